Context: an optimization exercise on an open-source flow, tuned for small area and a short achievable clock period. The choices shown serve that exercise and are no tape-out recipe.
Where RTL was checked, it was by simulation tests only, not by an equivalence proof against the original.
The runs stand in the order in which they began. Some may have run side by side, so a run need not build on the results above it, and the first need not be the original design.
Not every run is shown, and edits may drop behaviour that the tests do not exercise.
For runs 17, 21 and 34, only the layout was checked, not whether the RTL still works.
No driver is modelled on the clock port, so clocking that relies on it looks cheaper here than on a real chip.
Power and IR drop assume default switching activity.

<file path="flow/constraint.sdc">
create_clock -name core_clock -period 5.0 [get_ports {clk}]
set_input_delay 1.0000 -clock core_clock [delete_from_list [all_inputs] [get_ports {clk}]]
set_output_delay 1.0000 -clock core_clock [all_outputs]
set_load 0.01 [all_outputs]
</file>
<file path="flow/run.sh">
#!/bin/bash
# synth_recipe.tcl (not shown) runs the flow's synth.tcl, then flattens the netlist and writes it again
# the make line also repeats each setting of config.mk as NAME=value (left out here)
make -C /OpenROAD-flow-scripts/flow DESIGN_CONFIG=/design/flow/config.mk WORK_HOME=/design/flow/orfs CLKGATE_MAP_FILE= SYNTH_SCRIPT=/design/flow/synth_recipe.tcl finish
</file>
<file path="flow/design.v">
module RLE(in,load,clk,out);
	input [15:0] in;
	input load,clk;
	output reg [15:0] out;
        wire [15:0] mxout;
	wire [15:0] dffout;
	reg [15:0] dffin;
	reg [15:0] mxin;
	  MuxRLE #(16) Mux(mxin,in,load,mxout);
	  vDFF #(16) DFF(clk,dffin,dffout);
	  always @(*) begin
	   dffin = mxout;
	   mxin = dffout;
	   out = dffout;
	  end
endmodule
module Dec(a, b);
 parameter n=2 ;
 parameter m=4 ;
 input [n-1:0] a ;
 output [m-1:0] b ;
 wire [m-1:0] b = 1<<a ;
endmodule
module MuxRLE(in0,in1,load,out);
  	parameter k=1;
	input [k-1:0] in0,in1;
	input load;
	output reg[k-1:0] out;
	always @(*) begin
		case(load)
		 1'b0: out = in0;
		 1'b1: out = in1;
		 default: out = {k{1'bx}};
		endcase
	end
endmodule
module vDFF(clk, in, out) ;
	parameter n=1;
	input clk;
	input [n-1:0] in;
	output [n-1:0] out;
	reg [n-1:0] out;
	always @(posedge clk)
		out <= in;
endmodule
module ANDs(in,write,out);
 input [7:0] in;
 input write;
 output [7:0] out;
 assign out[0] = in[0] & write;
 assign out[1] = in[1] & write;
 assign out[2] = in[2] & write;
 assign out[3] = in[3] & write;
 assign out[4] = in[4] & write;
 assign out[5] = in[5] & write;
 assign out[6] = in[6] & write;
 assign out[7] = in[7] & write;
endmodule
module MuxMain(in0,in1,in2,in3,in4,in5,in6,in7,load,out);
  	parameter k=1;
	input [k-1:0] in0,in1,in2,in3,in4,in5,in6,in7;
	input [7:0] load;
	output reg[k-1:0] out;
	always @(*) begin
		case(load)
		 8'b00000001: out = in0;
		 8'b00000010: out = in1;
		 8'b00000100: out = in2;
		 8'b00001000: out = in3;
		 8'b00010000: out = in4;
		 8'b00100000: out = in5;
		 8'b01000000: out = in6;
		 8'b10000000: out = in7;
		 default: out = {k{1'bx}};
		endcase
	end
endmodule
module regfile(writenum,write,data_in,clk,readnum,data_out);
 input [15:0] data_in;
 input [2:0] writenum, readnum;
 input clk, write;
 output [15:0] data_out;
 wire [15:0] RLE_out0, RLE_out1, RLE_out2, RLE_out3, RLE_out4, RLE_out5, RLE_out6, RLE_out7;
 wire [7:0] dec_out0, dec_out1, AND_out;
 Dec #(3,8) dec0(writenum,dec_out0); 
 Dec #(3,8) dec1(readnum,dec_out1);
 ANDs ands(dec_out0,write,AND_out);
 RLE R0(data_in, AND_out[0], clk, RLE_out0);
 RLE R1(data_in, AND_out[1], clk, RLE_out1);
 RLE R2(data_in, AND_out[2], clk, RLE_out2);
 RLE R3(data_in, AND_out[3], clk, RLE_out3);
 RLE R4(data_in, AND_out[4], clk, RLE_out4);
 RLE R5(data_in, AND_out[5], clk, RLE_out5);
 RLE R6(data_in, AND_out[6], clk, RLE_out6);
 RLE R7(data_in, AND_out[7], clk, RLE_out7);
 MuxMain #(16) BIGMux(RLE_out0, RLE_out1, RLE_out2, RLE_out3, RLE_out4, RLE_out5, RLE_out6, RLE_out7, dec_out1, data_out);
endmodule
module pipelinereg(in,load,clk,out);
	input [15:0] in;
	input load,clk;
	output reg [15:0] out;
	wire [15:0] mxout,dffout;
	reg [15:0] dffin,mxin;
	MuxPLR #(16) Mux(mxin,in,load,mxout);
	vDFF2 #(16) DFF(clk,dffin,dffout);
	always@(*)begin
		dffin = mxout;
		mxin = dffout;
		out = dffout;
	end
endmodule
module vDFF2(clk, in, out) ;
	parameter n=1;
	input clk;
	input [n-1:0] in;
	output [n-1:0] out;
	reg [n-1:0] out;
	always @(posedge clk)
		out <= in;
endmodule
module MuxPLR(in0,in1,load,out);
  	parameter k=1;
	input [k-1:0] in0,in1;
	input load;
	output reg[k-1:0] out;
	always @(*) begin
		case(load)
		 1'b0: out = in0;
		 1'b1: out = in1;
		 default: out = {k{1'bx}};
		endcase
	end
endmodule
module pipelinereg_status(in,load,clk,out);
	input in;
	input load,clk;
	output reg out;
	wire mxout,dffout;
	reg dffin,mxin;
	MuxPLR #(1) Mux(mxin,in,load,mxout);
	vDFF2 #(1) DFF(clk,dffin,dffout);
	always@(*)begin
		dffin = mxout;
		mxin = dffout;
		out = dffout;
	end
endmodule
module sourcemux(muxin0,muxin1,select,muxout);
	parameter k=1;
	input[15:0] muxin0,muxin1;
	input select;
	output reg [15:0] muxout;
	always @(*) begin
		case(select)
		 1'b0: muxout = muxin0;
		 1'b1: muxout = muxin1;
		 default: muxout = {k{1'bx}};
		endcase
	end
endmodule
module shifter(in,shift,out);
  input [15:0] in;
  input [1:0] shift;
  output reg [15:0] out;
  always @(*) begin
    if (shift == 2'b0)
      out = in;
    else if (shift == 2'b01)
       out = in << 1;
    else if (shift == 2'b10)
       out = in >> 1;
    else if (shift == 2'b11) begin
       out = in >> 1;
       out[15] = in[15];
    end   
    else
       out = in;  
  end
endmodule
module ALU(Ain,Bin,ALUop,ALUout,status);
	input [15:0] Ain,Bin;
	input [1:0] ALUop;
	output reg status;
	output reg [15:0] ALUout;
	always@(*)begin
		case(ALUop)
		 2'b00: ALUout = Ain + Bin;
		 2'b01: ALUout = Ain - Bin;
		 2'b10: ALUout = Ain & Bin;
		 2'b11: ALUout =  ~Bin;
		endcase
	end
	always@(*)begin
		case(ALUout)
		 16'b0: status = 1'b1;
		 default: status = 1'b0;
		endcase
	end
endmodule
module datapath(clk,readnum,vsel,loada,loadb,shift,asel,bsel,ALUop,loadc,loads,writenum,write,datapath_in,status,datapath_out);
	input [2:0] readnum,writenum;
	input clk,vsel,loada,loadb,asel,bsel,loadc,loads,write;
	input [1:0] shift,ALUop;
	input [15:0] datapath_in;
	output status;
	output [15:0] datapath_out;
	wire [15:0] data_in, data_out, regA_out, regB_out, shiftB_out, Ain, Bin, ALUout;
	wire state;
	sourcemux sMUX(datapath_out,datapath_in,vsel,data_in);
	regfile datapathreg(writenum,write,data_in,clk,readnum,data_out);
	pipelinereg regA(data_out,loada,clk,regA_out);
	pipelinereg regB(data_out,loadb,clk,regB_out);
	shifter shifterB(regB_out,shift,shiftB_out);
	sourcemux muxA(regA_out,16'b0,asel,Ain);
	sourcemux muxB(shiftB_out,{11'b0,datapath_in[4:0]},bsel,Bin);
	ALU datapathALU(Ain,Bin,ALUop,ALUout,state);
	pipelinereg_status statusReg(state,loads,clk,status);
	pipelinereg regC(ALUout,loadc,clk,datapath_out);
 endmodule
</file>
<file path="flow/config.mk">
export PLATFORM = sky130hd
export DESIGN_NAME = datapath
export DESIGN_NICKNAME = datapath
export VERILOG_FILES = /design/flow/design.v
export SDC_FILE = /design/flow/constraint.sdc
export NUM_CORES = 4
export LEC_CHECK = 0
export CAP_MARGIN = 20
export CORE_MARGIN = 2
export CORE_UTILIZATION = 40
export SETUP_SLACK_MARGIN = 1.5
export SLEW_MARGIN = 20
</file>
==> results of run 1 <==
[cell usage in the layout, fill, tap and decap left out, types with 6 or more instances in the layout]
cell	instances
nor3_1	7
buf_4	119
nor2_1	53
a21oi_2	10
a211oi_1	10
inv_1	13
mux4_2	14
a21oi_1	25
nor2b_1	43
or3_1	6
buf_6	12
mux2i_1	31
mux2_2	28
clkbuf_16	17
nand2_1	31
o21ai_0	28
xnor2_1	12
ha_1	12
xor2_1	8
edfxtp_1	177
nand2b_1	10
clkdlybuf4s50_1	42
[area by class of cell]
cell class	count	area share [%]
Inverter	17	0.548
Multi-Input combinational cell	448	31.9
Sequential cell	177	45.7
Tap cell	280	3.01
Clock buffer	18	3.69
Clock inverter	14	1.68
Timing Repair Buffer	184	13.5
[power by group through the flow]
stage | Clock [mW] | Sequential [mW] | Combinational [mW]
after global routing | 1.47 | 1.78 | 0.938
final | 1.38 | 1.77 | 0.871
after global placement | 0 | 1.80 | 0.740
after detailed placement | 0 | 1.80 | 0.749
after floorplan | 0 | 1.80 | 0.397
after CTS | 1.40 | 1.77 | 0.815
[sequential cells by signal, indices dropped and copies added, names as in the netlist]
signal                  flops
datapathreg.R1.DFF.out     16
datapathreg.R7.DFF.out     16
datapathreg.R4.DFF.out     16
regB.DFF.out               16
statusReg.DFF.out           1
datapathreg.R5.DFF.out     16
regC.DFF.out               16
datapathreg.R2.DFF.out     16
regA.DFF.out               16
datapathreg.R0.DFF.out     16
datapathreg.R6.DFF.out     16
datapathreg.R3.DFF.out     16
[path summary, 6_finish.rpt]
check / start / endpoint / slack [ns]
min: datapathreg.R0.DFF.out[6] / regA.DFF.out[6] / 0.63
max: shift[1] / statusReg.DFF.out / 0.43
min reg2reg: datapathreg.R0.DFF.out[6] / regA.DFF.out[6] / 0.63
max reg2reg: regB.DFF.out[1] / statusReg.DFF.out / 0.65
[worst max-delay path, cell delays in order]
cell     delay [ns]
buf_12         0.11
or3b_4         0.39
a21oi_4        0.17
buf_6          0.12
nor3_4         0.04
and3_4         0.18
nor2_2         0.10
xnor2_1        0.10
ha_2           0.18
or3_1          0.38
o211a_1        0.24
or2_4          0.25
a31o_1         0.17
a311o_1        0.31
or4b_1         0.54
or3_1          0.38
nor4_2         0.14
[per-layer routing]
metal | vias up | share of wire, % | global-route usage [%]
met4 | 0 | 1.6 | 5.69
li1 | 2899 | - | -
met3 | 23 | 2.9 | 2.67
met1 | 3078 | 45 | 25.5
met5 | - | 0 | 0
met2 | 114 | 51 | 33.8
[kinds of logic after synthesis]
kind of cell	Yosys count	synth area share [%]
muxes	81	11.7
xor gates and xnor gates	23	2.28
AOI/OAI and AO/OA	137	10.1
buffers and inverters	49	2.27
and+or+nand+nor	189	10.8
DFF	177	60.2
adders and majority gates	18	2.63
[timing repair]
| action | in CTS | in global routing |
|---|---|---|
| resized for setup | 67 | 37 |
| hold endpoints to repair | 0 | 0 |
| endpoints found under the setup margin | 15 | 12 |
| buffers inserted | 13 | 8 |
| pin swaps | 41 | 13 |
==> flow_summary.json, run 1 <==
{
  "grt_antenna_before_repair": 0,
  "diodes": 0,
  "cts_tree": "done",
  "leakage_nw": 4.31,
  "wl_per_cell_um": 19.8,
  "final_nets": 898,
  "yosysWarnings": 13,
  "n_fill_cell": 1836,
  "worst_slack_ns": 0.430,
  "synth.avg_cell_area_um2": 13.1,
  "fmax_mhz": 219,
  "yosysUniqueCellTypes": 65,
  "areaGrowthSynthToFinish_pct": 31.7,
  "drtIter0Drc": 460,
  "multi_input_area_um2": 3710,
  "reg2reg_depth": 16,
  "track_usage_pct": 19.4,
  "drt-vias-per-instance": 5.37,
  "worst_setup_path_end_kind": "flop",
  "die_area_um2": 23300,
  "intPower_mw": 2.98,
  "slew_headroom_pct": 36.8,
  "place_area_um2": 10500,
  "yosys_register_bits": 177,
  "period_needed_ns": 4.57,
  "hold_viol_final": 0,
  "powerDensity_nw_per_um2": 346,
  "tns_ns": 0,
  "synth_edf_count": 177,
  "htreeDepth": 4,
  "finClkSkew_ns": 0.0133,
  "cts_root_buf": "clkbuf_16",
  "p_comb_share_pct": 21.6,
  "max-vdd-ir-drop_v": 0.000349,
  "clk_pin_slew_ns": 0.06,
  "grt_pass1_wl_um": 34800,
  "io_pins": 52,
  "ys_top_cells_by_area": "edfxtp_1 (60%), mux2i_1 (4.2%), mux2_2 (3.6%)",
  "core_area_um2": 21800,
  "drv_cap": 0,
  "postRouteAntennaNets": 0,
  "initial_core_util_pct": 40.6,
  "dp_hpwl_um": 15800,
  "ff_latch_area_um2": 5320,
  "min_path_type": "reg2reg",
  "die_w_um": 153,
  "slew_violations": 0,
  "num_rows": 54,
  "power.switching_mw": 1.04,
  "crit_fanout": 7,
  "whs_path_depth": 2,
  "cts_hold_buf": 0,
  "cts_buffers": 17,
  "p_total_mw": 4.02,
  "rsz0062_at_grt": "true",
  "synth.cell_area_um2": 8830,
  "drc": 0,
  "yosysSeqAreaShare_pct": 60.2,
  "yosys.area.top_type": "edfxtp_1",
  "drt_pass1_iterations": 5,
  "grt_overflow": 0,
  "vias": 6114,
  "synth_nets": 727,
  "holdWs_ns": 0.627,
  "setup_viol": 0,
  "p_clk_share_pct": 34.3,
  "ys_top_cells_by_count": "edfxtp_1 (177), nor2_1 (58), nor2b_1 (46)",
  "pre_cts_ws_ns": -0.582,
  "wl_um": 22500,
  "final_core_util_pct": 53.5,
  "cts_sinks": 177,
  "syn-instance-count": 674,
  "dp.cells": 1085,
  "final_cells": 1138,
  "cp.arrival_ns": 4.81,
  "crit_type": "in2reg",
  "fin_area_um2": 11600,
  "drive_above_1_share_pct": 33.3,
  "period_share_pct": 91.4,
  "synth_flop_cell": "edfxtp_1",
  "yosysMostFrequentCell": "edfxtp_1",
  "status": "complete, no violations",
  "tightest_slew_ns": 0.945,
  "cp.required_ns": 5.24,
  "dieHeight_um": 153,
  "grt_max_degree": 40,
  "cts_buffer_depth": 2,
  "insertion_delay_ns": 0.42,
  "synth_top_area_share_pct": 60.2,
  "switching_share_pct": 25.9,
  "cp-start-kind": "input port",
  "grt_pass1_vias": 6256,
  "async_reset_ff_share_pct": 0,
  "numPortBuffers": 51,
  "gp_congestion": 0.891,
  "pwr-share-seq_pct": 44.1
}
==> run 2: changes to the inputs <==
==> flow/design.v (replaced) <==
module datapath(clk,readnum,vsel,loada,loadb,shift,asel,bsel,ALUop,loadc,loads,writenum,write,datapath_in,status,datapath_out);
	input [2:0] readnum,writenum;
	input clk,vsel,loada,loadb,asel,bsel,loadc,loads,write;
	input [1:0] shift,ALUop;
	input [15:0] datapath_in;
	output status;
	output [15:0] datapath_out;
	reg [15:0] R0,R1,R2,R3,R4,R5,R6,R7;
	reg [15:0] A,B,C;
	reg S;
	assign datapath_out = C;
	assign status = S;
	wire [15:0] wd = vsel ? datapath_in : C;
	always @(posedge clk) begin
		if (write && writenum==3'd0) R0 <= wd;
		if (write && writenum==3'd1) R1 <= wd;
		if (write && writenum==3'd2) R2 <= wd;
		if (write && writenum==3'd3) R3 <= wd;
		if (write && writenum==3'd4) R4 <= wd;
		if (write && writenum==3'd5) R5 <= wd;
		if (write && writenum==3'd6) R6 <= wd;
		if (write && writenum==3'd7) R7 <= wd;
	end
	wire [7:0] rs = 8'd1 << readnum;
	wire [15:0] rd = ({16{rs[0]}} & R0) | ({16{rs[1]}} & R1) | ({16{rs[2]}} & R2) | ({16{rs[3]}} & R3)
	               | ({16{rs[4]}} & R4) | ({16{rs[5]}} & R5) | ({16{rs[6]}} & R6) | ({16{rs[7]}} & R7);
	always @(posedge clk) begin
		if (loada) A <= rd;
		if (loadb) B <= rd;
	end
	reg [15:0] bs;
	always @(*) begin
		case (shift)
			2'b00: bs = B;
			2'b01: bs = {B[14:0],1'b0};
			2'b10: bs = {1'b0,B[15:1]};
			default: bs = {B[15],B[15:1]};
		endcase
	end
	wire [15:0] ain = asel ? 16'd0 : A;
	wire [15:0] bin = bsel ? {11'd0,datapath_in[4:0]} : bs;
	wire sub = ~ALUop[1] & ALUop[0];
	wire [15:0] bb = bin ^ {16{sub}};
	wire [15:0] g0 = ain & bb;
	wire [15:0] p0 = ain ^ bb;
	wire [15:0] gA, pA, gB, pB, gC, pC, gD;
	wire gin0 = g0[0] | (p0[0] & sub);
	genvar i;
	generate for (i=0;i<16;i=i+1) begin : ks
		wire gi = (i==0) ? gin0 : g0[i];
		if (i>=1) begin
			assign gA[i] = gi | (p0[i] & ((i-1==0) ? gin0 : g0[i-1]));
			assign pA[i] = p0[i] & p0[i-1];
		end else begin
			assign gA[i] = gi; assign pA[i] = p0[i];
		end
		if (i>=2) begin
			assign gB[i] = gA[i] | (pA[i] & gA[i-2]);
			assign pB[i] = pA[i] & pA[i-2];
		end else begin
			assign gB[i] = gA[i]; assign pB[i] = pA[i];
		end
		if (i>=4) begin
			assign gC[i] = gB[i] | (pB[i] & gB[i-4]);
			assign pC[i] = pB[i] & pB[i-4];
		end else begin
			assign gC[i] = gB[i]; assign pC[i] = pB[i];
		end
		if (i>=8) begin
			assign gD[i] = gC[i] | (pC[i] & gC[i-8]);
		end else begin
			assign gD[i] = gC[i];
		end
	end endgenerate
	wire [15:0] cy = {gD[14:0], sub};
	wire [15:0] sum = p0 ^ cy;
	wire [15:0] res = ALUop[1] ? (ALUop[0] ? ~bin : (ain & bin)) : sum;
	wire [15:0] kk = {ain[14:0] | bb[14:0], sub};
	wire zas = &(p0 ~^ kk);
	wire z = ALUop[1] ? (ALUop[0] ? &bin : ~|(ain & bin)) : zas;
	always @(posedge clk) begin
		if (loadc) C <= res;
		if (loads) S <= z;
	end
endmodule
==> flow_summary.json, run 2 <==
{
  "hold_start": "R0[12]",
  "rsz0062_at_grt": "false",
  "synth_nets": 793,
  "setup_viol": 0,
  "crit_fanout": 4,
  "cts_buffer_depth": 2,
  "grt_pass1_vias": 6222,
  "wl_um": 23800,
  "min_path_type": "reg2reg",
  "reg2reg_setup_slack_ns": 2.00,
  "status": "complete, no violations",
  "postRouteAntennaNets": 0,
  "wl_met2_um": 11600,
  "period_share_pct": 68.3,
  "pwr-share-seq_pct": 46.3,
  "grt_pass1_wl_um": 35800,
  "max-vdd-ir-drop_v": 0.000313,
  "track_usage_pct": 19.8,
  "min_to": "B[12]",
  "dieHeight_um": 157,
  "met1_length_um": 10500,
  "vias": 6200,
  "slew_headroom_pct": 27.1,
  "synth_top_area_share_pct": 57.1,
  "worst_setup_path_end_kind": "flop",
  "period_needed_ns": 3.42,
  "cp-start-kind": "input port",
  "dp.cells": 1070,
  "ys_top_cells_by_count": "edfxtp_1 (177), nand2_1 (38), a21oi_1 (37)",
  "drc": 0,
  "die_area_um2": 24500,
  "drtIter0Drc": 450,
  "wl_per_cell_um": 21.2,
  "core_area_um2": 22800,
  "final_common_cell": "edfxtp_1",
  "switching_share_pct": 28.3,
  "rr_endpoint": "C[13]",
  "diodes": 0,
  "num_rows": 55,
  "ff_latch_area_um2": 5320,
  "leakage_nw": 4.01,
  "final_nets": 862,
  "yosys.area.top_type": "edfxtp_1",
  "cts_hold_buf": 0,
  "yosysWarnings": 1,
  "dp_hpwl_um": 16400,
  "drv_cap": 0,
  "yosysUniqueCellTypes": 66,
  "io_pins": 52,
  "drt-vias-per-instance": 5.54,
  "numPortBuffers": 51,
  "drive_above_1_share_pct": 23.0,
  "async_reset_ff_share_pct": 0,
  "cts_sinks": 177,
  "yosysMostFrequentCell": "edfxtp_1",
  "powerDensity_nw_per_um2": 340,
  "die_w_um": 157,
  "clk_pin_slew_ns": 0.07,
  "critical_path.startpoint": "datapath_in[0]",
  "grt_overflow": 0,
  "syn-instance-count": 725,
  "yosysSeqAreaShare_pct": 57.1,
  "ys_top_cells_by_area": "edfxtp_1 (57%), ha_1 (4.3%), mux2_2 (4.0%)",
  "crit_type": "in2reg",
  "power.switching_mw": 1.08,
  "timing.rr.start": "B[1]",
  "cp.required_ns": 5.16,
  "synth_flop_cell": "edfxtp_1",
  "tightest_slew_ns": 1.09,
  "dr.max_layer_used": "met4",
  "slew_violations": 0,
  "cts_buffers": 17,
  "cts_tree": "done",
  "route.met3.wl_um": 1170,
  "grt_antenna_before_repair": 0,
  "multi_input_area_um2": 3960,
  "yosys_register_bits": 177,
  "drt_pass1_iterations": 5,
  "htreeDepth": 4,
  "reg2reg_depth": 12,
  "final_cells": 1120,
  "p_comb_share_pct": 20.0,
  "tns_ns": 0,
  "areaGrowthSynthToFinish_pct": 21.0,
  "finClkSkew_ns": 0.0127,
  "gp_congestion": 0.896,
  "whs_path_depth": 1,
  "hold_viol_final": 0,
  "initial_core_util_pct": 40.9,
  "fmax_mhz": 293,
  "grt_max_degree": 45,
  "n_fill_cell": 1973,
  "synth.avg_cell_area_um2": 12.8,
  "cts_root_buf": "clkbuf_16",
  "synth_edf_count": 177,
  "intPower_mw": 2.75,
  "p_clk_share_pct": 33.7,
  "cp.arrival_ns": 3.58,
  "insertion_delay_ns": 0.42,
  "synth.cell_area_um2": 9310,
  "final_cell_mix": "edfxtp_1 (177), clkdlybuf4s50_1 (41), nand2_1 (38), buf_4 (38), inv_1 (35)"
}
run 2: cell types whose count changed after synthesis, sizes merged, moves of 8 or more:
| cell | change |
|---|---|
| xnor2 | +21 |
| nor2 | -24 |
| buf | +12 |
| inv | +19 |
| ha | +15 |
| nor2b | -28 |
| nand3 | +12 |
| o211ai | +9 |
| nand2b | +8 |
run 2: logic make-up after synthesis:
| logic type | Yosys count | share of synthesized area (%) |
|---|---|---|
| flip-flops | 177 | 57.1 |
| buffers and inverters | 80 | 3.78 |
| AND/OR/NAND/NOR | 177 | 9.85 |
| XOR/XNOR | 41 | 3.86 |
| multiplexers | 80 | 11.1 |
| AO/OA/AOI/OAI | 137 | 9.84 |
| adder cells (fa/ha/maj) | 33 | 4.52 |
run 2: metrics by stage:
stage                     total power, mW  util (%)  hold WS [ns]  worst slack (ns)  area [um^2]
final                                3.83      49.5         0.632              1.58        11300
after CTS                            3.82      48.7         0.624              1.47        11100
after global routing                 3.98      49.5         0.668              1.51        11300
after detailed placement             2.48      44.9         0.611             0.338        10200
after global placement               2.47      44.9         0.604             0.426        10200
after floorplan                      2.24         -         0.537              1.31         9380
run 2: how the worst max path moves through the flow:
stage,to,slack [ns],depth (start not counted)
3_3_place_gp,C[15],0.43,13
4_1_cts,C[15],1.47,12
3_5_place_dp,C[15],0.34,13
5_1_grt,C[15],1.51,13
6_report,C[14],1.58,11
2_1_floorplan,C[13],1.31,14
run 2: power groups by stage:
stage | registers [mW] | clock network [mW] | logic [mW]
2_1_floorplan | 1.80 | 0 | 0.444
3_3_place_gp | 1.80 | 0 | 0.671
3_5_place_dp | 1.80 | 0 | 0.676
4_1_cts | 1.77 | 1.32 | 0.734
5_1_grt | 1.78 | 1.37 | 0.828
6_report | 1.77 | 1.29 | 0.768
run 2: worst max-delay path: stages:
cell and delay (ns):
clkdlybuf4s50_1 0.57, o22ai_4 0.12, mux2i_4 0.21, fa_2 0.43, a21oi_4 0.18, o211ai_1 0.14, a211oi_2 0.28, o21ai_2 0.12
a21oi_2 0.24, o21a_1 0.17, o211ai_1 0.10
run 2: what timing repair did:
action,CTS,global route
setup endpoints to repair,13,9
setup buffers,14,4
resized for setup,45,36
pin swaps,13,15
run 2: cell type report:
class / count / share of cell area [%]
clock buffers: 18 / 3.81
inverters: 37 / 1.38
flip-flops and latches: 177 / 47.2
clock inverters: 14 / 1.41
repair buffers: 93 / 7.63
multi-input cells: 468 / 35.1
well taps: 313 / 3.48
run 2: metal layers:
layer | up-vias | GRT usage (%)
met3 | 37 | 4.13
met2 | 165 | 33.0
met1 | 3121 | 26.1
met5 | - | 0
li1 | 2877 | -
met4 | 0 | 6.33
==> run 3: changes to the inputs <==
--- a/flow/config.mk
+++ b/flow/config.mk
@@ -8,5 +8,5 @@
 export CAP_MARGIN = 20
 export CORE_MARGIN = 2
 export CORE_UTILIZATION = 40
-export SETUP_SLACK_MARGIN = 1.5
+export SETUP_SLACK_MARGIN = 2.5
 export SLEW_MARGIN = 20
==> flow_summary.json, run 3 <==
{
  "status": "complete, no violations",
  "final_nets": 889,
  "yosysMostFrequentCell": "edfxtp_1",
  "wl_met2_um": 12100,
  "async_reset_ff_share_pct": 0,
  "rsz0062_at_grt": "true",
  "drc": 0,
  "grt_antenna_before_repair": 0,
  "dr.max_layer_used": "met4",
  "initial_core_util_pct": 40.9,
  "cp.required_ns": 5.27,
  "ys_top_cells_by_count": "edfxtp_1 (177), nand2_1 (38), a21oi_1 (37)",
  "drtIter0Drc": 527,
  "num_rows": 55,
  "ys_top_cells_by_area": "edfxtp_1 (57%), ha_1 (4.3%), mux2_2 (4.0%)",
  "drv_cap": 0,
  "grt_pass1_vias": 6197,
  "synth.avg_cell_area_um2": 12.8,
  "synth_flop_cell": "edfxtp_1",
  "postRouteAntennaNets": 0,
  "cts_root_buf": "clkbuf_16",
  "yosysUniqueCellTypes": 66,
  "fmax_mhz": 305,
  "cp_cell_sequence": "buf_12 > buf_12 > mux2i_4 > a211oi_4 > xnor2_2 > buf_4 > ha_4 > nand3_2 > o211ai_1 > a211oi_2 > o21ai_2 > a21oi_2 > o211a_1 > a221oi_2",
  "p_comb_share_pct": 21.5,
  "min_path_type": "reg2reg",
  "setup_viol": 0,
  "n_fill_cell": 1898,
  "holdWs_ns": 0.616,
  "die_w_um": 157,
  "drive_above_1_share_pct": 30.7,
  "yosys_register_bits": 177,
  "diodes": 0,
  "p_clk_share_pct": 34.0,
  "finClkSkew_ns": 0.0214,
  "core_area_um2": 22800,
  "cts_buffers": 17,
  "crit_fanout": 6,
  "gp_congestion": 0.905,
  "final_cell_mix": "edfxtp_1 (177), buf_4 (64), nand2_1 (37)",
  "wl_per_cell_um": 21.7,
  "cp-start-kind": "input port",
  "crit_type": "in2reg",
  "crit_slowest_cell": "a211oi_4",
  "crit_top_cell": "buf_12",
  "io_pins": 52,
  "slew_violations": 0,
  "insertion_delay_ns": 0.44,
  "pwr-share-seq_pct": 44.5,
  "switching_share_pct": 28.7,
  "vias": 6281,
  "max-vdd-ir-drop_v": 0.000245,
  "synth_nets": 793,
  "numPortBuffers": 51,
  "synth_top_area_share_pct": 57.1,
  "worst_setup_path_end_kind": "flop",
  "max_stage_delay_ns": 0.31,
  "hold_viol_final": 0,
  "powerDensity_nw_per_um2": 338,
  "synth.cell_area_um2": 9310,
  "clk_pin_slew_ns": 0.07,
  "slew_headroom_pct": 33.3,
  "grt_max_degree": 45,
  "syn-instance-count": 725,
  "drt_pass1_iterations": 6,
  "period_share_pct": 65.7,
  "drt-vias-per-instance": 5.48,
  "grt_pass1_wl_um": 36900,
  "met1_length_um": 10800,
  "route.met3.wl_um": 1220,
  "cts_sinks": 177,
  "yosysSeqAreaShare_pct": 57.1,
  "grt_overflow": 0,
  "wl_um": 24800,
  "areaGrowthSynthToFinish_pct": 27.2,
  "tns_ns": 0,
  "synth_edf_count": 177,
  "cts_tree": "done",
  "dieHeight_um": 157,
  "yosys.area.top_type": "edfxtp_1",
  "yosysWarnings": 1,
  "htreeDepth": 4,
  "period_needed_ns": 3.28,
  "die_area_um2": 24500,
  "power.switching_mw": 1.15,
  "final_common_cell": "edfxtp_1",
  "tightest_slew_ns": 0.997,
  "cts_buffer_depth": 2,
  "intPower_mw": 2.85,
  "track_usage_pct": 20.7,
  "dp_hpwl_um": 17100,
  "leakage_nw": 4.23,
  "cp.arrival_ns": 3.56
}
-- run 3: cell counts after synthesis --
No cell type changed its count.
-- run 3: power by group through the flow --
stage	registers (mW)	clock network, mW	logic [mW]
floorplan	1.80	0	0.459
global placement	1.81	0	0.673
global route	1.79	1.44	0.923
CTS	1.78	1.38	0.784
finish	1.78	1.36	0.860
detailed placement	1.81	0	0.679
-- run 3: cell families (layout without fill, tap and decap cells) --
group / count (synthesis) / in the layout / share of synthesized area, %
flip-flops: 177 / 177 / 57.1
buffers and inverters: 80 / 189 / 3.78
AO/OA/AOI/OAI: 137 / 137 / 9.84
AND/OR/NAND/NOR: 177 / 177 / 9.85
XOR/XNOR: 41 / 41 / 3.86
multiplexers: 80 / 80 / 11.1
adder cells (fa/ha/maj): 33 / 33 / 4.52
-- run 3: area by class of cell --
type                            instances  area [um^2]  share of cell area [%]
Clock buffer                           17          425                    3.59
Clock inverter                         15          189                    1.60
Inverter                               37          158                    1.33
Multi-Input combinational cell        468         4290                    36.2
Sequential cell                       177         5320                    44.9
Tap cell                              313          392                    3.31
Timing Repair Buffer                  120         1070                    9.06
-- run 3: metrics by stage --
step | setup WS [ns] | util (%) | instances | power, mW | area, um^2
final | 1.72 | 52.0 | 1147 | 4.00 | 11800
after detailed placement | 0.382 | 44.9 | 1065 | 2.49 | 10200
after global routing | 1.59 | 52.0 | 1147 | 4.15 | 11800
after CTS | 1.75 | 50.3 | 1129 | 3.94 | 11500
after global placement | 0.443 | 44.9 | 1065 | 2.49 | 10200
after floorplan | 1.31 | - | 725 | 2.26 | 9480
-- run 3: metal layers --
metal,vias up,global-route usage (%)
li1,2930,-
met1,3105,27.5
met2,203,34.5
met3,43,3.32
met4,0,7.03
met5,-,0
-- run 3: final timing paths --
path	depth (start not counted)	slack [ns]	to	from
setup / recovery	14	1.72	C[12]	shift[0]
hold / removal	1	0.62	A[12]	R0[12]
hold reg to reg	1	0.62	A[12]	R0[12]
setup reg to reg	12	2.03	C[13]	B[4]
-- run 3: what timing repair did --
action	4_1_cts	5_1_grt
hold buffers	0	0
setup endpoints to repair	58	32
pin swaps	39	46
resized for setup	105	43
setup buffers	32	18
-- run 3: worst max-delay path, delay by kind of cell --
kind | cells | cell delay [ns]
AND/OR/NAND/NOR | 1 | 0.06
adder cells (fa/ha/maj) | 1 | 0.28
multiplexers | 1 | 0.18
buffers and inverters | 3 | 0.40
XOR/XNOR | 1 | 0.13
AO/OA/AOI/OAI | 7 | 1.49
==> run 4: changes to the inputs <==
==> flow/flow/run.sh (new file) <==
#!/bin/bash
# Standard layout, with plain buffers on the ports instead of delay cells and
# timing repair free to resize across cell footprints.
set -euo pipefail
export BUFFER_PORTS_ARGS="-buffer_cell sky130_fd_sc_hd__buf_2"
bash standard.sh MATCH_CELL_FOOTPRINT=0 finish > flow_standard.log 2>&1
==> flow/standard.sh (new file) <==
#!/bin/bash
# synth_recipe.tcl (not shown) runs the flow's synth.tcl, then flattens the netlist and writes it again
# the make line also repeats each setting of config.mk as NAME=value (left out here)
make -C /OpenROAD-flow-scripts/flow DESIGN_CONFIG=/design/flow/config.mk WORK_HOME=/design/flow/orfs CLKGATE_MAP_FILE= SYNTH_SCRIPT=/design/flow/synth_recipe.tcl "${@:-finish}"
--- a/flow/config.mk
+++ b/flow/config.mk
@@ -8,5 +8,5 @@
 export CAP_MARGIN = 20
 export CORE_MARGIN = 2
 export CORE_UTILIZATION = 40
-export SETUP_SLACK_MARGIN = 2.5
+export SETUP_SLACK_MARGIN = 1.5
 export SLEW_MARGIN = 20
removed: flow/run.sh
==> flow_summary.json, run 4 <==
{
  "fmax_mhz": 297,
  "drt_pass1_iterations": 5,
  "intPower_mw": 2.70,
  "wl_per_cell_um": 22.2,
  "grt_antenna_before_repair": 0,
  "yosysSeqAreaShare_pct": 57.1,
  "tns_ns": 0,
  "num_rows": 55,
  "powerDensity_nw_per_um2": 351,
  "crit_fanout": 15,
  "initial_core_util_pct": 40.9,
  "yosys.area.top_type": "edfxtp_1",
  "yosysUniqueCellTypes": 66,
  "track_usage_pct": 20.4,
  "period_share_pct": 67.4,
  "slew_headroom_pct": 35.9,
  "final_cells": 1105,
  "final_nets": 847,
  "yosys_register_bits": 177,
  "tightest_slew_ns": 0.962,
  "cts_hold_buf": 0,
  "final_common_cell": "edfxtp_1",
  "io_pins": 52,
  "setup_viol": 0,
  "status": "complete, no violations",
  "hold_viol_final": 0,
  "drt-vias-per-instance": 5.68,
  "dieHeight_um": 157,
  "p_clk_share_pct": 34.9,
  "vias": 6276,
  "yosysWarnings": 1,
  "grt_pass1_wl_um": 36600,
  "insertion_delay_ns": 0.44,
  "htreeDepth": 4,
  "ys_top_cells_by_area": "edfxtp_1 (57%), ha_1 (4.3%), mux2_2 (4.0%)",
  "dp_hpwl_um": 16800,
  "postRouteAntennaNets": 0,
  "n_fill_cell": 1989,
  "dp.cells": 1061,
  "core_area_um2": 22800,
  "cts_tree": "done",
  "gp_congestion": 0.865,
  "syn-instance-count": 725,
  "synth_nets": 793,
  "finClkSkew_ns": 0.0151,
  "die_area_um2": 24500,
  "cp.required_ns": 5.29,
  "yosysMostFrequentCell": "edfxtp_1",
  "die_w_um": 157,
  "power.switching_mw": 1.12,
  "cp-start-kind": "input port",
  "grt_max_degree": 45,
  "wl_um": 24500,
  "synth.avg_cell_area_um2": 12.8,
  "drtIter0Drc": 633,
  "leakage_nw": 3.90,
  "numPortBuffers": 51,
  "drc": 0,
  "cp.arrival_ns": 3.66,
  "final_cell_mix": "edfxtp_1 (177), buf_2 (48), nand2_1 (38)",
  "grt_overflow": 0,
  "pwr-share-seq_pct": 46.5,
  "cts_buffer_depth": 2,
  "synth_flop_cell": "edfxtp_1",
  "async_reset_ff_share_pct": 0,
  "period_needed_ns": 3.37,
  "synth_edf_count": 177,
  "areaGrowthSynthToFinish_pct": 16.6,
  "cts_buffers": 17,
  "drive_above_1_share_pct": 26.1,
  "max-vdd-ir-drop_v": 0.000213,
  "rsz0062_at_grt": "true",
  "clk_pin_slew_ns": 0.08,
  "min_path_type": "reg2reg",
  "switching_share_pct": 29.3,
  "cts_root_buf": "clkbuf_16",
  "synth.cell_area_um2": 9310,
  "p_comb_share_pct": 18.6,
  "diodes": 0,
  "crit_type": "in2reg",
  "cts_sinks": 177,
  "worst_setup_path_end_kind": "flop",
  "grt_pass1_vias": 6176,
  "ys_top_cells_by_count": "edfxtp_1 (177), nand2_1 (38), a21oi_1 (37)",
  "synth_top_area_share_pct": 57.1,
  "drv_cap": 0,
  "slew_violations": 0
}
==> run 4: cell families (layout without fill, tap and decap cells) <==
logic type,count (synthesis),count (layout),synth area share (%)
XOR/XNOR,41,41,3.86
adder cells (fa/ha/maj),33,33,4.52
AO/OA/AOI/OAI,137,137,9.84
multiplexers,80,80,11.1
AND/OR/NAND/NOR,177,177,9.85
buffers and inverters,80,147,3.78
flip-flops,177,177,57.1
==> run 4: critical path, cell delays in order <==
cell and delay, ns:
buf_4 0.17, buf_8 0.16, o21ai_2 0.24, mux2i_4 0.14, xnor2_2 0.16, ha_1 0.36, and3_1 0.19, and4b_1 0.19
mux2_4 0.30, o211ai_4 0.19, a21oi_2 0.09, o31a_1 0.28, o211ai_1 0.17
==> run 4: path summary, 6_finish.rpt <==
kind	start	end	slack, ns	cells after the start
max	shift[1]	C[13]	1.63	13
min	R0[12]	A[12]	0.61	1
max reg2reg	B[8]	C[15]	2.00	10
min reg2reg	R0[12]	A[12]	0.61	1
==> run 4: power groups by stage <==
stage,clock (mW),combinational [mW],sequential (mW)
final,1.33,0.709,1.77
after floorplan,0,0.444,1.80
after CTS,1.34,0.667,1.77
after detailed placement,0,0.639,1.81
after global routing,1.41,0.770,1.78
after global placement,0,0.633,1.80
==> run 4: per-stage QoR <==
| stage | hold slack, ns | instance area (um^2) | setup slack (ns) | total power [mW] | utilization, % |
|---|---|---|---|---|---|
| after global placement | 0.590 | 9930 | 0.615 | 2.44 | 43.6 |
| after global routing | 0.649 | 10900 | 1.49 | 3.96 | 47.6 |
| final | 0.613 | 10900 | 1.63 | 3.81 | 47.6 |
| after detailed placement | 0.603 | 9930 | 0.625 | 2.44 | 43.6 |
| after CTS | 0.622 | 10600 | 1.51 | 3.78 | 46.7 |
| after floorplan | 0.537 | 9380 | 1.31 | 2.24 | - |
==> run 4: routing by layer <==
layer	routed length, um	part of all wire (%)	track usage [%]	up-vias
met1	10400	43	26.9	3185
met4	741	3.0	7.08	0
met2	12000	49	33.8	199
met5	0	0	0	-
met3	1320	5.4	3.99	47
li1	-	-	-	2845
==> run 4: layout make-up <==
cell class / instances / area [um^2] / share of cell area (%)
clock buffers: 18 / 429 / 3.95
clock inverters: 14 / 160 / 1.48
inverters: 37 / 160 / 1.48
multi-input cells: 468 / 3900 / 35.9
flip-flops and latches: 177 / 5320 / 49.0
well taps: 313 / 392 / 3.61
repair buffers: 78 / 497 / 4.58
==> run 4: repair_timing <==
| item | 4_1_cts | 5_1_grt |
|---|---|---|
| pin swaps | 6 | 12 |
| setup endpoints to repair | 11 | 10 |
| buffers inserted | 7 | 5 |
| gates resized for setup | 22 | 33 |
==> run 5: changes to the inputs <==
==> flow/run.sh (new file) <==
#!/bin/bash
# synth_recipe.tcl (not shown) runs the flow's synth.tcl, then flattens the netlist and writes it again
# the make line also repeats each setting of config.mk as NAME=value (left out here)
make -C /OpenROAD-flow-scripts/flow DESIGN_CONFIG=/design/flow/config.mk WORK_HOME=/design/flow/orfs CLKGATE_MAP_FILE= SYNTH_SCRIPT=/design/flow/synth_recipe.tcl finish
--- a/flow/config.mk
+++ b/flow/config.mk
@@ -5,6 +5,7 @@
 export SDC_FILE = /design/flow/constraint.sdc
 export NUM_CORES = 4
 export LEC_CHECK = 0
+export ABC_AREA = 1
 export CAP_MARGIN = 20
 export CORE_MARGIN = 2
 export CORE_UTILIZATION = 40
removed: flow/flow/run.sh
removed: flow/standard.sh
==> flow_summary.json, run 5 <==
{
  "status": "complete, no violations",
  "synth_top_area_share_pct": 60.2,
  "cp.required_ns": 5.18,
  "leakage_nw": 4.04,
  "min_to": "A[10]",
  "synth_flop_cell": "edfxtp_1",
  "cts_tree": "done",
  "met1_usage_pct": 25.8,
  "htreeDepth": 4,
  "grt_pass1_vias": 6163,
  "syn-instance-count": 811,
  "min_path_type": "reg2reg",
  "worst_setup_path_end_kind": "flop",
  "cp.arrival_ns": 3.49,
  "max-vdd-ir-drop_v": 0.000231,
  "reg2reg_depth": 14,
  "ys_top_cells_by_count": "nand2_1 (208), edfxtp_1 (177), inv_1 (74)",
  "grt_antenna_before_repair": 0,
  "critical_path.startpoint": "shift[0]",
  "clk_pin_slew_ns": 0.07,
  "period_share_pct": 66.2,
  "period_needed_ns": 3.31,
  "whs_path_depth": 2,
  "io_pins": 52,
  "areaGrowthSynthToFinish_pct": 17.9,
  "rsz0062_at_grt": "false",
  "drv_cap": 0,
  "track_usage_pct": 20.0,
  "crit_fanout": 8,
  "gp_congestion": 0.896,
  "drtIter0Drc": 420,
  "yosys.area.top_type": "edfxtp_1",
  "cts_buffers": 17,
  "final_common_cell": "nand2_1",
  "drt_pass1_iterations": 6,
  "crit_type": "in2reg",
  "dieHeight_um": 153,
  "tns_ns": 0,
  "tightest_slew_ns": 0.875,
  "async_reset_ff_share_pct": 0,
  "grt_use_met2_pct": 34.4,
  "hold_start": "R5[10]",
  "synth.avg_cell_area_um2": 10.9,
  "timing.rr.start": "B[1]",
  "cp-start-kind": "input port",
  "grt_overflow": 0,
  "yosysUniqueCellTypes": 44,
  "met3_usage_pct": 3.44,
  "grt_max_degree": 29,
  "hold_viol_final": 0,
  "yosysSeqAreaShare_pct": 60.2,
  "slew_violations": 0,
  "diodes": 0,
  "insertion_delay_ns": 0.43,
  "slew_headroom_pct": 41.5,
  "grt_pass1_wl_um": 35200,
  "wl_um": 22900,
  "wl_per_cell_um": 19.5,
  "final_cell_mix": "nand2_1 (208), edfxtp_1 (177), inv_1 (72)",
  "finClkSkew_ns": 0.00713,
  "yosys_register_bits": 177,
  "num_rows": 54,
  "synth_edf_count": 177,
  "setup_viol": 0,
  "yosysWarnings": 1,
  "numPortBuffers": 51,
  "vias": 6173,
  "cts_hold_buf": 0,
  "final_nets": 950,
  "synth.cell_area_um2": 8830,
  "drive_above_1_share_pct": 13.1,
  "yosysMostFrequentCell": "nand2_1",
  "rr_endpoint": "C[10]",
  "reg2reg_setup_slack_ns": 2.27,
  "synth_nets": 879,
  "cts_root_buf": "clkbuf_16",
  "cts_buffer_depth": 2,
  "grt_busiest_layer": "met2",
  "drt-vias-per-instance": 5.25,
  "ys_top_cells_by_area": "edfxtp_1 (60%), nand2_1 (8.8%), ha_1 (4.5%)",
  "die_w_um": 153,
  "initial_core_util_pct": 40.6,
  "fmax_mhz": 302,
  "drc": 0,
  "cts_sinks": 177,
  "final_core_util_pct": 47.8,
  "die_area_um2": 23300,
  "dp_hpwl_um": 16100,
  "core_area_um2": 21800,
  "postRouteAntennaNets": 0,
  "powerDensity_nw_per_um2": 356
}
==> run 5: cell types whose count changed in the layout (fill, tap and decap cells not counted), moves of 14 or more <==
cell	delta
clkdlybuf4s50_1	+45
inv_1	+37
mux4_2	-14
nand2_1	+170
nand3_1	+28
mux2i_1	-24
buf_2	-48
xnor2_1	-22
nor2b_1	-17
nand2b_1	-18
mux2_2	-17
==> run 5: critical path, cell delays in order <==
cell	delay (ns)
clkbuf_2	0.18
inv_1	0.10
nor2_4	0.18
buf_4	0.18
nand2_1	0.06
nand3_1	0.06
nand2_1	0.09
xor2_1	0.26
ha_1	0.34
a21oi_1	0.32
nand2_1	0.12
a21oi_1	0.33
nand2_1	0.10
nand2_1	0.08
o22ai_1	0.08
==> run 5: timing repair <==
action / 4_1_cts / 5_1_grt
gates cloned: 0 / 0
buffers inserted: 6 / 2
gates resized for setup: 7 / 19
pin swaps: 2 / 0
setup endpoints to repair: 12 / 12
==> run 5: how the worst max path moves through the flow <==
stage | slack [ns] | cells after the start | end
6_report | 1.69 | 15 | C[8]
3_5_place_dp | 0.65 | 19 | C[11]
5_1_grt | 1.51 | 20 | C[11]
2_1_floorplan | 1.63 | 14 | C[9]
3_3_place_gp | 0.63 | 19 | C[11]
4_1_cts | 1.50 | 15 | C[10]
==> run 5: through the flow <==
step	cell area, um^2	power (mW)	hold WS [ns]	instances	setup slack (ns)
2_1_floorplan	8830	2.16	0.529	811	1.63
3_3_place_gp	9720	2.39	0.541	1135	0.632
3_5_place_dp	9720	2.39	0.563	1135	0.651
4_1_cts	10400	3.72	0.579	1173	1.50
5_1_grt	10400	3.84	0.608	1175	1.51
6_report	10400	3.71	0.575	1175	1.69
==> run 5: per-layer routing <==
metal  share of wire (%)  routed length, um
met5                   0                  0
met4                 1.9                434
met3                 3.8                862
met2                  50              11500
met1                  44              10100
==> run 5: layout make-up <==
| type | instances | area, um^2 |
|---|---|---|
| Clock inverter | 14 | 170 |
| Timing Repair Buffer | 77 | 691 |
| Tap cell | 280 | 350 |
| Sequential cell | 177 | 5320 |
| Fill cell | 2026 | 11400 |
| Clock buffer | 18 | 429 |
| Multi-Input combinational cell | 534 | 3160 |
| Inverter | 75 | 288 |
==> run 5: cells by family after synthesis <==
group	share of synthesized area, %
flops	60.2
mux	2.04
fa+ha+maj	4.76
xor+xnor	2.76
buf+inv	4.68
simple gates	17.4
compound gates	8.17
==> run 5: power by group <==
| part | total (mW) | internal [mW] | switching, mW |
|---|---|---|---|
| sequential | 1.77 | 1.73 | 0.0341 |
| combinational | 0.600 | 0.222 | 0.378 |
| clock | 1.34 | 0.714 | 0.624 |
| total | 3.71 | 2.67 | 1.04 |
==> run 6: changes to the inputs <==
==> flow/flow/run.sh (new file) <==
#!/bin/bash
# Standard layout (standard.sh), with three changes:
#  - the port buffers are buf_4 cells instead of the delay cells buffer_ports picks by default,
#  - timing repair may resize a cell to one of another footprint,
#  - the half and full adder cells are kept out of synthesis (their carry and sum outputs are
#    slow); the gates ABC maps the adders to instead are faster.
# Each make/tool run writes its own logs under orfs/logs; the whole output goes to flow_standard.log.
set -euo pipefail
PLATFORM_DONT_USE=$(make -s -C "$FLOW_HOME" DESIGN_CONFIG="$PWD/config.mk" WORK_HOME="$PWD/orfs" print-DONT_USE_CELLS | sed -n 's/^DONT_USE_CELLS: //p')
EXTRA_DONT_USE="sky130_fd_sc_hd__ha_1 sky130_fd_sc_hd__ha_2 sky130_fd_sc_hd__ha_4 sky130_fd_sc_hd__fa_1 sky130_fd_sc_hd__fa_2 sky130_fd_sc_hd__fa_4"
export BUFFER_PORTS_ARGS="-buffer_cell sky130_fd_sc_hd__buf_4"
bash standard.sh MATCH_CELL_FOOTPRINT=0 "DONT_USE_CELLS=$PLATFORM_DONT_USE $EXTRA_DONT_USE" finish > flow_standard.log 2>&1
==> flow/standard.sh (new file) <==
#!/bin/bash
# synth_recipe.tcl (not shown) runs the flow's synth.tcl, then flattens the netlist and writes it again
# the make line also repeats each setting of config.mk as NAME=value (left out here)
make -C /OpenROAD-flow-scripts/flow DESIGN_CONFIG=/design/flow/config.mk WORK_HOME=/design/flow/orfs CLKGATE_MAP_FILE= SYNTH_SCRIPT=/design/flow/synth_recipe.tcl "${@:-finish}"
--- a/flow/config.mk
+++ b/flow/config.mk
@@ -8,6 +8,6 @@
 export ABC_AREA = 1
 export CAP_MARGIN = 20
 export CORE_MARGIN = 2
-export CORE_UTILIZATION = 40
+export CORE_UTILIZATION = 60
 export SETUP_SLACK_MARGIN = 1.5
 export SLEW_MARGIN = 20
removed: flow/run.sh
==> flow_summary.json, run 6 <==
{
  "status": "complete, no violations",
  "synth_nets": 945,
  "ys_top_cells_by_count": "nand2_1 (213), edfxtp_1 (177), nand3_1 (78)",
  "final_nets": 998,
  "drt_pass1_iterations": 7,
  "holdWs_ns": 0.580,
  "multi_input_area_um2": 3560,
  "postRouteAntennaNets": 0,
  "leakage_nw": 4.24,
  "met1_length_um": 9560,
  "grt_max_degree": 30,
  "min_path_type": "reg2reg",
  "synth_edf_count": 177,
  "yosysUniqueCellTypes": 45,
  "clk_pin_slew_ns": 0.07,
  "cts_sinks": 177,
  "fmax_mhz": 316,
  "hold_viol_final": 0,
  "tightest_slew_ns": 0.925,
  "yosysWarnings": 1,
  "cts_tree": "done",
  "syn-instance-count": 910,
  "diodes": 0,
  "final_cell_mix": "nand2_1 (213), edfxtp_1 (177), nand3_1 (78)",
  "slew_headroom_pct": 38.2,
  "insertion_delay_ns": 0.43,
  "wl_per_cell_um": 20.3,
  "slew_violations": 0,
  "synth.avg_cell_area_um2": 10.3,
  "cp-start-kind": "input port",
  "yosys.area.top_type": "edfxtp_1",
  "core_area_um2": 15200,
  "max-vdd-ir-drop_v": 0.000378,
  "period_share_pct": 63.3,
  "cts_buffers": 17,
  "max_stage_delay_ns": 0.33,
  "final_common_cell": "nand2_1",
  "vias": 7044,
  "cts_root_buf": "clkbuf_16",
  "io_pins": 52,
  "cts_hold_buf": 0,
  "synth_compound_area_share_pct": 8.10,
  "cts_buffer_depth": 2,
  "numPortBuffers": 51,
  "grt_overflow": 0,
  "wl_um": 23600,
  "yosysSeqAreaShare_pct": 56.9,
  "synth_xor_xnor_area_share_pct": 1.22,
  "cp.arrival_ns": 3.33,
  "synth_flop_cell": "edfxtp_1",
  "setup_viol": 0,
  "finClkSkew_ns": 0.0108,
  "wl_met2_um": 11900,
  "period_needed_ns": 3.17,
  "powerDensity_nw_per_um2": 345,
  "dp_hpwl_um": 16800,
  "crit_top_cell": "nand2_2",
  "gp_congestion": 0.957,
  "grt_pass1_vias": 6777,
  "die_area_um2": 16600,
  "drv_cap": 0,
  "ff_latch_area_um2": 5320,
  "drtIter0Drc": 668,
  "drt-vias-per-instance": 6.05,
  "crit_type": "in2reg",
  "tns_ns": 0,
  "dieHeight_um": 129,
  "grt_pass1_wl_um": 36700,
  "dr.max_layer_used": "met4",
  "post-cts-setup-buffer-count": 0,
  "yosys.area_share.simple_pct": 26.6,
  "grt_antenna_before_repair": 0,
  "cp.required_ns": 5.17,
  "async_reset_ff_share_pct": 0,
  "track_usage_pct": 29.9,
  "synth.cell_area_um2": 9350,
  "synth_fa_ha_area_share_pct": 0,
  "synth_top_family_by_area": "simple AND/OR/NAND/NOR gates",
  "cp_cell_sequence": "buf_4 > inv_2 > nand2_4 > inv_4 > nand3_2 > nand2_2 > nand2_2 > nand2_2 > inv_2 > nand2_2 > nor2_1 > a21oi_1 > nand3_1 > nand3_1 > nand2_1",
  "htreeDepth": 4,
  "worst_setup_path_end_kind": "flop",
  "die_w_um": 129,
  "route.met3.wl_um": 1560,
  "synth_top_area_share_pct": 56.9,
  "initial_core_util_pct": 61.5,
  "ys_top_cells_by_area": "edfxtp_1 (57%), nand2_1 (8.6%), nand3_1 (4.2%)",
  "synthMuxAreaShare_pct": 1.93,
  "crit_slowest_cell": "inv_4",
  "yosys_register_bits": 177,
  "yosysMostFrequentCell": "nand2_1",
  "areaGrowthSynthToFinish_pct": 12.4,
  "crit_fanout": 25,
  "drc": 0,
  "drive_above_1_share_pct": 24.9,
  "n_fill_cell": 1124,
  "num_rows": 45,
  "rsz0062_at_grt": "false"
}
run 6: cell count changes after synthesis, moves of 11 or more:
cell / delta
inv_2: +14
nand2_2: +34
nand3_2: +35
xor2_1: -11
ha_1: -32
nand3_1: +32
run 6: what timing repair did:
| action | CTS | global route |
|---|---|---|
| setup endpoints to repair | 1 | 5 |
| resized for setup | 2 | 1 |
| cloned | 0 | 0 |
run 6: per-stage QoR:
step | utilization, % | instance area [um^2] | power, mW | setup WS (ns) | cells
3_5_place_dp | 65.3 | 9930 | 2.38 | 1.03 | 1132
4_1_cts | 69.1 | 10500 | 3.63 | 1.63 | 1164
6_report | 69.1 | 10500 | 3.63 | 1.83 | 1164
3_3_place_gp | 65.3 | 9930 | 2.37 | 1.12 | 1132
5_1_grt | 69.1 | 10500 | 3.75 | 1.57 | 1164
2_1_floorplan | - | 9350 | 2.19 | 2.30 | 910
run 6: power breakdown:
| group | leakage, nW | switching, mW | internal [mW] |
|---|---|---|---|
| clock network | 0.278 | 0.613 | 0.660 |
| registers | 1.65 | 0.0323 | 1.73 |
| logic | 2.31 | 0.401 | 0.195 |
| total | 4.24 | 1.05 | 2.58 |
run 6: final cells by class:
type / instances / share of cell area (%)
Tap cell: 188 / 2.24
Timing Repair Buffer: 65 / 4.64
Clock inverter: 15 / 1.42
Inverter: 87 / 3.16
Sequential cell: 177 / 50.6
Clock buffer: 17 / 4.05
Multi-Input combinational cell: 615 / 33.9
run 6: routing by layer:
layer  track usage (%)  vias up
li1                  -     3313
met2              51.1      308
met5                 0        -
met1              39.1     3371
met3              4.32       52
met4              10.9        0
run 6: cell families (layout without fill, tap and decap cells):
| logic type | after synthesis | after routing |
|---|---|---|
| flops | 177 | 177 |
| buf+inv | 118 | 184 |
| xor+xnor | 13 | 13 |
| compound gates | 108 | 108 |
| simple gates | 478 | 478 |
| mux | 16 | 16 |
run 6: path summary, 6_finish.rpt:
path,from,to,slack (ns),depth (start not counted)
worst max-delay path,ALUop[1],C[13],1.83,15
worst min-delay path,R5[4],A[4],0.58,2
worst max register to register,B[5],C[13],2.68,14
worst min register to register,R5[4],A[4],0.58,2
run 6: worst max-delay path, delay by kind of cell:
family	cells	cell delay [ns]
and+or+nand+nor	10	1.20
buffers and inverters	4	0.88
AOI/OAI and AO/OA	1	0.20
==> run 7: changes to the inputs <==
--- a/flow/config.mk
+++ b/flow/config.mk
@@ -9,5 +9,5 @@
 export CAP_MARGIN = 20
 export CORE_MARGIN = 2
 export CORE_UTILIZATION = 60
-export SETUP_SLACK_MARGIN = 1.5
+export SETUP_SLACK_MARGIN = 2.5
 export SLEW_MARGIN = 20
==> flow_summary.json, run 7 <==
{
  "max-vdd-ir-drop_v": 0.000268,
  "cp.arrival_ns": 2.77,
  "io_pins": 52,
  "synth.cell_area_um2": 9350,
  "yosys_register_bits": 177,
  "async_reset_ff_share_pct": 0,
  "period_needed_ns": 2.58,
  "crit_type": "in2reg",
  "powerDensity_nw_per_um2": 327,
  "yosys.area.top_type": "edfxtp_1",
  "initial_core_util_pct": 61.5,
  "synth_top_area_share_pct": 56.9,
  "yosysWarnings": 1,
  "gp_congestion": 0.919,
  "fmax_mhz": 387,
  "numPortBuffers": 51,
  "cts_buffer_depth": 2,
  "critical_path.startpoint": "shift[0]",
  "yosysUniqueCellTypes": 45,
  "slew_violations": 0,
  "worst_slack_ns": 2.42,
  "insertion_delay_ns": 0.43,
  "p_clk_share_pct": 34.2,
  "finClkSkew_ns": 0.00846,
  "rsz0062_at_grt": "true",
  "grt_max_degree": 30,
  "final_nets": 1056,
  "timing.rr.start": "B[4]",
  "pwr-share-seq_pct": 45.9,
  "grt_antenna_before_repair": 0,
  "max_stage_delay_ns": 0.19,
  "synth.avg_cell_area_um2": 10.3,
  "cts_buffers": 17,
  "setup_viol": 0,
  "intPower_mw": 2.68,
  "drv_cap": 0,
  "grt_overflow": 0,
  "rr_endpoint": "C[9]",
  "wl_um": 27600,
  "clk_pin_slew_ns": 0.08,
  "cts_root_buf": "clkbuf_16",
  "reg2reg_depth": 13,
  "drt-vias-per-instance": 6.34,
  "cp_cell_sequence": "buf_16 > nor2_4 > buf_4 > nand2_2 > nand3_4 > nand2_4 > nand2_2 > nand3_4 > nand2_4 > nor2_4 > nand2_2 > inv_2 > nand3b_1 > buf_4 > nand4_1 > nand3_2 > nand2_1",
  "final_common_cell": "edfxtp_1",
  "n_fill_cell": 937,
  "worst_setup_path_end_kind": "flop",
  "ys_top_cells_by_count": "nand2_1 (213), edfxtp_1 (177), nand3_1 (78)",
  "switching_share_pct": 30.4,
  "drt_pass1_iterations": 5,
  "synth_flop_cell": "edfxtp_1",
  "endpoint": "C[9]",
  "die_w_um": 129,
  "tns_ns": 0,
  "grt_pass1_wl_um": 38400,
  "ys_top_cells_by_area": "edfxtp_1 (57%), nand2_1 (8.6%), nand3_1 (4.2%)",
  "wl_per_cell_um": 22.6,
  "pre_cts_ws_ns": 1.05,
  "crit_top_cell": "nand2_2",
  "whs_path_depth": 2,
  "crit_fanout": 6,
  "drive_above_1_share_pct": 36.7,
  "power.switching_mw": 1.17,
  "cts_sinks": 177,
  "min_path_type": "reg2reg",
  "postRouteAntennaNets": 0,
  "p_comb_share_pct": 19.9,
  "drc": 0,
  "syn-instance-count": 910,
  "synth_nets": 945,
  "cp.required_ns": 5.19,
  "yosysSeqAreaShare_pct": 56.9,
  "leakage_nw": 4.75,
  "drtIter0Drc": 738,
  "crit_slowest_cell": "nor2_4",
  "reg2reg_setup_slack_ns": 2.73,
  "final_cell_mix": "edfxtp_1 (177), nand2_1 (170), buf_4 (103)",
  "status": "complete, no violations",
  "slew_headroom_pct": 62.5,
  "cp-start-kind": "input port",
  "track_usage_pct": 31.2,
  "dieHeight_um": 129,
  "diodes": 0,
  "hold_viol_final": 0,
  "vias": 7745,
  "htreeDepth": 4,
  "dp_hpwl_um": 16700,
  "num_rows": 45,
  "grt_pass1_vias": 7057,
  "yosysMostFrequentCell": "nand2_1",
  "cts_tree": "done",
  "synth_edf_count": 177,
  "die_area_um2": 16600,
  "core_area_um2": 15200,
  "period_share_pct": 51.6,
  "areaGrowthSynthToFinish_pct": 26.0,
  "tightest_slew_ns": 0.562
}
## run 7: changes by cell type in the layout (fill, tap and decap cells not counted), moves of 19 or more
cell and delta:
nand3_4 +21, buf_4 +38, nand2_4 +23, nand2_2 +20
nand2_1 -43, nand3_1 -19
## run 7: worst min path at each step
stage	slack, ns	to	startpoint
3_3_place_gp	0.55	A[9]	R5[9]
4_1_cts	0.58	B[9]	R4[9]
3_5_place_dp	0.56	A[9]	R5[9]
2_1_floorplan	0.53	A[0]	R4[0]
5_1_grt	0.60	B[9]	R4[9]
6_report	0.58	B[9]	R3[9]
## run 7: layer usage
layer  share of wire (%)  track usage, %  vias up
met3                 7.7            4.45       90
met1                  37            39.7     3746
met4                 3.6            11.3        0
li1                    -               -     3446
met5                   0               0        -
met2                  51            54.7      463
## run 7: cells by family (layout without fill, tap and decap cells)
logic type / after synthesis / after routing / synth area share [%]
AOI/OAI and AO/OA: 108 / 108 / 8.10
DFF: 177 / 177 / 56.9
and+or+nand+nor: 478 / 481 / 26.6
buffers and inverters: 118 / 239 / 5.33
muxes: 16 / 16 / 1.93
xor gates and xnor gates: 13 / 13 / 1.22
## run 7: repair_timing
item / in CTS / in global routing
endpoints found under the setup margin: 16 / 37
buffers inserted: 15 / 34
pin swaps: 16 / 60
hold buffers: 0 / 0
endpoints found under the hold margin: 0 / 0
gates cloned: 3 / 6
resized for setup: 46 / 112
## run 7: cell type report
class / instances / area [um^2] / area share [%]
inverters: 87 / 407 / 3.45
multi-input cells: 618 / 4160 / 35.3
clock buffers: 17 / 425 / 3.61
repair buffers: 117 / 1030 / 8.79
well taps: 188 / 235 / 2.00
flip-flops and latches: 177 / 5320 / 45.1
clock inverters: 15 / 171 / 1.46
repair inverters: 3 / 27.5 / 0.234
## run 7: critical path, delay by kind of cell
family | cells | cell delay [ns]
buffers and inverters | 4 | 0.45
AND/OR/NAND/NOR | 13 | 1.29
## run 7: power groups by stage
stage                     sequential (mW)  combinational [mW]  clock [mW]
after floorplan                      1.79               0.411           0
after global placement               1.79               0.585           0
after detailed placement             1.79               0.596           0
after CTS                            1.76               0.635        1.31
after global routing                 1.77               0.817        1.36
final                                1.76               0.766        1.32
## run 7: through the flow
step	power (mW)	cells	hold WS (ns)	cell area [um^2]	util, %
floorplan	2.20	910	0.534	9420	-
global placement	2.37	1132	0.553	9980	65.6
detailed placement	2.39	1132	0.562	9980	65.6
CTS	3.71	1182	0.581	10900	71.6
global route	3.95	1222	0.598	11800	77.5
finish	3.85	1222	0.583	11800	77.5
==> run 8: changes to the inputs <==
==> flow/flow/run.sh (replaced) <==
#!/bin/bash
# Layout flow: standard.sh (standard ORFS flow) with these changes:
#  - port buffers are plain buf cells (buffer_ports otherwise picks slow delay cells),
#  - timing repair may resize a cell to one of another footprint,
#  - half/full adder cells are kept out (their outputs are slow; ABC maps the adder to gates),
#  - a smaller clock tree: clkbuf_4/clkbuf_8 buffers, no dummy loads.
# The complete output of the flow goes to flow_standard.log here; ORFS keeps each
# step's own log under orfs/logs.
set -euo pipefail
PLATFORM_DONT_USE=$(make -s -C "$FLOW_HOME" DESIGN_CONFIG="$PWD/config.mk" WORK_HOME="$PWD/orfs" print-DONT_USE_CELLS | sed -n 's/^DONT_USE_CELLS: //p')
EXTRA_DONT_USE="sky130_fd_sc_hd__ha_1 sky130_fd_sc_hd__ha_2 sky130_fd_sc_hd__ha_4 sky130_fd_sc_hd__fa_1 sky130_fd_sc_hd__fa_2 sky130_fd_sc_hd__fa_4"
source flow/knobs.sh
export BUFFER_PORTS_ARGS="-buffer_cell $PORT_BUF"
bash standard.sh MATCH_CELL_FOOTPRINT=0 "DONT_USE_CELLS=$PLATFORM_DONT_USE $EXTRA_DONT_USE" "CTS_ARGS=$CTS" finish > flow_standard.log 2>&1
==> flow/flow/knobs.sh (new file) <==
PORT_BUF=sky130_fd_sc_hd__buf_2
CTS="-sink_clustering_enable -repair_clock_nets -dont_use_dummy_load -buf_list {sky130_fd_sc_hd__clkbuf_4 sky130_fd_sc_hd__clkbuf_8} -sink_clustering_size 20 -sink_clustering_max_diameter 60"
--- a/flow/config.mk
+++ b/flow/config.mk
@@ -8,6 +8,6 @@
 export ABC_AREA = 1
 export CAP_MARGIN = 20
 export CORE_MARGIN = 2
-export CORE_UTILIZATION = 60
+export CORE_UTILIZATION = 55
 export SETUP_SLACK_MARGIN = 2.5
 export SLEW_MARGIN = 20
==> flow_summary.json, run 8 <==
{
  "final_cell_mix": "edfxtp_1 (177), nand2_1 (177), inv_1 (67)",
  "cp.arrival_ns": 2.76,
  "yosysMostFrequentCell": "nand2_1",
  "dieHeight_um": 134,
  "insertion_delay_ns": 0.47,
  "timing.rr.start": "B[7]",
  "synth_fa_ha_area_share_pct": 0,
  "hold_viol_final": 0,
  "postRouteAntennaNets": 0,
  "hold_start": "R4[7]",
  "reg2reg_depth": 17,
  "crit_fanout": 5,
  "grt_max_degree": 25,
  "leakage_nw": 4.57,
  "gp_congestion": 0.860,
  "reg2reg_setup_slack_ns": 2.71,
  "synthMuxAreaShare_pct": 1.93,
  "synth_compound_area_share_pct": 8.10,
  "vias": 7317,
  "grt_antenna_before_repair": 0,
  "min_path_type": "reg2reg",
  "grt_pass1_vias": 7109,
  "final_nets": 1053,
  "synth_xor_xnor_area_share_pct": 1.22,
  "clk_pin_slew_ns": 0.07,
  "dp_hpwl_um": 17400,
  "drt_pass1_iterations": 5,
  "n_fill_cell": 1269,
  "slew_headroom_pct": 61.9,
  "diodes": 0,
  "powerDensity_nw_per_um2": 287,
  "status": "complete, no violations",
  "core_area_um2": 16600,
  "p_clk_share_pct": 22.7,
  "io_pins": 52,
  "p_total_mw": 3.25,
  "yosysSeqAreaShare_pct": 56.9,
  "cts_buffers": 17,
  "drtIter0Drc": 486,
  "ys_top_cells_by_area": "edfxtp_1 (57%), nand2_1 (8.6%), nand3_1 (4.2%)",
  "numPortBuffers": 51,
  "grt_pass1_wl_um": 38600,
  "wl_per_cell_um": 21.0,
  "pwr-share-seq_pct": 54.1,
  "synth.cell_area_um2": 9350,
  "initial_core_util_pct": 56.4,
  "power.switching_mw": 0.948,
  "whs_path_depth": 2,
  "period_needed_ns": 2.58,
  "drt-vias-per-instance": 5.92,
  "synth_edf_count": 177,
  "areaGrowthSynthToFinish_pct": 21.2,
  "intPower_mw": 2.30,
  "yosysWarnings": 1,
  "synth.avg_cell_area_um2": 10.3,
  "min_to": "B[7]",
  "ys_top_cells_by_count": "nand2_1 (213), edfxtp_1 (177), nand3_1 (78)",
  "wl_um": 26000,
  "yosys_register_bits": 177,
  "drive_above_1_share_pct": 35.4,
  "cts_sinks": 177,
  "cts_buffer_depth": 2,
  "tns_ns": 0,
  "cp.required_ns": 5.18,
  "max-vdd-ir-drop_v": 0.000343,
  "grt_overflow": 0,
  "yosysUniqueCellTypes": 45,
  "finClkSkew_ns": 0.0391,
  "synth_nets": 945,
  "track_usage_pct": 28.5,
  "num_rows": 47,
  "yosys.area.top_type": "edfxtp_1",
  "period_share_pct": 51.6,
  "cp-start-kind": "input port",
  "switching_share_pct": 29.2,
  "crit_type": "in2reg",
  "syn-instance-count": 910,
  "yosys.area_share.simple_pct": 26.6,
  "die_w_um": 134,
  "synth_top_family_by_area": "simple AND/OR/NAND/NOR gates",
  "p_comb_share_pct": 23.1,
  "rsz0062_at_grt": "true",
  "synth_top_area_share_pct": 56.9,
  "slew_violations": 0,
  "htreeDepth": 4,
  "rr_endpoint": "C[15]",
  "tightest_slew_ns": 0.572,
  "drc": 0,
  "setup_viol": 0,
  "synth_flop_cell": "edfxtp_1",
  "cts_tree": "done",
  "fmax_mhz": 388,
  "cts_root_buf": "clkbuf_8",
  "async_reset_ff_share_pct": 0,
  "die_area_um2": 18100,
  "worst_setup_path_end_kind": "flop",
  "drv_cap": 0
}
-- run 8: cell count changes in the layout (fill, tap and decap cells not counted), sizes merged --
| cell | previous run | this run |
|---|---|---|
| clkinv | 10 | 2 |
| buf | 114 | 115 |
| inv | 89 | 83 |
| nand2 | 267 | 266 |
| clkbuf | 20 | 19 |
| clkinvlp | 6 | 3 |
-- run 8: stage by stage --
step                      cells  hold WS (ns)  worst slack (ns)  area (um^2)  utilization (%)
after CTS                  1199         0.580              2.47        10500             63.4
after detailed placement   1164         0.564             0.917         9890             59.6
final                      1236         0.582              2.42        11300             68.3
after global placement     1164         0.546             0.941         9890             59.6
after global routing       1236         0.607              2.38        11300             68.3
after floorplan             910         0.534              2.32         9420                -
-- run 8: logic make-up (layout without fill, tap and decap cells) --
family | after synthesis | after routing
AO/OA/AOI/OAI | 108 | 108
XOR/XNOR | 13 | 13
buffers and inverters | 118 | 222
flip-flops | 177 | 177
multiplexers | 16 | 16
AND/OR/NAND/NOR | 478 | 480
-- run 8: worst max path at each step --
| stage | from | slack [ns] | endpoint | cells after the start |
|---|---|---|---|---|
| floorplan | shift[1] | 2.32 | C[9] | 18 |
| global placement | ALUop[1] | 0.94 | C[9] | 15 |
| detailed placement | ALUop[1] | 0.92 | C[9] | 16 |
| CTS | shift[0] | 2.47 | C[9] | 17 |
| global route | shift[0] | 2.38 | C[15] | 19 |
| finish | shift[1] | 2.42 | C[9] | 17 |
-- run 8: power groups by stage --
stage | Combinational, mW | Clock (mW) | Sequential (mW)
floorplan | 0.411 | 0 | 1.79
global placement | 0.581 | 0 | 1.79
detailed placement | 0.586 | 0 | 1.79
CTS | 0.632 | 0.741 | 1.76
global route | 0.807 | 0.789 | 1.77
finish | 0.752 | 0.739 | 1.76
-- run 8: critical path, cell delays in order --
cell	delay (ns)
buf_16	0.13
nor2_8	0.18
nand2_2	0.09
nand3_4	0.11
nand2_4	0.08
nand2_4	0.10
nand2_4	0.06
nand2_4	0.08
nand2_4	0.08
nor2_4	0.12
nand2_2	0.08
inv_2	0.08
nand3b_1	0.20
nand3_1	0.15
nand2_1	0.07
nand3_2	0.07
nand2_1	0.06
-- run 8: layer usage --
layer	vias to the layer above	wire length, um	GRT usage, %
met5	-	0	0
met4	0	865	11.4
met3	55	1340	3.51
met2	282	13600	50.9
met1	3564	10200	35.3
li1	3416	-	-
-- run 8: repair_timing --
action | 4_1_cts | 5_1_grt
endpoints found under the setup margin | 30 | 13
hold endpoints to repair | 0 | 0
resized for setup | 65 | 103
buffers inserted | 15 | 35
pin swaps | 11 | 60
gates cloned | 3 | 2
hold buffers | 0 | 0
-- run 8: area by class of cell --
| type | instances | area [um^2] | share of cell area [%] |
|---|---|---|---|
| multi-input combinational | 617 | 4160 | 36.7 |
| clock buffer | 17 | 234 | 2.06 |
| sequential | 177 | 5320 | 46.9 |
| inverter | 87 | 402 | 3.54 |
| timing repair buffer | 117 | 941 | 8.30 |
| tap | 220 | 275 | 2.43 |
| timing repair inverter | 1 | 8.76 | 0.0773 |
==> run 9: changes to the inputs <==
==> flow/design.v (replaced) <==
module regread_bit(s, r, o);
	input [7:0] s, r;
	output o;
	assign o = ~(~((s[0]&r[0]) | (s[1]&r[1]) | (s[2]&r[2]))
	           & ~((s[3]&r[3]) | (s[4]&r[4]) | (s[5]&r[5]))
	           & ~((s[6]&r[6]) | (s[7]&r[7])));
endmodule
module ALU(A,B,datapath_in,asel,bsel,shift,ALUop,ALUout,status);
	input [15:0] A,B,datapath_in;
	input asel,bsel;
	input [1:0] shift,ALUop;
	output [15:0] ALUout;
	output status;
	wire cN = ~bsel & ~shift[1] & ~shift[0];
	wire cL = ~bsel & ~shift[1] &  shift[0];
	wire cR = ~bsel &  shift[1];
	wire cS = ~bsel &  shift[1] &  shift[0];
	wire [15:0] Bl = {B[14:0],1'b0};
	wire [15:0] Br = {B[15]&cS,B[15:1]};
	wire [15:0] Bd = {11'd0,datapath_in[4:0]};
	wire [15:0] bin = ({16{cN}} & B) | ({16{cL}} & Bl) | ({16{cR}} & Br) | ({16{bsel}} & Bd);
	wire [15:0] ain = A & {16{~asel}};
	wire sub = ~ALUop[1] & ALUop[0];
	wire [15:0] bb = bin ^ {16{sub}};
	wire [15:0] p = ain ^ bb;
	wire [15:0] g = ain & bb;
	wire [15:0] k = ain | bb;
	wire [15:0] G0 = {g[15:1], g[0] | (p[0] & sub)};
	wire [15:0] G1,P1,G2,P2,G3,P3,G4;
	genvar i;
	generate for (i=0;i<16;i=i+1) begin : sk
		if (i%2==1) begin
			assign G1[i] = G0[i] | (p[i] & G0[i-1]);
			assign P1[i] = p[i] & p[i-1];
		end else begin
			assign G1[i] = G0[i]; assign P1[i] = p[i];
		end
		if (i%4>=2) begin
			assign G2[i] = G1[i] | (P1[i] & G1[(i/4)*4+1]);
			assign P2[i] = P1[i] & P1[(i/4)*4+1];
		end else begin
			assign G2[i] = G1[i]; assign P2[i] = P1[i];
		end
		if (i%8>=4) begin
			assign G3[i] = G2[i] | (P2[i] & G2[(i/8)*8+3]);
			assign P3[i] = P2[i] & P2[(i/8)*8+3];
		end else begin
			assign G3[i] = G2[i]; assign P3[i] = P2[i];
		end
		if (i>=8) assign G4[i] = G3[i] | (P3[i] & G3[7]);
		else assign G4[i] = G3[i];
	end endgenerate
	wire [15:0] cy = {G4[14:0], sub};
	wire [15:0] sum = p ^ cy;
	wire [15:0] lg = ALUop[0] ? ~bb : g;
	assign ALUout = ALUop[1] ? lg : sum;
	wire [15:0] kk = {k[14:0], sub};
	wire [15:0] zb = ALUop[1] ? ~lg : ~(p ^ kk);
	assign status = &zb;
endmodule
module datapath(clk,readnum,vsel,loada,loadb,shift,asel,bsel,ALUop,loadc,loads,writenum,write,datapath_in,status,datapath_out);
	input [2:0] readnum,writenum;
	input clk,vsel,loada,loadb,asel,bsel,loadc,loads,write;
	input [1:0] shift,ALUop;
	input [15:0] datapath_in;
	output status;
	output [15:0] datapath_out;
	reg [15:0] R0,R1,R2,R3,R4,R5,R6,R7;
	reg [15:0] A,B,C;
	reg S;
	assign datapath_out = C;
	assign status = S;
	wire [15:0] wd = vsel ? datapath_in : C;
	always @(posedge clk) begin
		if (write && writenum==3'd0) R0 <= wd;
		if (write && writenum==3'd1) R1 <= wd;
		if (write && writenum==3'd2) R2 <= wd;
		if (write && writenum==3'd3) R3 <= wd;
		if (write && writenum==3'd4) R4 <= wd;
		if (write && writenum==3'd5) R5 <= wd;
		if (write && writenum==3'd6) R6 <= wd;
		if (write && writenum==3'd7) R7 <= wd;
	end
	wire [7:0] rs = 8'd1 << readnum;
	wire [15:0] rd;
	genvar j;
	generate for (j=0;j<16;j=j+1) begin : rdbit
		regread_bit rb(rs, {R7[j],R6[j],R5[j],R4[j],R3[j],R2[j],R1[j],R0[j]}, rd[j]);
	end endgenerate
	always @(posedge clk) begin
		if (loada) A <= rd;
		if (loadb) B <= rd;
	end
	wire [15:0] alu_out;
	wire alu_zero;
	ALU alu(A,B,datapath_in,asel,bsel,shift,ALUop,alu_out,alu_zero);
	always @(posedge clk) begin
		if (loadc) C <= alu_out;
		if (loads) S <= alu_zero;
	end
endmodule
==> flow/flow/run.sh (replaced) <==
#!/bin/bash
# Layout flow: standard.sh (the standard ORFS flow) with these changes:
#  - half/full adder cells are kept out (their outputs are slow),
#  - port buffers are plain buf cells (buffer_ports otherwise picks slow delay cells),
#  - timing repair may resize a cell to one of another footprint,
#  - a smaller clock tree (knobs.sh).
# Each step's full log is under orfs/logs; the make output goes to flow_*.log here.
set -euo pipefail
W=$PWD
source flow/knobs.sh
PLATFORM_DONT_USE=$(make -s -C "$FLOW_HOME" DESIGN_CONFIG="$W/config.mk" WORK_HOME="$W/orfs" print-DONT_USE_CELLS | sed -n 's/^DONT_USE_CELLS: //p')
EXTRA_DONT_USE="sky130_fd_sc_hd__ha_1 sky130_fd_sc_hd__ha_2 sky130_fd_sc_hd__ha_4 sky130_fd_sc_hd__fa_1 sky130_fd_sc_hd__fa_2 sky130_fd_sc_hd__fa_4"
ARGS=(MATCH_CELL_FOOTPRINT=0 "DONT_USE_CELLS=$PLATFORM_DONT_USE $EXTRA_DONT_USE" "CTS_ARGS=$CTS")
export BUFFER_PORTS_ARGS="-buffer_cell $PORT_BUF"
export POST_GLOBAL_PLACE_TCL=$W/flow/ctrl_bufs.tcl
export CTRL_BUF

# 1. the standard synthesis, kept for the flip-flop comparison
bash standard.sh "${ARGS[@]}" synth > flow_ref_synth.log 2>&1
RES=orfs/results/sky130hd/datapath/base
cp $RES/1_2_yosys.v ref_synth.v
rm -rf orfs

# 2. the per-module-mapped synthesis
sed -e "s#^\(\s*\)log_cmd abc {\*}\$abc_args#\1my_abc \$abc_args#" "$FLOW_HOME/scripts/synth.tcl" > my_synth.tcl
grep -q "my_abc \$abc_args" my_synth.tcl
{ echo "source $W/flow/my_abc.tcl"; sed -e "s#source \$::env(SCRIPTS_DIR)/synth.tcl#source $W/my_synth.tcl#" synth_recipe.tcl; } > my_synth_recipe.tcl
grep -q "source $W/my_synth.tcl" my_synth_recipe.tcl
sed -e "s#SYNTH_SCRIPT=[^ ]*#SYNTH_SCRIPT=$W/my_synth_recipe.tcl#" standard.sh > my_standard.sh
export MY_ABC_MODULES="ALU $W/flow/abc_alu.script regread_bit $W/flow/abc_rest.script datapath $W/flow/abc_rest.script"
bash my_standard.sh "${ARGS[@]}" "SYNTH_KEEP_MODULES=ALU regread_bit" synth > flow_synth.log 2>&1

ffs() { grep -oE "sky130_fd_sc_hd__[a-z0-9_]*df[a-z0-9_]* +[^ ]+" "$1" | sort; }
if [[ "$(ffs ref_synth.v)" != "$(ffs $RES/1_2_yosys.v)" ]]; then
  echo "flip-flops differ from the standard synthesis; using it" > synth_fallback.txt
  rm -rf orfs
  bash standard.sh "${ARGS[@]}" synth > flow_synth.log 2>&1
fi

# 3. the rest of the flow
bash my_standard.sh "${ARGS[@]}" "SYNTH_KEEP_MODULES=ALU regread_bit" finish > flow_standard.log 2>&1
==> flow/flow/abc_alu.script (new file) <==
strash
dch
map -B 0.9
topo
stime -c
buffer -c
upsize -c
dnsize -c
==> flow/flow/abc_rest.script (new file) <==
&get -n
&st
&dch
&nf -a
&put
==> flow/flow/ctrl_bufs.tcl (new file) <==
# After global placement: the ALU's control inputs each fan out to every bit, so
# their port buffers get a strong drive from the start (timing repair sizes the rest).
foreach port {asel bsel {shift[0]} {shift[1]} {ALUop[0]} {ALUop[1]}} {
  set net [get_nets -of_objects [get_ports $port]]
  foreach pin [get_pins -of_objects $net -filter "direction == input"] {
    set inst [get_cells -of_objects $pin]
    puts "ctrl_bufs: [get_full_name $inst] -> $::env(CTRL_BUF)"
    replace_cell $inst $::env(CTRL_BUF)
  }
}
==> flow/flow/knobs.sh (replaced) <==
PORT_BUF=sky130_fd_sc_hd__buf_2
CTS="-sink_clustering_enable -repair_clock_nets -dont_use_dummy_load -buf_list {sky130_fd_sc_hd__clkbuf_4 sky130_fd_sc_hd__clkbuf_8} -sink_clustering_size 20 -sink_clustering_max_diameter 60"
CTRL_BUF=sky130_fd_sc_hd__buf_8
==> flow/flow/my_abc.tcl (new file) <==
# Technology mapping per module: the ALU (the critical paths) with ORFS's area
# script, the rest (register file read slices, write data, decoders) with an
# area-oriented &nf mapping. Replaces synth.tcl's single "abc" call.
proc my_abc { abc_args } {
  set i [lsearch -exact $abc_args -script]
  set rest [lreplace $abc_args $i [expr { $i + 1 }]]
  foreach {mod script} $::env(MY_ABC_MODULES) {
    log_cmd abc -script $script {*}$rest $mod
  }
}
==> flow/config.mk (replaced) <==
export PLATFORM = sky130hd
export DESIGN_NAME = datapath
export DESIGN_NICKNAME = datapath
export VERILOG_FILES = /design/flow/design.v
export SDC_FILE = /design/flow/constraint.sdc
export NUM_CORES = 4
export LEC_CHECK = 0
export CAP_MARGIN = 20
export CORE_MARGIN = 2
export CORE_UTILIZATION = 50
export SETUP_SLACK_MARGIN = 3.0
export SLEW_MARGIN = 20
==> flow_summary.json, run 9 <==
{
  "synth_edf_count": 177,
  "yosysWarnings": 1,
  "yosys.area.top_type": "edfxtp_1",
  "numPortBuffers": 51,
  "dieHeight_um": 134,
  "yosysMostFrequentCell": "edfxtp_1",
  "num_rows": 47,
  "yosysSeqAreaShare_pct": 63.0,
  "ys_top_cells_by_area": "edfxtp_1 (63%), nand2_1 (7.6%), nand3_1 (5.3%)",
  "yosys_register_bits": 177,
  "synth_top_area_share_pct": 63.0,
  "synth_nets": 771,
  "synth.cell_area_um2": 8440,
  "io_pins": 52,
  "stop_stage": "global placement (3_3_place_gp)",
  "async_reset_ff_share_pct": 0,
  "synth.avg_cell_area_um2": 11.5,
  "initial_core_util_pct": 51.1,
  "die_w_um": 134,
  "ys_top_cells_by_count": "edfxtp_1 (177), nand2_1 (170), nand3_1 (90)",
  "yosysUniqueCellTypes": 47,
  "synth_flop_cell": "edfxtp_1",
  "syn-instance-count": 736,
  "status": "stopped before the end",
  "toolErrorMsg": "[ERROR STA-0100] unsupported object type Port."
}
[run 9: cell families after synthesis]
group | count (synthesis) | share of synthesized area [%]
simple gates | 376 | 22.3
mux | 16 | 2.13
xor+xnor | 8 | 1.01
buf+inv | 73 | 3.71
flops | 177 | 63.0
compound gates | 86 | 7.93
[run 9: per-module statistics from Yosys, one instance, submodules excluded]
| module | area, um^2 | copies in the design |
|---|---|---|
| ALU | 2290 | 1 |
| datapath | 5630 | 1 |
| regread_bit | 32.5 | 16 |
==> run 10: changes to the inputs <==
--- a/flow/config.mk
+++ b/flow/config.mk
@@ -8,5 +8,5 @@
 export CAP_MARGIN = 20
 export CORE_MARGIN = 2
 export CORE_UTILIZATION = 50
-export SETUP_SLACK_MARGIN = 3.0
+export SETUP_SLACK_MARGIN = 2.5
 export SLEW_MARGIN = 20
==> flow_summary.json, run 10 <==
{
  "status": "stopped before the end",
  "stop_stage": "global placement (3_3_place_gp)",
  "toolErrorMsg": "[ERROR STA-0100] unsupported object type Port.",
  "synth_top_area_share_pct": 63.0,
  "synth_edf_count": 177,
  "yosysSeqAreaShare_pct": 63.0,
  "yosys.area.top_type": "edfxtp_1",
  "io_pins": 52,
  "synth.cell_area_um2": 8440,
  "yosysWarnings": 1,
  "yosysUniqueCellTypes": 47,
  "synth_nets": 771,
  "async_reset_ff_share_pct": 0,
  "yosys_register_bits": 177,
  "numPortBuffers": 51,
  "num_rows": 47,
  "die_w_um": 134,
  "synth_flop_cell": "edfxtp_1",
  "dieHeight_um": 134,
  "synth.avg_cell_area_um2": 11.5,
  "yosysMostFrequentCell": "edfxtp_1",
  "initial_core_util_pct": 51.1,
  "ys_top_cells_by_count": "edfxtp_1 (177), nand2_1 (170), nand3_1 (90)",
  "ys_top_cells_by_area": "edfxtp_1 (63%), nand2_1 (7.6%), nand3_1 (5.3%)",
  "syn-instance-count": 736
}
## run 10: cell counts after synthesis
Identical to the previous run, type by type.
## run 10: per-module statistics from Yosys (local to each module, per instance)
module	copies in the design	flip-flops and latches	cells inside	cell area (um^2)
datapath	1	177	209	5630
ALU	1	0	463	2290
regread_bit	16	0	4	32.5
## run 10: cells by family after synthesis
logic type,Yosys count,share of synthesized area (%)
AOI/OAI and AO/OA,86,7.93
DFF,177,63.0
buffers and inverters,73,3.71
and+or+nand+nor,376,22.3
muxes,16,2.13
xor gates and xnor gates,8,1.01
==> run 11: changes to the inputs <==
==> flow/flow/ctrl_bufs.tcl (replaced) <==
# After global placement: the ALU's control inputs each fan out to every bit, so
# their port buffers get a strong drive from the start (timing repair sizes the rest).
set block [ord::get_db_block]
foreach port {asel bsel {shift[0]} {shift[1]} {ALUop[0]} {ALUop[1]}} {
  set net [[$block findBTerm $port] getNet]
  foreach iterm [$net getITerms] {
    set inst [$iterm getInst]
    puts "ctrl_bufs: [$inst getName] ([[$inst getMaster] getName]) -> $::env(CTRL_BUF)"
    replace_cell [$inst getName] $::env(CTRL_BUF)
  }
}
--- a/flow/config.mk
+++ b/flow/config.mk
@@ -8,5 +8,5 @@
 export CAP_MARGIN = 20
 export CORE_MARGIN = 2
 export CORE_UTILIZATION = 50
-export SETUP_SLACK_MARGIN = 2.5
+export SETUP_SLACK_MARGIN = 3.0
 export SLEW_MARGIN = 20
==> flow_summary.json, run 11 <==
{
  "status": "complete, no violations",
  "dp_hpwl_um": 13900,
  "ys_top_cells_by_area": "edfxtp_1 (63%), nand2_1 (7.6%), nand3_1 (5.3%)",
  "critical_path.startpoint": "shift[0]",
  "max-vdd-ir-drop_v": 0.000238,
  "fmax_mhz": 384,
  "hold_start": "R7[4]",
  "final_nets": 908,
  "cp-start-kind": "input port",
  "drc": 0,
  "setup_viol": 0,
  "synth_flop_cell": "edfxtp_1",
  "final_common_cell": "edfxtp_1",
  "grt_pass1_vias": 5987,
  "timing.rr.start": "B[2]",
  "leakage_nw": 4.23,
  "die_w_um": 134,
  "tns_ns": 0,
  "async_reset_ff_share_pct": 0,
  "dieHeight_um": 134,
  "drt-vias-per-instance": 5.83,
  "drt_pass1_iterations": 7,
  "initial_core_util_pct": 51.1,
  "cts_root_buf": "clkbuf_8",
  "drv_cap": 0,
  "synth_nets": 771,
  "grt_antenna_before_repair": 0,
  "clk_pin_slew_ns": 0.07,
  "synth_top_area_share_pct": 63.0,
  "grt_pass1_wl_um": 32200,
  "powerDensity_nw_per_um2": 299,
  "cts_tree": "done",
  "p_total_mw": 3.15,
  "crit_type": "in2reg",
  "max_stage_delay_ns": 0.31,
  "yosysSeqAreaShare_pct": 63.0,
  "cp.arrival_ns": 2.79,
  "synth.avg_cell_area_um2": 11.5,
  "cts_sinks": 177,
  "track_usage_pct": 23.7,
  "core_area_um2": 16500,
  "final_cell_mix": "edfxtp_1 (177), nand2_1 (129), nand3_1 (65)",
  "wl_per_cell_um": 19.9,
  "drtIter0Drc": 746,
  "syn-instance-count": 736,
  "min_path_type": "reg2reg",
  "grt_overflow": 0,
  "htreeDepth": 4,
  "synth.cell_area_um2": 8440,
  "yosysUniqueCellTypes": 47,
  "numPortBuffers": 51,
  "crit_fanout": 6,
  "cts_buffer_depth": 2,
  "wl_um": 21700,
  "areaGrowthSynthToFinish_pct": 24.9,
  "yosys_register_bits": 177,
  "ys_top_cells_by_count": "edfxtp_1 (177), nand2_1 (170), nand3_1 (90)",
  "slew_violations": 0,
  "synth_edf_count": 177,
  "grt_max_degree": 28,
  "drive_above_1_share_pct": 36.3,
  "period_share_pct": 52.0,
  "tightest_slew_ns": 0.533,
  "rsz0062_at_grt": "true",
  "num_rows": 47,
  "finClkSkew_ns": 0.0360,
  "yosysMostFrequentCell": "edfxtp_1",
  "io_pins": 52,
  "slew_headroom_pct": 64.5,
  "period_needed_ns": 2.60,
  "cp_cell_sequence": "buf_12 > nor3_4 > buf_6 > nand2_4 > nand4_1 > nand3b_1 > nand2_4 > nor2_4 > nand2_1 > nand2_2 > nand2_2 > nand2_2 > nor2_2 > nand2_1 > nand3_2 > nand2_1",
  "fin_area_um2": 10500,
  "crit_slowest_cell": "nor3_4",
  "hold_viol_final": 0,
  "postRouteAntennaNets": 0,
  "vias": 6364,
  "cp.required_ns": 5.19,
  "yosysWarnings": 1,
  "place_area_um2": 9130,
  "diodes": 0,
  "yosys.area.top_type": "edfxtp_1",
  "insertion_delay_ns": 0.46,
  "worst_setup_path_end_kind": "flop",
  "die_area_um2": 17900,
  "cts_buffers": 17
}
## run 11: cell counts after synthesis
No cell type changed its count.
## run 11: area by class of cell
class | count | area [um^2]
Fill cell | 1264 | 5980
Sequential cell | 177 | 5320
Multi-Input combinational cell | 487 | 3400
Timing Repair Buffer | 131 | 1060
Tap cell | 220 | 275
Inverter | 59 | 259
Clock buffer | 17 | 234
## run 11: path summary, 6_finish.rpt
check | to | slack [ns] | cells after the start
max | C[14] | 2.40 | 16
min | A[4] | 0.59 | 2
max reg2reg | C[15] | 2.72 | 16
min reg2reg | A[4] | 0.59 | 2
## run 11: worst max-delay path: cells and delay by family
| kind | cells | cell delay (ns) |
|---|---|---|
| AND/OR/NAND/NOR | 14 | 1.49 |
| buffers and inverters | 2 | 0.30 |
## run 11: what timing repair did
action                                  in CTS  in global routing
pin swaps                                   51                 45
hold buffers                                 0                  0
resized for setup                           73                 82
cloned                                       1                  3
endpoints found under the setup margin     108                 58
buffers inserted                            49                 21
## run 11: cells by family after synthesis
logic type,count (synthesis),synth area share [%]
simple gates,376,22.3
compound gates,86,7.93
mux,16,2.13
xor+xnor,8,1.01
flops,177,63.0
buf+inv,73,3.71
## run 11: per-module statistics from Yosys, one instance, submodules excluded
module	cells inside	flip-flops and latches
regread_bit	4	0
ALU	463	0
datapath	209	177
## run 11: metrics by stage
| stage | hold slack, ns | cells | util [%] | worst slack, ns |
|---|---|---|---|---|
| 6_report | 0.586 | 1091 | 63.8 | 2.40 |
| 5_1_grt | 0.613 | 1091 | 63.8 | 2.30 |
| 4_1_cts | 0.591 | 1067 | 60.7 | 2.47 |
| 3_5_place_dp | 0.571 | 1000 | 55.3 | 1.65 |
| 3_3_place_gp | 0.556 | 1000 | 54.9 | 1.68 |
| 2_1_floorplan | 0.532 | 736 | - | 2.26 |
## run 11: per-layer routing
layer  global-route usage, %  up-vias  routed length, um
met5                       0        -                  0
met4                    6.68        0                405
met1                    31.5     3110               9270
met2                    40.2      204              11000
li1                        -     3015                  -
met3                    4.54       35               1010
## run 11: power breakdown
| group | leakage (nW) | internal [mW] | total [mW] | switching, mW |
|---|---|---|---|---|
| registers | 1.65 | 1.73 | 1.77 | 0.0359 |
| logic | 2.45 | 0.260 | 0.654 | 0.394 |
| clock network | 0.122 | 0.301 | 0.727 | 0.426 |
| total | 4.23 | 2.29 | 3.15 | 0.856 |
==> run 12: changes to the inputs <==
--- a/flow/config.mk
+++ b/flow/config.mk
@@ -8,5 +8,5 @@
 export CAP_MARGIN = 20
 export CORE_MARGIN = 2
 export CORE_UTILIZATION = 50
-export SETUP_SLACK_MARGIN = 3.0
+export SETUP_SLACK_MARGIN = 2.5
 export SLEW_MARGIN = 20
==> flow_summary.json, run 12 <==
{
  "status": "complete, no violations",
  "tns_ns": 0,
  "wl_per_cell_um": 20.1,
  "min_path_type": "reg2reg",
  "drtIter0Drc": 615,
  "track_usage_pct": 24.1,
  "fmax_mhz": 386,
  "vias": 6160,
  "wl_um": 21100,
  "die_area_um2": 17900,
  "cp_cell_sequence": "buf_12 > clkinvlp_4 > nor3_4 > buf_6 > nand2_4 > nand4_1 > nand3_4 > a21oi_4 > nand2_1 > nand2_4 > buf_4 > a21oi_1 > nand3_1 > nand2_1",
  "cp.required_ns": 5.18,
  "num_rows": 47,
  "rsz0062_at_grt": "true",
  "yosys.area.top_type": "edfxtp_1",
  "syn-instance-count": 736,
  "slew_violations": 0,
  "powerDensity_nw_per_um2": 310,
  "synth.avg_cell_area_um2": 11.5,
  "crit_fanout": 7,
  "synth_top_family_by_area": "simple AND/OR/NAND/NOR gates",
  "grt_antenna_before_repair": 0,
  "max-vdd-ir-drop_v": 0.000202,
  "yosysWarnings": 1,
  "drt-vias-per-instance": 5.86,
  "synth_xor_xnor_area_share_pct": 1.01,
  "period_needed_ns": 2.59,
  "period_share_pct": 51.9,
  "hold_viol_final": 0,
  "synth_edf_count": 177,
  "areaGrowthSynthToFinish_pct": 17.0,
  "drc": 0,
  "crit_slowest_cell": "nor3_4",
  "yosysMostFrequentCell": "edfxtp_1",
  "cts_buffer_depth": 2,
  "cts_sinks": 177,
  "synth.cell_area_um2": 8440,
  "synth_nets": 771,
  "final_common_cell": "edfxtp_1",
  "synth_top_area_share_pct": 63.0,
  "insertion_delay_ns": 0.47,
  "async_reset_ff_share_pct": 0,
  "cp.arrival_ns": 2.77,
  "clk_pin_slew_ns": 0.07,
  "io_pins": 52,
  "final_cell_mix": "edfxtp_1 (177), nand2_1 (146), nand3_1 (77)",
  "slew_headroom_pct": 32.4,
  "finClkSkew_ns": 0.0533,
  "worst_slack_ns": 2.41,
  "drv_cap": 0,
  "die_w_um": 134,
  "final_nets": 869,
  "grt_pass1_vias": 5824,
  "synthMuxAreaShare_pct": 2.13,
  "htreeDepth": 4,
  "cts_root_buf": "clkbuf_8",
  "postRouteAntennaNets": 0,
  "drt_pass1_iterations": 5,
  "initial_core_util_pct": 51.1,
  "worst-path-buf-inv": 4,
  "core_area_um2": 16500,
  "synth_compound_area_share_pct": 7.93,
  "ys_top_cells_by_area": "edfxtp_1 (63%), nand2_1 (7.6%), nand3_1 (5.3%)",
  "numPortBuffers": 51,
  "tightest_slew_ns": 1.01,
  "setup_viol": 0,
  "cts_buffers": 17,
  "synth_fa_ha_area_share_pct": 0,
  "dp_hpwl_um": 14300,
  "ys_top_cells_by_count": "edfxtp_1 (177), nand2_1 (170), nand3_1 (90)",
  "yosys_register_bits": 177,
  "grt_overflow": 0,
  "cts_tree": "done",
  "synth_flop_cell": "edfxtp_1",
  "diodes": 0,
  "max_stage_delay_ns": 0.24,
  "critPathTopFamily": "simple AND/OR/NAND/NOR gates",
  "yosysSeqAreaShare_pct": 63.0,
  "yosys.area_share.simple_pct": 22.3,
  "drive_above_1_share_pct": 27.5,
  "dieHeight_um": 134,
  "cp-start-kind": "input port",
  "grt_max_degree": 28,
  "yosysUniqueCellTypes": 47,
  "worst_setup_path_end_kind": "flop",
  "leakage_nw": 3.90,
  "pre_cts_ws_ns": 1.68,
  "grt_pass1_wl_um": 32400,
  "crit_type": "in2reg"
}
[run 12: per-module statistics from Yosys, one instance, submodules excluded]
module	flip-flops and latches	times used	area (um^2)	cells
ALU	0	1	2290	463
datapath	177	1	5630	209
regread_bit	0	16	32.5	4
[run 12: worst reg2reg max path, delay by kind of cell, from the launching register on]
family	cells	cell delay, ns
DFF	1	0.47
buffers and inverters	1	0.08
and+or+nand+nor	17	1.37
[run 12: worst paths after layout]
path | from | cells past startpoint | endpoint | slack, ns
setup reg to reg | B[2] | 18 | C[9] | 2.84
hold / removal | R7[2] | 2 | A[2] | 0.58
setup / recovery | shift[0] | 14 | C[12] | 2.41
hold reg to reg | R7[2] | 2 | A[2] | 0.58
[run 12: report_power, final]
group	internal (mW)	switching (mW)	total [mW]
combinational	0.199	0.353	0.552
sequential	1.73	0.0353	1.77
clock	0.301	0.437	0.738
total	2.23	0.825	3.06
[run 12: cells by family (layout without fill, tap and decap cells)]
group           after synthesis  after routing
compound gates               86             86
xor+xnor                      8              8
buf+inv                      73            169
flops                       177            177
mux                          16             16
simple gates                376            376
[run 12: metrics by stage]
| step | power, mW | util (%) | hold WS, ns | cells | cell area [um^2] |
|---|---|---|---|---|---|
| 2_1_floorplan | 2.11 | - | 0.532 | 736 | 8510 |
| 3_3_place_gp | 2.26 | 54.8 | 0.550 | 1002 | 9060 |
| 3_5_place_dp | 2.27 | 55.2 | 0.560 | 1002 | 9120 |
| 4_1_cts | 3.02 | 57.8 | 0.571 | 1030 | 9550 |
| 5_1_grt | 3.19 | 59.7 | 0.599 | 1052 | 9870 |
| 6_report | 3.06 | 59.7 | 0.581 | 1052 | 9870 |
[run 12: area by class of cell]
type	instances	area, um^2
multi-input combinational	486	3130
sequential	177	5320
inverter	59	244
clock buffer	17	234
timing repair buffer	93	672
fill	1354	6650
tap	220	275
[run 12: what timing repair did]
action | CTS | global route
buffers inserted | 11 | 22
setup endpoints to repair | 12 | 12
hold buffers | 0 | 0
pin swaps | 7 | 30
resized for setup | 22 | 49
[run 12: per-layer routing]
metal	wire length (um)	vias to the layer above	track usage, %
li1	-	2930	-
met1	9100	3001	31.9
met2	10600	194	41.3
met3	1070	35	3.97
met4	374	0	7.03
met5	0	-	0
==> run 13: changes to the inputs <==
--- a/flow/flow/run.sh
+++ b/flow/flow/run.sh
@@ -12,8 +12,6 @@
 EXTRA_DONT_USE="sky130_fd_sc_hd__ha_1 sky130_fd_sc_hd__ha_2 sky130_fd_sc_hd__ha_4 sky130_fd_sc_hd__fa_1 sky130_fd_sc_hd__fa_2 sky130_fd_sc_hd__fa_4"
 ARGS=(MATCH_CELL_FOOTPRINT=0 "DONT_USE_CELLS=$PLATFORM_DONT_USE $EXTRA_DONT_USE" "CTS_ARGS=$CTS")
 export BUFFER_PORTS_ARGS="-buffer_cell $PORT_BUF"
-export POST_GLOBAL_PLACE_TCL=$W/flow/ctrl_bufs.tcl
-export CTRL_BUF
 
 # 1. the standard synthesis, kept for the flip-flop comparison
 bash standard.sh "${ARGS[@]}" synth > flow_ref_synth.log 2>&1
==> flow/flow/knobs.sh (replaced) <==
PORT_BUF=sky130_fd_sc_hd__buf_2
CTS="-sink_clustering_enable -repair_clock_nets -dont_use_dummy_load -buf_list {sky130_fd_sc_hd__clkbuf_4 sky130_fd_sc_hd__clkbuf_8} -sink_clustering_size 20 -sink_clustering_max_diameter 60"
removed: flow/flow/ctrl_bufs.tcl
==> flow_summary.json, run 13 <==
{
  "status": "complete, no violations",
  "slew_headroom_pct": 33.6,
  "cts_sinks": 177,
  "final_cells": 1057,
  "yosys.area.top_type": "edfxtp_1",
  "min_path_type": "reg2reg",
  "critPathTopFamily": "simple AND/OR/NAND/NOR gates",
  "grt_max_degree": 28,
  "drv_cap": 0,
  "critical_path.startpoint": "asel",
  "synth_nets": 771,
  "holdWs_ns": 0.574,
  "cp.depth": 14,
  "yosysWarnings": 1,
  "reg2reg_depth": 16,
  "period_needed_ns": 2.57,
  "crit_top_cell": "nand2_1",
  "crit_type": "in2reg",
  "track_usage_pct": 24.2,
  "multi_input_area_um2": 3100,
  "synth_top_family_by_area": "simple AND/OR/NAND/NOR gates",
  "yosysSeqAreaShare_pct": 63.0,
  "synthMuxAreaShare_pct": 2.13,
  "initial_core_util_pct": 51.1,
  "yosys_register_bits": 177,
  "p_total_mw": 3.06,
  "die_area_um2": 17900,
  "leakage_nw": 3.91,
  "rsz0062_at_grt": "true",
  "hold_viol_final": 0,
  "drtIter0Drc": 528,
  "htreeDepth": 4,
  "tns_ns": 0,
  "fmax_mhz": 389,
  "ys_top_cells_by_area": "edfxtp_1 (63%), nand2_1 (7.6%), nand3_1 (5.3%)",
  "cts_buffers": 17,
  "worst_setup_path_end_kind": "flop",
  "cp.required_ns": 5.18,
  "final_cell_mix": "edfxtp_1 (177), nand2_1 (150), nand3_1 (80)",
  "final_common_cell": "edfxtp_1",
  "synth_xor_xnor_area_share_pct": 1.01,
  "grt_pass1_wl_um": 32600,
  "synth.avg_cell_area_um2": 11.5,
  "yosysMostFrequentCell": "edfxtp_1",
  "cp-start-kind": "input port",
  "setup_viol": 0,
  "ys_top_cells_by_count": "edfxtp_1 (177), nand2_1 (170), nand3_1 (90)",
  "async_reset_ff_share_pct": 0,
  "gp_congestion": 0.889,
  "num_rows": 47,
  "crit_fanout": 7,
  "vias": 6167,
  "wl_per_cell_um": 20.0,
  "grt_antenna_before_repair": 0,
  "synth.cell_area_um2": 8440,
  "dp_hpwl_um": 14200,
  "grt_overflow": 0,
  "drive_above_1_share_pct": 27.4,
  "grt_pass1_vias": 5932,
  "diodes": 0,
  "finClkSkew_ns": 0.0393,
  "ff_latch_area_um2": 5320,
  "cp_cell_sequence": "buf_2 > clkinvlp_4 > buf_12 > nand2_1 > nand3b_1 > inv_2 > a21oi_4 > nand2_4 > nand2_2 > nand2_1 > nor2_1 > nand2_1 > nand3_1 > nand2_1",
  "cts_buffer_depth": 2,
  "crit_slowest_cell": "nand3b_1",
  "max-vdd-ir-drop_v": 0.000177,
  "drt_pass1_iterations": 5,
  "timing.rr.start": "B[2]",
  "synth_top_area_share_pct": 63.0,
  "areaGrowthSynthToFinish_pct": 17.6,
  "max_stage_delay_ns": 0.24,
  "numPortBuffers": 51,
  "clk_pin_slew_ns": 0.08,
  "rr_endpoint": "C[15]",
  "final_core_util_pct": 60.0,
  "drt-vias-per-instance": 5.83,
  "endpoint": "C[14]",
  "synth_flop_cell": "edfxtp_1",
  "yosys.area_share.simple_pct": 22.3,
  "cp.arrival_ns": 2.75,
  "postRouteAntennaNets": 0,
  "die_w_um": 134,
  "tightest_slew_ns": 0.995,
  "dieHeight_um": 134,
  "synth_edf_count": 177,
  "syn-instance-count": 736,
  "n_fill_cell": 1347,
  "reg2reg_setup_slack_ns": 2.91,
  "powerDensity_nw_per_um2": 308,
  "dp.cells": 1002,
  "yosysUniqueCellTypes": 47,
  "synth_compound_area_share_pct": 7.93,
  "drc": 0,
  "period_share_pct": 51.4,
  "core_area_um2": 16500,
  "cts_hold_buf": 0,
  "worst-path-buf-inv": 4,
  "insertion_delay_ns": 0.44,
  "wl_um": 21200,
  "cts_tree": "done",
  "io_pins": 52,
  "final_nets": 874,
  "cts_root_buf": "clkbuf_8",
  "synth_fa_ha_area_share_pct": 0,
  "slew_violations": 0
}
==> run 13: cell counts after synthesis <==
No cell type changed its count.
==> run 13: timing repair <==
| item | in CTS | in global routing |
|---|---|---|
| pin swaps | 23 | 31 |
| hold endpoints to repair | 0 | 0 |
| buffers inserted | 24 | 12 |
| setup endpoints to repair | 14 | 12 |
| gates resized for setup | 53 | 36 |
| gates cloned | 1 | 1 |
==> run 13: worst reg2reg max path: cells and delay by family, from the launching register on <==
kind	cells	cell delay, ns
simple gates	15	1.35
buf+inv	1	0.07
flops	1	0.46
==> run 13: worst min-delay path by stage <==
stage,start,endpoint,slack (ns),cells past startpoint
global route,R5[8],B[8],0.61,2
CTS,R7[4],A[4],0.57,2
global placement,R7[2],B[2],0.55,2
finish,R7[4],B[4],0.57,2
floorplan,R7[0],A[0],0.53,2
detailed placement,R7[2],B[2],0.56,2
==> run 13: area by class of cell <==
class / count / share of cell area, %
inverter: 59 / 2.52
clock buffer: 17 / 2.36
tap: 220 / 2.77
multi-input combinational: 486 / 31.2
sequential: 177 / 53.6
timing repair buffer: 98 / 7.53
==> run 13: cells by family (layout without fill, tap and decap cells) <==
logic type	count (synthesis)	after routing
buffers and inverters	73	174
flip-flops	177	177
AND/OR/NAND/NOR	376	376
multiplexers	16	16
XOR/XNOR	8	8
AO/OA/AOI/OAI	86	86
==> run 13: through the flow <==
step / worst slack [ns] / area [um^2]
final: 2.43 / 9920
after global routing: 2.30 / 9920
after CTS: 2.51 / 9710
after detailed placement: 1.60 / 9060
after global placement: 1.68 / 9060
after floorplan: 2.26 / 8510
==> run 13: Yosys stat by module (local to each module, per instance) <==
module | cell area (um^2) | times used
ALU | 2290 | 1
datapath | 5630 | 1
regread_bit | 32.5 | 16
==> run 13: report_power, final <==
part / switching (mW) / total (mW) / internal [mW]
registers: 0.0356 / 1.77 / 1.73
logic: 0.354 / 0.562 / 0.207
clock network: 0.427 / 0.728 / 0.301
total: 0.817 / 3.06 / 2.24
==> run 13: metal layers <==
layer  wire length, um  global-route usage, %  vias to the layer above
met5                 0                      0                        -
met4               336                   6.91                        0
met3               970                   3.70                       31
met2             10700                   41.4                      180
met1              9140                   32.4                     3009
li1                  -                      -                     2947
==> run 14: changes to the inputs <==
==> flow/flow/abc_alu.script (replaced) <==
&get -n
&st
&dch
&nf
&st
&syn2
&if -g -K 6
&synch2
&nf
&st
&syn2
&if -g -K 6
&synch2
&nf
&st
&syn2
&if -g -K 6
&synch2
&nf
&st
&syn2
&if -g -K 6
&synch2
&nf
&st
&syn2
&if -g -K 6
&synch2
&nf
&put
buffer -c
topo
stime -c
upsize -c
dnsize -c
==> flow_summary.json, run 14 <==
{
  "period_needed_ns": 3.55,
  "rsz0062_at_grt": "true",
  "die_w_um": 143,
  "cts_buffer_depth": 2,
  "period_share_pct": 70.9,
  "drt_pass1_iterations": 6,
  "insertion_delay_ns": 0.46,
  "switching_share_pct": 28.9,
  "met1_usage_pct": 34.4,
  "io_pins": 52,
  "cts_hold_buf": 0,
  "drtIter0Drc": 670,
  "grt_pass1_wl_um": 39000,
  "grt_pass1_vias": 6962,
  "setup_viol": 0,
  "yosysMostFrequentCell": "edfxtp_1",
  "met3_usage_pct": 3.80,
  "hold_viol_final": 0,
  "cp_cell_sequence": "buf_2 > nand2b_1 > a211oi_1 > a211oi_2 > xnor2_2 > nor2_2 > a211oi_4 > o22ai_2 > buf_4 > or2_1 > nand2_1 > o22ai_1 > a221o_1",
  "synth.cell_area_um2": 9600,
  "cp.arrival_ns": 3.74,
  "status": "complete, no violations",
  "cts_buffers": 17,
  "gp_congestion": 0.907,
  "async_reset_ff_share_pct": 0,
  "drive_above_1_share_pct": 27.1,
  "final_core_util_pct": 60.4,
  "pwr-share-seq_pct": 53.7,
  "grt_busiest_layer": "met2",
  "synth.avg_cell_area_um2": 11.9,
  "track_usage_pct": 25.7,
  "ys_top_cells_by_area": "edfxtp_1 (55%), a222oi_1 (3.4%), xnor2_1 (3.0%)",
  "critPathTopFamily": "compound AO/OA/AOI/OAI gates",
  "die_area_um2": 20300,
  "finClkSkew_ns": 0.0401,
  "syn-instance-count": 805,
  "grt_overflow": 0,
  "ys_top_cells_by_count": "edfxtp_1 (177), a21oi_1 (45), nand2_1 (43)",
  "grt_max_degree": 47,
  "diodes": 0,
  "synth_edf_count": 177,
  "slew_violations": 0,
  "final_common_cell": "edfxtp_1",
  "powerDensity_nw_per_um2": 294,
  "yosys_register_bits": 177,
  "vias": 7426,
  "num_rows": 50,
  "synth_top_area_share_pct": 55.3,
  "final_cell_mix": "edfxtp_1 (177), buf_2 (46), buf_4 (46)",
  "drv_cap": 0,
  "intPower_mw": 2.37,
  "yosysWarnings": 1,
  "worst_setup_path_end_kind": "flop",
  "areaGrowthSynthToFinish_pct": 18.0,
  "cts_root_buf": "clkbuf_8",
  "cp-start-kind": "input port",
  "slew_headroom_pct": 31.0,
  "dieHeight_um": 143,
  "clk_pin_slew_ns": 0.09,
  "drt-vias-per-instance": 6.62,
  "drc": 0,
  "grt_use_met2_pct": 43.1,
  "synth_flop_cell": "edfxtp_1",
  "numPortBuffers": 51,
  "final_nets": 924,
  "min_path_type": "reg2reg",
  "synth_nets": 840,
  "fmax_mhz": 282,
  "yosysSeqAreaShare_pct": 55.3,
  "wl_um": 26500,
  "postRouteAntennaNets": 0,
  "crit_fanout": 10,
  "grt_antenna_before_repair": 0,
  "worst-path-buf-inv": 2,
  "core_area_um2": 18800,
  "crit_slowest_cell": "a211oi_2",
  "tightest_slew_ns": 1.03,
  "wl_per_cell_um": 23.6,
  "power.switching_mw": 0.963,
  "dp_hpwl_um": 17000,
  "p_comb_share_pct": 24.1,
  "yosys.area.top_type": "edfxtp_1",
  "cts_sinks": 177,
  "tns_ns": 0,
  "cp.required_ns": 5.20,
  "max_stage_delay_ns": 0.35,
  "p_clk_share_pct": 22.2,
  "max-vdd-ir-drop_v": 0.000167,
  "crit_type": "in2reg",
  "initial_core_util_pct": 51.2,
  "leakage_nw": 3.84,
  "cts_tree": "done",
  "htreeDepth": 4,
  "p_total_mw": 3.34,
  "yosysUniqueCellTypes": 86
}
-- run 14: cell types whose count changed in the layout (fill, tap and decap cells not counted), sizes merged, moves of 12 or more --
cell    before  now
a211oi       0   18
mux2i        0   12
nor2b        0   22
nand2      201   43
inv         56    9
o21ai       11   37
a21oi       11   46
xnor2        4   34
nand4       25    5
nor3         4   36
nor2        29   45
nand3       99   35
nand2b       0   18
-- run 14: routing by layer --
metal  wire length [um]  up-vias
li1                   -     3369
met1              11100     3690
met2              13200      313
met3               1590       54
met4                552        0
met5                  0        -
-- run 14: cell families after synthesis --
family                     after synthesis  share of synthesized area (%)
adders and majority gates                5                          0.560
muxes                                   33                           3.79
DFF                                    177                           55.3
buffers and inverters                   56                           2.96
AOI/OAI and AO/OA                      230                           18.5
xor gates and xnor gates                44                           4.09
and+or+nand+nor                        260                           14.8
-- run 14: worst paths after layout --
path	from	to	slack [ns]	depth (start not counted)
worst max-delay path	asel	C[8]	1.45	13
worst min register to register	R7[3]	B[3]	0.58	2
worst max register to register	B[5]	C[8]	1.73	12
worst min-delay path	R7[3]	B[3]	0.58	2
-- run 14: worst reg2reg max path, cell delays in order, from the launching register on --
cell       delay [ns]
edfxtp_1         0.47
mux2_4           0.34
o2111ai_4        0.30
a41oi_2          0.15
a31o_2           0.29
buf_6            0.12
a211oi_4         0.28
o22ai_2          0.16
buf_4            0.16
or2_1            0.23
nand2_1          0.12
o22ai_1          0.10
a221o_1          0.31
-- run 14: stage by stage --
step	hold slack [ns]	setup WS (ns)	cell area [um^2]	cells
after global placement	0.553	0.757	10200	1062
after floorplan	0.532	1.42	9800	805
after CTS	0.582	1.61	10900	1103
after detailed placement	0.564	0.741	10200	1062
final	0.579	1.45	11300	1121
after global routing	0.621	1.41	11300	1121
-- run 14: final cells by class --
class                   instances  area [um^2]
repair buffers                111          882
fillers                      1507         7430
inverters                      10         43.8
clock buffers                  17          234
flip-flops and latches        177         5320
well taps                     234          293
multi-input cells             572         4570
-- run 14: power groups by stage --
stage	Sequential (mW)	Clock [mW]	Combinational, mW
detailed placement	1.82	0	0.660
finish	1.79	0.739	0.803
global route	1.80	0.803	0.862
floorplan	1.80	0	0.480
CTS	1.79	0.754	0.729
global placement	1.82	0	0.642
-- run 14: repair_timing --
item,in CTS,in global routing
pin swaps,23,32
cloned,1,2
setup buffers,23,16
gates resized for setup,49,51
setup endpoints to repair,17,16
-- run 14: modules after synthesis, one instance, submodules excluded --
module       cells  flops+latches
datapath       209            177
ALU            532              0
regread_bit      4              0
==> run 15: changes to the inputs <==
==> flow/flow/abc_alu.script (replaced) <==
strash
dch
map -B 0.9
topo
stime -c
buffer -c
upsize -c
dnsize -c
==> flow/flow/knobs.sh (replaced) <==
PORT_BUF=sky130_fd_sc_hd__buf_1
CTS="-sink_clustering_enable -repair_clock_nets -dont_use_dummy_load -buf_list {sky130_fd_sc_hd__clkbuf_4 sky130_fd_sc_hd__clkbuf_8} -sink_clustering_size 20 -sink_clustering_max_diameter 60"
==> flow_summary.json, run 15 <==
{
  "status": "complete, no violations",
  "htreeDepth": 4,
  "final_cell_mix": "edfxtp_1 (177), nand2_1 (147), nand3_1 (79)",
  "p_total_mw": 3.08,
  "die_area_um2": 17900,
  "dp_hpwl_um": 14200,
  "min_path_type": "reg2reg",
  "areaGrowthSynthToFinish_pct": 19.7,
  "reg2reg_depth": 15,
  "async_reset_ff_share_pct": 0,
  "grt_use_met2_pct": 42.2,
  "setup_viol": 0,
  "cts_hold_buf": 0,
  "crit_fanout": 8,
  "finClkSkew_ns": 0.0473,
  "slew_headroom_pct": 30.3,
  "cts_buffers": 17,
  "synth.avg_cell_area_um2": 11.5,
  "drt-vias-per-instance": 5.86,
  "initial_core_util_pct": 51.1,
  "drt_pass1_iterations": 6,
  "worst_slack_ns": 2.28,
  "drc": 0,
  "met3_usage_pct": 4.46,
  "synth_top_area_share_pct": 63.0,
  "timing.rr.start": "B[4]",
  "numPortBuffers": 51,
  "fmax_mhz": 367,
  "grt_pass1_vias": 6091,
  "max-vdd-ir-drop_v": 0.000250,
  "worst-path-buf-inv": 6,
  "cts_tree": "done",
  "final_core_util_pct": 61.1,
  "tns_ns": 0,
  "synth_edf_count": 177,
  "postRouteAntennaNets": 0,
  "pre_cts_ws_ns": 1.32,
  "leakage_nw": 3.94,
  "worst_setup_path_end_kind": "flop",
  "yosys_register_bits": 177,
  "ys_top_cells_by_count": "edfxtp_1 (177), nand2_1 (170), nand3_1 (90)",
  "yosysSeqAreaShare_pct": 63.0,
  "clk_pin_slew_ns": 0.06,
  "whs_path_depth": 2,
  "ys_top_cells_by_area": "edfxtp_1 (63%), nand2_1 (7.6%), nand3_1 (5.3%)",
  "drtIter0Drc": 681,
  "critPathTopFamily": "simple AND/OR/NAND/NOR gates",
  "met1_usage_pct": 32.6,
  "period_needed_ns": 2.72,
  "cp_cell_sequence": "buf_1 > buf_6 > clkinv_8 > nor2_8 > buf_6 > nand4_1 > nand3_2 > buf_6 > buf_4 > a21oi_2 > nand2_2 > nand2_4 > nand2_8 > nand2_4 > nand2_1 > nand2_1 > nand3_1 > nand2_1",
  "grt_busiest_layer": "met2",
  "cts_sinks": 177,
  "die_w_um": 134,
  "powerDensity_nw_per_um2": 305,
  "drv_cap": 0,
  "yosysWarnings": 1,
  "yosysUniqueCellTypes": 47,
  "wl_per_cell_um": 20.2,
  "reg2reg_setup_slack_ns": 2.76,
  "fin_area_um2": 10100,
  "vias": 6296,
  "grt_max_degree": 28,
  "cp-start-kind": "input port",
  "hold_viol_final": 0,
  "grt_antenna_before_repair": 0,
  "wl_um": 21700,
  "hold_start": "R7[1]",
  "crit_type": "in2reg",
  "synth.cell_area_um2": 8440,
  "crit_slowest_cell": "nand4_1",
  "cp.arrival_ns": 2.89,
  "place_area_um2": 9000,
  "rsz0062_at_grt": "true",
  "grt_pass1_wl_um": 33200,
  "rr_endpoint": "C[5]",
  "insertion_delay_ns": 0.45,
  "tightest_slew_ns": 1.05,
  "final_common_cell": "edfxtp_1",
  "track_usage_pct": 24.7,
  "num_rows": 47,
  "period_share_pct": 54.4,
  "synth_nets": 771,
  "cp.required_ns": 5.17,
  "drive_above_1_share_pct": 24.0,
  "gp_congestion": 0.924,
  "slew_violations": 0,
  "cts_root_buf": "clkbuf_8",
  "yosysMostFrequentCell": "edfxtp_1",
  "yosys.area.top_type": "edfxtp_1",
  "grt_overflow": 0,
  "diodes": 0,
  "io_pins": 52,
  "syn-instance-count": 736,
  "max_stage_delay_ns": 0.21,
  "final_nets": 892,
  "min_to": "B[1]",
  "dieHeight_um": 134,
  "cp.depth": 18,
  "synth_flop_cell": "edfxtp_1",
  "core_area_um2": 16500,
  "cts_buffer_depth": 2
}
-- run 15: area by class of cell --
type | instances | area [um^2]
fill | 1298 | 6420
sequential | 177 | 5320
multi-input combinational | 487 | 3180
timing repair buffer | 115 | 848
tap | 220 | 275
inverter | 59 | 251
clock buffer | 17 | 234
-- run 15: through the flow --
step,hold WS (ns),cells
2_1_floorplan,0.532,736
3_3_place_gp,0.548,1003
3_5_place_dp,0.568,1003
4_1_cts,0.589,1062
5_1_grt,0.621,1075
6_report,0.584,1075
-- run 15: what timing repair did --
| item | CTS | global route |
|---|---|---|
| gates cloned | 4 | 0 |
| resized for setup | 83 | 26 |
| setup endpoints to repair | 16 | 13 |
| setup buffers | 38 | 13 |
| pin swaps | 42 | 22 |
-- run 15: logic make-up (layout without fill, tap and decap cells) --
family          count (synthesis)  in the layout  share of synthesized area (%)
compound gates                 86             86                           7.93
xor+xnor                        8              8                           1.01
buf+inv                        73            191                           3.71
flops                         177            177                           63.0
mux                            16             16                           2.13
simple gates                  376            377                           22.3
-- run 15: worst max-delay path by stage --
stage             start  endpoint  slack (ns)
5_1_grt        ALUop[0]      C[9]        2.22
3_3_place_gp   shift[0]     C[15]        1.36
3_5_place_dp   shift[0]     C[13]        1.32
6_report       ALUop[0]      C[9]        2.28
4_1_cts        ALUop[0]      C[9]        2.47
2_1_floorplan      bsel     C[15]        2.26
-- run 15: tightest hold or removal path: stages, from the launching register on --
cell and delay [ns]:
edfxtp_1 0.32, a22oi_1 0.06, nand3_1 0.09
-- run 15: modules after synthesis (local to each module, per instance) --
module,cell area (um^2),cells inside,flip-flops and latches,times used
datapath,5630,209,177,1
ALU,2290,463,0,1
regread_bit,32.5,4,0,16
-- run 15: power by group --
| group | internal [mW] | switching, mW | total (mW) |
|---|---|---|---|
| clock | 0.301 | 0.422 | 0.723 |
| sequential | 1.73 | 0.0369 | 1.77 |
| combinational | 0.219 | 0.369 | 0.588 |
| total | 2.25 | 0.828 | 3.08 |
-- run 15: per-layer routing --
metal,vias to the layer above,share of wire (%)
li1,2976,-
met1,3059,42
met2,228,50
met3,33,5.6
met4,0,1.8
met5,-,0
==> run 16: changes to the inputs <==
==> flow/flow/abc_alu.script (replaced) <==
&get -n
&st
&syn2
&dch
&nf
&put
buffer -c
topo
stime -c
upsize -c
dnsize -c
==> flow/flow/knobs.sh (replaced) <==
PORT_BUF=sky130_fd_sc_hd__buf_2
CTS="-sink_clustering_enable -repair_clock_nets -dont_use_dummy_load -buf_list {sky130_fd_sc_hd__clkbuf_4 sky130_fd_sc_hd__clkbuf_8} -sink_clustering_size 20 -sink_clustering_max_diameter 60"
==> flow_summary.json, run 16 <==
{
  "whs_path_depth": 2,
  "cp.required_ns": 5.17,
  "rsz0062_at_grt": "true",
  "drt-vias-per-instance": 6.21,
  "holdWs_ns": 0.569,
  "drc": 0,
  "grt_pass1_vias": 5539,
  "reg2reg_setup_slack_ns": 1.84,
  "cts_root_buf": "clkbuf_8",
  "ys_top_cells_by_count": "edfxtp_1 (177), nand2_1 (38), nor2_1 (34)",
  "powerDensity_nw_per_um2": 323,
  "rr_endpoint": "C[15]",
  "final_cell_mix": "edfxtp_1 (177), buf_2 (48), nand2_1 (37)",
  "die_area_um2": 17500,
  "final_nets": 714,
  "core_area_um2": 16000,
  "diodes": 0,
  "worst_setup_path_end_kind": "flop",
  "final_core_util_pct": 59.5,
  "num_rows": 46,
  "drt_pass1_iterations": 7,
  "synth_edf_count": 177,
  "postRouteAntennaNets": 0,
  "synth_xor_xnor_area_share_pct": 4.93,
  "synth_flop_cell": "edfxtp_1",
  "status": "complete, no violations",
  "yosys.area.top_type": "edfxtp_1",
  "cts_sinks": 177,
  "cp-start-kind": "input port",
  "grt_pass1_wl_um": 31400,
  "reg2reg_depth": 13,
  "yosysUniqueCellTypes": 74,
  "min_to": "A[13]",
  "synth_top_family_by_area": "compound AO/OA/AOI/OAI gates",
  "synth_top_area_share_pct": 64.7,
  "synth_nets": 627,
  "grt_antenna_before_repair": 0,
  "drv_cap": 0,
  "wl_um": 20800,
  "crit_type": "in2reg",
  "max-vdd-ir-drop_v": 0.000232,
  "clk_pin_slew_ns": 0.07,
  "yosys_register_bits": 177,
  "setup_viol": 0,
  "hold_start": "R7[13]",
  "hold_viol_final": 0,
  "crit_fanout": 7,
  "ys_top_cells_by_area": "edfxtp_1 (65%), a222oi_1 (3.9%), xnor2_1 (3.1%)",
  "gp_congestion": 0.907,
  "leakage_nw": 3.28,
  "areaGrowthSynthToFinish_pct": 15.8,
  "cts_tree": "done",
  "tns_ns": 0,
  "period_share_pct": 67.9,
  "dieHeight_um": 132,
  "cts_buffers": 17,
  "drtIter0Drc": 587,
  "synth.avg_cell_area_um2": 13.9,
  "n_fill_cell": 1317,
  "synth_compound_area_share_pct": 15.0,
  "synth_fa_ha_area_share_pct": 0,
  "dp_hpwl_um": 13900,
  "yosysWarnings": 1,
  "min_path_type": "reg2reg",
  "die_w_um": 132,
  "drive_above_1_share_pct": 26.0,
  "yosysSeqAreaShare_pct": 64.7,
  "tightest_slew_ns": 1.02,
  "timing.rr.start": "B[1]",
  "syn-instance-count": 592,
  "slew_violations": 0,
  "final_common_cell": "edfxtp_1",
  "wl_per_cell_um": 23.3,
  "insertion_delay_ns": 0.44,
  "io_pins": 52,
  "synthMuxAreaShare_pct": 2.71,
  "synth.cell_area_um2": 8220,
  "period_needed_ns": 3.39,
  "cts_buffer_depth": 2,
  "initial_core_util_pct": 51.4,
  "critical_path.startpoint": "shift[1]",
  "async_reset_ff_share_pct": 0,
  "cp.arrival_ns": 3.56,
  "track_usage_pct": 24.3,
  "htreeDepth": 4,
  "fmax_mhz": 295,
  "finClkSkew_ns": 0.0344,
  "slew_headroom_pct": 31.6,
  "grt_max_degree": 27,
  "vias": 5549,
  "grt_overflow": 0,
  "numPortBuffers": 51,
  "yosys.area_share.simple_pct": 10.6,
  "yosysMostFrequentCell": "edfxtp_1"
}
run 16: cell count changes in the layout (fill, tap and decap cells not counted), moves of 23 or more:
cell	before	now
buf_2	0	48
nand2_1	147	37
nand2_2	43	0
inv_1	47	15
nand3_1	79	19
nand4_1	24	1
buf_1	46	0
run 16: through the flow:
stage	std cells	cell area, um^2	setup WS (ns)	power (mW)
after floorplan	592	8260	1.43	2.13
after global placement	851	8810	0.881	2.30
after detailed placement	851	8810	0.790	2.31
after CTS	888	9360	1.64	3.06
after global routing	893	9520	1.54	3.19
final	893	9520	1.61	3.08
run 16: worst max-delay path, stage by stage:
cell	delay, ns
buf_12	0.11
and3b_1	0.15
a221o_2	0.35
buf_12	0.14
mux2i_4	0.17
nand3_2	0.11
a21oi_2	0.17
o21ai_2	0.08
a21oi_2	0.19
o21ai_2	0.10
a2111oi_4	0.44
o21ai_2	0.12
a311oi_1	0.27
o31ai_1	0.13
run 16: final cells by class:
cell class | count | area [um^2] | share of cell area [%]
sequential | 177 | 5320 | 55.8
multi-input combinational | 379 | 2990 | 31.4
timing repair buffer | 87 | 641 | 6.73
tap | 216 | 270 | 2.84
clock buffer | 17 | 234 | 2.46
inverter | 17 | 71.3 | 0.749
run 16: logic make-up after synthesis:
group,after synthesis
AND/OR/NAND/NOR,160
buffers and inverters,36
AO/OA/AOI/OAI,157
XOR/XNOR,43
multiplexers,19
flip-flops,177
run 16: per-module statistics from Yosys (local to each module, per instance):
module / copies in the design / area (um^2) / cells
ALU: 1 / 2060 / 319
datapath: 1 / 5630 / 209
regread_bit: 16 / 32.5 / 4
run 16: report_power, final:
part	switching, mW	internal [mW]	total [mW]
Combinational	0.350	0.229	0.579
Clock	0.422	0.301	0.723
Sequential	0.0388	1.74	1.77
Total	0.811	2.27	3.08
run 16: worst max path at each step:
stage                 end  slack, ns
floorplan           C[15]       1.43
global placement    C[15]       0.88
detailed placement  C[15]       0.79
CTS                 C[15]       1.64
global route            S       1.54
finish              C[15]       1.61
run 16: timing repair:
item,in CTS,in global routing
gates resized for setup,31,28
setup endpoints to repair,16,14
pin swaps,16,19
cloned,2,0
buffers inserted,18,5
hold buffers,0,0
run 16: routing by layer:
| metal | vias up | track usage [%] | wire length (um) |
|---|---|---|---|
| met5 | - | 0 | 0 |
| met4 | 0 | 10.5 | 770 |
| met3 | 47 | 4.84 | 1140 |
| met2 | 214 | 41.0 | 10300 |
| met1 | 2759 | 30.8 | 8590 |
| li1 | 2529 | - | - |
==> run 17: changes to the inputs <==
==> flow/design.v (replaced) <==
module regread_bit(s, r, o);
	input [7:0] s, r;
	output o;
	assign o = ~(~((s[0]&r[0]) | (s[1]&r[1]) | (s[2]&r[2]))
	           & ~((s[3]&r[3]) | (s[4]&r[4]) | (s[5]&r[5]))
	           & ~((s[6]&r[6]) | (s[7]&r[7])));
endmodule
module g_inv(a, y);            input a; output y; assign y = ~a; endmodule
module g_nand2(a, b, y);       input a, b; output y; assign y = ~(a & b); endmodule
module g_nor2(a, b, y);        input a, b; output y; assign y = ~(a | b); endmodule
module g_nor3(a, b, c, y);     input a, b, c; output y; assign y = ~(a | b | c); endmodule
module g_xor2(a, b, y);        input a, b; output y; assign y = a ^ b; endmodule
module g_xnor2(a, b, y);       input a, b; output y; assign y = ~(a ^ b); endmodule
module g_a22oi(a1, a2, b1, b2, y);
	input a1, a2, b1, b2; output y;
	assign y = ~((a1 & a2) | (b1 & b2));
endmodule
module g_a222oi(a1, a2, b1, b2, c1, c2, y);
	input a1, a2, b1, b2, c1, c2; output y;
	assign y = ~((a1 & a2) | (b1 & b2) | (c1 & c2));
endmodule
module g_mux2i(a0, a1, s, y);  input a0, a1, s; output y; assign y = ~(s ? a1 : a0); endmodule
module ALU(A,B,datapath_in,asel,bsel,shift,ALUop,ALUout,status);
	input [15:0] A,B,datapath_in;
	input asel,bsel;
	input [1:0] shift,ALUop;
	output [15:0] ALUout;
	output status;
	wire sh0_n, op0_n, sh1_n, asel_n, shx, cN, cL, cR, cNS, sub;
	g_inv  d0 (shift[0], sh0_n);
	g_inv  d1 (shift[1], sh1_n);
	g_inv  d2 (ALUop[0], op0_n);
	g_inv  d3 (asel, asel_n);
	g_nor3 d4 (bsel, shift[1], shift[0], cN);      
	g_nor3 d5 (bsel, shift[1], sh0_n, cL);         
	g_nor2 d6 (bsel, sh1_n, cR);                   
	g_xor2 d7 (shift[1], shift[0], shx);
	g_nor2 d8 (bsel, shx, cNS);                    
	g_nor2 d9 (op0_n, ALUop[1], sub);              
	wire [15:0] bin, bb_n, ain_n, g, t, p;
	wire b0_n, b15_n;
	g_a222oi o0 (cN, B[0], cR, B[1], bsel, datapath_in[0], b0_n);
	g_inv    o0i (b0_n, bin[0]);
	genvar i;
	generate for (i=1;i<5;i=i+1) begin : lo
		wire u, v;
		g_a22oi a (cN, B[i], cL, B[i-1], u);
		g_a22oi b (cR, B[i+1], bsel, datapath_in[i], v);
		g_nand2 c (u, v, bin[i]);
	end endgenerate
	generate for (i=5;i<15;i=i+1) begin : mid
		wire b_n;
		g_a222oi a (cN, B[i], cL, B[i-1], cR, B[i+1], b_n);
		g_inv    c (b_n, bin[i]);
	end endgenerate
	g_a22oi o15 (cNS, B[15], cL, B[14], b15_n);
	g_inv   o15i (b15_n, bin[15]);
	generate for (i=0;i<16;i=i+1) begin : pg
		g_xnor2 x (bin[i], sub, bb_n[i]);
		g_nand2 a (A[i], asel_n, ain_n[i]);
		g_nor2  gg (ain_n[i], bb_n[i], g[i]);      
		g_nand2 tt (ain_n[i], bb_n[i], t[i]);      
		g_xor2  pp (ain_n[i], bb_n[i], p[i]);      
	end endgenerate
	wire [15:0] cy;
	carries cc (g, t, sub, cy);
	wire [15:0] lg_n, lg, p_n, x0_n, x1_n;
	generate for (i=0;i<16;i=i+1) begin : rs
		g_mux2i m (g[i], bb_n[i], ALUop[0], lg_n[i]);
		g_inv   a (lg_n[i], lg[i]);
		g_inv   b (p[i], p_n[i]);
		g_mux2i c (p[i], lg[i], ALUop[1], x0_n[i]);      
		g_mux2i d (p_n[i], lg[i], ALUop[1], x1_n[i]);    
		g_mux2i e (x0_n[i], x1_n[i], cy[i], ALUout[i]);
	end endgenerate
	wire [15:0] kk = {t[14:0], sub};
	wire zas = &(p ~^ kk);
	wire zlg = &lg_n;
	assign status = ALUop[1] ? zlg : zas;
endmodule
module carries(g, t, cin, cy);
	input [15:0] g, t;
	input cin;
	output [15:0] cy;
	wire [15:0] G0 = {g[15:1], g[0] | (t[0] & cin)};
	wire [15:0] G1,T1,G2,T2,G3,T3,G4;
	genvar i;
	generate for (i=0;i<16;i=i+1) begin : sk
		if (i%2==1) begin
			assign G1[i] = G0[i] | (t[i] & G0[i-1]);
			assign T1[i] = t[i] & t[i-1];
		end else begin
			assign G1[i] = G0[i]; assign T1[i] = t[i];
		end
		if (i%4>=2) begin
			assign G2[i] = G1[i] | (T1[i] & G1[(i/4)*4+1]);
			assign T2[i] = T1[i] & T1[(i/4)*4+1];
		end else begin
			assign G2[i] = G1[i]; assign T2[i] = T1[i];
		end
		if (i%8>=4) begin
			assign G3[i] = G2[i] | (T2[i] & G2[(i/8)*8+3]);
			assign T3[i] = T2[i] & T2[(i/8)*8+3];
		end else begin
			assign G3[i] = G2[i]; assign T3[i] = T2[i];
		end
		if (i>=8) assign G4[i] = G3[i] | (T3[i] & G3[7]);
		else assign G4[i] = G3[i];
	end endgenerate
	assign cy = {G4[14:0], cin};
endmodule
module datapath(clk,readnum,vsel,loada,loadb,shift,asel,bsel,ALUop,loadc,loads,writenum,write,datapath_in,status,datapath_out);
	input [2:0] readnum,writenum;
	input clk,vsel,loada,loadb,asel,bsel,loadc,loads,write;
	input [1:0] shift,ALUop;
	input [15:0] datapath_in;
	output status;
	output [15:0] datapath_out;
	reg [15:0] R0,R1,R2,R3,R4,R5,R6,R7;
	reg [15:0] A,B,C;
	reg S;
	assign datapath_out = C;
	assign status = S;
	wire [15:0] wd = vsel ? datapath_in : C;
	always @(posedge clk) begin
		if (write && writenum==3'd0) R0 <= wd;
		if (write && writenum==3'd1) R1 <= wd;
		if (write && writenum==3'd2) R2 <= wd;
		if (write && writenum==3'd3) R3 <= wd;
		if (write && writenum==3'd4) R4 <= wd;
		if (write && writenum==3'd5) R5 <= wd;
		if (write && writenum==3'd6) R6 <= wd;
		if (write && writenum==3'd7) R7 <= wd;
	end
	wire [7:0] rs = 8'd1 << readnum;
	wire [15:0] rd;
	genvar j;
	generate for (j=0;j<16;j=j+1) begin : rdbit
		regread_bit rb(rs, {R7[j],R6[j],R5[j],R4[j],R3[j],R2[j],R1[j],R0[j]}, rd[j]);
	end endgenerate
	always @(posedge clk) begin
		if (loada) A <= rd;
		if (loadb) B <= rd;
	end
	wire [15:0] alu_out;
	wire alu_zero;
	ALU alu(A,B,datapath_in,asel,bsel,shift,ALUop,alu_out,alu_zero);
	always @(posedge clk) begin
		if (loadc) C <= alu_out;
		if (loads) S <= alu_zero;
	end
endmodule
--- a/flow/flow/run.sh
+++ b/flow/flow/run.sh
@@ -20,13 +20,23 @@
 rm -rf orfs
 
 # 2. the per-module-mapped synthesis
+MODS=""
+for m in $(grep -oE "^\s*module\s+g_[A-Za-z0-9_]+" design.v | awk '{print $2}'); do MODS="$MODS $m abc_rest.script"; done
+MODS="$MODS $ABC_MODULES"
+export MY_ABC_MODULES=""
+KEEP=""
+set -- $MODS
+while [[ $# -gt 0 ]]; do
+  MY_ABC_MODULES="$MY_ABC_MODULES $1 $W/flow/$2"
+  [[ "$1" != datapath ]] && KEEP="$KEEP $1"
+  shift 2
+done
 sed -e "s#^\(\s*\)log_cmd abc {\*}\$abc_args#\1my_abc \$abc_args#" "$FLOW_HOME/scripts/synth.tcl" > my_synth.tcl
 grep -q "my_abc \$abc_args" my_synth.tcl
 { echo "source $W/flow/my_abc.tcl"; sed -e "s#source \$::env(SCRIPTS_DIR)/synth.tcl#source $W/my_synth.tcl#" synth_recipe.tcl; } > my_synth_recipe.tcl
 grep -q "source $W/my_synth.tcl" my_synth_recipe.tcl
 sed -e "s#SYNTH_SCRIPT=[^ ]*#SYNTH_SCRIPT=$W/my_synth_recipe.tcl#" standard.sh > my_standard.sh
-export MY_ABC_MODULES="ALU $W/flow/abc_alu.script regread_bit $W/flow/abc_rest.script datapath $W/flow/abc_rest.script"
-bash my_standard.sh "${ARGS[@]}" "SYNTH_KEEP_MODULES=ALU regread_bit" synth > flow_synth.log 2>&1
+bash my_standard.sh "${ARGS[@]}" "SYNTH_KEEP_MODULES=$KEEP" synth > flow_synth.log 2>&1
 
 ffs() { grep -oE "sky130_fd_sc_hd__[a-z0-9_]*df[a-z0-9_]* +[^ ]+" "$1" | sort; }
 if [[ "$(ffs ref_synth.v)" != "$(ffs $RES/1_2_yosys.v)" ]]; then
@@ -36,4 +46,4 @@
 fi
 
 # 3. the rest of the flow
-bash my_standard.sh "${ARGS[@]}" "SYNTH_KEEP_MODULES=ALU regread_bit" finish > flow_standard.log 2>&1
+bash my_standard.sh "${ARGS[@]}" "SYNTH_KEEP_MODULES=$KEEP" finish > flow_standard.log 2>&1
==> flow/flow/abc_alu.script (replaced) <==
strash
dch
map -B 0.9
topo
stime -c
buffer -c
upsize -c
dnsize -c
==> flow/flow/knobs.sh (replaced) <==
PORT_BUF=sky130_fd_sc_hd__buf_2
CTS="-sink_clustering_enable -repair_clock_nets -dont_use_dummy_load -buf_list {sky130_fd_sc_hd__clkbuf_4 sky130_fd_sc_hd__clkbuf_8} -sink_clustering_size 20 -sink_clustering_max_diameter 60"
# modules kept through technology mapping, each with its ABC script (the one-gate
# g_* modules of the design are added with abc_rest.script)
ABC_MODULES="ALU abc_alu.script carries abc_alu.script regread_bit abc_rest.script datapath abc_rest.script"
==> flow_summary.json, run 17 <==
{
  "status": "complete, no violations",
  "io_pins": 52,
  "dp_hpwl_um": 13000,
  "insertion_delay_ns": 0.46,
  "n_fill_cell": 1295,
  "core_area_um2": 16500,
  "numPortBuffers": 51,
  "met1_usage_pct": 30.1,
  "wl_um": 20100,
  "htreeDepth": 4,
  "intPower_mw": 2.33,
  "tightest_slew_ns": 0.989,
  "wl_per_cell_um": 20.6,
  "clk_pin_slew_ns": 0.08,
  "areaGrowthSynthToFinish_pct": 20.5,
  "cts_sinks": 177,
  "drt_pass1_iterations": 6,
  "worst_setup_path_end_kind": "flop",
  "final_core_util_pct": 61.1,
  "leakage_nw": 3.87,
  "drt-vias-per-instance": 5.71,
  "pwr-share-seq_pct": 55.6,
  "crit_top_cell": "nand2_4",
  "dp.cells": 924,
  "cts_hold_buf": 0,
  "max_stage_delay_ns": 0.34,
  "grt_busiest_layer": "met2",
  "drive_above_1_share_pct": 27.9,
  "postRouteAntennaNets": 0,
  "cts_tree": "done",
  "met3_usage_pct": 3.58,
  "min_path_type": "reg2reg",
  "power.switching_mw": 0.889,
  "track_usage_pct": 23.1,
  "rsz0062_at_grt": "true",
  "synth.avg_cell_area_um2": 13.0,
  "crit_fanout": 8,
  "crit_type": "in2reg",
  "drv_cap": 0,
  "cp.required_ns": 5.18,
  "cp_cell_sequence": "buf_12 > buf_12 > nor3_4 > a22oi_1 > nand2_1 > xnor2_4 > nand2_2 > nand2_2 > nand2_4 > nand2_4 > nand2_4 > nand2_4 > nand2_8 > nand2_1 > nand2_1 > mux2i_1",
  "initial_core_util_pct": 50.7,
  "drtIter0Drc": 555,
  "final_cells": 975,
  "period_share_pct": 54.1,
  "p_clk_share_pct": 22.6,
  "die_area_um2": 17700,
  "final_common_cell": "edfxtp_1",
  "period_needed_ns": 2.70,
  "p_comb_share_pct": 21.8,
  "cts_buffers": 17,
  "grt_antenna_before_repair": 0,
  "drc": 0,
  "num_rows": 47,
  "dieHeight_um": 133,
  "final_cell_mix": "edfxtp_1 (177), nand2_1 (83), mux2i_1 (63)",
  "grt_overflow": 0,
  "cp.arrival_ns": 2.88,
  "yosysWarnings": 1,
  "cts_root_buf": "clkbuf_8",
  "final_nets": 792,
  "fmax_mhz": 370,
  "tns_ns": 0,
  "slew_violations": 0,
  "diodes": 0,
  "pre_cts_ws_ns": 1.58,
  "synth.cell_area_um2": 8350,
  "cp-start-kind": "input port",
  "gp_congestion": 0.827,
  "switching_share_pct": 27.6,
  "setup_viol": 0,
  "synth_nets": 679,
  "grt_pass1_wl_um": 30600,
  "hold_viol_final": 0,
  "cts_buffer_depth": 2,
  "finClkSkew_ns": 0.0454,
  "grt_pass1_vias": 5551,
  "max-vdd-ir-drop_v": 0.000185,
  "grt_use_met2_pct": 40.7,
  "crit_slowest_cell": "nor3_4",
  "worst_slack_ns": 2.30,
  "powerDensity_nw_per_um2": 320,
  "syn-instance-count": 644,
  "vias": 5567,
  "grt_max_degree": 35,
  "die_w_um": 133,
  "p_total_mw": 3.22,
  "slew_headroom_pct": 34.0
}
run 17: what timing repair did:
| item | CTS | global route |
|---|---|---|
| gates resized for setup | 51 | 35 |
| pin swaps | 19 | 24 |
| setup endpoints to repair | 17 | 17 |
| endpoints found under the hold margin | 0 | 0 |
| buffers inserted | 18 | 13 |
| gates cloned | 3 | 0 |
run 17: worst paths after layout:
kind	slack [ns]	from	cells past startpoint	to
max	2.30	bsel	16	C[12]
min	0.57	R7[4]	2	B[4]
min reg2reg	0.57	R7[4]	2	B[4]
max reg2reg	2.73	B[5]	11	C[12]
run 17: routing by layer:
metal	routed length, um	part of all wire, %
met1	8400	42
met2	10400	52
met3	963	4.8
met4	347	1.7
met5	0	0
run 17: final cells by class:
class / count / area, um^2 / share of cell area [%]
clock buffer: 17 / 234 / 2.33
tap: 220 / 275 / 2.74
multi-input combinational: 388 / 3270 / 32.5
inverter: 81 / 315 / 3.13
timing repair buffer: 92 / 649 / 6.45
sequential: 177 / 5320 / 52.8
run 17: power groups by stage:
stage,Clock [mW],Sequential [mW],Combinational (mW)
2_1_floorplan,0,1.82,0.393
3_3_place_gp,0,1.82,0.578
3_5_place_dp,0,1.82,0.592
4_1_cts,0.743,1.79,0.653
5_1_grt,0.794,1.80,0.765
6_report,0.728,1.79,0.701
run 17: metrics by stage:
stage | hold slack (ns) | instance area, um^2
floorplan | 0.532 | 8490
global placement | 0.552 | 9140
detailed placement | 0.564 | 9140
CTS | 0.573 | 9780
global route | 0.616 | 10100
finish | 0.569 | 10100
run 17: critical path: cells and delay by family:
kind	cells	cell delay (ns)
AND/OR/NAND/NOR	11	1.19
XOR/XNOR	1	0.17
buffers and inverters	2	0.24
multiplexers	1	0.12
AO/OA/AOI/OAI	1	0.15
==> run 18: changes to the inputs <==
==> flow/design.v: back to that of run 9 <==
--- a/flow/flow/run.sh
+++ b/flow/flow/run.sh
@@ -20,23 +20,13 @@
 rm -rf orfs
 
 # 2. the per-module-mapped synthesis
-MODS=""
-for m in $(grep -oE "^\s*module\s+g_[A-Za-z0-9_]+" design.v | awk '{print $2}'); do MODS="$MODS $m abc_rest.script"; done
-MODS="$MODS $ABC_MODULES"
-export MY_ABC_MODULES=""
-KEEP=""
-set -- $MODS
-while [[ $# -gt 0 ]]; do
-  MY_ABC_MODULES="$MY_ABC_MODULES $1 $W/flow/$2"
-  [[ "$1" != datapath ]] && KEEP="$KEEP $1"
-  shift 2
-done
 sed -e "s#^\(\s*\)log_cmd abc {\*}\$abc_args#\1my_abc \$abc_args#" "$FLOW_HOME/scripts/synth.tcl" > my_synth.tcl
 grep -q "my_abc \$abc_args" my_synth.tcl
 { echo "source $W/flow/my_abc.tcl"; sed -e "s#source \$::env(SCRIPTS_DIR)/synth.tcl#source $W/my_synth.tcl#" synth_recipe.tcl; } > my_synth_recipe.tcl
 grep -q "source $W/my_synth.tcl" my_synth_recipe.tcl
 sed -e "s#SYNTH_SCRIPT=[^ ]*#SYNTH_SCRIPT=$W/my_synth_recipe.tcl#" standard.sh > my_standard.sh
-bash my_standard.sh "${ARGS[@]}" "SYNTH_KEEP_MODULES=$KEEP" synth > flow_synth.log 2>&1
+export MY_ABC_MODULES="ALU $W/flow/abc_alu.script regread_bit $W/flow/abc_rest.script datapath $W/flow/abc_rest.script"
+bash my_standard.sh "${ARGS[@]}" "SYNTH_KEEP_MODULES=ALU regread_bit" synth > flow_synth.log 2>&1
 
 ffs() { grep -oE "sky130_fd_sc_hd__[a-z0-9_]*df[a-z0-9_]* +[^ ]+" "$1" | sort; }
 if [[ "$(ffs ref_synth.v)" != "$(ffs $RES/1_2_yosys.v)" ]]; then
@@ -46,4 +36,4 @@
 fi
 
 # 3. the rest of the flow
-bash my_standard.sh "${ARGS[@]}" "SYNTH_KEEP_MODULES=$KEEP" finish > flow_standard.log 2>&1
+bash my_standard.sh "${ARGS[@]}" "SYNTH_KEEP_MODULES=ALU regread_bit" finish > flow_standard.log 2>&1
==> flow/flow/knobs.sh (replaced) <==
PORT_BUF=sky130_fd_sc_hd__buf_2
CTS="-sink_clustering_enable -repair_clock_nets -dont_use_dummy_load -buf_list {sky130_fd_sc_hd__clkbuf_4 sky130_fd_sc_hd__clkbuf_8} -sink_clustering_size 20 -sink_clustering_max_diameter 60"
--- a/flow/config.mk
+++ b/flow/config.mk
@@ -7,6 +7,6 @@
 export LEC_CHECK = 0
 export CAP_MARGIN = 20
 export CORE_MARGIN = 2
-export CORE_UTILIZATION = 50
+export CORE_UTILIZATION = 65
 export SETUP_SLACK_MARGIN = 2.5
 export SLEW_MARGIN = 20
==> flow_summary.json, run 18 <==
{
  "status": "complete, no violations",
  "synth_nets": 771,
  "whs_path_depth": 2,
  "grt_overflow": 0,
  "final_cell_mix": "edfxtp_1 (177), nand2_1 (133), nand3_1 (67)",
  "hold_start": "R7[1]",
  "die_area_um2": 13900,
  "cts_buffers": 17,
  "drv_cap": 0,
  "cp_cell_sequence": "buf_12 > nor2_4 > nand3_1 > nand3_1 > nand2_1 > nand2_1 > nand2_2 > nand3_2 > nand2_2 > nand2_1 > nand2_2 > buf_6 > nand2_4 > nand2_2 > xor2_1 > o21ai_1",
  "drt-vias-per-instance": 6.45,
  "final_nets": 888,
  "cts_buffer_depth": 2,
  "yosys.area.top_type": "edfxtp_1",
  "crit_type": "in2reg",
  "tightest_slew_ns": 0.961,
  "grt_busiest_layer": "met2",
  "cp.arrival_ns": 2.92,
  "yosysWarnings": 1,
  "synth_flop_cell": "edfxtp_1",
  "holdWs_ns": 0.570,
  "tns_ns": 0,
  "numPortBuffers": 51,
  "cts_tree": "done",
  "synth.cell_area_um2": 8440,
  "grt_use_met2_pct": 48.3,
  "cp.required_ns": 5.18,
  "met1_usage_pct": 37.2,
  "insertion_delay_ns": 0.45,
  "pre_cts_ws_ns": 1.64,
  "p_total_mw": 3.10,
  "period_needed_ns": 2.74,
  "grt_pass1_vias": 5957,
  "postRouteAntennaNets": 0,
  "drtIter0Drc": 808,
  "slew_headroom_pct": 35.9,
  "clk_pin_slew_ns": 0.08,
  "dieHeight_um": 118,
  "wl_per_cell_um": 20.6,
  "crit_slowest_cell": "nor2_4",
  "final_common_cell": "edfxtp_1",
  "areaGrowthSynthToFinish_pct": 21.3,
  "gp_congestion": 0.888,
  "rr_endpoint": "C[13]",
  "grt_pass1_wl_um": 30300,
  "grt_antenna_before_repair": 0,
  "grt_max_degree": 28,
  "htreeDepth": 4,
  "yosysSeqAreaShare_pct": 63.0,
  "drt_pass1_iterations": 8,
  "powerDensity_nw_per_um2": 303,
  "die_w_um": 118,
  "synth_top_area_share_pct": 63.0,
  "synth.avg_cell_area_um2": 11.5,
  "slew_violations": 0,
  "diodes": 0,
  "num_rows": 41,
  "min_to": "A[1]",
  "worst_setup_path_end_kind": "flop",
  "ys_top_cells_by_count": "edfxtp_1 (177), nand2_1 (170), nand3_1 (90)",
  "final_core_util_pct": 80.8,
  "io_pins": 52,
  "cts_root_buf": "clkbuf_8",
  "syn-instance-count": 736,
  "initial_core_util_pct": 66.6,
  "leakage_nw": 4.14,
  "core_area_um2": 12700,
  "drive_above_1_share_pct": 32.3,
  "max_stage_delay_ns": 0.23,
  "vias": 6599,
  "cts_sinks": 177,
  "worst_slack_ns": 2.26,
  "rsz0062_at_grt": "true",
  "hold_viol_final": 0,
  "reg2reg_setup_slack_ns": 2.57,
  "synth_edf_count": 177,
  "track_usage_pct": 28.5,
  "yosysUniqueCellTypes": 47,
  "timing.rr.start": "B[2]",
  "crit_top_cell": "nand2_2",
  "setup_viol": 0,
  "crit_fanout": 6,
  "period_share_pct": 54.9,
  "min_path_type": "reg2reg",
  "cp-start-kind": "input port",
  "finClkSkew_ns": 0.0365,
  "yosys_register_bits": 177,
  "async_reset_ff_share_pct": 0,
  "wl_um": 21100,
  "fmax_mhz": 364,
  "yosysMostFrequentCell": "edfxtp_1",
  "drc": 0,
  "reg2reg_depth": 18,
  "max-vdd-ir-drop_v": 0.000261,
  "ys_top_cells_by_area": "edfxtp_1 (63%), nand2_1 (7.6%), nand3_1 (5.3%)",
  "dp_hpwl_um": 12800,
  "met3_usage_pct": 5.28
}
## run 18: worst max-delay path: cells and delay by family
family / cells / cell delay [ns]
compound gates: 1 / 0.12
xor+xnor: 1 / 0.17
buf+inv: 2 / 0.27
simple gates: 12 / 1.36
## run 18: how the worst max path moves through the flow
stage                     startpoint     to  slack, ns  cells after the start
after floorplan                 bsel  C[15]       2.26                     18
after global placement      shift[0]  C[15]       1.72                     17
after detailed placement    shift[0]  C[15]       1.64                     18
after CTS                   shift[0]  C[14]       2.50                     14
after global routing            bsel  C[11]       2.16                     17
final                           bsel   C[5]       2.26                     16
## run 18: per-module statistics from Yosys (local to each module, per instance)
module | times used | cells inside
datapath | 1 | 209
ALU | 1 | 463
regread_bit | 16 | 4
## run 18: layout make-up
cell class	instances	area (um^2)
well taps	172	215
repair buffers	112	890
inverters	59	248
fillers	743	2430
flip-flops and latches	177	5320
multi-input cells	486	3330
clock buffers	17	234
## run 18: routing by layer
layer	vias up	routed length, um	part of all wire, %
li1	2976	-	-
met2	354	10600	50
met5	-	0	0
met1	3206	8260	39
met3	63	1600	7.6
met4	0	618	2.9
## run 18: cell families (layout without fill, tap and decap cells)
| kind of cell | Yosys count | after routing | share of synthesized area [%] |
|---|---|---|---|
| xor gates and xnor gates | 8 | 8 | 1.01 |
| and+or+nand+nor | 376 | 376 | 22.3 |
| muxes | 16 | 16 | 2.13 |
| DFF | 177 | 177 | 63.0 |
| buffers and inverters | 73 | 188 | 3.71 |
| AOI/OAI and AO/OA | 86 | 86 | 7.93 |
## run 18: repair_timing
item                                   4_1_cts  5_1_grt
endpoints found under the hold margin        0        0
setup endpoints to repair                   14       12
resized for setup                           39      106
pin swaps                                   18       54
cloned                                       0        2
hold buffers                                 0        0
buffers inserted                            18       32
## run 18: metrics by stage
stage / cells / instance area, um^2
after floorplan: 736 / 8510
after global placement: 954 / 9000
after detailed placement: 954 / 9000
after CTS: 989 / 9510
after global routing: 1023 / 10200
final: 1023 / 10200
## run 18: power by group
| part | internal (mW) | total [mW] | switching (mW) |
|---|---|---|---|
| logic | 0.230 | 0.612 | 0.382 |
| clock network | 0.301 | 0.721 | 0.420 |
| registers | 1.73 | 1.77 | 0.0390 |
==> run 19: changes to the inputs <==
--- a/flow/config.mk
+++ b/flow/config.mk
@@ -7,6 +7,6 @@
 export LEC_CHECK = 0
 export CAP_MARGIN = 20
 export CORE_MARGIN = 2
-export CORE_UTILIZATION = 65
-export SETUP_SLACK_MARGIN = 2.5
+export CORE_UTILIZATION = 50
+export SETUP_SLACK_MARGIN = 2.2
 export SLEW_MARGIN = 20
==> flow_summary.json, run 19 <==
{
  "synth_flop_cell": "edfxtp_1",
  "yosysMostFrequentCell": "edfxtp_1",
  "postRouteAntennaNets": 0,
  "wl_per_cell_um": 19.5,
  "status": "complete, no violations",
  "place_area_um2": 9030,
  "diodes": 0,
  "slew_headroom_pct": 33.6,
  "grt_overflow": 0,
  "crit_top_cell": "nand2_2",
  "io_pins": 52,
  "intPower_mw": 2.20,
  "fmax_mhz": 376,
  "ys_top_cells_by_area": "edfxtp_1 (63%), nand2_1 (7.6%), nand3_1 (5.3%)",
  "final_cells": 1040,
  "p_clk_share_pct": 24.2,
  "finClkSkew_ns": 0.0395,
  "tightest_slew_ns": 0.995,
  "p_comb_share_pct": 16.8,
  "dp.cells": 1002,
  "power.switching_mw": 0.791,
  "switching_share_pct": 26.4,
  "final_cell_mix": "edfxtp_1 (177), nand2_1 (162), nand3_1 (82)",
  "critPathTopFamily": "simple AND/OR/NAND/NOR gates",
  "cp.required_ns": 5.19,
  "insertion_delay_ns": 0.46,
  "grt_antenna_before_repair": 0,
  "drive_above_1_share_pct": 22.6,
  "pwr-share-seq_pct": 58.9,
  "grt_pass1_vias": 5884,
  "period_needed_ns": 2.66,
  "track_usage_pct": 23.2,
  "cts_hold_buf": 0,
  "cp.arrival_ns": 2.85,
  "worst_setup_path_end_kind": "flop",
  "initial_core_util_pct": 51.1,
  "cts_tree": "done",
  "worst_slack_ns": 2.34,
  "synth_nets": 771,
  "synth.cell_area_um2": 8440,
  "crit_type": "in2reg",
  "powerDensity_nw_per_um2": 312,
  "leakage_nw": 3.79,
  "slew_violations": 0,
  "die_w_um": 134,
  "crit_slowest_cell": "nor3_4",
  "yosys.area.top_type": "edfxtp_1",
  "drc": 0,
  "yosys_register_bits": 177,
  "async_reset_ff_share_pct": 0,
  "drt-vias-per-instance": 5.89,
  "tns_ns": 0,
  "max-vdd-ir-drop_v": 0.000222,
  "die_area_um2": 17900,
  "numPortBuffers": 51,
  "grt_max_degree": 27,
  "gp_congestion": 0.915,
  "max_stage_delay_ns": 0.26,
  "num_rows": 47,
  "synth_edf_count": 177,
  "crit_fanout": 12,
  "worst-path-buf-inv": 5,
  "cts_root_buf": "clkbuf_8",
  "htreeDepth": 4,
  "setup_viol": 0,
  "cts_buffer_depth": 2,
  "core_area_um2": 16500,
  "synth.avg_cell_area_um2": 11.5,
  "grt_pass1_wl_um": 31300,
  "yosysSeqAreaShare_pct": 63.0,
  "final_nets": 857,
  "cts_buffers": 17,
  "fin_area_um2": 9610,
  "cp-start-kind": "input port",
  "synth_top_area_share_pct": 63.0,
  "dp_hpwl_um": 13800,
  "yosysUniqueCellTypes": 47,
  "drt_pass1_iterations": 5,
  "period_share_pct": 53.2,
  "drtIter0Drc": 598,
  "areaGrowthSynthToFinish_pct": 13.9,
  "wl_um": 20200,
  "clk_pin_slew_ns": 0.08,
  "ys_top_cells_by_count": "edfxtp_1 (177), nand2_1 (170), nand3_1 (90)",
  "vias": 6121,
  "yosysWarnings": 1,
  "pre_cts_ws_ns": 1.54,
  "cts_sinks": 177,
  "syn-instance-count": 736,
  "cp_cell_sequence": "buf_12 > clkinvlp_4 > nor3_4 > buf_12 > nand2_2 > nand3_2 > nand2_2 > nand3b_1 > nand2_2 > inv_2 > nand2_2 > inv_1 > nand2_1 > nor2_2 > nand2_2 > nand2_1 > nand2_1 > nand3_1 > nand2_1",
  "final_common_cell": "edfxtp_1",
  "hold_viol_final": 0,
  "min_path_type": "reg2reg",
  "dieHeight_um": 134,
  "rsz0062_at_grt": "false",
  "drv_cap": 0
}
-- run 19: cell count changes in the layout (fill, tap and decap cells not counted), moves of 4 or more --
cell | previous run | this run
nand3_1 | 67 | 82
nand3_2 | 25 | 16
nand3_4 | 7 | 1
buf_6 | 5 | 1
buf_4 | 50 | 27
inv_2 | 11 | 4
nand2_4 | 17 | 2
nand2_2 | 50 | 37
nor2_4 | 7 | 3
inv_1 | 43 | 50
nand2_1 | 133 | 162
-- run 19: final timing paths --
| path | start | end | slack (ns) | cells after the start |
|---|---|---|---|---|
| hold reg to reg | R7[7] | A[7] | 0.58 | 2 |
| hold / removal | R7[7] | A[7] | 0.58 | 2 |
| setup reg to reg | B[2] | C[9] | 2.78 | 18 |
| setup / recovery | shift[0] | C[15] | 2.34 | 19 |
-- run 19: final cells by class --
cell class	instances	area, um^2
fillers	1369	6910
flip-flops and latches	177	5320
multi-input cells	487	3000
repair buffers	80	539
well taps	220	275
inverters	59	246
clock buffers	17	234
-- run 19: cell families (layout without fill, tap and decap cells) --
| kind of cell | count (synthesis) | after routing | synth area share (%) |
|---|---|---|---|
| AND/OR/NAND/NOR | 376 | 377 | 22.3 |
| buffers and inverters | 73 | 156 | 3.71 |
| AO/OA/AOI/OAI | 86 | 86 | 7.93 |
| XOR/XNOR | 8 | 8 | 1.01 |
| flip-flops | 177 | 177 | 63.0 |
| multiplexers | 16 | 16 | 2.13 |
-- run 19: metrics by stage --
step	total power, mW	utilization [%]	hold slack [ns]
2_1_floorplan	2.10	-	0.532
3_3_place_gp	2.25	54.7	0.556
3_5_place_dp	2.26	54.7	0.562
4_1_cts	2.97	56.4	0.581
5_1_grt	3.13	58.2	0.624
6_report	2.99	58.2	0.576
-- run 19: worst reg2reg max path, cell delays in order (launching register included) --
cell,delay [ns]
edfxtp_1,0.45
nand3_1,0.11
nand2_1,0.05
inv_1,0.06
nand3_1,0.07
nand2_1,0.10
nand2_1,0.08
nand2_1,0.15
nand3_2,0.13
nand2_2,0.09
nand2_1,0.06
nand2_2,0.10
nand2_2,0.07
nand2_4,0.13
nand2_2,0.08
nand2_1,0.07
nand2_1,0.05
nand3_1,0.06
nand2_1,0.05
-- run 19: Yosys stat by module (local to each module, per instance) --
module       flops+latches  cells
ALU                      0    463
datapath               177    209
regread_bit              0      4
-- run 19: power groups by stage --
stage               Combinational (mW)  Clock [mW]  Sequential, mW
floorplan                        0.312           0            1.79
global placement                 0.454           0            1.79
detailed placement               0.464           0            1.80
CTS                              0.470       0.738            1.76
global route                     0.560       0.797            1.77
finish                           0.504       0.726            1.76
-- run 19: metal layers --
layer,GRT usage (%),vias up,share of wire (%)
met5,0,-,0
met2,38.6,211,50
met4,8.16,0,2.2
li1,-,2905,-
met1,30.7,2974,43
met3,4.38,31,5.7
-- run 19: timing repair --
item | in CTS | in global routing
endpoints found under the hold margin | 0 | 0
gates resized for setup | 3 | 41
setup buffers | 3 | 17
endpoints found under the setup margin | 12 | 12
pin swaps | 2 | 15
gates cloned | 0 | 1
==> run 20: changes to the inputs <==
==> flow/flow/knobs.sh (replaced) <==
PORT_BUF=sky130_fd_sc_hd__buf_2
CTS="-sink_clustering_enable -repair_clock_nets -dont_use_dummy_load -buf_list {sky130_fd_sc_hd__clkbuf_8} -sink_clustering_size 30 -sink_clustering_max_diameter 100"
--- a/flow/config.mk
+++ b/flow/config.mk
@@ -8,5 +8,5 @@
 export CAP_MARGIN = 20
 export CORE_MARGIN = 2
 export CORE_UTILIZATION = 50
-export SETUP_SLACK_MARGIN = 2.2
+export SETUP_SLACK_MARGIN = 2.5
 export SLEW_MARGIN = 20
==> flow_summary.json, run 20 <==
{
  "status": "complete, no violations",
  "worst_slack_ns": 2.43,
  "grt_max_degree": 28,
  "postRouteAntennaNets": 0,
  "min_path_type": "reg2reg",
  "pre_cts_ws_ns": 1.60,
  "areaGrowthSynthToFinish_pct": 17.6,
  "core_area_um2": 16500,
  "vias": 6167,
  "wl_per_cell_um": 20.0,
  "yosysWarnings": 1,
  "final_nets": 874,
  "cp.arrival_ns": 2.75,
  "grt_antenna_before_repair": 0,
  "final_cell_mix": "edfxtp_1 (177), nand2_1 (150), nand3_1 (80)",
  "holdWs_ns": 0.574,
  "clk_pin_slew_ns": 0.08,
  "drtIter0Drc": 528,
  "initial_core_util_pct": 51.1,
  "cts_sinks": 177,
  "met1_usage_pct": 32.4,
  "drc": 0,
  "ys_top_cells_by_count": "edfxtp_1 (177), nand2_1 (170), nand3_1 (90)",
  "cp_cell_sequence": "buf_2 > clkinvlp_4 > buf_12 > nand2_1 > nand3b_1 > inv_2 > a21oi_4 > nand2_4 > nand2_2 > nand2_1 > nor2_1 > nand2_1 > nand3_1 > nand2_1",
  "crit_type": "in2reg",
  "worst_setup_path_end_kind": "flop",
  "die_w_um": 134,
  "setup_viol": 0,
  "synth_nets": 771,
  "rsz0062_at_grt": "true",
  "grt_busiest_layer": "met2",
  "powerDensity_nw_per_um2": 308,
  "cts_hold_buf": 0,
  "tightest_slew_ns": 0.995,
  "hold_viol_final": 0,
  "numPortBuffers": 51,
  "met3_usage_pct": 3.70,
  "cts_tree": "done",
  "grt_pass1_wl_um": 32600,
  "dieHeight_um": 134,
  "grt_pass1_vias": 5932,
  "max_stage_delay_ns": 0.24,
  "yosys.area.top_type": "edfxtp_1",
  "drv_cap": 0,
  "tns_ns": 0,
  "drt_pass1_iterations": 5,
  "cp-start-kind": "input port",
  "num_rows": 47,
  "cp.required_ns": 5.18,
  "final_common_cell": "edfxtp_1",
  "period_share_pct": 51.4,
  "syn-instance-count": 736,
  "finClkSkew_ns": 0.0393,
  "drt-vias-per-instance": 5.83,
  "insertion_delay_ns": 0.44,
  "crit_top_cell": "nand2_1",
  "leakage_nw": 3.91,
  "max-vdd-ir-drop_v": 0.000177,
  "cts_buffer_depth": 2,
  "slew_violations": 0,
  "wl_um": 21200,
  "die_area_um2": 17900,
  "dp_hpwl_um": 14200,
  "final_cells": 1057,
  "htreeDepth": 4,
  "drive_above_1_share_pct": 27.4,
  "grt_overflow": 0,
  "synth.cell_area_um2": 8440,
  "p_total_mw": 3.06,
  "synth_flop_cell": "edfxtp_1",
  "place_area_um2": 9060,
  "slew_headroom_pct": 33.6,
  "cts_root_buf": "clkbuf_8",
  "diodes": 0,
  "grt_use_met2_pct": 41.4,
  "cts_buffers": 17,
  "crit_fanout": 7,
  "fmax_mhz": 389,
  "synth_edf_count": 177,
  "ys_top_cells_by_area": "edfxtp_1 (63%), nand2_1 (7.6%), nand3_1 (5.3%)",
  "crit_slowest_cell": "nand3b_1",
  "synth_top_area_share_pct": 63.0,
  "yosysMostFrequentCell": "edfxtp_1",
  "track_usage_pct": 24.2,
  "yosysSeqAreaShare_pct": 63.0,
  "yosysUniqueCellTypes": 47,
  "synth.avg_cell_area_um2": 11.5,
  "gp_congestion": 0.889,
  "period_needed_ns": 2.57,
  "dp.cells": 1002,
  "final_core_util_pct": 60.0,
  "yosys_register_bits": 177,
  "io_pins": 52,
  "fin_area_um2": 9920,
  "async_reset_ff_share_pct": 0
}
-- run 20: cell count changes in the layout (fill, tap and decap cells not counted), sizes merged --
cell      previous run  this run
buf                 78        97
clkbuf              19        18
clkinvlp             2         1
inv                 55        56
nor2                30        29
-- run 20: cell type report --
cell class | instances | area, um^2
Clock buffer | 17 | 234
Inverter | 59 | 250
Tap cell | 220 | 275
Fill cell | 1347 | 6600
Timing Repair Buffer | 98 | 747
Sequential cell | 177 | 5320
Multi-Input combinational cell | 486 | 3100
-- run 20: layer usage --
| metal | vias up | wire, um |
|---|---|---|
| li1 | 2947 | - |
| met1 | 3009 | 9140 |
| met2 | 180 | 10700 |
| met3 | 31 | 970 |
| met4 | 0 | 336 |
| met5 | - | 0 |
-- run 20: kinds of logic after synthesis --
logic type      count (synthesis)  share of synthesized area [%]
buf+inv                        73                           3.71
mux                            16                           2.13
flops                         177                           63.0
xor+xnor                        8                           1.01
compound gates                 86                           7.93
simple gates                  376                           22.3
-- run 20: power by group --
part           switching, mW  total, mW  internal (mW)  leakage (nW)
Clock                  0.427      0.728          0.301         0.122
Sequential            0.0356       1.77           1.73          1.65
Combinational          0.354      0.562          0.207          2.13
-- run 20: path summary, 6_finish.rpt --
kind         startpoint  endpoint  slack (ns)  depth (start not counted)
max                asel     C[14]        2.43                         14
min               R7[4]      B[4]        0.57                          2
min reg2reg       R7[4]      B[4]        0.57                          2
max reg2reg        B[2]     C[15]        2.91                         16
-- run 20: Yosys stat by module, one instance, submodules excluded --
| module | times used | flops+latches | cells inside | cell area (um^2) |
|---|---|---|---|---|
| datapath | 1 | 177 | 209 | 5630 |
| ALU | 1 | 0 | 463 | 2290 |
| regread_bit | 16 | 0 | 4 | 32.5 |
-- run 20: what timing repair did --
action / in CTS / in global routing
cloned: 1 / 1
pin swaps: 23 / 31
resized for setup: 53 / 36
setup endpoints to repair: 14 / 12
setup buffers: 24 / 12
-- run 20: worst max-delay path: cells and delay by family --
kind            cells  cell delay (ns)
simple gates        9             0.88
buf+inv             4             0.68
compound gates      1             0.18
==> run 21: changes to the inputs <==
--- a/flow/design.v
+++ b/flow/design.v
@@ -5,12 +5,16 @@
 	           & ~((s[3]&r[3]) | (s[4]&r[4]) | (s[5]&r[5]))
 	           & ~((s[6]&r[6]) | (s[7]&r[7])));
 endmodule
-module ALU(A,B,datapath_in,asel,bsel,shift,ALUop,ALUout,status);
+module ALU(A,B,datapath_in,asel,bsel,shift,ALUop,C,S,loadc,loads,C_next,S_next);
 	input [15:0] A,B,datapath_in;
 	input asel,bsel;
 	input [1:0] shift,ALUop;
-	output [15:0] ALUout;
-	output status;
+	input [15:0] C;
+	input S, loadc, loads;
+	output [15:0] C_next;
+	output S_next;
+	wire [15:0] ALUout;
+	wire status;
 	wire cN = ~bsel & ~shift[1] & ~shift[0];
 	wire cL = ~bsel & ~shift[1] &  shift[0];
 	wire cR = ~bsel &  shift[1];
@@ -57,6 +61,8 @@
 	wire [15:0] kk = {k[14:0], sub};
 	wire [15:0] zb = ALUop[1] ? ~lg : ~(p ^ kk);
 	assign status = &zb;
+	assign C_next = loadc ? ALUout : C;
+	assign S_next = loads ? status : S;
 endmodule
 module datapath(clk,readnum,vsel,loada,loadb,shift,asel,bsel,ALUop,loadc,loads,writenum,write,datapath_in,status,datapath_out);
 	input [2:0] readnum,writenum;
@@ -91,11 +97,11 @@
 		if (loada) A <= rd;
 		if (loadb) B <= rd;
 	end
-	wire [15:0] alu_out;
-	wire alu_zero;
-	ALU alu(A,B,datapath_in,asel,bsel,shift,ALUop,alu_out,alu_zero);
+	wire [15:0] C_next;
+	wire S_next;
+	ALU alu(A,B,datapath_in,asel,bsel,shift,ALUop,C,S,loadc,loads,C_next,S_next);
 	always @(posedge clk) begin
-		if (loadc) C <= alu_out;
-		if (loads) S <= alu_zero;
+		C <= C_next;
+		S <= S_next;
 	end
 endmodule
--- a/flow/flow/run.sh
+++ b/flow/flow/run.sh
@@ -20,13 +20,26 @@
 rm -rf orfs
 
 # 2. the per-module-mapped synthesis
+MODS=""
+for m in $(grep -oE "^\s*module\s+g_[A-Za-z0-9_]+" design.v | awk '{print $2}'); do
+  # only the ones instantiated (yosys drops the others)
+  if grep -qE "^\s*$m\s" design.v; then MODS="$MODS $m abc_rest.script"; fi
+done
+MODS="$MODS $ABC_MODULES"
+export MY_ABC_MODULES=""
+KEEP=""
+set -- $MODS
+while [[ $# -gt 0 ]]; do
+  MY_ABC_MODULES="$MY_ABC_MODULES $1 $W/flow/$2"
+  [[ "$1" != datapath ]] && KEEP="$KEEP $1"
+  shift 2
+done
 sed -e "s#^\(\s*\)log_cmd abc {\*}\$abc_args#\1my_abc \$abc_args#" "$FLOW_HOME/scripts/synth.tcl" > my_synth.tcl
 grep -q "my_abc \$abc_args" my_synth.tcl
 { echo "source $W/flow/my_abc.tcl"; sed -e "s#source \$::env(SCRIPTS_DIR)/synth.tcl#source $W/my_synth.tcl#" synth_recipe.tcl; } > my_synth_recipe.tcl
 grep -q "source $W/my_synth.tcl" my_synth_recipe.tcl
 sed -e "s#SYNTH_SCRIPT=[^ ]*#SYNTH_SCRIPT=$W/my_synth_recipe.tcl#" standard.sh > my_standard.sh
-export MY_ABC_MODULES="ALU $W/flow/abc_alu.script regread_bit $W/flow/abc_rest.script datapath $W/flow/abc_rest.script"
-bash my_standard.sh "${ARGS[@]}" "SYNTH_KEEP_MODULES=ALU regread_bit" synth > flow_synth.log 2>&1
+bash my_standard.sh "${ARGS[@]}" "SYNTH_KEEP_MODULES=$KEEP" synth > flow_synth.log 2>&1
 
 ffs() { grep -oE "sky130_fd_sc_hd__[a-z0-9_]*df[a-z0-9_]* +[^ ]+" "$1" | sort; }
 if [[ "$(ffs ref_synth.v)" != "$(ffs $RES/1_2_yosys.v)" ]]; then
@@ -36,4 +49,4 @@
 fi
 
 # 3. the rest of the flow
-bash my_standard.sh "${ARGS[@]}" "SYNTH_KEEP_MODULES=ALU regread_bit" finish > flow_standard.log 2>&1
+bash my_standard.sh "${ARGS[@]}" "SYNTH_KEEP_MODULES=$KEEP" finish > flow_standard.log 2>&1
==> flow/flow/knobs.sh (replaced) <==
PORT_BUF=sky130_fd_sc_hd__buf_2
CTS="-sink_clustering_enable -repair_clock_nets -dont_use_dummy_load -buf_list {sky130_fd_sc_hd__clkbuf_4 sky130_fd_sc_hd__clkbuf_8} -sink_clustering_size 20 -sink_clustering_max_diameter 60"
# modules kept through technology mapping, each with its ABC script (the one-gate
# g_* modules of the design are added with abc_rest.script)
ABC_MODULES="ALU abc_alu.script regread_bit abc_rest.script datapath abc_rest.script"
--- a/flow/config.mk
+++ b/flow/config.mk
@@ -10,3 +10,4 @@
 export CORE_UTILIZATION = 50
 export SETUP_SLACK_MARGIN = 2.5
 export SLEW_MARGIN = 20
+export SYNTH_HIERARCHICAL = 1
==> flow_summary.json, run 21 <==
{
  "status": "complete, no violations",
  "yosysMostFrequentCell": "nand2_1",
  "powerDensity_nw_per_um2": 311,
  "cts_tree": "done",
  "crit_fanout": 8,
  "wl_per_cell_um": 20.2,
  "gp_congestion": 0.942,
  "drive_above_1_share_pct": 29.1,
  "n_fill_cell": 1325,
  "cp.arrival_ns": 2.96,
  "drt-vias-per-instance": 5.78,
  "slew_violations": 0,
  "ys_top_cells_by_count": "nand2_1 (224), edfxtp_1 (160), nand3_1 (77)",
  "grt_pass1_wl_um": 33800,
  "final_common_cell": "nand2_1",
  "htreeDepth": 4,
  "max-vdd-ir-drop_v": 0.000219,
  "synth_flop_cell": "edfxtp_1",
  "setup_viol": 0,
  "worst-path-buf-inv": 2,
  "synth.avg_cell_area_um2": 10.7,
  "p_comb_share_pct": 21.0,
  "core_area_um2": 16400,
  "rsz0062_at_grt": "true",
  "num_rows": 47,
  "crit_top_cell": "nand2_1",
  "cts_root_buf": "clkbuf_8",
  "die_w_um": 133,
  "critPathTopFamily": "simple AND/OR/NAND/NOR gates",
  "tns_ns": 0,
  "tightest_slew_ns": 1.02,
  "final_nets": 927,
  "numPortBuffers": 51,
  "cp-start-kind": "input port",
  "crit_type": "in2reg",
  "yosys.area.top_type": "edfxtp_1",
  "period_share_pct": 51.6,
  "drtIter0Drc": 673,
  "cts_buffers": 17,
  "intPower_mw": 2.28,
  "final_cell_mix": "nand2_1 (169), edfxtp_1 (160), nand3_1 (58)",
  "wl_um": 22400,
  "yosysSeqAreaShare_pct": 61.8,
  "grt_max_degree": 22,
  "synth_top_area_share_pct": 57.7,
  "synth.cell_area_um2": 8320,
  "cp_cell_sequence": "buf_12 > nor3_4 > clkbuf_16 > nand2_1 > nand4_1 > nand2_2 > o21ai_0 > nand4_1 > nand3b_1 > a21oi_1 > nand2_1 > nand2_1",
  "areaGrowthSynthToFinish_pct": 22.7,
  "slew_headroom_pct": 32.0,
  "min_path_type": "reg2reg",
  "cp.required_ns": 5.38,
  "cts_sinks": 177,
  "postRouteAntennaNets": 0,
  "syn-instance-count": 776,
  "drc": 0,
  "leakage_nw": 4.20,
  "power.switching_mw": 0.901,
  "finClkSkew_ns": 0.0349,
  "grt_antenna_before_repair": 1,
  "drt_pass1_iterations": 7,
  "dieHeight_um": 133,
  "initial_core_util_pct": 50.7,
  "crit_slowest_cell": "nor3_4",
  "worst_setup_path_end_kind": "flop",
  "yosysWarnings": 7,
  "die_area_um2": 17700,
  "fmax_mhz": 387,
  "cts_buffer_depth": 2,
  "io_pins": 52,
  "drv_cap": 0,
  "synth_nets": 811,
  "diodes": 0,
  "synth_edf_count": 160,
  "p_clk_share_pct": 23.4,
  "clk_pin_slew_ns": 0.07,
  "yosys_register_bits": 177,
  "grt_overflow": 0,
  "dp_hpwl_um": 14600,
  "grt_pass1_vias": 6199,
  "async_reset_ff_share_pct": 0,
  "insertion_delay_ns": 0.45,
  "max_stage_delay_ns": 0.33,
  "yosysUniqueCellTypes": 38,
  "worst_slack_ns": 2.42,
  "track_usage_pct": 25.4,
  "switching_share_pct": 28.3,
  "vias": 6419,
  "pwr-share-seq_pct": 55.6,
  "pre_cts_ws_ns": 1.43,
  "ys_top_cells_by_area": "edfxtp_1 (58%), nand2_1 (10%), nand3_1 (4.6%)",
  "hold_viol_final": 0,
  "period_needed_ns": 2.58
}
==> run 21: layout make-up <==
cell class / instances / area [um^2] / share of cell area, %
Clock buffer: 17 / 234 / 2.29
Inverter: 61 / 251 / 2.46
Multi-Input combinational cell: 522 / 3420 / 33.5
Sequential cell: 177 / 5140 / 50.4
Tap cell: 220 / 275 / 2.70
Timing Repair Buffer: 113 / 887 / 8.69
==> run 21: Yosys stat by module (local to each module, per instance) <==
module | flip-flops and latches | copies in the design | cell area [um^2]
ALU | 0 | 1 | 2340
regread_bit | 0 | 16 | 32.5
datapath | 177 | 1 | 5460
==> run 21: final timing paths <==
kind,start,slack (ns),endpoint,cells past startpoint
worst max register to register,B[4],2.96,C[11],18
worst min-delay path,S,0.48,S,2
worst max-delay path,bsel,2.42,S,12
worst min register to register,S,0.48,S,2
==> run 21: repair_timing <==
action                     in CTS  in global routing
setup buffers                  20                 33
hold buffers                    0                  0
pin swaps                      15                 59
setup endpoints to repair      16                 12
gates cloned                    0                  1
gates resized for setup        48                101
==> run 21: logic make-up after synthesis <==
kind of cell	share of synthesized area, %
compound gates	8.18
xor+xnor	3.08
buf+inv	3.62
flops	61.8
mux	2.16
simple gates	21.1
==> run 21: metal layers <==
layer,GRT usage [%],vias up,part of all wire (%)
met5,0,-,0
met4,8.60,0,2.6
met3,4.29,47,4.9
met2,43.5,211,51
met1,32.9,3134,41
li1,-,3027,-
==> run 21: metrics by stage <==
step	hold slack, ns	util [%]	cell area, um^2	power, mW	cells
after floorplan	0.473	-	8470	2.14	776
after global placement	0.437	54.9	9000	2.31	1039
after detailed placement	0.468	54.9	9000	2.32	1039
after CTS	0.478	58.4	9580	3.09	1076
after global routing	0.495	62.2	10200	3.32	1110
final	0.476	62.2	10200	3.18	1110
==> run 21: power by group through the flow <==
stage          sequential [mW]  combinational (mW)  clock, mW
6_report                  1.77               0.668      0.746
5_1_grt                   1.77               0.727      0.818
2_1_floorplan             1.79               0.347          0
3_5_place_dp              1.80               0.524          0
4_1_cts                   1.77               0.564      0.758
3_3_place_gp              1.80               0.514          0
==> run 21: worst min-delay path, cell delays in order, from the launching register on <==
cell and delay, ns:
dfxtp_1 0.32, nand2_1 0.07, nand2_1 0.05
==> run 22: changes to the inputs <==
--- a/flow/design.v
+++ b/flow/design.v
@@ -5,16 +5,12 @@
 	           & ~((s[3]&r[3]) | (s[4]&r[4]) | (s[5]&r[5]))
 	           & ~((s[6]&r[6]) | (s[7]&r[7])));
 endmodule
-module ALU(A,B,datapath_in,asel,bsel,shift,ALUop,C,S,loadc,loads,C_next,S_next);
+module ALU(A,B,datapath_in,asel,bsel,shift,ALUop,ALUout,status);
 	input [15:0] A,B,datapath_in;
 	input asel,bsel;
 	input [1:0] shift,ALUop;
-	input [15:0] C;
-	input S, loadc, loads;
-	output [15:0] C_next;
-	output S_next;
-	wire [15:0] ALUout;
-	wire status;
+	output [15:0] ALUout;
+	output status;
 	wire cN = ~bsel & ~shift[1] & ~shift[0];
 	wire cL = ~bsel & ~shift[1] &  shift[0];
 	wire cR = ~bsel &  shift[1];
@@ -61,8 +57,6 @@
 	wire [15:0] kk = {k[14:0], sub};
 	wire [15:0] zb = ALUop[1] ? ~lg : ~(p ^ kk);
 	assign status = &zb;
-	assign C_next = loadc ? ALUout : C;
-	assign S_next = loads ? status : S;
 endmodule
 module datapath(clk,readnum,vsel,loada,loadb,shift,asel,bsel,ALUop,loadc,loads,writenum,write,datapath_in,status,datapath_out);
 	input [2:0] readnum,writenum;
@@ -97,11 +91,11 @@
 		if (loada) A <= rd;
 		if (loadb) B <= rd;
 	end
-	wire [15:0] C_next;
-	wire S_next;
-	ALU alu(A,B,datapath_in,asel,bsel,shift,ALUop,C,S,loadc,loads,C_next,S_next);
+	wire [15:0] alu_out;
+	wire alu_zero;
+	ALU alu(A,B,datapath_in,asel,bsel,shift,ALUop,alu_out,alu_zero);
 	always @(posedge clk) begin
-		C <= C_next;
-		S <= S_next;
+		if (loadc) C <= alu_out;
+		if (loads) S <= alu_zero;
 	end
 endmodule
==> flow/flow/run.sh (replaced) <==
#!/bin/bash
# Layout flow: standard.sh (the standard ORFS flow) with these changes:
#  - half/full adder cells are kept out (their outputs are slow),
#  - port buffers are plain buf cells (buffer_ports otherwise picks slow delay cells),
#  - timing repair may resize a cell to one of another footprint,
#  - a smaller clock tree (knobs.sh),
#  - area recovery after the global-route timing repair (post_grt.tcl, downsize.tcl).
# Each step's full log is under orfs/logs; the make output goes to flow_*.log here.
set -euo pipefail
W=$PWD
source flow/knobs.sh
PLATFORM_DONT_USE=$(make -s -C "$FLOW_HOME" DESIGN_CONFIG="$W/config.mk" WORK_HOME="$W/orfs" print-DONT_USE_CELLS | sed -n 's/^DONT_USE_CELLS: //p')
EXTRA_DONT_USE="sky130_fd_sc_hd__ha_1 sky130_fd_sc_hd__ha_2 sky130_fd_sc_hd__ha_4 sky130_fd_sc_hd__fa_1 sky130_fd_sc_hd__fa_2 sky130_fd_sc_hd__fa_4"
ARGS=(MATCH_CELL_FOOTPRINT=0 "DONT_USE_CELLS=$PLATFORM_DONT_USE $EXTRA_DONT_USE" "CTS_ARGS=$CTS")
export BUFFER_PORTS_ARGS="-buffer_cell $PORT_BUF"
export FLOW_DIR_OWN=$W/flow POST_GLOBAL_ROUTE_TCL=$W/flow/post_grt.tcl DS_GUARD

# 1. the standard synthesis, kept for the flip-flop comparison
bash standard.sh "${ARGS[@]}" synth > flow_ref_synth.log 2>&1
RES=orfs/results/sky130hd/datapath/base
cp $RES/1_2_yosys.v ref_synth.v
rm -rf orfs

# 2. the per-module-mapped synthesis
sed -e "s#^\(\s*\)log_cmd abc {\*}\$abc_args#\1my_abc \$abc_args#" "$FLOW_HOME/scripts/synth.tcl" > my_synth.tcl
grep -q "my_abc \$abc_args" my_synth.tcl
{ echo "source $W/flow/my_abc.tcl"; sed -e "s#source \$::env(SCRIPTS_DIR)/synth.tcl#source $W/my_synth.tcl#" synth_recipe.tcl; } > my_synth_recipe.tcl
grep -q "source $W/my_synth.tcl" my_synth_recipe.tcl
sed -e "s#SYNTH_SCRIPT=[^ ]*#SYNTH_SCRIPT=$W/my_synth_recipe.tcl#" standard.sh > my_standard.sh
export MY_ABC_MODULES="ALU $W/flow/abc_alu.script regread_bit $W/flow/abc_rest.script datapath $W/flow/abc_rest.script"
bash my_standard.sh "${ARGS[@]}" "SYNTH_KEEP_MODULES=ALU regread_bit" synth > flow_synth.log 2>&1

ffs() { grep -oE "sky130_fd_sc_hd__[a-z0-9_]*df[a-z0-9_]* +[^ ]+" "$1" | sort; }
if [[ "$(ffs ref_synth.v)" != "$(ffs $RES/1_2_yosys.v)" ]]; then
  echo "flip-flops differ from the standard synthesis; using it" > synth_fallback.txt
  rm -rf orfs
  bash standard.sh "${ARGS[@]}" synth > flow_synth.log 2>&1
fi

# 3. the rest of the flow
bash my_standard.sh "${ARGS[@]}" "SYNTH_KEEP_MODULES=ALU regread_bit" finish > flow_standard.log 2>&1
==> flow/flow/downsize.tcl (new file) <==
# Area recovery after the last timing repair: each logic cell, most slack first, is
# swapped for the smallest cell of the same function (same name but drive strength)
# that keeps the design's worst setup slack (to within 1 ps), keeps the cell's own
# slack at least DS_GUARD ns above it, and adds no max slew/capacitance violation.
proc ds_ns {} { return [expr {[sta::worst_slack_cmd max] * 1e9}] }
proc ds_inst_slack { inst } {
  set s 1e9
  foreach p [get_pins -of_objects $inst] {
    set v [get_property $p slack_max]
    if { $v ne "" && $v ne "INF" && $v < $s } { set s $v }
  }
  return $s
}
proc ds_drv {} {
  return [expr {[sta::max_slew_violation_count] + [sta::max_capacitance_violation_count]}]
}
proc downsize { guard } {
  set dont_use [split $::env(DONT_USE_CELLS)]
  set areas [dict create]
  foreach lc [get_lib_cells *] {
    set n [get_name $lc]
    dict set areas $n [get_property $lc area]
  }
  set wns0 [ds_ns]
  set drv0 [ds_drv]
  set area0 0.0
  set items {}
  foreach inst [get_cells *] {
    set m [get_property $inst ref_name]
    if { [regexp {df|dl|clkbuf|clkinv|tap|fill|decap|conb|clkdly|dly} $m] } { continue }
    if { ![regexp {^(.*)_([0-9]+)$} $m -> base size] } { continue }
    lappend items [list [ds_inst_slack $inst] $inst $m $base]
  }
  set n_changed 0
  set saved 0.0
  foreach it [lsort -real -decreasing -index 0 $items] {
    lassign $it s0 inst m base
    if { $s0 < $wns0 + $guard } { continue }
    set cands {}
    dict for {n a} $areas {
      if { [regexp "^${base}_\[0-9\]+\$" $n] && $a < [dict get $areas $m] && [lsearch -exact $dont_use $n] < 0 } {
        lappend cands [list $a $n]
      }
    }
    foreach c [lsort -real -index 0 $cands] {
      lassign $c a n
      replace_cell $inst $n
      if { [ds_ns] >= $wns0 - 0.001 && [ds_inst_slack $inst] >= $wns0 + $guard && [ds_drv] <= $drv0 } {
        incr n_changed
        set saved [expr {$saved + [dict get $areas $m] - $a}]
        break
      }
      replace_cell $inst $m
    }
  }
  puts "downsize: $n_changed cells smaller, [format %.1f $saved] um2 less, worst slack [format %.3f $wns0] -> [format %.3f [ds_ns]]"
}
==> flow/flow/knobs.sh (replaced) <==
PORT_BUF=sky130_fd_sc_hd__buf_2
CTS="-sink_clustering_enable -repair_clock_nets -dont_use_dummy_load -buf_list {sky130_fd_sc_hd__clkbuf_4 sky130_fd_sc_hd__clkbuf_8} -sink_clustering_size 20 -sink_clustering_max_diameter 60"
DS_GUARD=0.03
==> flow/flow/post_grt.tcl (new file) <==
# After the global-route timing repair: area recovery (downsize.tcl), then the
# placement is legalized and the changed nets rerouted as the ORFS step does.
source $::env(FLOW_DIR_OWN)/downsize.tcl
global_route -start_incremental
downsize $::env(DS_GUARD)
detailed_placement
global_route -end_incremental
estimate_parasitics -global_routing
report_worst_slack -max
write_guides $::env(RESULTS_DIR)/route.guide
--- a/flow/config.mk
+++ b/flow/config.mk
@@ -10,4 +10,3 @@
 export CORE_UTILIZATION = 50
 export SETUP_SLACK_MARGIN = 2.5
 export SLEW_MARGIN = 20
-export SYNTH_HIERARCHICAL = 1
==> flow_summary.json, run 22 <==
{
  "status": "complete, no violations",
  "crit_top_cell": "nand2_1",
  "cp.required_ns": 5.19,
  "dp_hpwl_um": 14200,
  "slew_headroom_pct": 16.3,
  "setup_viol": 0,
  "max_stage_delay_ns": 0.29,
  "p_clk_share_pct": 24.3,
  "period_share_pct": 56.7,
  "die_w_um": 134,
  "dp.cells": 1002,
  "core_area_um2": 16500,
  "place_area_um2": 9060,
  "intPower_mw": 2.20,
  "power.switching_mw": 0.799,
  "leakage_nw": 3.55,
  "worst_slack_ns": 2.16,
  "dr.max_layer_used": "met4",
  "holdWs_ns": 0.576,
  "drive_above_1_share_pct": 13.4,
  "cts_sinks": 177,
  "met1_length_um": 9180,
  "fin_area_um2": 9480,
  "final_common_cell": "edfxtp_1",
  "yosys_register_bits": 177,
  "powerDensity_nw_per_um2": 316,
  "grt_antenna_before_repair": 0,
  "dieHeight_um": 134,
  "vias": 6185,
  "tightest_slew_ns": 1.26,
  "yosysWarnings": 1,
  "cts_tree": "done",
  "htreeDepth": 4,
  "route.met3.wl_um": 1010,
  "drv_cap": 0,
  "postRouteAntennaNets": 0,
  "synth_nets": 771,
  "diodes": 0,
  "finClkSkew_ns": 0.0395,
  "ys_top_cells_by_area": "edfxtp_1 (63%), nand2_1 (7.6%), nand3_1 (5.3%)",
  "hold_viol_final": 0,
  "synth_edf_count": 177,
  "synth.avg_cell_area_um2": 11.5,
  "drtIter0Drc": 574,
  "cts_buffer_depth": 2,
  "io_pins": 52,
  "yosysSeqAreaShare_pct": 63.0,
  "post-cts-setup-buffer-count": 24,
  "drc": 0,
  "wl_per_cell_um": 20.0,
  "wl_um": 21100,
  "tns_ns": 0,
  "clk_pin_slew_ns": 0.08,
  "cp.arrival_ns": 3.02,
  "min_path_type": "reg2reg",
  "grt_max_degree": 28,
  "yosys.area.top_type": "edfxtp_1",
  "gp_congestion": 0.889,
  "fmax_mhz": 353,
  "cts_root_buf": "clkbuf_8",
  "yosysMostFrequentCell": "edfxtp_1",
  "cts_buffers": 17,
  "numPortBuffers": 51,
  "syn-instance-count": 736,
  "period_needed_ns": 2.84,
  "track_usage_pct": 24.2,
  "synth_flop_cell": "edfxtp_1",
  "insertion_delay_ns": 0.44,
  "areaGrowthSynthToFinish_pct": 12.3,
  "crit_type": "in2reg",
  "p_comb_share_pct": 16.8,
  "pre_cts_ws_ns": 1.60,
  "num_rows": 47,
  "synth_top_area_share_pct": 63.0,
  "grt_pass1_wl_um": 32600,
  "crit_fanout": 8,
  "wl_met2_um": 10600,
  "async_reset_ff_share_pct": 0,
  "worst_setup_path_end_kind": "flop",
  "drt-vias-per-instance": 5.85,
  "initial_core_util_pct": 51.1,
  "final_cells": 1057,
  "grt_overflow": 0,
  "switching_share_pct": 26.7,
  "max-vdd-ir-drop_v": 0.000172,
  "critPathTopFamily": "simple AND/OR/NAND/NOR gates",
  "cp-start-kind": "input port",
  "worst-path-buf-inv": 5,
  "slew_violations": 0,
  "pwr-share-seq_pct": 58.9,
  "final_nets": 874,
  "grt_pass1_vias": 5932,
  "final_cell_mix": "edfxtp_1 (177), nand2_1 (169), nand3_1 (87)",
  "drt_pass1_iterations": 5,
  "yosysUniqueCellTypes": 47,
  "cts_hold_buf": 0,
  "cp_cell_sequence": "buf_6 > clkinv_8 > nor2_2 > buf_2 > nand4_1 > nand2_1 > nand2_1 > nand2_4 > buf_1 > inv_1 > nand2_1 > nand3_1 > nand4_1 > nor2_1 > nand2_1 > nor2_1",
  "crit_slowest_cell": "nor2_2",
  "cts_resized": 53,
  "synth.cell_area_um2": 8440,
  "die_area_um2": 17900,
  "ys_top_cells_by_count": "edfxtp_1 (177), nand2_1 (170), nand3_1 (90)"
}
run 22: cell count changes after synthesis, sizes merged, moves of 11 or more:
| cell | change |
|---|---|
| nand3 | +22 |
| nand2 | -29 |
| nor2 | -15 |
| edfxtp | +17 |
| nand4 | +11 |
| dfxtp | -17 |
| xor2 | -12 |
run 22: logic make-up (layout without fill, tap and decap cells):
family          count (synthesis)  count (layout)  share of synthesized area (%)
compound gates                 86              86                           7.93
buf+inv                        73             174                           3.71
xor+xnor                        8               8                           1.01
mux                            16              16                           2.13
simple gates                  376             376                           22.3
flops                         177             177                           63.0
run 22: through the flow:
| step | power (mW) | utilization (%) |
|---|---|---|
| after detailed placement | 2.27 | 54.8 |
| after floorplan | 2.11 | - |
| after CTS | 3.03 | 58.8 |
| after global placement | 2.26 | 54.8 |
| final | 3.00 | 57.4 |
run 22: final cells by class:
type / count / area, um^2
tap: 220 / 275
clock buffer: 17 / 234
multi-input combinational: 486 / 2900
fill: 1450 / 7050
timing repair buffer: 98 / 512
inverter: 59 / 245
sequential: 177 / 5320
run 22: path summary, 6_finish.rpt:
path          end      from  slack [ns]  cells past startpoint
min          B[4]     R7[4]        0.58                      2
max reg2reg     S     B[10]        2.92                     13
max             S  ALUop[0]        2.16                     16
min reg2reg  B[4]     R7[4]        0.58                      2
run 22: power groups by stage:
stage	Clock, mW	Sequential (mW)	Combinational (mW)
6_report	0.727	1.77	0.505
4_1_cts	0.745	1.76	0.520
3_5_place_dp	0	1.80	0.468
3_3_place_gp	0	1.80	0.459
2_1_floorplan	0	1.79	0.317
run 22: modules after synthesis (local to each module, per instance):
| module | area, um^2 | cells inside | copies in the design |
|---|---|---|---|
| datapath | 5630 | 209 | 1 |
| ALU | 2290 | 463 | 1 |
| regread_bit | 32.5 | 4 | 16 |
run 22: worst reg2reg max path: stages, from the launching register on:
cell,delay [ns]
edfxtp_1,0.44
nand3_1,0.14
nand4_1,0.19
nand2_1,0.14
nand2_1,0.12
nand2_4,0.10
buf_1,0.19
inv_1,0.10
nand2_1,0.07
nand3_1,0.09
nand4_1,0.12
nor2_1,0.05
nand2_1,0.06
nor2_1,0.04
run 22: metal layers:
metal	GRT usage, %	up-vias
met1	32.4	3026
met5	0	-
li1	-	2946
met3	3.70	30
met2	41.4	183
met4	6.91	0
==> run 23: changes to the inputs <==
==> flow/flow/knobs.sh (replaced) <==
PORT_BUF=sky130_fd_sc_hd__buf_2
CTS="-sink_clustering_enable -repair_clock_nets -dont_use_dummy_load -buf_list {sky130_fd_sc_hd__clkbuf_4 sky130_fd_sc_hd__clkbuf_8} -sink_clustering_size 20 -sink_clustering_max_diameter 60"
DS_GUARD=0.00
==> flow_summary.json, run 23 <==
{
  "status": "complete, no violations",
  "cts_resized": 53,
  "yosysUniqueCellTypes": 47,
  "power.switching_mw": 0.787,
  "drv_cap": 0,
  "die_w_um": 134,
  "grt_pass1_vias": 5932,
  "core_area_um2": 16500,
  "drt_pass1_iterations": 6,
  "min_path_type": "reg2reg",
  "drc": 0,
  "place_area_um2": 9060,
  "areaGrowthSynthToFinish_pct": 9.19,
  "period_needed_ns": 2.85,
  "cp_cell_sequence": "buf_6 > nor3_2 > buf_1 > nand2_1 > nand3_1 > nand2_1 > nand2_1 > nor2_1 > inv_2 > nand2_1 > nor2_2 > nand2_1 > nor2_1 > nand2_1 > nand2_1 > nand2_1 > nand3_1 > nand2_1",
  "drt-vias-per-instance": 5.85,
  "synth.cell_area_um2": 8440,
  "postRouteAntennaNets": 0,
  "fin_area_um2": 9220,
  "dp_hpwl_um": 14200,
  "synth_nets": 771,
  "diodes": 0,
  "max_stage_delay_ns": 0.28,
  "initial_core_util_pct": 51.1,
  "vias": 6179,
  "num_rows": 47,
  "p_total_mw": 2.97,
  "final_nets": 874,
  "grt_antenna_before_repair": 0,
  "hold_viol_final": 0,
  "synth.avg_cell_area_um2": 11.5,
  "drtIter0Drc": 519,
  "tns_ns": 0,
  "gp_congestion": 0.889,
  "cp.arrival_ns": 3.03,
  "drive_above_1_share_pct": 7.29,
  "switching_share_pct": 26.5,
  "intPower_mw": 2.18,
  "wl_per_cell_um": 20.1,
  "cts_buffers": 17,
  "grt_max_degree": 28,
  "crit_top_cell": "nand2_1",
  "p_clk_share_pct": 24.6,
  "cts_root_buf": "clkbuf_8",
  "crit_slowest_cell": "nor3_2",
  "syn-instance-count": 736,
  "p_comb_share_pct": 15.9,
  "final_common_cell": "nand2_1",
  "cts_tree": "done",
  "slew_headroom_pct": 13.4,
  "setup_viol": 0,
  "cts_sinks": 177,
  "powerDensity_nw_per_um2": 322,
  "io_pins": 52,
  "synth_flop_cell": "edfxtp_1",
  "final_core_util_pct": 55.8,
  "cts_buffer_depth": 2,
  "crit_type": "in2reg",
  "cts_hold_buf": 0,
  "slew_violations": 0,
  "worst_setup_path_end_kind": "flop",
  "leakage_nw": 3.46,
  "period_share_pct": 56.9,
  "final_cell_mix": "nand2_1 (196), edfxtp_1 (177), nand3_1 (97)",
  "die_area_um2": 17900,
  "clk_pin_slew_ns": 0.08,
  "cp.required_ns": 5.19,
  "yosysWarnings": 1,
  "synth_top_area_share_pct": 63.0,
  "max-vdd-ir-drop_v": 0.000173,
  "holdWs_ns": 0.571,
  "numPortBuffers": 51,
  "ys_top_cells_by_area": "edfxtp_1 (63%), nand2_1 (7.6%), nand3_1 (5.3%)",
  "post-cts-setup-buffer-count": 24,
  "insertion_delay_ns": 0.44,
  "ys_top_cells_by_count": "edfxtp_1 (177), nand2_1 (170), nand3_1 (90)",
  "yosys_register_bits": 177,
  "htreeDepth": 4,
  "cp-start-kind": "input port",
  "yosysMostFrequentCell": "edfxtp_1",
  "synth_edf_count": 177,
  "grt_pass1_wl_um": 32600,
  "async_reset_ff_share_pct": 0,
  "finClkSkew_ns": 0.0389,
  "yosys.area.top_type": "edfxtp_1",
  "crit_fanout": 7,
  "fmax_mhz": 351,
  "track_usage_pct": 24.2,
  "yosysSeqAreaShare_pct": 63.0,
  "pwr-share-seq_pct": 59.4,
  "tightest_slew_ns": 1.30,
  "dieHeight_um": 134,
  "grt_overflow": 0,
  "wl_um": 21200
}
==> run 23: worst max-delay path, delay by kind of cell <==
family	cells	cell delay, ns
and+or+nand+nor	15	1.55
buffers and inverters	3	0.46
==> run 23: modules after synthesis, one instance, submodules excluded <==
module,cell area (um^2),flip-flops and latches,cells
datapath,5630,177,209
ALU,2290,0,463
regread_bit,32.5,0,4
==> run 23: layout make-up <==
type,instances,area [um^2]
Tap cell,220,275
Timing Repair Buffer,98,430
Fill cell,1501,7310
Sequential cell,177,5320
Multi-Input combinational cell,486,2720
Inverter,59,245
Clock buffer,17,234
==> run 23: power by group through the flow <==
stage | sequential [mW] | clock, mW | combinational (mW)
3_5_place_dp | 1.80 | 0 | 0.468
2_1_floorplan | 1.79 | 0 | 0.317
4_1_cts | 1.76 | 0.745 | 0.520
6_report | 1.76 | 0.730 | 0.473
3_3_place_gp | 1.80 | 0 | 0.459
==> run 23: worst paths after layout <==
kind | startpoint | depth (start not counted) | endpoint | slack [ns]
max | shift[1] | 18 | C[15] | 2.15
min | R7[4] | 2 | B[4] | 0.57
max reg2reg | B[3] | 18 | C[9] | 2.81
min reg2reg | R7[4] | 2 | B[4] | 0.57
==> run 23: logic make-up (layout without fill, tap and decap cells) <==
group,after synthesis,count (layout),synth area share [%]
buffers and inverters,73,174,3.71
AO/OA/AOI/OAI,86,86,7.93
flip-flops,177,177,63.0
AND/OR/NAND/NOR,376,376,22.3
XOR/XNOR,8,8,1.01
multiplexers,16,16,2.13
==> run 23: per-layer routing <==
layer  part of all wire [%]  track usage (%)  routed length [um]
met1                     44             32.4                9270
met2                     50             41.4               10600
met3                    4.6             3.70                 982
met4                    1.6             6.91                 333
met5                      0                0                   0
==> run 23: per-stage QoR <==
stage	cells	worst slack, ns
floorplan	736	2.26
global placement	1002	1.68
detailed placement	1002	1.60
CTS	1044	2.51
finish	1057	2.15
==> run 24: changes to the inputs <==
--- a/flow/flow/run.sh
+++ b/flow/flow/run.sh
@@ -13,7 +13,7 @@
 EXTRA_DONT_USE="sky130_fd_sc_hd__ha_1 sky130_fd_sc_hd__ha_2 sky130_fd_sc_hd__ha_4 sky130_fd_sc_hd__fa_1 sky130_fd_sc_hd__fa_2 sky130_fd_sc_hd__fa_4"
 ARGS=(MATCH_CELL_FOOTPRINT=0 "DONT_USE_CELLS=$PLATFORM_DONT_USE $EXTRA_DONT_USE" "CTS_ARGS=$CTS")
 export BUFFER_PORTS_ARGS="-buffer_cell $PORT_BUF"
-export FLOW_DIR_OWN=$W/flow POST_GLOBAL_ROUTE_TCL=$W/flow/post_grt.tcl DS_GUARD
+export FLOW_DIR_OWN=$W/flow POST_GLOBAL_ROUTE_TCL=$W/flow/post_grt.tcl DS_GUARD DS_PARASITICS=-global_routing
 
 # 1. the standard synthesis, kept for the flip-flop comparison
 bash standard.sh "${ARGS[@]}" synth > flow_ref_synth.log 2>&1
--- a/flow/flow/downsize.tcl
+++ b/flow/flow/downsize.tcl
@@ -45,12 +45,14 @@
     foreach c [lsort -real -index 0 $cands] {
       lassign $c a n
       replace_cell $inst $n
+      estimate_parasitics $::env(DS_PARASITICS)
       if { [ds_ns] >= $wns0 - 0.001 && [ds_inst_slack $inst] >= $wns0 + $guard && [ds_drv] <= $drv0 } {
         incr n_changed
         set saved [expr {$saved + [dict get $areas $m] - $a}]
         break
       }
       replace_cell $inst $m
+      estimate_parasitics $::env(DS_PARASITICS)
     }
   }
   puts "downsize: $n_changed cells smaller, [format %.1f $saved] um2 less, worst slack [format %.3f $wns0] -> [format %.3f [ds_ns]]"
==> flow/flow/knobs.sh (replaced) <==
PORT_BUF=sky130_fd_sc_hd__buf_2
CTS="-sink_clustering_enable -repair_clock_nets -dont_use_dummy_load -buf_list {sky130_fd_sc_hd__clkbuf_4 sky130_fd_sc_hd__clkbuf_8} -sink_clustering_size 20 -sink_clustering_max_diameter 60"
DS_GUARD=0.03
==> flow_summary.json, run 24 <==
{
  "io_pins": 52,
  "synth_edf_count": 177,
  "crit_type": "in2reg",
  "yosysUniqueCellTypes": 47,
  "postRouteAntennaNets": 0,
  "final_cell_mix": "edfxtp_1 (177), nand2_1 (160), nand3_1 (82)",
  "yosys_register_bits": 177,
  "drt-vias-per-instance": 5.83,
  "wl_um": 21100,
  "cts_sinks": 177,
  "numPortBuffers": 51,
  "drive_above_1_share_pct": 16.5,
  "cp.arrival_ns": 2.74,
  "grt_antenna_before_repair": 0,
  "async_reset_ff_share_pct": 0,
  "pre_cts_ws_ns": 1.60,
  "slew_headroom_pct": 15.9,
  "yosysMostFrequentCell": "edfxtp_1",
  "yosysSeqAreaShare_pct": 63.0,
  "dieHeight_um": 134,
  "grt_overflow": 0,
  "setup_viol": 0,
  "ys_top_cells_by_area": "edfxtp_1 (63%), nand2_1 (7.6%), nand3_1 (5.3%)",
  "finClkSkew_ns": 0.0396,
  "synth_top_area_share_pct": 63.0,
  "slew_violations": 0,
  "htreeDepth": 4,
  "core_area_um2": 16500,
  "drv_cap": 0,
  "track_usage_pct": 24.2,
  "insertion_delay_ns": 0.44,
  "max-vdd-ir-drop_v": 0.000171,
  "yosysWarnings": 1,
  "syn-instance-count": 736,
  "p_total_mw": 3.01,
  "cts_root_buf": "clkbuf_8",
  "clk_pin_slew_ns": 0.08,
  "cts_resized": 53,
  "synth.avg_cell_area_um2": 11.5,
  "powerDensity_nw_per_um2": 314,
  "final_nets": 874,
  "synth_flop_cell": "edfxtp_1",
  "period_share_pct": 51.3,
  "ys_top_cells_by_count": "edfxtp_1 (177), nand2_1 (170), nand3_1 (90)",
  "cts_buffer_depth": 2,
  "fmax_mhz": 390,
  "synth_nets": 771,
  "crit_fanout": 7,
  "n_fill_cell": 1420,
  "cts_tree": "done",
  "hold_viol_final": 0,
  "worst_slack_ns": 2.44,
  "drt_pass1_iterations": 7,
  "synth.cell_area_um2": 8440,
  "areaGrowthSynthToFinish_pct": 13.6,
  "cp.required_ns": 5.18,
  "drtIter0Drc": 533,
  "wl_per_cell_um": 20.0,
  "min_path_type": "reg2reg",
  "worst_setup_path_end_kind": "flop",
  "status": "complete, no violations",
  "die_area_um2": 17900,
  "num_rows": 47,
  "final_common_cell": "edfxtp_1",
  "cts_buffers": 17,
  "cp-start-kind": "input port",
  "post-cts-setup-buffer-count": 24,
  "cts_hold_buf": 0,
  "tns_ns": 0,
  "period_needed_ns": 2.56,
  "leakage_nw": 3.61,
  "drc": 0,
  "initial_core_util_pct": 51.1,
  "vias": 6164,
  "grt_max_degree": 28,
  "diodes": 0,
  "dp_hpwl_um": 14200,
  "yosys.area.top_type": "edfxtp_1",
  "grt_pass1_vias": 5932,
  "tightest_slew_ns": 1.26,
  "gp_congestion": 0.889,
  "die_w_um": 134,
  "grt_pass1_wl_um": 32600
}
## run 24: cell counts after synthesis
Identical to the previous run, type by type.
## run 24: routing by layer
layer	global-route usage, %	share of wire (%)
met1	32.4	44
met4	6.91	1.7
met5	0	0
met2	41.4	50
met3	3.70	4.7
## run 24: final timing paths
path / startpoint / endpoint / slack, ns / cells after the start
max: asel / C[14] / 2.44 / 14
min: R7[4] / A[4] / 0.57 / 2
max reg2reg: B[3] / C[15] / 2.92 / 16
min reg2reg: R7[4] / A[4] / 0.57 / 2
## run 24: cell families (layout without fill, tap and decap cells)
| family | after synthesis | count (layout) | synth area share [%] |
|---|---|---|---|
| muxes | 16 | 16 | 2.13 |
| buffers and inverters | 73 | 174 | 3.71 |
| and+or+nand+nor | 376 | 376 | 22.3 |
| AOI/OAI and AO/OA | 86 | 86 | 7.93 |
| DFF | 177 | 177 | 63.0 |
| xor gates and xnor gates | 8 | 8 | 1.01 |
## run 24: per-module statistics from Yosys, one instance, submodules excluded
module       times used  area [um^2]  flops+latches
ALU                   1         2290              0
regread_bit          16         32.5              0
datapath              1         5630            177
## run 24: report_power, final
part | total, mW | switching [mW] | internal [mW]
clock | 0.725 | 0.423 | 0.301
combinational | 0.520 | 0.346 | 0.174
sequential | 1.77 | 0.0347 | 1.73
total | 3.01 | 0.804 | 2.21
## run 24: through the flow
stage / utilization, % / hold slack, ns / cells / area (um^2)
after floorplan: - / 0.532 / 736 / 8510
after global placement: 54.8 / 0.550 / 1002 / 9060
after detailed placement: 54.8 / 0.561 / 1002 / 9060
after CTS: 58.8 / 0.573 / 1044 / 9710
final: 58.0 / 0.572 / 1057 / 9590
## run 24: layout make-up
type	count	area (um^2)	share of cell area, %
clock buffer	17	234	2.44
inverter	59	245	2.56
multi-input combinational	486	2980	31.1
sequential	177	5320	55.4
tap	220	275	2.87
timing repair buffer	98	539	5.62
## run 24: worst max-delay path, stage by stage
cell	delay, ns
buf_2	0.18
clkinvlp_4	0.22
buf_12	0.19
nand2_1	0.12
nand3b_1	0.24
inv_2	0.09
a21oi_4	0.18
nand2_4	0.09
nand2_2	0.06
nand2_1	0.06
nor2_1	0.11
nand2_1	0.06
nand3_1	0.08
nand2_1	0.06
==> run 25: changes to the inputs <==
==> flow/flow/knobs.sh (replaced) <==
PORT_BUF=sky130_fd_sc_hd__buf_2
CTS="-sink_clustering_enable -repair_clock_nets -dont_use_dummy_load -buf_list {sky130_fd_sc_hd__clkbuf_4 sky130_fd_sc_hd__clkbuf_8} -sink_clustering_size 20 -sink_clustering_max_diameter 60"
DS_GUARD=0.00
==> flow_summary.json, run 25 <==
{
  "hold_start": "R7[4]",
  "clk_pin_slew_ns": 0.08,
  "holdWs_ns": 0.572,
  "yosysUniqueCellTypes": 47,
  "drive_above_1_share_pct": 14.7,
  "die_w_um": 134,
  "timing.rr.start": "B[2]",
  "final_cells": 1057,
  "slew_headroom_pct": 15.3,
  "drt_pass1_iterations": 5,
  "async_reset_ff_share_pct": 0,
  "cp_cell_sequence": "buf_6 > nor3_4 > nand2_1 > nand3_1 > xor3_1 > nand2_1 > inv_1 > nand2_1 > nand2_1 > nand2_1 > nand2_1 > o21ai_1",
  "setup_viol": 0,
  "vias": 6166,
  "slew_violations": 0,
  "final_common_cell": "edfxtp_1",
  "dieHeight_um": 134,
  "drv_cap": 0,
  "dp.cells": 1002,
  "cts_hold_buf": 0,
  "postRouteAntennaNets": 0,
  "crit_type": "in2reg",
  "drc": 0,
  "dp_hpwl_um": 14200,
  "yosysWarnings": 1,
  "crit_fanout": 10,
  "min_to": "B[4]",
  "insertion_delay_ns": 0.44,
  "yosysMostFrequentCell": "edfxtp_1",
  "synth.avg_cell_area_um2": 11.5,
  "whs_path_depth": 2,
  "yosys_register_bits": 177,
  "wl_um": 21100,
  "wl_per_cell_um": 20.0,
  "synth.cell_area_um2": 8440,
  "fmax_mhz": 392,
  "final_core_util_pct": 57.4,
  "cts_resized": 53,
  "period_share_pct": 51.1,
  "drt-vias-per-instance": 5.83,
  "crit_slowest_cell": "xor3_1",
  "ys_top_cells_by_count": "edfxtp_1 (177), nand2_1 (170), nand3_1 (90)",
  "hold_viol_final": 0,
  "diodes": 0,
  "num_rows": 47,
  "grt_max_degree": 28,
  "syn-instance-count": 736,
  "max_stage_delay_ns": 0.37,
  "place_area_um2": 9060,
  "tightest_slew_ns": 1.27,
  "final_cell_mix": "edfxtp_1 (177), nand2_1 (166), nand3_1 (86)",
  "die_area_um2": 17900,
  "grt_use_met2_pct": 41.4,
  "met1_usage_pct": 32.4,
  "synth_nets": 771,
  "pre_cts_ws_ns": 1.60,
  "areaGrowthSynthToFinish_pct": 12.4,
  "ys_top_cells_by_area": "edfxtp_1 (63%), nand2_1 (7.6%), nand3_1 (5.3%)",
  "finClkSkew_ns": 0.0394,
  "grt_pass1_wl_um": 32600,
  "crit_top_cell": "nand2_1",
  "cts_buffers": 17,
  "cp.required_ns": 5.24,
  "cp-start-kind": "input port",
  "cts_root_buf": "clkbuf_8",
  "period_needed_ns": 2.55,
  "synth_edf_count": 177,
  "p_total_mw": 3.00,
  "track_usage_pct": 24.2,
  "drtIter0Drc": 553,
  "status": "complete, no violations",
  "powerDensity_nw_per_um2": 316,
  "cts_sinks": 177,
  "min_path_type": "reg2reg",
  "post-cts-setup-buffer-count": 24,
  "gp_congestion": 0.889,
  "worst_slack_ns": 2.45,
  "fin_area_um2": 9490,
  "cts_buffer_depth": 2,
  "initial_core_util_pct": 51.1,
  "grt_pass1_vias": 5932,
  "rr_endpoint": "C[15]",
  "cts_tree": "done",
  "grt_antenna_before_repair": 0,
  "io_pins": 52,
  "synth_flop_cell": "edfxtp_1",
  "reg2reg_depth": 16,
  "max-vdd-ir-drop_v": 0.000172,
  "met3_usage_pct": 3.70,
  "yosysSeqAreaShare_pct": 63.0,
  "grt_overflow": 0,
  "numPortBuffers": 51,
  "htreeDepth": 4,
  "tns_ns": 0,
  "cp.arrival_ns": 2.79,
  "worst_setup_path_end_kind": "flop",
  "final_nets": 874,
  "yosys.area.top_type": "edfxtp_1",
  "grt_busiest_layer": "met2",
  "synth_top_area_share_pct": 63.0,
  "leakage_nw": 3.57,
  "core_area_um2": 16500,
  "reg2reg_setup_slack_ns": 2.92
}
==> run 25: changes by cell type in the layout (fill, tap and decap cells not counted), moves of 2 or more <==
cell	previous run	this run
nand2_2	35	31
buf_4	8	5
nand2_1	160	166
nand3_2	17	13
buf_1	71	74
nand2_4	6	4
buf_12	4	2
nand3_1	82	86
==> run 25: worst max path at each step <==
stage | slack [ns] | start | cells after the start | to
final | 2.45 | bsel | 12 | C[6]
after CTS | 2.51 | shift[1] | 16 | C[11]
after detailed placement | 1.60 | shift[0] | 17 | C[15]
after global placement | 1.68 | shift[0] | 17 | C[15]
after floorplan | 2.26 | bsel | 18 | C[15]
==> run 25: cells by family (layout without fill, tap and decap cells) <==
kind of cell | after synthesis | count (layout) | share of synthesized area, %
compound gates | 86 | 86 | 7.93
xor+xnor | 8 | 8 | 1.01
buf+inv | 73 | 174 | 3.71
flops | 177 | 177 | 63.0
mux | 16 | 16 | 2.13
simple gates | 376 | 376 | 22.3
==> run 25: area by class of cell <==
| class | count | area, um^2 |
|---|---|---|
| Fill cell | 1442 | 7030 |
| Sequential cell | 177 | 5320 |
| Multi-Input combinational cell | 486 | 2910 |
| Timing Repair Buffer | 98 | 508 |
| Tap cell | 220 | 275 |
| Inverter | 59 | 245 |
| Clock buffer | 17 | 234 |
==> run 25: modules after synthesis, one instance, submodules excluded <==
module / flip-flops and latches / area, um^2
ALU: 0 / 2290
datapath: 177 / 5630
regread_bit: 0 / 32.5
==> run 25: critical path, delay by kind of cell <==
| family | cells | cell delay, ns |
|---|---|---|
| buffers and inverters | 2 | 0.18 |
| AO/OA/AOI/OAI | 1 | 0.26 |
| XOR/XNOR | 1 | 0.37 |
| AND/OR/NAND/NOR | 8 | 1.00 |
==> run 25: power by group <==
part,internal [mW],switching [mW]
combinational,0.167,0.341
clock,0.301,0.426
sequential,1.73,0.0343
==> run 25: layer usage <==
layer  vias to the layer above  wire (um)
met1                      3008       9170
li1                       2947          -
met2                       179      10700
met3                        32        945
met5                         -          0
met4                         0        327
==> run 26: changes to the inputs <==
--- a/flow/config.mk
+++ b/flow/config.mk
@@ -8,5 +8,5 @@
 export CAP_MARGIN = 20
 export CORE_MARGIN = 2
 export CORE_UTILIZATION = 50
-export SETUP_SLACK_MARGIN = 2.5
+export SETUP_SLACK_MARGIN = 2.8
 export SLEW_MARGIN = 20
==> flow_summary.json, run 26 <==
{
  "synth_top_area_share_pct": 63.0,
  "worst-path-buf-inv": 4,
  "synth_fa_ha_area_share_pct": 0,
  "yosysSeqAreaShare_pct": 63.0,
  "grt_pass1_wl_um": 33800,
  "status": "complete, no violations",
  "vias": 6427,
  "synth.cell_area_um2": 8440,
  "grt_max_degree": 28,
  "htreeDepth": 4,
  "max-vdd-ir-drop_v": 0.000203,
  "ys_top_cells_by_count": "edfxtp_1 (177), nand2_1 (170), nand3_1 (90)",
  "cp_cell_sequence": "buf_12 > inv_2 > nor3_2 > buf_2 > nand2_1 > nand4_1 > buf_2 > nand3_2 > a21oi_2 > nand2_2 > nand2_4 > nand2_1 > nand2_1 > a21oi_1 > nand3_2 > nand2_2",
  "tightest_slew_ns": 1.21,
  "timing.rr.start": "B[2]",
  "tns_ns": 0,
  "core_area_um2": 16500,
  "die_w_um": 134,
  "insertion_delay_ns": 0.44,
  "cts_resized": 80,
  "whs_path_depth": 2,
  "crit_type": "in2reg",
  "final_nets": 905,
  "n_fill_cell": 1465,
  "wl_per_cell_um": 20.7,
  "areaGrowthSynthToFinish_pct": 14.3,
  "hold_viol_final": 0,
  "crit_top_cell": "nand2_1",
  "critPathTopFamily": "simple AND/OR/NAND/NOR gates",
  "reg2reg_setup_slack_ns": 2.82,
  "drt_pass1_iterations": 6,
  "track_usage_pct": 25.1,
  "crit_slowest_cell": "a21oi_2",
  "grt_pass1_vias": 6126,
  "synth_xor_xnor_area_share_pct": 1.01,
  "num_rows": 47,
  "p_total_mw": 3.03,
  "io_pins": 52,
  "clk_pin_slew_ns": 0.08,
  "post-cts-setup-buffer-count": 47,
  "drt-vias-per-instance": 5.91,
  "crit_fanout": 12,
  "min_path_type": "reg2reg",
  "synth_flop_cell": "edfxtp_1",
  "cts_root_buf": "clkbuf_8",
  "cts_buffers": 17,
  "slew_headroom_pct": 19.4,
  "cts_sinks": 177,
  "fmax_mhz": 379,
  "initial_core_util_pct": 51.1,
  "synth_nets": 771,
  "diodes": 0,
  "die_area_um2": 17900,
  "powerDensity_nw_per_um2": 314,
  "cp-start-kind": "input port",
  "async_reset_ff_share_pct": 0,
  "worst_slack_ns": 2.36,
  "cp.arrival_ns": 2.82,
  "hold_start": "R7[0]",
  "yosys.area_share.simple_pct": 22.3,
  "synth.avg_cell_area_um2": 11.5,
  "numPortBuffers": 51,
  "setup_viol": 0,
  "postRouteAntennaNets": 0,
  "cp.required_ns": 5.18,
  "period_needed_ns": 2.64,
  "wl_um": 22500,
  "finClkSkew_ns": 0.0243,
  "grt_antenna_before_repair": 0,
  "period_share_pct": 52.7,
  "synth_compound_area_share_pct": 7.93,
  "syn-instance-count": 736,
  "gp_congestion": 0.899,
  "leakage_nw": 3.65,
  "final_cell_mix": "edfxtp_1 (177), nand2_1 (161), buf_1 (103)",
  "cts_tree": "done",
  "yosys_register_bits": 177,
  "synth_top_family_by_area": "simple AND/OR/NAND/NOR gates",
  "critical_path.startpoint": "shift[0]",
  "drtIter0Drc": 686,
  "pre_cts_ws_ns": 1.51,
  "final_core_util_pct": 58.4,
  "drive_above_1_share_pct": 15.4,
  "yosysMostFrequentCell": "edfxtp_1",
  "slew_violations": 0,
  "worst_setup_path_end_kind": "flop",
  "ys_top_cells_by_area": "edfxtp_1 (63%), nand2_1 (7.6%), nand3_1 (5.3%)",
  "min_to": "B[0]",
  "final_cells": 1088,
  "dp_hpwl_um": 14700,
  "yosysUniqueCellTypes": 47,
  "synthMuxAreaShare_pct": 2.13,
  "max_stage_delay_ns": 0.23,
  "cts_buffer_depth": 2,
  "grt_overflow": 0,
  "cts_hold_buf": 0,
  "yosysWarnings": 1,
  "dieHeight_um": 134,
  "yosys.area.top_type": "edfxtp_1",
  "drc": 0,
  "synth_edf_count": 177,
  "dp.cells": 1001,
  "rr_endpoint": "C[7]",
  "reg2reg_depth": 17,
  "drv_cap": 0,
  "final_common_cell": "edfxtp_1"
}
-- run 26: area by class of cell --
cell class                      instances  area (um^2)  area share [%]
Clock buffer                           17          234            2.42
Inverter                               59          245            2.54
Multi-Input combinational cell        486         2980            30.9
Sequential cell                       177         5320            55.1
Tap cell                              220          275            2.85
Timing Repair Buffer                  129          597            6.18
-- run 26: power by group --
| part | internal, mW | switching, mW | leakage [nW] | total, mW |
|---|---|---|---|---|
| registers | 1.73 | 0.0350 | 1.65 | 1.77 |
| clock network | 0.301 | 0.424 | 0.122 | 0.725 |
| logic | 0.177 | 0.365 | 1.87 | 0.543 |
-- run 26: cell families after synthesis --
logic type      after synthesis
simple gates                376
flops                       177
compound gates               86
buf+inv                      73
mux                          16
xor+xnor                      8
-- run 26: worst reg2reg max path: stages, from the launching register on --
cell	delay (ns)
edfxtp_1	0.43
nand3_1	0.11
nand2_1	0.05
inv_1	0.06
nand4_1	0.11
buf_2	0.15
nand3_2	0.12
nand3_2	0.10
nand2_1	0.09
nand2_1	0.07
nand2_2	0.11
nand2_1	0.07
nand2_1	0.09
nand2_2	0.08
nand2_1	0.06
nand2_1	0.05
nand3_1	0.08
nand2_2	0.08
-- run 26: per-stage QoR --
step	cell area (um^2)	hold slack, ns
after floorplan	8590	0.532
after global placement	9070	0.552
after detailed placement	9070	0.565
after CTS	9940	0.585
final	9650	0.580
-- run 26: worst max path at each step --
stage / cells past startpoint / end
2_1_floorplan: 18 / C[15]
3_3_place_gp: 15 / C[13]
3_5_place_dp: 15 / C[15]
4_1_cts: 13 / S
6_report: 16 / C[14]
-- run 26: Yosys stat by module (local to each module, per instance) --
module / flip-flops and latches / cells / copies in the design
regread_bit: 0 / 4 / 16
datapath: 177 / 209 / 1
ALU: 0 / 463 / 1
-- run 26: routing by layer --
metal  vias to the layer above  track usage [%]  share of wire [%]
met5                         -                0                  0
met4                         0             7.03                1.8
met3                        35             3.97                5.0
met2                       217             43.4                 51
met1                      3165             33.1                 42
li1                       3010                -                  -
==> run 27: changes to the inputs <==
--- a/flow/config.mk
+++ b/flow/config.mk
@@ -7,6 +7,6 @@
 export LEC_CHECK = 0
 export CAP_MARGIN = 20
 export CORE_MARGIN = 2
-export CORE_UTILIZATION = 50
-export SETUP_SLACK_MARGIN = 2.8
+export CORE_UTILIZATION = 45
+export SETUP_SLACK_MARGIN = 2.5
 export SLEW_MARGIN = 20
==> flow_summary.json, run 27 <==
{
  "diodes": 0,
  "insertion_delay_ns": 0.45,
  "synth.cell_area_um2": 8440,
  "cts_tree": "done",
  "grt_max_degree": 28,
  "async_reset_ff_share_pct": 0,
  "drt_pass1_iterations": 5,
  "ys_top_cells_by_count": "edfxtp_1 (177), nand2_1 (170), nand3_1 (90)",
  "num_rows": 50,
  "track_usage_pct": 22.2,
  "fmax_mhz": 377,
  "setup_viol": 0,
  "synth_top_area_share_pct": 63.0,
  "powerDensity_nw_per_um2": 315,
  "cts_sinks": 177,
  "cts_root_buf": "clkbuf_8",
  "cts_resized": 51,
  "leakage_nw": 3.62,
  "ys_top_cells_by_area": "edfxtp_1 (63%), nand2_1 (7.6%), nand3_1 (5.3%)",
  "final_common_cell": "edfxtp_1",
  "crit_type": "in2reg",
  "synth_flop_cell": "edfxtp_1",
  "htreeDepth": 4,
  "whs_path_depth": 2,
  "period_share_pct": 53.1,
  "clk_pin_slew_ns": 0.07,
  "drc": 0,
  "yosys_register_bits": 177,
  "dp_hpwl_um": 14200,
  "min_path_type": "reg2reg",
  "die_w_um": 141,
  "final_core_util_pct": 51.7,
  "drtIter0Drc": 674,
  "cp-start-kind": "input port",
  "max-vdd-ir-drop_v": 0.000199,
  "synth_nets": 771,
  "synth_edf_count": 177,
  "yosys.area.top_type": "edfxtp_1",
  "final_nets": 901,
  "drt-vias-per-instance": 5.85,
  "crit_fanout": 20,
  "hold_viol_final": 0,
  "tightest_slew_ns": 1.28,
  "areaGrowthSynthToFinish_pct": 13.8,
  "drive_above_1_share_pct": 12.8,
  "wl_per_cell_um": 20.5,
  "postRouteAntennaNets": 0,
  "synth.avg_cell_area_um2": 11.5,
  "post-cts-setup-buffer-count": 29,
  "cts_buffer_depth": 2,
  "reg2reg_depth": 18,
  "die_area_um2": 19900,
  "yosysMostFrequentCell": "edfxtp_1",
  "worst_setup_path_end_kind": "flop",
  "grt_pass1_vias": 6021,
  "final_cell_mix": "edfxtp_1 (177), nand2_1 (170), buf_1 (101)",
  "gp_congestion": 0.884,
  "yosysSeqAreaShare_pct": 63.0,
  "io_pins": 52,
  "yosysWarnings": 1,
  "vias": 6420,
  "initial_core_util_pct": 45.4,
  "wl_um": 22500,
  "drv_cap": 0,
  "cts_buffers": 17,
  "dieHeight_um": 141,
  "period_needed_ns": 2.65,
  "grt_pass1_wl_um": 33300,
  "slew_violations": 0,
  "tns_ns": 0,
  "grt_antenna_before_repair": 0,
  "slew_headroom_pct": 13.2,
  "yosysUniqueCellTypes": 47,
  "syn-instance-count": 736,
  "cts_hold_buf": 0,
  "cp.required_ns": 5.17,
  "status": "complete, no violations",
  "numPortBuffers": 51,
  "grt_overflow": 0,
  "core_area_um2": 18600,
  "finClkSkew_ns": 0.0332,
  "cp.arrival_ns": 2.82
}
[run 27: cells by family after synthesis]
logic type / Yosys count / share of synthesized area, %
AO/OA/AOI/OAI: 86 / 7.93
XOR/XNOR: 8 / 1.01
buffers and inverters: 73 / 3.71
flip-flops: 177 / 63.0
multiplexers: 16 / 2.13
AND/OR/NAND/NOR: 376 / 22.3
[run 27: final cells by class]
class | instances | area (um^2)
repair buffers | 125 | 593
flip-flops and latches | 177 | 5320
clock buffers | 17 | 234
inverters | 59 | 254
well taps | 234 | 293
fillers | 1721 | 8980
multi-input cells | 486 | 2920
[run 27: where the power goes]
| group | leakage (nW) | switching [mW] | total [mW] | internal (mW) |
|---|---|---|---|---|
| clock | 0.122 | 0.433 | 0.734 | 0.301 |
| sequential | 1.65 | 0.0344 | 1.77 | 1.73 |
| combinational | 1.85 | 0.356 | 0.528 | 0.172 |
[run 27: modules after synthesis, one instance, submodules excluded]
| module | area [um^2] | flip-flops and latches | cells inside |
|---|---|---|---|
| datapath | 5630 | 177 | 209 |
| ALU | 2290 | 0 | 463 |
| regread_bit | 32.5 | 0 | 4 |
[run 27: routing by layer]
layer	up-vias	GRT usage [%]	part of all wire, %
li1	2992	-	-
met1	3153	30.4	45
met2	237	37.0	49
met3	38	3.60	4.7
met4	0	6.00	1.6
met5	-	0	0
[run 27: stage by stage]
step / power [mW] / setup slack [ns] / std cells / cell area (um^2) / hold slack [ns]
floorplan: 2.11 / 2.26 / 736 / 8510 / 0.532
global placement: 2.26 / 1.65 / 1016 / 9070 / 0.550
detailed placement: 2.27 / 1.56 / 1016 / 9070 / 0.558
CTS: 3.04 / 2.51 / 1063 / 9700 / 0.575
finish: 3.03 / 2.35 / 1098 / 9600 / 0.568
[run 27: path summary, 6_finish.rpt]
check                           startpoint    end  slack (ns)
worst max-delay path              ALUop[1]  C[10]        2.35
worst min-delay path                R7[15]  A[15]        0.57
worst max register to register        B[4]  C[10]        2.74
worst min register to register      R7[15]  A[15]        0.57
[run 27: critical path: stages]
cell and delay, ns:
buf_6 0.16, nor2_8 0.19, clkinv_8 0.09, buf_1 0.12, nand4_1 0.14, nand2_1 0.12
nand2_1 0.10, nand2_1 0.10, nor2_1 0.10, nand2_1 0.07, nand2_2 0.12, nand2_4 0.08
nand2_8 0.10, nand2_4 0.06, nand2_1 0.06, nand2_1 0.05, nand3_1 0.07, nand2_1 0.08
==> run 28: changes to the inputs <==
==> flow/flow/abc_alu.script (replaced) <==
strash
balance
dch
map -B 0.9
topo
stime -c
buffer -c
upsize -c
dnsize -c
--- a/flow/config.mk
+++ b/flow/config.mk
@@ -7,6 +7,6 @@
 export LEC_CHECK = 0
 export CAP_MARGIN = 20
 export CORE_MARGIN = 2
-export CORE_UTILIZATION = 45
+export CORE_UTILIZATION = 50
 export SETUP_SLACK_MARGIN = 2.5
 export SLEW_MARGIN = 20
==> flow_summary.json, run 28 <==
{
  "cts_buffers": 17,
  "cts_root_buf": "clkbuf_8",
  "yosysSeqAreaShare_pct": 62.8,
  "cp.required_ns": 5.16,
  "n_fill_cell": 1441,
  "worst_setup_path_end_kind": "flop",
  "synth_top_area_share_pct": 62.8,
  "post-cts-setup-buffer-count": 27,
  "min_path_type": "reg2reg",
  "grt_pass1_wl_um": 34100,
  "core_area_um2": 16600,
  "cp-start-kind": "input port",
  "drv_cap": 0,
  "powerDensity_nw_per_um2": 315,
  "slew_violations": 0,
  "period_needed_ns": 2.67,
  "gp_congestion": 0.902,
  "drive_above_1_share_pct": 13.3,
  "intPower_mw": 2.21,
  "vias": 6338,
  "holdWs_ns": 0.576,
  "postRouteAntennaNets": 0,
  "yosys_register_bits": 177,
  "insertion_delay_ns": 0.45,
  "numPortBuffers": 51,
  "num_rows": 47,
  "finClkSkew_ns": 0.0478,
  "areaGrowthSynthToFinish_pct": 13.9,
  "grt_busiest_layer": "met2",
  "drtIter0Drc": 667,
  "grt_use_met2_pct": 42.3,
  "synth.avg_cell_area_um2": 11.4,
  "hold_viol_final": 0,
  "final_nets": 889,
  "yosys.area.top_type": "edfxtp_1",
  "ff_latch_area_um2": 5320,
  "grt_overflow": 0,
  "htreeDepth": 4,
  "io_pins": 52,
  "track_usage_pct": 25.3,
  "grt_max_degree": 34,
  "wl_um": 22400,
  "grt_pass1_vias": 6138,
  "setup_viol": 0,
  "yosysUniqueCellTypes": 45,
  "multi_input_area_um2": 3000,
  "async_reset_ff_share_pct": 0,
  "fin_area_um2": 9640,
  "die_area_um2": 18000,
  "yosysWarnings": 1,
  "period_share_pct": 53.3,
  "yosysMostFrequentCell": "nand2_1",
  "synth_nets": 776,
  "synth_edf_count": 177,
  "tightest_slew_ns": 1.15,
  "cts_buffer_depth": 2,
  "met3_usage_pct": 3.93,
  "die_w_um": 134,
  "p_comb_share_pct": 17.7,
  "ys_top_cells_by_count": "nand2_1 (186), edfxtp_1 (177), nand3_1 (83)",
  "final_core_util_pct": 58.2,
  "power.switching_mw": 0.830,
  "pwr-share-seq_pct": 58.0,
  "p_total_mw": 3.04,
  "cts_resized": 92,
  "clk_pin_slew_ns": 0.07,
  "dp_hpwl_um": 14400,
  "final_cell_mix": "edfxtp_1 (177), nand2_1 (167), buf_1 (92)",
  "final_common_cell": "edfxtp_1",
  "max-vdd-ir-drop_v": 0.000217,
  "fmax_mhz": 375,
  "initial_core_util_pct": 51.1,
  "synth.cell_area_um2": 8470,
  "drc": 0,
  "place_area_um2": 9090,
  "ys_top_cells_by_area": "edfxtp_1 (63%), nand2_1 (8.2%), nand3_1 (4.9%)",
  "drt_pass1_iterations": 6,
  "wl_per_cell_um": 20.9,
  "cp.arrival_ns": 2.83,
  "dieHeight_um": 134,
  "p_clk_share_pct": 24.3,
  "crit_type": "in2reg",
  "switching_share_pct": 27.3,
  "met1_usage_pct": 34.5,
  "pre_cts_ws_ns": 1.54,
  "final_cells": 1072,
  "grt_antenna_before_repair": 0,
  "cts_tree": "done",
  "tns_ns": 0,
  "syn-instance-count": 741,
  "drt-vias-per-instance": 5.91,
  "diodes": 0,
  "leakage_nw": 3.66,
  "crit_fanout": 11,
  "synth_flop_cell": "edfxtp_1",
  "worst_slack_ns": 2.33,
  "cts_sinks": 177,
  "status": "complete, no violations",
  "dp.cells": 1006,
  "slew_headroom_pct": 23.7,
  "cts_hold_buf": 0
}
[run 28: changes by cell type in the layout (fill, tap and decap cells not counted), sizes merged, moves of 4 or more]
cell,delta
nand4,-8
xor2,+7
o22ai,-4
nand3,-10
nor2,+10
buf,-21
inv,-6
o211ai,-7
clkbuf,+5
xnor3,+4
o21ai,+19
[run 28: worst paths after layout]
path	endpoint	cells after the start	from	slack, ns
worst min-delay path	A[3]	2	R7[3]	0.58
worst max-delay path	C[15]	11	asel	2.33
worst min register to register	A[3]	2	R7[3]	0.58
worst max register to register	C[15]	18	B[4]	2.76
[run 28: cells by family (layout without fill, tap and decap cells)]
kind of cell	count (synthesis)	after routing	synth area share [%]
AO/OA/AOI/OAI	97	97	8.26
XOR/XNOR	15	15	2.29
buffers and inverters	66	177	3.58
flip-flops	177	177	62.8
multiplexers	16	16	2.13
AND/OR/NAND/NOR	370	370	21.0
[run 28: worst max-delay path, stage by stage]
cell and delay [ns]:
clkbuf_4 0.20, clkinvlp_4 0.14, buf_1 0.23, nand2_1 0.16, xnor3_1 0.46, nand2_2 0.15, nor2_1 0.07, a21oi_2 0.16
nand3_1 0.11, nand3_2 0.08, nand2_1 0.07
[run 28: layout make-up]
class / count / area share [%]
tap: 220 / 2.85
timing repair buffer: 109 / 6.15
inverter: 51 / 2.32
clock buffer: 17 / 2.43
multi-input combinational: 498 / 31.1
sequential: 177 / 55.1
[run 28: per-layer routing]
| metal | vias to the layer above | part of all wire (%) |
|---|---|---|
| met2 | 229 | 50 |
| li1 | 2971 | - |
| met4 | 0 | 2.0 |
| met5 | - | 0 |
| met3 | 39 | 5.3 |
| met1 | 3099 | 43 |
[run 28: power by group through the flow]
stage / Combinational, mW / Clock (mW) / Sequential (mW)
CTS: 0.559 / 0.754 / 1.76
detailed placement: 0.485 / 0 / 1.79
global placement: 0.476 / 0 / 1.79
floorplan: 0.327 / 0 / 1.79
finish: 0.537 / 0.739 / 1.76
[run 28: modules after synthesis, one instance, submodules excluded]
| module | copies in the design | cell area (um^2) | flip-flops and latches |
|---|---|---|---|
| ALU | 1 | 2310 | 0 |
| regread_bit | 16 | 32.5 | 0 |
| datapath | 1 | 5630 | 177 |
==> run 29: changes to the inputs <==
==> flow/flow/abc_alu.script (replaced) <==
strash
dch
map -B 0.5
topo
stime -c
buffer -c
upsize -c
dnsize -c
==> flow_summary.json, run 29 <==
{
  "wl_per_cell_um": 20.8,
  "numPortBuffers": 51,
  "yosysUniqueCellTypes": 46,
  "synth_flop_cell": "edfxtp_1",
  "dieHeight_um": 134,
  "min_to": "A[12]",
  "gp_congestion": 0.884,
  "setup_viol": 0,
  "post-cts-setup-buffer-count": 42,
  "cp.arrival_ns": 2.89,
  "yosysWarnings": 1,
  "powerDensity_nw_per_um2": 312,
  "tightest_slew_ns": 1.23,
  "slew_headroom_pct": 17.8,
  "timing.rr.start": "B[3]",
  "postRouteAntennaNets": 0,
  "drtIter0Drc": 636,
  "whs_path_depth": 2,
  "synth.avg_cell_area_um2": 11.6,
  "areaGrowthSynthToFinish_pct": 16.0,
  "grt_antenna_before_repair": 0,
  "yosys.area.top_type": "edfxtp_1",
  "final_common_cell": "edfxtp_1",
  "yosysSeqAreaShare_pct": 63.2,
  "grt_max_degree": 28,
  "fmax_mhz": 368,
  "cts_buffer_depth": 2,
  "synth.cell_area_um2": 8410,
  "tns_ns": 0,
  "async_reset_ff_share_pct": 0,
  "cts_buffers": 17,
  "final_core_util_pct": 59.0,
  "htreeDepth": 4,
  "hold_viol_final": 0,
  "wl_um": 22300,
  "slew_violations": 0,
  "drv_cap": 0,
  "cts_resized": 72,
  "status": "complete, no violations",
  "drc": 0,
  "finClkSkew_ns": 0.0356,
  "hold_start": "R7[12]",
  "cts_tree": "done",
  "max-vdd-ir-drop_v": 0.000205,
  "leakage_nw": 3.63,
  "final_cell_mix": "edfxtp_1 (177), nand2_1 (139), buf_1 (94)",
  "die_w_um": 134,
  "cts_root_buf": "clkbuf_8",
  "synth_edf_count": 177,
  "drive_above_1_share_pct": 16.2,
  "reg2reg_depth": 11,
  "diodes": 0,
  "num_rows": 47,
  "drt_pass1_iterations": 7,
  "period_share_pct": 54.4,
  "grt_pass1_vias": 6117,
  "cts_hold_buf": 0,
  "dp_hpwl_um": 14300,
  "cp-start-kind": "input port",
  "die_area_um2": 17900,
  "core_area_um2": 16500,
  "initial_core_util_pct": 50.9,
  "yosysMostFrequentCell": "edfxtp_1",
  "syn-instance-count": 723,
  "clk_pin_slew_ns": 0.07,
  "worst_setup_path_end_kind": "flop",
  "io_pins": 52,
  "crit_type": "in2reg",
  "track_usage_pct": 24.9,
  "vias": 6439,
  "ys_top_cells_by_count": "edfxtp_1 (177), nand2_1 (156), nand3_1 (89)",
  "cts_sinks": 177,
  "ys_top_cells_by_area": "edfxtp_1 (63%), nand2_1 (7.0%), nand3_1 (5.3%)",
  "insertion_delay_ns": 0.44,
  "synth_nets": 758,
  "period_needed_ns": 2.72,
  "rr_endpoint": "C[6]",
  "grt_pass1_wl_um": 33300,
  "crit_fanout": 6,
  "min_path_type": "reg2reg",
  "grt_overflow": 0,
  "synth_top_area_share_pct": 63.2,
  "drt-vias-per-instance": 6.02,
  "cp.required_ns": 5.17,
  "reg2reg_setup_slack_ns": 2.80,
  "yosys_register_bits": 177,
  "final_nets": 887
}
## run 29: cell count changes in the layout (fill, tap and decap cells not counted), moves of 5 or more
cell and delta:
nand3_1 +7, nor2_2 -5, nand4_1 +14, buf_2 +12, buf_4 +5, o211ai_1 +10, nand2_1 -28, nor2_1 -7
inv_1 -9, o21ai_0 -16
## run 29: cell families after synthesis
| family | count (synthesis) | share of synthesized area [%] |
|---|---|---|
| simple gates | 358 | 21.0 |
| flops | 177 | 63.2 |
| compound gates | 102 | 9.27 |
| buf+inv | 60 | 3.01 |
| mux | 16 | 2.14 |
| xor+xnor | 10 | 1.37 |
## run 29: critical path: stages
cell and delay [ns]:
buf_8 0.12, nor3_4 0.28, buf_6 0.19, nand2_2 0.08, nand4_1 0.11, nand3_2 0.17
inv_2 0.14, o21ai_1 0.08, a21oi_2 0.11, buf_4 0.15, buf_1 0.10, a21oi_1 0.08
o211ai_1 0.19, nand2_1 0.09
## run 29: power by group
| part | internal (mW) | switching [mW] |
|---|---|---|
| sequential | 1.73 | 0.0366 |
| clock | 0.301 | 0.423 |
| combinational | 0.184 | 0.368 |
## run 29: area by class of cell
class                           count  area, um^2
Sequential cell                   177        5320
Fill cell                        1447        6770
Tap cell                          220         275
Clock buffer                       17         234
Timing Repair inverter              2        10.0
Inverter                           44         178
Timing Repair Buffer              124         623
Multi-Input combinational cell    486        3120
## run 29: per-module statistics from Yosys, one instance, submodules excluded
module | times used | flops+latches | cells | area (um^2)
regread_bit | 16 | 0 | 4 | 32.5
datapath | 1 | 177 | 209 | 5630
ALU | 1 | 0 | 450 | 2250
## run 29: per-stage QoR
step / instances / worst slack [ns] / area, um^2 / hold WS (ns) / power, mW
finish: 1070 / 2.28 / 9750 / 0.582 / 3.05
CTS: 1049 / 2.38 / 9940 / 0.587 / 3.06
detailed placement: 987 / 1.10 / 9050 / 0.570 / 2.28
global placement: 987 / 1.23 / 9050 / 0.549 / 2.26
floorplan: 723 / 2.26 / 8510 / 0.532 / 2.11
## run 29: layer usage
metal | GRT usage [%] | share of wire [%]
met5 | 0 | 0
met4 | 8.16 | 2.8
met3 | 4.68 | 5.3
met2 | 43.3 | 51
met1 | 31.7 | 41
## run 29: worst max-delay path by stage
stage               startpoint     to  cells past startpoint
floorplan                 bsel  C[12]                     13
global placement      ALUop[0]  C[10]                     15
detailed placement    ALUop[0]  C[10]                     15
CTS                       bsel  C[15]                     16
finish                    bsel  C[12]                     14
==> run 30: changes to the inputs <==
==> flow/flow/abc_alu.script (replaced) <==
strash
dch -f
map -B 0.9
topo
stime -c
buffer -c
upsize -c
dnsize -c
==> flow_summary.json, run 30 <==
{
  "setup_viol": 0,
  "yosysWarnings": 1,
  "clk_pin_slew_ns": 0.09,
  "cp-start-kind": "input port",
  "async_reset_ff_share_pct": 0,
  "vias": 6407,
  "syn-instance-count": 738,
  "post-cts-setup-buffer-count": 30,
  "drv_cap": 0,
  "yosysSeqAreaShare_pct": 63.4,
  "grt_antenna_before_repair": 0,
  "diodes": 0,
  "rr_endpoint": "C[7]",
  "reg2reg_setup_slack_ns": 2.81,
  "fmax_mhz": 378,
  "fin_area_um2": 9700,
  "min_path_type": "reg2reg",
  "drtIter0Drc": 705,
  "max-vdd-ir-drop_v": 0.000206,
  "crit_type": "in2reg",
  "wl_um": 22800,
  "grt_pass1_wl_um": 34100,
  "final_cells": 1081,
  "gp_congestion": 0.948,
  "wl_per_cell_um": 21.1,
  "cp.required_ns": 5.25,
  "htreeDepth": 4,
  "numPortBuffers": 51,
  "crit_slowest_cell": "nor3_1",
  "critPathTopFamily": "simple AND/OR/NAND/NOR gates",
  "max_stage_delay_ns": 0.80,
  "period_share_pct": 52.9,
  "drt_pass1_iterations": 5,
  "final_core_util_pct": 58.9,
  "timing.rr.start": "B[4]",
  "cts_hold_buf": 0,
  "dp.cells": 1003,
  "final_cell_mix": "edfxtp_1 (177), nand2_1 (160), buf_1 (93)",
  "status": "complete, no violations",
  "ys_top_cells_by_area": "edfxtp_1 (63%), nand2_1 (8.7%), nand3_1 (5.8%)",
  "dieHeight_um": 133,
  "cts_sinks": 177,
  "reg2reg_depth": 16,
  "worst-path-buf-inv": 2,
  "hold_viol_final": 0,
  "yosysMostFrequentCell": "nand2_1",
  "tightest_slew_ns": 1.16,
  "grt_overflow": 0,
  "leakage_nw": 3.69,
  "synth_top_area_share_pct": 63.4,
  "drive_above_1_share_pct": 15.8,
  "yosys_register_bits": 177,
  "final_common_cell": "edfxtp_1",
  "die_area_um2": 17800,
  "grt_max_degree": 28,
  "place_area_um2": 9000,
  "initial_core_util_pct": 50.9,
  "hold_start": "R7[11]",
  "tns_ns": 0,
  "finClkSkew_ns": 0.0363,
  "period_needed_ns": 2.65,
  "cts_buffers": 17,
  "grt_pass1_vias": 6081,
  "track_usage_pct": 25.6,
  "crit_fanout": 10,
  "cp_cell_sequence": "buf_2 > nor3_1 > buf_1 > a222oi_1 > nand3_1",
  "cts_tree": "done",
  "areaGrowthSynthToFinish_pct": 15.7,
  "io_pins": 52,
  "die_w_um": 133,
  "final_nets": 898,
  "yosys.area.top_type": "edfxtp_1",
  "min_to": "A[11]",
  "synth_nets": 773,
  "worst_setup_path_end_kind": "flop",
  "insertion_delay_ns": 0.44,
  "dp_hpwl_um": 15000,
  "cp.arrival_ns": 2.89,
  "yosysUniqueCellTypes": 42,
  "synth_flop_cell": "edfxtp_1",
  "holdWs_ns": 0.583,
  "postRouteAntennaNets": 0,
  "powerDensity_nw_per_um2": 316,
  "core_area_um2": 16500,
  "cts_resized": 98,
  "ys_top_cells_by_count": "nand2_1 (195), edfxtp_1 (177), nand3_1 (98)",
  "synth_edf_count": 177,
  "whs_path_depth": 2,
  "cts_buffer_depth": 2,
  "synth.cell_area_um2": 8380,
  "cts_root_buf": "clkbuf_8",
  "synth.avg_cell_area_um2": 11.4,
  "slew_headroom_pct": 22.9,
  "slew_violations": 0,
  "num_rows": 47,
  "drt-vias-per-instance": 5.93,
  "drc": 0
}
run 30: cell count changes in the layout (fill, tap and decap cells not counted), moves of 5 or more:
cell      delta
nand3_1      +9
nand4_1      -8
nand2_1     +21
inv_1       +16
o211ai_1     -5
a21oi_1     -10
nand2_4      +5
run 30: area by class of cell:
class | instances | area [um^2]
Inverter | 60 | 249
Multi-Input combinational cell | 488 | 3070
Timing Repair inverter | 1 | 3.75
Tap cell | 220 | 275
Sequential cell | 177 | 5320
Fill cell | 1433 | 6770
Clock buffer | 17 | 234
Timing Repair Buffer | 118 | 551
run 30: Yosys stat by module (local to each module, per instance):
module,cells,times used
ALU,465,1
datapath,209,1
regread_bit,4,16
run 30: worst register-to-register path: cells and delay by family (launching register included):
kind	cells	cell delay [ns]
buffers and inverters	3	0.32
AND/OR/NAND/NOR	13	1.20
flip-flops	1	0.44
run 30: how the worst max path moves through the flow:
stage | start | endpoint | slack [ns] | cells after the start
4_1_cts | shift[0] | C[13] | 2.49 | 15
3_3_place_gp | ALUop[0] | C[14] | 1.54 | 17
3_5_place_dp | ALUop[0] | C[14] | 1.45 | 17
6_report | readnum[0] | A[2] | 2.35 | 5
2_1_floorplan | shift[1] | C[10] | 2.23 | 13
run 30: metrics by stage:
step	total power, mW	setup WS (ns)
after global placement	2.26	1.54
after CTS	3.07	2.49
after floorplan	2.10	2.23
after detailed placement	2.27	1.45
final	3.07	2.35
run 30: power breakdown:
| group | leakage, nW | total (mW) | internal, mW | switching, mW |
|---|---|---|---|---|
| sequential | 1.65 | 1.77 | 1.73 | 0.0345 |
| clock | 0.122 | 0.742 | 0.301 | 0.441 |
| combinational | 1.92 | 0.560 | 0.186 | 0.374 |
run 30: kinds of logic (layout without fill, tap and decap cells):
family          after synthesis  count (layout)  synth area share [%]
simple gates                381             382                  21.5
flops                       177             177                  63.4
compound gates               77              77                  7.31
buf+inv                      74             196                  3.91
mux                          16              16                  2.15
xor+xnor                     13              13                  1.78
run 30: per-layer routing:
metal / track usage [%] / vias up / part of all wire (%)
met5: 0 / - / 0
met4: 8.63 / 0 / 2.5
met3: 3.69 / 38 / 5.3
met2: 43.6 / 236 / 51
met1: 34.0 / 3153 / 41
li1: - / 2980 / -
==> run 31: changes to the inputs <==
==> flow/flow/abc_alu.script (replaced) <==
strash
dch
map -B 0.9
strash
dch
map -B 0.9
topo
stime -c
buffer -c
upsize -c
dnsize -c
==> flow_summary.json, run 31 <==
{
  "htreeDepth": 4,
  "grt_max_degree": 23,
  "dp_hpwl_um": 14900,
  "place_area_um2": 9050,
  "grt_overflow": 0,
  "initial_core_util_pct": 50.7,
  "track_usage_pct": 25.5,
  "syn-instance-count": 731,
  "yosysSeqAreaShare_pct": 63.7,
  "leakage_nw": 3.69,
  "crit_slowest_cell": "nor2_4",
  "drt_pass1_iterations": 6,
  "io_pins": 52,
  "p_clk_share_pct": 24.2,
  "drc": 0,
  "final_common_cell": "edfxtp_1",
  "period_needed_ns": 2.66,
  "final_cells": 1072,
  "ys_top_cells_by_area": "edfxtp_1 (64%), nand2_1 (8.1%), nand3_1 (5.0%)",
  "holdWs_ns": 0.587,
  "core_area_um2": 16500,
  "max_stage_delay_ns": 0.25,
  "grt_pass1_wl_um": 33800,
  "min_path_type": "reg2reg",
  "ys_top_cells_by_count": "nand2_1 (181), edfxtp_1 (177), nand3_1 (83)",
  "drt-vias-per-instance": 5.99,
  "power.switching_mw": 0.833,
  "cts_buffers": 17,
  "yosysMostFrequentCell": "nand2_1",
  "gp_congestion": 0.932,
  "cts_resized": 72,
  "clk_pin_slew_ns": 0.09,
  "tightest_slew_ns": 1.22,
  "max-vdd-ir-drop_v": 0.000209,
  "yosysUniqueCellTypes": 49,
  "hold_viol_final": 0,
  "cts_buffer_depth": 2,
  "post-cts-setup-buffer-count": 34,
  "worst_slack_ns": 2.34,
  "postRouteAntennaNets": 0,
  "drive_above_1_share_pct": 15.4,
  "intPower_mw": 2.21,
  "pwr-share-seq_pct": 58.0,
  "fmax_mhz": 376,
  "synth_top_area_share_pct": 63.7,
  "dp.cells": 997,
  "cp_cell_sequence": "buf_4 > nor2_4 > buf_2 > nand4_1 > buf_1 > nand3_4 > nand2_4 > inv_4 > nand2_2 > nor2_4 > nand2_4 > nand2_8 > nand2_4 > nand2_2 > nor2_1 > nand2_1 > nand2_2",
  "insertion_delay_ns": 0.47,
  "fin_area_um2": 9660,
  "final_nets": 889,
  "dieHeight_um": 133,
  "vias": 6426,
  "wl_um": 22800,
  "cp-start-kind": "input port",
  "cts_tree": "done",
  "grt_antenna_before_repair": 0,
  "num_rows": 47,
  "cp.required_ns": 5.20,
  "tns_ns": 0,
  "cts_root_buf": "clkbuf_8",
  "synth_nets": 766,
  "async_reset_ff_share_pct": 0,
  "powerDensity_nw_per_um2": 315,
  "status": "complete, no violations",
  "die_w_um": 133,
  "cp.arrival_ns": 2.86,
  "synth.cell_area_um2": 8350,
  "drtIter0Drc": 684,
  "wl_per_cell_um": 21.3,
  "crit_type": "in2reg",
  "synth_edf_count": 177,
  "slew_headroom_pct": 18.7,
  "synth.avg_cell_area_um2": 11.4,
  "worst-path-buf-inv": 4,
  "yosys.area.top_type": "edfxtp_1",
  "pre_cts_ws_ns": 1.52,
  "cts_hold_buf": 0,
  "diodes": 0,
  "synth_flop_cell": "edfxtp_1",
  "cts_sinks": 177,
  "period_share_pct": 53.2,
  "final_cell_mix": "edfxtp_1 (177), nand2_1 (151), buf_1 (93)",
  "finClkSkew_ns": 0.0526,
  "setup_viol": 0,
  "p_comb_share_pct": 17.8,
  "drv_cap": 0,
  "worst_setup_path_end_kind": "flop",
  "critPathTopFamily": "simple AND/OR/NAND/NOR gates",
  "die_area_um2": 17700,
  "switching_share_pct": 27.4,
  "crit_fanout": 11,
  "grt_pass1_vias": 6142,
  "areaGrowthSynthToFinish_pct": 15.6,
  "slew_violations": 0,
  "yosysWarnings": 1,
  "yosys_register_bits": 177,
  "numPortBuffers": 51
}
==> run 31: stage by stage <==
stage	power [mW]	utilization, %
2_1_floorplan	2.11	-
3_3_place_gp	2.27	55.0
3_5_place_dp	2.27	55.0
4_1_cts	3.07	60.0
6_report	3.04	58.6
==> run 31: cells by family (layout without fill, tap and decap cells) <==
kind of cell | count (synthesis) | in the layout | share of synthesized area (%)
compound gates | 91 | 91 | 8.54
simple gates | 362 | 363 | 20.4
buf+inv | 75 | 195 | 4.00
flops | 177 | 177 | 63.7
xor+xnor | 10 | 10 | 1.21
mux | 16 | 16 | 2.16
==> run 31: layer usage <==
metal	wire length (um)	up-vias	GRT usage (%)
li1	-	2970	-
met2	11500	271	44.8
met1	9200	3123	32.0
met3	1310	62	4.76
met5	0	-	0
met4	794	0	8.51
==> run 31: cell type report <==
cell class	instances	area, um^2
clock buffer	17	234
fill	1479	6810
inverter	60	249
multi-input combinational	480	2990
sequential	177	5320
tap	220	275
timing repair buffer	117	583
timing repair inverter	1	5.00
==> run 31: per-module statistics from Yosys, one instance, submodules excluded <==
module	cells inside	cell area [um^2]	flops+latches
datapath	209	5630	177
ALU	458	2200	0
regread_bit	4	32.5	0
==> run 31: power groups by stage <==
stage	clock [mW]	combinational, mW	sequential [mW]
after floorplan	0	0.319	1.79
after global placement	0	0.473	1.79
after detailed placement	0	0.481	1.79
after CTS	0.752	0.556	1.76
final	0.735	0.542	1.76
==> run 31: worst min-delay path, cell delays in order, from the launching register on <==
cell and delay [ns]:
edfxtp_1 0.33, a22oi_1 0.06, nand3_1 0.09
==> run 31: final timing paths <==
check,from,end,slack [ns],cells past startpoint
setup / recovery,ALUop[1],C[10],2.34,17
hold reg to reg,R7[13],A[13],0.59,2
hold / removal,R7[13],A[13],0.59,2
setup reg to reg,B[2],C[8],2.76,14
==> run 32: changes to the inputs <==
==> flow/flow/abc_alu.script (replaced) <==
strash
dch
map -B 0.9
topo
stime -c
buffer -c
upsize -c
dnsize -c
--- a/flow/config.mk
+++ b/flow/config.mk
@@ -8,5 +8,6 @@
 export CAP_MARGIN = 20
 export CORE_MARGIN = 2
 export CORE_UTILIZATION = 50
+export PLACE_DENSITY = 0.7
 export SETUP_SLACK_MARGIN = 2.5
 export SLEW_MARGIN = 20
==> flow_summary.json, run 32 <==
{
  "status": "complete, no violations",
  "hold_start": "R7[10]",
  "final_cells": 1058,
  "place_area_um2": 9060,
  "min_to": "B[10]",
  "cts_tree": "done",
  "wl_um": 20700,
  "drt-vias-per-instance": 5.97,
  "cp.required_ns": 5.19,
  "grt_use_met2_pct": 37.6,
  "timing.rr.start": "B[2]",
  "yosys_register_bits": 177,
  "fin_area_um2": 9350,
  "ys_top_cells_by_count": "edfxtp_1 (177), nand2_1 (170), nand3_1 (90)",
  "min_path_type": "reg2reg",
  "reg2reg_setup_slack_ns": 2.82,
  "io_pins": 52,
  "cts_buffers": 17,
  "drt_pass1_iterations": 7,
  "final_cell_mix": "nand2_1 (178), edfxtp_1 (177), nand3_1 (90)",
  "cts_resized": 41,
  "insertion_delay_ns": 0.45,
  "synth_flop_cell": "edfxtp_1",
  "clk_pin_slew_ns": 0.07,
  "cp-start-kind": "input port",
  "cp.arrival_ns": 2.78,
  "yosys.area.top_type": "edfxtp_1",
  "tightest_slew_ns": 1.20,
  "htreeDepth": 4,
  "initial_core_util_pct": 51.1,
  "drv_cap": 0,
  "period_needed_ns": 2.59,
  "setup_viol": 0,
  "drive_above_1_share_pct": 10.7,
  "synth_edf_count": 177,
  "grt_busiest_layer": "met2",
  "max-vdd-ir-drop_v": 0.000204,
  "met3_usage_pct": 4.76,
  "grt_max_degree": 27,
  "yosysSeqAreaShare_pct": 63.0,
  "async_reset_ff_share_pct": 0,
  "die_area_um2": 17900,
  "reg2reg_depth": 16,
  "die_w_um": 134,
  "synth_top_area_share_pct": 63.0,
  "ys_top_cells_by_area": "edfxtp_1 (63%), nand2_1 (7.6%), nand3_1 (5.3%)",
  "syn-instance-count": 736,
  "grt_overflow": 0,
  "dieHeight_um": 134,
  "powerDensity_nw_per_um2": 318,
  "worst_setup_path_end_kind": "flop",
  "cts_root_buf": "clkbuf_8",
  "grt_pass1_wl_um": 31700,
  "diodes": 0,
  "dp.cells": 1002,
  "crit_fanout": 8,
  "leakage_nw": 3.52,
  "met1_usage_pct": 32.1,
  "grt_pass1_vias": 5970,
  "numPortBuffers": 51,
  "yosysWarnings": 1,
  "yosysUniqueCellTypes": 47,
  "areaGrowthSynthToFinish_pct": 10.8,
  "drtIter0Drc": 808,
  "final_nets": 875,
  "wl_per_cell_um": 19.6,
  "vias": 6319,
  "drc": 0,
  "p_total_mw": 2.97,
  "finClkSkew_ns": 0.0391,
  "synth.cell_area_um2": 8440,
  "hold_viol_final": 0,
  "synth.avg_cell_area_um2": 11.5,
  "slew_violations": 0,
  "tns_ns": 0,
  "synth_nets": 771,
  "cts_sinks": 177,
  "fmax_mhz": 386,
  "core_area_um2": 16500,
  "postRouteAntennaNets": 0,
  "track_usage_pct": 23.4,
  "yosysMostFrequentCell": "edfxtp_1",
  "dp_hpwl_um": 13500,
  "whs_path_depth": 2,
  "grt_antenna_before_repair": 0,
  "gp_congestion": 0.908,
  "cts_buffer_depth": 2,
  "n_fill_cell": 1416,
  "crit_type": "in2reg",
  "rr_endpoint": "C[10]",
  "slew_headroom_pct": 19.9,
  "post-cts-setup-buffer-count": 21,
  "holdWs_ns": 0.578,
  "period_share_pct": 51.8,
  "cts_hold_buf": 0,
  "num_rows": 47,
  "final_common_cell": "nand2_1"
}
## run 32: how the worst max path moves through the flow
stage / from / cells past startpoint / end / slack, ns
after floorplan: bsel / 18 / C[15] / 2.26
after global placement: shift[1] / 17 / C[15] / 1.72
after detailed placement: shift[0] / 17 / C[10] / 1.61
after CTS: shift[0] / 18 / C[10] / 2.49
final: shift[1] / 19 / C[10] / 2.41
## run 32: per-module statistics from Yosys, one instance, submodules excluded
module	copies in the design	cell area (um^2)	cells inside
datapath	1	5630	209
ALU	1	2290	463
regread_bit	16	32.5	4
## run 32: kinds of logic (layout without fill, tap and decap cells)
kind of cell    count (synthesis)  in the layout  share of synthesized area, %
simple gates                  376            376                          22.3
flops                         177            177                          63.0
compound gates                 86             86                          7.93
buf+inv                        73            175                          3.71
mux                            16             16                          2.13
xor+xnor                        8              8                          1.01
## run 32: per-stage QoR
stage          setup WS (ns)  utilization [%]
2_1_floorplan           2.26                -
3_3_place_gp            1.72             54.8
3_5_place_dp            1.61             54.8
4_1_cts                 2.49             58.2
6_report                2.41             56.6
## run 32: final cells by class
| type | count | area [um^2] | share of cell area [%] |
|---|---|---|---|
| sequential | 177 | 5320 | 56.8 |
| multi-input combinational | 486 | 2820 | 30.1 |
| timing repair buffer | 99 | 469 | 5.02 |
| tap | 220 | 275 | 2.94 |
| inverter | 59 | 240 | 2.57 |
| clock buffer | 17 | 234 | 2.50 |
## run 32: critical path, stage by stage
cell	delay, ns
buf_8	0.12
inv_2	0.05
nor2_4	0.18
clkbuf_16	0.18
nand2_2	0.05
nand4_1	0.13
nand2_1	0.07
nand2_1	0.12
nand2_2	0.10
inv_2	0.08
nand2_1	0.06
nor2_2	0.11
nand2_2	0.07
nand2_4	0.11
nand2_1	0.10
nand2_1	0.08
nand2_1	0.06
nand3_1	0.06
nand2_1	0.05
## run 32: metal layers
metal  part of all wire, %  routed length [um]
met1                    43                8940
met2                    48                9990
met3                   6.7                1390
met4                   1.8                 382
met5                     0                   0
## run 32: report_power, final
part / internal, mW / total, mW / switching [mW]
logic: 0.158 / 0.489 / 0.331
clock network: 0.301 / 0.722 / 0.422
registers: 1.73 / 1.76 / 0.0326
total: 2.19 / 2.97 / 0.785
==> run 33: changes to the inputs <==
--- a/flow/config.mk
+++ b/flow/config.mk
@@ -7,7 +7,6 @@
 export LEC_CHECK = 0
 export CAP_MARGIN = 20
 export CORE_MARGIN = 2
-export CORE_UTILIZATION = 50
-export PLACE_DENSITY = 0.7
+export CORE_UTILIZATION = 55
 export SETUP_SLACK_MARGIN = 2.5
 export SLEW_MARGIN = 20
==> flow_summary.json, run 33 <==
{
  "async_reset_ff_share_pct": 0,
  "max-vdd-ir-drop_v": 0.000251,
  "cts_resized": 45,
  "numPortBuffers": 51,
  "whs_path_depth": 2,
  "grt_pass1_wl_um": 31500,
  "worst-path-buf-inv": 3,
  "cts_sinks": 177,
  "yosys.area.top_type": "edfxtp_1",
  "ys_top_cells_by_count": "edfxtp_1 (177), nand2_1 (170), nand3_1 (90)",
  "post-cts-setup-buffer-count": 24,
  "reg2reg_depth": 18,
  "intPower_mw": 2.19,
  "grt_overflow": 0,
  "tightest_slew_ns": 1.17,
  "hold_viol_final": 0,
  "power.switching_mw": 0.799,
  "synth_edf_count": 177,
  "slew_violations": 0,
  "cp.arrival_ns": 2.78,
  "slew_headroom_pct": 22.3,
  "powerDensity_nw_per_um2": 320,
  "synth.avg_cell_area_um2": 11.5,
  "cp_cell_sequence": "buf_2 > clkinvlp_4 > buf_1 > nand2_1 > nand3_1 > nand2_2 > nor2_2 > nand2_1 > nand2_2 > a21boi_1 > nand3_1 > nand3_1 > nand2_1",
  "grt_pass1_vias": 5838,
  "period_share_pct": 51.5,
  "synth_nets": 771,
  "vias": 6154,
  "p_comb_share_pct": 16.4,
  "cts_buffers": 17,
  "synth_top_area_share_pct": 63.0,
  "cts_hold_buf": 0,
  "fmax_mhz": 389,
  "tns_ns": 0,
  "syn-instance-count": 736,
  "setup_viol": 0,
  "cts_buffer_depth": 2,
  "postRouteAntennaNets": 0,
  "drv_cap": 0,
  "rr_endpoint": "C[10]",
  "areaGrowthSynthToFinish_pct": 10.6,
  "grt_antenna_before_repair": 0,
  "wl_per_cell_um": 20.0,
  "diodes": 0,
  "dp_hpwl_um": 13900,
  "cts_tree": "done",
  "crit_type": "in2reg",
  "leakage_nw": 3.51,
  "pwr-share-seq_pct": 59.0,
  "period_needed_ns": 2.57,
  "yosysWarnings": 1,
  "yosysSeqAreaShare_pct": 63.0,
  "insertion_delay_ns": 0.46,
  "worst_setup_path_end_kind": "flop",
  "wl_um": 20600,
  "min_path_type": "reg2reg",
  "hold_start": "R7[1]",
  "cts_root_buf": "clkbuf_8",
  "dieHeight_um": 128,
  "core_area_um2": 15100,
  "drive_above_1_share_pct": 11.1,
  "drt_pass1_iterations": 5,
  "htreeDepth": 4,
  "reg2reg_setup_slack_ns": 2.83,
  "drt-vias-per-instance": 5.96,
  "min_to": "B[1]",
  "final_cell_mix": "edfxtp_1 (177), nand2_1 (177), nand3_1 (90)",
  "cp-start-kind": "input port",
  "timing.rr.start": "B[3]",
  "yosys_register_bits": 177,
  "ys_top_cells_by_area": "edfxtp_1 (63%), nand2_1 (7.6%), nand3_1 (5.3%)",
  "finClkSkew_ns": 0.0280,
  "critPathTopFamily": "simple AND/OR/NAND/NOR gates",
  "io_pins": 52,
  "die_area_um2": 16400,
  "status": "complete, no violations",
  "synth_flop_cell": "edfxtp_1",
  "grt_max_degree": 21,
  "crit_fanout": 5,
  "synth.cell_area_um2": 8440,
  "drtIter0Drc": 585,
  "fin_area_um2": 9340,
  "yosysMostFrequentCell": "edfxtp_1",
  "place_area_um2": 9020,
  "track_usage_pct": 25.8,
  "crit_slowest_cell": "clkinvlp_4",
  "initial_core_util_pct": 55.9,
  "drc": 0,
  "p_clk_share_pct": 24.6,
  "die_w_um": 128,
  "clk_pin_slew_ns": 0.08,
  "num_rows": 45,
  "final_nets": 881,
  "max_stage_delay_ns": 0.24,
  "switching_share_pct": 26.7,
  "p_total_mw": 2.99,
  "yosysUniqueCellTypes": 47,
  "gp_congestion": 0.884,
  "cp.required_ns": 5.20
}
-- run 33: cell counts after synthesis --
Identical to the previous run, type by type.
-- run 33: cell type report --
| class | instances | area (um^2) |
|---|---|---|
| Clock buffer | 17 | 234 |
| Fill cell | 1290 | 5750 |
| Inverter | 59 | 244 |
| Multi-Input combinational cell | 487 | 2830 |
| Sequential cell | 177 | 5320 |
| Tap cell | 188 | 235 |
| Timing Repair Buffer | 103 | 474 |
| Timing Repair inverter | 1 | 7.51 |
-- run 33: logic make-up after synthesis --
logic type	Yosys count	synth area share [%]
xor gates and xnor gates	8	1.01
muxes	16	2.13
buffers and inverters	73	3.71
DFF	177	63.0
AOI/OAI and AO/OA	86	7.93
and+or+nand+nor	376	22.3
-- run 33: how the worst max path moves through the flow --
stage,from,end,slack [ns],cells after the start
final,asel,C[13],2.43,13
after CTS,shift[0],C[13],2.46,16
after detailed placement,shift[0],C[10],1.54,17
after global placement,shift[0],C[10],1.66,17
after floorplan,bsel,C[15],2.26,18
-- run 33: worst register-to-register path: cells and delay by family (launching register included) --
family,cells,cell delay [ns]
simple gates,17,1.41
buf+inv,1,0.07
flops,1,0.44
-- run 33: stage by stage --
stage	hold WS [ns]	worst slack [ns]	instances	utilization (%)
2_1_floorplan	0.532	2.26	736	-
3_3_place_gp	0.560	1.66	970	59.8
3_5_place_dp	0.560	1.54	970	59.8
4_1_cts	0.577	2.46	1013	63.7
6_report	0.572	2.43	1032	61.9
-- run 33: modules after synthesis, one instance, submodules excluded --
module | cell area, um^2 | times used | cells
regread_bit | 32.5 | 16 | 4
ALU | 2290 | 1 | 463
datapath | 5630 | 1 | 209
-- run 33: routing by layer --
metal | vias up | GRT usage (%) | routed length (um)
met4 | 0 | 7.56 | 303
met5 | - | 0 | 0
met3 | 26 | 3.30 | 999
met2 | 215 | 44.9 | 10600
met1 | 2958 | 34.2 | 8750
li1 | 2955 | - | -
-- run 33: power by group through the flow --
stage | logic, mW | registers, mW | clock network [mW]
global placement | 0.454 | 1.80 | 0
CTS | 0.507 | 1.77 | 0.746
floorplan | 0.317 | 1.79 | 0
detailed placement | 0.465 | 1.80 | 0
finish | 0.490 | 1.77 | 0.735
==> run 34: changes to the inputs <==
--- a/flow/design.v
+++ b/flow/design.v
@@ -5,12 +5,16 @@
 	           & ~((s[3]&r[3]) | (s[4]&r[4]) | (s[5]&r[5]))
 	           & ~((s[6]&r[6]) | (s[7]&r[7])));
 endmodule
-module ALU(A,B,datapath_in,asel,bsel,shift,ALUop,ALUout,status);
+module ALU(A,B,datapath_in,asel,bsel,shift,ALUop,C,S,loadc,loads,C_next,S_next);
 	input [15:0] A,B,datapath_in;
 	input asel,bsel;
 	input [1:0] shift,ALUop;
-	output [15:0] ALUout;
-	output status;
+	input [15:0] C;
+	input S, loadc, loads;
+	output [15:0] C_next;
+	output S_next;
+	wire [15:0] ALUout;
+	wire status;
 	wire cN = ~bsel & ~shift[1] & ~shift[0];
 	wire cL = ~bsel & ~shift[1] &  shift[0];
 	wire cR = ~bsel &  shift[1];
@@ -57,6 +61,8 @@
 	wire [15:0] kk = {k[14:0], sub};
 	wire [15:0] zb = ALUop[1] ? ~lg : ~(p ^ kk);
 	assign status = &zb;
+	assign C_next = loadc ? ALUout : C;
+	assign S_next = loads ? status : S;
 endmodule
 module datapath(clk,readnum,vsel,loada,loadb,shift,asel,bsel,ALUop,loadc,loads,writenum,write,datapath_in,status,datapath_out);
 	input [2:0] readnum,writenum;
@@ -91,11 +97,11 @@
 		if (loada) A <= rd;
 		if (loadb) B <= rd;
 	end
-	wire [15:0] alu_out;
-	wire alu_zero;
-	ALU alu(A,B,datapath_in,asel,bsel,shift,ALUop,alu_out,alu_zero);
+	wire [15:0] C_next;
+	wire S_next;
+	ALU alu(A,B,datapath_in,asel,bsel,shift,ALUop,C,S,loadc,loads,C_next,S_next);
 	always @(posedge clk) begin
-		if (loadc) C <= alu_out;
-		if (loads) S <= alu_zero;
+		C <= C_next;
+		S <= S_next;
 	end
 endmodule
--- a/flow/config.mk
+++ b/flow/config.mk
@@ -10,3 +10,4 @@
 export CORE_UTILIZATION = 55
 export SETUP_SLACK_MARGIN = 2.5
 export SLEW_MARGIN = 20
+export SYNTH_HIERARCHICAL = 1
==> flow_summary.json, run 34 <==
{
  "rr_endpoint": "C[9]",
  "wl_um": 21900,
  "clk_pin_slew_ns": 0.05,
  "route.met3.wl_um": 1260,
  "final_core_util_pct": 65.1,
  "insertion_delay_ns": 0.45,
  "cts_resized": 33,
  "cts_hold_buf": 0,
  "synth.cell_area_um2": 8320,
  "period_share_pct": 52.8,
  "cts_buffers": 17,
  "yosysUniqueCellTypes": 38,
  "whs_path_depth": 2,
  "diodes": 0,
  "cts_sinks": 177,
  "core_area_um2": 14600,
  "timing.rr.start": "B[2]",
  "post-cts-setup-buffer-count": 11,
  "min_to": "S",
  "status": "complete, no violations",
  "max-vdd-ir-drop_v": 0.000270,
  "dr.max_layer_used": "met4",
  "setup_viol": 0,
  "min_path_type": "reg2reg",
  "io_pins": 52,
  "cp.arrival_ns": 2.99,
  "drtIter0Drc": 799,
  "crit_type": "in2reg",
  "hold_viol_final": 0,
  "worst_setup_path_end_kind": "flop",
  "yosys_register_bits": 177,
  "num_rows": 44,
  "async_reset_ff_share_pct": 0,
  "n_fill_cell": 1221,
  "syn-instance-count": 776,
  "met1_length_um": 8680,
  "crit_fanout": 7,
  "dp_hpwl_um": 14300,
  "final_nets": 914,
  "htreeDepth": 4,
  "grt_antenna_before_repair": 0,
  "slew_violations": 0,
  "gp_congestion": 0.906,
  "drt-vias-per-instance": 6.12,
  "powerDensity_nw_per_um2": 322,
  "synth_edf_count": 160,
  "die_w_um": 127,
  "numPortBuffers": 51,
  "grt_overflow": 0,
  "die_area_um2": 16100,
  "hold_start": "S",
  "tightest_slew_ns": 1.28,
  "track_usage_pct": 26.7,
  "ys_top_cells_by_count": "nand2_1 (224), edfxtp_1 (160), nand3_1 (77)",
  "yosysWarnings": 7,
  "final_cell_mix": "nand2_1 (191), edfxtp_1 (160), buf_1 (74)",
  "drive_above_1_share_pct": 13.9,
  "grt_pass1_wl_um": 32500,
  "final_common_cell": "nand2_1",
  "postRouteAntennaNets": 0,
  "wl_met2_um": 11200,
  "vias": 6493,
  "drv_cap": 0,
  "leakage_nw": 3.75,
  "tns_ns": 0,
  "drc": 0,
  "initial_core_util_pct": 56.8,
  "synth_flop_cell": "edfxtp_1",
  "finClkSkew_ns": 0.0416,
  "cts_buffer_depth": 2,
  "ys_top_cells_by_area": "edfxtp_1 (58%), nand2_1 (10%), nand3_1 (4.6%)",
  "cts_tree": "done",
  "reg2reg_depth": 17,
  "wl_per_cell_um": 20.6,
  "areaGrowthSynthToFinish_pct": 14.6,
  "cp-start-kind": "input port",
  "yosys.area.top_type": "edfxtp_1",
  "dieHeight_um": 127,
  "yosysSeqAreaShare_pct": 61.8,
  "cp.required_ns": 5.35,
  "yosysMostFrequentCell": "nand2_1",
  "drt_pass1_iterations": 8,
  "reg2reg_setup_slack_ns": 2.84,
  "fmax_mhz": 379,
  "slew_headroom_pct": 14.8,
  "cts_root_buf": "clkbuf_8",
  "synth_nets": 811,
  "synth.avg_cell_area_um2": 10.7,
  "synth_top_area_share_pct": 57.7,
  "grt_pass1_vias": 6102,
  "grt_max_degree": 22,
  "period_needed_ns": 2.64
}
[run 34: worst max-delay path by stage]
| stage | startpoint | to | slack (ns) | cells after the start |
|---|---|---|---|---|
| final | bsel | C[9] | 2.36 | 16 |
| after CTS | shift[0] | C[10] | 2.47 | 19 |
| after detailed placement | shift[1] | C[10] | 1.46 | 20 |
| after global placement | shift[1] | C[10] | 1.56 | 20 |
| after floorplan | bsel | C[14] | 2.24 | 13 |
[run 34: metal layers]
| metal | up-vias | track usage, % |
|---|---|---|
| met5 | - | 0 |
| met3 | 60 | 4.02 |
| met4 | 0 | 10.9 |
| li1 | 3003 | - |
| met2 | 286 | 46.3 |
| met1 | 3144 | 34.1 |
[run 34: area by class of cell]
| type | count | area, um^2 | area share [%] |
|---|---|---|---|
| Clock buffer | 17 | 234 | 2.45 |
| Inverter | 61 | 244 | 2.56 |
| Multi-Input combinational cell | 523 | 3130 | 32.8 |
| Sequential cell | 177 | 5140 | 53.9 |
| Tap cell | 184 | 230 | 2.41 |
| Timing Repair Buffer | 99 | 559 | 5.86 |
[run 34: where the power goes]
group	switching [mW]	total (mW)	internal, mW
registers	0.0478	1.77	1.72
logic	0.387	0.584	0.197
clock network	0.419	0.720	0.301
[run 34: worst max-delay path, stage by stage]
cell and delay [ns]:
buf_8 0.12, nor2_1 0.29, nand3_1 0.19, nand3_1 0.14
nand2_1 0.08, nand3_1 0.17, nand2_2 0.09, inv_2 0.09
nand2_2 0.07, nor2_2 0.10, nand2_2 0.08, nand2_4 0.14
nand2_4 0.07, nand3_1 0.11, nand3_2 0.09, a21oi_2 0.15
[run 34: modules after synthesis, one instance, submodules excluded]
module / copies in the design / area, um^2 / cells / flops+latches
regread_bit: 16 / 32.5 / 4 / 0
ALU: 1 / 2340 / 503 / 0
datapath: 1 / 5460 / 209 / 177
[run 34: stage by stage]
stage | power, mW | cell area, um^2 | hold WS [ns] | setup slack (ns) | std cells
after CTS | 3.05 | 9420 | 0.453 | 2.47 | 1032
after global placement | 2.30 | 8960 | 0.439 | 1.56 | 1003
after floorplan | 2.14 | 8470 | 0.473 | 2.24 | 776
after detailed placement | 2.32 | 8960 | 0.445 | 1.46 | 1003
final | 3.07 | 9540 | 0.448 | 2.36 | 1061
[run 34: cells by family after synthesis]
family	after synthesis	synth area share (%)
flip-flops	177	61.8
AO/OA/AOI/OAI	91	8.18
buffers and inverters	77	3.62
multiplexers	16	2.16
XOR/XNOR	23	3.08
AND/OR/NAND/NOR	392	21.1
==> run 35: changes to the inputs <==
--- a/flow/design.v
+++ b/flow/design.v
@@ -5,16 +5,12 @@
 	           & ~((s[3]&r[3]) | (s[4]&r[4]) | (s[5]&r[5]))
 	           & ~((s[6]&r[6]) | (s[7]&r[7])));
 endmodule
-module ALU(A,B,datapath_in,asel,bsel,shift,ALUop,C,S,loadc,loads,C_next,S_next);
+module ALU(A,B,datapath_in,asel,bsel,shift,ALUop,ALUout,status);
 	input [15:0] A,B,datapath_in;
 	input asel,bsel;
 	input [1:0] shift,ALUop;
-	input [15:0] C;
-	input S, loadc, loads;
-	output [15:0] C_next;
-	output S_next;
-	wire [15:0] ALUout;
-	wire status;
+	output [15:0] ALUout;
+	output status;
 	wire cN = ~bsel & ~shift[1] & ~shift[0];
 	wire cL = ~bsel & ~shift[1] &  shift[0];
 	wire cR = ~bsel &  shift[1];
@@ -61,8 +57,6 @@
 	wire [15:0] kk = {k[14:0], sub};
 	wire [15:0] zb = ALUop[1] ? ~lg : ~(p ^ kk);
 	assign status = &zb;
-	assign C_next = loadc ? ALUout : C;
-	assign S_next = loads ? status : S;
 endmodule
 module datapath(clk,readnum,vsel,loada,loadb,shift,asel,bsel,ALUop,loadc,loads,writenum,write,datapath_in,status,datapath_out);
 	input [2:0] readnum,writenum;
@@ -97,11 +91,11 @@
 		if (loada) A <= rd;
 		if (loadb) B <= rd;
 	end
-	wire [15:0] C_next;
-	wire S_next;
-	ALU alu(A,B,datapath_in,asel,bsel,shift,ALUop,C,S,loadc,loads,C_next,S_next);
+	wire [15:0] alu_out;
+	wire alu_zero;
+	ALU alu(A,B,datapath_in,asel,bsel,shift,ALUop,alu_out,alu_zero);
 	always @(posedge clk) begin
-		C <= C_next;
-		S <= S_next;
+		if (loadc) C <= alu_out;
+		if (loads) S <= alu_zero;
 	end
 endmodule
--- a/flow/flow/run.sh
+++ b/flow/flow/run.sh
@@ -4,7 +4,8 @@
 #  - port buffers are plain buf cells (buffer_ports otherwise picks slow delay cells),
 #  - timing repair may resize a cell to one of another footprint,
 #  - a smaller clock tree (knobs.sh),
-#  - area recovery after the global-route timing repair (post_grt.tcl, downsize.tcl).
+#  - area recovery after the CTS and the global-route timing repairs (post_cts.tcl,
+#    post_grt.tcl, downsize.tcl).
 # Each step's full log is under orfs/logs; the make output goes to flow_*.log here.
 set -euo pipefail
 W=$PWD
@@ -13,7 +14,7 @@
 EXTRA_DONT_USE="sky130_fd_sc_hd__ha_1 sky130_fd_sc_hd__ha_2 sky130_fd_sc_hd__ha_4 sky130_fd_sc_hd__fa_1 sky130_fd_sc_hd__fa_2 sky130_fd_sc_hd__fa_4"
 ARGS=(MATCH_CELL_FOOTPRINT=0 "DONT_USE_CELLS=$PLATFORM_DONT_USE $EXTRA_DONT_USE" "CTS_ARGS=$CTS")
 export BUFFER_PORTS_ARGS="-buffer_cell $PORT_BUF"
-export FLOW_DIR_OWN=$W/flow POST_GLOBAL_ROUTE_TCL=$W/flow/post_grt.tcl DS_GUARD DS_PARASITICS=-global_routing
+export FLOW_DIR_OWN=$W/flow POST_CTS_TCL=$W/flow/post_cts.tcl POST_GLOBAL_ROUTE_TCL=$W/flow/post_grt.tcl DS_GUARD DS_PARASITICS=-global_routing
 
 # 1. the standard synthesis, kept for the flip-flop comparison
 bash standard.sh "${ARGS[@]}" synth > flow_ref_synth.log 2>&1
==> flow/flow/post_cts.tcl (new file) <==
# After the CTS-stage timing repair: area recovery (downsize.tcl) with placement
# parasitics, then the placement is legalized again.
source $::env(FLOW_DIR_OWN)/downsize.tcl
set ::env(DS_PARASITICS) -placement
downsize $::env(DS_GUARD)
set ::env(DS_PARASITICS) -global_routing
detailed_placement
estimate_parasitics -placement
report_worst_slack -max
--- a/flow/config.mk
+++ b/flow/config.mk
@@ -10,4 +10,3 @@
 export CORE_UTILIZATION = 55
 export SETUP_SLACK_MARGIN = 2.5
 export SLEW_MARGIN = 20
-export SYNTH_HIERARCHICAL = 1
==> flow_summary.json, run 35 <==
{
  "intPower_mw": 2.19,
  "final_cells": 1034,
  "yosysWarnings": 1,
  "synth_flop_cell": "edfxtp_1",
  "cp_cell_sequence": "buf_8 > nor2_4 > buf_1 > nand3_2 > nand4_1 > nand2_1 > nand2_2 > nand2_4 > nor2_1 > nand2_1 > nand2_2 > nand2_2 > nand2_4 > nand2_2 > nand2_1 > nand2_1 > nand3_1 > nand2_1",
  "grt_pass1_vias": 5836,
  "dieHeight_um": 128,
  "hold_viol_final": 0,
  "grt_pass1_wl_um": 31500,
  "period_share_pct": 51.8,
  "powerDensity_nw_per_um2": 319,
  "max_stage_delay_ns": 0.20,
  "synth_nets": 771,
  "synth.cell_area_um2": 8440,
  "setup_viol": 0,
  "ys_top_cells_by_area": "edfxtp_1 (63%), nand2_1 (7.6%), nand3_1 (5.3%)",
  "synth.avg_cell_area_um2": 11.5,
  "dp.cells": 970,
  "io_pins": 52,
  "die_w_um": 128,
  "grt_use_met2_pct": 44.9,
  "drc": 0,
  "yosysSeqAreaShare_pct": 63.0,
  "diodes": 0,
  "reg2reg_setup_slack_ns": 2.79,
  "synth_top_area_share_pct": 63.0,
  "tightest_slew_ns": 1.20,
  "dp_hpwl_um": 13900,
  "yosysMostFrequentCell": "edfxtp_1",
  "max-vdd-ir-drop_v": 0.000252,
  "drtIter0Drc": 619,
  "clk_pin_slew_ns": 0.08,
  "syn-instance-count": 736,
  "core_area_um2": 15100,
  "p_comb_share_pct": 16.5,
  "cp.required_ns": 5.18,
  "drt-vias-per-instance": 5.99,
  "yosysUniqueCellTypes": 47,
  "slew_headroom_pct": 20.2,
  "period_needed_ns": 2.59,
  "min_path_type": "reg2reg",
  "die_area_um2": 16400,
  "power.switching_mw": 0.799,
  "crit_slowest_cell": "nor2_4",
  "drive_above_1_share_pct": 11.2,
  "met3_usage_pct": 3.30,
  "worst_setup_path_end_kind": "flop",
  "crit_fanout": 11,
  "final_common_cell": "nand2_1",
  "num_rows": 45,
  "finClkSkew_ns": 0.0293,
  "met1_usage_pct": 34.2,
  "async_reset_ff_share_pct": 0,
  "fmax_mhz": 386,
  "drv_cap": 0,
  "vias": 6191,
  "pwr-share-seq_pct": 59.1,
  "cts_tree": "done",
  "worst-path-buf-inv": 2,
  "grt_busiest_layer": "met2",
  "status": "complete, no violations",
  "critPathTopFamily": "simple AND/OR/NAND/NOR gates",
  "yosys.area.top_type": "edfxtp_1",
  "synth_edf_count": 177,
  "leakage_nw": 3.52,
  "tns_ns": 0,
  "gp_congestion": 0.884,
  "postRouteAntennaNets": 0,
  "crit_top_cell": "nand2_1",
  "drt_pass1_iterations": 5,
  "insertion_delay_ns": 0.46,
  "final_cell_mix": "nand2_1 (178), edfxtp_1 (177), buf_1 (90)",
  "track_usage_pct": 25.8,
  "cp-start-kind": "input port",
  "crit_type": "in2reg",
  "slew_violations": 0,
  "final_nets": 883,
  "ys_top_cells_by_count": "edfxtp_1 (177), nand2_1 (170), nand3_1 (90)",
  "cp.arrival_ns": 2.77,
  "n_fill_cell": 1281,
  "grt_antenna_before_repair": 0,
  "yosys_register_bits": 177,
  "wl_um": 20700,
  "cts_sinks": 177,
  "areaGrowthSynthToFinish_pct": 11.0,
  "wl_per_cell_um": 20.1,
  "initial_core_util_pct": 55.9,
  "grt_max_degree": 21,
  "grt_overflow": 0,
  "switching_share_pct": 26.7,
  "numPortBuffers": 51,
  "p_clk_share_pct": 24.5
}
## run 35: cell count changes after synthesis, moves of 4 or more
cell,before,now
xor2_1,15,3
nor2_1,40,23
nand4_1,14,24
nand3_1,77,90
clkbuf_1,7,3
edfxtp_1,160,177
o21ai_0,16,9
dfxtp_1,17,0
nand2_1,224,170
inv_1,58,52
nand3_2,0,9
nand2_2,6,29
xnor3_1,4,0
## run 35: layout make-up
cell class | count | area [um^2] | area share [%]
repair buffers | 105 | 494 | 5.27
flip-flops and latches | 177 | 5320 | 56.7
multi-input cells | 487 | 2840 | 30.3
clock buffers | 17 | 234 | 2.50
repair inverters | 1 | 7.51 | 0.0801
inverters | 59 | 246 | 2.63
well taps | 188 | 235 | 2.51
## run 35: worst paths after layout
path / startpoint / to / cells after the start
worst min register to register: R7[13] / A[13] / 2
worst max register to register: B[2] / C[10] / 16
worst max-delay path: bsel / C[10] / 18
worst min-delay path: R7[13] / A[13] / 2
## run 35: power by group through the flow
stage                     Clock (mW)  Sequential [mW]  Combinational [mW]
after global placement             0             1.80               0.454
after detailed placement           0             1.80               0.465
after floorplan                    0             1.79               0.317
final                          0.732             1.77               0.494
## run 35: logic make-up (layout without fill, tap and decap cells)
logic type             count (synthesis)  after routing  share of synthesized area (%)
AO/OA/AOI/OAI                         86             86                           7.93
XOR/XNOR                               8              8                           1.01
multiplexers                          16             16                           2.13
buffers and inverters                 73            182                           3.71
flip-flops                           177            177                           63.0
AND/OR/NAND/NOR                      376            377                           22.3
## run 35: metrics by stage
| stage | area [um^2] | utilization, % | hold WS [ns] | power (mW) | worst slack, ns |
|---|---|---|---|---|---|
| 6_report | 9370 | 62.1 | 0.573 | 2.99 | 2.41 |
| 3_5_place_dp | 9020 | 59.8 | 0.560 | 2.26 | 1.54 |
| 3_3_place_gp | 9020 | 59.8 | 0.560 | 2.25 | 1.66 |
| 2_1_floorplan | 8510 | - | 0.532 | 2.11 | 2.26 |
## run 35: worst min-delay path, stage by stage, from the launching register on
cell and delay [ns]:
edfxtp_1 0.32, a22oi_1 0.06, nand3_1 0.08
## run 35: layer usage
metal  vias up  wire, um
li1       2959         -
met4         0       298
met1      3008      8860
met2       202     10700
met5         -         0
met3        22       889
## run 35: modules after synthesis, one instance, submodules excluded
module / cells / times used
datapath: 209 / 1
regread_bit: 4 / 16
ALU: 463 / 1

static timing again, ports no longer ideal:
In the flow no input, the clock included, has a driving cell. The finished layouts below were timed again as built, in two steps. Step 1, drivers: a clkbuf_16 drives clk and a buf_2 each remaining input, both assumed. Step 2 moves the port delays by t, midway between the first and last clock arrival at a register: inputs arrive t later, outputs are due t later. That takes back most of the time a late clock gives input paths. Slacks: ideal ports / drivers / drivers and shift; pairs: ideal ports / drivers.
run | t (ns) | setup WS [ns] | cell pins on the clock port's net
run 1 | 0.462 | 0.430 / 0.424 / -0.038 | 1
run 2 | 0.463 | 1.584 / 1.573 / 1.110 | 1
run 3 | 0.474 | 1.716 / 1.710 / 1.236 | 1
run 4 | 0.476 | 1.628 / 1.632 / 1.156 | 1
run 5 | 0.472 | 1.691 / 1.709 / 1.237 | 1
run 6 | 0.467 | 1.834 / 1.853 / 1.386 | 1
run 7 | 0.473 | 2.419 / 2.262 / 1.788 | 1
run 8 | 0.486 | 2.423 / 2.329 / 1.843 | 1
run 11 | 0.482 | 2.399 / 2.374 / 1.892 | 1
run 12 | 0.480 | 2.407 / 2.384 / 1.904 | 1
run 13 | 0.463 | 2.430 / 2.429 / 1.966 | 1
run 14 | 0.476 | 1.453 / 1.409 / 0.934 | 1
run 15 | 0.467 | 2.279 / 2.282 / 1.816 | 1
run 16 | 0.462 | 1.605 / 1.484 / 1.022 | 1
run 17 | 0.476 | 2.297 / 2.286 / 1.810 | 1
run 18 | 0.468 | 2.255 / 2.216 / 1.748 | 1
run 19 | 0.478 | 2.338 / 2.313 / 1.835 | 1
run 20 | 0.463 | 2.430 / 2.429 / 1.966 | 1
run 21 | 0.473 | 2.419 / 2.410 / 1.937 | 1
run 22 | 0.464 | 2.165 / 2.165 / 1.702 | 1
run 23 | 0.465 | 2.153 / 2.163 / 1.698 | 1
run 24 | 0.459 | 2.436 / 2.437 / 1.978 | 1
run 25 | 0.461 | 2.446 / 2.435 / 1.974 | 1
run 26 | 0.470 | 2.363 / 2.335 / 1.865 | 1
run 27 | 0.472 | 2.347 / 2.324 / 1.852 | 1
run 28 | 0.465 | 2.335 / 2.337 / 1.873 | 1
run 29 | 0.464 | 2.281 / 2.272 / 1.808 | 1
run 30 | 0.475 | 2.354 / 2.361 / 1.887 | 1
run 31 | 0.477 | 2.338 / 2.342 / 1.865 | 1
run 32 | 0.466 | 2.409 / 2.373 / 1.907 | 1
run 33 | 0.480 | 2.427 / 2.409 / 1.929 | 1
run 34 | 0.466 | 2.359 / 2.327 / 1.861 | 1
run 35 | 0.479 | 2.410 / 2.408 / 1.929 | 1
Met with ideal ports but missed after step 2: setup timing in run 1. For run 7, which loses most, drivers alone change the setup slack by -0.157 ns; drivers and shift together by -0.631 ns.
